This is an optimization exercise on Yosys and OpenROAD, whose aim is small area and a short achievable clock period, not a production implementation. RTL that was checked went through simulation tests only; none was proved equivalent to the original. Runs are listed by start time; runs that overlapped did not see each other's results, and the first one shown may already differ from the original design. Not every run is shown, and edits may drop behaviour that the tests do not exercise. Function not checked in runs 2, 5, 6, 8 to 12, 21 to 23 and 32: the RTL went through the layout flow alone. Power is estimated from default activity; no workload was simulated. The clock port is modelled as an ideal driver; clocking choices that lean on that would not hold on a real chip.

$ cat design/flow/run.sh
#!/bin/bash
# synth_recipe.tcl (not shown) runs the flow's synth.tcl, then flattens the netlist and writes it again
# the make line also repeats each setting of config.mk as NAME=value (left out here)
make -C /OpenROAD-flow-scripts/flow DESIGN_CONFIG=/design/flow/config.mk WORK_HOME=/design/flow/orfs CLKGATE_MAP_FILE= SYNTH_SCRIPT=/design/flow/synth_recipe.tcl finish
$ cat design/flow/config.mk
export PLATFORM = sky130hd
export DESIGN_NAME = ml_demodulator
export DESIGN_NICKNAME = ml_demodulator
export VERILOG_FILES = /design/flow/design.v
export SDC_FILE = /design/flow/constraint.sdc
export NUM_CORES = 8
export LEC_CHECK = 0
export CAP_MARGIN = 20
export CORE_MARGIN = 2
export CORE_UTILIZATION = 40
export SLEW_MARGIN = 20
$ cat design/flow/constraint.sdc
create_clock -name core_clock -period 11.0 [get_ports {i_clk}]
set_input_delay 2.2000 -clock core_clock [delete_from_list [all_inputs] [get_ports {i_clk}]]
set_output_delay 2.2000 -clock core_clock [all_outputs]
set_load 0.01 [all_outputs]
$ cat design/flow/design.v
module ml_demodulator(
    i_clk,
    i_reset,
    i_trig,
    i_y_hat,
    i_r,
    i_rd_rdy,
    o_rd_vld,
    o_llr,
    o_hard_bit
);
    input i_clk;
    input i_reset;
    input i_trig;
    input [159:0] i_y_hat;
    input [319:0] i_r;
    input i_rd_rdy;
    output o_rd_vld;
    output [7:0] o_llr;
    output o_hard_bit;
integer i;
parameter   INT = 4;
parameter   FRAC = 7;
parameter   INT_TRUNC = 2;
parameter   FRAC_TRUNC = 9;
parameter   LENGTH = INT + FRAC;
parameter   TRUNCATION = INT_TRUNC + FRAC_TRUNC;
parameter   LENGTH_MUL = 2*LENGTH;
parameter   IDLE    		= 4'd0;
parameter   COMPUTE_s4     	= 4'd1;
parameter   COMPUTE_s3_1st  = 4'd2;
parameter   COMPUTE_s3_2nd  = 4'd3;
parameter   COMPUTE_s2_1st  = 4'd4;
parameter   COMPUTE_s2_2nd  = 4'd5;
parameter   COMPUTE_s2_3rd  = 4'd6;
parameter   COMPUTE_s1_1st  = 4'd7;
parameter   COMPUTE_s1_2nd  = 4'd8;
parameter   COMPUTE_s1_3rd  = 4'd9;
parameter   COMPARE_4to1    = 4'd10;
parameter   LLR    		    = 4'd11;
parameter   COMPARE_4to2    = 4'd12;
parameter   COMPARE         = 4'd13;
parameter   COMPARE_3to1    = 4'd14;
reg  [3:0] state, state_nxt;
reg signed [LENGTH - 1 : 0 ] i_y_hat_im_4;
reg signed [LENGTH - 1 : 0 ] i_y_hat_re_4;
reg signed [LENGTH - 1 : 0 ] i_y_hat_im_3;
reg signed [LENGTH - 1 : 0 ] i_y_hat_re_3;
reg signed [LENGTH - 1 : 0 ] i_y_hat_im_2;
reg signed [LENGTH - 1 : 0 ] i_y_hat_re_2;
reg signed [LENGTH - 1 : 0 ] i_y_hat_im_1;
reg signed [LENGTH - 1 : 0 ] i_y_hat_re_1;
reg signed [LENGTH - 1 : 0 ] i_r_re_44;
reg signed [LENGTH - 1 : 0 ] i_r_im_34;
reg signed [LENGTH - 1 : 0 ] i_r_re_34;
reg signed [LENGTH - 1 : 0 ] i_r_im_24;
reg signed [LENGTH - 1 : 0 ] i_r_re_24;
reg signed [LENGTH - 1 : 0 ] i_r_im_14;
reg signed [LENGTH - 1 : 0 ] i_r_re_14;
reg signed [LENGTH - 1 : 0 ] i_r_re_33;
reg signed [LENGTH - 1 : 0 ] i_r_im_23;
reg signed [LENGTH - 1 : 0 ] i_r_re_23;
reg signed [LENGTH - 1 : 0 ] i_r_im_13;
reg signed [LENGTH - 1 : 0 ] i_r_re_13;
reg signed [LENGTH - 1 : 0 ] i_r_re_22;
reg signed [LENGTH - 1 : 0 ] i_r_im_12;
reg signed [LENGTH - 1 : 0 ] i_r_re_12;
reg signed [LENGTH - 1 : 0 ] i_r_re_11;
wire signed [LENGTH - 1 : 0 ] i_r_re_44_pos;
wire signed [LENGTH - 1 : 0 ] i_r_im_34_pos;
wire signed [LENGTH - 1 : 0 ] i_r_re_34_pos;
wire signed [LENGTH - 1 : 0 ] i_r_im_24_pos;
wire signed [LENGTH - 1 : 0 ] i_r_re_24_pos;
wire signed [LENGTH - 1 : 0 ] i_r_im_14_pos;
wire signed [LENGTH - 1 : 0 ] i_r_re_14_pos;
wire signed [LENGTH - 1 : 0 ] i_r_re_33_pos;
wire signed [LENGTH - 1 : 0 ] i_r_im_23_pos;
wire signed [LENGTH - 1 : 0 ] i_r_re_23_pos;
wire signed [LENGTH - 1 : 0 ] i_r_im_13_pos;
wire signed [LENGTH - 1 : 0 ] i_r_re_13_pos;
wire signed [LENGTH - 1 : 0 ] i_r_re_22_pos;
wire signed [LENGTH - 1 : 0 ] i_r_im_12_pos;
wire signed [LENGTH - 1 : 0 ] i_r_re_12_pos;
wire signed [LENGTH - 1 : 0 ] i_r_re_11_pos;
wire signed [LENGTH - 1 : 0 ] i_r_re_44_neg;
wire signed [LENGTH - 1 : 0 ] i_r_im_34_neg;
wire signed [LENGTH - 1 : 0 ] i_r_re_34_neg;
wire signed [LENGTH - 1 : 0 ] i_r_im_24_neg;
wire signed [LENGTH - 1 : 0 ] i_r_re_24_neg;
wire signed [LENGTH - 1 : 0 ] i_r_im_14_neg;
wire signed [LENGTH - 1 : 0 ] i_r_re_14_neg;
wire signed [LENGTH - 1 : 0 ] i_r_re_33_neg;
wire signed [LENGTH - 1 : 0 ] i_r_im_23_neg;
wire signed [LENGTH - 1 : 0 ] i_r_re_23_neg;
wire signed [LENGTH - 1 : 0 ] i_r_im_13_neg;
wire signed [LENGTH - 1 : 0 ] i_r_re_13_neg;
wire signed [LENGTH - 1 : 0 ] i_r_re_22_neg;
wire signed [LENGTH - 1 : 0 ] i_r_im_12_neg;
wire signed [LENGTH - 1 : 0 ] i_r_re_12_neg;
wire signed [LENGTH - 1 : 0 ] i_r_re_11_neg;
assign i_r_re_44_pos = (i_r_re_44 >>> 1) + (i_r_re_44 >>> 3) + (i_r_re_44 >>> 4);
assign i_r_im_34_pos = (i_r_im_34 >>> 1) + (i_r_im_34 >>> 3) + (i_r_im_34 >>> 4);
assign i_r_re_34_pos = (i_r_re_34 >>> 1) + (i_r_re_34 >>> 3) + (i_r_re_34 >>> 4);
assign i_r_im_24_pos = (i_r_im_24 >>> 1) + (i_r_im_24 >>> 3) + (i_r_im_24 >>> 4);
assign i_r_re_24_pos = (i_r_re_24 >>> 1) + (i_r_re_24 >>> 3) + (i_r_re_24 >>> 4);
assign i_r_im_14_pos = (i_r_im_14 >>> 1) + (i_r_im_14 >>> 3) + (i_r_im_14 >>> 4);
assign i_r_re_14_pos = (i_r_re_14 >>> 1) + (i_r_re_14 >>> 3) + (i_r_re_14 >>> 4);
assign i_r_re_33_pos = (i_r_re_33 >>> 1) + (i_r_re_33 >>> 3) + (i_r_re_33 >>> 4);
assign i_r_im_23_pos = (i_r_im_23 >>> 1) + (i_r_im_23 >>> 3) + (i_r_im_23 >>> 4);
assign i_r_re_23_pos = (i_r_re_23 >>> 1) + (i_r_re_23 >>> 3) + (i_r_re_23 >>> 4);
assign i_r_im_13_pos = (i_r_im_13 >>> 1) + (i_r_im_13 >>> 3) + (i_r_im_13 >>> 4);
assign i_r_re_13_pos = (i_r_re_13 >>> 1) + (i_r_re_13 >>> 3) + (i_r_re_13 >>> 4);
assign i_r_re_22_pos = (i_r_re_22 >>> 1) + (i_r_re_22 >>> 3) + (i_r_re_22 >>> 4);
assign i_r_im_12_pos = (i_r_im_12 >>> 1) + (i_r_im_12 >>> 3) + (i_r_im_12 >>> 4);
assign i_r_re_12_pos = (i_r_re_12 >>> 1) + (i_r_re_12 >>> 3) + (i_r_re_12 >>> 4);
assign i_r_re_11_pos = (i_r_re_11 >>> 1) + (i_r_re_11 >>> 3) + (i_r_re_11 >>> 4);
assign i_r_re_44_neg = (-i_r_re_44 >>> 1) + (-i_r_re_44 >>> 3) + (-i_r_re_44 >>> 4);
assign i_r_im_34_neg = (-i_r_im_34 >>> 1) + (-i_r_im_34 >>> 3) + (-i_r_im_34 >>> 4);
assign i_r_re_34_neg = (-i_r_re_34 >>> 1) + (-i_r_re_34 >>> 3) + (-i_r_re_34 >>> 4);
assign i_r_im_24_neg = (-i_r_im_24 >>> 1) + (-i_r_im_24 >>> 3) + (-i_r_im_24 >>> 4);
assign i_r_re_24_neg = (-i_r_re_24 >>> 1) + (-i_r_re_24 >>> 3) + (-i_r_re_24 >>> 4);
assign i_r_im_14_neg = (-i_r_im_14 >>> 1) + (-i_r_im_14 >>> 3) + (-i_r_im_14 >>> 4);
assign i_r_re_14_neg = (-i_r_re_14 >>> 1) + (-i_r_re_14 >>> 3) + (-i_r_re_14 >>> 4);
assign i_r_re_33_neg = (-i_r_re_33 >>> 1) + (-i_r_re_33 >>> 3) + (-i_r_re_33 >>> 4);
assign i_r_im_23_neg = (-i_r_im_23 >>> 1) + (-i_r_im_23 >>> 3) + (-i_r_im_23 >>> 4);
assign i_r_re_23_neg = (-i_r_re_23 >>> 1) + (-i_r_re_23 >>> 3) + (-i_r_re_23 >>> 4);
assign i_r_im_13_neg = (-i_r_im_13 >>> 1) + (-i_r_im_13 >>> 3) + (-i_r_im_13 >>> 4);
assign i_r_re_13_neg = (-i_r_re_13 >>> 1) + (-i_r_re_13 >>> 3) + (-i_r_re_13 >>> 4);
assign i_r_re_22_neg = (-i_r_re_22 >>> 1) + (-i_r_re_22 >>> 3) + (-i_r_re_22 >>> 4);
assign i_r_im_12_neg = (-i_r_im_12 >>> 1) + (-i_r_im_12 >>> 3) + (-i_r_im_12 >>> 4);
assign i_r_re_12_neg = (-i_r_re_12 >>> 1) + (-i_r_re_12 >>> 3) + (-i_r_re_12 >>> 4);
assign i_r_re_11_neg = (-i_r_re_11 >>> 1) + (-i_r_re_11 >>> 3) + (-i_r_re_11 >>> 4);
reg [1:0] s_choose;
reg [7:0] s_fianl_1st;
reg [7:0] s_fianl_2nd;
reg [7:0] s_fianl_3rd;
reg [7:0] s_final_temp;
reg [7:0] s_final_temp2;
reg [7:0] s_fianl_1st_p;
reg [7:0] s_fianl_2nd_p;
reg [7:0] s_fianl_3rd_p;
reg [7:0] s_final_temp_p;
reg [7:0] s_final_temp2_p;
reg [3:0] s_cnt_r, s_cnt_w;
reg       comp_cnt;
reg  [LENGTH_MUL - 1 - TRUNCATION : 0 ] s_temp [3:0];
reg  [LENGTH_MUL - 1 - TRUNCATION : 0 ] min_PED_1st;
reg  [LENGTH_MUL - 1 - TRUNCATION : 0 ] min_PED_2nd;
reg  [LENGTH_MUL - 1 - TRUNCATION : 0 ] min_PED_3rd;
reg  [LENGTH_MUL - 1 - TRUNCATION : 0 ] min_PED_temp;
reg  [LENGTH_MUL - 1 - TRUNCATION : 0 ] min_PED_temp2;
reg  [LENGTH_MUL - 1 - TRUNCATION : 0 ] s_temp_p [3:0];
reg  [LENGTH_MUL - 1 - TRUNCATION : 0 ] min_PED_1st_p;
reg  [LENGTH_MUL - 1 - TRUNCATION : 0 ] min_PED_2nd_p;
reg  [LENGTH_MUL - 1 - TRUNCATION : 0 ] min_PED_3rd_p;
reg  [LENGTH_MUL - 1 - TRUNCATION : 0 ] min_PED_temp_p;
reg  [LENGTH_MUL - 1 - TRUNCATION : 0 ] min_PED_temp2_p;
reg  [LENGTH_MUL - 1 - TRUNCATION : 0 ] mul_temp_01;
reg  [LENGTH_MUL - 1 - TRUNCATION : 0 ] mul_temp_02;
reg  [LENGTH_MUL - 1 - TRUNCATION : 0 ] mul_temp_03;
reg  [LENGTH_MUL - 1 - TRUNCATION : 0 ] mul_temp_04;
reg  [LENGTH_MUL - 1 - TRUNCATION : 0 ] mul_temp_05;
reg  [LENGTH_MUL - 1 - TRUNCATION : 0 ] mul_temp_06;
reg  [LENGTH_MUL - 1 - TRUNCATION : 0 ] mul_temp_07;
reg  [LENGTH_MUL - 1 - TRUNCATION : 0 ] mul_temp_08;
reg signed [LENGTH - 1 : 0 ] i_r_01;
reg signed [LENGTH - 1 : 0 ] i_r_02;
reg signed [LENGTH - 1 : 0 ] i_r_03;
reg signed [LENGTH - 1 : 0 ] i_r_04;
reg signed [LENGTH - 1 : 0 ] i_r_05;
reg signed [LENGTH - 1 : 0 ] i_r_06;
reg signed [LENGTH - 1 : 0 ] i_r_07;
reg signed [LENGTH - 1 : 0 ] i_r_08;
reg signed [LENGTH - 1 : 0 ] i_r_09;
reg signed [LENGTH - 1 : 0 ] i_r_10;
reg signed [LENGTH - 1 : 0 ] i_r_11;
reg signed [LENGTH - 1 : 0 ] i_r_12;
reg signed [LENGTH - 1 : 0 ] i_r_13;
reg signed [LENGTH - 1 : 0 ] i_r_14;
reg signed [LENGTH - 1 : 0 ] i_r_15;
reg signed [LENGTH - 1 : 0 ] i_r_16;
reg signed [LENGTH - 1 : 0 ] i_r_17;
reg signed [LENGTH - 1 : 0 ] i_r_18;
reg signed [LENGTH - 1 : 0 ] i_r_19;
reg signed [LENGTH - 1 : 0 ] i_r_20;
reg signed [LENGTH - 1 : 0 ] i_r_21;
reg signed [LENGTH - 1 : 0 ] i_r_22;
reg signed [LENGTH - 1 : 0 ] i_r_23;
reg signed [LENGTH - 1 : 0 ] i_r_24;
reg signed [LENGTH - 1 : 0 ] i_r_25;
reg signed [LENGTH - 1 : 0 ] i_r_26;
reg  [LENGTH_MUL - 1 - TRUNCATION : 0 ] s_temp_w [3:0];
reg  [LENGTH_MUL - 1 - TRUNCATION : 0 ] min_PED_1st_w;
reg  [LENGTH_MUL - 1 - TRUNCATION : 0 ] min_PED_2nd_w;
reg  [LENGTH_MUL - 1 - TRUNCATION : 0 ] s_temp_p_w [3:0];
reg  [LENGTH_MUL - 1 - TRUNCATION : 0 ] min_PED_1st_p_w;
reg  [LENGTH_MUL - 1 - TRUNCATION : 0 ] min_PED_2nd_p_w;
reg  [LENGTH_MUL - 1 - TRUNCATION : 0 ] mul_temp_01_w;
reg  [LENGTH_MUL - 1 - TRUNCATION : 0 ] mul_temp_02_w;
reg  [LENGTH_MUL - 1 - TRUNCATION : 0 ] mul_temp_03_w;
reg  [LENGTH_MUL - 1 - TRUNCATION : 0 ] mul_temp_04_w;
reg  [LENGTH_MUL - 1 - TRUNCATION : 0 ] mul_temp_05_w;
reg  [LENGTH_MUL - 1 - TRUNCATION : 0 ] mul_temp_06_w;
reg  [LENGTH_MUL - 1 - TRUNCATION : 0 ] mul_temp_07_w;
reg  [LENGTH_MUL - 1 - TRUNCATION : 0 ] mul_temp_08_w;
reg signed [LENGTH - 1 : 0 ] i_r_01_w;
reg signed [LENGTH - 1 : 0 ] i_r_02_w;
reg signed [LENGTH - 1 : 0 ] i_r_03_w;
reg signed [LENGTH - 1 : 0 ] i_r_04_w;
reg signed [LENGTH - 1 : 0 ] i_r_05_w;
reg signed [LENGTH - 1 : 0 ] i_r_06_w;
reg signed [LENGTH - 1 : 0 ] i_r_07_w;
reg signed [LENGTH - 1 : 0 ] i_r_08_w;
reg signed [LENGTH - 1 : 0 ] i_r_09_w;
reg signed [LENGTH - 1 : 0 ] i_r_10_w;
reg signed [LENGTH - 1 : 0 ] i_r_11_w;
reg signed [LENGTH - 1 : 0 ] i_r_12_w;
reg signed [LENGTH - 1 : 0 ] i_r_13_w;
reg signed [LENGTH - 1 : 0 ] i_r_14_w;
reg signed [LENGTH - 1 : 0 ] i_r_15_w;
reg signed [LENGTH - 1 : 0 ] i_r_16_w;
reg signed [LENGTH - 1 : 0 ] i_r_17_w;
reg signed [LENGTH - 1 : 0 ] i_r_18_w;
reg signed [LENGTH - 1 : 0 ] i_r_19_w;
reg signed [LENGTH - 1 : 0 ] i_r_20_w;
reg signed [LENGTH - 1 : 0 ] i_r_21_w;
reg signed [LENGTH - 1 : 0 ] i_r_22_w;
reg signed [LENGTH - 1 : 0 ] i_r_23_w;
reg signed [LENGTH - 1 : 0 ] i_r_24_w;
reg signed [LENGTH - 1 : 0 ] i_r_25_w;
reg signed [LENGTH - 1 : 0 ] i_r_26_w;
wire  [7:0] min111;
wire  [7:0] min110;
wire  [7:0] min121;
wire  [7:0] min120;
wire  [7:0] min211;
wire  [7:0] min210;
wire  [7:0] min221;
wire  [7:0] min220;
wire  [7:0] min311;
wire  [7:0] min310;
wire  [7:0] min321;
wire  [7:0] min320;
wire  [7:0] min411;
wire  [7:0] min410;
wire  [7:0] min421;
wire  [7:0] min420;
reg [ 7:0] i_cnt;
reg	[ 7:0] o_LLR [135:0];
reg [ 7:0] o_cnt;
reg [ 7:0] o_cnt_r;
reg        rd_vld;   
always @(*) begin
    state_nxt = state;
    s_cnt_w = s_cnt_r;
    case (state)
        IDLE:
        begin
            s_cnt_w = 0;
            if(i_trig)
                state_nxt = COMPUTE_s4;
        end
        COMPUTE_s4:
        begin
            if(s_choose == 2'b11)
                state_nxt = COMPUTE_s3_1st;
        end
        COMPUTE_s3_1st:
        begin
            if(s_choose == 2'b11)
            begin
                state_nxt = COMPARE_4to2;
                s_cnt_w = s_cnt_r + 1;
            end
        end
        COMPUTE_s3_2nd:
        begin
            if(s_choose == 2'b11)
            begin
                state_nxt = COMPARE_4to2;
                s_cnt_w = s_cnt_r + 1;
            end
        end
        COMPUTE_s2_1st:
        begin
            if(s_choose == 2'b11)
            begin
                state_nxt = COMPARE_4to2;
                s_cnt_w = s_cnt_r + 1;
            end
        end
        COMPUTE_s2_2nd:
        begin
            if(s_choose == 2'b11)
            begin
                state_nxt = COMPARE_4to2;
                s_cnt_w = s_cnt_r + 1;
            end
        end
        COMPUTE_s2_3rd:
        begin
            if(s_choose == 2'b11)
            begin
                state_nxt = COMPARE_4to2;
                s_cnt_w = s_cnt_r + 1;
            end
        end
        COMPUTE_s1_1st:
        begin
            if(s_choose == 2'b11)
            begin
                state_nxt = COMPARE_4to1;
                s_cnt_w = s_cnt_r + 1;
            end
        end
        COMPUTE_s1_2nd:
        begin
            if(s_choose == 2'b11)
            begin
                state_nxt = COMPARE_4to1;
                s_cnt_w = s_cnt_r + 1;
            end
        end
        COMPUTE_s1_3rd:
        begin
            if(s_choose == 2'b11)
            begin
                state_nxt = COMPARE_4to1;
                s_cnt_w = s_cnt_r + 1;
            end
        end
        COMPARE_4to1:
        begin
            case(s_cnt_r)
                4'b0110:
                    state_nxt = COMPUTE_s1_2nd;
                4'b0111:
                    state_nxt = COMPUTE_s1_3rd;
                4'b1000:
                    state_nxt = COMPARE_3to1;
                default:
                    state_nxt = state;
            endcase
        end
        COMPARE_4to2:
        begin
            case(s_cnt_r)
                4'b0001:
                    state_nxt = COMPUTE_s3_2nd;
                4'b0010:
                    state_nxt = COMPARE;
                4'b0011:
                    state_nxt = COMPUTE_s2_2nd;
                4'b0100:
                    state_nxt = COMPUTE_s2_3rd;
                4'b0101:
                    state_nxt = COMPARE;
                default:
                    state_nxt = state;
            endcase
        end
        COMPARE:
        begin
            if(comp_cnt)
                case(s_cnt_r)
                    4'b0010:
                        state_nxt = COMPUTE_s2_1st;
                    4'b0101:
                        state_nxt = COMPUTE_s1_1st;
                endcase
        end
        COMPARE_3to1:
        begin
            state_nxt = LLR;
        end
        LLR:
        begin
            state_nxt = IDLE;
        end
    endcase    
end
always @(*) begin
    o_cnt = o_cnt_r;
    if ((o_cnt_r != i_cnt) && rd_vld && i_rd_rdy)
    begin
        if (o_cnt_r == 135) o_cnt = 0;
		else        o_cnt = o_cnt_r +1;
	end
end
always @(posedge i_clk or posedge i_reset) begin
	if(i_reset) 
    begin
		i_y_hat_im_4 <= 0;
        i_y_hat_re_4 <= 0;
        i_y_hat_im_3 <= 0;
        i_y_hat_re_3 <= 0;
        i_y_hat_im_2 <= 0;
        i_y_hat_re_2 <= 0;
        i_y_hat_im_1 <= 0;
        i_y_hat_re_1 <= 0;
        i_r_re_44 <= 0;
        i_r_im_34 <= 0;
        i_r_re_34 <= 0;
        i_r_im_24 <= 0;
        i_r_re_24 <= 0;
        i_r_im_14 <= 0;
        i_r_re_14 <= 0;
        i_r_re_33 <= 0;
        i_r_im_23 <= 0;
        i_r_re_23 <= 0;
        i_r_im_13 <= 0;
        i_r_re_13 <= 0;
        i_r_re_22 <= 0;
        i_r_im_12 <= 0;
        i_r_re_12 <= 0;
        i_r_re_11 <= 0;
	end
    else if (i_trig) 
    begin
        i_y_hat_im_4 <= $signed(i_y_hat[159:160 - LENGTH]);
        i_y_hat_re_4 <= $signed(i_y_hat[139:140 - LENGTH]);
        i_y_hat_im_3 <= $signed(i_y_hat[119:120 - LENGTH]);
        i_y_hat_re_3 <= $signed(i_y_hat[ 99:100 - LENGTH]);
        i_y_hat_im_2 <= $signed(i_y_hat[ 79: 80 - LENGTH]);
        i_y_hat_re_2 <= $signed(i_y_hat[ 59: 60 - LENGTH]);
        i_y_hat_im_1 <= $signed(i_y_hat[ 39: 40 - LENGTH]);
        i_y_hat_re_1 <= $signed(i_y_hat[ 19: 20 - LENGTH]);
        i_r_re_44 <= $signed(i_r[319:320 - LENGTH]);
        i_r_im_34 <= $signed(i_r[299:300 - LENGTH]);
        i_r_re_34 <= $signed(i_r[279:280 - LENGTH]);
        i_r_im_24 <= $signed(i_r[259:260 - LENGTH]);
        i_r_re_24 <= $signed(i_r[239:240 - LENGTH]);
        i_r_im_14 <= $signed(i_r[219:220 - LENGTH]);
        i_r_re_14 <= $signed(i_r[199:200 - LENGTH]);
        i_r_re_33 <= $signed(i_r[179:180 - LENGTH]);
        i_r_im_23 <= $signed(i_r[159:160 - LENGTH]);
        i_r_re_23 <= $signed(i_r[139:140 - LENGTH]);
        i_r_im_13 <= $signed(i_r[119:120 - LENGTH]);
        i_r_re_13 <= $signed(i_r[ 99:100 - LENGTH]);
        i_r_re_22 <= $signed(i_r[ 79: 80 - LENGTH]);
        i_r_im_12 <= $signed(i_r[ 59: 60 - LENGTH]);
        i_r_re_12 <= $signed(i_r[ 39: 40 - LENGTH]);
        i_r_re_11 <= $signed(i_r[ 19: 20 - LENGTH]);
    end
end
always@ (*) begin
    s_temp_w[0] = s_temp[0];
    s_temp_w[1] = s_temp[1];
    s_temp_w[2] = s_temp[2];
    s_temp_w[3] = s_temp[3];
    min_PED_1st_w = min_PED_1st;
    min_PED_2nd_w = min_PED_2nd;
    s_temp_p_w[0] = s_temp_p[0];
    s_temp_p_w[1] = s_temp_p[1];
    s_temp_p_w[2] = s_temp_p[2];
    s_temp_p_w[3] = s_temp_p[3];
    min_PED_1st_p_w = min_PED_1st_p;
    min_PED_2nd_p_w = min_PED_2nd_p;
    mul_temp_01_w = mul_temp_01;
    mul_temp_02_w = mul_temp_02;
    mul_temp_03_w = mul_temp_03;
    mul_temp_04_w = mul_temp_04;
    mul_temp_05_w = mul_temp_05;
    mul_temp_06_w = mul_temp_06;
    mul_temp_07_w = mul_temp_07;
    mul_temp_08_w = mul_temp_08;
    i_r_01_w = i_r_01;
    i_r_02_w = i_r_02;
    i_r_03_w = i_r_03;
    i_r_04_w = i_r_04;
    i_r_05_w = i_r_05;
    i_r_06_w = i_r_06;
    i_r_07_w = i_r_07;
    i_r_08_w = i_r_08;
    i_r_09_w = i_r_09;
    i_r_10_w = i_r_10;
    i_r_11_w = i_r_11;
    i_r_12_w = i_r_12;
    i_r_13_w = i_r_13;
    i_r_14_w = i_r_14;
    i_r_15_w = i_r_15;
    i_r_16_w = i_r_16;
    i_r_17_w = i_r_17;
    i_r_18_w = i_r_18;
    i_r_19_w = i_r_19;
    i_r_20_w = i_r_20;
    i_r_21_w = i_r_21;
    i_r_22_w = i_r_22;
    i_r_23_w = i_r_23;
    i_r_24_w = i_r_24;
    i_r_25_w = i_r_25;
    i_r_26_w = i_r_26;
    case (state)
        COMPUTE_s4:
        begin
            case(s_choose)
                2'b00:
                begin
                    i_r_01_w = i_r_re_44_pos;
                    i_r_02_w = i_r_re_44_neg;
                end
                2'b01:
                begin
                    i_r_01_w = i_y_hat_re_4 - i_r_01;
                    i_r_02_w = i_y_hat_im_4 - i_r_01;
                    i_r_03_w = i_y_hat_re_4 - i_r_02;
                    i_r_04_w = i_y_hat_im_4 - i_r_02;
                end
                2'b10:
                begin
                    mul_temp_01_w = trunc(i_r_01 * i_r_01);
                    mul_temp_02_w = trunc(i_r_02 * i_r_02);
                    mul_temp_03_w = trunc(i_r_03 * i_r_03);
                    mul_temp_04_w = trunc(i_r_04 * i_r_04);
                end
                2'b11:
                begin
                    min_PED_1st_w = mul_temp_01 + mul_temp_02;
                    min_PED_2nd_w = mul_temp_01 + mul_temp_04;
                    min_PED_1st_p_w = mul_temp_03 + mul_temp_02;
                    min_PED_2nd_p_w = mul_temp_03 + mul_temp_04;
                end
            endcase
        end
        COMPUTE_s3_1st:
        begin
            case(s_choose)
                2'b00:
                begin
                    i_r_01_w = i_r_re_33_pos;
                    i_r_02_w = i_r_re_33_neg;
                    i_r_03_w = (s_fianl_1st[1])? i_r_re_34_neg : i_r_re_34_pos;
                    i_r_04_w = (s_fianl_1st[0])? i_r_re_34_neg : i_r_re_34_pos;
                    i_r_05_w = (s_fianl_1st_p[1])? i_r_re_34_neg: i_r_re_34_pos;
                    i_r_06_w = (s_fianl_1st_p[0])? i_r_re_34_neg : i_r_re_34_pos;
                    i_r_07_w = (s_fianl_1st[1])? i_r_im_34_neg : i_r_im_34_pos;
                    i_r_08_w = (s_fianl_1st[0])? i_r_im_34_neg : i_r_im_34_pos;
                    i_r_09_w = (s_fianl_1st_p[1])? i_r_im_34_neg: i_r_im_34_pos;
                    i_r_10_w = (s_fianl_1st_p[0])? i_r_im_34_neg : i_r_im_34_pos;
                end
                2'b01:
                begin
                    i_r_01_w = i_y_hat_re_3 - i_r_01 - (i_r_03 - i_r_08);
                    i_r_02_w = i_y_hat_im_3 - i_r_01 - (i_r_04 + i_r_07);
                    i_r_03_w = i_y_hat_re_3 - i_r_02 - (i_r_03 - i_r_08);
                    i_r_04_w = i_y_hat_im_3 - i_r_02 - (i_r_04 + i_r_07);
                    i_r_05_w = i_y_hat_re_3 - i_r_01 - (i_r_05 - i_r_10);
                    i_r_06_w = i_y_hat_im_3 - i_r_01 - (i_r_06 + i_r_09);
                    i_r_07_w = i_y_hat_re_3 - i_r_02 - (i_r_05 - i_r_10);
                    i_r_08_w = i_y_hat_im_3 - i_r_02 - (i_r_06 + i_r_09);
                end
                2'b10:
                begin
                    mul_temp_01_w = trunc(i_r_01 * i_r_01);
                    mul_temp_02_w = trunc(i_r_02 * i_r_02);
                    mul_temp_03_w = trunc(i_r_03 * i_r_03);
                    mul_temp_04_w = trunc(i_r_04 * i_r_04);
                    mul_temp_05_w = trunc(i_r_05 * i_r_05);
                    mul_temp_06_w = trunc(i_r_06 * i_r_06);
                    mul_temp_07_w = trunc(i_r_07 * i_r_07);
                    mul_temp_08_w = trunc(i_r_08 * i_r_08);
                end
                2'b11:
                begin
                    s_temp_w[0] = min_PED_1st + mul_temp_01 + mul_temp_02;
                    s_temp_w[1] = min_PED_1st + mul_temp_01 + mul_temp_04;
                    s_temp_w[2] = min_PED_1st + mul_temp_03 + mul_temp_02;
                    s_temp_w[3] = min_PED_1st + mul_temp_03 + mul_temp_04;
                    s_temp_p_w[0] = min_PED_1st_p + mul_temp_05 + mul_temp_06;
                    s_temp_p_w[1] = min_PED_1st_p + mul_temp_05 + mul_temp_08;
                    s_temp_p_w[2] = min_PED_1st_p + mul_temp_07 + mul_temp_06;
                    s_temp_p_w[3] = min_PED_1st_p + mul_temp_07 + mul_temp_08;
                end
            endcase
        end
        COMPUTE_s3_2nd:
        begin
            case(s_choose)
                2'b00:
                begin
                    i_r_01_w = i_r_re_33_pos;
                    i_r_02_w = i_r_re_33_neg;
                    i_r_03_w = (s_fianl_2nd[1])? i_r_re_34_neg : i_r_re_34_pos;
                    i_r_04_w = (s_fianl_2nd[0])? i_r_re_34_neg : i_r_re_34_pos;
                    i_r_05_w = (s_fianl_2nd_p[1])? i_r_re_34_neg: i_r_re_34_pos;
                    i_r_06_w = (s_fianl_2nd_p[0])? i_r_re_34_neg : i_r_re_34_pos;
                    i_r_07_w = (s_fianl_2nd[1])? i_r_im_34_neg : i_r_im_34_pos;
                    i_r_08_w = (s_fianl_2nd[0])? i_r_im_34_neg : i_r_im_34_pos;
                    i_r_09_w = (s_fianl_2nd_p[1])? i_r_im_34_neg: i_r_im_34_pos;
                    i_r_10_w = (s_fianl_2nd_p[0])? i_r_im_34_neg : i_r_im_34_pos;
                end
                2'b01:
                begin
                    i_r_01_w = i_y_hat_re_3 - i_r_01 - (i_r_03 - i_r_08);
                    i_r_02_w = i_y_hat_im_3 - i_r_01 - (i_r_04 + i_r_07);
                    i_r_03_w = i_y_hat_re_3 - i_r_02 - (i_r_03 - i_r_08);
                    i_r_04_w = i_y_hat_im_3 - i_r_02 - (i_r_04 + i_r_07);
                    i_r_05_w = i_y_hat_re_3 - i_r_01 - (i_r_05 - i_r_10);
                    i_r_06_w = i_y_hat_im_3 - i_r_01 - (i_r_06 + i_r_09);
                    i_r_07_w = i_y_hat_re_3 - i_r_02 - (i_r_05 - i_r_10);
                    i_r_08_w = i_y_hat_im_3 - i_r_02 - (i_r_06 + i_r_09);
                end
                2'b10:
                begin
                    mul_temp_01_w = trunc(i_r_01 * i_r_01);
                    mul_temp_02_w = trunc(i_r_02 * i_r_02);
                    mul_temp_03_w = trunc(i_r_03 * i_r_03);
                    mul_temp_04_w = trunc(i_r_04 * i_r_04);
                    mul_temp_05_w = trunc(i_r_05 * i_r_05);
                    mul_temp_06_w = trunc(i_r_06 * i_r_06);
                    mul_temp_07_w = trunc(i_r_07 * i_r_07);
                    mul_temp_08_w = trunc(i_r_08 * i_r_08);
                end
                2'b11:
                begin
                    s_temp_w[0] = min_PED_2nd + mul_temp_01 + mul_temp_02;
                    s_temp_w[1] = min_PED_2nd + mul_temp_01 + mul_temp_04;
                    s_temp_w[2] = min_PED_2nd + mul_temp_03 + mul_temp_02;
                    s_temp_w[3] = min_PED_2nd + mul_temp_03 + mul_temp_04;
                    s_temp_p_w[0] = min_PED_2nd_p + mul_temp_05 + mul_temp_06;
                    s_temp_p_w[1] = min_PED_2nd_p + mul_temp_05 + mul_temp_08;
                    s_temp_p_w[2] = min_PED_2nd_p + mul_temp_07 + mul_temp_06;
                    s_temp_p_w[3] = min_PED_2nd_p + mul_temp_07 + mul_temp_08;
                end
            endcase
        end
        COMPUTE_s2_1st:
        begin
            case(s_choose)
                2'b00:
                begin
                    i_r_01_w = i_r_re_22_pos;
                    i_r_02_w = i_r_re_22_neg;
                    i_r_03_w = (s_fianl_1st[1])? i_r_re_24_neg : i_r_re_24_pos;
                    i_r_04_w = (s_fianl_1st[0])? i_r_re_24_neg : i_r_re_24_pos;
                    i_r_05_w = (s_fianl_1st_p[1])? i_r_re_24_neg: i_r_re_24_pos;
                    i_r_06_w = (s_fianl_1st_p[0])? i_r_re_24_neg : i_r_re_24_pos;
                    i_r_07_w = (s_fianl_1st[1])? i_r_im_24_neg : i_r_im_24_pos;
                    i_r_08_w = (s_fianl_1st[0])? i_r_im_24_neg : i_r_im_24_pos;
                    i_r_09_w = (s_fianl_1st_p[1])? i_r_im_24_neg: i_r_im_24_pos;
                    i_r_10_w = (s_fianl_1st_p[0])? i_r_im_24_neg : i_r_im_24_pos;
                    i_r_11_w = (s_fianl_1st[3])? i_r_re_23_neg : i_r_re_23_pos;
                    i_r_12_w = (s_fianl_1st[2])? i_r_re_23_neg : i_r_re_23_pos;
                    i_r_13_w = (s_fianl_1st_p[3])? i_r_re_23_neg: i_r_re_23_pos;
                    i_r_14_w = (s_fianl_1st_p[2])? i_r_re_23_neg : i_r_re_23_pos;
                    i_r_15_w = (s_fianl_1st[3])? i_r_im_23_neg : i_r_im_23_pos;
                    i_r_16_w = (s_fianl_1st[2])? i_r_im_23_neg : i_r_im_23_pos;
                    i_r_17_w = (s_fianl_1st_p[3])? i_r_im_23_neg: i_r_im_23_pos;
                    i_r_18_w = (s_fianl_1st_p[2])? i_r_im_23_neg : i_r_im_23_pos;
                end
                2'b01:
                begin
                    i_r_01_w = i_y_hat_re_2 - i_r_01 - (i_r_03 - i_r_08) - (i_r_11 - i_r_16);
                    i_r_02_w = i_y_hat_im_2 - i_r_01 - (i_r_04 + i_r_07) - (i_r_12 + i_r_15);
                    i_r_03_w = i_y_hat_re_2 - i_r_02 - (i_r_03 - i_r_08) - (i_r_11 - i_r_16);
                    i_r_04_w = i_y_hat_im_2 - i_r_02 - (i_r_04 + i_r_07) - (i_r_12 + i_r_15);
                    i_r_05_w = i_y_hat_re_2 - i_r_01 - (i_r_05 - i_r_10) - (i_r_13 - i_r_18);
                    i_r_06_w = i_y_hat_im_2 - i_r_01 - (i_r_06 + i_r_09) - (i_r_14 + i_r_17);
                    i_r_07_w = i_y_hat_re_2 - i_r_02 - (i_r_05 - i_r_10) - (i_r_13 - i_r_18);
                    i_r_08_w = i_y_hat_im_2 - i_r_02 - (i_r_06 + i_r_09) - (i_r_14 + i_r_17);
                end
                2'b10:
                begin
                    mul_temp_01_w = trunc(i_r_01 * i_r_01);
                    mul_temp_02_w = trunc(i_r_02 * i_r_02);
                    mul_temp_03_w = trunc(i_r_03 * i_r_03);
                    mul_temp_04_w = trunc(i_r_04 * i_r_04);
                    mul_temp_05_w = trunc(i_r_05 * i_r_05);
                    mul_temp_06_w = trunc(i_r_06 * i_r_06);
                    mul_temp_07_w = trunc(i_r_07 * i_r_07);
                    mul_temp_08_w = trunc(i_r_08 * i_r_08);
                end
                2'b11:
                begin
                    s_temp_w[0] = min_PED_1st + mul_temp_01 + mul_temp_02;
                    s_temp_w[1] = min_PED_1st + mul_temp_01 + mul_temp_04;
                    s_temp_w[2] = min_PED_1st + mul_temp_03 + mul_temp_02;
                    s_temp_w[3] = min_PED_1st + mul_temp_03 + mul_temp_04;
                    s_temp_p_w[0] = min_PED_1st_p + mul_temp_05 + mul_temp_06;
                    s_temp_p_w[1] = min_PED_1st_p + mul_temp_05 + mul_temp_08;
                    s_temp_p_w[2] = min_PED_1st_p + mul_temp_07 + mul_temp_06;
                    s_temp_p_w[3] = min_PED_1st_p + mul_temp_07 + mul_temp_08;
                end
            endcase
        end
        COMPUTE_s2_2nd:
        begin
            case(s_choose)
                2'b00:
                begin
                    i_r_01_w= i_r_re_22_pos;
                    i_r_02_w= i_r_re_22_neg;
                    i_r_03_w= (s_fianl_2nd[1])? i_r_re_24_neg : i_r_re_24_pos;
                    i_r_04_w= (s_fianl_2nd[0])? i_r_re_24_neg : i_r_re_24_pos;
                    i_r_05_w= (s_fianl_2nd_p[1])? i_r_re_24_neg: i_r_re_24_pos;
                    i_r_06_w= (s_fianl_2nd_p[0])? i_r_re_24_neg : i_r_re_24_pos;
                    i_r_07_w= (s_fianl_2nd[1])? i_r_im_24_neg : i_r_im_24_pos;
                    i_r_08_w= (s_fianl_2nd[0])? i_r_im_24_neg : i_r_im_24_pos;
                    i_r_09_w= (s_fianl_2nd_p[1])? i_r_im_24_neg: i_r_im_24_pos;
                    i_r_10_w= (s_fianl_2nd_p[0])? i_r_im_24_neg : i_r_im_24_pos;
                    i_r_11_w= (s_fianl_2nd[3])? i_r_re_23_neg : i_r_re_23_pos;
                    i_r_12_w= (s_fianl_2nd[2])? i_r_re_23_neg : i_r_re_23_pos;
                    i_r_13_w= (s_fianl_2nd_p[3])? i_r_re_23_neg: i_r_re_23_pos;
                    i_r_14_w= (s_fianl_2nd_p[2])? i_r_re_23_neg : i_r_re_23_pos;
                    i_r_15_w= (s_fianl_2nd[3])? i_r_im_23_neg : i_r_im_23_pos;
                    i_r_16_w= (s_fianl_2nd[2])? i_r_im_23_neg : i_r_im_23_pos;
                    i_r_17_w= (s_fianl_2nd_p[3])? i_r_im_23_neg: i_r_im_23_pos;
                    i_r_18_w= (s_fianl_2nd_p[2])? i_r_im_23_neg : i_r_im_23_pos;
                end
                2'b01:
                begin
                    i_r_01_w = i_y_hat_re_2 - i_r_01 - (i_r_03 - i_r_08) - (i_r_11 - i_r_16);
                    i_r_02_w = i_y_hat_im_2 - i_r_01 - (i_r_04 + i_r_07) - (i_r_12 + i_r_15);
                    i_r_03_w = i_y_hat_re_2 - i_r_02 - (i_r_03 - i_r_08) - (i_r_11 - i_r_16);
                    i_r_04_w = i_y_hat_im_2 - i_r_02 - (i_r_04 + i_r_07) - (i_r_12 + i_r_15);
                    i_r_05_w = i_y_hat_re_2 - i_r_01 - (i_r_05 - i_r_10) - (i_r_13 - i_r_18);
                    i_r_06_w = i_y_hat_im_2 - i_r_01 - (i_r_06 + i_r_09) - (i_r_14 + i_r_17);
                    i_r_07_w = i_y_hat_re_2 - i_r_02 - (i_r_05 - i_r_10) - (i_r_13 - i_r_18);
                    i_r_08_w = i_y_hat_im_2 - i_r_02 - (i_r_06 + i_r_09) - (i_r_14 + i_r_17);
                end
                2'b10:
                begin
                    mul_temp_01_w = trunc(i_r_01 * i_r_01);
                    mul_temp_02_w = trunc(i_r_02 * i_r_02);
                    mul_temp_03_w = trunc(i_r_03 * i_r_03);
                    mul_temp_04_w = trunc(i_r_04 * i_r_04);
                    mul_temp_05_w = trunc(i_r_05 * i_r_05);
                    mul_temp_06_w = trunc(i_r_06 * i_r_06);
                    mul_temp_07_w = trunc(i_r_07 * i_r_07);
                    mul_temp_08_w = trunc(i_r_08 * i_r_08);
                end
                2'b11:
                begin
                    s_temp_w[0] = min_PED_2nd + mul_temp_01 + mul_temp_02;
                    s_temp_w[1] = min_PED_2nd + mul_temp_01 + mul_temp_04;
                    s_temp_w[2] = min_PED_2nd + mul_temp_03 + mul_temp_02;
                    s_temp_w[3] = min_PED_2nd + mul_temp_03 + mul_temp_04;
                    s_temp_p_w[0] = min_PED_2nd_p + mul_temp_05 + mul_temp_06;
                    s_temp_p_w[1] = min_PED_2nd_p + mul_temp_05 + mul_temp_08;
                    s_temp_p_w[2] = min_PED_2nd_p + mul_temp_07 + mul_temp_06;
                    s_temp_p_w[3] = min_PED_2nd_p + mul_temp_07 + mul_temp_08;
                end
            endcase
        end
        COMPUTE_s2_3rd:
        begin
            case(s_choose)
                2'b00:
                begin
                    i_r_01_w= i_r_re_22_pos;
                    i_r_02_w= i_r_re_22_neg;
                    i_r_03_w= (s_fianl_3rd[1])? i_r_re_24_neg : i_r_re_24_pos;
                    i_r_04_w= (s_fianl_3rd[0])? i_r_re_24_neg : i_r_re_24_pos;
                    i_r_05_w= (s_fianl_3rd_p[1])? i_r_re_24_neg: i_r_re_24_pos;
                    i_r_06_w= (s_fianl_3rd_p[0])? i_r_re_24_neg : i_r_re_24_pos;
                    i_r_07_w= (s_fianl_3rd[1])? i_r_im_24_neg : i_r_im_24_pos;
                    i_r_08_w= (s_fianl_3rd[0])? i_r_im_24_neg : i_r_im_24_pos;
                    i_r_09_w= (s_fianl_3rd_p[1])? i_r_im_24_neg: i_r_im_24_pos;
                    i_r_10_w= (s_fianl_3rd_p[0])? i_r_im_24_neg : i_r_im_24_pos;
                    i_r_11_w= (s_fianl_3rd[3])? i_r_re_23_neg : i_r_re_23_pos;
                    i_r_12_w= (s_fianl_3rd[2])? i_r_re_23_neg : i_r_re_23_pos;
                    i_r_13_w= (s_fianl_3rd_p[3])? i_r_re_23_neg: i_r_re_23_pos;
                    i_r_14_w= (s_fianl_3rd_p[2])? i_r_re_23_neg : i_r_re_23_pos;
                    i_r_15_w= (s_fianl_3rd[3])? i_r_im_23_neg : i_r_im_23_pos;
                    i_r_16_w= (s_fianl_3rd[2])? i_r_im_23_neg : i_r_im_23_pos;
                    i_r_17_w= (s_fianl_3rd_p[3])? i_r_im_23_neg: i_r_im_23_pos;
                    i_r_18_w= (s_fianl_3rd_p[2])? i_r_im_23_neg : i_r_im_23_pos;
                end
                2'b01:
                begin
                    i_r_01_w = i_y_hat_re_2 - i_r_01 - (i_r_03 - i_r_08) - (i_r_11 - i_r_16);
                    i_r_02_w = i_y_hat_im_2 - i_r_01 - (i_r_04 + i_r_07) - (i_r_12 + i_r_15);
                    i_r_03_w = i_y_hat_re_2 - i_r_02 - (i_r_03 - i_r_08) - (i_r_11 - i_r_16);
                    i_r_04_w = i_y_hat_im_2 - i_r_02 - (i_r_04 + i_r_07) - (i_r_12 + i_r_15);
                    i_r_05_w = i_y_hat_re_2 - i_r_01 - (i_r_05 - i_r_10) - (i_r_13 - i_r_18);
                    i_r_06_w = i_y_hat_im_2 - i_r_01 - (i_r_06 + i_r_09) - (i_r_14 + i_r_17);
                    i_r_07_w = i_y_hat_re_2 - i_r_02 - (i_r_05 - i_r_10) - (i_r_13 - i_r_18);
                    i_r_08_w = i_y_hat_im_2 - i_r_02 - (i_r_06 + i_r_09) - (i_r_14 + i_r_17);
                end
                2'b10:
                begin
                    mul_temp_01_w = trunc(i_r_01 * i_r_01);
                    mul_temp_02_w = trunc(i_r_02 * i_r_02);
                    mul_temp_03_w = trunc(i_r_03 * i_r_03);
                    mul_temp_04_w = trunc(i_r_04 * i_r_04);
                    mul_temp_05_w = trunc(i_r_05 * i_r_05);
                    mul_temp_06_w = trunc(i_r_06 * i_r_06);
                    mul_temp_07_w = trunc(i_r_07 * i_r_07);
                    mul_temp_08_w = trunc(i_r_08 * i_r_08);
                end
                2'b11:
                begin
                    s_temp_w[0] = min_PED_3rd + mul_temp_01 + mul_temp_02;
                    s_temp_w[1] = min_PED_3rd + mul_temp_01 + mul_temp_04;
                    s_temp_w[2] = min_PED_3rd + mul_temp_03 + mul_temp_02;
                    s_temp_w[3] = min_PED_3rd + mul_temp_03 + mul_temp_04;
                    s_temp_p_w[0] = min_PED_3rd_p + mul_temp_05 + mul_temp_06;
                    s_temp_p_w[1] = min_PED_3rd_p + mul_temp_05 + mul_temp_08;
                    s_temp_p_w[2] = min_PED_3rd_p + mul_temp_07 + mul_temp_06;
                    s_temp_p_w[3] = min_PED_3rd_p + mul_temp_07 + mul_temp_08;
                end
            endcase
        end
        COMPUTE_s1_1st:
        begin
            case(s_choose)
                2'b00:
                begin
                    i_r_01_w = i_r_re_11_pos;
                    i_r_02_w = i_r_re_11_neg;
                    i_r_03_w = (s_fianl_1st[1])? i_r_re_14_neg : i_r_re_14_pos;
                    i_r_04_w = (s_fianl_1st[0])? i_r_re_14_neg : i_r_re_14_pos;
                    i_r_05_w = (s_fianl_1st_p[1])? i_r_re_14_neg : i_r_re_14_pos;
                    i_r_06_w = (s_fianl_1st_p[0])? i_r_re_14_neg : i_r_re_14_pos;
                    i_r_07_w = (s_fianl_1st[1])? i_r_im_14_neg : i_r_im_14_pos;
                    i_r_08_w = (s_fianl_1st[0])? i_r_im_14_neg : i_r_im_14_pos;
                    i_r_09_w = (s_fianl_1st_p[1])? i_r_im_14_neg : i_r_im_14_pos;
                    i_r_10_w = (s_fianl_1st_p[0])? i_r_im_14_neg : i_r_im_14_pos;
                    i_r_11_w = (s_fianl_1st[3])? i_r_re_13_neg : i_r_re_13_pos;
                    i_r_12_w = (s_fianl_1st[2])? i_r_re_13_neg : i_r_re_13_pos;
                    i_r_13_w = (s_fianl_1st_p[3])? i_r_re_13_neg : i_r_re_13_pos;
                    i_r_14_w = (s_fianl_1st_p[2])? i_r_re_13_neg : i_r_re_13_pos;
                    i_r_15_w = (s_fianl_1st[3])? i_r_im_13_neg : i_r_im_13_pos;
                    i_r_16_w = (s_fianl_1st[2])? i_r_im_13_neg : i_r_im_13_pos;
                    i_r_17_w = (s_fianl_1st_p[3])? i_r_im_13_neg : i_r_im_13_pos;
                    i_r_18_w = (s_fianl_1st_p[2])? i_r_im_13_neg : i_r_im_13_pos;
                    i_r_19_w = (s_fianl_1st[5])? i_r_re_12_neg : i_r_re_12_pos;
                    i_r_20_w = (s_fianl_1st[4])? i_r_re_12_neg : i_r_re_12_pos;
                    i_r_21_w = (s_fianl_1st_p[5])? i_r_re_12_neg : i_r_re_12_pos;
                    i_r_22_w = (s_fianl_1st_p[4])? i_r_re_12_neg : i_r_re_12_pos;
                    i_r_23_w = (s_fianl_1st[5])? i_r_im_12_neg : i_r_im_12_pos;
                    i_r_24_w = (s_fianl_1st[4])? i_r_im_12_neg : i_r_im_12_pos;
                    i_r_25_w = (s_fianl_1st_p[5])? i_r_im_12_neg : i_r_im_12_pos;
                    i_r_26_w = (s_fianl_1st_p[4])? i_r_im_12_neg : i_r_im_12_pos;
                end
                2'b01:
                begin
                    i_r_01_w = i_y_hat_re_1 - i_r_01 - (i_r_03 - i_r_08) - (i_r_11 - i_r_16) - (i_r_19 - i_r_24);
                    i_r_02_w = i_y_hat_im_1 - i_r_01 - (i_r_04 + i_r_07) - (i_r_12 + i_r_15) - (i_r_20 + i_r_23);
                    i_r_03_w = i_y_hat_re_1 - i_r_02 - (i_r_03 - i_r_08) - (i_r_11 - i_r_16) - (i_r_19 - i_r_24);
                    i_r_04_w = i_y_hat_im_1 - i_r_02 - (i_r_04 + i_r_07) - (i_r_12 + i_r_15) - (i_r_20 + i_r_23);
                    i_r_05_w = i_y_hat_re_1 - i_r_01 - (i_r_05 - i_r_10) - (i_r_13 - i_r_18) - (i_r_21 - i_r_26);
                    i_r_06_w = i_y_hat_im_1 - i_r_01 - (i_r_06 + i_r_09) - (i_r_14 + i_r_17) - (i_r_22 + i_r_25);
                    i_r_07_w = i_y_hat_re_1 - i_r_02 - (i_r_05 - i_r_10) - (i_r_13 - i_r_18) - (i_r_21 - i_r_26);
                    i_r_08_w = i_y_hat_im_1 - i_r_02 - (i_r_06 + i_r_09) - (i_r_14 + i_r_17) - (i_r_22 + i_r_25);
                end
                2'b10:
                begin
                    mul_temp_01_w = trunc(i_r_01 * i_r_01);
                    mul_temp_02_w = trunc(i_r_02 * i_r_02);
                    mul_temp_03_w = trunc(i_r_03 * i_r_03);
                    mul_temp_04_w = trunc(i_r_04 * i_r_04);
                    mul_temp_05_w = trunc(i_r_05 * i_r_05);
                    mul_temp_06_w = trunc(i_r_06 * i_r_06);
                    mul_temp_07_w = trunc(i_r_07 * i_r_07);
                    mul_temp_08_w = trunc(i_r_08 * i_r_08);
                end
                2'b11:
                begin
                    s_temp_w[0] = min_PED_1st + mul_temp_01 + mul_temp_02;
                    s_temp_w[1] = min_PED_1st + mul_temp_01 + mul_temp_04;
                    s_temp_w[2] = min_PED_1st + mul_temp_03 + mul_temp_02;
                    s_temp_w[3] = min_PED_1st + mul_temp_03 + mul_temp_04;
                    s_temp_p_w[0] = min_PED_1st_p + mul_temp_05 + mul_temp_06;
                    s_temp_p_w[1] = min_PED_1st_p + mul_temp_05 + mul_temp_08;
                    s_temp_p_w[2] = min_PED_1st_p + mul_temp_07 + mul_temp_06;
                    s_temp_p_w[3] = min_PED_1st_p + mul_temp_07 + mul_temp_08;
                end
            endcase
        end
        COMPUTE_s1_2nd:
        begin
            case(s_choose)
                2'b00:
                begin
                    i_r_01_w = i_r_re_11_pos;
                    i_r_02_w = i_r_re_11_neg;
                    i_r_03_w = (s_fianl_2nd[1])? i_r_re_14_neg : i_r_re_14_pos;
                    i_r_04_w = (s_fianl_2nd[0])? i_r_re_14_neg : i_r_re_14_pos;
                    i_r_05_w = (s_fianl_2nd_p[1])? i_r_re_14_neg : i_r_re_14_pos;
                    i_r_06_w = (s_fianl_2nd_p[0])? i_r_re_14_neg : i_r_re_14_pos;
                    i_r_07_w = (s_fianl_2nd[1])? i_r_im_14_neg : i_r_im_14_pos;
                    i_r_08_w = (s_fianl_2nd[0])? i_r_im_14_neg : i_r_im_14_pos;
                    i_r_09_w = (s_fianl_2nd_p[1])? i_r_im_14_neg : i_r_im_14_pos;
                    i_r_10_w = (s_fianl_2nd_p[0])? i_r_im_14_neg : i_r_im_14_pos;
                    i_r_11_w = (s_fianl_2nd[3])? i_r_re_13_neg : i_r_re_13_pos;
                    i_r_12_w = (s_fianl_2nd[2])? i_r_re_13_neg : i_r_re_13_pos;
                    i_r_13_w = (s_fianl_2nd_p[3])? i_r_re_13_neg : i_r_re_13_pos;
                    i_r_14_w = (s_fianl_2nd_p[2])? i_r_re_13_neg : i_r_re_13_pos;
                    i_r_15_w = (s_fianl_2nd[3])? i_r_im_13_neg : i_r_im_13_pos;
                    i_r_16_w = (s_fianl_2nd[2])? i_r_im_13_neg : i_r_im_13_pos;
                    i_r_17_w = (s_fianl_2nd_p[3])? i_r_im_13_neg : i_r_im_13_pos;
                    i_r_18_w = (s_fianl_2nd_p[2])? i_r_im_13_neg : i_r_im_13_pos;
                    i_r_19_w = (s_fianl_2nd[5])? i_r_re_12_neg : i_r_re_12_pos;
                    i_r_20_w = (s_fianl_2nd[4])? i_r_re_12_neg : i_r_re_12_pos;
                    i_r_21_w = (s_fianl_2nd_p[5])? i_r_re_12_neg : i_r_re_12_pos;
                    i_r_22_w = (s_fianl_2nd_p[4])? i_r_re_12_neg : i_r_re_12_pos;
                    i_r_23_w = (s_fianl_2nd[5])? i_r_im_12_neg : i_r_im_12_pos;
                    i_r_24_w = (s_fianl_2nd[4])? i_r_im_12_neg : i_r_im_12_pos;
                    i_r_25_w = (s_fianl_2nd_p[5])? i_r_im_12_neg : i_r_im_12_pos;
                    i_r_26_w = (s_fianl_2nd_p[4])? i_r_im_12_neg : i_r_im_12_pos;
                end
                2'b01:
                begin
                    i_r_01_w = i_y_hat_re_1 - i_r_01 - (i_r_03 - i_r_08) - (i_r_11 - i_r_16) - (i_r_19 - i_r_24);
                    i_r_02_w = i_y_hat_im_1 - i_r_01 - (i_r_04 + i_r_07) - (i_r_12 + i_r_15) - (i_r_20 + i_r_23);
                    i_r_03_w = i_y_hat_re_1 - i_r_02 - (i_r_03 - i_r_08) - (i_r_11 - i_r_16) - (i_r_19 - i_r_24);
                    i_r_04_w = i_y_hat_im_1 - i_r_02 - (i_r_04 + i_r_07) - (i_r_12 + i_r_15) - (i_r_20 + i_r_23);
                    i_r_05_w = i_y_hat_re_1 - i_r_01 - (i_r_05 - i_r_10) - (i_r_13 - i_r_18) - (i_r_21 - i_r_26);
                    i_r_06_w = i_y_hat_im_1 - i_r_01 - (i_r_06 + i_r_09) - (i_r_14 + i_r_17) - (i_r_22 + i_r_25);
                    i_r_07_w = i_y_hat_re_1 - i_r_02 - (i_r_05 - i_r_10) - (i_r_13 - i_r_18) - (i_r_21 - i_r_26);
                    i_r_08_w = i_y_hat_im_1 - i_r_02 - (i_r_06 + i_r_09) - (i_r_14 + i_r_17) - (i_r_22 + i_r_25);
                end
                2'b10:
                begin
                    mul_temp_01_w = trunc(i_r_01 * i_r_01);
                    mul_temp_02_w = trunc(i_r_02 * i_r_02);
                    mul_temp_03_w = trunc(i_r_03 * i_r_03);
                    mul_temp_04_w = trunc(i_r_04 * i_r_04);
                    mul_temp_05_w = trunc(i_r_05 * i_r_05);
                    mul_temp_06_w = trunc(i_r_06 * i_r_06);
                    mul_temp_07_w = trunc(i_r_07 * i_r_07);
                    mul_temp_08_w = trunc(i_r_08 * i_r_08);
                end
                2'b11:
                begin
                    s_temp_w[0] = min_PED_2nd + mul_temp_01 + mul_temp_02;
                    s_temp_w[1] = min_PED_2nd + mul_temp_01 + mul_temp_04;
                    s_temp_w[2] = min_PED_2nd + mul_temp_03 + mul_temp_02;
                    s_temp_w[3] = min_PED_2nd + mul_temp_03 + mul_temp_04;
                    s_temp_p_w[0] = min_PED_2nd_p + mul_temp_05 + mul_temp_06;
                    s_temp_p_w[1] = min_PED_2nd_p + mul_temp_05 + mul_temp_08;
                    s_temp_p_w[2] = min_PED_2nd_p + mul_temp_07 + mul_temp_06;
                    s_temp_p_w[3] = min_PED_2nd_p + mul_temp_07 + mul_temp_08;
                end
            endcase
        end
        COMPUTE_s1_3rd:
        begin
            case(s_choose)
                2'b00:
                begin
                    i_r_01_w = i_r_re_11_pos;
                    i_r_02_w = i_r_re_11_neg;
                    i_r_03_w = (s_fianl_3rd[1])? i_r_re_14_neg : i_r_re_14_pos;
                    i_r_04_w = (s_fianl_3rd[0])? i_r_re_14_neg : i_r_re_14_pos;
                    i_r_05_w = (s_fianl_3rd_p[1])? i_r_re_14_neg : i_r_re_14_pos;
                    i_r_06_w = (s_fianl_3rd_p[0])? i_r_re_14_neg : i_r_re_14_pos;
                    i_r_07_w = (s_fianl_3rd[1])? i_r_im_14_neg : i_r_im_14_pos;
                    i_r_08_w = (s_fianl_3rd[0])? i_r_im_14_neg : i_r_im_14_pos;
                    i_r_09_w = (s_fianl_3rd_p[1])? i_r_im_14_neg : i_r_im_14_pos;
                    i_r_10_w = (s_fianl_3rd_p[0])? i_r_im_14_neg : i_r_im_14_pos;
                    i_r_11_w = (s_fianl_3rd[3])? i_r_re_13_neg : i_r_re_13_pos;
                    i_r_12_w = (s_fianl_3rd[2])? i_r_re_13_neg : i_r_re_13_pos;
                    i_r_13_w = (s_fianl_3rd_p[3])? i_r_re_13_neg : i_r_re_13_pos;
                    i_r_14_w = (s_fianl_3rd_p[2])? i_r_re_13_neg : i_r_re_13_pos;
                    i_r_15_w = (s_fianl_3rd[3])? i_r_im_13_neg : i_r_im_13_pos;
                    i_r_16_w = (s_fianl_3rd[2])? i_r_im_13_neg : i_r_im_13_pos;
                    i_r_17_w = (s_fianl_3rd_p[3])? i_r_im_13_neg : i_r_im_13_pos;
                    i_r_18_w = (s_fianl_3rd_p[2])? i_r_im_13_neg : i_r_im_13_pos;
                    i_r_19_w = (s_fianl_3rd[5])? i_r_re_12_neg : i_r_re_12_pos;
                    i_r_20_w = (s_fianl_3rd[4])? i_r_re_12_neg : i_r_re_12_pos;
                    i_r_21_w = (s_fianl_3rd_p[5])? i_r_re_12_neg : i_r_re_12_pos;
                    i_r_22_w = (s_fianl_3rd_p[4])? i_r_re_12_neg : i_r_re_12_pos;
                    i_r_23_w = (s_fianl_3rd[5])? i_r_im_12_neg : i_r_im_12_pos;
                    i_r_24_w = (s_fianl_3rd[4])? i_r_im_12_neg : i_r_im_12_pos;
                    i_r_25_w = (s_fianl_3rd_p[5])? i_r_im_12_neg : i_r_im_12_pos;
                    i_r_26_w = (s_fianl_3rd_p[4])? i_r_im_12_neg : i_r_im_12_pos;
                end
                2'b01:
                begin
                    i_r_01_w = i_y_hat_re_1 - i_r_01 - (i_r_03 - i_r_08) - (i_r_11 - i_r_16) - (i_r_19 - i_r_24);
                    i_r_02_w = i_y_hat_im_1 - i_r_01 - (i_r_04 + i_r_07) - (i_r_12 + i_r_15) - (i_r_20 + i_r_23);
                    i_r_03_w = i_y_hat_re_1 - i_r_02 - (i_r_03 - i_r_08) - (i_r_11 - i_r_16) - (i_r_19 - i_r_24);
                    i_r_04_w = i_y_hat_im_1 - i_r_02 - (i_r_04 + i_r_07) - (i_r_12 + i_r_15) - (i_r_20 + i_r_23);
                    i_r_05_w = i_y_hat_re_1 - i_r_01 - (i_r_05 - i_r_10) - (i_r_13 - i_r_18) - (i_r_21 - i_r_26);
                    i_r_06_w = i_y_hat_im_1 - i_r_01 - (i_r_06 + i_r_09) - (i_r_14 + i_r_17) - (i_r_22 + i_r_25);
                    i_r_07_w = i_y_hat_re_1 - i_r_02 - (i_r_05 - i_r_10) - (i_r_13 - i_r_18) - (i_r_21 - i_r_26);
                    i_r_08_w = i_y_hat_im_1 - i_r_02 - (i_r_06 + i_r_09) - (i_r_14 + i_r_17) - (i_r_22 + i_r_25);
                end
                2'b10:
                begin
                    mul_temp_01_w = trunc(i_r_01 * i_r_01);
                    mul_temp_02_w = trunc(i_r_02 * i_r_02);
                    mul_temp_03_w = trunc(i_r_03 * i_r_03);
                    mul_temp_04_w = trunc(i_r_04 * i_r_04);
                    mul_temp_05_w = trunc(i_r_05 * i_r_05);
                    mul_temp_06_w = trunc(i_r_06 * i_r_06);
                    mul_temp_07_w = trunc(i_r_07 * i_r_07);
                    mul_temp_08_w = trunc(i_r_08 * i_r_08);
                end
                2'b11:
                begin
                    s_temp_w[0] = min_PED_3rd + mul_temp_01 + mul_temp_02;
                    s_temp_w[1] = min_PED_3rd + mul_temp_01 + mul_temp_04;
                    s_temp_w[2] = min_PED_3rd + mul_temp_03 + mul_temp_02;
                    s_temp_w[3] = min_PED_3rd + mul_temp_03 + mul_temp_04;
                    s_temp_p_w[0] = min_PED_3rd_p + mul_temp_05 + mul_temp_06;
                    s_temp_p_w[1] = min_PED_3rd_p + mul_temp_05 + mul_temp_08;
                    s_temp_p_w[2] = min_PED_3rd_p + mul_temp_07 + mul_temp_06;
                    s_temp_p_w[3] = min_PED_3rd_p + mul_temp_07 + mul_temp_08;
                end
            endcase
        end  
    endcase    
end
always @(posedge i_clk or posedge i_reset) begin
	if(i_reset) 
    begin
        for(i=0;i<4;i=i+1)
        begin
            s_temp[i] <= 0;
        end
        s_choose    <= 0;
        s_fianl_1st <= 0;
        s_fianl_2nd <= 0;
        s_fianl_3rd <= 0;
        s_final_temp<= 0;
        s_final_temp2<= 0;
        min_PED_1st <= 0;
        min_PED_2nd <= 0;
        min_PED_3rd <= 0;
        min_PED_temp<= 0;
        min_PED_temp2<= 0;
        s_fianl_1st_p <= 0;
        s_fianl_2nd_p <= 0;
        s_fianl_3rd_p <= 0;
        s_final_temp_p<= 0;
        s_final_temp2_p<= 0;
        min_PED_1st_p <= 0;
        min_PED_2nd_p <= 0;
        min_PED_3rd_p <= 0;
        min_PED_temp_p<= 0;
        min_PED_temp2_p<= 0;
        comp_cnt <=0;
        s_temp[0] <= 0;
        s_temp[1] <= 0;
        s_temp[2] <= 0;
        s_temp[3] <= 0;
        min_PED_1st <= 0;
        min_PED_2nd <= 0;
        s_temp_p[0] <= 0;
        s_temp_p[1] <= 0;
        s_temp_p[2] <= 0;
        s_temp_p[3] <= 0;
        min_PED_1st_p <= 0;
        min_PED_2nd_p <= 0;
        mul_temp_01 <= 0;
        mul_temp_02 <= 0;
        mul_temp_03 <= 0;
        mul_temp_04 <= 0;
        mul_temp_05 <= 0;
        mul_temp_06 <= 0;
        mul_temp_07 <= 0;
        mul_temp_08 <= 0;
        i_r_01 <= 0;
        i_r_02 <= 0;
        i_r_03 <= 0;
        i_r_04 <= 0;
        i_r_05 <= 0;
        i_r_06 <= 0;
        i_r_07 <= 0;
        i_r_08 <= 0;
        i_r_09 <= 0;
        i_r_10 <= 0;
        i_r_11 <= 0;
        i_r_12 <= 0;
        i_r_13 <= 0;
        i_r_14 <= 0;
        i_r_15 <= 0;
        i_r_16 <= 0;
        i_r_17 <= 0;
        i_r_18 <= 0;
        i_r_19 <= 0;
        i_r_20 <= 0;
        i_r_21 <= 0;
        i_r_22 <= 0;
        i_r_23 <= 0;
        i_r_24 <= 0;
        i_r_25 <= 0;
        i_r_26 <= 0;
    end
    else if (state == IDLE)
    begin
        for(i=0;i<4;i=i+1)
        begin
            s_temp[i] <= 0;
        end
        s_choose    <= 0;
        s_fianl_1st <= 0;
        s_fianl_2nd <= 0;
        s_fianl_3rd <= 0;
        s_final_temp<= 0;
        s_final_temp2<= 0;
        min_PED_1st <= 0;
        min_PED_2nd <= 0;
        min_PED_3rd <= 0;
        min_PED_temp<= 0;
        min_PED_temp2<= 0;
        s_fianl_1st_p <= 0;
        s_fianl_2nd_p <= 0;
        s_fianl_3rd_p <= 0;
        s_final_temp_p<= 0;
        s_final_temp2_p<= 0;
        min_PED_1st_p <= 0;
        min_PED_2nd_p <= 0;
        min_PED_3rd_p <= 0;
        min_PED_temp_p<= 0;
        min_PED_temp2_p<= 0;
        comp_cnt <=0;
        s_temp[0] <= 0;
        s_temp[1] <= 0;
        s_temp[2] <= 0;
        s_temp[3] <= 0;
        min_PED_1st <= 0;
        min_PED_2nd <= 0;
        s_temp_p[0] <= 0;
        s_temp_p[1] <= 0;
        s_temp_p[2] <= 0;
        s_temp_p[3] <= 0;
        min_PED_1st_p <= 0;
        min_PED_2nd_p <= 0;
        mul_temp_01 <= 0;
        mul_temp_02 <= 0;
        mul_temp_03 <= 0;
        mul_temp_04 <= 0;
        mul_temp_05 <= 0;
        mul_temp_06 <= 0;
        mul_temp_07 <= 0;
        mul_temp_08 <= 0;
        i_r_01 <= 0;
        i_r_02 <= 0;
        i_r_03 <= 0;
        i_r_04 <= 0;
        i_r_05 <= 0;
        i_r_06 <= 0;
        i_r_07 <= 0;
        i_r_08 <= 0;
        i_r_09 <= 0;
        i_r_10 <= 0;
        i_r_11 <= 0;
        i_r_12 <= 0;
        i_r_13 <= 0;
        i_r_14 <= 0;
        i_r_15 <= 0;
        i_r_16 <= 0;
        i_r_17 <= 0;
        i_r_18 <= 0;
        i_r_19 <= 0;
        i_r_20 <= 0;
        i_r_21 <= 0;
        i_r_22 <= 0;
        i_r_23 <= 0;
        i_r_24 <= 0;
        i_r_25 <= 0;
        i_r_26 <= 0;
    end
    else if (state == COMPUTE_s4)
    begin
        case(s_choose)
            2'b00:
            begin
                i_r_01 <= i_r_01_w;
                i_r_02 <= i_r_02_w;
                s_fianl_1st <= 8'h00;
            end
            2'b01:
            begin
                i_r_01 <=i_r_01_w ;
                i_r_02 <=i_r_02_w ;
                i_r_03 <=i_r_03_w ;
                i_r_04 <=i_r_04_w ;
                s_fianl_2nd <= 8'h01;
            end
            2'b10:
            begin
                mul_temp_01 <= mul_temp_01_w;
                mul_temp_02 <= mul_temp_02_w;
                mul_temp_03 <= mul_temp_03_w;
                mul_temp_04 <= mul_temp_04_w;
                s_fianl_1st_p <= 8'h02;
            end
            2'b11:
            begin
                min_PED_1st <= min_PED_1st_w;
                min_PED_2nd <= min_PED_2nd_w;
                min_PED_1st_p <= min_PED_1st_p_w;
                min_PED_2nd_p <= min_PED_2nd_p_w;
                s_fianl_2nd_p <= 8'h03;
            end
        endcase
		s_choose <= s_choose + 1;
    end
    else if (state == COMPUTE_s3_1st)
    begin
        case(s_choose)
            2'b00:
            begin
                i_r_01 <= i_r_01_w;
                i_r_02 <= i_r_02_w;
                i_r_03 <= i_r_03_w;
                i_r_04 <= i_r_04_w;
                i_r_05 <= i_r_05_w;
                i_r_06 <= i_r_06_w;
                i_r_07 <= i_r_07_w;
                i_r_08 <= i_r_08_w;
                i_r_09 <= i_r_09_w;
                i_r_10 <= i_r_10_w;
            end
            2'b01:
            begin
                i_r_01 <= i_r_01_w;
                i_r_02 <= i_r_02_w;
                i_r_03 <= i_r_03_w;
                i_r_04 <= i_r_04_w;
                i_r_05 <= i_r_05_w;
                i_r_06 <= i_r_06_w;
                i_r_07 <= i_r_07_w;
                i_r_08 <= i_r_08_w;
            end
            2'b10:
            begin
                mul_temp_01 <= mul_temp_01_w;
                mul_temp_02 <= mul_temp_02_w;
                mul_temp_03 <= mul_temp_03_w;
                mul_temp_04 <= mul_temp_04_w;
                mul_temp_05 <= mul_temp_05_w;
                mul_temp_06 <= mul_temp_06_w;
                mul_temp_07 <= mul_temp_07_w;
                mul_temp_08 <= mul_temp_08_w;
            end
            2'b11:
            begin
                s_temp[0] <= s_temp_w[0];
                s_temp[1] <= s_temp_w[1];
                s_temp[2] <= s_temp_w[2];
                s_temp[3] <= s_temp_w[3];
                s_temp_p[0] <= s_temp_p_w[0];
                s_temp_p[1] <= s_temp_p_w[1];
                s_temp_p[2] <= s_temp_p_w[2];
                s_temp_p[3] <= s_temp_p_w[3];
            end
        endcase
        s_choose <= s_choose + 1;
    end
    else if (state == COMPUTE_s3_2nd)
    begin
	    case(s_choose)
            2'b00:
            begin
                i_r_01 <= i_r_01_w;
                i_r_02 <= i_r_02_w;
                i_r_03 <= i_r_03_w;
                i_r_04 <= i_r_04_w;
                i_r_05 <= i_r_05_w;
                i_r_06 <= i_r_06_w;
                i_r_07 <= i_r_07_w;
                i_r_08 <= i_r_08_w;
                i_r_09 <= i_r_09_w;
                i_r_10 <= i_r_10_w;
            end
            2'b01:
            begin
                i_r_01 <= i_r_01_w;
                i_r_02 <= i_r_02_w;
                i_r_03 <= i_r_03_w;
                i_r_04 <= i_r_04_w;
                i_r_05 <= i_r_05_w;
                i_r_06 <= i_r_06_w;
                i_r_07 <= i_r_07_w;
                i_r_08 <= i_r_08_w;
            end
            2'b10:
            begin
                mul_temp_01 <= mul_temp_01_w;
                mul_temp_02 <= mul_temp_02_w;
                mul_temp_03 <= mul_temp_03_w;
                mul_temp_04 <= mul_temp_04_w;
                mul_temp_05 <= mul_temp_05_w;
                mul_temp_06 <= mul_temp_06_w;
                mul_temp_07 <= mul_temp_07_w;
                mul_temp_08 <= mul_temp_08_w;
            end
            2'b11:
            begin
                s_temp[0] <= s_temp_w[0];
                s_temp[1] <= s_temp_w[1];
                s_temp[2] <= s_temp_w[2];
                s_temp[3] <= s_temp_w[3];
                s_temp_p[0] <= s_temp_p_w[0];
                s_temp_p[1] <= s_temp_p_w[1];
                s_temp_p[2] <= s_temp_p_w[2];
                s_temp_p[3] <= s_temp_p_w[3];
            end
        endcase
        s_choose <= s_choose + 1;
    end
    else if (state == COMPARE_4to1)
    begin
        case(s_cnt_r)
            4'b0110:
            begin
                if(s_temp[0]<s_temp[1] && s_temp[0]<s_temp[2] && s_temp[0]<s_temp[3])
                begin
                    min_PED_1st <= s_temp[0];
                    s_fianl_1st <= {{2'b00},s_fianl_1st[5:0]};
                end
                else if(s_temp[1]<s_temp[0] && s_temp[1]<s_temp[2] && s_temp[1]<s_temp[3])
                begin
                    min_PED_1st <= s_temp[1];
                    s_fianl_1st <= {{2'b01},s_fianl_1st[5:0]};
                end
                else if(s_temp[2]<s_temp[0] && s_temp[2]<s_temp[1] && s_temp[2]<s_temp[3])
                begin
                    min_PED_1st <= s_temp[2];
                    s_fianl_1st <= {{2'b10},s_fianl_1st[5:0]};
                end
                else
                begin
                    min_PED_1st <= s_temp[3];
                    s_fianl_1st <= {{2'b11},s_fianl_1st[5:0]};
                end
                if(s_temp_p[0]<s_temp_p[1] && s_temp_p[0]<s_temp_p[2] && s_temp_p[0]<s_temp_p[3])
                begin
                    min_PED_1st_p <= s_temp_p[0];
                    s_fianl_1st_p <= {{2'b00},s_fianl_1st_p[5:0]};
                end
                else if(s_temp_p[1]<s_temp_p[0] && s_temp_p[1]<s_temp_p[2] && s_temp_p[1]<s_temp_p[3])
                begin
                    min_PED_1st_p <= s_temp_p[1];
                    s_fianl_1st_p <= {{2'b01},s_fianl_1st_p[5:0]};
                end
                else if(s_temp_p[2]<s_temp_p[0] && s_temp_p[2]<s_temp_p[1] && s_temp_p[2]<s_temp_p[3])
                begin
                    min_PED_1st_p <= s_temp_p[2];
                    s_fianl_1st_p <= {{2'b10},s_fianl_1st_p[5:0]};
                end
                else
                begin
                    min_PED_1st_p <= s_temp_p[3];
                    s_fianl_1st_p <= {{2'b11},s_fianl_1st_p[5:0]};
                end
            end
            4'b0111:
            begin
                if(s_temp[0]<s_temp[1] && s_temp[0]<s_temp[2] && s_temp[0]<s_temp[3])
                begin
                    min_PED_2nd <= s_temp[0];
                    s_fianl_2nd <= {{2'b00},s_fianl_2nd[5:0]};
                end
                else if(s_temp[1]<s_temp[0] && s_temp[1]<s_temp[2] && s_temp[1]<s_temp[3])
                begin
                    min_PED_2nd <= s_temp[1];
                    s_fianl_2nd <= {{2'b01},s_fianl_2nd[5:0]};
                end
                else if(s_temp[2]<s_temp[0] && s_temp[2]<s_temp[1] && s_temp[2]<s_temp[3])
                begin
                    min_PED_2nd <= s_temp[2];
                    s_fianl_2nd <= {{2'b10},s_fianl_2nd[5:0]};
                end
                else
                begin
                    min_PED_2nd <= s_temp[3];
                    s_fianl_2nd <= {{2'b11},s_fianl_2nd[5:0]};
                end
                if(s_temp_p[0]<s_temp_p[1] && s_temp_p[0]<s_temp_p[2] && s_temp_p[0]<s_temp_p[3])
                begin
                    min_PED_2nd_p <= s_temp_p[0];
                    s_fianl_2nd_p <= {{2'b00},s_fianl_2nd_p[5:0]};
                end
                else if(s_temp_p[1]<s_temp_p[0] && s_temp_p[1]<s_temp_p[2] && s_temp_p[1]<s_temp_p[3])
                begin
                    min_PED_2nd_p <= s_temp_p[1];
                    s_fianl_2nd_p <= {{2'b01},s_fianl_2nd_p[5:0]};
                end
                else if(s_temp_p[2]<s_temp_p[0] && s_temp_p[2]<s_temp_p[1] && s_temp_p[2]<s_temp_p[3])
                begin
                    min_PED_2nd_p <= s_temp_p[2];
                    s_fianl_2nd_p <= {{2'b10},s_fianl_2nd_p[5:0]};
                end
                else
                begin
                    min_PED_2nd_p <= s_temp_p[3];
                    s_fianl_2nd_p <= {{2'b11},s_fianl_2nd_p[5:0]};
                end
            end
            4'b1000:
            begin
                if(s_temp[0]<s_temp[1] && s_temp[0]<s_temp[2] && s_temp[0]<s_temp[3])
                begin
                    min_PED_3rd <= s_temp[0];
                    s_fianl_3rd <= {{2'b00},s_fianl_3rd[5:0]};
                end
                else if(s_temp[1]<s_temp[0] && s_temp[1]<s_temp[2] && s_temp[1]<s_temp[3])
                begin
                    min_PED_3rd <= s_temp[1];
                    s_fianl_3rd <= {{2'b01},s_fianl_3rd[5:0]};
                end
                else if(s_temp[2]<s_temp[0] && s_temp[2]<s_temp[1] && s_temp[2]<s_temp[3])
                begin
                    min_PED_3rd <= s_temp[2];
                    s_fianl_3rd <= {{2'b10},s_fianl_3rd[5:0]};
                end
                else
                begin
                    min_PED_3rd <= s_temp[3];
                    s_fianl_3rd <= {{2'b11},s_fianl_3rd[5:0]};
                end
                if(s_temp_p[0]<s_temp_p[1] && s_temp_p[0]<s_temp_p[2] && s_temp_p[0]<s_temp_p[3])
                begin
                    min_PED_3rd_p <= s_temp_p[0];
                    s_fianl_3rd_p <= {{2'b00},s_fianl_3rd_p[5:0]};
                end
                else if(s_temp_p[1]<s_temp_p[0] && s_temp_p[1]<s_temp_p[2] && s_temp_p[1]<s_temp_p[3])
                begin
                    min_PED_3rd_p <= s_temp_p[1];
                    s_fianl_3rd_p <= {{2'b01},s_fianl_3rd_p[5:0]};
                end
                else if(s_temp_p[2]<s_temp_p[0] && s_temp_p[2]<s_temp_p[1] && s_temp_p[2]<s_temp_p[3])
                begin
                    min_PED_3rd_p <= s_temp_p[2];
                    s_fianl_3rd_p <= {{2'b10},s_fianl_3rd_p[5:0]};
                end
                else
                begin
                    min_PED_3rd_p <= s_temp_p[3];
                    s_fianl_3rd_p <= {{2'b11},s_fianl_3rd_p[5:0]};
                end
            end
        endcase
    end
    else if (state == COMPARE_4to2)
    begin
		case(s_cnt_r)
            4'b0001:
            begin
                if(s_temp[0]<s_temp[1] && s_temp[0]<s_temp[2] && s_temp[0]<s_temp[3])
                begin
                    min_PED_1st <= s_temp[0];
                    s_fianl_1st <= {s_fianl_1st[7:4],{2'b00},s_fianl_1st[1:0]};
                    if(s_temp[3]>s_temp[1] && s_temp[3]>s_temp[2])
                    begin
                        min_PED_3rd <= s_temp[1];
                        s_fianl_3rd <= {s_fianl_1st[7:4],{2'b01},s_fianl_1st[1:0]};
                        min_PED_temp <= s_temp[2];
                        s_final_temp <= {s_fianl_1st[7:4],{2'b10},s_fianl_1st[1:0]};
                    end
                    else if(s_temp[2]>s_temp[1] && s_temp[2]>s_temp[3])
                    begin
                        min_PED_3rd <= s_temp[1];
                        s_fianl_3rd <= {s_fianl_1st[7:4],{2'b01},s_fianl_1st[1:0]};
                        min_PED_temp <= s_temp[3];
                        s_final_temp <= {s_fianl_1st[7:4],{2'b11},s_fianl_1st[1:0]};
                    end
                    else
                    begin
                        min_PED_3rd <= s_temp[2];
                        s_fianl_3rd <= {s_fianl_1st[7:4],{2'b10},s_fianl_1st[1:0]};
                        min_PED_temp <= s_temp[3];
                        s_final_temp <= {s_fianl_1st[7:4],{2'b11},s_fianl_1st[1:0]};
                    end
                end
                else if(s_temp[1]<s_temp[0] && s_temp[1]<s_temp[2] && s_temp[1]<s_temp[3])
                begin
                    min_PED_1st <= s_temp[1];
                    s_fianl_1st <= {s_fianl_1st[7:4],{2'b01},s_fianl_1st[1:0]};
                    if(s_temp[3]>s_temp[0] && s_temp[3]>s_temp[2])
                    begin
                        min_PED_3rd <= s_temp[0];
                        s_fianl_3rd <= {s_fianl_1st[7:4],{2'b00},s_fianl_1st[1:0]};
                        min_PED_temp <= s_temp[2];
                        s_final_temp <= {s_fianl_1st[7:4],{2'b10},s_fianl_1st[1:0]};
                    end
                    else if(s_temp[2]>s_temp[0] && s_temp[2]>s_temp[3])
                    begin
                        min_PED_3rd <= s_temp[0];
                        s_fianl_3rd <= {s_fianl_1st[7:4],{2'b00},s_fianl_1st[1:0]};
                        min_PED_temp <= s_temp[3];
                        s_final_temp <= {s_fianl_1st[7:4],{2'b11},s_fianl_1st[1:0]};
                    end
                    else
                    begin
                        min_PED_3rd <= s_temp[2];
                        s_fianl_3rd <= {s_fianl_1st[7:4],{2'b10},s_fianl_1st[1:0]};
                        min_PED_temp <= s_temp[3];
                        s_final_temp <= {s_fianl_1st[7:4],{2'b11},s_fianl_1st[1:0]};
                    end
                end
                else if(s_temp[2]<s_temp[0] && s_temp[2]<s_temp[1] && s_temp[2]<s_temp[3])
                begin
                    min_PED_1st <= s_temp[2];
                    s_fianl_1st <= {s_fianl_1st[7:4],{2'b10},s_fianl_1st[1:0]};
                    if(s_temp[3]>s_temp[0] && s_temp[3]>s_temp[1])
                    begin
                        min_PED_3rd <= s_temp[0];
                        s_fianl_3rd <= {s_fianl_1st[7:4],{2'b00},s_fianl_1st[1:0]};
                        min_PED_temp <= s_temp[1];
                        s_final_temp <= {s_fianl_1st[7:4],{2'b01},s_fianl_1st[1:0]};
                    end
                    else if(s_temp[0]>s_temp[1] && s_temp[0]<s_temp[3])
                    begin
                        min_PED_3rd <= s_temp[1];
                        s_fianl_3rd <= {s_fianl_1st[7:4],{2'b01},s_fianl_1st[1:0]};
                        min_PED_temp <= s_temp[3];
                        s_final_temp <= {s_fianl_1st[7:4],{2'b11},s_fianl_1st[1:0]};
                    end
                    else
                    begin
                        min_PED_3rd <= s_temp[0];
                        s_fianl_3rd <= {s_fianl_1st[7:4],{2'b00},s_fianl_1st[1:0]};
                        min_PED_temp <= s_temp[3];
                        s_final_temp <= {s_fianl_1st[7:4],{2'b11},s_fianl_1st[1:0]};
                    end
                end
                else
                begin
                    min_PED_1st <= s_temp[3];
                    s_fianl_1st <= {s_fianl_1st[7:4],{2'b11},s_fianl_1st[1:0]};
                    if(s_temp[2]>s_temp[0] && s_temp[2]>s_temp[1])
                    begin
                        min_PED_3rd <= s_temp[0];
                        s_fianl_3rd <= {s_fianl_1st[7:4],{2'b00},s_fianl_1st[1:0]};
                        min_PED_temp <= s_temp[1];
                        s_final_temp <= {s_fianl_1st[7:4],{2'b01},s_fianl_1st[1:0]};
                    end
                    else if(s_temp[1]>s_temp[0] && s_temp[1]>s_temp[2])
                    begin
                        min_PED_3rd <= s_temp[0];
                        s_fianl_3rd <= {s_fianl_1st[7:4],{2'b00},s_fianl_1st[1:0]};
                        min_PED_temp <= s_temp[2];
                        s_final_temp <= {s_fianl_1st[7:4],{2'b10},s_fianl_1st[1:0]};
                    end
                    else
                    begin
                        min_PED_3rd <= s_temp[2];
                        s_fianl_3rd <= {s_fianl_1st[7:4],{2'b10},s_fianl_1st[1:0]};
                        min_PED_temp <= s_temp[1];
                        s_final_temp <= {s_fianl_1st[7:4],{2'b01},s_fianl_1st[1:0]};
                    end
                end
                if(s_temp_p[0]<s_temp_p[1] && s_temp_p[0]<s_temp_p[2] && s_temp_p[0]<s_temp_p[3])
                begin
                    min_PED_1st_p <= s_temp_p[0];
                    s_fianl_1st_p <= {s_fianl_1st_p[7:4],{2'b00},s_fianl_1st_p[1:0]};
                    if(s_temp_p[3]>s_temp_p[1] && s_temp_p[3]>s_temp_p[2])
                    begin
                        min_PED_3rd_p <= s_temp_p[1];
                        s_fianl_3rd_p <= {s_fianl_1st_p[7:4],{2'b01},s_fianl_1st_p[1:0]};
                        min_PED_temp_p <= s_temp_p[2];
                        s_final_temp_p <= {s_fianl_1st_p[7:4],{2'b10},s_fianl_1st_p[1:0]};
                    end
                    else if(s_temp_p[2]>s_temp_p[1] && s_temp_p[2]>s_temp_p[3])
                    begin
                        min_PED_3rd_p <= s_temp_p[1];
                        s_fianl_3rd_p <= {s_fianl_1st_p[7:4],{2'b01},s_fianl_1st_p[1:0]};
                        min_PED_temp_p <= s_temp_p[3];
                        s_final_temp_p <= {s_fianl_1st_p[7:4],{2'b11},s_fianl_1st_p[1:0]};
                    end
                    else
                    begin
                        min_PED_3rd_p <= s_temp_p[2];
                        s_fianl_3rd_p <= {s_fianl_1st_p[7:4],{2'b10},s_fianl_1st_p[1:0]};
                        min_PED_temp_p <= s_temp_p[3];
                        s_final_temp_p <= {s_fianl_1st_p[7:4],{2'b11},s_fianl_1st_p[1:0]};
                    end
                end
                else if(s_temp_p[1]<s_temp_p[0] && s_temp_p[1]<s_temp_p[2] && s_temp_p[1]<s_temp_p[3])
                begin
                    min_PED_1st_p <= s_temp_p[1];
                    s_fianl_1st_p <= {s_fianl_1st_p[7:4],{2'b01},s_fianl_1st_p[1:0]};
                    if(s_temp_p[3]>s_temp_p[0] && s_temp_p[3]>s_temp_p[2])
                    begin
                        min_PED_3rd_p <= s_temp_p[0];
                        s_fianl_3rd_p <= {s_fianl_1st_p[7:4],{2'b00},s_fianl_1st_p[1:0]};
                        min_PED_temp_p <= s_temp_p[2];
                        s_final_temp_p <= {s_fianl_1st_p[7:4],{2'b10},s_fianl_1st_p[1:0]};
                    end
                    else if(s_temp_p[2]>s_temp_p[0] && s_temp_p[2]>s_temp_p[3])
                    begin
                        min_PED_3rd_p <= s_temp_p[0];
                        s_fianl_3rd_p <= {s_fianl_1st_p[7:4],{2'b00},s_fianl_1st_p[1:0]};
                        min_PED_temp_p <= s_temp_p[3];
                        s_final_temp_p <= {s_fianl_1st_p[7:4],{2'b11},s_fianl_1st_p[1:0]};
                    end
                    else
                    begin
                        min_PED_3rd_p <= s_temp_p[2];
                        s_fianl_3rd_p <= {s_fianl_1st_p[7:4],{2'b10},s_fianl_1st_p[1:0]};
                        min_PED_temp_p <= s_temp_p[3];
                        s_final_temp_p <= {s_fianl_1st_p[7:4],{2'b11},s_fianl_1st_p[1:0]};
                    end
                end
                else if(s_temp_p[2]<s_temp_p[0] && s_temp_p[2]<s_temp_p[1] && s_temp_p[2]<s_temp_p[3])
                begin
                    min_PED_1st_p <= s_temp_p[2];
                    s_fianl_1st_p <= {s_fianl_1st_p[7:4],{2'b10},s_fianl_1st_p[1:0]};
                    if(s_temp_p[3]>s_temp_p[0] && s_temp_p[3]>s_temp_p[1])
                    begin
                        min_PED_3rd_p <= s_temp_p[0];
                        s_fianl_3rd_p <= {s_fianl_1st_p[7:4],{2'b00},s_fianl_1st_p[1:0]};
                        min_PED_temp_p <= s_temp_p[1];
                        s_final_temp_p <= {s_fianl_1st_p[7:4],{2'b01},s_fianl_1st_p[1:0]};
                    end
                    else if(s_temp_p[0]>s_temp_p[1] && s_temp_p[0]<s_temp_p[3])
                    begin
                        min_PED_3rd_p <= s_temp_p[1];
                        s_fianl_3rd_p <= {s_fianl_1st_p[7:4],{2'b01},s_fianl_1st_p[1:0]};
                        min_PED_temp_p <= s_temp_p[3];
                        s_final_temp_p <= {s_fianl_1st_p[7:4],{2'b11},s_fianl_1st_p[1:0]};
                    end
                    else
                    begin
                        min_PED_3rd_p <= s_temp_p[0];
                        s_fianl_3rd_p <= {s_fianl_1st_p[7:4],{2'b00},s_fianl_1st_p[1:0]};
                        min_PED_temp_p <= s_temp_p[3];
                        s_final_temp_p <= {s_fianl_1st_p[7:4],{2'b11},s_fianl_1st_p[1:0]};
                    end
                end
                else
                begin
                    min_PED_1st_p <= s_temp_p[3];
                    s_fianl_1st_p <= {s_fianl_1st_p[7:4],{2'b11},s_fianl_1st_p[1:0]};
                    if(s_temp_p[2]>s_temp_p[0] && s_temp_p[2]>s_temp_p[1])
                    begin
                        min_PED_3rd_p <= s_temp_p[0];
                        s_fianl_3rd_p <= {s_fianl_1st_p[7:4],{2'b00},s_fianl_1st_p[1:0]};
                        min_PED_temp_p <= s_temp_p[1];
                        s_final_temp_p <= {s_fianl_1st_p[7:4],{2'b01},s_fianl_1st_p[1:0]};
                    end
                    else if(s_temp_p[1]>s_temp_p[0] && s_temp_p[1]>s_temp_p[2])
                    begin
                        min_PED_3rd_p <= s_temp_p[0];
                        s_fianl_3rd_p <= {s_fianl_1st_p[7:4],{2'b00},s_fianl_1st_p[1:0]};
                        min_PED_temp_p <= s_temp_p[2];
                        s_final_temp_p <= {s_fianl_1st_p[7:4],{2'b10},s_fianl_1st_p[1:0]};
                    end
                    else
                    begin
                        min_PED_3rd_p <= s_temp_p[2];
                        s_fianl_3rd_p <= {s_fianl_1st_p[7:4],{2'b10},s_fianl_1st_p[1:0]};
                        min_PED_temp_p <= s_temp_p[1];
                        s_final_temp_p <= {s_fianl_1st_p[7:4],{2'b01},s_fianl_1st_p[1:0]};
                    end
                end
            end
            4'b0010:
            begin
                if(s_temp[0]<s_temp[1] && s_temp[0]<s_temp[2] && s_temp[0]<s_temp[3])
                begin
                    min_PED_2nd <= s_temp[0];
                    s_fianl_2nd <= {s_fianl_2nd[7:4],{2'b00},s_fianl_2nd[1:0]};
                    if(s_temp[1]<s_temp[2] && s_temp[1]<s_temp[3])
                    begin
                        min_PED_temp2 <= s_temp[1];
                        s_final_temp2 <= {s_fianl_2nd[7:4],{2'b01},s_fianl_2nd[1:0]};
                    end
                    else if(s_temp[2]<s_temp[1] && s_temp[2]<s_temp[3])
                    begin
                        min_PED_temp2 <= s_temp[2];
                        s_final_temp2 <= {s_fianl_2nd[7:4],{2'b10},s_fianl_2nd[1:0]};
                    end
                    else
                    begin
                        min_PED_temp2 <= s_temp[3];
                        s_final_temp2 <= {s_fianl_2nd[7:4],{2'b11},s_fianl_2nd[1:0]};
                    end
                end
                else if(s_temp[1]<s_temp[0] && s_temp[1]<s_temp[2] && s_temp[1]<s_temp[3])
                begin
                    min_PED_2nd <= s_temp[1];
                    s_fianl_2nd <= {s_fianl_2nd[7:4],{2'b01},s_fianl_2nd[1:0]};
                    if(s_temp[0]<s_temp[2] && s_temp[0]<s_temp[3])
                    begin
                        min_PED_temp2 <= s_temp[0];
                        s_final_temp2 <= {s_fianl_2nd[7:4],{2'b00},s_fianl_2nd[1:0]};
                    end
                    else if(s_temp[2]<s_temp[0] && s_temp[2]<s_temp[3])
                    begin
                        min_PED_temp2 <= s_temp[2];
                        s_final_temp2 <= {s_fianl_2nd[7:4],{2'b10},s_fianl_2nd[1:0]};
                    end
                    else
                    begin
                        min_PED_temp2 <= s_temp[3];
                        s_final_temp2 <= {s_fianl_2nd[7:4],{2'b11},s_fianl_2nd[1:0]};
                    end
                end
                else if(s_temp[2]<s_temp[0] && s_temp[2]<s_temp[1] && s_temp[2]<s_temp[3])
                begin
                    min_PED_2nd <= s_temp[2];
                    s_fianl_2nd <= {s_fianl_2nd[7:4],{2'b10},s_fianl_2nd[1:0]};
                    if(s_temp[0]<s_temp[1] && s_temp[0]<s_temp[3])
                    begin
                        min_PED_temp2 <= s_temp[0];
                        s_final_temp2 <= {s_fianl_2nd[7:4],{2'b00},s_fianl_2nd[1:0]};
                    end
                    else if(s_temp[1]<s_temp[0] && s_temp[1]<s_temp[3])
                    begin
                        min_PED_temp2 <= s_temp[1];
                        s_final_temp2 <= {s_fianl_2nd[7:4],{2'b01},s_fianl_2nd[1:0]};
                    end
                    else
                    begin
                        min_PED_temp2 <= s_temp[3];
                        s_final_temp2 <= {s_fianl_2nd[7:4],{2'b11},s_fianl_2nd[1:0]};
                    end
                end
                else
                begin
                    min_PED_2nd <= s_temp[3];
                    s_fianl_2nd <= {s_fianl_2nd[7:4],{2'b11},s_fianl_2nd[1:0]};
                    if(s_temp[0]<s_temp[1] && s_temp[0]<s_temp[2])
                    begin
                        min_PED_temp2 <= s_temp[0];
                        s_final_temp2 <= {s_fianl_2nd[7:4],{2'b00},s_fianl_2nd[1:0]};
                    end
                    else if(s_temp[1]<s_temp[0] && s_temp[1]<s_temp[2])
                    begin
                        min_PED_temp2 <= s_temp[1];
                        s_final_temp2 <= {s_fianl_2nd[7:4],{2'b01},s_fianl_2nd[1:0]};
                    end
                    else
                    begin
                        min_PED_temp2 <= s_temp[2];
                        s_final_temp2 <= {s_fianl_2nd[7:4],{2'b10},s_fianl_2nd[1:0]};
                    end
                end
                if(s_temp_p[0]<s_temp_p[1] && s_temp_p[0]<s_temp_p[2] && s_temp_p[0]<s_temp_p[3])
                begin
                    min_PED_2nd_p <= s_temp_p[0];
                    s_fianl_2nd_p <= {s_fianl_2nd_p[7:4],{2'b00},s_fianl_2nd_p[1:0]};
                    if(s_temp_p[1]<s_temp_p[2] && s_temp_p[1]<s_temp_p[3])
                    begin
                        min_PED_temp2_p <= s_temp_p[1];
                        s_final_temp2_p <= {s_fianl_2nd_p[7:4],{2'b01},s_fianl_2nd_p[1:0]};
                    end
                    else if(s_temp_p[2]<s_temp_p[1] && s_temp_p[2]<s_temp_p[3])
                    begin
                        min_PED_temp2_p <= s_temp_p[2];
                        s_final_temp2_p <= {s_fianl_2nd_p[7:4],{2'b10},s_fianl_2nd_p[1:0]};
                    end
                    else
                    begin
                        min_PED_temp2_p <= s_temp_p[3];
                        s_final_temp2_p <= {s_fianl_2nd_p[7:4],{2'b11},s_fianl_2nd_p[1:0]};
                    end
                end
                else if(s_temp_p[1]<s_temp_p[0] && s_temp_p[1]<s_temp_p[2] && s_temp_p[1]<s_temp_p[3])
                begin
                    min_PED_2nd_p <= s_temp_p[1];
                    s_fianl_2nd_p <= {s_fianl_2nd_p[7:4],{2'b01},s_fianl_2nd_p[1:0]};
                    if(s_temp_p[0]<s_temp_p[2] && s_temp_p[0]<s_temp_p[3])
                    begin
                        min_PED_temp2_p <= s_temp_p[0];
                        s_final_temp2_p <= {s_fianl_2nd_p[7:4],{2'b00},s_fianl_2nd_p[1:0]};
                    end
                    else if(s_temp_p[2]<s_temp_p[0] && s_temp_p[2]<s_temp_p[3])
                    begin
                        min_PED_temp2_p <= s_temp_p[2];
                        s_final_temp2_p <= {s_fianl_2nd_p[7:4],{2'b10},s_fianl_2nd_p[1:0]};
                    end
                    else
                    begin
                        min_PED_temp2_p <= s_temp_p[3];
                        s_final_temp2_p <= {s_fianl_2nd_p[7:4],{2'b11},s_fianl_2nd_p[1:0]};
                    end
                end
                else if(s_temp_p[2]<s_temp_p[0] && s_temp_p[2]<s_temp_p[1] && s_temp_p[2]<s_temp_p[3])
                begin
                    min_PED_2nd_p <= s_temp_p[2];
                    s_fianl_2nd_p <= {s_fianl_2nd_p[7:4],{2'b10},s_fianl_2nd_p[1:0]};
                    if(s_temp_p[0]<s_temp_p[1] && s_temp_p[0]<s_temp_p[3])
                    begin
                        min_PED_temp2_p <= s_temp_p[0];
                        s_final_temp2_p <= {s_fianl_2nd_p[7:4],{2'b00},s_fianl_2nd_p[1:0]};
                    end
                    else if(s_temp_p[1]<s_temp_p[0] && s_temp_p[1]<s_temp_p[3])
                    begin
                        min_PED_temp2_p <= s_temp_p[1];
                        s_final_temp2_p <= {s_fianl_2nd_p[7:4],{2'b01},s_fianl_2nd_p[1:0]};
                    end
                    else
                    begin
                        min_PED_temp2_p <= s_temp_p[3];
                        s_final_temp2_p <= {s_fianl_2nd_p[7:4],{2'b11},s_fianl_2nd_p[1:0]};
                    end
                end
                else
                begin
                    min_PED_2nd_p <= s_temp_p[3];
                    s_fianl_2nd_p <= {s_fianl_2nd_p[7:4],{2'b11},s_fianl_2nd_p[1:0]};
                    if(s_temp_p[0]<s_temp_p[1] && s_temp_p[0]<s_temp_p[2])
                    begin
                        min_PED_temp2_p <= s_temp_p[0];
                        s_final_temp2_p <= {s_fianl_2nd_p[7:4],{2'b00},s_fianl_2nd_p[1:0]};
                    end
                    else if(s_temp_p[1]<s_temp_p[0] && s_temp_p[1]<s_temp_p[2])
                    begin
                        min_PED_temp2_p <= s_temp_p[1];
                        s_final_temp2_p <= {s_fianl_2nd_p[7:4],{2'b01},s_fianl_2nd_p[1:0]};
                    end
                    else
                    begin
                        min_PED_temp2_p <= s_temp_p[2];
                        s_final_temp2_p <= {s_fianl_2nd_p[7:4],{2'b10},s_fianl_2nd_p[1:0]};
                    end
                end
            end
            4'b0011:
            begin
                if(s_temp[0]<s_temp[1] && s_temp[0]<s_temp[2] && s_temp[0]<s_temp[3])
                begin
                    min_PED_1st <= s_temp[0];
                    s_fianl_1st <= {s_fianl_1st[7:6],{2'b00},s_fianl_1st[3:0]};
                    if(s_temp[1]<s_temp[2] && s_temp[1]<s_temp[3])
                    begin
                        min_PED_temp <= s_temp[1];
                        s_final_temp <= {s_fianl_1st[7:6],{2'b01},s_fianl_1st[3:0]};
                    end
                    else if(s_temp[2]<s_temp[1] && s_temp[2]<s_temp[3])
                    begin
                        min_PED_temp <= s_temp[2];
                        s_final_temp <= {s_fianl_1st[7:6],{2'b10},s_fianl_1st[3:0]};
                    end
                    else
                    begin
                        min_PED_temp <= s_temp[3];
                        s_final_temp <= {s_fianl_1st[7:6],{2'b11},s_fianl_1st[3:0]};
                    end
                end
                else if(s_temp[1]<s_temp[0] && s_temp[1]<s_temp[2] && s_temp[1]<s_temp[3])
                begin
                    min_PED_1st <= s_temp[1];
                    s_fianl_1st <= {s_fianl_1st[7:6],{2'b01},s_fianl_1st[3:0]};
                    if(s_temp[0]<s_temp[2] && s_temp[0]<s_temp[3])
                    begin
                        min_PED_temp <= s_temp[0];
                        s_final_temp <= {s_fianl_1st[7:6],{2'b00},s_fianl_1st[3:0]};
                    end
                    else if(s_temp[2]<s_temp[0] && s_temp[2]<s_temp[3])
                    begin
                        min_PED_temp <= s_temp[2];
                        s_final_temp <= {s_fianl_1st[7:6],{2'b10},s_fianl_1st[3:0]};
                    end
                    else
                    begin
                        min_PED_temp <= s_temp[3];
                        s_final_temp <= {s_fianl_1st[7:6],{2'b11},s_fianl_1st[3:0]};
                    end
                end
                else if(s_temp[2]<s_temp[0] && s_temp[2]<s_temp[1] && s_temp[2]<s_temp[3])
                begin
                    min_PED_1st <= s_temp[2];
                    s_fianl_1st <= {s_fianl_1st[7:6],{2'b10},s_fianl_1st[3:0]};
                    if(s_temp[0]<s_temp[1] && s_temp[0]<s_temp[3])
                    begin
                        min_PED_temp <= s_temp[0];
                        s_final_temp <= {s_fianl_1st[7:6],{2'b00},s_fianl_1st[3:0]};
                    end
                    else if(s_temp[1]<s_temp[0] && s_temp[1]<s_temp[3])
                    begin
                        min_PED_temp <= s_temp[1];
                        s_final_temp <= {s_fianl_1st[7:6],{2'b01},s_fianl_1st[3:0]};
                    end
                    else
                    begin
                        min_PED_temp <= s_temp[3];
                        s_final_temp <= {s_fianl_1st[7:6],{2'b11},s_fianl_1st[3:0]};
                    end
                end
                else
                begin
                    min_PED_1st <= s_temp[3];
                    s_fianl_1st <= {s_fianl_1st[7:4],{2'b11},s_fianl_1st[3:0]};
                    if(s_temp[0]<s_temp[1] && s_temp[0]<s_temp[2])
                    begin
                        min_PED_temp <= s_temp[0];
                        s_final_temp <= {s_fianl_1st[7:6],{2'b00},s_fianl_1st[3:0]};
                    end
                    else if(s_temp[1]<s_temp[0] && s_temp[1]<s_temp[2])
                    begin
                        min_PED_temp <= s_temp[1];
                        s_final_temp <= {s_fianl_1st[7:6],{2'b01},s_fianl_1st[3:0]};
                    end
                    else
                    begin
                        min_PED_temp <= s_temp[2];
                        s_final_temp <= {s_fianl_1st[7:6],{2'b10},s_fianl_1st[3:0]};
                    end
                end
                if(s_temp_p[0]<s_temp_p[1] && s_temp_p[0]<s_temp_p[2] && s_temp_p[0]<s_temp_p[3])
                begin
                    min_PED_1st_p <= s_temp_p[0];
                    s_fianl_1st_p <= {s_fianl_1st_p[7:6],{2'b00},s_fianl_1st_p[3:0]};
                    if(s_temp_p[1]<s_temp_p[2] && s_temp_p[1]<s_temp_p[3])
                    begin
                        min_PED_temp_p <= s_temp_p[1];
                        s_final_temp_p <= {s_fianl_1st_p[7:6],{2'b01},s_fianl_1st_p[3:0]};
                    end
                    else if(s_temp_p[2]<s_temp_p[1] && s_temp_p[2]<s_temp_p[3])
                    begin
                        min_PED_temp_p <= s_temp_p[2];
                        s_final_temp_p <= {s_fianl_1st_p[7:6],{2'b10},s_fianl_1st_p[3:0]};
                    end
                    else
                    begin
                        min_PED_temp_p <= s_temp_p[3];
                        s_final_temp_p <= {s_fianl_1st_p[7:6],{2'b11},s_fianl_1st_p[3:0]};
                    end
                end
                else if(s_temp_p[1]<s_temp_p[0] && s_temp_p[1]<s_temp_p[2] && s_temp_p[1]<s_temp_p[3])
                begin
                    min_PED_1st_p <= s_temp_p[1];
                    s_fianl_1st_p <= {s_fianl_1st_p[7:6],{2'b01},s_fianl_1st_p[3:0]};
                    if(s_temp_p[0]<s_temp_p[2] && s_temp_p[0]<s_temp_p[3])
                    begin
                        min_PED_temp_p <= s_temp_p[0];
                        s_final_temp_p <= {s_fianl_1st_p[7:6],{2'b00},s_fianl_1st_p[3:0]};
                    end
                    else if(s_temp_p[2]<s_temp_p[0] && s_temp_p[2]<s_temp_p[3])
                    begin
                        min_PED_temp_p <= s_temp_p[2];
                        s_final_temp_p <= {s_fianl_1st_p[7:6],{2'b10},s_fianl_1st_p[3:0]};
                    end
                    else
                    begin
                        min_PED_temp_p <= s_temp_p[3];
                        s_final_temp_p <= {s_fianl_1st_p[7:6],{2'b11},s_fianl_1st_p[3:0]};
                    end
                end
                else if(s_temp_p[2]<s_temp_p[0] && s_temp_p[2]<s_temp_p[1] && s_temp_p[2]<s_temp_p[3])
                begin
                    min_PED_1st_p <= s_temp_p[2];
                    s_fianl_1st_p <= {s_fianl_1st_p[7:6],{2'b10},s_fianl_1st_p[3:0]};
                    if(s_temp_p[0]<s_temp_p[1] && s_temp_p[0]<s_temp_p[3])
                    begin
                        min_PED_temp_p <= s_temp_p[0];
                        s_final_temp_p <= {s_fianl_1st_p[7:6],{2'b00},s_fianl_1st_p[3:0]};
                    end
                    else if(s_temp_p[1]<s_temp_p[0] && s_temp_p[1]<s_temp_p[3])
                    begin
                        min_PED_temp_p <= s_temp_p[1];
                        s_final_temp_p <= {s_fianl_1st_p[7:6],{2'b01},s_fianl_1st_p[3:0]};
                    end
                    else
                    begin
                        min_PED_temp_p <= s_temp_p[3];
                        s_final_temp_p <= {s_fianl_1st_p[7:6],{2'b11},s_fianl_1st_p[3:0]};
                    end
                end
                else
                begin
                    min_PED_1st_p <= s_temp_p[3];
                    s_fianl_1st_p <= {s_fianl_1st_p[7:4],{2'b11},s_fianl_1st_p[3:0]};
                    if(s_temp_p[0]<s_temp_p[1] && s_temp_p[0]<s_temp_p[2])
                    begin
                        min_PED_temp_p <= s_temp_p[0];
                        s_final_temp_p <= {s_fianl_1st_p[7:6],{2'b00},s_fianl_1st_p[3:0]};
                    end
                    else if(s_temp_p[1]<s_temp_p[0] && s_temp_p[1]<s_temp_p[2])
                    begin
                        min_PED_temp_p <= s_temp_p[1];
                        s_final_temp_p <= {s_fianl_1st_p[7:6],{2'b01},s_fianl_1st_p[3:0]};
                    end
                    else
                    begin
                        min_PED_temp_p <= s_temp_p[2];
                        s_final_temp_p <= {s_fianl_1st_p[7:6],{2'b10},s_fianl_1st_p[3:0]};
                    end
                end
            end
            4'b0100:
            begin
                if(s_temp[0]<s_temp[1] && s_temp[0]<s_temp[2] && s_temp[0]<s_temp[3])
                begin
                    min_PED_2nd <= s_temp[0];
                    s_fianl_2nd <= {s_fianl_2nd[7:6],{2'b00},s_fianl_2nd[3:0]};
                    if(s_temp[1]<s_temp[2] && s_temp[1]<s_temp[3])
                    begin
                        min_PED_temp2 <= s_temp[1];
                        s_final_temp2 <= {s_fianl_2nd[7:6],{2'b01},s_fianl_2nd[3:0]};
                    end
                    else if(s_temp[2]<s_temp[1] && s_temp[2]<s_temp[3])
                    begin
                        min_PED_temp2 <= s_temp[2];
                        s_final_temp2 <= {s_fianl_2nd[7:6],{2'b10},s_fianl_2nd[3:0]};
                    end
                    else
                    begin
                        min_PED_temp2 <= s_temp[3];
                        s_final_temp2 <= {s_fianl_2nd[7:6],{2'b11},s_fianl_2nd[3:0]};
                    end
                end
                else if(s_temp[1]<s_temp[0] && s_temp[1]<s_temp[2] && s_temp[1]<s_temp[3])
                begin
                    min_PED_2nd <= s_temp[1];
                    s_fianl_2nd <= {s_fianl_2nd[7:6],{2'b01},s_fianl_2nd[3:0]};
                    if(s_temp[0]<s_temp[2] && s_temp[0]<s_temp[3])
                    begin
                        min_PED_temp2 <= s_temp[0];
                        s_final_temp2 <= {s_fianl_2nd[7:6],{2'b00},s_fianl_2nd[3:0]};
                    end
                    else if(s_temp[2]<s_temp[0] && s_temp[2]<s_temp[3])
                    begin
                        min_PED_temp2 <= s_temp[2];
                        s_final_temp2 <= {s_fianl_2nd[7:6],{2'b10},s_fianl_2nd[3:0]};
                    end
                    else
                    begin
                        min_PED_temp2 <= s_temp[3];
                        s_final_temp2 <= {s_fianl_2nd[7:6],{2'b11},s_fianl_2nd[3:0]};
                    end
                end
                else if(s_temp[2]<s_temp[0] && s_temp[2]<s_temp[1] && s_temp[2]<s_temp[3])
                begin
                    min_PED_2nd <= s_temp[2];
                    s_fianl_2nd <= {s_fianl_2nd[7:6],{2'b10},s_fianl_2nd[3:0]};
                    if(s_temp[0]<s_temp[1] && s_temp[0]<s_temp[3])
                    begin
                        min_PED_temp2 <= s_temp[0];
                        s_final_temp2 <= {s_fianl_2nd[7:6],{2'b00},s_fianl_2nd[3:0]};
                    end
                    else if(s_temp[1]<s_temp[0] && s_temp[1]<s_temp[3])
                    begin
                        min_PED_temp2 <= s_temp[1];
                        s_final_temp2 <= {s_fianl_2nd[7:6],{2'b01},s_fianl_2nd[3:0]};
                    end
                    else
                    begin
                        min_PED_temp2 <= s_temp[3];
                        s_final_temp2 <= {s_fianl_2nd[7:6],{2'b11},s_fianl_2nd[3:0]};
                    end
                end
                else
                begin
                    min_PED_2nd <= s_temp[3];
                    s_fianl_2nd <= {s_fianl_2nd[7:6],{2'b11},s_fianl_2nd[3:0]};
                    if(s_temp[0]<s_temp[1] && s_temp[0]<s_temp[2])
                    begin
                        min_PED_temp2 <= s_temp[0];
                        s_final_temp2 <= {s_fianl_2nd[7:6],{2'b00},s_fianl_2nd[3:0]};
                    end
                    else if(s_temp[1]<s_temp[0] && s_temp[1]<s_temp[2])
                    begin
                        min_PED_temp2 <= s_temp[1];
                        s_final_temp2 <= {s_fianl_2nd[7:6],{2'b01},s_fianl_2nd[3:0]};
                    end
                    else
                    begin
                        min_PED_temp2 <= s_temp[2];
                        s_final_temp2 <= {s_fianl_2nd[7:6],{2'b10},s_fianl_2nd[3:0]};
                    end
                end
                if(s_temp_p[0]<s_temp_p[1] && s_temp_p[0]<s_temp_p[2] && s_temp_p[0]<s_temp_p[3])
                begin
                    min_PED_2nd_p <= s_temp_p[0];
                    s_fianl_2nd_p <= {s_fianl_2nd_p[7:6],{2'b00},s_fianl_2nd_p[3:0]};
                    if(s_temp_p[1]<s_temp_p[2] && s_temp_p[1]<s_temp_p[3])
                    begin
                        min_PED_temp2_p <= s_temp_p[1];
                        s_final_temp2_p <= {s_fianl_2nd_p[7:6],{2'b01},s_fianl_2nd_p[3:0]};
                    end
                    else if(s_temp_p[2]<s_temp_p[1] && s_temp_p[2]<s_temp_p[3])
                    begin
                        min_PED_temp2_p <= s_temp_p[2];
                        s_final_temp2_p <= {s_fianl_2nd_p[7:6],{2'b10},s_fianl_2nd_p[3:0]};
                    end
                    else
                    begin
                        min_PED_temp2_p <= s_temp_p[3];
                        s_final_temp2_p <= {s_fianl_2nd_p[7:6],{2'b11},s_fianl_2nd_p[3:0]};
                    end
                end
                else if(s_temp_p[1]<s_temp_p[0] && s_temp_p[1]<s_temp_p[2] && s_temp_p[1]<s_temp_p[3])
                begin
                    min_PED_2nd_p <= s_temp_p[1];
                    s_fianl_2nd_p <= {s_fianl_2nd_p[7:6],{2'b01},s_fianl_2nd_p[3:0]};
                    if(s_temp_p[0]<s_temp_p[2] && s_temp_p[0]<s_temp_p[3])
                    begin
                        min_PED_temp2_p <= s_temp_p[0];
                        s_final_temp2_p <= {s_fianl_2nd_p[7:6],{2'b00},s_fianl_2nd_p[3:0]};
                    end
                    else if(s_temp_p[2]<s_temp_p[0] && s_temp_p[2]<s_temp_p[3])
                    begin
                        min_PED_temp2_p <= s_temp_p[2];
                        s_final_temp2_p <= {s_fianl_2nd_p[7:6],{2'b10},s_fianl_2nd_p[3:0]};
                    end
                    else
                    begin
                        min_PED_temp2_p <= s_temp_p[3];
                        s_final_temp2_p <= {s_fianl_2nd_p[7:6],{2'b11},s_fianl_2nd_p[3:0]};
                    end
                end
                else if(s_temp_p[2]<s_temp_p[0] && s_temp_p[2]<s_temp_p[1] && s_temp_p[2]<s_temp_p[3])
                begin
                    min_PED_2nd_p <= s_temp_p[2];
                    s_fianl_2nd_p <= {s_fianl_2nd_p[7:6],{2'b10},s_fianl_2nd_p[3:0]};
                    if(s_temp_p[0]<s_temp_p[1] && s_temp_p[0]<s_temp_p[3])
                    begin
                        min_PED_temp2_p <= s_temp_p[0];
                        s_final_temp2_p <= {s_fianl_2nd_p[7:6],{2'b00},s_fianl_2nd_p[3:0]};
                    end
                    else if(s_temp_p[1]<s_temp_p[0] && s_temp_p[1]<s_temp_p[3])
                    begin
                        min_PED_temp2_p <= s_temp_p[1];
                        s_final_temp2_p <= {s_fianl_2nd_p[7:6],{2'b01},s_fianl_2nd_p[3:0]};
                    end
                    else
                    begin
                        min_PED_temp2_p <= s_temp_p[3];
                        s_final_temp2_p <= {s_fianl_2nd_p[7:6],{2'b11},s_fianl_2nd_p[3:0]};
                    end
                end
                else
                begin
                    min_PED_2nd_p <= s_temp_p[3];
                    s_fianl_2nd_p <= {s_fianl_2nd_p[7:6],{2'b11},s_fianl_2nd_p[3:0]};
                    if(s_temp_p[0]<s_temp_p[1] && s_temp_p[0]<s_temp_p[2])
                    begin
                        min_PED_temp2_p <= s_temp_p[0];
                        s_final_temp2_p <= {s_fianl_2nd_p[7:6],{2'b00},s_fianl_2nd_p[3:0]};
                    end
                    else if(s_temp_p[1]<s_temp_p[0] && s_temp_p[1]<s_temp_p[2])
                    begin
                        min_PED_temp2_p <= s_temp_p[1];
                        s_final_temp2_p <= {s_fianl_2nd_p[7:6],{2'b01},s_fianl_2nd_p[3:0]};
                    end
                    else
                    begin
                        min_PED_temp2_p <= s_temp_p[2];
                        s_final_temp2_p <= {s_fianl_2nd_p[7:6],{2'b10},s_fianl_2nd_p[3:0]};
                    end
                end
            end
            4'b0101:
            begin
                if(s_temp[0]<s_temp[1] && s_temp[0]<s_temp[2] && s_temp[0]<s_temp[3])
                begin
                    min_PED_3rd <= s_temp[0];
                    s_fianl_3rd <= {s_fianl_3rd[7:6],{2'b00},s_fianl_3rd[3:0]};
                    if(s_temp[1]<s_temp[2] && s_temp[1]<s_temp[3])
                    begin
                        min_PED_temp2 <= s_temp[1];
                        s_final_temp2 <= {s_fianl_3rd[7:6],{2'b01},s_fianl_3rd[3:0]};
                    end
                    else if(s_temp[2]<s_temp[1] && s_temp[2]<s_temp[3])
                    begin
                        min_PED_temp2 <= s_temp[2];
                        s_final_temp2 <= {s_fianl_3rd[7:6],{2'b10},s_fianl_3rd[3:0]};
                    end
                    else
                    begin
                        min_PED_temp2 <= s_temp[3];
                        s_final_temp2 <= {s_fianl_3rd[7:6],{2'b11},s_fianl_3rd[3:0]};
                    end
                end
                else if(s_temp[1]<s_temp[0] && s_temp[1]<s_temp[2] && s_temp[1]<s_temp[3])
                begin
                    min_PED_3rd <= s_temp[1];
                    s_fianl_3rd <= {s_fianl_3rd[7:6],{2'b01},s_fianl_3rd[3:0]};
                    if(s_temp[0]<s_temp[2] && s_temp[0]<s_temp[3])
                    begin
                        min_PED_temp2 <= s_temp[0];
                        s_final_temp2 <= {s_fianl_3rd[7:6],{2'b00},s_fianl_3rd[3:0]};
                    end
                    else if(s_temp[2]<s_temp[0] && s_temp[2]<s_temp[3])
                    begin
                        min_PED_temp2 <= s_temp[2];
                        s_final_temp2 <= {s_fianl_3rd[7:6],{2'b10},s_fianl_3rd[3:0]};
                    end
                    else
                    begin
                        min_PED_temp2 <= s_temp[3];
                        s_final_temp2 <= {s_fianl_3rd[7:6],{2'b11},s_fianl_3rd[3:0]};
                    end
                end
                else if(s_temp[2]<s_temp[0] && s_temp[2]<s_temp[1] && s_temp[2]<s_temp[3])
                begin
                    min_PED_3rd <= s_temp[2];
                    s_fianl_3rd <= {s_fianl_3rd[7:6],{2'b10},s_fianl_3rd[3:0]};
                    if(s_temp[0]<s_temp[1] && s_temp[0]<s_temp[3])
                    begin
                        min_PED_temp2 <= s_temp[0];
                        s_final_temp2 <= {s_fianl_3rd[7:6],{2'b00},s_fianl_3rd[3:0]};
                    end
                    else if(s_temp[1]<s_temp[0] && s_temp[1]<s_temp[3])
                    begin
                        min_PED_temp2 <= s_temp[1];
                        s_final_temp2 <= {s_fianl_3rd[7:6],{2'b01},s_fianl_3rd[3:0]};
                    end
                    else
                    begin
                        min_PED_temp2 <= s_temp[3];
                        s_final_temp2 <= {s_fianl_3rd[7:6],{2'b11},s_fianl_3rd[3:0]};
                    end
                end
                else
                begin
                    min_PED_3rd <= s_temp[3];
                    s_fianl_3rd <= {s_fianl_3rd[7:6],{2'b11},s_fianl_3rd[3:0]};
                    if(s_temp[0]<s_temp[1] && s_temp[0]<s_temp[2])
                    begin
                        min_PED_temp2 <= s_temp[0];
                        s_final_temp2 <= {s_fianl_3rd[7:6],{2'b00},s_fianl_3rd[3:0]};
                    end
                    else if(s_temp[1]<s_temp[0] && s_temp[1]<s_temp[2])
                    begin
                        min_PED_temp2 <= s_temp[1];
                        s_final_temp2 <= {s_fianl_3rd[7:6],{2'b01},s_fianl_3rd[3:0]};
                    end
                    else
                    begin
                        min_PED_temp2 <= s_temp[2];
                        s_final_temp2 <= {s_fianl_3rd[7:6],{2'b10},s_fianl_3rd[3:0]};
                    end
                end
                if(s_temp_p[0]<s_temp_p[1] && s_temp_p[0]<s_temp_p[2] && s_temp_p[0]<s_temp_p[3])
                begin
                    min_PED_3rd_p <= s_temp_p[0];
                    s_fianl_3rd_p <= {s_fianl_3rd_p[7:6],{2'b00},s_fianl_3rd_p[3:0]};
                    if(s_temp_p[1]<s_temp_p[2] && s_temp_p[1]<s_temp_p[3])
                    begin
                        min_PED_temp2_p <= s_temp_p[1];
                        s_final_temp2_p <= {s_fianl_3rd_p[7:6],{2'b01},s_fianl_3rd_p[3:0]};
                    end
                    else if(s_temp_p[2]<s_temp_p[1] && s_temp_p[2]<s_temp_p[3])
                    begin
                        min_PED_temp2_p <= s_temp_p[2];
                        s_final_temp2_p <= {s_fianl_3rd_p[7:6],{2'b10},s_fianl_3rd_p[3:0]};
                    end
                    else
                    begin
                        min_PED_temp2_p <= s_temp_p[3];
                        s_final_temp2_p <= {s_fianl_3rd_p[7:6],{2'b11},s_fianl_3rd_p[3:0]};
                    end
                end
                else if(s_temp_p[1]<s_temp_p[0] && s_temp_p[1]<s_temp_p[2] && s_temp_p[1]<s_temp_p[3])
                begin
                    min_PED_3rd_p <= s_temp_p[1];
                    s_fianl_3rd_p <= {s_fianl_3rd_p[7:6],{2'b01},s_fianl_3rd_p[3:0]};
                    if(s_temp_p[0]<s_temp_p[2] && s_temp_p[0]<s_temp_p[3])
                    begin
                        min_PED_temp2_p <= s_temp_p[0];
                        s_final_temp2_p <= {s_fianl_3rd_p[7:6],{2'b00},s_fianl_3rd_p[3:0]};
                    end
                    else if(s_temp_p[2]<s_temp_p[0] && s_temp_p[2]<s_temp_p[3])
                    begin
                        min_PED_temp2_p <= s_temp_p[2];
                        s_final_temp2_p <= {s_fianl_3rd_p[7:6],{2'b10},s_fianl_3rd_p[3:0]};
                    end
                    else
                    begin
                        min_PED_temp2_p <= s_temp_p[3];
                        s_final_temp2_p <= {s_fianl_3rd_p[7:6],{2'b11},s_fianl_3rd_p[3:0]};
                    end
                end
                else if(s_temp_p[2]<s_temp_p[0] && s_temp_p[2]<s_temp_p[1] && s_temp_p[2]<s_temp_p[3])
                begin
                    min_PED_3rd_p <= s_temp_p[2];
                    s_fianl_3rd_p <= {s_fianl_3rd_p[7:6],{2'b10},s_fianl_3rd_p[3:0]};
                    if(s_temp_p[0]<s_temp_p[1] && s_temp_p[0]<s_temp_p[3])
                    begin
                        min_PED_temp2_p <= s_temp_p[0];
                        s_final_temp2_p <= {s_fianl_3rd_p[7:6],{2'b00},s_fianl_3rd_p[3:0]};
                    end
                    else if(s_temp_p[1]<s_temp_p[0] && s_temp_p[1]<s_temp_p[3])
                    begin
                        min_PED_temp2_p <= s_temp_p[1];
                        s_final_temp2_p <= {s_fianl_3rd_p[7:6],{2'b01},s_fianl_3rd_p[3:0]};
                    end
                    else
                    begin
                        min_PED_temp2_p <= s_temp_p[3];
                        s_final_temp2_p <= {s_fianl_3rd_p[7:6],{2'b11},s_fianl_3rd_p[3:0]};
                    end
                end
                else
                begin
                    min_PED_3rd_p <= s_temp_p[3];
                    s_fianl_3rd_p <= {s_fianl_3rd_p[7:6],{2'b11},s_fianl_3rd_p[3:0]};
                    if(s_temp_p[0]<s_temp_p[1] && s_temp_p[0]<s_temp_p[2])
                    begin
                        min_PED_temp2_p <= s_temp_p[0];
                        s_final_temp2_p <= {s_fianl_3rd_p[7:6],{2'b00},s_fianl_3rd_p[3:0]};
                    end
                    else if(s_temp_p[1]<s_temp_p[0] && s_temp_p[1]<s_temp_p[2])
                    begin
                        min_PED_temp2_p <= s_temp_p[1];
                        s_final_temp2_p <= {s_fianl_3rd_p[7:6],{2'b01},s_fianl_3rd_p[3:0]};
                    end
                    else
                    begin
                        min_PED_temp2_p <= s_temp_p[2];
                        s_final_temp2_p <= {s_fianl_3rd_p[7:6],{2'b10},s_fianl_3rd_p[3:0]};
                    end
                end
            end
        endcase
    end
    else if (state == COMPARE)
    begin
        comp_cnt <= comp_cnt+1;
        if(comp_cnt)
        begin
            if(min_PED_1st > min_PED_2nd && min_PED_1st > min_PED_3rd)
            begin
                if(min_PED_temp < min_PED_1st)
                begin
                    min_PED_1st <= min_PED_temp;
                    s_fianl_1st <= s_final_temp;
                end
            end
            else if(min_PED_2nd > min_PED_1st && min_PED_2nd > min_PED_3rd)
            begin
                if(min_PED_temp < min_PED_2nd)
                begin
                    min_PED_2nd <= min_PED_temp;
                    s_fianl_2nd <= s_final_temp;
                end
            end
            else if(min_PED_3rd > min_PED_1st && min_PED_3rd > min_PED_2nd)
            begin
                if(min_PED_temp < min_PED_3rd)
                begin
                    min_PED_3rd <= min_PED_temp;
                    s_fianl_3rd <= s_final_temp;
                end
            end
            if(min_PED_1st_p > min_PED_2nd_p && min_PED_1st_p > min_PED_3rd_p)
            begin
                if(min_PED_temp_p < min_PED_1st_p)
                begin
                    min_PED_1st_p <= min_PED_temp_p;
                    s_fianl_1st_p <= s_final_temp_p;
                end
            end
            else if(min_PED_2nd_p > min_PED_1st_p && min_PED_2nd_p > min_PED_3rd_p)
            begin
                if(min_PED_temp_p < min_PED_2nd_p)
                begin
                    min_PED_2nd_p <= min_PED_temp_p;
                    s_fianl_2nd_p <= s_final_temp_p;
                end
            end
            else if(min_PED_3rd_p > min_PED_1st_p && min_PED_3rd_p > min_PED_2nd_p)
            begin
                if(min_PED_temp_p < min_PED_3rd_p)
                begin
                    min_PED_3rd_p <= min_PED_temp_p;
                    s_fianl_3rd_p <= s_final_temp_p;
                end
            end
        end
        else
        begin
            if(min_PED_1st > min_PED_2nd && min_PED_1st > min_PED_3rd)
            begin
                if(min_PED_temp2 < min_PED_1st)
                begin
                    min_PED_1st <= min_PED_temp2;
                    s_fianl_1st <= s_final_temp2;
                end
            end
            else if(min_PED_2nd > min_PED_1st && min_PED_2nd > min_PED_3rd)
            begin
                if(min_PED_temp2 < min_PED_2nd)
                begin
                    min_PED_2nd <= min_PED_temp2;
                    s_fianl_2nd <= s_final_temp2;
                end
            end
            else if(min_PED_3rd > min_PED_1st && min_PED_3rd > min_PED_2nd)
            begin
                if(min_PED_temp2 < min_PED_3rd)
                begin
                    min_PED_3rd <= min_PED_temp2;
                    s_fianl_3rd <= s_final_temp2;
                end
            end
            if(min_PED_1st_p > min_PED_2nd_p && min_PED_1st_p > min_PED_3rd_p)
            begin
                if(min_PED_temp2_p < min_PED_1st_p)
                begin
                    min_PED_1st_p <= min_PED_temp2_p;
                    s_fianl_1st_p <= s_final_temp2_p;
                end
            end
            else if(min_PED_2nd_p > min_PED_1st_p && min_PED_2nd_p > min_PED_3rd_p)
            begin
                if(min_PED_temp2_p < min_PED_2nd_p)
                begin
                    min_PED_2nd_p <= min_PED_temp2_p;
                    s_fianl_2nd_p <= s_final_temp2_p;
                end
            end
            else if(min_PED_3rd_p > min_PED_1st_p && min_PED_3rd_p > min_PED_2nd_p)
            begin
                if(min_PED_temp2_p < min_PED_3rd_p)
                begin
                    min_PED_3rd_p <= min_PED_temp2_p;
                    s_fianl_3rd_p <= s_final_temp2_p;
                end
            end
        end
    end
    else if (state == COMPUTE_s2_1st)
    begin
        case(s_choose)
            2'b00:
            begin
                i_r_01 <= i_r_01_w;
                i_r_02 <= i_r_02_w;
                i_r_03 <= i_r_03_w;
                i_r_04 <= i_r_04_w;
                i_r_05 <= i_r_05_w;
                i_r_06 <= i_r_06_w;
                i_r_07 <= i_r_07_w;
                i_r_08 <= i_r_08_w;
                i_r_09 <= i_r_09_w;
                i_r_10 <= i_r_10_w;
                i_r_11 <= i_r_11_w;
                i_r_12 <= i_r_12_w;
                i_r_13 <= i_r_13_w;
                i_r_14 <= i_r_14_w;
                i_r_15 <= i_r_15_w;
                i_r_16 <= i_r_16_w;
                i_r_17 <= i_r_17_w;
                i_r_18 <= i_r_18_w;
            end
            2'b01:
            begin
                i_r_01 <= i_r_01_w;
                i_r_02 <= i_r_02_w;
                i_r_03 <= i_r_03_w;
                i_r_04 <= i_r_04_w;
                i_r_05 <= i_r_05_w;
                i_r_06 <= i_r_06_w;
                i_r_07 <= i_r_07_w;
                i_r_08 <= i_r_08_w;
            end
            2'b10:
            begin
                mul_temp_01 <= mul_temp_01_w;
                mul_temp_02 <= mul_temp_02_w;
                mul_temp_03 <= mul_temp_03_w;
                mul_temp_04 <= mul_temp_04_w;
                mul_temp_05 <= mul_temp_05_w;
                mul_temp_06 <= mul_temp_06_w;
                mul_temp_07 <= mul_temp_07_w;
                mul_temp_08 <= mul_temp_08_w;
            end
            2'b11:
            begin
                s_temp[0] <= s_temp_w[0];
                s_temp[1] <= s_temp_w[1];
                s_temp[2] <= s_temp_w[2];
                s_temp[3] <= s_temp_w[3];
                s_temp_p[0] <= s_temp_p_w[0];
                s_temp_p[1] <= s_temp_p_w[1];
                s_temp_p[2] <= s_temp_p_w[2];
                s_temp_p[3] <= s_temp_p_w[3];
            end
        endcase
        s_choose <= s_choose + 1;
    end
    else if (state == COMPUTE_s2_2nd)
    begin
		case(s_choose)
            2'b00:
            begin
                i_r_01 <= i_r_01_w;
                i_r_02 <= i_r_02_w;
                i_r_03 <= i_r_03_w;
                i_r_04 <= i_r_04_w;
                i_r_05 <= i_r_05_w;
                i_r_06 <= i_r_06_w;
                i_r_07 <= i_r_07_w;
                i_r_08 <= i_r_08_w;
                i_r_09 <= i_r_09_w;
                i_r_10 <= i_r_10_w;
                i_r_11 <= i_r_11_w;
                i_r_12 <= i_r_12_w;
                i_r_13 <= i_r_13_w;
                i_r_14 <= i_r_14_w;
                i_r_15 <= i_r_15_w;
                i_r_16 <= i_r_16_w;
                i_r_17 <= i_r_17_w;
                i_r_18 <= i_r_18_w;
            end
            2'b01:
            begin
                i_r_01 <= i_r_01_w;
                i_r_02 <= i_r_02_w;
                i_r_03 <= i_r_03_w;
                i_r_04 <= i_r_04_w;
                i_r_05 <= i_r_05_w;
                i_r_06 <= i_r_06_w;
                i_r_07 <= i_r_07_w;
                i_r_08 <= i_r_08_w;
            end
            2'b10:
            begin
                mul_temp_01 <= mul_temp_01_w;
                mul_temp_02 <= mul_temp_02_w;
                mul_temp_03 <= mul_temp_03_w;
                mul_temp_04 <= mul_temp_04_w;
                mul_temp_05 <= mul_temp_05_w;
                mul_temp_06 <= mul_temp_06_w;
                mul_temp_07 <= mul_temp_07_w;
                mul_temp_08 <= mul_temp_08_w;
            end
            2'b11:
            begin
                s_temp[0] <= s_temp_w[0];
                s_temp[1] <= s_temp_w[1];
                s_temp[2] <= s_temp_w[2];
                s_temp[3] <= s_temp_w[3];
                s_temp_p[0] <= s_temp_p_w[0];
                s_temp_p[1] <= s_temp_p_w[1];
                s_temp_p[2] <= s_temp_p_w[2];
                s_temp_p[3] <= s_temp_p_w[3];
            end
        endcase
        s_choose <= s_choose + 1;
    end
    else if (state == COMPUTE_s2_3rd)
    begin
		case(s_choose)
            2'b00:
            begin
                i_r_01 <= i_r_01_w;
                i_r_02 <= i_r_02_w;
                i_r_03 <= i_r_03_w;
                i_r_04 <= i_r_04_w;
                i_r_05 <= i_r_05_w;
                i_r_06 <= i_r_06_w;
                i_r_07 <= i_r_07_w;
                i_r_08 <= i_r_08_w;
                i_r_09 <= i_r_09_w;
                i_r_10 <= i_r_10_w;
                i_r_11 <= i_r_11_w;
                i_r_12 <= i_r_12_w;
                i_r_13 <= i_r_13_w;
                i_r_14 <= i_r_14_w;
                i_r_15 <= i_r_15_w;
                i_r_16 <= i_r_16_w;
                i_r_17 <= i_r_17_w;
                i_r_18 <= i_r_18_w;
            end
            2'b01:
            begin
                i_r_01 <= i_r_01_w;
                i_r_02 <= i_r_02_w;
                i_r_03 <= i_r_03_w;
                i_r_04 <= i_r_04_w;
                i_r_05 <= i_r_05_w;
                i_r_06 <= i_r_06_w;
                i_r_07 <= i_r_07_w;
                i_r_08 <= i_r_08_w;
            end
            2'b10:
            begin
                mul_temp_01 <= mul_temp_01_w;
                mul_temp_02 <= mul_temp_02_w;
                mul_temp_03 <= mul_temp_03_w;
                mul_temp_04 <= mul_temp_04_w;
                mul_temp_05 <= mul_temp_05_w;
                mul_temp_06 <= mul_temp_06_w;
                mul_temp_07 <= mul_temp_07_w;
                mul_temp_08 <= mul_temp_08_w;
            end
            2'b11:
            begin
                s_temp[0] <= s_temp_w[0];
                s_temp[1] <= s_temp_w[1];
                s_temp[2] <= s_temp_w[2];
                s_temp[3] <= s_temp_w[3];
                s_temp_p[0] <= s_temp_p_w[0];
                s_temp_p[1] <= s_temp_p_w[1];
                s_temp_p[2] <= s_temp_p_w[2];
                s_temp_p[3] <= s_temp_p_w[3];
            end
        endcase
        s_choose <= s_choose + 1;
        if(min_PED_1st > min_PED_2nd && min_PED_1st > min_PED_temp && min_PED_1st > min_PED_temp2)
        begin
            min_PED_1st <= min_PED_temp2;
            s_fianl_1st <= s_final_temp2;
        end
        else if(min_PED_2nd > min_PED_1st && min_PED_2nd > min_PED_temp && min_PED_2nd > min_PED_temp2)
        begin
            min_PED_2nd <= min_PED_temp2;
            s_fianl_2nd <= s_final_temp2;
        end
        else if(min_PED_temp > min_PED_1st && min_PED_temp > min_PED_2nd && min_PED_temp > min_PED_temp2)
        begin
            min_PED_temp <= min_PED_temp2;
            s_final_temp <= s_final_temp2;
        end
        if(min_PED_1st_p > min_PED_2nd_p && min_PED_1st_p > min_PED_temp_p && min_PED_1st_p > min_PED_temp2_p)
        begin
            min_PED_1st_p <= min_PED_temp2_p;
            s_fianl_1st_p <= s_final_temp2_p;
        end
        else if(min_PED_2nd_p > min_PED_1st_p && min_PED_2nd_p > min_PED_temp_p && min_PED_2nd_p > min_PED_temp2_p)
        begin
            min_PED_2nd_p <= min_PED_temp2_p;
            s_fianl_2nd_p <= s_final_temp2_p;
        end
        else if(min_PED_temp_p > min_PED_1st_p && min_PED_temp_p > min_PED_2nd_p && min_PED_temp_p > min_PED_temp2_p)
        begin
            min_PED_temp_p <= min_PED_temp2_p;
            s_final_temp_p <= s_final_temp2_p;
        end
    end
    else if (state == COMPUTE_s1_1st)
    begin
        case(s_choose)
            2'b00:
            begin
                i_r_01 <= i_r_01_w;
                i_r_02 <= i_r_02_w;
                i_r_03 <= i_r_03_w;
                i_r_04 <= i_r_04_w;
                i_r_05 <= i_r_05_w;
                i_r_06 <= i_r_06_w;
                i_r_07 <= i_r_07_w;
                i_r_08 <= i_r_08_w;
                i_r_09 <= i_r_09_w;
                i_r_10 <= i_r_10_w;
                i_r_11 <= i_r_11_w;
                i_r_12 <= i_r_12_w;
                i_r_13 <= i_r_13_w;
                i_r_14 <= i_r_14_w;
                i_r_15 <= i_r_15_w;
                i_r_16 <= i_r_16_w;
                i_r_17 <= i_r_17_w;
                i_r_18 <= i_r_18_w;
                i_r_19 <= i_r_19_w;
                i_r_20 <= i_r_20_w;
                i_r_21 <= i_r_21_w;
                i_r_22 <= i_r_22_w;
                i_r_23 <= i_r_23_w;
                i_r_24 <= i_r_24_w;
                i_r_25 <= i_r_25_w;
                i_r_26 <= i_r_26_w;
            end
            2'b01:
            begin
                i_r_01 <= i_r_01_w;
                i_r_02 <= i_r_02_w;
                i_r_03 <= i_r_03_w;
                i_r_04 <= i_r_04_w;
                i_r_05 <= i_r_05_w;
                i_r_06 <= i_r_06_w;
                i_r_07 <= i_r_07_w;
                i_r_08 <= i_r_08_w;
            end
            2'b10:
            begin
                mul_temp_01 <= mul_temp_01_w;
                mul_temp_02 <= mul_temp_02_w;
                mul_temp_03 <= mul_temp_03_w;
                mul_temp_04 <= mul_temp_04_w;
                mul_temp_05 <= mul_temp_05_w;
                mul_temp_06 <= mul_temp_06_w;
                mul_temp_07 <= mul_temp_07_w;
                mul_temp_08 <= mul_temp_08_w;
            end
            2'b11:
            begin
                s_temp[0] <= s_temp_w[0];
                s_temp[1] <= s_temp_w[1];
                s_temp[2] <= s_temp_w[2];
                s_temp[3] <= s_temp_w[3];
                s_temp_p[0] <= s_temp_p_w[0];
                s_temp_p[1] <= s_temp_p_w[1];
                s_temp_p[2] <= s_temp_p_w[2];
                s_temp_p[3] <= s_temp_p_w[3];
            end
        endcase
        s_choose <= s_choose + 1;
    end
    else if (state == COMPUTE_s1_2nd)
    begin
		case(s_choose)
            2'b00:
            begin
                i_r_01 <= i_r_01_w;
                i_r_02 <= i_r_02_w;
                i_r_03 <= i_r_03_w;
                i_r_04 <= i_r_04_w;
                i_r_05 <= i_r_05_w;
                i_r_06 <= i_r_06_w;
                i_r_07 <= i_r_07_w;
                i_r_08 <= i_r_08_w;
                i_r_09 <= i_r_09_w;
                i_r_10 <= i_r_10_w;
                i_r_11 <= i_r_11_w;
                i_r_12 <= i_r_12_w;
                i_r_13 <= i_r_13_w;
                i_r_14 <= i_r_14_w;
                i_r_15 <= i_r_15_w;
                i_r_16 <= i_r_16_w;
                i_r_17 <= i_r_17_w;
                i_r_18 <= i_r_18_w;
                i_r_19 <= i_r_19_w;
                i_r_20 <= i_r_20_w;
                i_r_21 <= i_r_21_w;
                i_r_22 <= i_r_22_w;
                i_r_23 <= i_r_23_w;
                i_r_24 <= i_r_24_w;
                i_r_25 <= i_r_25_w;
                i_r_26 <= i_r_26_w;
            end
            2'b01:
            begin
                i_r_01 <= i_r_01_w;
                i_r_02 <= i_r_02_w;
                i_r_03 <= i_r_03_w;
                i_r_04 <= i_r_04_w;
                i_r_05 <= i_r_05_w;
                i_r_06 <= i_r_06_w;
                i_r_07 <= i_r_07_w;
                i_r_08 <= i_r_08_w;
            end
            2'b10:
            begin
                mul_temp_01 <= mul_temp_01_w;
                mul_temp_02 <= mul_temp_02_w;
                mul_temp_03 <= mul_temp_03_w;
                mul_temp_04 <= mul_temp_04_w;
                mul_temp_05 <= mul_temp_05_w;
                mul_temp_06 <= mul_temp_06_w;
                mul_temp_07 <= mul_temp_07_w;
                mul_temp_08 <= mul_temp_08_w;
            end
            2'b11:
            begin
                s_temp[0] <= s_temp_w[0];
                s_temp[1] <= s_temp_w[1];
                s_temp[2] <= s_temp_w[2];
                s_temp[3] <= s_temp_w[3];
                s_temp_p[0] <= s_temp_p_w[0];
                s_temp_p[1] <= s_temp_p_w[1];
                s_temp_p[2] <= s_temp_p_w[2];
                s_temp_p[3] <= s_temp_p_w[3];
            end
        endcase
        s_choose <= s_choose + 1;
    end
    else if (state == COMPUTE_s1_3rd)
    begin
		case(s_choose)
            2'b00:
            begin
                i_r_01 <= i_r_01_w;
                i_r_02 <= i_r_02_w;
                i_r_03 <= i_r_03_w;
                i_r_04 <= i_r_04_w;
                i_r_05 <= i_r_05_w;
                i_r_06 <= i_r_06_w;
                i_r_07 <= i_r_07_w;
                i_r_08 <= i_r_08_w;
                i_r_09 <= i_r_09_w;
                i_r_10 <= i_r_10_w;
                i_r_11 <= i_r_11_w;
                i_r_12 <= i_r_12_w;
                i_r_13 <= i_r_13_w;
                i_r_14 <= i_r_14_w;
                i_r_15 <= i_r_15_w;
                i_r_16 <= i_r_16_w;
                i_r_17 <= i_r_17_w;
                i_r_18 <= i_r_18_w;
                i_r_19 <= i_r_19_w;
                i_r_20 <= i_r_20_w;
                i_r_21 <= i_r_21_w;
                i_r_22 <= i_r_22_w;
                i_r_23 <= i_r_23_w;
                i_r_24 <= i_r_24_w;
                i_r_25 <= i_r_25_w;
                i_r_26 <= i_r_26_w;
            end
            2'b01:
            begin
                i_r_01 <= i_r_01_w;
                i_r_02 <= i_r_02_w;
                i_r_03 <= i_r_03_w;
                i_r_04 <= i_r_04_w;
                i_r_05 <= i_r_05_w;
                i_r_06 <= i_r_06_w;
                i_r_07 <= i_r_07_w;
                i_r_08 <= i_r_08_w;
            end
            2'b10:
            begin
                mul_temp_01 <= mul_temp_01_w;
                mul_temp_02 <= mul_temp_02_w;
                mul_temp_03 <= mul_temp_03_w;
                mul_temp_04 <= mul_temp_04_w;
                mul_temp_05 <= mul_temp_05_w;
                mul_temp_06 <= mul_temp_06_w;
                mul_temp_07 <= mul_temp_07_w;
                mul_temp_08 <= mul_temp_08_w;
            end
            2'b11:
            begin
                s_temp[0] <= s_temp_w[0];
                s_temp[1] <= s_temp_w[1];
                s_temp[2] <= s_temp_w[2];
                s_temp[3] <= s_temp_w[3];
                s_temp_p[0] <= s_temp_p_w[0];
                s_temp_p[1] <= s_temp_p_w[1];
                s_temp_p[2] <= s_temp_p_w[2];
                s_temp_p[3] <= s_temp_p_w[3];
            end
        endcase
        s_choose <= s_choose + 1;
    end
    else if (state == COMPARE_3to1)
    begin
        if(min_PED_2nd < min_PED_1st && min_PED_2nd < min_PED_3rd)
        begin
            min_PED_1st <= min_PED_2nd;
            s_fianl_1st <= s_fianl_2nd;
        end
        else if(min_PED_3rd < min_PED_1st && min_PED_3rd < min_PED_2nd)
        begin
            min_PED_1st <= min_PED_3rd;
            s_fianl_1st <= s_fianl_3rd;
        end
        if(min_PED_2nd_p < min_PED_1st_p && min_PED_2nd_p < min_PED_3rd_p)
        begin
            min_PED_1st_p <= min_PED_2nd_p;
            s_fianl_1st_p <= s_fianl_2nd_p;
        end
        else if(min_PED_3rd_p < min_PED_1st_p && min_PED_3rd_p < min_PED_2nd_p)
        begin
            min_PED_1st_p <= min_PED_3rd_p;
            s_fianl_1st_p <= s_fianl_3rd_p;
        end
    end
end
always @(posedge i_clk or posedge i_reset) begin
	if(i_reset) 
    begin
		state <= IDLE;
        o_cnt_r <= 0;
        s_cnt_r <= 0;
	end 
    else 
    begin
		state <= state_nxt;
        o_cnt_r <= o_cnt;
        s_cnt_r <= s_cnt_w;
	end
end
always @(posedge i_clk or posedge i_reset) begin
	if(i_reset) 
    begin
        rd_vld <= 0;
	end 
    else if (state == LLR)
    begin
		rd_vld <= 1;
	end
    else if(i_cnt == o_cnt)
        rd_vld <= 0;
end
assign min111 = (state == LLR) ? 
                (min_PED_1st < min_PED_1st_p) ? 
                (s_fianl_1st[7])   ? min_PED_1st[LENGTH_MUL -1 -TRUNCATION - INT + INT_TRUNC : LENGTH_MUL - TRUNCATION -INT*3 + INT_TRUNC]  : 8'h7f :
                (s_fianl_1st_p[7]) ? min_PED_1st_p[LENGTH_MUL -1 -TRUNCATION - INT + INT_TRUNC : LENGTH_MUL - TRUNCATION -INT*3 + INT_TRUNC]: 8'h7f : 8'h7f;
assign min110 = (state == LLR) ? 
                (min_PED_1st < min_PED_1st_p) ? 
                (s_fianl_1st[7])   ? 8'h7f  : min_PED_1st[LENGTH_MUL -1 -TRUNCATION - INT + INT_TRUNC : LENGTH_MUL - TRUNCATION -INT*3 + INT_TRUNC] :
                (s_fianl_1st_p[7]) ? 8'h7f  : min_PED_1st_p[LENGTH_MUL -1 -TRUNCATION - INT + INT_TRUNC : LENGTH_MUL - TRUNCATION -INT*3 + INT_TRUNC] : 8'h7f;
assign min121 = (state == LLR) ? 
                (min_PED_1st < min_PED_1st_p) ? 
                (s_fianl_1st[6])   ? min_PED_1st[LENGTH_MUL -1 -TRUNCATION - INT + INT_TRUNC : LENGTH_MUL - TRUNCATION -INT*3 + INT_TRUNC]  : 8'h7f :
                (s_fianl_1st_p[6]) ? min_PED_1st_p[LENGTH_MUL -1 -TRUNCATION - INT + INT_TRUNC : LENGTH_MUL - TRUNCATION -INT*3 + INT_TRUNC]: 8'h7f : 8'h7f;
assign min120 = (state == LLR) ? 
                (min_PED_1st < min_PED_1st_p) ? 
                (s_fianl_1st[6])   ? 8'h7f  : min_PED_1st[LENGTH_MUL -1 -TRUNCATION - INT + INT_TRUNC : LENGTH_MUL - TRUNCATION -INT*3 + INT_TRUNC] :
                (s_fianl_1st_p[6]) ? 8'h7f  : min_PED_1st_p[LENGTH_MUL -1 -TRUNCATION - INT + INT_TRUNC : LENGTH_MUL - TRUNCATION -INT*3 + INT_TRUNC] : 8'h7f;
assign min211 = (state == LLR) ? 
                (min_PED_1st < min_PED_1st_p) ? 
                (s_fianl_1st[5])   ? min_PED_1st[LENGTH_MUL -1 -TRUNCATION - INT + INT_TRUNC : LENGTH_MUL - TRUNCATION -INT*3 + INT_TRUNC]  : 8'h7f :
                (s_fianl_1st_p[5]) ? min_PED_1st_p[LENGTH_MUL -1 -TRUNCATION - INT + INT_TRUNC : LENGTH_MUL - TRUNCATION -INT*3 + INT_TRUNC]: 8'h7f : 8'h7f;
assign min210 = (state == LLR) ? 
                (min_PED_1st < min_PED_1st_p) ? 
                (s_fianl_1st[5])   ? 8'h7f  : min_PED_1st[LENGTH_MUL -1 -TRUNCATION - INT + INT_TRUNC : LENGTH_MUL - TRUNCATION -INT*3 + INT_TRUNC] :
                (s_fianl_1st_p[5]) ? 8'h7f  : min_PED_1st_p[LENGTH_MUL -1 -TRUNCATION - INT + INT_TRUNC : LENGTH_MUL - TRUNCATION -INT*3 + INT_TRUNC] : 8'h7f;
assign min221 = (state == LLR) ? 
                (min_PED_1st < min_PED_1st_p) ? 
                (s_fianl_1st[4])   ? min_PED_1st[LENGTH_MUL -1 -TRUNCATION - INT + INT_TRUNC : LENGTH_MUL - TRUNCATION -INT*3 + INT_TRUNC]  : 8'h7f :
                (s_fianl_1st_p[4]) ? min_PED_1st_p[LENGTH_MUL -1 -TRUNCATION - INT + INT_TRUNC : LENGTH_MUL - TRUNCATION -INT*3 + INT_TRUNC]: 8'h7f : 8'h7f;
assign min220 = (state == LLR) ? 
                (min_PED_1st < min_PED_1st_p) ? 
                (s_fianl_1st[4])   ? 8'h7f  : min_PED_1st[LENGTH_MUL -1 -TRUNCATION - INT + INT_TRUNC : LENGTH_MUL - TRUNCATION -INT*3 + INT_TRUNC] :
                (s_fianl_1st_p[4]) ? 8'h7f  : min_PED_1st_p[LENGTH_MUL -1 -TRUNCATION - INT + INT_TRUNC : LENGTH_MUL - TRUNCATION -INT*3 + INT_TRUNC] : 8'h7f;
assign min311 = (state == LLR) ? 
                (min_PED_1st < min_PED_1st_p) ? 
                (s_fianl_1st[3])   ? min_PED_1st[LENGTH_MUL -1 -TRUNCATION - INT + INT_TRUNC : LENGTH_MUL - TRUNCATION -INT*3 + INT_TRUNC]  : 8'h7f :
                (s_fianl_1st_p[3]) ? min_PED_1st_p[LENGTH_MUL -1 -TRUNCATION - INT + INT_TRUNC : LENGTH_MUL - TRUNCATION -INT*3 + INT_TRUNC]: 8'h7f : 8'h7f;
assign min310 = (state == LLR) ? 
                (min_PED_1st < min_PED_1st_p) ? 
                (s_fianl_1st[3])   ? 8'h7f  : min_PED_1st[LENGTH_MUL -1 -TRUNCATION - INT + INT_TRUNC : LENGTH_MUL - TRUNCATION -INT*3 + INT_TRUNC] :
                (s_fianl_1st_p[3]) ? 8'h7f  : min_PED_1st_p[LENGTH_MUL -1 -TRUNCATION - INT + INT_TRUNC : LENGTH_MUL - TRUNCATION -INT*3 + INT_TRUNC] : 8'h7f;
assign min321 = (state == LLR) ? 
                (min_PED_1st < min_PED_1st_p) ? 
                (s_fianl_1st[2])   ? min_PED_1st[LENGTH_MUL -1 -TRUNCATION - INT + INT_TRUNC : LENGTH_MUL - TRUNCATION -INT*3 + INT_TRUNC]  : 8'h7f :
                (s_fianl_1st_p[2]) ? min_PED_1st_p[LENGTH_MUL -1 -TRUNCATION - INT + INT_TRUNC : LENGTH_MUL - TRUNCATION -INT*3 + INT_TRUNC]: 8'h7f : 8'h7f;
assign min320 = (state == LLR) ? 
                (min_PED_1st < min_PED_1st_p) ? 
                (s_fianl_1st[2])   ? 8'h7f  : min_PED_1st[LENGTH_MUL -1 -TRUNCATION - INT + INT_TRUNC : LENGTH_MUL - TRUNCATION -INT*3 + INT_TRUNC] :
                (s_fianl_1st_p[2]) ? 8'h7f  : min_PED_1st_p[LENGTH_MUL -1 -TRUNCATION - INT + INT_TRUNC : LENGTH_MUL - TRUNCATION -INT*3 + INT_TRUNC] : 8'h7f;
assign min411 = (state == LLR) ? 
                (min_PED_1st < min_PED_1st_p) ? 
                (s_fianl_1st[1])   ? min_PED_1st[LENGTH_MUL -1 -TRUNCATION - INT + INT_TRUNC : LENGTH_MUL - TRUNCATION -INT*3 + INT_TRUNC]  : 8'h7f :
                (s_fianl_1st_p[1]) ? min_PED_1st_p[LENGTH_MUL -1 -TRUNCATION - INT + INT_TRUNC : LENGTH_MUL - TRUNCATION -INT*3 + INT_TRUNC]: 8'h7f : 8'h7f;
assign min410 = (state == LLR) ? 
                (min_PED_1st < min_PED_1st_p) ? 
                (s_fianl_1st[1])   ? 8'h7f  : min_PED_1st[LENGTH_MUL -1 -TRUNCATION - INT + INT_TRUNC : LENGTH_MUL - TRUNCATION -INT*3 + INT_TRUNC] :
                (s_fianl_1st_p[1]) ? 8'h7f  : min_PED_1st_p[LENGTH_MUL -1 -TRUNCATION - INT + INT_TRUNC : LENGTH_MUL - TRUNCATION -INT*3 + INT_TRUNC] : 8'h7f;
assign min421 = (state == LLR) ? 
                (min_PED_1st < min_PED_1st_p) ? 
                (s_fianl_1st[0])   ? min_PED_1st[LENGTH_MUL -1 -TRUNCATION - INT + INT_TRUNC : LENGTH_MUL - TRUNCATION -INT*3 + INT_TRUNC]  : 8'h7f :
                (s_fianl_1st_p[0]) ? min_PED_1st_p[LENGTH_MUL -1 -TRUNCATION - INT + INT_TRUNC : LENGTH_MUL - TRUNCATION -INT*3 + INT_TRUNC]: 8'h7f : 8'h7f;
assign min420 = (state == LLR) ? 
                (min_PED_1st < min_PED_1st_p) ? 
                (s_fianl_1st[0])   ? 8'h7f  : min_PED_1st[LENGTH_MUL -1 -TRUNCATION - INT + INT_TRUNC : LENGTH_MUL - TRUNCATION -INT*3 + INT_TRUNC] :
                (s_fianl_1st_p[0]) ? 8'h7f  : min_PED_1st_p[LENGTH_MUL -1 -TRUNCATION - INT + INT_TRUNC : LENGTH_MUL - TRUNCATION -INT*3 + INT_TRUNC] : 8'h7f;
always @(posedge i_clk or posedge i_reset) begin
	if(i_reset) 
    begin
		for(i=0; i<136; i=i+1) 
        begin
            o_LLR[i] <= 0;
        end
        i_cnt <= 0;
	end
    else if (state == LLR)
    begin
        o_LLR[i_cnt   ] <= (min111 - min110);
        o_LLR[i_cnt +1] <= (min121 - min120);
        o_LLR[i_cnt +2] <= (min211 - min210);
        o_LLR[i_cnt +3] <= (min221 - min220);
        o_LLR[i_cnt +4] <= (min311 - min310);
        o_LLR[i_cnt +5] <= (min321 - min320);
        o_LLR[i_cnt +6] <= (min411 - min410);
        o_LLR[i_cnt +7] <= (min421 - min420);
        if(i_cnt == 128) i_cnt <=0;
        else             i_cnt <= i_cnt +8;
    end 
end
assign o_rd_vld = rd_vld;
assign o_llr = (rd_vld)? o_LLR[o_cnt_r] : 0;
assign o_hard_bit = (rd_vld)? o_LLR[o_cnt_r][7] : 0;
function     [LENGTH_MUL -1 -INT_TRUNC : FRAC_TRUNC] trunc;
input [LENGTH_MUL - 1 : 0] a;  
begin
    trunc = a[LENGTH_MUL -1 -INT_TRUNC : FRAC_TRUNC];
end
endfunction
endmodule
==> flow_summary.toml, run 1 <==
[status]
status = "no timing/DRC/antenna violations"

[clock_network]
clock_sinks = 2029
cts-resized-gates = 0
worstSkewPairLatency_ns = 1.10
cts_buffers = 239
holdBufCountCts = 0
h-tree-depth = 4
post-cts-setup-buffers = 0
clk_pin_slew_ns = 0.07
clk_path_buf_depth = 4
cts_tree = "built"
clockRootBuffer = "clkbuf_16"

[cells_and_area]
area_growth_pct = 10.7
final_cell_mix = "nand2_1, o21ai_0, inv_1"
top_register = "o_LLR"
nFillCells = 48198
final_common_cell = "nand2_1"
drive_gt1_share_pct = 7.58
largest_reg_flops = 1088
nets = 26219
top_regs = "o_LLR: 1088 flops, s_temp: 44 flops, s_temp_p: 44 flops"

[floorplanning]
dieHeight_um = 707
placementRows = 258
io_pins = 494
die_area_um2 = 499000
initial_core_util_pct = 40.1
fp.coreArea_um2 = 493000
fp.dieW_um = 707

[detailed_routing]
drt-total-wl_mm = 918
drc = 0
drt_first_pass_iters = 14
first_iter_violations = 24194
wire_per_inst_um = 31.1
drt-vias-per-instance = 6.25
via_count = 184459
antenna_left = 0

[job]
cap_violations = 0

[synthesis]
netlist_area_um2 = 197000
ys_seq_area_share_pct = 25.7
synth_cell_type_count = 111
synth-edff-count = 0
syn_area_per_cell_um2 = 8.63
synth_nets = 26338
yosys_warnings = 6
ys_ff_latch = 2029
async_flop_share_pct = 100
synthFlopType = "dfrtp_1"
netlist_instances = 22895

[worst_setup_path]
crit_type = "reg -> out"
r2r_start = "i_r_04[1]"
required_ns = 8.80
crit_path_start_kind = "flip-flop"
endpoint = "o_llr[4]"
reg2reg_to = "i_r_04[8]"
setup.worst_path.start = "o_cnt_r[2]"
crit_fanout = 15
end_kind = "output port"
worst_r2r_path_depth = 18
critPathArrivalTime_ns = 6.87
r2r_setup_slack_ns = 3.39

[timing]
period_needed_ns = 9.07
setup_violations = 0
max_freq_mhz = 110
max_slew_margin_pct = 8.52
rsz0062_at_grt = "false"
slew_viol_final = 0
period_share_pct = 82.4
finClkSkew_ns = 0.155
tns_ns = 0
worst_slew_pin_slew_ns = 1.36
hold_viol_final = 0

[grt]
grt_pass1_wl_mm = 1300
grt_overflow = 0
grt_max_degree = 174
grtUsageTotal_pct = 35.8
antenna_found_initial = 61
grt_pass1_vias = 175311

[hold_path]
worst_hold_path_type = "reg -> reg"

[place]
place_hpwl_mm = 693
io_buffers = 277
gp_congestion = 1.08
[synthesized netlist by cell type (84+ instances only)]
| library cell | count | area, um^2 |
|---|---|---|
| nand2_1 | 2411 | 9050 |
| o21ai_0 | 2272 | 11400 |
| inv_1 | 2103 | 7890 |
| dfrtp_1 | 2029 | 50800 |
| ha_1 | 1703 | 21300 |
| nor2_1 | 1459 | 5480 |
| a21oi_1 | 1360 | 6810 |
| fa_1 | 1256 | 25100 |
| clkbuf_1 | 1096 | 4110 |
| xnor2_1 | 807 | 7070 |
| xor2_1 | 418 | 3660 |
| nor3_1 | 403 | 2020 |
| a21o_1 | 402 | 3020 |
| a22oi_1 | 388 | 2910 |
| o22ai_1 | 350 | 2190 |
| mux2_2 | 333 | 3750 |
| and2_1 | 286 | 1790 |
| nand3_1 | 276 | 1380 |
| mux2i_1 | 259 | 2590 |
| a221oi_1 | 258 | 2260 |
| a22o_1 | 241 | 2110 |
| nor2b_1 | 239 | 1500 |
| a211oi_1 | 212 | 1590 |
| o21bai_1 | 162 | 1220 |
| o211ai_1 | 157 | 1180 |
| nand2b_1 | 154 | 963 |
| nand4_1 | 140 | 876 |
| and3_1 | 130 | 813 |
| buf_1 | 118 | 443 |
| or3_1 | 102 | 638 |
| o31ai_1 | 96 | 721 |
| o21a_1 | 95 | 713 |
| nor4_1 | 93 | 582 |
| o221ai_1 | 84 | 736 |
[per-stage QoR]
stage	hold slack, ns	cell area (um^2)	instances	setup WS [ns]	util (%)
floorplan	0.443	197000	22895	-19.37	-
global placement	0.458	210000	29019	3.29	42.5
detailed placement	0.468	210000	29022	3.18	42.6
CTS	0.482	218000	29461	2.05	44.3
global route	0.492	218000	29477	2.01	44.3
finish	0.480	219000	29529	1.93	44.4
[critical path, stage by stage (launching register included)]
cell and delay, ns:
dfrtp_1 0.69, inv_1 0.27, nor2_1 0.54, nand2_1 0.78, nor2_2 1.24, nor4_1 0.12
nand4_1 0.19, nor4_1 0.09, nand3_1 0.13, a2111oi_4 0.05, buf_4 0.27, a21oi_1 0.69
nor2_1 0.15, clkdlybuf4s50_1 0.53
[per-layer routing]
layer,vias up,global-route usage [%],wire length [um]
li1,80243,-,-
met3,2806,11.2,109000
met1,90316,46.1,357000
met4,44,24.1,77200
met2,11050,51.5,374000
met5,-,0.298,629
[kinds of logic after synthesis]
logic type      Yosys count  synth area share [%]
compound gates         6855                  22.2
xor+xnor               1249                  5.68
fa+ha+maj              2960                  23.5
buf+inv                3373                  6.44
flops                  2029                  25.7
mux                     593                  3.22
simple gates           5836                  13.3
[worst min-delay path by stage]
stage	startpoint	to	slack (ns)	depth (start not counted)
2_1_floorplan	i_r_10[4]	i_r_10[4]	0.44	2
3_3_place_gp	s_final_temp_p[1]	s_final_temp_p[1]	0.46	1
3_5_place_dp	s_final_temp_p[1]	s_final_temp_p[1]	0.47	1
4_1_cts	s_final_temp_p[1]	s_final_temp_p[1]	0.48	1
5_1_grt	o_LLR[128][0]	o_LLR[128][0]	0.49	2
6_report	o_LLR[66][5]	o_LLR[66][5]	0.48	2
[cell type report]
type                            count  area [um^2]  area share, %
Clock buffer                      330         6790           3.11
Timing Repair Buffer              888         7560           3.46
Sequential cell                  2029        50800           23.2
Clock inverter                    109         1630          0.745
Multi-Input combinational cell  17493       135000           62.0
Inverter                         2125         7980           3.65
Antenna cell                       55          138         0.0630
Tap cell                         6500         8130           3.72
Power of run 1 is left out: the tool's default activity adds up to more than one toggle a clock period on the data nets, which glitch-free logic cannot reach.
## Run 2: large edit since run 1, in outline
design/flow/design.v: 2966 -> 892 lines; modules unchanged: 0
  ml_demodulator_lane: new, 613 lines, shown in part
  ml_demodulator: edited, 2966 -> 279 lines, not shown
==> module ml_demodulator_lane as of run 2, first 42 of 613 lines <==
module ml_demodulator_lane #(parameter LANE = 0) (
    input             clk,
    input             bwe,         
    input             rb,          
    input             sen,         
    input      [1:0]  sk,          
    input      [1:0]  sp,          
    input      [3:0]  ev,          
    input      [10:0] t_s, t_c,    
    input      [10:0] dpos, dneg,  
    input      [1:0]  sel_j,       
    output reg [5:0]  s_out,
    output     [10:0] p1,
    output     [7:0]  s1
);
    localparam EV_L4 = 4'd1, EV_C1 = 4'd2, EV_C2 = 4'd3, EV_CA = 4'd4, EV_CB = 4'd5,
               EV_C3 = 4'd6, EV_C4 = 4'd7, EV_IT = 4'd8, EV_C5 = 4'd9, EV_D1 = 4'd10,
               EV_D2 = 4'd11, EV_D3 = 4'd12, EV_C31 = 4'd13;
    reg  [10:0] s_temp [0:3];
    reg  [10:0] min_PED_1st, min_PED_2nd, min_PED_3rd, min_PED_temp, min_PED_temp2;
    reg  [1:0]  d1_76, d2_76, d3_76;
    reg  [3:0]  d1_h, d2_h, d3_h, dt_h, dt2_h;      
    reg         d1_0, d2_0, d3_0, dt_0, dt2_0;      
    wire [7:0]  s_fianl_1st   = {d1_76, d1_h, LANE[0], d1_0};
    wire [7:0]  s_fianl_2nd   = {d2_76, d2_h, LANE[0], d2_0};
    wire [7:0]  s_fianl_3rd   = {d3_76, d3_h, LANE[0], d3_0};
    wire [7:0]  s_final_temp  = {2'b00, dt_h, LANE[0], dt_0};
    wire [7:0]  s_final_temp2 = {2'b00, dt2_h, LANE[0], dt2_0};
    assign p1 = min_PED_1st;
    assign s1 = s_fianl_1st;
    always @(*) begin
        case (sel_j)
            2'd0: s_out = s_fianl_1st[5:0];
            2'd1: s_out = s_fianl_2nd[5:0];
            default: s_out = s_fianl_3rd[5:0];
        endcase
    end
    reg [10:0] b_s, b_c;
    always @(posedge clk) if (bwe) begin b_s <= t_s; b_c <= t_c; end
    wire [10:0] rx = rb ? dneg : dpos;
    wire [10:0] e  = b_s + b_c + ~rx + 11'd1;
    wire [9:0]  ae = e[10] ? (~e[9:0] + 10'd1) : e[9:0];    
--- a/design/flow/config.mk
+++ b/design/flow/config.mk
@@ -7,2 +7,3 @@
 export LEC_CHECK = 0
+export ABC_CLOCK_PERIOD_IN_PS = 3000
 export CAP_MARGIN = 20
@@ -10,2 +11,3 @@
 export CORE_UTILIZATION = 40
+export SETUP_SLACK_MARGIN = 5
 export SLEW_MARGIN = 20
==> flow_summary.toml, run 2 <==
[status]
status = "no timing/DRC/antenna violations"

[power]
leakagePower_nw = 28.8
vdd_drop_max_mv = 0.197
power_density_nw_per_um2 = 282

[grt]
grt_overflow = 0
antenna_found_initial = 3
grtUsageTotal_pct = 20.7
grt_max_degree = 129
grt_pass1_vias = 43177
grt_pass1_wl_mm = 261

[detailed_routing]
wire_per_inst_um = 21.8
drt_first_pass_iters = 5
drt-total-wl_mm = 170
via_count = 43550
drc = 0
first_iter_violations = 3678
antenna_left = 0
drt-vias-per-instance = 5.57

[timing]
max_slew_margin_pct = 26.2
slew_viol_final = 0
rsz0062_at_grt = "false"
tns_ns = 0
max_freq_mhz = 174
setup_violations = 0
worst_slew_pin_slew_ns = 1.11
setup_ws_ns = 5.27
holdWs_ns = 0.352
finClkSkew_ns = 0.0679
period_share_pct = 52.1
period_needed_ns = 5.73
hold_viol_final = 0

[clock_network]
h-tree-depth = 3
clk_pin_slew_ns = 0.06
cts_tree = "built"
clock_sinks = 1108
clockRootBuffer = "clkbuf_16"
worstSkewPairLatency_ns = 0.77
clk_path_buf_depth = 3
cts_buffers = 119

[place]
io_buffers = 277
place_ws_ns = 4.13
place_hpwl_mm = 127
gp_congestion = 0.915

[synthesis]
netlist_instances = 5384
ys_ff_latch = 1108
async_flop_share_pct = 2.17
synth-edff-count = 982
post-synth-top-area-fraction_pct = 46.0
synthTopCellsByArea = "edfxtp_1, ha_1, fa_1"
synth_cell_type_count = 89
synthFlopType = "edfxtp_1"
synth_common_cells = "edfxtp_1, ha_1, inv_1"
synthMostInstantiatedCell = "edfxtp_1"
yosysTopAreaCell = "edfxtp_1"
yosys_warnings = 5
synth_nets = 6530
syn_area_per_cell_um2 = 11.9
ys_seq_area_share_pct = 50.1
netlist_area_um2 = 64100

[job]
cap_violations = 0

[worst_setup_path]
path_depth = 20
critPathArrivalTime_ns = 6.29
end_kind = "flip-flop"
crit_fanout = 11
crit_path_start_kind = "flip-flop"
cpPeakStageDelay_ns = 0.64
path_delay_family = "XOR/XNOR gates"
worst-path-buf-inv = 2
required_ns = 11.55
crit_type = "reg -> reg"
critPathSlowestCell = "dfxtp_1"
worst_r2r_path_depth = 20
cp_common_cell = "xnor2_1"
cp_cell_sequence = "mux2_2, mux4_2, mux2i_1, nor2_1, a21oi_1, buf_4, mux2i_1, nor2_1, xnor2_1, fa_1, inv_1, fa_1, fa_1, xor2_1, xnor2_1, xnor2_1, xnor2_1, xnor2_1, xnor2_1, xnor2_1"

[hold_path]
min_path_cells = 0
worst_hold_path_type = "reg -> reg"

[cells_and_area]
final_common_cell = "edfxtp_1"
final_cell_mix = "edfxtp_1, ha_1, inv_1"
top_regs = "q_m: 128 flops, q_sb: 128 flops"
nets = 6794
area_growth_pct = 15.1
fin_util_pct = 46.5
drive_gt1_share_pct = 9.82
antenna_cells = 0

[floorplanning]
die_area_um2 = 164000
placementRows = 146
dieHeight_um = 404
io_pins = 494
fp.dieW_um = 404
initial_core_util_pct = 40.4
fp.coreArea_um2 = 159000
run 2: cell count changes after synthesis, moves of 371 or more:
cell      change
nand2_1    -2061
o21ai_0    -1966
dfrtp_1    -2005
xor2_1      -371
clkbuf_1    -940
nor2_1     -1116
a21oi_1    -1092
edfxtp_1    +982
inv_1      -1611
fa_1       -1089
ha_1       -1208
xnor2_1     -696
run 2: power breakdown:
part	total, W	leakage, nW	internal, W	switching (W)
sequential	0.00657	10.2	0.00608	0.000485
clock	0.00433	2.09	0.00259	0.00174
combinational	0.00988	16.4	0.00410	0.00578
run 2: worst reg2reg max path, cell delays in order (launching register included):
cell and delay, ns:
dfxtp_1 0.64, mux2_2 0.40, mux4_2 0.50, mux2i_1 0.25
nor2_1 0.07, a21oi_1 0.14, buf_4 0.29, mux2i_1 0.23
nor2_1 0.06, xnor2_1 0.16, fa_1 0.52, inv_1 0.05
fa_1 0.48, fa_1 0.45, xor2_1 0.19, xnor2_1 0.19
xnor2_1 0.16, xnor2_1 0.18, xnor2_1 0.17, xnor2_1 0.12
xnor2_1 0.30
run 2: cell families (layout without fill, tap and decap cells):
logic type                 count (synthesis)  count (layout)  synth area share [%]
and+or+nand+nor                         1113            1113                  8.13
adders and majority gates                662             662                  14.9
AOI/OAI and AO/OA                       1159            1159                  11.9
xor gates and xnor gates                 158             158                  2.16
muxes                                    471             471                  8.52
buffers and inverters                    713            1080                  4.27
DFF                                     1108            1108                  50.1
run 2: path summary, 6_finish.rpt:
check | to | start | slack, ns
worst min register to register | cwp[10] | cw[11] | 0.35
max in group asynchronous | rp[0] | i_reset | 8.79
worst max register to register | lane_p.b_s[10] | cw[21] | 5.27
worst min-delay path | cwp[10] | cw[11] | 0.35
min in group asynchronous | cyc[1] | i_reset | 1.85
worst max-delay path | lane_p.b_s[10] | cw[21] | 5.27
run 2: layout make-up:
| class | instances | area (um^2) |
|---|---|---|
| Clock buffer | 147 | 3210 |
| Clock inverter | 77 | 1050 |
| Fill cell | 14240 | 84900 |
| Inverter | 494 | 1870 |
| Multi-Input combinational cell | 3563 | 29500 |
| Sequential cell | 1108 | 32100 |
| Tap cell | 2072 | 2590 |
| Timing Repair Buffer | 362 | 3460 |
run 2: layer usage:
layer | track usage (%) | vias to the layer above | wire, um | share of wire [%]
met5 | 0 | - | 47 | 0.028
met4 | 5.58 | 6 | 4750 | 2.8
met3 | 2.73 | 250 | 8760 | 5.1
met2 | 34.5 | 1364 | 81600 | 48
met1 | 28.3 | 21582 | 75400 | 44
li1 | - | 20348 | - | -
run 2: timing repair:
item                                    in CTS  in global routing
gates resized for setup                     14                 18
endpoints found under the hold margin        0                  0
endpoints found under the setup margin      84                 42
pin swaps                                    1                  0
buffers inserted                             1                  6
hold buffers                                 0                  0
run 2: per-stage QoR:
stage	total power, W	cell area, um^2	instances
detailed placement	0.0166	69300	7591
global route	0.0224	73800	7823
global placement	0.0163	69300	7591
CTS	0.0210	73600	7816
floorplan	0.0136	64100	5384
finish	0.0208	73800	7823
==> run 3, diff against run 2 <==
--- a/design/flow/design.v
+++ b/design/flow/design.v
@@ -634,3 +634,2 @@
     reg [10:0] y4i, y4r, y3i, y3r, y2i, y2r, y1i, y1r;
-    reg [10:0] r44, im34, re34, im24, re24, im14, re14, r33, im23, re23, im13, re13, r22, im12, re12, r11;
     always @(posedge i_clk) if (i_trig) begin
@@ -640,18 +639,27 @@
         y1i <= i_y_hat[ 39: 29]; y1r <= i_y_hat[ 19:  9];
-        r44 <= i_r[319:309];
-        im34 <= i_r[299:289];
-        re34 <= i_r[279:269];
-        im24 <= i_r[259:249];
-        re24 <= i_r[239:229];
-        im14 <= i_r[219:209];
-        re14 <= i_r[199:189];
-        r33 <= i_r[179:169];
-        im23 <= i_r[159:149];
-        re23 <= i_r[139:129];
-        im13 <= i_r[119:109];
-        re13 <= i_r[99:89];
-        r22 <= i_r[79:69];
-        im12 <= i_r[59:49];
-        re12 <= i_r[39:29];
-        r11 <= i_r[19:9];
+    end
+    reg [10:0] ch [0:15];
+    wire       ch_sh = (k_slot != 3'd0);
+    integer ci;
+    always @(posedge i_clk) begin
+        if (i_trig) begin
+        ch[0] <= i_r[319:309];    
+        ch[1] <= i_r[279:269];    
+        ch[2] <= i_r[299:289];    
+        ch[3] <= i_r[179:169];    
+        ch[4] <= i_r[239:229];    
+        ch[5] <= i_r[259:249];    
+        ch[6] <= i_r[139:129];    
+        ch[7] <= i_r[159:149];    
+        ch[8] <= i_r[79:69];    
+        ch[9] <= i_r[39:29];    
+        ch[10] <= i_r[59:49];    
+        ch[11] <= i_r[199:189];    
+        ch[12] <= i_r[219:209];    
+        ch[13] <= i_r[99:89];    
+        ch[14] <= i_r[119:109];    
+        ch[15] <= i_r[19:9];    
+        end else if (ch_sh) begin
+            for (ci = 0; ci < 15; ci = ci + 1) ch[ci] <= ch[ci + 1];
+        end
     end
@@ -668,67 +676,69 @@
             cyc  <= cyc + 6'd1;
-            if (cyc == 6'd55) busy <= 1'b0;
+            if (cyc == 6'd57) busy <= 1'b0;
         end
     end
-    reg [25-1:0] cw_next, cw;
+    reg [21-1:0] cw_next, cw;
     always @(*) begin
-        cw_next = 25'h1800;
+        cw_next = 21'h1800;
         if (busy) begin
             case (cyc)
-            6'd0: cw_next = 25'h112000;
-            6'd1: cw_next = 25'h8bc00;
-            6'd2: cw_next = 25'h180200;
-            6'd3: cw_next = 25'h680;
-            6'd4: cw_next = 25'h839b00;
-            6'd5: cw_next = 25'h900380;
-            6'd6: cw_next = 25'h880c02;
-            6'd7: cw_next = 25'h980220;
-            6'd8: cw_next = 25'ha00ea0;
-            6'd9: cw_next = 25'hb00320;
-            6'd10: cw_next = 25'ha80fa0;
-            6'd11: cw_next = 25'hb80244;
-            6'd12: cw_next = 25'h226c0;
-            6'd13: cw_next = 25'h1b340;
-            6'd14: cw_next = 25'h4c3c0;
-            6'd15: cw_next = 25'h45006;
-            6'd16: cw_next = 25'h61008;
-            6'd17: cw_next = 25'ha;
-            6'd18: cw_next = 25'h1000800;
-            6'd19: cw_next = 25'h1176000;
-            6'd20: cw_next = 25'h10efc00;
-            6'd21: cw_next = 25'h1180220;
-            6'd22: cw_next = 25'h1200ea0;
-            6'd23: cw_next = 25'h1300320;
-            6'd24: cw_next = 25'h1280fa0;
-            6'd25: cw_next = 25'h138024c;
-            6'd26: cw_next = 25'h1400ec0;
-            6'd27: cw_next = 25'h1500340;
-            6'd28: cw_next = 25'h1480fc0;
-            6'd29: cw_next = 25'h158026e;
-            6'd30: cw_next = 25'h326f0;
-            6'd31: cw_next = 25'h2b370;
-            6'd32: cw_next = 25'h5c3f0;
-            6'd33: cw_next = 25'h55012;
-            6'd34: cw_next = 25'h79008;
-            6'd35: cw_next = 25'ha;
-            6'd36: cw_next = 25'h1800800;
-            6'd37: cw_next = 25'h1900000;
-            6'd38: cw_next = 25'h1880c00;
-            6'd39: cw_next = 25'h1980220;
-            6'd40: cw_next = 25'h1a00ea0;
-            6'd41: cw_next = 25'h1b00320;
-            6'd42: cw_next = 25'h1a80fa0;
-            6'd43: cw_next = 25'h1b80254;
-            6'd44: cw_next = 25'h1c00ec0;
-            6'd45: cw_next = 25'h1d00340;
-            6'd46: cw_next = 25'h1c80fc0;
-            6'd47: cw_next = 25'h1d80276;
-            6'd48: cw_next = 25'h6e0;
-            6'd49: cw_next = 25'h360;
-            6'd50: cw_next = 25'h3e0;
-            6'd51: cw_next = 25'h18;
-            6'd52: cw_next = 25'h1a;
-            6'd53: cw_next = 25'h0;
-            6'd54: cw_next = 25'h1;
-            6'd55: cw_next = 25'h1800;
-                default: cw_next = 25'h1800;
+            6'd0: cw_next = 21'h12000;
+            6'd1: cw_next = 21'hbc00;
+            6'd2: cw_next = 21'h18200;
+            6'd3: cw_next = 21'h680;
+            6'd4: cw_next = 21'h81b00;
+            6'd5: cw_next = 21'h90380;
+            6'd6: cw_next = 21'h88c02;
+            6'd7: cw_next = 21'h98220;
+            6'd8: cw_next = 21'ha0ea0;
+            6'd9: cw_next = 21'hb0320;
+            6'd10: cw_next = 21'ha8fa0;
+            6'd11: cw_next = 21'hb8244;
+            6'd12: cw_next = 21'h26c0;
+            6'd13: cw_next = 21'h3340;
+            6'd14: cw_next = 21'h43c0;
+            6'd15: cw_next = 21'h5006;
+            6'd16: cw_next = 21'h1008;
+            6'd17: cw_next = 21'ha;
+            6'd18: cw_next = 21'h0;
+            6'd19: cw_next = 21'h100800;
+            6'd20: cw_next = 21'h116000;
+            6'd21: cw_next = 21'h10fc00;
+            6'd22: cw_next = 21'h118220;
+            6'd23: cw_next = 21'h120ea0;
+            6'd24: cw_next = 21'h130320;
+            6'd25: cw_next = 21'h128fa0;
+            6'd26: cw_next = 21'h13824c;
+            6'd27: cw_next = 21'h140ec0;
+            6'd28: cw_next = 21'h150340;
+            6'd29: cw_next = 21'h148fc0;
+            6'd30: cw_next = 21'h15826e;
+            6'd31: cw_next = 21'h26f0;
+            6'd32: cw_next = 21'h3370;
+            6'd33: cw_next = 21'h43f0;
+            6'd34: cw_next = 21'h5012;
+            6'd35: cw_next = 21'h1008;
+            6'd36: cw_next = 21'ha;
+            6'd37: cw_next = 21'h0;
+            6'd38: cw_next = 21'h180800;
+            6'd39: cw_next = 21'h190000;
+            6'd40: cw_next = 21'h188c00;
+            6'd41: cw_next = 21'h198220;
+            6'd42: cw_next = 21'h1a0ea0;
+            6'd43: cw_next = 21'h1b0320;
+            6'd44: cw_next = 21'h1a8fa0;
+            6'd45: cw_next = 21'h1b8254;
+            6'd46: cw_next = 21'h1c0ec0;
+            6'd47: cw_next = 21'h1d0340;
+            6'd48: cw_next = 21'h1c8fc0;
+            6'd49: cw_next = 21'h1d8276;
+            6'd50: cw_next = 21'h6e0;
+            6'd51: cw_next = 21'h360;
+            6'd52: cw_next = 21'h3e0;
+            6'd53: cw_next = 21'h18;
+            6'd54: cw_next = 21'h1a;
+            6'd55: cw_next = 21'h0;
+            6'd56: cw_next = 21'h1;
+            6'd57: cw_next = 21'h1800;
+                default: cw_next = 21'h1800;
             endcase
@@ -737,7 +747,6 @@
     always @(posedge i_clk) cw <= cw_next;
-    wire [1:0] k_lay = cw[24:23];
-    wire [1:0] k_j = cw[22:21];
-    wire [0:0] k_lane = cw[20:20];
-    wire [0:0] k_part = cw[19:19];
-    wire [3:0] k_fld = cw[18:15];
+    wire [1:0] k_lay = cw[20:19];
+    wire [1:0] k_j = cw[18:17];
+    wire [0:0] k_lane = cw[16:16];
+    wire [0:0] k_part = cw[15:15];
     wire [2:0] k_slot = cw[14:12];
@@ -752,24 +761,3 @@
     always @(posedge i_clk) cwp <= {k_bwe, k_rb, k_sen, k_sk, k_sp, k_ev};
-    reg [10:0] cx;
-    always @(*) begin
-        case (k_fld)
-            4'd0: cx = r44;
-            4'd1: cx = im34;
-            4'd2: cx = re34;
-            4'd3: cx = im24;
-            4'd4: cx = re24;
-            4'd5: cx = im14;
-            4'd6: cx = re14;
-            4'd7: cx = r33;
-            4'd8: cx = im23;
-            4'd9: cx = re23;
-            4'd10: cx = im13;
-            4'd11: cx = re13;
-            4'd12: cx = r22;
-            4'd13: cx = im12;
-            4'd14: cx = re12;
-            4'd15: cx = r11;
-            default: cx = 11'd0;
-        endcase
-    end
+    wire [10:0] cx = ch[0];
     wire [10:0] cx1 = {cx[10], cx[10:1]};
@@ -794,10 +782,17 @@
     end
+    wire [1:0] n_lay = cw_next[20:19];
+    wire [1:0] n_j = cw_next[18:17];
+    wire [0:0] n_lane = cw_next[16:16];
+    wire [0:0] n_part = cw_next[15:15];
     wire [5:0] s_n, s_p;
-    wire [5:0] ts = (k_lay == 2'd1) ? {4'd0, k_lane, k_j[0]} : (k_lane ? s_p : s_n);
-    wire a1s = k_part ? ts[0] : ts[1];
-    wire b1s = k_part ? ts[1] : ts[0];
-    wire a2s = k_part ? ts[2] : ts[3];
-    wire b2s = k_part ? ts[3] : ts[2];
-    wire a3s = k_part ? ts[4] : ts[5];
-    wire b3s = k_part ? ts[5] : ts[4];
+    wire [5:0] ns = (n_lay == 2'd1) ? {4'd0, n_lane, n_j[0]} : (n_lane ? s_p : s_n);
+    reg  a1s, b1s, a2s, b2s, a3s, b3s;
+    always @(posedge i_clk) begin
+        a1s <= n_part ? ns[0] : ns[1];
+        b1s <= n_part ? ns[1] : ns[0];
+        a2s <= n_part ? ns[2] : ns[3];
+        b2s <= n_part ? ns[3] : ns[2];
+        a3s <= n_part ? ns[4] : ns[5];
+        b3s <= n_part ? ns[5] : ns[4];
+    end
     wire g1 = (k_lay != 2'd0);
@@ -848,3 +843,3 @@
         .t_s(trt_s14), .t_c(trt_c14), .dpos(dP), .dneg(dN),
-        .sel_j(k_j), .s_out(s_n), .p1(p1_n), .s1(s1_n));
+        .sel_j(n_j), .s_out(s_n), .p1(p1_n), .s1(s1_n));
     ml_demodulator_lane #(.LANE(1)) lane_p (
@@ -852,3 +847,3 @@
         .t_s(trt_s14), .t_c(trt_c14), .dpos(dP), .dneg(dN),
-        .sel_j(k_j), .s_out(s_p), .p1(p1_p), .s1(s1_p));
+        .sel_j(n_j), .s_out(s_p), .p1(p1_p), .s1(s1_p));
     wire        fin  = busy & k_fin;
==> flow_summary.toml, run 3 <==
[cells_and_area]
drive_gt1_share_pct = 11.3
nFillCells = 14608
fin_util_pct = 46.2
final_cell_mix = "edfxtp_1, inv_1, ha_1"
nets = 6818
area_growth_pct = 14.5
top_regs = "ch: 176 flops, q_m: 128 flops, q_sb: 128 flops"
largest_reg_flops = 176
final_common_cell = "edfxtp_1"
top_register = "ch"

[job]
cap_violations = 0

[worst_setup_path]
crit_fanout = 19
crit_path_start_kind = "flip-flop"
end_kind = "flip-flop"
required_ns = 11.36
crit_type = "reg -> reg"
critPathArrivalTime_ns = 5.68
r2r_setup_slack_ns = 5.68

[clock_network]
holdBufCountCts = 0
clockRootBuffer = "clkbuf_16"
cts_buffers = 119
post-cts-setup-buffers = 0
clk_pin_slew_ns = 0.06
h-tree-depth = 3
cts-resized-gates = 0
worstSkewPairLatency_ns = 0.77
clk_path_buf_depth = 3
cts_tree = "built"
clock_sinks = 1108

[status]
status = "no timing/DRC/antenna violations"

[detailed_routing]
antenna_left = 0
drt-total-wl_mm = 168
drt_first_pass_iters = 6
drc = 0
via_count = 43001
first_iter_violations = 3716
wire_per_inst_um = 21.2
drt-vias-per-instance = 5.41

[grt]
grtUsageTotal_pct = 20.2
antenna_found_initial = 14
grt_pass1_vias = 43337
grt_overflow = 0
grt_pass1_wl_mm = 258
grt_max_degree = 81

[synthesis]
ys_seq_area_share_pct = 49.5
async_flop_share_pct = 2.17
ys_ff_latch = 1108
synth_common_cells = "edfxtp_1, inv_1, ha_1"
synth-edff-count = 982
netlist_instances = 5420
yosys_warnings = 6
netlist_area_um2 = 64900
post-synth-top-area-fraction_pct = 45.4
synthMostInstantiatedCell = "edfxtp_1"
synthFlopType = "edfxtp_1"
synth_cell_type_count = 89
yosysTopAreaCell = "edfxtp_1"
synthTopCellsByArea = "edfxtp_1, ha_1, fa_1"
synth_nets = 6562
syn_area_per_cell_um2 = 12.0

[timing]
finClkSkew_ns = 0.0636
setup_violations = 0
worst_slew_pin_slew_ns = 1.17
rsz0062_at_grt = "false"
period_needed_ns = 5.32
max_slew_margin_pct = 21.4
slew_viol_final = 0
tns_ns = 0
hold_viol_final = 0
max_freq_mhz = 188
period_share_pct = 48.4

[place]
gp_congestion = 0.914
place_hpwl_mm = 124
io_buffers = 277

[floorplanning]
dieHeight_um = 407
die_area_um2 = 166000
io_pins = 494
placementRows = 147
fp.dieW_um = 407
initial_core_util_pct = 40.3
fp.coreArea_um2 = 161000

[power]
vdd_drop_max_mv = 0.215
leakagePower_nw = 28.9
power_density_nw_per_um2 = 270

[hold_path]
worst_hold_path_type = "reg -> reg"
## run 3: changes by cell type after synthesis, sizes merged, moves of 13 or more
cell	before	now
o22ai	36	21
a21oi	269	338
nand3	62	48
o21a	52	35
mux2	156	290
a31oi	42	23
nand2	350	302
o211ai	24	39
o21bai	28	15
a221oi	27	42
and2	119	97
clkbuf	156	171
## run 3: through the flow
step | cell area, um^2 | setup slack (ns) | cells | power, W | hold slack [ns]
floorplan | 64900 | 6.07 | 5420 | 0.0133 | 0.324
global placement | 70300 | 5.19 | 7712 | 0.0159 | 0.333
detailed placement | 70300 | 5.18 | 7713 | 0.0160 | 0.329
CTS | 74300 | 5.16 | 7934 | 0.0202 | 0.353
global route | 74300 | 5.27 | 7939 | 0.0216 | 0.362
finish | 74400 | 5.68 | 7943 | 0.0200 | 0.352
## run 3: layout make-up
| type | count | area, um^2 | area share, % |
|---|---|---|---|
| Sequential cell | 1108 | 32100 | 43.2 |
| Multi-Input combinational cell | 3579 | 30200 | 40.5 |
| Timing Repair Buffer | 367 | 3450 | 4.64 |
| Clock buffer | 150 | 3160 | 4.25 |
| Tap cell | 2160 | 2700 | 3.63 |
| Inverter | 501 | 1880 | 2.53 |
| Clock inverter | 71 | 862 | 1.16 |
| Antenna cell | 7 | 17.5 | 0.0236 |
## run 3: cell families after synthesis
family	after synthesis	share of synthesized area [%]
muxes	607	10.6
adders and majority gates	658	14.6
buffers and inverters	733	4.36
AOI/OAI and AO/OA	1130	11.3
xor gates and xnor gates	156	2.10
DFF	1108	49.5
and+or+nand+nor	1028	7.48
## run 3: metal layers
layer / wire, um / GRT usage, %
met1: 72200 / 26.2
met2: 83000 / 34.9
met3: 8310 / 3.33
met4: 4400 / 5.65
met5: 102 / 0
## run 3: final timing paths
check | startpoint | to | cells after the start
max in group asynchronous | i_reset | cyc[3] | 3
min | cw[11] | cwp[10] | 0
min in group asynchronous | i_reset | vld | 3
max | cwp[2] | lane_p.dt_h[3] | 13
max reg2reg | cwp[2] | lane_p.dt_h[3] | 13
min reg2reg | cw[11] | cwp[10] | 0
## run 3: power breakdown
group          total, W  switching (W)  internal, W
logic           0.00952        0.00555      0.00398
registers       0.00641       0.000504      0.00590
clock network   0.00411        0.00174      0.00237
## run 3: worst max-delay path: stages (launching register included)
cell and delay (ns):
dfxtp_1 0.75, nor4bb_4 0.73, buf_4 0.36, mux2i_1 0.30
inv_1 0.15, ha_1 0.34, a21oi_1 0.14, nor2b_1 0.06
o21ai_0 0.36, o311a_1 0.23, o21ai_0 0.07, nor4_1 0.66
nand2_1 0.12, nand2_1 0.67
==> run 4, diff against run 3 <==
--- a/design/flow/config.mk
+++ b/design/flow/config.mk
@@ -7,3 +7,3 @@
 export LEC_CHECK = 0
-export ABC_CLOCK_PERIOD_IN_PS = 3000
+export ABC_CLOCK_PERIOD_IN_PS = 1500
 export CAP_MARGIN = 20
==> flow_summary.toml, run 4 <==
[timing]
max_freq_mhz = 188
slew_viol_final = 0
rsz0062_at_grt = "false"
period_share_pct = 48.4
period_needed_ns = 5.32
hold_viol_final = 0
worst_slew_pin_slew_ns = 1.17
setup_violations = 0
tns_ns = 0
max_slew_margin_pct = 21.4
finClkSkew_ns = 0.0636

[grt]
grt_pass1_wl_mm = 258
grtUsageTotal_pct = 20.2
grt_pass1_vias = 43337
antenna_found_initial = 14
grt_overflow = 0
grt_max_degree = 81

[worst_setup_path]
critPathArrivalTime_ns = 5.68
cpPeakStageDelay_ns = 0.75
required_ns = 11.36
r2r_setup_slack_ns = 5.68
crit_path_start_kind = "flip-flop"
crit_fanout = 19
critPathSlowestCell = "dfxtp_1"
end_kind = "flip-flop"
cp_cell_sequence = "nor4bb_4, buf_4, mux2i_1, inv_1, ha_1, a21oi_1, nor2b_1, o21ai_0, o311a_1, o21ai_0, nor4_1, nand2_1, nand2_1"
crit_type = "reg -> reg"

[synthesis]
ys_seq_area_share_pct = 49.5
yosysTopAreaCell = "edfxtp_1"
syn_area_per_cell_um2 = 12.0
synthMostInstantiatedCell = "edfxtp_1"
synth_nets = 6562
yosys_warnings = 6
post-synth-top-area-fraction_pct = 45.4
async_flop_share_pct = 2.17
synth-edff-count = 982
synthTopCellsByArea = "edfxtp_1, ha_1, fa_1"
netlist_area_um2 = 64900
ys_ff_latch = 1108
synth_cell_type_count = 89
netlist_instances = 5420
synth_common_cells = "edfxtp_1, inv_1, ha_1"
synthFlopType = "edfxtp_1"

[power]
power_density_nw_per_um2 = 270
vdd_drop_max_mv = 0.215
leakagePower_nw = 28.9

[clock_network]
clk_path_buf_depth = 3
holdBufCountCts = 0
cts-resized-gates = 0
post-cts-setup-buffers = 0
clockRootBuffer = "clkbuf_16"
worstSkewPairLatency_ns = 0.77
clock_sinks = 1108
cts_buffers = 119
h-tree-depth = 3
cts_tree = "built"
clk_pin_slew_ns = 0.06

[status]
status = "no timing/DRC/antenna violations"

[hold_path]
worst_hold_path_type = "reg -> reg"

[detailed_routing]
drt-total-wl_mm = 168
wire_per_inst_um = 21.2
antenna_left = 0
drt-vias-per-instance = 5.41
drc = 0
first_iter_violations = 3716
via_count = 43001
drt_first_pass_iters = 6

[place]
gp_congestion = 0.914
io_buffers = 277
place_inst = 7713
place_hpwl_mm = 124

[cells_and_area]
top_register = "ch"
nFillCells = 14608
stdcell_count = 7943
final_common_cell = "edfxtp_1"
final_cell_mix = "edfxtp_1, inv_1, ha_1"
top_regs = "ch: 176 flops, q_m: 128 flops, q_sb: 128 flops"
area_growth_pct = 14.5
drive_gt1_share_pct = 11.3
nets = 6818
largest_reg_flops = 176

[floorplanning]
placementRows = 147
fp.coreArea_um2 = 161000
dieHeight_um = 407
fp.dieW_um = 407
initial_core_util_pct = 40.3
io_pins = 494
die_area_um2 = 166000

[job]
cap_violations = 0
run 4: logic make-up (layout without fill, tap and decap cells):
group	Yosys count	in the layout	synth area share (%)
fa+ha+maj	658	658	14.6
buf+inv	733	1089	4.36
flops	1108	1108	49.5
xor+xnor	156	156	2.10
simple gates	1028	1028	7.48
mux	607	607	10.6
compound gates	1130	1130	11.3
other cells	0	7	0
run 4: final timing paths:
| check | startpoint | cells after the start | to |
|---|---|---|---|
| setup / recovery | cwp[2] | 13 | lane_p.dt_h[3] |
| hold reg to reg | cw[11] | 0 | cwp[10] |
| max in group asynchronous | i_reset | 3 | cyc[3] |
| min in group asynchronous | i_reset | 3 | vld |
| setup reg to reg | cwp[2] | 13 | lane_p.dt_h[3] |
| hold / removal | cw[11] | 0 | cwp[10] |
run 4: worst max-delay path, delay by kind of cell, from the launching register on:
kind,cells,cell delay [ns]
mux,1,0.30
flops,1,0.75
compound gates,4,0.80
fa+ha+maj,1,0.34
simple gates,5,2.24
buf+inv,2,0.51
run 4: metal layers:
layer / global-route usage (%) / routed length [um] / vias to the layer above
li1: - / - / 20467
met1: 26.2 / 72200 / 21168
met2: 34.9 / 83000 / 1108
met3: 3.33 / 8310 / 244
met4: 5.65 / 4400 / 14
met5: 0 / 102 / -
run 4: metrics by stage:
step / total power, W / setup slack [ns] / instance area, um^2 / hold WS [ns] / utilization, %
after floorplan: 0.0133 / 6.07 / 64900 / 0.324 / -
after global placement: 0.0159 / 5.19 / 70300 / 0.333 / 43.7
after detailed placement: 0.0160 / 5.18 / 70300 / 0.329 / 43.7
after CTS: 0.0202 / 5.16 / 74300 / 0.353 / 46.2
final: 0.0200 / 5.68 / 74400 / 0.352 / 46.2
after global routing: 0.0216 / 5.27 / 74300 / 0.362 / 46.2
run 4: power by group:
group	switching, W	total (W)	internal (W)
logic	0.00555	0.00952	0.00398
clock network	0.00174	0.00411	0.00237
registers	0.000504	0.00641	0.00590
total	0.00779	0.0200	0.0123
run 4: final cells by class:
| type | instances | area (um^2) | share of cell area, % |
|---|---|---|---|
| clock buffer | 150 | 3160 | 4.25 |
| timing repair buffer | 367 | 3450 | 4.64 |
| sequential | 1108 | 32100 | 43.2 |
| multi-input combinational | 3579 | 30200 | 40.5 |
| inverter | 501 | 1880 | 2.53 |
| antenna | 7 | 17.5 | 0.0236 |
| clock inverter | 71 | 862 | 1.16 |
| tap | 2160 | 2700 | 3.63 |
## Run 5: large edit since run 4, in outline
design/flow/design.v: 887 -> 896 lines; modules unchanged: 0
  ml_demodulator_lane: edited, 613 -> 607 lines, not shown
  ml_demodulator: edited, 274 -> 289 lines, shown in part
==> module ml_demodulator as of run 5, first 62 of 289 lines <==
module ml_demodulator(
    i_clk,
    i_reset,
    i_trig,
    i_y_hat,
    i_r,
    i_rd_rdy,
    o_rd_vld,
    o_llr,
    o_hard_bit
);
    input i_clk;
    input i_reset;
    input i_trig;
    input [159:0] i_y_hat;
    input [319:0] i_r;
    input i_rd_rdy;
    output o_rd_vld;
    output [7:0] o_llr;
    output o_hard_bit;
    reg [10:0] y4i, y4r, y3i, y3r, y2i, y2r, y1i, y1r;
    always @(posedge i_clk) if (i_trig) begin
        y4i <= i_y_hat[159:149]; y4r <= i_y_hat[139:129];
        y3i <= i_y_hat[119:109]; y3r <= i_y_hat[ 99: 89];
        y2i <= i_y_hat[ 79: 69]; y2r <= i_y_hat[ 59: 49];
        y1i <= i_y_hat[ 39: 29]; y1r <= i_y_hat[ 19:  9];
    end
    reg [10:0] ch [0:15];
    wire       ch_sh = (k_slot != 3'd0);
    integer ci;
    always @(posedge i_clk) begin
        if (i_trig) begin
        ch[0] <= i_r[319:309];    
        ch[1] <= i_r[279:269];    
        ch[2] <= i_r[299:289];    
        ch[3] <= i_r[179:169];    
        ch[4] <= i_r[239:229];    
        ch[5] <= i_r[259:249];    
        ch[6] <= i_r[139:129];    
        ch[7] <= i_r[159:149];    
        ch[8] <= i_r[79:69];    
        ch[9] <= i_r[39:29];    
        ch[10] <= i_r[59:49];    
        ch[11] <= i_r[199:189];    
        ch[12] <= i_r[219:209];    
        ch[13] <= i_r[99:89];    
        ch[14] <= i_r[119:109];    
        ch[15] <= i_r[19:9];    
        end else if (ch_sh) begin
            for (ci = 0; ci < 15; ci = ci + 1) ch[ci] <= ch[ci + 1];
        end
    end
    reg       busy;
    reg [5:0] cyc;
    always @(posedge i_clk or posedge i_reset) begin
        if (i_reset) begin
            busy <= 1'b0;
            cyc  <= 6'd0;
        end else if (i_trig) begin
            busy <= 1'b1;
            cyc  <= 6'd0;
        end else if (busy) begin
removed: design/flow/run.sh
==> design/flow/flow/run.sh (new file) <==
#!/bin/bash
set -euo pipefail
cd "$(dirname "$0")/.."
bash standard.sh synth > flow_synth.log 2>&1
bash standard.sh SETUP_SLACK_MARGIN=7.5 finish > flow_layout.log 2>&1
==> design/flow/standard.sh (new file) <==
#!/bin/bash
# synth_recipe.tcl (not shown) runs the flow's synth.tcl, then flattens the netlist and writes it again
# the make line also repeats each setting of config.mk as NAME=value (left out here)
make -C /OpenROAD-flow-scripts/flow DESIGN_CONFIG=/design/flow/config.mk WORK_HOME=/design/flow/orfs CLKGATE_MAP_FILE= SYNTH_SCRIPT=/design/flow/synth_recipe.tcl "${@:-finish}"
--- a/design/flow/config.mk
+++ b/design/flow/config.mk
@@ -7,3 +7,3 @@
 export LEC_CHECK = 0
-export ABC_CLOCK_PERIOD_IN_PS = 1500
+export ABC_CLOCK_PERIOD_IN_PS = 3000
 export CAP_MARGIN = 20
==> flow_summary.toml, run 5 <==
[clock_network]
clock_sinks = 1088
cts_buffers = 120
worstSkewPairLatency_ns = 0.79
h-tree-depth = 3
clk_pin_slew_ns = 0.07
clockRootBuffer = "clkbuf_16"
holdBufCountCts = 0
clk_path_buf_depth = 3
cts_tree = "built"

[power]
sw_frac_of_total_pct = 37.3
clkPwrFrac_pct = 20.0
power_density_nw_per_um2 = 252
combPwrFrac_pct = 52.0
leakagePower_nw = 31.9
p_int_w = 0.0130
switching_power_w = 0.00772
vdd_drop_max_mv = 0.173
seq_power_share_pct = 28.0

[worst_setup_path]
setup.worst_path.start = "cyc[1]"
crit_type = "reg -> reg"
crit_path_start_kind = "flip-flop"
r2r_setup_slack_ns = 5.25
required_ns = 11.72
endpoint = "tk[4]"
end_kind = "flip-flop"
r2r_start = "cyc[1]"
crit_fanout = 6
reg2reg_to = "tk[4]"
worst_r2r_path_depth = 21
critPathArrivalTime_ns = 6.46

[timing]
max_slew_margin_pct = 15.1
slew_viol_final = 0
max_freq_mhz = 174
rsz0062_at_grt = "true"
period_share_pct = 52.3
tns_ns = 0
hold_viol_final = 0
finClkSkew_ns = 0.113
worst_slew_pin_slew_ns = 1.27
holdWs_ns = 0.380
setup_violations = 0
period_needed_ns = 5.75

[cells_and_area]
area_growth_pct = 31.5
nFillCells = 12813
top_register = "ch"
largest_reg_flops = 176
final_cell_mix = "edfxtp_1, inv_1, buf_4"
drive_gt1_share_pct = 31.8
fin_util_pct = 53.1
final_common_cell = "edfxtp_1"
top_regs = "ch: 176 flops, q_m: 128 flops, q_sb: 128 flops"
nets = 6824

[synthesis]
synthMostInstantiatedCell = "edfxtp_1"
ys_ff_latch = 1088
synth-edff-count = 934
synthTopCellsByArea = "edfxtp_1, ha_1, fa_1"
synth_nets = 6081
synth_cell_type_count = 98
yosys_warnings = 6
synth_common_cells = "edfxtp_1, inv_1, ha_1"
netlist_area_um2 = 62300
syn_area_per_cell_um2 = 12.4
yosysTopAreaCell = "edfxtp_1"
ys_seq_area_share_pct = 50.2
synthFlopType = "edfxtp_1"
post-synth-top-area-fraction_pct = 45.0
netlist_instances = 5029
async_flop_share_pct = 2.21

[grt]
grt_overflow = 0
grt_pass1_wl_mm = 279
grtUsageTotal_pct = 23.0
grt_pass1_vias = 45230
antenna_found_initial = 18
grt_max_degree = 77

[detailed_routing]
wl_met1_mm = 74.1
wire_per_inst_um = 23.6
drt-total-wl_mm = 187
met3WireLength_mm = 15.6
drc = 0
antenna_left = 0
via_count = 44614
wl_met2_mm = 87.3
drt-vias-per-instance = 5.63
drt_first_pass_iters = 8
first_iter_violations = 4419
top_layer_used = "met5"

[floorplanning]
fp.dieW_um = 399
initial_core_util_pct = 40.3
placementRows = 144
die_area_um2 = 159000
fp.coreArea_um2 = 154000
dieHeight_um = 399
io_pins = 494

[job]
cap_violations = 0

[place]
place_hpwl_mm = 117
io_buffers = 277
gp_congestion = 0.906

[hold_path]
hp-start = "cw[20]"
worst_hold_path_type = "reg -> reg"

[status]
status = "no timing/DRC/antenna violations"
-- run 5: cell types whose count changed in the layout (fill, tap and decap cells not counted), moves of 57 or more --
cell      before  now
ha_1         490  304
o21ai_2        1   61
o21ai_0      282  137
buf_6          0  111
ha_4           0   57
buf_4         89  319
a21oi_1      337  118
nor2_1       329  184
mux2_4         0   66
o221ai_2       0   69
mux2i_1      274  148
buf_12         0   73
-- run 5: through the flow --
step,power [W],instance area (um^2),std cells,worst slack (ns)
2_1_floorplan,0.0117,63700,5029,5.47
3_3_place_gp,0.0137,68500,7211,4.22
3_5_place_dp,0.0138,68500,7211,4.29
4_1_cts,0.0198,79200,7774,5.30
5_1_grt,0.0220,81900,7923,5.03
6_report,0.0207,81900,7930,5.25
-- run 5: worst min-delay path by stage --
| stage | endpoint | slack (ns) | depth (start not counted) |
|---|---|---|---|
| CTS | cwp[19] | 0.37 | 0 |
| global placement | cwp[19] | 0.34 | 0 |
| detailed placement | cwp[19] | 0.35 | 0 |
| floorplan | cwp[19] | 0.32 | 0 |
| finish | cwp[19] | 0.38 | 0 |
| global route | cwp[19] | 0.39 | 0 |
-- run 5: layout make-up --
type	instances	area (um^2)	share of cell area (%)
Multi-Input combinational cell	3228	33100	40.4
Sequential cell	1088	31300	38.2
Timing Repair Buffer	826	8930	10.9
Clock buffer	145	3150	3.84
Tap cell	2044	2560	3.12
Inverter	508	1950	2.39
Clock inverter	83	923	1.13
Antenna cell	8	20.0	0.0244
-- run 5: per-layer routing --
layer	vias to the layer above	track usage, %
met3	595	5.61
met1	22012	29.1
met2	2025	37.4
li1	19964	-
met4	18	10.5
met5	-	0
-- run 5: repair_timing --
action	CTS	global route
endpoints found under the setup margin	635	510
resized for setup	743	337
setup buffers	289	144
gates cloned	46	1
pin swaps	194	194
-- run 5: cells by family after synthesis --
family / count (synthesis) / share of synthesized area (%)
AOI/OAI and AO/OA: 911 / 9.90
xor gates and xnor gates: 175 / 2.46
adders and majority gates: 568 / 13.9
buffers and inverters: 728 / 4.48
DFF: 1088 / 50.2
muxes: 610 / 11.7
and+or+nand+nor: 949 / 7.47
-- run 5: power groups by stage --
stage	Sequential (W)	Clock (W)	Combinational, W
2_1_floorplan	0.00568	0	0.00600
3_3_place_gp	0.00589	0	0.00779
3_5_place_dp	0.00590	0	0.00794
4_1_cts	0.00580	0.00421	0.00983
5_1_grt	0.00585	0.00437	0.0118
6_report	0.00578	0.00414	0.0107
-- run 5: worst max-delay path, cell delays in order, from the launching register on --
cell	delay (ns)
dfrtp_2	0.50
ha_4	0.19
or3b_4	0.41
a311oi_4	0.38
o21ai_4	0.15
mux2_4	0.33
mux4_2	0.51
inv_2	0.06
mux2_4	0.19
nand2_1	0.06
o211ai_1	0.14
o21a_1	0.17
fa_1	0.43
inv_2	0.07
fa_2	0.45
fa_1	0.58
inv_2	0.05
ha_4	0.16
fa_2	0.38
a21o_1	0.18
a21oi_2	0.13
xor2_1	0.15
==> run 6, diff against run 5 <==
--- a/design/flow/design.v
+++ b/design/flow/design.v
@@ -7,3 +7,3 @@
     input      [1:0]  sp,          
-    input      [12:0] eo,          
+    input      [3:0]  ev,          
     input      [10:0] t_s, t_c,    
@@ -15,4 +15,5 @@
 );
-    wire e_l4 = eo[12], e_c1 = eo[11], e_c2 = eo[10], e_c3 = eo[9], e_c4 = eo[8], e_c5 = eo[7];
-    wire e_d1 = eo[6], e_d2 = eo[5], e_d3 = eo[4], e_mrg = eo[3], e_cb = eo[2], e_it = eo[1], e_c31 = eo[0];
+    localparam EV_L4 = 4'd1, EV_C1 = 4'd2, EV_C2 = 4'd3, EV_CA = 4'd4, EV_CB = 4'd5,
+               EV_C3 = 4'd6, EV_C4 = 4'd7, EV_IT = 4'd8, EV_C5 = 4'd9, EV_D1 = 4'd10,
+               EV_D2 = 4'd11, EV_D3 = 4'd12, EV_C31 = 4'd13;
     reg  [10:0] s_temp [0:3];
@@ -121,5 +122,5 @@
     end
-    wire        mIT = e_it;
-    wire        mCB = e_cb;
-    wire        mrg = e_mrg;
+    wire        mIT = (ev == EV_IT);
+    wire        mCB = (ev == EV_CB);
+    wire        mrg = (ev == EV_CA) | (ev == EV_CB) | (ev == EV_IT) | (ev == EV_C31);
     wire [10:0] mC = mIT ? min_PED_temp : min_PED_3rd;
@@ -548,9 +549,20 @@
     end
-    wire [1:0] iM  = e_l4 ? (LANE ? 2'd2 : 2'd0) : C1_1st;
-    wire [1:0] iX2 = e_l4 ? (LANE ? 2'd3 : 2'd1) : (e_c1 ? C1_3rd : C2_temp2);
-    wire [1:0] iX3 = C1_temp;
-    wire       ps1 = e_c1 | e_c3 | e_d1;
-    wire       ps2 = e_c2 | e_c4 | e_d2;
-    wire [4:0] par = ps1 ? {d1_h, d1_0} : (ps2 ? {d2_h, d2_0} : {d3_h, d3_0});
-    wire       f32 = e_c1 | e_c2;        
+    reg  [1:0] iM, iX2, iX3;
+    reg  [4:0] par;         
+    reg        f32;         
+    always @(*) begin
+        iM = D1_1st; iX2 = C2_temp2; iX3 = C1_temp;
+        par = {d1_h, d1_0}; f32 = 1'b0;
+        case (ev)
+            EV_L4: begin iM = LANE ? 2'd2 : 2'd0; iX2 = LANE ? 2'd3 : 2'd1; end
+            EV_C1: begin iM = C1_1st; iX2 = C1_3rd; f32 = 1'b1; end
+            EV_C2: begin iM = C2_2nd; iX2 = C2_temp2; par = {d2_h, d2_0}; f32 = 1'b1; end
+            EV_C3: begin iM = C3_1st; iX2 = C3_temp; end
+            EV_C4: begin iM = C4_2nd; iX2 = C4_temp2; par = {d2_h, d2_0}; end
+            EV_C5: begin iM = C5_3rd; iX2 = C5_temp2; par = {d3_h, d3_0}; end
+            EV_D2: begin iM = D2_2nd; par = {d2_h, d2_0}; end
+            EV_D3: begin iM = D3_3rd; par = {d3_h, d3_0}; end
+            default: ;
+        endcase
+    end
     wire [10:0] vM  = s_temp[iM];
@@ -569,38 +581,40 @@
     wire c31b = ~c31a & gAC & gBC;    
-    wire mg   = e_mrg & ~e_c31;
-    wire rA   = mg & repA, rB = mg & repB, rC3 = mg & repC & ~mIT, rCT = mg & repC & mIT;
-    wire c3a  = e_c31 & c31a, c3b = e_c31 & c31b;
-    wire p1m  = e_l4 | e_c1 | e_c3 | e_d1;
-    wire p2m  = e_c2 | e_c4 | e_d2;
-    wire p3m  = e_c5 | e_d3;
-    wire s1n  = e_c1 | e_c3;
-    wire s2n  = e_c2 | e_c4;
-    wire t2x  = e_c2 | e_c4 | e_c5;
-    wire en1  = p1m | rA | c3a | c3b;
-    wire en2  = p2m | e_l4 | rB;
-    wire en3  = p3m | e_c1 | rC3;
-    wire enT  = e_c1 | e_c3 | rCT;
-    wire [10:0] nP1 = ({11{p1m}} & vM) | ({11{rA}} & mT) | ({11{c3a}} & min_PED_2nd) | ({11{c3b}} & min_PED_3rd);
-    wire [10:0] nP2 = ({11{p2m}} & vM) | ({11{e_l4}} & vX2) | ({11{rB}} & mT);
-    wire [10:0] nP3 = ({11{p3m}} & vM) | ({11{e_c1}} & vX2) | ({11{rC3}} & mT);
-    wire [10:0] nPT = ({11{e_c1}} & vX3) | ({11{e_c3}} & vX2) | ({11{rCT}} & mT);
-    wire [4:0]  nS1 = ({5{s1n}} & nM) | ({5{rA}} & mS) | ({5{c3a}} & {d2_h, d2_0}) | ({5{c3b}} & {d3_h, d3_0});
-    wire [4:0]  nS2 = ({5{s2n}} & nM) | ({5{e_l4}} & 5'b00001) | ({5{rB}} & mS);
-    wire [4:0]  nS3 = ({5{e_c5}} & nM) | ({5{e_c1}} & nX2) | ({5{rC3}} & mS);
-    wire [4:0]  nST = ({5{e_c1}} & nX3) | ({5{e_c3}} & nX2) | ({5{rCT}} & mS);
-    wire [1:0]  n76 = ({2{e_d1}} & iM) | ({2{c3a}} & d2_76) | ({2{c3b}} & d3_76);
     always @(posedge clk) begin
-        if (en1) min_PED_1st <= nP1;
-        if (en2) min_PED_2nd <= nP2;
-        if (en3) min_PED_3rd <= nP3;
-        if (enT) min_PED_temp <= nPT;
-        if (t2x) min_PED_temp2 <= vX2;
-        if (e_l4 | s1n | rA | c3a | c3b) {d1_h, d1_0} <= nS1;
-        if (e_l4 | s2n | rB) {d2_h, d2_0} <= nS2;
-        if (e_c5 | e_c1 | rC3) {d3_h, d3_0} <= nS3;
-        if (enT) {dt_h, dt_0} <= nST;
-        if (t2x) {dt2_h, dt2_0} <= nX2;
-        if (e_d1 | c3a | c3b) d1_76 <= n76;
-        if (e_d2) d2_76 <= iM;
-        if (e_d3) d3_76 <= iM;
+        case (ev)
+            EV_L4: begin
+                min_PED_1st <= vM; min_PED_2nd <= vX2;
+                {d1_h, d1_0} <= 5'b00000; {d2_h, d2_0} <= 5'b00001;
+            end
+            EV_C1: begin
+                min_PED_1st <= vM;  {d1_h, d1_0} <= nM;
+                min_PED_3rd <= vX2; {d3_h, d3_0} <= nX2;
+                min_PED_temp <= vX3; {dt_h, dt_0} <= nX3;
+            end
+            EV_C2, EV_C4: begin
+                min_PED_2nd <= vM;    {d2_h, d2_0} <= nM;
+                min_PED_temp2 <= vX2; {dt2_h, dt2_0} <= nX2;
+            end
+            EV_C3: begin
+                min_PED_1st <= vM;   {d1_h, d1_0} <= nM;
+                min_PED_temp <= vX2; {dt_h, dt_0} <= nX2;
+            end
+            EV_C5: begin
+                min_PED_3rd <= vM;    {d3_h, d3_0} <= nM;
+                min_PED_temp2 <= vX2; {dt2_h, dt2_0} <= nX2;
+            end
+            EV_D1: begin min_PED_1st <= vM; d1_76 <= iM; end
+            EV_D2: begin min_PED_2nd <= vM; d2_76 <= iM; end
+            EV_D3: begin min_PED_3rd <= vM; d3_76 <= iM; end
+            EV_CA, EV_CB, EV_IT: begin
+                if (repA) begin min_PED_1st <= mT; {d1_h, d1_0} <= mS; end
+                if (repB) begin min_PED_2nd <= mT; {d2_h, d2_0} <= mS; end
+                if (repC & mIT) begin min_PED_temp <= mT; {dt_h, dt_0} <= mS; end
+                if (repC & ~mIT) begin min_PED_3rd <= mT; {d3_h, d3_0} <= mS; end
+            end
+            EV_C31: begin
+                if (c31a) begin min_PED_1st <= min_PED_2nd; {d1_76, d1_h, d1_0} <= {d2_76, d2_h, d2_0}; end
+                if (c31b) begin min_PED_1st <= min_PED_3rd; {d1_76, d1_h, d1_0} <= {d3_76, d3_h, d3_0}; end
+            end
+            default: ;
+        endcase
     end
@@ -673,66 +687,66 @@
     end
-    reg [30-1:0] cw_next, cw;
+    reg [21-1:0] cw_next, cw;
     always @(*) begin
-        cw_next = 30'h300000;
+        cw_next = 21'h1800;
         if (busy) begin
             case (cyc)
-            6'd0: cw_next = 30'h2400000;
-            6'd1: cw_next = 30'h1780000;
-            6'd2: cw_next = 30'h3040000;
-            6'd3: cw_next = 30'hd0000;
-            6'd4: cw_next = 30'h10360000;
-            6'd5: cw_next = 30'h12070000;
-            6'd6: cw_next = 30'h11182000;
-            6'd7: cw_next = 30'h13044000;
-            6'd8: cw_next = 30'h141d4000;
-            6'd9: cw_next = 30'h16064000;
-            6'd10: cw_next = 30'h151f4000;
-            6'd11: cw_next = 30'h17049000;
-            6'd12: cw_next = 30'h4d8000;
-            6'd13: cw_next = 30'h668000;
-            6'd14: cw_next = 30'h878000;
-            6'd15: cw_next = 30'ha00800;
-            6'd16: cw_next = 30'h200010;
-            6'd17: cw_next = 30'h18;
-            6'd18: cw_next = 30'h0;
-            6'd19: cw_next = 30'h20100000;
-            6'd20: cw_next = 30'h22c00000;
-            6'd21: cw_next = 30'h21f80000;
-            6'd22: cw_next = 30'h23044000;
-            6'd23: cw_next = 30'h241d4000;
-            6'd24: cw_next = 30'h26064000;
-            6'd25: cw_next = 30'h251f4000;
-            6'd26: cw_next = 30'h27048400;
-            6'd27: cw_next = 30'h281d8000;
-            6'd28: cw_next = 30'h2a068000;
-            6'd29: cw_next = 30'h291f8000;
-            6'd30: cw_next = 30'h2b04c200;
-            6'd31: cw_next = 30'h4dc014;
-            6'd32: cw_next = 30'h66c014;
-            6'd33: cw_next = 30'h87c014;
-            6'd34: cw_next = 30'ha00100;
-            6'd35: cw_next = 30'h200010;
-            6'd36: cw_next = 30'h18;
-            6'd37: cw_next = 30'h0;
-            6'd38: cw_next = 30'h30100000;
-            6'd39: cw_next = 30'h32000000;
-            6'd40: cw_next = 30'h31180000;
-            6'd41: cw_next = 30'h33044000;
-            6'd42: cw_next = 30'h341d4000;
-            6'd43: cw_next = 30'h36064000;
-            6'd44: cw_next = 30'h351f4000;
-            6'd45: cw_next = 30'h37048080;
-            6'd46: cw_next = 30'h381d8000;
-            6'd47: cw_next = 30'h3a068000;
-            6'd48: cw_next = 30'h391f8000;
-            6'd49: cw_next = 30'h3b04c040;
-            6'd50: cw_next = 30'hdc000;
-            6'd51: cw_next = 30'h6c000;
-            6'd52: cw_next = 30'h7c000;
-            6'd53: cw_next = 30'h20;
-            6'd54: cw_next = 30'h12;
-            6'd55: cw_next = 30'h0;
-            6'd56: cw_next = 30'h1;
-            6'd57: cw_next = 30'h300000;
-                default: cw_next = 30'h300000;
+            6'd0: cw_next = 21'h12000;
+            6'd1: cw_next = 21'hbc00;
+            6'd2: cw_next = 21'h18200;
+            6'd3: cw_next = 21'h680;
+            6'd4: cw_next = 21'h81b00;
+            6'd5: cw_next = 21'h90380;
+            6'd6: cw_next = 21'h88c02;
+            6'd7: cw_next = 21'h98220;
+            6'd8: cw_next = 21'ha0ea0;
+            6'd9: cw_next = 21'hb0320;
+            6'd10: cw_next = 21'ha8fa0;
+            6'd11: cw_next = 21'hb8244;
+            6'd12: cw_next = 21'h26c0;
+            6'd13: cw_next = 21'h3340;
+            6'd14: cw_next = 21'h43c0;
+            6'd15: cw_next = 21'h5006;
+            6'd16: cw_next = 21'h1008;
+            6'd17: cw_next = 21'ha;
+            6'd18: cw_next = 21'h0;
+            6'd19: cw_next = 21'h100800;
+            6'd20: cw_next = 21'h116000;
+            6'd21: cw_next = 21'h10fc00;
+            6'd22: cw_next = 21'h118220;
+            6'd23: cw_next = 21'h120ea0;
+            6'd24: cw_next = 21'h130320;
+            6'd25: cw_next = 21'h128fa0;
+            6'd26: cw_next = 21'h13824c;
+            6'd27: cw_next = 21'h140ec0;
+            6'd28: cw_next = 21'h150340;
+            6'd29: cw_next = 21'h148fc0;
+            6'd30: cw_next = 21'h15826e;
+            6'd31: cw_next = 21'h26f0;
+            6'd32: cw_next = 21'h3370;
+            6'd33: cw_next = 21'h43f0;
+            6'd34: cw_next = 21'h5012;
+            6'd35: cw_next = 21'h1008;
+            6'd36: cw_next = 21'ha;
+            6'd37: cw_next = 21'h0;
+            6'd38: cw_next = 21'h180800;
+            6'd39: cw_next = 21'h190000;
+            6'd40: cw_next = 21'h188c00;
+            6'd41: cw_next = 21'h198220;
+            6'd42: cw_next = 21'h1a0ea0;
+            6'd43: cw_next = 21'h1b0320;
+            6'd44: cw_next = 21'h1a8fa0;
+            6'd45: cw_next = 21'h1b8254;
+            6'd46: cw_next = 21'h1c0ec0;
+            6'd47: cw_next = 21'h1d0340;
+            6'd48: cw_next = 21'h1c8fc0;
+            6'd49: cw_next = 21'h1d8276;
+            6'd50: cw_next = 21'h6e0;
+            6'd51: cw_next = 21'h360;
+            6'd52: cw_next = 21'h3e0;
+            6'd53: cw_next = 21'h18;
+            6'd54: cw_next = 21'h1a;
+            6'd55: cw_next = 21'h0;
+            6'd56: cw_next = 21'h1;
+            6'd57: cw_next = 21'h1800;
+                default: cw_next = 21'h1800;
             endcase
@@ -741,16 +755,16 @@
     always @(posedge i_clk) cw <= cw_next;
-    wire [1:0] k_lay = cw[29:28];
-    wire [1:0] k_j = cw[27:26];
-    wire [0:0] k_lane = cw[25:25];
-    wire [0:0] k_part = cw[24:24];
-    wire [2:0] k_slot = cw[23:21];
-    wire [0:0] k_bwe = cw[20:20];
-    wire [0:0] k_rb = cw[19:19];
-    wire [0:0] k_sen = cw[18:18];
-    wire [1:0] k_sk = cw[17:16];
-    wire [1:0] k_sp = cw[15:14];
-    wire [12:0] k_eo = cw[13:1];
+    wire [1:0] k_lay = cw[20:19];
+    wire [1:0] k_j = cw[18:17];
+    wire [0:0] k_lane = cw[16:16];
+    wire [0:0] k_part = cw[15:15];
+    wire [2:0] k_slot = cw[14:12];
+    wire [0:0] k_bwe = cw[11:11];
+    wire [0:0] k_rb = cw[10:10];
+    wire [0:0] k_sen = cw[9:9];
+    wire [1:0] k_sk = cw[8:7];
+    wire [1:0] k_sp = cw[6:5];
+    wire [3:0] k_ev = cw[4:1];
     wire [0:0] k_fin = cw[0:0];
-    reg [19:0] cwp;     
-    always @(posedge i_clk) cwp <= {k_bwe, k_rb, k_sen, k_sk, k_sp, k_eo};
+    reg [10:0] cwp;     
+    always @(posedge i_clk) cwp <= {k_bwe, k_rb, k_sen, k_sk, k_sp, k_ev};
     wire [10:0] cx = ch[0];
@@ -779,6 +793,6 @@
     end
-    wire [1:0] n_lay = cw_next[29:28];
-    wire [1:0] n_j = cw_next[27:26];
-    wire [0:0] n_lane = cw_next[25:25];
-    wire [0:0] n_part = cw_next[24:24];
+    wire [1:0] n_lay = cw_next[20:19];
+    wire [1:0] n_j = cw_next[18:17];
+    wire [0:0] n_lane = cw_next[16:16];
+    wire [0:0] n_part = cw_next[15:15];
     wire [5:0] s_n, s_p;
@@ -811,4 +825,5 @@
     end
-    reg  g1, g2, g3;
-    always @(posedge i_clk) begin g1 <= ng1; g2 <= ng2; g3 <= ng3; end
+    wire g1 = (k_lay != 2'd0);
+    wire g2 = k_lay[1];
+    wire g3 = (k_lay == 2'd3);
     reg  [10:0] t_y;
@@ -850,3 +865,3 @@
     ml_demodulator_lane #(.LANE(0)) lane_n (
-        .clk(i_clk), .bwe(k_bwe & ~k_lane), .rb(k_rb), .sen(k_sen), .sk(k_sk), .sp(k_sp), .eo(k_eo),
+        .clk(i_clk), .bwe(k_bwe & ~k_lane), .rb(k_rb), .sen(k_sen), .sk(k_sk), .sp(k_sp), .ev(k_ev),
         .t_s(trt_s15), .t_c(trt_c15), .dpos(dP), .dneg(dN),
@@ -854,3 +869,3 @@
     ml_demodulator_lane #(.LANE(1)) lane_p (
-        .clk(i_clk), .bwe(cwp[19] & k_lane), .rb(cwp[18]), .sen(cwp[17]), .sk(cwp[16:15]), .sp(cwp[14:13]), .eo(cwp[12:0]),
+        .clk(i_clk), .bwe(cwp[10] & k_lane), .rb(cwp[9]), .sen(cwp[8]), .sk(cwp[7:6]), .sp(cwp[5:4]), .ev(cwp[3:0]),
         .t_s(trt_s15), .t_c(trt_c15), .dpos(dP), .dneg(dN),
==> flow_summary.toml, run 6 <==
[clock_network]
cts_buffers = 117
holdBufCountCts = 0
h-tree-depth = 3
cts_tree = "built"
clock_sinks = 1068
worstSkewPairLatency_ns = 0.78
clk_path_buf_depth = 3
clockRootBuffer = "clkbuf_16"
clk_pin_slew_ns = 0.06

[timing]
setup_violations = 0
tns_ns = 0
slew_viol_final = 0
setup_ws_ns = 5.39
rsz0062_at_grt = "true"
period_share_pct = 51.0
hold_viol_final = 0
period_needed_ns = 5.61
worst_slew_pin_slew_ns = 1.13
max_slew_margin_pct = 24.6
finClkSkew_ns = 0.0654
max_freq_mhz = 178

[detailed_routing]
wl_met2_mm = 85.6
drt_first_pass_iters = 8
first_iter_violations = 3918
drt-vias-per-instance = 5.64
drc = 0
via_count = 43797
top_layer_used = "met5"
antenna_left = 0
wl_met1_mm = 72.8
wire_per_inst_um = 23.7
drt-total-wl_mm = 184
met3WireLength_mm = 16.1

[cells_and_area]
final_cell_mix = "edfxtp_1, inv_1, nand2_1"
nFillCells = 12741
multi_input_area_um2 = 33600
stdcell_count = 7763
drive_gt1_share_pct = 32.8
final_common_cell = "edfxtp_1"
top_regs = "ch: 176 flops, q_m: 128 flops, q_sb: 128 flops"
top_register = "ch"
largest_reg_flops = 176
nets = 6666
area_growth_pct = 31.7
register_area_um2 = 30900

[synthesis]
syn_area_per_cell_um2 = 12.6
ys_seq_area_share_pct = 50.1
post-synth-top-area-fraction_pct = 45.5
synth-edff-count = 934
synthTopCellsByArea = "edfxtp_1, ha_1, fa_1"
synthMostInstantiatedCell = "edfxtp_1"
synth_common_cells = "edfxtp_1, inv_1, ha_1, nand2_1, mux2_2"
synthFlopType = "edfxtp_1"
async_flop_share_pct = 2.25
yosys_warnings = 6
synth_nets = 5946
netlist_area_um2 = 61600
yosysTopAreaCell = "edfxtp_1"
ys_ff_latch = 1068
synth_cell_type_count = 90
netlist_instances = 4894

[power]
combPwrFrac_pct = 55.9
p_int_w = 0.0140
clkPwrFrac_pct = 17.7
vdd_drop_max_mv = 0.296
switching_power_w = 0.00861
seq_power_share_pct = 26.4
sw_frac_of_total_pct = 38.0
leakagePower_nw = 30.7
power_density_nw_per_um2 = 279

[worst_setup_path]
critPathArrivalTime_ns = 6.28
required_ns = 11.67
crit_fanout = 8
critPathSlowestCell = "fa_1"
setup.worst_path.start = "cyc[1]"
crit_path_start_kind = "flip-flop"
r2r_start = "cyc[1]"
end_kind = "flip-flop"
path_delay_family = "adder cells"
cpPeakStageDelay_ns = 0.51
crit_type = "reg -> reg"
worst-path-buf-inv = 4

[floorplanning]
initial_core_util_pct = 40.1
placementRows = 144
dieHeight_um = 397
fp.dieW_um = 397
die_area_um2 = 157000
fp.coreArea_um2 = 154000
io_pins = 494

[grt]
grt_pass1_vias = 44566
grt_pass1_wl_mm = 272
grt_overflow = 0
grt_max_degree = 94
antenna_found_initial = 20
grtUsageTotal_pct = 22.7

[place]
place_ws_ns = 3.70
place_inst = 7073
io_buffers = 277
place_hpwl_mm = 115
gp_congestion = 0.877

[job]
cap_violations = 0

[hold_path]
worst_hold_path_type = "reg -> reg"
hp-start = "cw[11]"

[status]
status = "no timing/DRC/antenna violations"
## run 6: cell count changes after synthesis, moves of 27 or more
cell      before  now
nand2_1      322  365
a21o_1        66   38
o211ai_1      20   52
inv_1        501  423
o21ai_0      266  206
mux2i_1      204  150
o221ai_1      83   56
mux4_2        55  104
a21oi_1      165  196
## run 6: routing by layer
layer	vias up	global-route usage (%)
li1	19508	-
met1	21701	29.0
met2	1967	36.9
met3	597	5.26
met4	24	9.63
met5	-	0
## run 6: kinds of logic (layout without fill, tap and decap cells)
family	count (synthesis)	after routing	share of synthesized area (%)
AOI/OAI and AO/OA	841	842	9.16
xor gates and xnor gates	175	175	2.49
adders and majority gates	568	568	14.0
buffers and inverters	635	1431	3.91
DFF	1068	1068	50.1
muxes	586	593	12.4
other	0	5	0
and+or+nand+nor	1021	1037	7.96
## run 6: final cells by class
type                            count  area share [%]
Multi-Input combinational cell   3215            41.4
Sequential cell                  1068            38.1
Timing Repair Buffer              783            10.5
Clock buffer                      148            3.76
Tap cell                         2044            3.15
Inverter                          429            2.04
Clock inverter                     71            1.02
Antenna cell                        5          0.0154
## run 6: worst paths after layout
check	endpoint	slack (ns)	cells past startpoint
max in group asynchronous	cyc[1]	8.78	3
min in group asynchronous	oi[0]	1.85	3
hold / removal	cwp[10]	0.35	0
setup / recovery	tk[5]	5.39	25
hold reg to reg	cwp[10]	0.35	0
setup reg to reg	tk[5]	5.39	25
## run 6: power groups by stage
stage / Clock [W] / Sequential [W] / Combinational [W]
2_1_floorplan: 0 / 0.00584 / 0.00712
3_5_place_dp: 0 / 0.00609 / 0.00923
4_1_cts: 0.00407 / 0.00597 / 0.0116
3_3_place_gp: 0 / 0.00607 / 0.00906
6_report: 0.00400 / 0.00598 / 0.0127
5_1_grt: 0.00422 / 0.00604 / 0.0138
## run 6: repair_timing
item | in CTS | in global routing
resized for setup | 723 | 309
hold endpoints to repair | 0 | 0
gates cloned | 41 | 12
setup endpoints to repair | 947 | 853
buffers inserted | 313 | 100
pin swaps | 251 | 190
## run 6: through the flow
step / total power (W) / cell area, um^2 / util (%) / hold WS (ns)
global placement: 0.0151 / 68300 / 44.5 / 0.335
CTS: 0.0217 / 78900 / 51.4 / 0.351
global route: 0.0241 / 81100 / 52.9 / 0.354
detailed placement: 0.0153 / 68400 / 44.5 / 0.344
floorplan: 0.0130 / 63800 / - / 0.324
finish: 0.0226 / 81100 / 52.9 / 0.347
==> run 7, diff against run 6 <==
==> design/flow/design.v: back to that of run 3 <==
==> flow_summary.toml, run 7 <==
[synthesis]
yosys_warnings = 6
synth-edff-count = 982
synth_common_cells = "edfxtp_1, inv_1, ha_1"
ys_ff_latch = 1108
synthMostInstantiatedCell = "edfxtp_1"
syn_area_per_cell_um2 = 12.0
yosysTopAreaCell = "edfxtp_1"
synthTopCellsByArea = "edfxtp_1, ha_1, fa_1"
netlist_area_um2 = 64900
synthFlopType = "edfxtp_1"
synth_nets = 6562
synth_cell_type_count = 89
netlist_instances = 5420
async_flop_share_pct = 2.17
post-synth-top-area-fraction_pct = 45.4
ys_seq_area_share_pct = 49.5

[worst_setup_path]
reg2reg_to = "lane_n.s_temp[2][4]"
r2r_setup_slack_ns = 7.08
endpoint = "lane_n.s_temp[2][4]"
setup.worst_path.start = "cw[5]"
crit_path_start_kind = "flip-flop"
r2r_start = "cw[5]"
required_ns = 11.47
worst_r2r_path_depth = 22
end_kind = "flip-flop"
crit_type = "reg -> reg"
critPathArrivalTime_ns = 4.39
crit_fanout = 7

[detailed_routing]
first_iter_violations = 3831
wire_per_inst_um = 22.5
drt-vias-per-instance = 5.57
drc = 0
drt-total-wl_mm = 191
antenna_left = 0
drt_first_pass_iters = 6
via_count = 47243

[floorplanning]
initial_core_util_pct = 40.3
fp.coreArea_um2 = 161000
die_area_um2 = 166000
placementRows = 147
fp.dieW_um = 407
io_pins = 494
dieHeight_um = 407

[grt]
grt_overflow = 0
grt_pass1_wl_mm = 283
antenna_found_initial = 14
grt_pass1_vias = 47139
grt_max_degree = 81
grtUsageTotal_pct = 22.3

[cells_and_area]
drive_gt1_share_pct = 30.1
final_cell_mix = "edfxtp_1, ha_1, buf_4"
area_growth_pct = 30.2
nets = 7361
fin_util_pct = 52.5
final_common_cell = "edfxtp_1"
top_regs = "ch: 176 flops, q_m: 128 flops, q_sb: 128 flops"
top_register = "ch"
largest_reg_flops = 176

[timing]
period_share_pct = 35.6
period_needed_ns = 3.92
setup_ws_ns = 7.08
setup_violations = 0
rsz0062_at_grt = "true"
slew_viol_final = 0
tns_ns = 0
finClkSkew_ns = 0.0815
hold_viol_final = 0
worst_slew_pin_slew_ns = 1.33
max_slew_margin_pct = 11.3
max_freq_mhz = 255
holdWs_ns = 0.354

[power]
leakagePower_nw = 32.9
power_density_nw_per_um2 = 283
vdd_drop_max_mv = 0.252
p_total_w = 0.0240

[clock_network]
clk_path_buf_depth = 3
clock_sinks = 1108
clk_pin_slew_ns = 0.06
cts_buffers = 119
h-tree-depth = 3
clockRootBuffer = "clkbuf_16"
worstSkewPairLatency_ns = 0.78
cts_tree = "built"

[place]
place_ws_ns = 5.40
io_buffers = 277
place_hpwl_mm = 124
gp_congestion = 0.901

[status]
status = "no timing/DRC/antenna violations"

[job]
cap_violations = 0

[hold_path]
worst_hold_path_type = "reg -> reg"
## run 7: changes by cell type after synthesis, moves of 28 or more
cell | previous run | this run
a21oi_1 | 196 | 338
a221oi_1 | 11 | 42
edfxtp_1 | 934 | 982
fa_1 | 203 | 168
ha_1 | 365 | 490
inv_1 | 423 | 497
mux2_2 | 327 | 289
mux2i_1 | 150 | 279
mux4_2 | 104 | 38
nand2_1 | 365 | 302
nor2_1 | 230 | 333
nor2b_1 | 69 | 41
o21ai_0 | 206 | 284
xor2_1 | 73 | 38
## run 7: final cells by class
cell class / instances / area [um^2]
inverter: 501 / 1940
clock inverter: 87 / 901
fill: 13565 / 76400
clock buffer: 138 / 3080
antenna: 2 / 5.00
tap: 2160 / 2700
multi-input combinational: 3597 / 34900
timing repair inverter: 1 / 8.76
sequential: 1108 / 32200
timing repair buffer: 891 / 8850
## run 7: repair_timing
action,in CTS,in global routing
gates cloned,40,5
setup buffers,379,126
pin swaps,304,246
gates resized for setup,828,428
setup endpoints to repair,779,697
hold buffers,0,0
## run 7: report_power, final
group          switching [W]  internal (W)  leakage, nW
clock                0.00172       0.00232         1.92
sequential          0.000442       0.00590         10.4
combinational        0.00725       0.00633         20.6
total                0.00942        0.0145         32.9
## run 7: cell families (layout without fill, tap and decap cells)
logic type      count (synthesis)  in the layout  share of synthesized area (%)
buf+inv                       733           1618                           4.36
fa+ha+maj                     658            658                           14.6
simple gates                 1028           1041                           7.48
compound gates               1130           1134                           11.3
xor+xnor                      156            157                           2.10
flops                        1108           1108                           49.5
other cells                     0              2                              0
mux                           607            607                           10.6
## run 7: worst min path at each step
stage	from	to	slack, ns	depth (start not counted)
2_1_floorplan	cw[11]	cwp[10]	0.32	0
3_3_place_gp	cw[11]	cwp[10]	0.33	0
3_5_place_dp	cw[7]	cwp[6]	0.34	0
4_1_cts	cw[11]	cwp[10]	0.36	0
5_1_grt	cw[11]	cwp[10]	0.38	0
6_report	cw[11]	cwp[10]	0.35	0
## run 7: critical path, stage by stage (launching register included)
cell,delay (ns)
dfxtp_4,0.35
buf_12,0.14
nor2b_4,0.14
a221o_1,0.43
o21ai_2,0.13
fa_1,0.45
inv_1,0.07
ha_2,0.18
inv_2,0.04
fa_2,0.34
nor2b_2,0.13
o21ai_2,0.08
a21boi_2,0.19
buf_4,0.14
buf_6,0.08
buf_6,0.08
buf_6,0.08
buf_6,0.08
buf_6,0.08
buf_6,0.08
buf_6,0.08
nor2_4,0.04
mux2_4,0.27
## run 7: metal layers
layer / GRT usage [%] / vias to the layer above / part of all wire (%)
met3: 3.54 / 461 / 6.3
met1: 28.3 / 23353 / 40
li1: - / 21646 / -
met5: 0 / - / 0.060
met2: 38.8 / 1765 / 50
met4: 7.19 / 18 / 4.0
## run 7: through the flow
stage | area [um^2] | instances
floorplan | 65500 | 5420
finish | 84600 | 8485
global route | 84600 | 8484
detailed placement | 70600 | 7708
CTS | 81700 | 8352
global placement | 70600 | 7708
==> run 8: too many edits to list; what changed since run 7 <==
design/flow/design.v: 887 -> 974 lines; modules unchanged: 0
  ml_demodulator_lane: edited, 613 -> 607 lines, not shown
  ml_demodulator: edited, 274 -> 367 lines, shown in part
==> module ml_demodulator as of run 8, first 66 of 367 lines <==
module ml_demodulator(
    i_clk,
    i_reset,
    i_trig,
    i_y_hat,
    i_r,
    i_rd_rdy,
    o_rd_vld,
    o_llr,
    o_hard_bit
);
    input i_clk;
    input i_reset;
    input i_trig;
    input [159:0] i_y_hat;
    input [319:0] i_r;
    input i_rd_rdy;
    output o_rd_vld;
    output [7:0] o_llr;
    output o_hard_bit;
    reg [10:0] y4i, y4r, y3i, y3r, y2i, y2r, y1i, y1r;
    reg [10:0] ch [0:15];
    wire       ch_sh = (k_slot != 3'd0);
    integer ci;
    always @(posedge i_clk) begin
        if (i_trig) begin
        ch[0] <= i_r[319:309];    
        ch[1] <= i_r[279:269];    
        ch[2] <= i_r[299:289];    
        ch[3] <= i_r[179:169];    
        ch[4] <= i_r[239:229];    
        ch[5] <= i_r[259:249];    
        ch[6] <= i_r[139:129];    
        ch[7] <= i_r[159:149];    
        ch[8] <= i_r[79:69];    
        ch[9] <= i_r[39:29];    
        ch[10] <= i_r[59:49];    
        ch[11] <= i_r[199:189];    
        ch[12] <= i_r[219:209];    
        ch[13] <= i_r[99:89];    
        ch[14] <= i_r[119:109];    
        ch[15] <= i_r[19:9];    
        end else if (ch_sh) begin
            for (ci = 0; ci < 15; ci = ci + 1) ch[ci] <= ch[ci + 1];
        end
    end
    reg       busy;
    reg [5:0] cyc;
    always @(posedge i_clk or posedge i_reset) begin
        if (i_reset) begin
            busy <= 1'b0;
            cyc  <= 6'd0;
        end else if (i_trig) begin
            busy <= 1'b1;
            cyc  <= 6'd0;
        end else if (busy) begin
            cyc  <= cyc + 6'd1;
            if (cyc == 6'd57) busy <= 1'b0;
        end
    end
    reg [30-1:0] cw_next, cw;
    always @(*) begin
        cw_next = 30'h300000;
        if (busy) begin
            case (cyc)
            6'd0: cw_next = 30'h2400000;
==> flow_summary.toml, run 8 <==
[status]
status = "no timing/DRC/antenna violations"

[timing]
max_slew_margin_pct = 12.2
slew_viol_final = 0
hold_viol_final = 0
period_needed_ns = 4.60
tns_ns = 0
rsz0062_at_grt = "true"
worst_slew_pin_slew_ns = 1.31
period_share_pct = 41.8
finClkSkew_ns = 0.0436
max_freq_mhz = 217
setup_violations = 0

[hold_path]
worst_hold_path_type = "reg -> reg"

[floorplanning]
die_area_um2 = 155000
fp.dieW_um = 393
io_pins = 494
placementRows = 142
initial_core_util_pct = 40.4
dieHeight_um = 393
fp.coreArea_um2 = 150000

[cells_and_area]
largest_reg_flops = 176
fin_util_pct = 53.3
nets = 6664
drive_gt1_share_pct = 33.1
final_cell_mix = "edfxtp_1, inv_1, buf_4"
top_register = "ch"
final_common_cell = "edfxtp_1"
top_regs = "ch: 176 flops, q_m: 120 flops, q_sb: 120 flops"
area_growth_pct = 32.1

[grt]
antenna_found_initial = 15
grtUsageTotal_pct = 22.8
grt_max_degree = 172
grt_pass1_vias = 44460
grt_pass1_wl_mm = 272
grt_overflow = 0

[clock_network]
cts_tree = "built"
clk_path_buf_depth = 3
clockRootBuffer = "clkbuf_16"
clk_pin_slew_ns = 0.06
clock_sinks = 1035
h-tree-depth = 3
cts_buffers = 115
worstSkewPairLatency_ns = 0.74
holdBufCountCts = 0

[synthesis]
synthMuxAreaShare_pct = 12.4
synthTopCellsByArea = "edfxtp_1, ha_1, fa_1"
synth_nets = 5958
synthSimpleGateAreaFrac_pct = 7.21
yosysTopAreaCell = "edfxtp_1"
netlist_instances = 4913
synth-edff-count = 874
synth_cell_type_count = 98
synth_xor_area_share_pct = 2.57
async_flop_share_pct = 2.32
syn_area_per_cell_um2 = 12.4
post-synth-top-area-fraction_pct = 43.3
synth_top_family_by_area = "adder cells"
synthAdderAreaFrac_pct = 14.1
synthFlopType = "edfxtp_1"
synth_common_cells = "edfxtp_1, inv_1, ha_1"
yosys_warnings = 6
netlist_area_um2 = 60700
synthMostInstantiatedCell = "edfxtp_1"
synth-compound-area-share_pct = 10.7
ys_seq_area_share_pct = 48.8
ys_ff_latch = 1035

[power]
leakagePower_nw = 30.7
seq_power_share_pct = 27.4
clkPwrFrac_pct = 19.1
power_density_nw_per_um2 = 260
p_int_w = 0.0130
combPwrFrac_pct = 53.5
switching_power_w = 0.00788
sw_frac_of_total_pct = 37.7
vdd_drop_max_mv = 0.173

[worst_setup_path]
crit_path_start_kind = "flip-flop"
r2r_setup_slack_ns = 6.40
critPathSlowestCell = "fa_1"
cpPeakStageDelay_ns = 0.53
cp_cell_sequence = "mux2_4, mux4_2, nand2_2, nor2_2, a31oi_4, nor2_2, and3_4, fa_1, fa_1, inv_2, fa_1, inv_1, ha_1, a21o_1, a21oi_2, inv_1, a21oi_2, nor2_1, nor2_2, xnor2_2"
required_ns = 11.65
crit_type = "reg -> reg"
critPathArrivalTime_ns = 5.25
end_kind = "flip-flop"
crit_fanout = 8

[detailed_routing]
drt-vias-per-instance = 5.65
drt_first_pass_iters = 8
drt-total-wl_mm = 184
antenna_left = 0
wire_per_inst_um = 23.8
drc = 0
first_iter_violations = 4234
via_count = 43737

[place]
gp_congestion = 0.905
io_buffers = 277
place_hpwl_mm = 115

[job]
cap_violations = 0
## run 8: cell count changes after synthesis, moves of 58 or more
cell	delta
a21oi_1	-157
inv_1	-58
edfxtp_1	-108
ha_1	-132
mux2i_1	-58
nor2_1	-103
## run 8: routing by layer
layer | vias up | GRT usage [%] | part of all wire, %
met1 | 21480 | 28.4 | 39
met4 | 18 | 11.9 | 6.3
met2 | 2088 | 37.1 | 46
met5 | - | 0 | 0.062
li1 | 19520 | - | -
met3 | 631 | 5.21 | 8.7
## run 8: layout make-up
| class | instances | area, um^2 |
|---|---|---|
| diodes | 7 | 17.5 |
| clock buffers | 160 | 3360 |
| clock inverters | 58 | 588 |
| fillers | 12471 | 70100 |
| inverters | 442 | 1700 |
| multi-input cells | 3227 | 33600 |
| flip-flops and latches | 1035 | 29700 |
| well taps | 2016 | 2520 |
| repair buffers | 798 | 8690 |
## run 8: final timing paths
kind	startpoint	endpoint	depth (start not counted)
max	tf2[2]	tk[5]	20
min in group asynchronous	i_reset	oi[1]	3
max reg2reg	tf2[2]	tk[5]	20
min	cw[20]	cwp[19]	0
min reg2reg	cw[20]	cwp[19]	0
max in group asynchronous	i_reset	cyc[1]	3
## run 8: timing repair
item | CTS | global route
setup buffers | 308 | 100
pin swaps | 251 | 213
resized for setup | 864 | 359
endpoints found under the hold margin | 0 | 0
cloned | 46 | 10
endpoints found under the setup margin | 656 | 742
## run 8: worst max-delay path: cells and delay by family, from the launching register on
kind / cells / cell delay, ns
buffers and inverters: 3 / 0.16
xor gates and xnor gates: 1 / 0.14
AOI/OAI and AO/OA: 4 / 0.64
and+or+nand+nor: 6 / 0.57
muxes: 2 / 0.83
adders and majority gates: 4 / 1.73
DFF: 1 / 0.43
## run 8: per-stage QoR
stage               worst slack, ns  hold WS [ns]  instance area [um^2]  cells  power [W]
floorplan                      6.67         0.324                 61600   4913     0.0116
finish                         6.40         0.357                 80200   7743     0.0209
global route                   6.16         0.366                 80200   7738     0.0222
CTS                            6.38         0.355                 77600   7626     0.0200
detailed placement             4.91         0.345                 66300   7054     0.0138
global placement               5.04         0.333                 66300   7054     0.0136
## run 8: logic make-up after synthesis
group,after synthesis
flops,1035
compound gates,941
simple gates,913
buf+inv,665
mux,620
fa+ha+maj,561
xor+xnor,178
## run 8: power by group through the flow
stage	logic, W	clock network [W]	registers (W)
2_1_floorplan	0.00606	0	0.00553
3_3_place_gp	0.00782	0	0.00577
3_5_place_dp	0.00798	0	0.00578
4_1_cts	0.0102	0.00406	0.00572
5_1_grt	0.0122	0.00420	0.00579
6_report	0.0112	0.00398	0.00572
==> run 9, diff against run 8 <==
--- a/design/flow/config.mk
+++ b/design/flow/config.mk
@@ -7,3 +7,2 @@
 export LEC_CHECK = 0
-export ABC_CLOCK_PERIOD_IN_PS = 3000
 export CAP_MARGIN = 20
@@ -13 +12,2 @@
 export SLEW_MARGIN = 20
+export TNS_END_PERCENT = 0
==> flow_summary.toml, run 9 <==
[worst_setup_path]
r2r_setup_slack_ns = 6.32
crit_fanout = 68
crit_path_start_kind = "flip-flop"
end_kind = "flip-flop"
critPathArrivalTime_ns = 5.17
r2r_start = "cw[4]"
setup.worst_path.start = "cw[4]"
endpoint = "lane_n.min_PED_temp[0]"
worst_r2r_path_depth = 16
reg2reg_to = "lane_n.min_PED_temp[0]"
crit_type = "reg -> reg"
required_ns = 11.48

[floorplanning]
initial_core_util_pct = 40.4
placementRows = 142
fp.coreArea_um2 = 150000
fp.dieW_um = 393
io_pins = 494
dieHeight_um = 393
die_area_um2 = 155000

[power]
clkPwrFrac_pct = 22.0
switching_power_w = 0.00665
seq_power_share_pct = 32.3
combPwrFrac_pct = 45.6
leakagePower_nw = 27.2
p_int_w = 0.0110
vdd_drop_max_mv = 0.265
power_density_nw_per_um2 = 250
sw_frac_of_total_pct = 37.7

[clock_network]
cts_buffers = 113
holdBufCountCts = 0
worstSkewPairLatency_ns = 0.78
clock_sinks = 1035
cts_tree = "built"
h-tree-depth = 3
clk_pin_slew_ns = 0.06
clockRootBuffer = "clkbuf_16"
clk_path_buf_depth = 3

[synthesis]
synth-edff-count = 874
synth_cell_type_count = 98
synthMostInstantiatedCell = "edfxtp_1"
syn_area_per_cell_um2 = 12.4
yosysTopAreaCell = "edfxtp_1"
synthTopCellsByArea = "edfxtp_1, ha_1, fa_1"
post-synth-top-area-fraction_pct = 43.3
async_flop_share_pct = 2.32
netlist_area_um2 = 60700
ys_ff_latch = 1035
netlist_instances = 4913
synth_nets = 5958
yosys_warnings = 6
synth_common_cells = "edfxtp_1, inv_1, ha_1"
synthFlopType = "edfxtp_1"
ys_seq_area_share_pct = 48.8

[cells_and_area]
drive_gt1_share_pct = 16.1
largest_reg_flops = 176
register_area_um2 = 29600
top_regs = "ch: 176 flops, q_m: 120 flops, q_sb: 120 flops"
nFillCells = 13543
top_register = "ch"
area_growth_pct = 16.4
final_common_cell = "edfxtp_1"
final_cell_mix = "edfxtp_1, inv_1, ha_1"
nets = 6242
final_area_um2 = 70600
multi_input_area_um2 = 29200

[timing]
hold_viol_final = 0
setup_ws_ns = 6.32
setup_violations = 0
period_share_pct = 42.6
worst_slew_pin_slew_ns = 1.17
rsz0062_at_grt = "true"
period_needed_ns = 4.68
slew_viol_final = 0
max_slew_margin_pct = 22.1
finClkSkew_ns = 0.0747
tns_ns = 0
max_freq_mhz = 214

[job]
cap_violations = 0

[grt]
grt_max_degree = 76
antenna_found_initial = 14
grt_pass1_vias = 41140
grtUsageTotal_pct = 20.8
grt_overflow = 0
grt_pass1_wl_mm = 250

[place]
place_ws_ns = 4.94
gp_congestion = 0.899
io_buffers = 277
dpl_cell_area_um2 = 65800
place_hpwl_mm = 116

[detailed_routing]
drt-total-wl_mm = 164
wire_per_inst_um = 22.4
drt-vias-per-instance = 5.52
first_iter_violations = 3550
drc = 0
antenna_left = 0
drt_first_pass_iters = 8
via_count = 40403

[status]
status = "no timing/DRC/antenna violations"

[hold_path]
worst_hold_path_type = "reg -> reg"
-- run 9: cell count changes in the layout (fill, tap and decap cells not counted), moves of 46 or more --
cell	previous run	this run
ha_4	77	0
buf_12	57	7
mux2i_1	143	194
inv_1	392	438
o21ai_0	122	231
a21oi_2	54	8
ha_1	277	358
mux2i_4	64	14
buf_4	310	94
o21ai_2	71	16
a21oi_1	119	177
buf_6	100	9
-- run 9: cells by family (layout without fill, tap and decap cells) --
logic type / count (synthesis) / in the layout / share of synthesized area [%]
multiplexers: 620 / 620 / 12.4
adder cells (fa/ha/maj): 561 / 561 / 14.1
other: 0 / 6 / 0
XOR/XNOR: 178 / 178 / 2.57
flip-flops: 1035 / 1035 / 48.8
buffers and inverters: 665 / 1044 / 4.24
AO/OA/AOI/OAI: 941 / 942 / 10.7
AND/OR/NAND/NOR: 913 / 915 / 7.21
-- run 9: how the worst min path moves through the flow --
stage / startpoint / cells past startpoint / end / slack, ns
floorplan: cw[20] / 0 / cwp[19] / 0.32
global placement: cw[20] / 0 / cwp[19] / 0.33
detailed placement: cw[20] / 0 / cwp[19] / 0.34
CTS: cw[20] / 0 / cwp[19] / 0.35
global route: cw[2] / 0 / cwp[1] / 0.36
finish: cw[20] / 0 / cwp[19] / 0.35
-- run 9: cell type report --
cell class	count	area share (%)
clock inverter	49	0.851
tap	2016	3.57
sequential	1035	41.9
inverter	442	2.35
timing repair buffer	389	5.32
multi-input combinational	3216	41.4
antenna	6	0.0213
clock buffer	164	4.58
-- run 9: metal layers --
metal / vias up / global-route usage (%) / wire length (um)
li1: 18632 / - / -
met4: 14 / 6.85 / 5940
met2: 1633 / 34.1 / 76400
met5: - / 0 / 90
met3: 362 / 4.25 / 12600
met1: 19762 / 27.6 / 68600
-- run 9: what timing repair did --
| item | in CTS | in global routing |
|---|---|---|
| setup endpoints to repair | 722 | 889 |
| cloned | 2 | 1 |
| resized for setup | 131 | 40 |
| pin swaps | 18 | 7 |
| buffers inserted | 31 | 3 |
-- run 9: power groups by stage --
stage	Combinational, W	Clock (W)	Sequential, W
global placement	0.00756	0	0.00577
CTS	0.00803	0.00397	0.00571
detailed placement	0.00771	0	0.00579
floorplan	0.00581	0	0.00552
global route	0.00909	0.00412	0.00579
finish	0.00806	0.00389	0.00571
-- run 9: metrics by stage --
stage	hold WS (ns)	power, W	cells	utilization (%)
floorplan	0.324	0.0113	4913	-
global route	0.363	0.0190	7313	47.0
CTS	0.350	0.0177	7307	46.8
detailed placement	0.342	0.0135	7061	43.8
global placement	0.330	0.0133	7060	43.8
finish	0.349	0.0177	7317	47.0
-- run 9: worst max-delay path, stage by stage (launching register included) --
cell and delay [ns]:
dfxtp_2 0.34, buf_12 0.28, mux2i_1 0.47, inv_1 0.13, ha_1 0.33, nand4_1 0.15, a211oi_2 0.37, a2111o_1 0.33
nor4_4 0.08, buf_6 0.19, or4_1 0.51, o31ai_2 0.09, buf_6 0.27, nor2_1 0.08, buf_4 0.21, a211oi_1 0.31
o221ai_1 0.19
==> run 10, diff against run 9 <==
--- a/design/flow/config.mk
+++ b/design/flow/config.mk
@@ -12,2 +12,2 @@
 export SLEW_MARGIN = 20
-export TNS_END_PERCENT = 0
+export TNS_END_PERCENT = 20
==> flow_summary.toml, run 10 <==
[status]
status = "no timing/DRC/antenna violations"

[grt]
grtUsageMet3_pct = 4.71
antenna_found_initial = 17
use_met1_pct = 28.2
grt_use_met2_pct = 35.6
grt_max_degree = 152
grt_pass1_wl_mm = 262
grt_most_used_layer = "met2"
grt_pass1_vias = 42832
grtUsageTotal_pct = 21.9
grt_overflow = 0

[clock_network]
clock_sinks = 1035
clk_path_buf_depth = 3
cts_tree = "built"
h-tree-depth = 3
clk_pin_slew_ns = 0.06
clockRootBuffer = "clkbuf_16"
cts_buffers = 113
worstSkewPairLatency_ns = 0.76

[timing]
holdWs_ns = 0.354
tns_ns = 0
rsz0062_at_grt = "true"
period_share_pct = 43.4
slew_viol_final = 0
max_freq_mhz = 209
setup_ws_ns = 6.22
setup_violations = 0
max_slew_margin_pct = 20.9
period_needed_ns = 4.78
worst_slew_pin_slew_ns = 1.19
finClkSkew_ns = 0.0682
hold_viol_final = 0

[synthesis]
synthMostInstantiatedCell = "edfxtp_1"
synth_common_cells = "edfxtp_1, inv_1, ha_1"
synth-edff-count = 874
yosys_warnings = 6
ys_ff_latch = 1035
synth_cell_type_count = 98
synthFlopType = "edfxtp_1"
async_flop_share_pct = 2.32
syn_area_per_cell_um2 = 12.4
synthTopCellsByArea = "edfxtp_1, ha_1, fa_1"
netlist_instances = 4913
ys_seq_area_share_pct = 48.8
post-synth-top-area-fraction_pct = 43.3
yosysTopAreaCell = "edfxtp_1"
synth_nets = 5958
netlist_area_um2 = 60700

[detailed_routing]
drt-total-wl_mm = 180
antenna_left = 0
via_count = 43057
drt-vias-per-instance = 5.62
drc = 0
drt_first_pass_iters = 8
first_iter_violations = 4037
wire_per_inst_um = 23.5

[worst_setup_path]
worst-path-buf-inv = 3
cp_cell_sequence = "mux2_4, mux4_2, nand2_2, nor2_1, a31oi_4, nor2_2, and3_4, fa_1, fa_1, inv_1, fa_1, inv_1, ha_1, a21o_1, a21oi_2, inv_1, a21oi_1, nor2_1, nor2_1, xnor2_1"
cpPeakStageDelay_ns = 0.53
critPathArrivalTime_ns = 5.41
crit_fanout = 3
crit_path_start_kind = "flip-flop"
path_delay_family = "adder cells"
crit_type = "reg -> reg"
required_ns = 11.64
end_kind = "flip-flop"
critPathSlowestCell = "fa_1"

[hold_path]
worst_hold_path_type = "reg -> reg"

[place]
place_ws_ns = 5.00
place_inst = 7057
place_hpwl_mm = 116
io_buffers = 277
gp_congestion = 0.895

[floorplanning]
io_pins = 494
placementRows = 142
fp.dieW_um = 393
fp.coreArea_um2 = 150000
die_area_um2 = 155000
dieHeight_um = 393
initial_core_util_pct = 40.4

[cells_and_area]
top_regs = "ch: 176 flops, q_m: 120 flops, q_sb: 120 flops"
register_area_um2 = 29600
largest_reg_flops = 176
drive_gt1_share_pct = 28.0
multi_input_area_um2 = 32300
area_growth_pct = 27.6
top_register = "ch"
final_cell_mix = "edfxtp_1, inv_1, ha_1"
nets = 6577
final_common_cell = "edfxtp_1"
nFillCells = 12754
stdcell_count = 7655

[power]
leakagePower_nw = 29.7
vdd_drop_max_mv = 0.158
power_density_nw_per_um2 = 256

[job]
cap_violations = 0
run 10: cell types whose count changed in the layout (fill, tap and decap cells not counted), sizes merged, moves of 2 or more:
cell | previous run | this run
buf | 113 | 431
inv | 444 | 442
diode | 6 | 8
clkinvlp | 2 | 7
clkbuf | 164 | 158
clkinv | 37 | 54
or2 | 17 | 21
bufinv | 8 | 4
run 10: final timing paths:
kind                           startpoint  endpoint  slack (ns)  cells after the start
min in group asynchronous         i_reset       vld        1.84                      3
hold reg to reg                    cw[20]   cwp[19]        0.35                      0
setup reg to reg           lane_p.d1_h[1]     tk[5]        6.22                     20
max in group asynchronous         i_reset     rp[0]        8.79                      3
hold / removal                     cw[20]   cwp[19]        0.35                      0
setup / recovery           lane_p.d1_h[1]     tk[5]        6.22                     20
run 10: cell families (layout without fill, tap and decap cells):
family | Yosys count | in the layout | synth area share, %
XOR/XNOR | 178 | 178 | 2.57
other | 0 | 8 | 0
buffers and inverters | 665 | 1372 | 4.24
AO/OA/AOI/OAI | 941 | 942 | 10.7
flip-flops | 1035 | 1035 | 48.8
multiplexers | 620 | 620 | 12.4
adder cells (fa/ha/maj) | 561 | 561 | 14.1
AND/OR/NAND/NOR | 913 | 923 | 7.21
run 10: layout make-up:
cell class / count / area share (%)
Multi-Input combinational cell: 3224 / 41.7
Sequential cell: 1035 / 38.3
Timing Repair Buffer: 716 / 9.84
Clock buffer: 149 / 4.00
Tap cell: 2016 / 3.26
Inverter: 442 / 2.16
Clock inverter: 65 / 0.745
Antenna cell: 8 / 0.0259
run 10: metrics by stage:
step           area, um^2  util (%)  power [W]
6_report            77400      51.5     0.0198
5_1_grt             77400      51.5     0.0211
4_1_cts             74200      49.3     0.0190
3_5_place_dp        65800      43.8     0.0135
3_3_place_gp        65800      43.8     0.0134
2_1_floorplan       60700         -     0.0113
run 10: repair_timing:
item,in CTS,in global routing
setup buffers,178,157
cloned,27,14
endpoints found under the setup margin,573,821
pin swaps,170,216
hold buffers,0,0
resized for setup,560,415
run 10: worst register-to-register path, cell delays in order, from the launching register on:
cell,delay [ns]
edfxtp_1,0.44
mux2_4,0.31
mux4_2,0.51
nand2_2,0.11
nor2_1,0.07
a31oi_4,0.24
nor2_2,0.07
and3_4,0.17
fa_1,0.46
fa_1,0.51
inv_1,0.06
fa_1,0.53
inv_1,0.05
ha_1,0.27
a21o_1,0.19
a21oi_2,0.15
inv_1,0.05
a21oi_1,0.13
nor2_1,0.05
nor2_1,0.12
xnor2_1,0.18
run 10: where the power goes:
group	internal, W	total [W]	switching (W)
registers	0.00519	0.00573	0.000533
logic	0.00500	0.0104	0.00539
clock network	0.00209	0.00373	0.00164
run 10: layer usage:
layer | wire length, um | vias up
met5 | 93 | -
met4 | 8740 | 14
li1 | - | 19345
met1 | 71600 | 21104
met3 | 15400 | 557
met2 | 83800 | 2037
==> run 11, diff against run 10 <==
--- a/design/flow/design.v
+++ b/design/flow/design.v
@@ -757,16 +757,10 @@
     wire [10:0] cneg = cmin ? cpos : (~cx1 + ~cx3 + ~cx4 + {9'd0, ccor});
-    wire [1:0]  cc = {1'b0, cx[0]} + {1'b0, |cx[2:0]} + {1'b0, |cx[3:0]};
-    reg [10:0] dP, dN, f1rP, f1iP;
-    wire [10:0] f2rP = y4r, f2iP = y4i, f3rP = y3r, f3iP = y3i;
-    reg [1:0]  f1rC, f1iC, f2rC, f2iC, f3rC, f3iC;
-    reg        f1rM, f1iM, f2rM, f2iM, f3rM, f3iM;
+    reg [10:0] dP, dN, f1rP, f1rN, f1iP, f1iN, f3rP, f3rN, f3iP, f3iN;
     always @(posedge i_clk) begin
         case (k_slot)
-            3'd1: begin dP <= cpos; dN <= cneg; end
-            3'd2: begin f1rP <= cpos; f1rC <= cc; f1rM <= cmin; end
-            3'd3: begin f1iP <= cpos; f1iC <= cc; f1iM <= cmin; end
-            3'd4: begin f2rC <= cc; f2rM <= cmin; end
-            3'd5: begin f2iC <= cc; f2iM <= cmin; end
-            3'd6: begin f3rC <= cc; f3rM <= cmin; end
-            3'd7: begin f3iC <= cc; f3iM <= cmin; end
+            3'd1: begin dP   <= cpos; dN   <= cneg; end
+            3'd2: begin f1rP <= cpos; f1rN <= cneg; end
+            3'd3: begin f1iP <= cpos; f1iN <= cneg; end
+            3'd6: begin f3rP <= cpos; f3rN <= cneg; end
+            3'd7: begin f3iP <= cpos; f3iN <= cneg; end
             default: ;
@@ -781,8 +775,7 @@
         end else begin
-            if (k_slot == 3'd4) y4r <= cpos;
-            if (k_slot == 3'd5) y4i <= cpos;
-            if (k_slot == 3'd6) y3r <= cpos;
-            if (k_slot == 3'd7) y3i <= cpos;
+            if (k_slot == 3'd4) begin y4r <= cpos; y3r <= cneg; end
+            if (k_slot == 3'd5) begin y4i <= cpos; y3i <= cneg; end
         end
     end
+    wire [10:0] f2rP = y4r, f2iP = y4i, f2rN = y3r, f2iN = y3i;
     reg [5:0] tf2_next, tf2;
@@ -861,30 +854,19 @@
     wire [5:0] ns = (n_lay == 2'd1) ? {4'd0, n_lane, n_j[0]} : (n_lane ? s_p : s_n);
-    function automatic [4:0] term;    
-        input g, sub, s, m;
-        input [1:0] c;
-        reg se;
-        begin
-            se = s & ~m;
-            if (!g)       term = 5'b0_0000;
-            else if (sub) term = se ? {1'b0, 2'b00, c} : {1'b1, 4'd1};
-            else          term = se ? {1'b1, 4'd1 - {2'b00, c}} : {1'b0, 4'd0};
-        end
-    endfunction
     wire ng1 = (n_lay != 2'd0), ng2 = n_lay[1], ng3 = (n_lay == 2'd3);
-    wire [4:0] ta1 = term(ng1, 1'b1,   n_part ? ns[0] : ns[1], f1rM, f1rC);
-    wire [4:0] tb1 = term(ng1, n_part, n_part ? ns[1] : ns[0], f1iM, f1iC);
-    wire [4:0] ta2 = term(ng2, 1'b1,   n_part ? ns[2] : ns[3], f2rM, f2rC);
-    wire [4:0] tb2 = term(ng2, n_part, n_part ? ns[3] : ns[2], f2iM, f2iC);
-    wire [4:0] ta3 = term(ng3, 1'b1,   n_part ? ns[4] : ns[5], f3rM, f3rC);
-    wire [4:0] tb3 = term(ng3, n_part, n_part ? ns[5] : ns[4], f3iM, f3iC);
-    wire [5:0] nk = {{2{ta1[3]}}, ta1[3:0]} + {{2{tb1[3]}}, tb1[3:0]} + {{2{ta2[3]}}, ta2[3:0]}
-                  + {{2{tb2[3]}}, tb2[3:0]} + {{2{ta3[3]}}, ta3[3:0]} + {{2{tb3[3]}}, tb3[3:0]};
-    reg  fa1, fb1, fa2, fb2, fa3, fb3;
-    reg  [5:0] tk;
+    reg  a1s, b1s, a2s, b2s, a3s, b3s, g1, g2, g3;
     always @(posedge i_clk) begin
-        fa1 <= ta1[4]; fb1 <= tb1[4]; fa2 <= ta2[4]; fb2 <= tb2[4]; fa3 <= ta3[4]; fb3 <= tb3[4];
-        tk <= nk;
+        a1s <= n_part ? ns[0] : ns[1];
+        b1s <= n_part ? ns[1] : ns[0];
+        a2s <= n_part ? ns[2] : ns[3];
+        b2s <= n_part ? ns[3] : ns[2];
+        a3s <= n_part ? ns[4] : ns[5];
+        b3s <= n_part ? ns[5] : ns[4];
+        g1 <= ng1; g2 <= ng2; g3 <= ng3;
     end
-    reg  g1, g2, g3;
-    always @(posedge i_clk) begin g1 <= ng1; g2 <= ng2; g3 <= ng3; end
+    wire [10:0] va1 = {11{g1}} & (a1s ? f1rN : f1rP);
+    wire [10:0] vb1 = {11{g1}} & (b1s ? f1iN : f1iP);
+    wire [10:0] va2 = {11{g2}} & (a2s ? f2rN : f2rP);
+    wire [10:0] vb2 = {11{g2}} & (b2s ? f2iN : f2iP);
+    wire [10:0] va3 = {11{g3}} & (a3s ? f3rN : f3rP);
+    wire [10:0] vb3 = {11{g3}} & (b3s ? f3iN : f3iP);
     reg  [10:0] t_y;
@@ -898,9 +880,7 @@
     end
-    wire [10:0] t_a1 = ({11{g1}} & f1rP) ^ {11{fa1}};
-    wire [10:0] t_b1 = ({11{g1}} & f1iP) ^ {11{fb1}};
-    wire [10:0] t_a2 = ({11{g2}} & f2rP) ^ {11{fa2}};
-    wire [10:0] t_b2 = ({11{g2}} & f2iP) ^ {11{fb2}};
-    wire [10:0] t_a3 = ({11{g3}} & f3rP) ^ {11{fa3}};
-    wire [10:0] t_b3 = ({11{g3}} & f3iP) ^ {11{fb3}};
-    wire [10:0] t_k  = {{5{tk[5]}}, tk};
+    wire [10:0] t_a1 = ~va1, t_a2 = ~va2, t_a3 = ~va3;
+    wire [10:0] t_b1 = k_part ? ~vb1 : vb1;
+    wire [10:0] t_b2 = k_part ? ~vb2 : vb2;
+    wire [10:0] t_b3 = k_part ? ~vb3 : vb3;
+    wire [10:0] t_k  = k_part ? 11'd6 : 11'd3;
     wire [10:0] trt_s10 = t_y ^ t_a1 ^ t_a2;
--- a/design/flow/config.mk
+++ b/design/flow/config.mk
@@ -7,2 +7,3 @@
 export LEC_CHECK = 0
+export ABC_CLOCK_PERIOD_IN_PS = 3000
 export CAP_MARGIN = 20
@@ -12,2 +13 @@
 export SLEW_MARGIN = 20
-export TNS_END_PERCENT = 20
==> flow_summary.toml, run 11 <==
[detailed_routing]
drt_first_pass_iters = 6
drt-vias-per-instance = 5.77
drt-total-wl_mm = 196
antenna_left = 0
via_count = 45291
drc = 0
first_iter_violations = 4364
wire_per_inst_um = 25.0

[cells_and_area]
top_register = "ch"
area_growth_pct = 31.0
top_regs = "ch: 176 flops, q_m: 120 flops, q_sb: 120 flops"
register_area_um2 = 31000
nFillCells = 12761
final_cell_mix = "edfxtp_1, inv_1, mux2_2"
largest_reg_flops = 176
multi_input_area_um2 = 33800
final_common_cell = "edfxtp_1"
drive_gt1_share_pct = 32.4
nets = 6721

[synthesis]
synthMostInstantiatedCell = "edfxtp_1"
post-synth-top-area-fraction_pct = 44.5
synth_nets = 6036
synthTopCellsByArea = "edfxtp_1, ha_1, mux2_2"
syn_area_per_cell_um2 = 12.4
async_flop_share_pct = 2.23
synthFlopType = "edfxtp_1"
netlist_area_um2 = 62300
yosys_warnings = 6
yosysTopAreaCell = "edfxtp_1"
synth_cell_type_count = 94
synth-edff-count = 922
synth_common_cells = "edfxtp_1, inv_1, mux2_2"
netlist_instances = 5011
ys_ff_latch = 1077
ys_seq_area_share_pct = 49.6

[hold_path]
worst_hold_path_type = "reg -> reg"
min_path_cells = 0
min_to = "g2"
hp-start = "tf2[5]"

[timing]
setup_ws_ns = 6.44
max_slew_margin_pct = 5.36
worst_slew_pin_slew_ns = 1.41
period_needed_ns = 4.56
max_freq_mhz = 219
finClkSkew_ns = 0.0776
period_share_pct = 41.5
setup_violations = 0
rsz0062_at_grt = "true"
hold_viol_final = 0
tns_ns = 0
slew_viol_final = 0

[clock_network]
clk_pin_slew_ns = 0.07
clk_path_buf_depth = 3
worstSkewPairLatency_ns = 0.78
h-tree-depth = 3
cts_buffers = 117
clock_sinks = 1077
clockRootBuffer = "clkbuf_16"
cts_tree = "built"

[floorplanning]
dieHeight_um = 399
initial_core_util_pct = 40.3
io_pins = 494
fp.coreArea_um2 = 154000
placementRows = 144
die_area_um2 = 159000
fp.dieW_um = 399

[worst_setup_path]
worst_r2r_path_depth = 18
required_ns = 11.46
crit_fanout = 6
crit_type = "reg -> reg"
r2r_setup_slack_ns = 6.44
crit_path_start_kind = "flip-flop"
critPathArrivalTime_ns = 5.03
end_kind = "flip-flop"
r2r_start = "cwp[3]"
reg2reg_to = "lane_p.min_PED_temp[7]"

[grt]
grt_overflow = 0
grt_max_degree = 87
grt_pass1_wl_mm = 282
grt_pass1_vias = 45332
grtUsageTotal_pct = 23.6
antenna_found_initial = 20

[place]
place_ws_ns = 4.63
io_buffers = 277
gp_congestion = 0.933
place_hpwl_mm = 123

[job]
cap_violations = 0

[power]
vdd_drop_max_mv = 0.205
leakagePower_nw = 30.7
power_density_nw_per_um2 = 287

[status]
status = "no timing/DRC/antenna violations"
run 11: cell count changes after synthesis, sizes merged, moves of 19 or more:
cell    delta
a22oi     +21
fa        -19
o21ai     -38
edfxtp    +48
nand3     +28
nor2b     +23
o211ai    +20
xor2      -50
inv       -20
mux2      +44
clkbuf    +25
a21o      -20
run 11: through the flow:
step                      cell area [um^2]  hold WS (ns)  instances  power [W]  util [%]
after global placement               67800         0.334       7174     0.0153      43.9
final                                81600         0.394       7852     0.0234      52.8
after global routing                 81500         0.381       7843     0.0248      52.8
after CTS                            78500         0.378       7707     0.0222      50.8
after floorplan                      63000         0.324       5011     0.0129         -
after detailed placement             67800         0.342       7174     0.0155      43.9
run 11: worst max path at each step:
stage / cells after the start / slack (ns) / endpoint / startpoint
2_1_floorplan: 17 / 6.88 / lane_n.min_PED_temp[0] / cw[3]
3_3_place_gp: 14 / 4.69 / lane_n.min_PED_temp[10] / cw[3]
3_5_place_dp: 14 / 4.63 / lane_n.min_PED_temp[1] / cw[3]
4_1_cts: 15 / 6.69 / lane_n.min_PED_temp[1] / cw[3]
5_1_grt: 18 / 6.39 / lane_p.min_PED_temp[7] / cwp[3]
6_report: 18 / 6.44 / lane_p.min_PED_temp[7] / cwp[3]
run 11: metal layers:
metal	share of wire (%)	GRT usage (%)	vias up	routed length, um
met5	0.091	0	-	178
met4	6.1	11.0	24	11900
met3	9.6	5.84	738	18900
met2	47	39.2	2387	91900
met1	37	28.8	22156	73100
li1	-	-	19986	-
run 11: power by group:
group          total, W  internal, W  switching [W]  leakage [nW]
clock network   0.00423      0.00247        0.00176          2.00
logic            0.0130      0.00614        0.00682          18.8
registers       0.00622      0.00565       0.000571          9.90
run 11: layout make-up:
class	count	share of cell area, %
clock inverters	78	1.29
multi-input cells	3289	41.5
inverters	423	1.97
clock buffers	144	3.80
flip-flops and latches	1077	38.0
well taps	2044	3.14
repair buffers	788	10.3
diodes	9	0.0276
run 11: timing repair:
action / in CTS / in global routing
gates resized for setup: 813 / 386
endpoints found under the setup margin: 690 / 536
setup buffers: 268 / 124
cloned: 43 / 10
pin swaps: 201 / 206
hold buffers: 0 / 0
run 11: logic make-up after synthesis:
group	synth area share (%)
buf+inv	4.15
mux	13.1
compound gates	10.5
xor+xnor	1.94
fa+ha+maj	13.1
flops	49.6
simple gates	7.60
run 11: critical path, stage by stage, from the launching register on:
cell	delay [ns]
dfxtp_4	0.39
buf_12	0.16
buf_12	0.12
buf_16	0.12
mux2_4	0.35
ha_4	0.29
nand4_1	0.22
a211oi_4	0.35
a2111o_1	0.24
buf_6	0.13
nand4_1	0.11
or3_1	0.39
a21oi_2	0.24
a31oi_4	0.12
buf_12	0.17
buf_16	0.16
mux2i_1	0.22
mux2i_2	0.14
a221o_1	0.35
==> run 12, diff against run 11 <==
--- a/design/flow/design.v
+++ b/design/flow/design.v
@@ -632,3 +632,3 @@
     always @(posedge i_clk) begin
-        if (i_trig) begin
+        if (~busy) begin
         ch[0] <= i_r[319:309];    
@@ -769,3 +769,3 @@
     always @(posedge i_clk) begin
-        if (i_trig) begin
+        if (~busy) begin
             y4i <= i_y_hat[159:149]; y4r <= i_y_hat[139:129];
==> flow_summary.toml, run 12 <==
[status]
status = "no timing/DRC/antenna violations"

[synthesis]
synthTopCellsByArea = "edfxtp_1, ha_1, mux2_2"
synth_common_cells = "edfxtp_1, inv_1, mux2_2"
yosys_warnings = 6
yosysTopAreaCell = "edfxtp_1"
ys_seq_area_share_pct = 49.7
synth-edff-count = 922
synthFlopType = "edfxtp_1"
synth_cell_type_count = 91
netlist_area_um2 = 62200
synthMostInstantiatedCell = "edfxtp_1"
syn_area_per_cell_um2 = 12.3
synth_nets = 6066
netlist_instances = 5041
async_flop_share_pct = 2.23
post-synth-top-area-fraction_pct = 44.5
ys_ff_latch = 1077

[detailed_routing]
drt-total-wl_mm = 197
drt-vias-per-instance = 5.79
first_iter_violations = 4544
drt_first_pass_iters = 9
antenna_left = 0
via_count = 46015
wire_per_inst_um = 24.8
drc = 0

[power]
sw_frac_of_total_pct = 39.7
seq_power_share_pct = 26.3
switching_power_w = 0.0100
power_density_nw_per_um2 = 306
combPwrFrac_pct = 57.6
leakagePower_nw = 31.6
vdd_drop_max_mv = 0.259
clkPwrFrac_pct = 16.0
p_int_w = 0.0152

[cells_and_area]
final_area_um2 = 82500
nets = 6820
fin_util_pct = 53.5
nFillCells = 12637
drive_gt1_share_pct = 33.8
final_cell_mix = "edfxtp_1, inv_1, buf_4"
register_area_um2 = 31000
top_regs = "ch: 176 flops, q_m: 120 flops, q_sb: 120 flops"
multi_input_area_um2 = 33900
top_register = "ch"
largest_reg_flops = 176
final_common_cell = "edfxtp_1"
area_growth_pct = 32.7

[grt]
antenna_found_initial = 19
grt_max_degree = 166
grt_overflow = 0
grt_pass1_vias = 46616
use_met1_pct = 29.2
grt_most_used_layer = "met2"
grt_use_met2_pct = 39.5
grtUsageMet3_pct = 5.01
grtUsageTotal_pct = 23.7
grt_pass1_wl_mm = 285

[timing]
period_needed_ns = 4.56
slew_viol_final = 0
holdWs_ns = 0.349
setup_violations = 0
worst_slew_pin_slew_ns = 1.37
finClkSkew_ns = 0.0832
setup_ws_ns = 6.44
rsz0062_at_grt = "true"
period_share_pct = 41.4
hold_viol_final = 0
tns_ns = 0
max_freq_mhz = 220
max_slew_margin_pct = 8.40

[clock_network]
clock_sinks = 1077
h-tree-depth = 3
worstSkewPairLatency_ns = 0.77
clockRootBuffer = "clkbuf_16"
clk_pin_slew_ns = 0.07
holdBufCountCts = 0
clk_path_buf_depth = 3
cts_buffers = 116
cts_tree = "built"

[worst_setup_path]
crit_path_start_kind = "flip-flop"
crit_type = "reg -> reg"
critPathArrivalTime_ns = 5.06
critPathSlowestCell = "dfxtp_4"
worst-path-buf-inv = 4
path_delay_family = "compound AO/OA/AOI/OAI gates"
cpPeakStageDelay_ns = 0.49
required_ns = 11.51
crit_fanout = 11
cp_cell_sequence = "buf_12, buf_16, nor2_4, a21o_1, ha_1, nand4_1, a211oi_4, a2111oi_4, buf_4, or3_4, a32oi_2, nand2_1, a221o_2, buf_12, mux4_2, a221o_1"
end_kind = "flip-flop"
cp_common_cell = "buf_12"

[place]
dpl_cell_area_um2 = 68000
io_buffers = 277
gp_congestion = 0.918
place_hpwl_mm = 121
place_ws_ns = 4.68

[floorplanning]
fp.coreArea_um2 = 154000
dieHeight_um = 398
die_area_um2 = 159000
placementRows = 144
fp.dieW_um = 398
io_pins = 494
initial_core_util_pct = 40.3

[job]
cap_violations = 0

[hold_path]
worst_hold_path_type = "reg -> reg"
## run 12: cell types whose count changed in the layout (fill, tap and decap cells not counted), moves of 21 or more
cell	previous run	this run
a21oi_1	121	89
a21oi_2	65	42
a22oi_1	27	5
buf_4	293	323
buf_6	119	141
nand2_1	303	275
o21a_1	10	31
## run 12: cell families after synthesis
group,Yosys count,share of synthesized area (%)
AOI/OAI and AO/OA,940,10.3
xor gates and xnor gates,127,1.79
adders and majority gates,541,13.1
buffers and inverters,700,4.29
DFF,1077,49.7
muxes,671,13.1
and+or+nand+nor,985,7.71
## run 12: cell type report
cell class,instances,area share (%)
multi-input combinational,3277,41.0
sequential,1077,37.5
timing repair buffer,860,11.3
clock buffer,141,3.74
tap,2044,3.10
inverter,463,2.19
clock inverter,79,1.05
antenna,8,0.0243
## run 12: power groups by stage
| stage | clock network, W | logic [W] | registers [W] |
|---|---|---|---|
| finish | 0.00405 | 0.0146 | 0.00665 |
| global placement | 0 | 0.0101 | 0.00672 |
| floorplan | 0 | 0.00754 | 0.00643 |
| CTS | 0.00412 | 0.0128 | 0.00663 |
| global route | 0.00427 | 0.0158 | 0.00672 |
| detailed placement | 0 | 0.0103 | 0.00673 |
## run 12: final timing paths
path | startpoint | endpoint | slack (ns) | cells after the start
worst max-delay path | cwp[3] | lane_p.min_PED_temp[7] | 6.44 | 16
worst min-delay path | cw[17] | cwp[16] | 0.35 | 0
worst max register to register | cwp[3] | lane_p.min_PED_temp[7] | 6.44 | 16
worst min register to register | cw[17] | cwp[16] | 0.35 | 0
max in group asynchronous | i_reset | wp[2] | 8.78 | 3
min in group asynchronous | i_reset | vld | 1.84 | 3
## run 12: per-stage QoR
step | std cells | power (W)
finish | 7949 | 0.0252
global route | 7943 | 0.0268
CTS | 7792 | 0.0235
detailed placement | 7207 | 0.0170
global placement | 7205 | 0.0168
floorplan | 5041 | 0.0140
## run 12: timing repair
action | 4_1_cts | 5_1_grt
endpoints found under the setup margin | 754 | 678
pin swaps | 230 | 202
buffers inserted | 327 | 138
gates resized for setup | 912 | 419
gates cloned | 38 | 11
## run 12: per-layer routing
metal | vias up | wire (um) | part of all wire [%]
met4 | 26 | 12000 | 6.1
met2 | 2475 | 93000 | 47
met3 | 796 | 17600 | 8.9
met1 | 22576 | 74200 | 38
li1 | 20142 | - | -
met5 | - | 178 | 0.090
==> run 13, diff against run 12 <==
--- a/design/flow/design.v
+++ b/design/flow/design.v
@@ -121,15 +121,6 @@
     end
-    wire        mIT = e_it;
-    wire        mCB = e_cb;
-    wire        mrg = e_mrg;
-    wire [10:0] mC = mIT ? min_PED_temp : min_PED_3rd;
-    wire [10:0] mT = mCB ? min_PED_temp : min_PED_temp2;
-    wire [10:0] k0 = mrg ? min_PED_1st : s_temp[0];
-    wire [10:0] k1 = mrg ? min_PED_2nd : s_temp[1];
-    wire [10:0] k2 = mrg ? mC : s_temp[2];
-    wire [10:0] k3 = mrg ? mT : s_temp[3];
-    wire lt01 = k0 < k1, lt02 = k0 < k2, lt03 = k0 < k3;
-    wire lt12 = k1 < k2, lt13 = k1 < k3, lt23 = k2 < k3;
-    wire eq01 = k0 == k1, eq02 = k0 == k2, eq03 = k0 == k3;
-    wire eq12 = k1 == k2, eq13 = k1 == k3, eq23 = k2 == k3;
+    wire lt01 = s_temp[0] < s_temp[1], lt02 = s_temp[0] < s_temp[2], lt03 = s_temp[0] < s_temp[3];
+    wire lt12 = s_temp[1] < s_temp[2], lt13 = s_temp[1] < s_temp[3], lt23 = s_temp[2] < s_temp[3];
+    wire eq01 = s_temp[0] == s_temp[1], eq02 = s_temp[0] == s_temp[2], eq03 = s_temp[0] == s_temp[3];
+    wire eq12 = s_temp[1] == s_temp[2], eq13 = s_temp[1] == s_temp[3], eq23 = s_temp[2] == s_temp[3];
     wire lt10 = ~lt01 & ~eq01, lt20 = ~lt02 & ~eq02, lt30 = ~lt03 & ~eq03;
@@ -561,8 +552,15 @@
     wire [4:0]  nX3 = {par[4:3], iX3, par[0]};
+    wire        mIT = e_it;
+    wire        mCB = e_cb;
+    wire [10:0] mA = min_PED_1st, mB = min_PED_2nd;
+    wire [10:0] mC = mIT ? min_PED_temp : min_PED_3rd;
+    wire [10:0] mT = mCB ? min_PED_temp : min_PED_temp2;
     wire [4:0]  mS = mCB ? {dt_h, dt_0} : {dt2_h, dt2_0};
-    wire gAB = lt10, gAC = lt20, gBA = lt01, gBC = lt21, gCA = lt02, gCB = lt12;
+    wire gAB = mB < mA, gAC = mC < mA, gBC = mC < mB;
+    wire eAB = mA == mB, eAC = mA == mC, eBC = mB == mC;
+    wire gBA = ~gAB & ~eAB, gCA = ~gAC & ~eAC, gCB = ~gBC & ~eBC;
     wire amax = gAB & gAC, bmax = gBA & gBC, cmax = gCA & gCB;
-    wire repA = amax & lt30;
-    wire repB = ~amax & bmax & lt31;
-    wire repC = ~amax & ~bmax & cmax & lt32;
+    wire repA = amax & (mT < mA);
+    wire repB = ~amax & bmax & (mT < mB);
+    wire repC = ~amax & ~bmax & cmax & (mT < mC);
     wire c31a = gAB & gCB;            
==> flow_summary.toml, run 13 <==
[cells_and_area]
nets = 7192
largest_reg_flops = 176
fin_util_pct = 52.0
stdcell_count = 8225
top_regs = "ch: 176 flops, q_m: 120 flops, q_sb: 120 flops"
area_growth_pct = 29.0
top_register = "ch"
nFillCells = 13362
final_cell_mix = "edfxtp_1, inv_1, ha_1"
final_common_cell = "edfxtp_1"
drive_gt1_share_pct = 29.9

[timing]
period_needed_ns = 4.07
worst_slew_pin_slew_ns = 1.21
tns_ns = 0
rsz0062_at_grt = "true"
setup_violations = 0
max_slew_margin_pct = 19.3
max_freq_mhz = 246
setup_ws_ns = 6.93
hold_viol_final = 0
finClkSkew_ns = 0.0796
slew_viol_final = 0
period_share_pct = 37.0

[power]
sw_frac_of_total_pct = 39.6
leakagePower_nw = 32.3
vdd_drop_max_mv = 0.230
switching_power_w = 0.0102
clkPwrFrac_pct = 15.9
combPwrFrac_pct = 58.3
seq_power_share_pct = 25.8
p_int_w = 0.0156
p_total_w = 0.0258
power_density_nw_per_um2 = 314

[floorplanning]
fp.coreArea_um2 = 158000
fp.dieW_um = 403
dieHeight_um = 403
initial_core_util_pct = 40.3
placementRows = 146
die_area_um2 = 163000
io_pins = 494

[synthesis]
synth_cell_type_count = 94
synth_common_cells = "edfxtp_1, inv_1, ha_1"
yosys_warnings = 6
netlist_area_um2 = 63800
async_flop_share_pct = 2.23
syn_area_per_cell_um2 = 12.1
synthMostInstantiatedCell = "edfxtp_1"
netlist_instances = 5272
ys_seq_area_share_pct = 48.4
synth_nets = 6419
ys_ff_latch = 1077
synth-edff-count = 922
post-synth-top-area-fraction_pct = 43.4
yosysTopAreaCell = "edfxtp_1"
synthFlopType = "edfxtp_1"
synthTopCellsByArea = "edfxtp_1, ha_1, fa_1"

[worst_setup_path]
crit_type = "reg -> reg"
required_ns = 11.42
end_kind = "flip-flop"
r2r_setup_slack_ns = 6.93
crit_fanout = 6
reg2reg_to = "lane_p.min_PED_temp[1]"
crit_path_start_kind = "flip-flop"
r2r_start = "lane_p.s_temp[2][10]"
critPathArrivalTime_ns = 4.48
endpoint = "lane_p.min_PED_temp[1]"
setup.worst_path.start = "lane_p.s_temp[2][10]"
worst_r2r_path_depth = 13

[detailed_routing]
wire_per_inst_um = 22.4
drt-vias-per-instance = 5.54
via_count = 45583
antenna_left = 0
first_iter_violations = 3926
drt-total-wl_mm = 184
drc = 0
drt_first_pass_iters = 7

[clock_network]
holdBufCountCts = 0
clk_path_buf_depth = 3
clockRootBuffer = "clkbuf_16"
cts_tree = "built"
worstSkewPairLatency_ns = 0.76
clk_pin_slew_ns = 0.06
h-tree-depth = 3
clock_sinks = 1077
cts_buffers = 121

[status]
status = "no timing/DRC/antenna violations"

[grt]
grt_pass1_vias = 45757
antenna_found_initial = 13
grtUsageTotal_pct = 21.7
grt_max_degree = 89
grt_pass1_wl_mm = 274
grt_overflow = 0

[place]
place_hpwl_mm = 123
gp_congestion = 0.896
io_buffers = 277
place_inst = 7484
place_ws_ns = 5.50

[hold_path]
worst_hold_path_type = "reg -> reg"

[job]
cap_violations = 0
-- run 13: changes by cell type in the layout (fill, tap and decap cells not counted), moves of 28 or more --
cell,delta
ha_1,+134
buf_4,+82
a21oi_1,+66
inv_1,+63
o21ai_0,+59
nand2_1,+55
buf_6,-48
mux2_2,-46
mux2_4,-34
nor2_1,+30
o21a_1,+28
-- run 13: metrics by stage --
step	instance area, um^2	hold slack [ns]
floorplan	64300	0.324
global placement	69300	0.333
detailed placement	69400	0.343
CTS	78900	0.359
global route	82300	0.373
finish	82300	0.361
-- run 13: worst min path at each step --
stage,from,endpoint,slack (ns),depth (start not counted)
floorplan,cw[20],cwp[19],0.32,0
global placement,cw[20],cwp[19],0.33,0
detailed placement,cw[20],cwp[19],0.34,0
CTS,cw[20],cwp[19],0.36,0
global route,cw[20],cwp[19],0.37,0
finish,cw[20],cwp[19],0.36,0
-- run 13: final cells by class --
cell class                 count  area (um^2)  share of cell area (%)
antenna                        3         7.51                 0.00912
clock buffer                 155         3280                    3.99
clock inverter                73          807                   0.980
inverter                     541         2090                    2.53
multi-input combinational   3449        34100                    41.5
sequential                  1077        31000                    37.6
tap                         2072         2590                    3.15
timing repair buffer         855         8450                    10.3
-- run 13: timing repair --
item,4_1_cts,5_1_grt
buffers inserted,309,167
pin swaps,180,230
cloned,20,13
setup endpoints to repair,703,438
resized for setup,638,408
-- run 13: power groups by stage --
stage | registers, W | logic [W] | clock network, W
detailed placement | 0.00683 | 0.0109 | 0
floorplan | 0.00649 | 0.00773 | 0
CTS | 0.00667 | 0.0134 | 0.00420
finish | 0.00665 | 0.0151 | 0.00411
global route | 0.00673 | 0.0165 | 0.00435
global placement | 0.00682 | 0.0106 | 0
-- run 13: critical path: stages (launching register included) --
cell	delay, ns
edfxtp_1	0.49
inv_2	0.13
ha_4	0.29
nand4_1	0.25
a211oi_4	0.41
a2111o_1	0.23
and4_4	0.30
nand3_2	0.08
and3_4	0.18
o21a_1	0.19
a221o_4	0.49
mux4_2	0.49
nand2_2	0.09
o221ai_2	0.10
-- run 13: cells by family (layout without fill, tap and decap cells) --
logic type / after synthesis / count (layout) / synth area share (%)
flops: 1077 / 1077 / 48.4
compound gates: 1033 / 1035 / 10.8
simple gates: 1024 / 1033 / 7.62
buf+inv: 757 / 1624 / 4.57
fa+ha+maj: 663 / 663 / 15.2
mux: 582 / 582 / 11.5
xor+xnor: 136 / 136 / 1.87
other cells: 0 / 3 / 0
-- run 13: layer usage --
metal,vias up,global-route usage (%),wire (um)
met5,-,0,80
met4,12,6.12,6470
met3,412,4.34,13600
met2,1767,36.1,88100
met1,22466,28.7,76000
li1,20926,-,-
==> run 14, diff against run 13 <==
==> design/flow/flow/run.sh (replaced) <==
#!/bin/bash
set -euo pipefail
cd "$(dirname "$0")/.."
bash standard.sh synth > flow_synth.log 2>&1
bash standard.sh SETUP_SLACK_MARGIN=7.0 finish > flow_layout.log 2>&1
==> flow_summary.toml, run 14 <==
[detailed_routing]
via_count = 44237
drt-vias-per-instance = 5.51
first_iter_violations = 3356
drt_first_pass_iters = 9
antenna_left = 0
drt-total-wl_mm = 175
wire_per_inst_um = 21.9
drc = 0

[cells_and_area]
register_area_um2 = 30900
drive_gt1_share_pct = 22.9
top_register = "ch"
nets = 7000
area_growth_pct = 22.5
final_cell_mix = "edfxtp_1, inv_1, ha_1"
largest_reg_flops = 176
multi_input_area_um2 = 32300
final_common_cell = "edfxtp_1"
top_regs = "ch: 176 flops, q_m: 120 flops, q_sb: 120 flops"
nFillCells = 13768
fin_util_pct = 49.4
stdcell_count = 8026

[worst_setup_path]
cpPeakStageDelay_ns = 0.52
required_ns = 11.44
critPathSlowestCell = "a2111o_2"
end_kind = "flip-flop"
crit_path_start_kind = "flip-flop"
critPathArrivalTime_ns = 4.54
crit_type = "reg -> reg"
setup.worst_path.start = "lane_p.s_temp[2][7]"
crit_fanout = 6
r2r_start = "lane_p.s_temp[2][7]"
cp_cell_sequence = "inv_2, ha_4, nand4_1, a211oi_2, buf_4, a2111oi_4, buf_4, buf_6, or3_4, o21ai_2, a211oi_2, a2111o_2, buf_12, bufbuf_16, mux4_2, nand2_1, o221ai_2"
reg2reg_to = "lane_p.min_PED_temp[7]"
r2r_setup_slack_ns = 6.90
worst-path-buf-inv = 6
path_delay_family = "compound AO/OA/AOI/OAI gates"
worst_r2r_path_depth = 17

[timing]
rsz0062_at_grt = "true"
hold_viol_final = 0
slew_viol_final = 0
worst_slew_pin_slew_ns = 1.21
max_slew_margin_pct = 19.0
finClkSkew_ns = 0.0611
tns_ns = 0
setup_violations = 0
max_freq_mhz = 244
period_share_pct = 37.3
period_needed_ns = 4.10

[hold_path]
hp-start = "cw[20]"
min_path_cells = 0
worst_hold_path_type = "reg -> reg"
min_to = "cwp[19]"

[synthesis]
post-synth-top-area-fraction_pct = 43.4
ys_ff_latch = 1077
async_flop_share_pct = 2.23
netlist_instances = 5272
synth_nets = 6419
synthMostInstantiatedCell = "edfxtp_1"
yosysTopAreaCell = "edfxtp_1"
yosys_warnings = 6
synth_cell_type_count = 94
syn_area_per_cell_um2 = 12.1
synthFlopType = "edfxtp_1"
netlist_area_um2 = 63800
synth-edff-count = 922
ys_seq_area_share_pct = 48.4
synth_common_cells = "edfxtp_1, inv_1, ha_1"
synthTopCellsByArea = "edfxtp_1, ha_1, fa_1"

[clock_network]
clockRootBuffer = "clkbuf_16"
clk_pin_slew_ns = 0.06
h-tree-depth = 3
cts_tree = "built"
clk_path_buf_depth = 3
cts_buffers = 116
worstSkewPairLatency_ns = 0.75
holdBufCountCts = 0
clock_sinks = 1077

[grt]
grt_max_degree = 80
antenna_found_initial = 13
grt_pass1_wl_mm = 265
grt_pass1_vias = 44132
grt_overflow = 0
grtUsageTotal_pct = 20.9

[place]
gp_congestion = 0.918
place_hpwl_mm = 124
place_inst = 7489
io_buffers = 277

[job]
cap_violations = 0

[floorplanning]
fp.dieW_um = 403
placementRows = 146
die_area_um2 = 163000
io_pins = 494
dieHeight_um = 403
initial_core_util_pct = 40.3
fp.coreArea_um2 = 158000

[power]
vdd_drop_max_mv = 0.216
power_density_nw_per_um2 = 304
leakagePower_nw = 30.7

[status]
status = "no timing/DRC/antenna violations"
## run 14: worst max-delay path by stage
stage	endpoint	cells after the start	slack (ns)
after global routing	lane_p.min_PED_1st[4]	14	6.79
after global placement	lane_p.s_temp[3][10]	20	5.87
final	lane_p.min_PED_temp[7]	17	6.90
after floorplan	lane_n.b_s[10]	14	7.03
after CTS	y3i[10]	18	6.93
after detailed placement	lane_p.s_temp[3][10]	20	5.72
## run 14: per-stage QoR
stage                     total power (W)  hold slack, ns  setup slack [ns]  cell area (um^2)
after global routing               0.0254           0.366              6.79             78200
after global placement             0.0174           0.342              5.87             69000
final                              0.0238           0.350              6.90             78200
after CTS                          0.0226           0.355              6.93             75300
after floorplan                    0.0141           0.324              7.03             63800
after detailed placement           0.0176           0.342              5.72             69000
## run 14: worst reg2reg max path, cell delays in order, from the launching register on
cell and delay, ns:
edfxtp_1 0.49, inv_2 0.12, ha_4 0.29, nand4_1 0.19, a211oi_2 0.25, buf_4 0.17
a2111oi_4 0.05, buf_4 0.17, buf_6 0.12, or3_4 0.33, o21ai_2 0.08, a211oi_2 0.10
a2111o_2 0.52, buf_12 0.16, bufbuf_16 0.27, mux4_2 0.32, nand2_1 0.10, o221ai_2 0.11
## run 14: routing by layer
| metal | vias to the layer above | GRT usage (%) | part of all wire, % |
|---|---|---|---|
| met3 | 340 | 4.06 | 6.8 |
| met5 | - | 0 | 0.062 |
| li1 | 20538 | - | - |
| met2 | 1517 | 34.7 | 48 |
| met4 | 16 | 5.57 | 2.9 |
| met1 | 21826 | 28.1 | 43 |
## run 14: cells by family (layout without fill, tap and decap cells)
group	after synthesis	after routing	synth area share, %
mux	582	582	11.5
compound gates	1033	1035	10.8
buf+inv	757	1429	4.57
xor+xnor	136	136	1.87
flops	1077	1077	48.4
other cells	0	5	0
fa+ha+maj	663	663	15.2
simple gates	1024	1027	7.62
## run 14: layout make-up
class / count / share of cell area [%]
Antenna cell: 5 / 0.0160
Clock buffer: 147 / 4.08
Clock inverter: 67 / 0.810
Inverter: 541 / 2.62
Multi-Input combinational cell: 3443 / 41.3
Sequential cell: 1077 / 39.6
Tap cell: 2072 / 3.32
Timing Repair Buffer: 674 / 8.22
## run 14: timing repair
action                     4_1_cts  5_1_grt
setup endpoints to repair      458      393
buffers inserted               162      136
pin swaps                       78      134
cloned                          11        9
gates resized for setup        248      357
## run 14: report_power, final
group          leakage [nW]  switching, W  internal (W)  total, W
logic                  18.9       0.00729       0.00589    0.0132
registers              9.93      0.000545       0.00612   0.00666
clock network          1.85       0.00168       0.00223   0.00391
total                  30.7       0.00952        0.0142    0.0238
==> run 15, diff against run 14 <==
==> design/flow/flow/run.sh (replaced) <==
#!/bin/bash
set -euo pipefail
cd "$(dirname "$0")/.."
bash standard.sh synth > flow_synth.log 2>&1
bash standard.sh SETUP_SLACK_MARGIN=6.6 finish > flow_layout.log 2>&1
==> flow_summary.toml, run 15 <==
[status]
status = "no timing/DRC/antenna violations"

[power]
p_int_w = 0.0129
clkPwrFrac_pct = 17.5
seq_power_share_pct = 30.7
p_total_w = 0.0217
sw_frac_of_total_pct = 40.5
vdd_drop_max_mv = 0.250
combPwrFrac_pct = 51.8
power_density_nw_per_um2 = 294
leakagePower_nw = 29.0
switching_power_w = 0.00878

[cells_and_area]
area_growth_pct = 15.7
final_common_cell = "edfxtp_1"
nFillCells = 14234
largest_reg_flops = 176
drive_gt1_share_pct = 14.6
nets = 6749
top_regs = "ch: 176 flops, q_m: 120 flops, q_sb: 120 flops"
final_cell_mix = "edfxtp_1, inv_1, ha_1"
top_register = "ch"

[clock_network]
cts_buffers = 118
h-tree-depth = 3
worstSkewPairLatency_ns = 0.77
clock_sinks = 1077
holdBufCountCts = 0
clk_pin_slew_ns = 0.06
cts_tree = "built"
clk_path_buf_depth = 3
clockRootBuffer = "clkbuf_16"

[synthesis]
syn_area_per_cell_um2 = 12.1
async_flop_share_pct = 2.23
synth-edff-count = 922
synth_common_cells = "edfxtp_1, inv_1, ha_1"
yosys_warnings = 6
synthTopCellsByArea = "edfxtp_1, ha_1, fa_1"
synth_cell_type_count = 94
ys_seq_area_share_pct = 48.4
synth_nets = 6419
netlist_instances = 5272
yosysTopAreaCell = "edfxtp_1"
synthMostInstantiatedCell = "edfxtp_1"
ys_ff_latch = 1077
post-synth-top-area-fraction_pct = 43.4
netlist_area_um2 = 63800
synthFlopType = "edfxtp_1"

[hold_path]
worst_hold_path_type = "reg -> reg"

[timing]
setup_violations = 0
tns_ns = 0
worst_slew_pin_slew_ns = 1.09
hold_viol_final = 0
finClkSkew_ns = 0.0512
max_slew_margin_pct = 26.6
period_needed_ns = 4.37
max_freq_mhz = 229
period_share_pct = 39.7
slew_viol_final = 0
rsz0062_at_grt = "true"
setup_ws_ns = 6.63

[grt]
grt_overflow = 0
grt_pass1_vias = 43722
grtUsageTotal_pct = 20.4
antenna_found_initial = 18
grt_max_degree = 87
grt_pass1_wl_mm = 259

[floorplanning]
placementRows = 146
initial_core_util_pct = 40.3
fp.dieW_um = 403
io_pins = 494
dieHeight_um = 403
fp.coreArea_um2 = 158000
die_area_um2 = 163000

[detailed_routing]
drt_first_pass_iters = 9
via_count = 42591
wire_per_inst_um = 21.7
drt-vias-per-instance = 5.48
drt-total-wl_mm = 168
first_iter_violations = 3148
antenna_left = 0
drc = 0

[place]
gp_congestion = 0.897
place_ws_ns = 5.58
io_buffers = 277
place_hpwl_mm = 124

[worst_setup_path]
critPathArrivalTime_ns = 4.81
crit_type = "reg -> reg"
crit_fanout = 7
end_kind = "flip-flop"
required_ns = 11.44
crit_path_start_kind = "flip-flop"

[job]
cap_violations = 0
-- run 15: stage by stage --
| step | cell area (um^2) | hold WS (ns) | instances | utilization [%] |
|---|---|---|---|---|
| detailed placement | 69000 | 0.356 | 7486 | 43.6 |
| global route | 73800 | 0.379 | 7775 | 46.6 |
| floorplan | 63800 | 0.324 | 5272 | - |
| CTS | 73100 | 0.366 | 7724 | 46.2 |
| finish | 73800 | 0.372 | 7778 | 46.6 |
| global placement | 69000 | 0.335 | 7486 | 43.6 |
-- run 15: power groups by stage --
| stage | combinational, W | sequential [W] | clock (W) |
|---|---|---|---|
| floorplan | 0.00759 | 0.00648 | 0 |
| global placement | 0.0106 | 0.00676 | 0 |
| detailed placement | 0.0109 | 0.00678 | 0 |
| CTS | 0.0111 | 0.00669 | 0.00388 |
| global route | 0.0126 | 0.00676 | 0.00404 |
| finish | 0.0112 | 0.00667 | 0.00379 |
-- run 15: logic make-up (layout without fill, tap and decap cells) --
kind of cell	after synthesis	after routing	share of synthesized area, %
xor+xnor	136	136	1.87
compound gates	1033	1036	10.8
flops	1077	1077	48.4
mux	582	582	11.5
simple gates	1024	1025	7.62
buf+inv	757	1183	4.57
other cells	0	4	0
fa+ha+maj	663	663	15.2
-- run 15: path summary, 6_finish.rpt --
kind                                          start                      to  slack [ns]  cells past startpoint
worst max register to register  lane_p.s_temp[3][1]  lane_p.min_PED_temp[0]        6.63                     12
min in group asynchronous                   i_reset                     vld        1.67                      2
worst min register to register               cw[20]                 cwp[19]        0.37                      0
worst max-delay path            lane_p.s_temp[3][1]  lane_p.min_PED_temp[0]        6.63                     12
worst min-delay path                         cw[20]                 cwp[19]        0.37                      0
max in group asynchronous                   i_reset                    busy        8.62                      3
-- run 15: final cells by class --
cell class | instances | area, um^2 | share of cell area, %
sequential | 1077 | 30900 | 41.9
multi-input combinational | 3442 | 30600 | 41.4
inverter | 541 | 2040 | 2.76
antenna | 4 | 10.0 | 0.0136
tap | 2072 | 2590 | 3.51
clock inverter | 64 | 520 | 0.705
clock buffer | 156 | 3190 | 4.32
timing repair buffer | 422 | 3980 | 5.39
-- run 15: per-layer routing --
metal  share of wire, %  GRT usage [%]  up-vias
li1                   -              -    20031
met3                6.4           4.02      284
met4                3.0           5.41       16
met2                 47           33.9     1300
met1                 44           27.4    20960
met5              0.062              0        -
-- run 15: what timing repair did --
item                       4_1_cts  5_1_grt
gates cloned                     2        4
pin swaps                        7       27
buffers inserted                16       46
resized for setup               60       78
setup endpoints to repair      208      208
-- run 15: worst max-delay path, cell delays in order, from the launching register on --
cell and delay (ns):
edfxtp_1 0.56, inv_1 0.15, ha_1 0.22, a21o_1 0.16, a31oi_1 0.25, or3_1 0.20
a32o_1 0.46, nand3_1 0.39, o21ai_1 0.53, a2111o_2 0.38, mux4_2 0.58, nand2_1 0.09
o221ai_1 0.12
==> run 16, diff against run 15 <==
==> design/flow/flow/run.sh (replaced) <==
#!/bin/bash
set -euo pipefail
cd "$(dirname "$0")/.."
bash standard.sh synth > flow_synth.log 2>&1
bash standard.sh SETUP_SLACK_MARGIN=7.0 \
  'CTS_ARGS=-sink_clustering_enable -repair_clock_nets -dont_use_dummy_load -sink_clustering_size 24 -buf_list sky130_fd_sc_hd__clkbuf_8' \
  finish > flow_layout.log 2>&1
==> flow_summary.toml, run 16 <==
[cells_and_area]
area_growth_pct = 19.3
drive_gt1_share_pct = 22.1
nets = 7038
top_register = "ch"
stdcell_count = 7964
final_cell_mix = "edfxtp_1, inv_1, ha_1"
largest_reg_flops = 176
final_common_cell = "edfxtp_1"
top_regs = "ch: 176 flops, q_m: 120 flops, q_sb: 120 flops"

[grt]
grt_overflow = 0
antenna_found_initial = 14
grt_pass1_vias = 44461
grtUsageTotal_pct = 20.9
grt_max_degree = 80
grt_pass1_wl_mm = 264

[synthesis]
yosysTopAreaCell = "edfxtp_1"
synthMostInstantiatedCell = "edfxtp_1"
yosys_warnings = 6
async_flop_share_pct = 2.23
netlist_area_um2 = 63800
netlist_instances = 5272
synth_common_cells = "edfxtp_1, inv_1, ha_1"
synth_nets = 6419
ys_ff_latch = 1077
synthTopCellsByArea = "edfxtp_1, ha_1, fa_1"
post-synth-top-area-fraction_pct = 43.4
synthFlopType = "edfxtp_1"
syn_area_per_cell_um2 = 12.1
synth-edff-count = 922
synth_cell_type_count = 94
ys_seq_area_share_pct = 48.4

[job]
cap_violations = 0

[power]
p_int_w = 0.0131
leakagePower_nw = 29.9
switching_power_w = 0.00909
vdd_drop_max_mv = 0.217
clkPwrFrac_pct = 13.0
sw_frac_of_total_pct = 40.9
power_density_nw_per_um2 = 292
combPwrFrac_pct = 57.0
seq_power_share_pct = 30.0

[worst_setup_path]
required_ns = 11.52
crit_fanout = 6
crit_type = "reg -> reg"
cpPeakStageDelay_ns = 0.51
crit_path_start_kind = "flip-flop"
end_kind = "flip-flop"
worst-path-buf-inv = 6
critPathSlowestCell = "edfxtp_1"
cp_cell_sequence = "buf_6, ha_4, nand4_1, a211oi_2, buf_4, buf_4, a2111oi_4, buf_4, buf_6, nor2_4, o21ai_2, a311oi_2, a21oi_2, buf_6, a221o_4, mux4_2, nand2_2, o221ai_2"
critPathArrivalTime_ns = 4.66
path_delay_family = "compound AO/OA/AOI/OAI gates"

[floorplanning]
placementRows = 146
fp.dieW_um = 403
die_area_um2 = 163000
dieHeight_um = 403
initial_core_util_pct = 40.3
io_pins = 494
fp.coreArea_um2 = 158000

[clock_network]
clk_pin_slew_ns = 0.05
clock_sinks = 1077
clk_path_buf_depth = 3
cts_buffers = 180
cts_tree = "built"
h-tree-depth = 4
clockRootBuffer = "clkbuf_8"
holdBufCountCts = 0
worstSkewPairLatency_ns = 0.90

[timing]
worst_slew_pin_slew_ns = 1.15
max_freq_mhz = 241
max_slew_margin_pct = 23.1
setup_violations = 0
finClkSkew_ns = 0.112
rsz0062_at_grt = "true"
period_needed_ns = 4.14
hold_viol_final = 0
slew_viol_final = 0
period_share_pct = 37.7
setup_ws_ns = 6.86
tns_ns = 0

[place]
gp_congestion = 0.918
place_inst = 7489
place_hpwl_mm = 124
place_ws_ns = 5.72
io_buffers = 277

[status]
status = "no timing/DRC/antenna violations"

[hold_path]
worst_hold_path_type = "reg -> reg"

[detailed_routing]
via_count = 44127
first_iter_violations = 3470
wire_per_inst_um = 21.9
antenna_left = 0
drt_first_pass_iters = 8
drt-vias-per-instance = 5.54
drt-total-wl_mm = 174
drc = 0
## run 16: cell count changes in the layout (fill, tap and decap cells not counted), moves of 24 or more
cell	change
buf_4	+188
clkbuf_1	-30
clkbuf_16	-118
clkbuf_8	+174
clkinv_1	-26
ha_1	-25
ha_4	+24
inv_1	-35
inv_2	+32
o21ai_0	-41
## run 16: worst paths after layout
path / startpoint / end / slack (ns) / cells after the start
max: lane_p.s_temp[1][7] / lane_p.min_PED_temp[10] / 6.86 / 18
min: cw[20] / cwp[19] / 0.35 / 0
max reg2reg: lane_p.s_temp[1][7] / lane_p.min_PED_temp[10] / 6.86 / 18
min reg2reg: cw[20] / cwp[19] / 0.35 / 0
max in group asynchronous: i_reset / cnt[1] / 8.91 / 3
min in group asynchronous: i_reset / rp[3] / 1.69 / 3
## run 16: layer usage
| layer | share of wire, % | global-route usage [%] |
|---|---|---|
| met1 | 43 | 27.8 |
| met2 | 48 | 34.4 |
| met3 | 7.1 | 4.42 |
| met4 | 2.7 | 6.07 |
| met5 | 0.082 | 0 |
## run 16: cell families after synthesis
family / count (synthesis) / synth area share (%)
flops: 1077 / 48.4
buf+inv: 757 / 4.57
xor+xnor: 136 / 1.87
fa+ha+maj: 663 / 15.2
simple gates: 1024 / 7.62
mux: 582 / 11.5
compound gates: 1033 / 10.8
## run 16: timing repair
| action | CTS | global route |
|---|---|---|
| setup endpoints to repair | 463 | 361 |
| gates cloned | 9 | 5 |
| gates resized for setup | 278 | 260 |
| pin swaps | 83 | 97 |
| setup buffers | 164 | 114 |
| hold endpoints to repair | 0 | 0 |
## run 16: metrics by stage
stage | total power [W] | instance area, um^2 | util (%) | hold WS [ns]
after detailed placement | 0.0176 | 69000 | 43.6 | 0.342
after global routing | 0.0239 | 76100 | 48.1 | 0.361
after global placement | 0.0174 | 69000 | 43.6 | 0.342
after CTS | 0.0215 | 74000 | 46.7 | 0.349
after floorplan | 0.0141 | 63800 | - | 0.324
final | 0.0222 | 76100 | 48.1 | 0.349
## run 16: final cells by class
| type | instances | area, um^2 |
|---|---|---|
| clock buffers | 180 | 2480 |
| flip-flops and latches | 1077 | 30900 |
| diodes | 3 | 7.51 |
| multi-input cells | 3443 | 32000 |
| repair buffers | 648 | 6040 |
| fillers | 14003 | 82300 |
| inverters | 541 | 2050 |
| well taps | 2072 | 2590 |
## run 16: power by group through the flow
stage	clock network [W]	logic, W	registers [W]
finish	0.00289	0.0127	0.00667
global route	0.00313	0.0140	0.00675
CTS	0.00298	0.0119	0.00669
detailed placement	0	0.0108	0.00682
global placement	0	0.0106	0.00680
floorplan	0	0.00759	0.00648
==> run 17, diff against run 16 <==
==> design/flow/flow/run.sh (replaced) <==
#!/bin/bash
set -euo pipefail
cd "$(dirname "$0")/.."
bash standard.sh synth > flow_synth.log 2>&1
bash standard.sh SETUP_SLACK_MARGIN=7.0 \
  'CTS_ARGS=-sink_clustering_enable -repair_clock_nets -dont_use_dummy_load' \
  finish > flow_layout.log 2>&1
==> flow_summary.toml, run 17 <==
[synthesis]
netlist_area_um2 = 63800
synth_nets = 6419
async_flop_share_pct = 2.23
yosysTopAreaCell = "edfxtp_1"
synth_common_cells = "edfxtp_1, inv_1, ha_1"
netlist_instances = 5272
synthAdderAreaFrac_pct = 15.2
yosys_warnings = 6
synth-edff-count = 922
ys_ff_latch = 1077
synthMuxAreaShare_pct = 11.5
synthMostInstantiatedCell = "edfxtp_1"
post-synth-top-area-fraction_pct = 43.4
synthTopCellsByArea = "edfxtp_1, ha_1, fa_1"
ys_seq_area_share_pct = 48.4
synth_top_family_by_area = "adder cells"
synthSimpleGateAreaFrac_pct = 7.62
synthFlopType = "edfxtp_1"
synth_xor_area_share_pct = 1.87
syn_area_per_cell_um2 = 12.1
synth-compound-area-share_pct = 10.8
synth_cell_type_count = 94

[timing]
slew_viol_final = 0
tns_ns = 0
setup_ws_ns = 6.91
hold_viol_final = 0
finClkSkew_ns = 0.105
max_freq_mhz = 244
worst_slew_pin_slew_ns = 1.14
max_slew_margin_pct = 24.0
holdWs_ns = 0.349
setup_violations = 0
period_share_pct = 37.2
period_needed_ns = 4.09
rsz0062_at_grt = "true"

[place]
io_buffers = 277
dpl_cell_area_um2 = 69000
place_hpwl_mm = 124
place_ws_ns = 5.72
gp_congestion = 0.918
place_inst = 7489

[floorplanning]
initial_core_util_pct = 40.3
dieHeight_um = 403
fp.coreArea_um2 = 158000
placementRows = 146
die_area_um2 = 163000
fp.dieW_um = 403
io_pins = 494

[hold_path]
min_path_cells = 0
worst_hold_path_type = "reg -> reg"

[power]
switching_power_w = 0.00916
seq_power_share_pct = 29.3
vdd_drop_max_mv = 0.212
p_int_w = 0.0136
power_density_nw_per_um2 = 297
leakagePower_nw = 30.0
sw_frac_of_total_pct = 40.3
combPwrFrac_pct = 56.1
clkPwrFrac_pct = 14.6

[cells_and_area]
largest_reg_flops = 176
multi_input_area_um2 = 32000
final_area_um2 = 76500
final_cell_mix = "edfxtp_1, inv_1, ha_1"
top_regs = "ch: 176 flops, q_m: 120 flops, q_sb: 120 flops"
stdcell_count = 7893
nets = 6967
top_register = "ch"
area_growth_pct = 19.9
register_area_um2 = 30900
drive_gt1_share_pct = 21.3
nFillCells = 13897
final_common_cell = "edfxtp_1"

[worst_setup_path]
required_ns = 11.39
worst_r2r_path_depth = 17
cp_cell_sequence = "inv_2, ha_1, nand4_1, a211oi_2, buf_4, a2111o_1, and4_4, buf_6, a21oi_2, o22ai_2, nand2_2, a221o_2, buf_6, buf_6, mux4_2, nand2_1, o221ai_1"
critPathSlowestCell = "a221o_2"
crit_type = "reg -> reg"
path_depth = 17
worst-path-buf-inv = 5
cpPeakStageDelay_ns = 0.51
crit_path_start_kind = "flip-flop"
crit_fanout = 5
cp_common_cell = "buf_6"
critPathArrivalTime_ns = 4.48
path_delay_family = "compound AO/OA/AOI/OAI gates"
end_kind = "flip-flop"

[grt]
grt_max_degree = 80
grt_overflow = 0
grt_pass1_vias = 43782
grtUsageTotal_pct = 20.7
grt_pass1_wl_mm = 263
antenna_found_initial = 13

[detailed_routing]
first_iter_violations = 3605
drt_first_pass_iters = 6
antenna_left = 0
drt-vias-per-instance = 5.56
drc = 0
via_count = 43876
wire_per_inst_um = 22.1
drt-total-wl_mm = 174

[clock_network]
holdBufCountCts = 0
cts_buffers = 116
worstSkewPairLatency_ns = 0.75
clk_pin_slew_ns = 0.06
clockRootBuffer = "clkbuf_16"
clock_sinks = 1077
clk_path_buf_depth = 3
cts_tree = "built"
h-tree-depth = 3

[status]
status = "no timing/DRC/antenna violations"

[job]
cap_violations = 0
==> run 17: cell counts after synthesis <==
Identical to the previous run, type by type.
==> run 17: worst register-to-register path, stage by stage (launching register included) <==
cell      delay (ns)
edfxtp_1        0.47
inv_2           0.13
ha_1            0.39
nand4_1         0.19
a211oi_2        0.18
buf_4           0.16
a2111o_1        0.25
and4_4          0.32
buf_6           0.12
a21oi_2         0.05
o22ai_2         0.17
nand2_2         0.11
a221o_2         0.51
buf_6           0.16
buf_6           0.12
mux4_2          0.30
nand2_1         0.08
o221ai_1        0.12
==> run 17: area by class of cell <==
class	count	area share [%]
Multi-Input combinational cell	3443	41.9
Sequential cell	1077	40.4
Timing Repair Buffer	641	7.83
Clock buffer	116	3.79
Tap cell	2072	3.39
Inverter	541	2.68
Antenna cell	3	0.00981
==> run 17: repair_timing <==
item                                    4_1_cts  5_1_grt
gates resized for setup                     229      313
pin swaps                                    68      122
endpoints found under the setup margin      459      350
endpoints found under the hold margin         0        0
gates cloned                                  8        6
setup buffers                               153      118
==> run 17: power by group through the flow <==
stage | Combinational (W) | Sequential (W) | Clock (W)
after global routing | 0.0141 | 0.00675 | 0.00353
final | 0.0128 | 0.00666 | 0.00331
after CTS | 0.0117 | 0.00667 | 0.00340
after floorplan | 0.00759 | 0.00648 | 0
after detailed placement | 0.0108 | 0.00682 | 0
after global placement | 0.0106 | 0.00680 | 0
==> run 17: final timing paths <==
kind	startpoint	end	slack [ns]
max	lane_p.s_temp[2][5]	lane_p.min_PED_temp[9]	6.91
min	cw[20]	cwp[19]	0.35
max reg2reg	lane_p.s_temp[2][5]	lane_p.min_PED_temp[9]	6.91
min reg2reg	cw[20]	cwp[19]	0.35
max in group asynchronous	i_reset	busy	8.76
min in group asynchronous	i_reset	oi[2]	1.84
==> run 17: routing by layer <==
layer  track usage [%]  vias up  part of all wire, %
met2              34.5     1483                   48
met5                 0        -                0.063
li1                  -    20349                    -
met4              5.32       16                  2.6
met1              27.9    21712                   43
met3              3.82      316                  6.8
==> run 17: kinds of logic after synthesis <==
group | count (synthesis)
compound gates | 1033
xor+xnor | 136
fa+ha+maj | 663
buf+inv | 757
flops | 1077
mux | 582
simple gates | 1024
==> run 17: stage by stage <==
step / total power (W) / utilization (%)
after floorplan: 0.0141 / -
after global placement: 0.0174 / 43.6
after detailed placement: 0.0176 / 43.6
after CTS: 0.0218 / 46.8
after global routing: 0.0244 / 48.3
final: 0.0227 / 48.3
==> run 18, diff against run 17 <==
--- a/design/flow/config.mk
+++ b/design/flow/config.mk
@@ -7,6 +7,6 @@
 export LEC_CHECK = 0
-export ABC_CLOCK_PERIOD_IN_PS = 3000
 export CAP_MARGIN = 20
 export CORE_MARGIN = 2
-export CORE_UTILIZATION = 40
+export CORE_UTILIZATION = 70
+export PLACE_DENSITY = 0.8
 export SETUP_SLACK_MARGIN = 5
==> flow_summary.toml, run 18 <==
[status]
status = "no timing/DRC/antenna violations"

[synthesis]
synthMuxAreaShare_pct = 11.5
synthTopCellsByArea = "edfxtp_1, ha_1, fa_1"
netlist_area_um2 = 63800
yosys_warnings = 6
yosysTopAreaCell = "edfxtp_1"
ys_ff_latch = 1077
synth-edff-count = 922
synth_common_cells = "edfxtp_1, inv_1, ha_1"
synthAdderAreaFrac_pct = 15.2
async_flop_share_pct = 2.23
synth_nets = 6419
synthSimpleGateAreaFrac_pct = 7.62
synth-compound-area-share_pct = 10.8
post-synth-top-area-fraction_pct = 43.4
synthFlopType = "edfxtp_1"
ys_seq_area_share_pct = 48.4
synth_cell_type_count = 94
netlist_instances = 5272
synthMostInstantiatedCell = "edfxtp_1"
synth_xor_area_share_pct = 1.87
syn_area_per_cell_um2 = 12.1
synth_top_family_by_area = "adder cells"

[worst_setup_path]
critPathArrivalTime_ns = 4.54
required_ns = 11.41
cp_cell_sequence = "inv_2, ha_4, nand4_1, buf_6, a211oi_4, a2111o_1, and4_4, nand3_2, and3_4, o21a_1, a221o_4, mux4_2, nand2_2, o221ai_2"
r2r_setup_slack_ns = 6.88
worst-path-buf-inv = 2
crit_fanout = 7
critPathSlowestCell = "a221o_4"
crit_path_start_kind = "flip-flop"
path_delay_family = "compound AO/OA/AOI/OAI gates"
end_kind = "flip-flop"
cpPeakStageDelay_ns = 0.55
crit_type = "reg -> reg"

[detailed_routing]
via_count = 45272
drc = 0
drt_first_pass_iters = 8
drt-vias-per-instance = 6.52
drt-total-wl_mm = 168
first_iter_violations = 5122
antenna_left = 0
wire_per_inst_um = 24.3

[floorplanning]
dieHeight_um = 306
fp.coreArea_um2 = 90100
die_area_um2 = 93600
initial_core_util_pct = 70.8
io_pins = 494
placementRows = 110
fp.dieW_um = 306

[power]
clkPwrFrac_pct = 14.0
seq_power_share_pct = 29.9
power_density_nw_per_um2 = 299
combPwrFrac_pct = 56.1
p_int_w = 0.0132
leakagePower_nw = 29.6
switching_power_w = 0.00902
vdd_drop_max_mv = 0.466
sw_frac_of_total_pct = 40.6

[cells_and_area]
nFillCells = 5017
final_cell_mix = "edfxtp_1, inv_1, ha_1"
nets = 6913
area_growth_pct = 16.2
top_regs = "ch: 176 flops, q_m: 120 flops, q_sb: 120 flops"
largest_reg_flops = 176
drive_gt1_share_pct = 19.4
fin_util_pct = 82.3
top_register = "ch"
final_common_cell = "edfxtp_1"

[timing]
tns_ns = 0
max_freq_mhz = 242
max_slew_margin_pct = 27.9
slew_viol_final = 0
holdWs_ns = 0.335
finClkSkew_ns = 0.0837
setup_violations = 0
rsz0062_at_grt = "true"
hold_viol_final = 0
worst_slew_pin_slew_ns = 1.08
period_share_pct = 37.5
period_needed_ns = 4.12

[grt]
grt_pass1_wl_mm = 257
grt_max_degree = 98
antenna_found_initial = 5
grtUsageTotal_pct = 35.4
grt_overflow = 0
grt_pass1_vias = 46077

[clock_network]
worstSkewPairLatency_ns = 0.70
clk_path_buf_depth = 3
clk_pin_slew_ns = 0.06
clock_sinks = 1077
cts_tree = "built"
h-tree-depth = 3
holdBufCountCts = 0
clockRootBuffer = "clkbuf_16"
cts_buffers = 108

[place]
io_buffers = 277
place_hpwl_mm = 117
gp_congestion = 0.960

[hold_path]
worst_hold_path_type = "reg -> reg"

[job]
cap_violations = 0
[run 18: cell counts after synthesis]
No cell type changed its count.
[run 18: worst register-to-register path, cell delays in order, from the launching register on]
cell and delay [ns]:
edfxtp_1 0.53, inv_2 0.17, ha_4 0.31, nand4_1 0.10
buf_6 0.15, a211oi_4 0.34, a2111o_1 0.25, and4_4 0.32
nand3_2 0.09, and3_4 0.17, o21a_1 0.21, a221o_4 0.55
mux4_2 0.49, nand2_2 0.10, o221ai_2 0.11
[run 18: path summary, 6_finish.rpt]
check / endpoint / depth (start not counted) / from
min in group asynchronous: cnt[2] / 3 / i_reset
max reg2reg: lane_p.min_PED_temp[3] / 14 / lane_p.s_temp[2][8]
min: g2 / 0 / tf2[5]
max in group asynchronous: busy / 3 / i_reset
min reg2reg: g2 / 0 / tf2[5]
max: lane_p.min_PED_temp[3] / 14 / lane_p.s_temp[2][8]
[run 18: area by class of cell]
type | count | area [um^2] | area share (%)
multi-input cells | 3442 | 31500 | 42.5
inverters | 541 | 2040 | 2.75
flip-flops and latches | 1077 | 31000 | 41.7
clock buffers | 108 | 2700 | 3.64
repair buffers | 596 | 5500 | 7.42
well taps | 1176 | 1470 | 1.98
diodes | 3 | 7.51 | 0.0101
[run 18: kinds of logic after synthesis]
family / Yosys count
DFF: 1077
AOI/OAI and AO/OA: 1033
and+or+nand+nor: 1024
buffers and inverters: 757
adders and majority gates: 663
muxes: 582
xor gates and xnor gates: 136
[run 18: repair_timing]
item | 4_1_cts | 5_1_grt
pin swaps | 68 | 114
gates cloned | 7 | 2
endpoints found under the setup margin | 383 | 263
gates resized for setup | 210 | 202
setup buffers | 129 | 112
[run 18: power groups by stage]
stage / Combinational [W] / Sequential, W / Clock (W)
global placement: 0.0102 / 0.00675 / 0
floorplan: 0.00759 / 0.00648 / 0
CTS: 0.0114 / 0.00665 / 0.00314
detailed placement: 0.0106 / 0.00677 / 0
finish: 0.0124 / 0.00664 / 0.00311
global route: 0.0136 / 0.00671 / 0.00328
[run 18: through the flow]
step	cell area (um^2)	instances	power (W)	setup slack (ns)
after CTS	72400	6826	0.0212	6.91
after detailed placement	67800	6582	0.0174	5.64
after floorplan	63800	5272	0.0141	7.03
after global routing	74200	6940	0.0235	6.78
final	74200	6943	0.0222	6.88
after global placement	67800	6582	0.0169	5.65
[run 18: routing by layer]
layer  GRT usage, %  wire length (um)  vias up
li1               -                 -    20213
met1           45.7             64600    22107
met2           59.0             81400     2442
met3           7.47             15600      504
met4           13.5              6790        6
met5              0                39        -
==> run 19, diff against run 18 <==
--- a/design/flow/config.mk
+++ b/design/flow/config.mk
@@ -9,4 +9,4 @@
 export CORE_MARGIN = 2
-export CORE_UTILIZATION = 70
-export PLACE_DENSITY = 0.8
+export CORE_UTILIZATION = 60
+export PLACE_DENSITY = 0.7
 export SETUP_SLACK_MARGIN = 5
==> flow_summary.toml, run 19 <==
[synthesis]
ys_seq_area_share_pct = 48.4
post-synth-top-area-fraction_pct = 43.4
async_flop_share_pct = 2.23
synthMostInstantiatedCell = "edfxtp_1"
synth_top_family_by_area = "adder cells"
synthFlopType = "edfxtp_1"
synthTopCellsByArea = "edfxtp_1, ha_1, fa_1"
synth-compound-area-share_pct = 10.8
synth_nets = 6419
synth-edff-count = 922
synth_common_cells = "edfxtp_1, inv_1, ha_1"
ys_ff_latch = 1077
yosys_warnings = 6
synth_xor_area_share_pct = 1.87
syn_area_per_cell_um2 = 12.1
synthMuxAreaShare_pct = 11.5
synthSimpleGateAreaFrac_pct = 7.62
netlist_instances = 5272
synthAdderAreaFrac_pct = 15.2
synth_cell_type_count = 94
yosysTopAreaCell = "edfxtp_1"
netlist_area_um2 = 63800

[detailed_routing]
drt-vias-per-instance = 6.18
drc = 0
first_iter_violations = 3976
antenna_left = 0
drt_first_pass_iters = 17
drt-total-wl_mm = 170
via_count = 44357
wire_per_inst_um = 23.7

[timing]
period_needed_ns = 4.06
slew_viol_final = 0
setup_violations = 0
holdWs_ns = 0.361
hold_viol_final = 0
rsz0062_at_grt = "true"
period_share_pct = 37.0
max_freq_mhz = 246
max_slew_margin_pct = 26.2
worst_slew_pin_slew_ns = 1.11
tns_ns = 0
finClkSkew_ns = 0.0895

[floorplanning]
io_pins = 494
placementRows = 119
dieHeight_um = 330
die_area_um2 = 109000
fp.coreArea_um2 = 105000
fp.dieW_um = 330
initial_core_util_pct = 60.5

[worst_setup_path]
required_ns = 11.43
worst_r2r_path_depth = 14
crit_path_start_kind = "flip-flop"
critPathArrivalTime_ns = 4.49
end_kind = "flip-flop"
crit_fanout = 8
crit_type = "reg -> reg"

[power]
clkPwrFrac_pct = 14.3
seq_power_share_pct = 29.6
switching_power_w = 0.00903
leakagePower_nw = 29.9
sw_frac_of_total_pct = 40.2
vdd_drop_max_mv = 0.396
power_density_nw_per_um2 = 299
combPwrFrac_pct = 56.1
p_int_w = 0.0134

[clock_network]
h-tree-depth = 3
clock_sinks = 1077
cts_tree = "built"
clk_pin_slew_ns = 0.06
cts_buffers = 112
clk_path_buf_depth = 3
clockRootBuffer = "clkbuf_16"
worstSkewPairLatency_ns = 0.71

[cells_and_area]
fin_util_pct = 71.2
top_regs = "ch: 176 flops, q_m: 120 flops, q_sb: 120 flops"
final_common_cell = "edfxtp_1"
largest_reg_flops = 176
stdcell_count = 7177
nets = 6934
area_growth_pct = 17.6
drive_gt1_share_pct = 20.3
nFillCells = 7473
final_cell_mix = "edfxtp_1, inv_1, ha_1"
top_register = "ch"
register_area_um2 = 30900
multi_input_area_um2 = 31700

[status]
status = "no timing/DRC/antenna violations"

[job]
cap_violations = 0

[grt]
grtUsageTotal_pct = 30.6
grt_pass1_wl_mm = 256
antenna_found_initial = 9
grt_pass1_vias = 44613
grt_overflow = 0
grt_max_degree = 90

[place]
place_hpwl_mm = 118
place_inst = 6795
io_buffers = 277
gp_congestion = 0.925

[hold_path]
min_path_cells = 0
worst_hold_path_type = "reg -> reg"
==> run 19: changes by cell type in the layout (fill, tap and decap cells not counted), sizes merged, moves of 2 or more <==
cell	before	now
diode	3	1
inv	533	535
buf	316	328
clkbuf	108	114
bufbuf	3	6
==> run 19: power groups by stage <==
stage	Sequential, W	Combinational [W]	Clock, W
after floorplan	0.00648	0.00759	0
after detailed placement	0.00677	0.0107	0
after CTS	0.00666	0.0116	0.00326
after global placement	0.00676	0.0105	0
final	0.00664	0.0126	0.00320
after global routing	0.00672	0.0138	0.00340
==> run 19: cell type report <==
type,instances,area share (%)
inverter,541,2.73
sequential,1077,41.2
tap,1391,2.32
clock buffer,112,3.73
timing repair buffer,613,7.74
multi-input combinational,3442,42.3
antenna,1,0.00333
==> run 19: routing by layer <==
| layer | up-vias | part of all wire, % | global-route usage, % |
|---|---|---|---|
| met2 | 1775 | 48 | 51.7 |
| met5 | - | 0.071 | 0 |
| met3 | 395 | 7.8 | 5.73 |
| li1 | 20293 | - | - |
| met4 | 18 | 3.2 | 8.89 |
| met1 | 21876 | 41 | 40.5 |
==> run 19: final timing paths <==
path / start / to / slack, ns
min reg2reg: cw[20] / cwp[19] / 0.36
max reg2reg: lane_n.s_temp[1][6] / lane_n.min_PED_temp[2] / 6.94
max in group asynchronous: i_reset / busy / 8.58
min: cw[20] / cwp[19] / 0.36
max: lane_n.s_temp[1][6] / lane_n.min_PED_temp[2] / 6.94
min in group asynchronous: i_reset / rp[3] / 1.90
==> run 19: stage by stage <==
stage	area, um^2	power (W)	setup WS (ns)
2_1_floorplan	63800	0.0141	7.03
3_3_place_gp	68100	0.0172	5.76
3_5_place_dp	68100	0.0175	5.62
4_1_cts	73000	0.0216	6.97
5_1_grt	75100	0.0239	6.82
6_report	75100	0.0225	6.94
==> run 19: logic make-up (layout without fill, tap and decap cells) <==
| kind of cell | count (synthesis) | count (layout) |
|---|---|---|
| adders and majority gates | 663 | 663 |
| and+or+nand+nor | 1024 | 1027 |
| AOI/OAI and AO/OA | 1033 | 1034 |
| xor gates and xnor gates | 136 | 136 |
| muxes | 582 | 582 |
| other | 0 | 1 |
| buffers and inverters | 757 | 1266 |
| DFF | 1077 | 1077 |
==> run 19: critical path: stages, from the launching register on <==
cell       delay [ns]
edfxtp_1         0.46
buf_4            0.18
ha_1             0.34
and3_4           0.24
o2111ai_2        0.17
o211a_4          0.22
or3_4            0.38
or4_4            0.43
a31o_4           0.26
o221ai_4         0.18
buf_12           0.19
buf_12           0.11
mux2i_4          0.25
o22ai_2          0.08
or3b_1           0.35
==> run 19: what timing repair did <==
action / 4_1_cts / 5_1_grt
gates cloned: 8 / 5
endpoints found under the setup margin: 369 / 329
hold buffers: 0 / 0
gates resized for setup: 220 / 248
pin swaps: 61 / 109
setup buffers: 146 / 109
==> run 20, diff against run 19 <==
--- a/design/flow/config.mk
+++ b/design/flow/config.mk
@@ -7,3 +7,3 @@
 export LEC_CHECK = 0
-export CAP_MARGIN = 20
+export CAP_MARGIN = 5
 export CORE_MARGIN = 2
@@ -12,2 +12,2 @@
 export SETUP_SLACK_MARGIN = 5
-export SLEW_MARGIN = 20
+export SLEW_MARGIN = 5
==> flow_summary.toml, run 20 <==
[power]
power_density_nw_per_um2 = 299
vdd_drop_max_mv = 0.374
leakagePower_nw = 29.9

[timing]
setup_ws_ns = 6.89
worst_slew_pin_slew_ns = 1.27
period_needed_ns = 4.11
tns_ns = 0
period_share_pct = 37.3
hold_viol_final = 0
max_freq_mhz = 243
rsz0062_at_grt = "true"
slew_viol_final = 0
finClkSkew_ns = 0.0647
max_slew_margin_pct = 14.7
setup_violations = 0

[cells_and_area]
area_growth_pct = 18.0
final_cell_mix = "edfxtp_1, inv_1, ha_1"
final_common_cell = "edfxtp_1"
largest_reg_flops = 176
stdcell_count = 7198
top_register = "ch"
top_regs = "ch: 176 flops, q_m: 120 flops, q_sb: 120 flops"
nets = 6953
drive_gt1_share_pct = 20.8

[synthesis]
netlist_area_um2 = 63800
post-synth-top-area-fraction_pct = 43.4
synth_top_family_by_area = "adder cells"
syn_area_per_cell_um2 = 12.1
synth-compound-area-share_pct = 10.8
yosys_warnings = 6
synthFlopType = "edfxtp_1"
ys_seq_area_share_pct = 48.4
synthMuxAreaShare_pct = 11.5
synthTopCellsByArea = "edfxtp_1, ha_1, fa_1"
synthSimpleGateAreaFrac_pct = 7.62
yosysTopAreaCell = "edfxtp_1"
ys_ff_latch = 1077
synth_xor_area_share_pct = 1.87
synth_common_cells = "edfxtp_1, inv_1, ha_1"
netlist_instances = 5272
synthMostInstantiatedCell = "edfxtp_1"
synth-edff-count = 922
synth_cell_type_count = 94
synthAdderAreaFrac_pct = 15.2
async_flop_share_pct = 2.23
synth_nets = 6419

[clock_network]
clk_pin_slew_ns = 0.07
cts_buffers = 112
clock_sinks = 1077
clk_path_buf_depth = 3
h-tree-depth = 3
worstSkewPairLatency_ns = 0.70
clockRootBuffer = "clkbuf_16"
cts_tree = "built"
holdBufCountCts = 0

[detailed_routing]
via_count = 44291
antenna_left = 0
first_iter_violations = 3847
drt-total-wl_mm = 169
drt_first_pass_iters = 17
drc = 0
drt-vias-per-instance = 6.15
wire_per_inst_um = 23.4

[place]
io_buffers = 277
place_inst = 6795
place_hpwl_mm = 118
place_ws_ns = 5.60
gp_congestion = 0.925

[floorplanning]
placementRows = 119
dieHeight_um = 330
fp.dieW_um = 330
io_pins = 494
initial_core_util_pct = 60.5
die_area_um2 = 109000
fp.coreArea_um2 = 105000

[worst_setup_path]
end_kind = "flip-flop"
crit_type = "reg -> reg"
crit_path_start_kind = "flip-flop"
worst_r2r_path_depth = 14
reg2reg_to = "lane_p.min_PED_temp[8]"
required_ns = 11.42
crit_fanout = 6
critPathArrivalTime_ns = 4.52
r2r_setup_slack_ns = 6.89
r2r_start = "lane_p.s_temp[1][9]"

[hold_path]
min_path_cells = 0
worst_hold_path_type = "reg -> reg"
hp-start = "cw[20]"
min_to = "cwp[19]"

[status]
status = "no timing/DRC/antenna violations"

[grt]
grt_max_degree = 90
grt_pass1_vias = 44396
antenna_found_initial = 14
grt_overflow = 0
grtUsageTotal_pct = 30.4
grt_pass1_wl_mm = 255

[job]
cap_violations = 0
-- run 20: changes by cell type in the layout (fill, tap and decap cells not counted), moves of 6 or more --
cell      delta
mux2i_4      +9
mux2i_1     -10
o221ai_1     -6
buf_4       +23
ha_4         +8
ha_1         -7
o221ai_2     +6
-- run 20: timing repair --
item	in CTS	in global routing
pin swaps	71	101
endpoints found under the setup margin	374	402
gates resized for setup	221	271
setup buffers	159	115
cloned	10	4
-- run 20: power breakdown --
part           switching (W)  total (W)  internal [W]
Sequential          0.000526    0.00665       0.00612
Combinational        0.00712     0.0127       0.00556
Clock                0.00144    0.00321       0.00177
Total                0.00908     0.0225        0.0134
-- run 20: cell type report --
type / instances / area [um^2]
Multi-Input combinational cell: 3442 / 31800
Sequential cell: 1077 / 30900
Fill cell: 7457 / 30100
Timing Repair Buffer: 632 / 5900
Clock buffer: 112 / 2800
Inverter: 541 / 2060
Tap cell: 1391 / 1740
Antenna cell: 3 / 7.51
-- run 20: worst max path at each step --
stage / start / cells past startpoint / endpoint
floorplan: cw[24] / 14 / lane_n.b_s[10]
global placement: cw[14] / 19 / lane_n.s_temp[3][10]
detailed placement: cw[14] / 19 / lane_n.s_temp[3][10]
CTS: ch[0][4] / 16 / f3iN[9]
global route: lane_p.s_temp[1][9] / 14 / lane_p.min_PED_temp[3]
finish: lane_p.s_temp[1][9] / 14 / lane_p.min_PED_temp[8]
-- run 20: cells by family (layout without fill, tap and decap cells) --
kind of cell / after synthesis / in the layout
compound gates: 1033 / 1035
xor+xnor: 136 / 136
fa+ha+maj: 663 / 663
buf+inv: 757 / 1285
flops: 1077 / 1077
mux: 582 / 582
other cells: 0 / 3
simple gates: 1024 / 1026
-- run 20: per-stage QoR --
step	instance area (um^2)	utilization [%]	power [W]	hold WS [ns]
after detailed placement	68100	64.6	0.0175	0.339
after global routing	75300	71.4	0.0240	0.372
after CTS	73100	69.4	0.0216	0.363
final	75300	71.4	0.0225	0.361
after global placement	68100	64.6	0.0172	0.334
after floorplan	63800	-	0.0141	0.324
-- run 20: worst max-delay path: stages (launching register included) --
cell and delay, ns:
edfxtp_1 0.55, inv_2 0.12, ha_4 0.30, nand4_1 0.24
a211oi_4 0.36, a2111o_1 0.26, and2_4 0.24, nand3_4 0.09
a311oi_2 0.26, a21oi_2 0.06, buf_4 0.15, a221o_4 0.49
mux4_2 0.50, nand2_2 0.10, o221ai_2 0.10
-- run 20: per-layer routing --
layer,vias to the layer above,part of all wire (%),global-route usage [%]
met3,354,7.7,5.87
met1,21760,41,40.3
li1,20314,-,-
met2,1837,48,51.2
met4,26,2.8,8.54
met5,-,0.10,0
==> run 21, diff against run 20 <==
--- a/design/flow/design.v
+++ b/design/flow/design.v
@@ -627,26 +627,2 @@
     reg [10:0] ch [0:15];
-    wire       ch_sh = (k_slot != 3'd0);
-    integer ci;
-    always @(posedge i_clk) begin
-        if (~busy) begin
-        ch[0] <= i_r[319:309];    
-        ch[1] <= i_r[279:269];    
-        ch[2] <= i_r[299:289];    
-        ch[3] <= i_r[179:169];    
-        ch[4] <= i_r[239:229];    
-        ch[5] <= i_r[259:249];    
-        ch[6] <= i_r[139:129];    
-        ch[7] <= i_r[159:149];    
-        ch[8] <= i_r[79:69];    
-        ch[9] <= i_r[39:29];    
-        ch[10] <= i_r[59:49];    
-        ch[11] <= i_r[199:189];    
-        ch[12] <= i_r[219:209];    
-        ch[13] <= i_r[99:89];    
-        ch[14] <= i_r[119:109];    
-        ch[15] <= i_r[19:9];    
-        end else if (ch_sh) begin
-            for (ci = 0; ci < 15; ci = ci + 1) ch[ci] <= ch[ci + 1];
-        end
-    end
     reg       busy;
@@ -755,3 +731,4 @@
     wire [10:0] cneg = cmin ? cpos : (~cx1 + ~cx3 + ~cx4 + {9'd0, ccor});
-    reg [10:0] dP, dN, f1rP, f1rN, f1iP, f1iN, f3rP, f3rN, f3iP, f3iN;
+    reg [10:0] dP, dN, f1rP, f1rN, f1iP, f1iN;
+    wire [10:0] f3rP = ch[12], f3rN = ch[13], f3iP = ch[14], f3iN = ch[15];
     always @(posedge i_clk) begin
@@ -761,4 +738,2 @@
             3'd3: begin f1iP <= cpos; f1iN <= cneg; end
-            3'd6: begin f3rP <= cpos; f3rN <= cneg; end
-            3'd7: begin f3iP <= cpos; f3iN <= cneg; end
             default: ;
@@ -766,2 +741,30 @@
     end
+    wire       ch_sh = (k_slot != 3'd0);
+    wire       ch_tail = ch_sh & (cyc < 6'd6);
+    integer ci;
+    always @(posedge i_clk) begin
+        if (~busy) begin
+        ch[0] <= i_r[319:309];    
+        ch[1] <= i_r[279:269];    
+        ch[2] <= i_r[299:289];    
+        ch[3] <= i_r[179:169];    
+        ch[4] <= i_r[239:229];    
+        ch[5] <= i_r[259:249];    
+        ch[6] <= i_r[139:129];    
+        ch[7] <= i_r[159:149];    
+        ch[8] <= i_r[79:69];    
+        ch[9] <= i_r[39:29];    
+        ch[10] <= i_r[59:49];    
+        ch[11] <= i_r[199:189];    
+        ch[12] <= i_r[219:209];    
+        ch[13] <= i_r[99:89];    
+        ch[14] <= i_r[119:109];    
+        ch[15] <= i_r[19:9];    
+        end else begin
+            if (ch_sh) for (ci = 0; ci < 12; ci = ci + 1) ch[ci] <= ch[ci + 1];
+            if (k_slot == 3'd6) begin ch[12] <= cpos; ch[13] <= cneg; end
+            else if (k_slot == 3'd7) begin ch[14] <= cpos; ch[15] <= cneg; end
+            else if (ch_tail) for (ci = 12; ci < 15; ci = ci + 1) ch[ci] <= ch[ci + 1];
+        end
+    end
     always @(posedge i_clk) begin
--- a/design/flow/config.mk
+++ b/design/flow/config.mk
@@ -7,3 +7,3 @@
 export LEC_CHECK = 0
-export CAP_MARGIN = 5
+export CAP_MARGIN = 20
 export CORE_MARGIN = 2
@@ -12,2 +12,2 @@
 export SETUP_SLACK_MARGIN = 5
-export SLEW_MARGIN = 5
+export SLEW_MARGIN = 20
==> flow_summary.toml, run 21 <==
[floorplanning]
fp.dieW_um = 328
io_pins = 494
fp.coreArea_um2 = 104000
initial_core_util_pct = 60.6
placementRows = 118
dieHeight_um = 328
die_area_um2 = 107000

[status]
status = "no timing/DRC/antenna violations"

[clock_network]
clk_path_buf_depth = 3
cts_buffers = 109
cts_tree = "built"
clock_sinks = 1033
worstSkewPairLatency_ns = 0.70
clockRootBuffer = "clkbuf_16"
clk_pin_slew_ns = 0.06
holdBufCountCts = 0
h-tree-depth = 3

[synthesis]
syn_area_per_cell_um2 = 11.8
netlist_area_um2 = 62900
synthFlopType = "edfxtp_1"
netlist_instances = 5345
async_flop_share_pct = 2.32
synth_common_cells = "edfxtp_1, inv_1, ha_1"
synthTopCellsByArea = "edfxtp_1, ha_1, fa_1"
post-synth-top-area-fraction_pct = 41.9
synthMostInstantiatedCell = "edfxtp_1"
yosysTopAreaCell = "edfxtp_1"
ys_seq_area_share_pct = 47.1
ys_ff_latch = 1033
synth_cell_type_count = 92
yosys_warnings = 6
synth_nets = 6494
synth-edff-count = 878

[worst_setup_path]
crit_fanout = 15
critPathArrivalTime_ns = 4.45
end_kind = "flip-flop"
r2r_start = "cw[28]"
required_ns = 11.42
crit_path_start_kind = "flip-flop"
r2r_setup_slack_ns = 6.97
reg2reg_to = "lane_n.b_s[10]"
crit_type = "reg -> reg"
worst_r2r_path_depth = 15

[cells_and_area]
largest_reg_flops = 176
final_common_cell = "edfxtp_1"
area_growth_pct = 16.4
final_area_um2 = 73200
top_register = "ch"
top_regs = "ch: 176 flops, q_m: 120 flops, q_sb: 120 flops"
final_cell_mix = "edfxtp_1, inv_1, ha_1"
drive_gt1_share_pct = 18.1
nets = 6968
stdcell_count = 7204
nFillCells = 7507

[power]
power_density_nw_per_um2 = 300
combPwrFrac_pct = 57.0
p_total_w = 0.0220
seq_power_share_pct = 28.8
leakagePower_nw = 29.2
switching_power_w = 0.00914
p_int_w = 0.0128
vdd_drop_max_mv = 0.413
sw_frac_of_total_pct = 41.6
clkPwrFrac_pct = 14.2

[detailed_routing]
wire_per_inst_um = 24.0
via_count = 44611
first_iter_violations = 4307
drt_first_pass_iters = 8
drt-total-wl_mm = 173
drc = 0
drt-vias-per-instance = 6.19
antenna_left = 0

[timing]
slew_viol_final = 0
max_freq_mhz = 248
period_needed_ns = 4.03
worst_slew_pin_slew_ns = 1.08
setup_ws_ns = 6.97
tns_ns = 0
max_slew_margin_pct = 28.2
rsz0062_at_grt = "true"
period_share_pct = 36.6
finClkSkew_ns = 0.0578
setup_violations = 0
hold_viol_final = 0

[grt]
grtUsageTotal_pct = 31.3
grt_pass1_wl_mm = 259
grt_overflow = 0
grt_max_degree = 133
grt_pass1_vias = 44291
antenna_found_initial = 7

[place]
place_inst = 6852
dpl_cell_area_um2 = 67200
gp_congestion = 0.927
io_buffers = 277
place_ws_ns = 5.18
place_hpwl_mm = 123

[hold_path]
min_path_cells = 0
worst_hold_path_type = "reg -> reg"
hp-start = "cw[20]"
min_to = "cwp[19]"

[job]
cap_violations = 0
[run 21: through the flow]
stage | hold slack [ns] | util [%]
final | 0.381 | 70.5
after global routing | 0.402 | 70.5
after CTS | 0.384 | 68.8
after detailed placement | 0.348 | 64.7
after global placement | 0.327 | 64.7
after floorplan | 0.324 | -
[run 21: timing repair]
item / 4_1_cts / 5_1_grt
setup buffers: 102 / 121
gates resized for setup: 197 / 182
gates cloned: 3 / 9
setup endpoints to repair: 422 / 303
pin swaps: 75 / 96
hold endpoints to repair: 0 / 0
[run 21: kinds of logic after synthesis]
family	count (synthesis)	synth area share (%)
AOI/OAI and AO/OA	1165	12.1
DFF	1033	47.1
muxes	551	11.1
xor gates and xnor gates	124	1.73
and+or+nand+nor	1027	7.85
buffers and inverters	780	4.74
adders and majority gates	665	15.4
[run 21: worst max-delay path: stages, from the launching register on]
cell	delay [ns]
dfxtp_4	0.40
buf_12	0.17
mux2i_1	0.19
nor2_1	0.05
a311oi_1	0.33
a21oi_1	0.11
o22ai_2	0.16
fa_1	0.46
fa_1	0.49
fa_2	0.37
xor2_2	0.18
xnor2_2	0.22
xnor2_1	0.16
xnor2_1	0.09
xnor2_1	0.25
xnor2_2	0.13
[run 21: how the worst max path moves through the flow]
| stage | start | endpoint | slack (ns) |
|---|---|---|---|
| floorplan | cw[24] | lane_n.b_s[5] | 7.02 |
| global placement | lane_n.s_temp[3][8] | lane_n.min_PED_temp[2] | 5.23 |
| detailed placement | lane_n.s_temp[3][8] | lane_n.min_PED_temp[2] | 5.18 |
| CTS | cw[29] | lane_p.b_s[10] | 6.88 |
| global route | cw[28] | lane_p.b_s[10] | 6.85 |
| finish | cw[28] | lane_n.b_s[10] | 6.97 |
[run 21: area by class of cell]
| cell class | instances | area (um^2) | area share [%] |
|---|---|---|---|
| multi-input cells | 3535 | 31600 | 43.1 |
| repair buffers | 585 | 5470 | 7.47 |
| well taps | 1380 | 1730 | 2.36 |
| inverters | 555 | 2100 | 2.87 |
| diodes | 7 | 17.5 | 0.0239 |
| flip-flops and latches | 1033 | 29600 | 40.5 |
| clock buffers | 109 | 2730 | 3.73 |
[run 21: power by group through the flow]
stage / Clock (W) / Combinational (W) / Sequential, W
2_1_floorplan: 0 / 0.00755 / 0.00616
3_3_place_gp: 0 / 0.0108 / 0.00642
3_5_place_dp: 0 / 0.0110 / 0.00644
4_1_cts: 0.00315 / 0.0117 / 0.00635
5_1_grt: 0.00328 / 0.0137 / 0.00640
6_report: 0.00311 / 0.0125 / 0.00633
[run 21: per-layer routing]
layer	GRT usage (%)	vias to the layer above	share of wire (%)
met2	52.0	1914	48
met5	0	-	0.0075
met3	4.29	350	7.1
met4	10.4	2	3.5
met1	42.7	21852	41
li1	-	20493	-
==> run 22, diff against run 21 <==
--- a/design/flow/config.mk
+++ b/design/flow/config.mk
@@ -9,4 +9,4 @@
 export CORE_MARGIN = 2
-export CORE_UTILIZATION = 60
-export PLACE_DENSITY = 0.7
+export CORE_UTILIZATION = 70
+export PLACE_DENSITY = 0.8
 export SETUP_SLACK_MARGIN = 5
==> flow_summary.toml, run 22 <==
[synthesis]
post-synth-top-area-fraction_pct = 41.9
yosys_warnings = 6
async_flop_share_pct = 2.32
yosysTopAreaCell = "edfxtp_1"
syn_area_per_cell_um2 = 11.8
ys_ff_latch = 1033
ys_seq_area_share_pct = 47.1
synthTopCellsByArea = "edfxtp_1, ha_1, fa_1"
synthFlopType = "edfxtp_1"
synth_nets = 6494
synth_cell_type_count = 92
synth_common_cells = "edfxtp_1, inv_1, ha_1"
netlist_area_um2 = 62900
synthMostInstantiatedCell = "edfxtp_1"
netlist_instances = 5345
synth-edff-count = 878

[detailed_routing]
first_iter_violations = 6082
drt-total-wl_mm = 180
via_count = 46410
antenna_left = 0
wire_per_inst_um = 26.0
drc = 0
drt_first_pass_iters = 10
drt-vias-per-instance = 6.68

[place]
io_buffers = 277
place_hpwl_mm = 124
place_inst = 6635
gp_congestion = 0.958

[clock_network]
worstSkewPairLatency_ns = 0.71
clk_path_buf_depth = 3
cts_buffers = 105
clk_pin_slew_ns = 0.06
clockRootBuffer = "clkbuf_16"
h-tree-depth = 3
cts_tree = "built"
clock_sinks = 1033

[cells_and_area]
final_common_cell = "edfxtp_1"
top_regs = "ch: 176 flops, q_m: 120 flops, q_sb: 120 flops"
top_register = "ch"
area_growth_pct = 15.5
fin_util_pct = 81.9
drive_gt1_share_pct = 17.4
stdcell_count = 6946
final_cell_mix = "edfxtp_1, inv_1, ha_1"
nets = 6923
largest_reg_flops = 176

[floorplanning]
placementRows = 109
io_pins = 494
fp.coreArea_um2 = 88600
initial_core_util_pct = 70.9
fp.dieW_um = 304
dieHeight_um = 304
die_area_um2 = 92200

[worst_setup_path]
worst_r2r_path_depth = 13
path_delay_family = "compound AO/OA/AOI/OAI gates"
critPathSlowestCell = "edfxtp_1"
r2r_start = "lane_n.s_temp[2][10]"
worst-path-buf-inv = 2
crit_fanout = 6
end_kind = "flip-flop"
reg2reg_to = "lane_n.min_PED_temp[5]"
critPathArrivalTime_ns = 4.54
crit_type = "reg -> reg"
crit_path_start_kind = "flip-flop"
cp_cell_sequence = "ha_4, nand4_1, a211oi_4, a2111o_1, o31ai_2, a311oi_1, a41oi_1, a32oi_2, a21boi_4, buf_12, buf_8, mux4_2, a221o_1"
required_ns = 11.40
cpPeakStageDelay_ns = 0.53
r2r_setup_slack_ns = 6.86

[hold_path]
min_path_cells = 0
worst_hold_path_type = "reg -> reg"
hp-start = "tf2[5]"
min_to = "g2"

[power]
p_total_w = 0.0223
power_density_nw_per_um2 = 307
leakagePower_nw = 28.9
vdd_drop_max_mv = 0.396

[timing]
slew_viol_final = 0
setup_violations = 0
max_freq_mhz = 242
worst_slew_pin_slew_ns = 1.10
finClkSkew_ns = 0.0761
max_slew_margin_pct = 26.6
hold_viol_final = 0
period_needed_ns = 4.14
period_share_pct = 37.6
rsz0062_at_grt = "true"
tns_ns = 0

[grt]
grt_pass1_vias = 45831
antenna_found_initial = 15
grtUsageTotal_pct = 37.5
grt_max_degree = 180
grt_overflow = 0
grt_pass1_wl_mm = 267

[job]
cap_violations = 0

[status]
status = "no timing/DRC/antenna violations"
## run 22: layout make-up
cell class / instances / area [um^2]
Antenna cell: 9 / 22.5
Inverter: 555 / 2090
Fill cell: 5064 / 16000
Timing Repair Buffer: 542 / 5100
Multi-Input combinational cell: 3537 / 31700
Clock buffer: 105 / 2630
Tap cell: 1165 / 1460
Sequential cell: 1033 / 29600
## run 22: cells by family (layout without fill, tap and decap cells)
kind of cell | Yosys count | after routing | synth area share (%)
xor+xnor | 124 | 124 | 1.73
buf+inv | 780 | 1202 | 4.74
simple gates | 1027 | 1032 | 7.85
compound gates | 1165 | 1165 | 12.1
flops | 1033 | 1033 | 47.1
mux | 551 | 551 | 11.1
fa+ha+maj | 665 | 665 | 15.4
other cells | 0 | 9 | 0
## run 22: worst max-delay path by stage
stage	slack, ns	cells after the start	startpoint	to
after floorplan	7.02	11	cw[24]	lane_n.b_s[5]
after global placement	5.29	11	lane_n.s_temp[3][5]	lane_n.min_PED_temp[2]
after detailed placement	5.27	11	lane_n.s_temp[3][6]	lane_n.min_PED_temp[2]
after CTS	6.84	11	lane_p.min_PED_1st[1]	q_m[11][1]
after global routing	6.79	13	lane_n.s_temp[0][4]	lane_n.min_PED_temp[0]
final	6.86	13	lane_n.s_temp[2][10]	lane_n.min_PED_temp[5]
## run 22: power breakdown
part	switching (W)	internal, W	leakage, nW
registers	0.000547	0.00580	9.47
clock network	0.00140	0.00166	1.29
logic	0.00744	0.00542	18.2
total	0.00939	0.0129	28.9
## run 22: per-layer routing
metal  global-route usage (%)  up-vias  wire [um]
met3                     5.39      630      16800
met2                     62.5     2887      87100
met5                        0        -         23
met4                     17.3        4       9760
met1                     48.9    22466      66600
li1                         -    20423          -
## run 22: what timing repair did
item                                    CTS  global route
gates cloned                              2             9
endpoints found under the setup margin  503           354
hold endpoints to repair                  0             0
buffers inserted                        105            80
pin swaps                                73            94
resized for setup                       196           188
hold buffers                              0             0
## run 22: stage by stage
stage	setup WS [ns]	area (um^2)	hold WS, ns
final	6.86	72600	0.346
after global routing	6.79	72600	0.358
after CTS	6.84	71000	0.345
after global placement	5.29	66900	0.338
after detailed placement	5.27	66900	0.334
after floorplan	7.02	62900	0.324
==> run 23, diff against run 22 <==
==> design/flow/flow/run.sh (replaced) <==
#!/bin/bash
set -euo pipefail
cd "$(dirname "$0")/.."
bash standard.sh synth > flow_synth.log 2>&1
bash standard.sh SETUP_SLACK_MARGIN=7.2 \
  'CTS_ARGS=-sink_clustering_enable -repair_clock_nets -dont_use_dummy_load' \
  finish > flow_layout.log 2>&1
--- a/design/flow/config.mk
+++ b/design/flow/config.mk
@@ -9,4 +9,4 @@
 export CORE_MARGIN = 2
-export CORE_UTILIZATION = 70
-export PLACE_DENSITY = 0.8
+export CORE_UTILIZATION = 60
+export PLACE_DENSITY = 0.7
 export SETUP_SLACK_MARGIN = 5
==> flow_summary.toml, run 23 <==
[status]
status = "no timing/DRC/antenna violations"

[worst_setup_path]
required_ns = 11.45
critPathArrivalTime_ns = 4.53
r2r_setup_slack_ns = 6.93
worst-path-buf-inv = 1
crit_fanout = 3
critPathSlowestCell = "fa_2"
worst_r2r_path_depth = 15
crit_type = "reg -> reg"
cp_cell_sequence = "buf_12, mux2_4, a221oi_2, a31oi_1, a221oi_1, a21o_1, fa_2, fa_2, fa_2, xor2_4, xnor2_2, xnor2_1, xnor2_1, xnor2_1, xnor2_2"
end_kind = "flip-flop"
path_delay_family = "adder cells"
cpPeakStageDelay_ns = 0.46
path_depth = 15
crit_path_start_kind = "flip-flop"

[detailed_routing]
antenna_left = 0
wl_met2_mm = 84.6
first_iter_violations = 4909
drt-total-wl_mm = 175
wire_per_inst_um = 24.0
met3WireLength_mm = 12.6
drc = 0
drt-vias-per-instance = 6.21
wl_met1_mm = 71.7
via_count = 45189
top_layer_used = "met4"
drt_first_pass_iters = 8

[floorplanning]
io_pins = 494
initial_core_util_pct = 60.6
dieHeight_um = 328
fp.coreArea_um2 = 104000
placementRows = 118
die_area_um2 = 107000
fp.dieW_um = 328

[hold_path]
worst_hold_path_type = "reg -> reg"
min_path_cells = 0

[clock_network]
h-tree-depth = 3
clockRootBuffer = "clkbuf_16"
worstSkewPairLatency_ns = 0.73
holdBufCountCts = 0
cts_buffers = 110
cts_tree = "built"
clk_pin_slew_ns = 0.05
clock_sinks = 1033
clk_path_buf_depth = 3

[cells_and_area]
largest_reg_flops = 176
top_regs = "ch: 176 flops, q_m: 120 flops, q_sb: 120 flops"
final_cell_mix = "edfxtp_1, inv_1, ha_1"
final_area_um2 = 74900
area_growth_pct = 19.0
stdcell_count = 7276
nFillCells = 7162
nets = 7041
drive_gt1_share_pct = 21.3
top_register = "ch"
final_common_cell = "edfxtp_1"

[synthesis]
synthMostInstantiatedCell = "edfxtp_1"
synth_cell_type_count = 92
netlist_area_um2 = 62900
synth-edff-count = 878
ys_ff_latch = 1033
async_flop_share_pct = 2.32
yosys_warnings = 6
synth_common_cells = "edfxtp_1, inv_1, ha_1"
synthFlopType = "edfxtp_1"
netlist_instances = 5345
yosysTopAreaCell = "edfxtp_1"
synthTopCellsByArea = "edfxtp_1, ha_1, fa_1"
syn_area_per_cell_um2 = 11.8
synth_nets = 6494
ys_seq_area_share_pct = 47.1
post-synth-top-area-fraction_pct = 41.9

[power]
seq_power_share_pct = 27.6
vdd_drop_max_mv = 0.456
sw_frac_of_total_pct = 41.6
combPwrFrac_pct = 58.7
leakagePower_nw = 29.7
switching_power_w = 0.00950
clkPwrFrac_pct = 13.7
p_int_w = 0.0134
power_density_nw_per_um2 = 305

[timing]
period_needed_ns = 4.07
max_freq_mhz = 245
max_slew_margin_pct = 17.8
setup_violations = 0
tns_ns = 0
slew_viol_final = 0
setup_ws_ns = 6.93
rsz0062_at_grt = "true"
period_share_pct = 37.0
hold_viol_final = 0
finClkSkew_ns = 0.0877
worst_slew_pin_slew_ns = 1.22

[grt]
grt_pass1_vias = 45091
grt_pass1_wl_mm = 262
antenna_found_initial = 6
grt_max_degree = 206
grtUsageTotal_pct = 31.7
grt_overflow = 0

[place]
place_hpwl_mm = 123
io_buffers = 277
place_ws_ns = 5.15
dpl_cell_area_um2 = 67300
gp_congestion = 0.933
place_inst = 6853

[job]
cap_violations = 0
==> run 23: cell type report <==
cell class | instances | area [um^2] | share of cell area, %
Antenna cell | 6 | 15.0 | 0.0201
Multi-Input combinational cell | 3536 | 32300 | 43.2
Timing Repair Buffer | 656 | 6270 | 8.37
Inverter | 555 | 2110 | 2.81
Tap cell | 1380 | 1730 | 2.31
Sequential cell | 1033 | 29600 | 39.6
Clock buffer | 110 | 2750 | 3.68
==> run 23: power by group through the flow <==
stage	Combinational [W]	Sequential (W)	Clock, W
2_1_floorplan	0.00758	0.00616	0
3_3_place_gp	0.0108	0.00642	0
3_5_place_dp	0.0110	0.00645	0
4_1_cts	0.0123	0.00632	0.00316
5_1_grt	0.0146	0.00639	0.00330
6_report	0.0134	0.00632	0.00312
==> run 23: repair_timing <==
item / 4_1_cts / 5_1_grt
gates resized for setup: 331 / 243
setup buffers: 196 / 93
pin swaps: 108 / 110
cloned: 8 / 9
endpoints found under the setup margin: 544 / 392
==> run 23: cells by family (layout without fill, tap and decap cells) <==
kind of cell             Yosys count  in the layout  synth area share [%]
flip-flops                      1033           1033                  47.1
AO/OA/AOI/OAI                   1165           1165                  12.1
multiplexers                     551            551                  11.1
buffers and inverters            780           1321                  4.74
adder cells (fa/ha/maj)          665            665                  15.4
other                              0              6                     0
AND/OR/NAND/NOR                 1027           1031                  7.85
XOR/XNOR                         124            124                  1.73
==> run 23: through the flow <==
step / util [%] / total power (W) / hold slack (ns)
6_report: 72.1 / 0.0229 / 0.354
5_1_grt: 72.1 / 0.0243 / 0.360
4_1_cts: 70.3 / 0.0218 / 0.348
3_5_place_dp: 64.9 / 0.0175 / 0.336
3_3_place_gp: 64.9 / 0.0172 / 0.335
2_1_floorplan: - / 0.0137 / 0.324
==> run 23: worst paths after layout <==
kind                              start        endpoint
worst max-delay path             cw[29]  lane_p.b_s[10]
worst min-delay path             cw[20]         cwp[19]
worst max register to register   cw[29]  lane_p.b_s[10]
worst min register to register   cw[20]         cwp[19]
max in group asynchronous       i_reset           rp[0]
min in group asynchronous       i_reset          cyc[0]
==> run 23: layer usage <==
layer  up-vias  track usage [%]
li1      20673                -
met1     22191             43.3
met2      1961             52.8
met3       364             4.23
met4         0             10.2
met5         -                0
==> run 24, diff against run 23 <==
--- a/design/flow/design.v
+++ b/design/flow/design.v
@@ -7,3 +7,3 @@
     input      [1:0]  sp,          
-    input      [12:0] eo,          
+    input      [3:0]  eo,          
     input      [10:0] t_s, t_c,    
@@ -15,4 +15,6 @@
 );
-    wire e_l4 = eo[12], e_c1 = eo[11], e_c2 = eo[10], e_c3 = eo[9], e_c4 = eo[8], e_c5 = eo[7];
-    wire e_d1 = eo[6], e_d2 = eo[5], e_d3 = eo[4], e_mrg = eo[3], e_cb = eo[2], e_it = eo[1], e_c31 = eo[0];
+    wire e_l4 = (eo == 4'd1), e_c1 = (eo == 4'd2), e_c2 = (eo == 4'd3), e_c3 = (eo == 4'd4);
+    wire e_c4 = (eo == 4'd5), e_c5 = (eo == 4'd6), e_d1 = (eo == 4'd7), e_d2 = (eo == 4'd8);
+    wire e_d3 = (eo == 4'd9), e_cb = (eo == 4'd11), e_it = (eo == 4'd12), e_c31 = (eo == 4'd13);
+    wire e_mrg = (eo == 4'd10) | e_cb | e_it | e_c31;
     reg  [10:0] s_temp [0:3];
@@ -641,66 +643,66 @@
     end
-    reg [30-1:0] cw_next, cw;
+    reg [21-1:0] cw_next, cw;
     always @(*) begin
-        cw_next = 30'h300000;
+        cw_next = 21'h1800;
         if (busy) begin
             case (cyc)
-            6'd0: cw_next = 30'h2400000;
-            6'd1: cw_next = 30'h1780000;
-            6'd2: cw_next = 30'h3040000;
-            6'd3: cw_next = 30'hd0000;
-            6'd4: cw_next = 30'h10360000;
-            6'd5: cw_next = 30'h12070000;
-            6'd6: cw_next = 30'h11182000;
-            6'd7: cw_next = 30'h13044000;
-            6'd8: cw_next = 30'h141d4000;
-            6'd9: cw_next = 30'h16064000;
-            6'd10: cw_next = 30'h151f4000;
-            6'd11: cw_next = 30'h17049000;
-            6'd12: cw_next = 30'h4d8000;
-            6'd13: cw_next = 30'h668000;
-            6'd14: cw_next = 30'h878000;
-            6'd15: cw_next = 30'ha00800;
-            6'd16: cw_next = 30'h200010;
-            6'd17: cw_next = 30'h18;
-            6'd18: cw_next = 30'h0;
-            6'd19: cw_next = 30'h20100000;
-            6'd20: cw_next = 30'h22c00000;
-            6'd21: cw_next = 30'h21f80000;
-            6'd22: cw_next = 30'h23044000;
-            6'd23: cw_next = 30'h241d4000;
-            6'd24: cw_next = 30'h26064000;
-            6'd25: cw_next = 30'h251f4000;
-            6'd26: cw_next = 30'h27048400;
-            6'd27: cw_next = 30'h281d8000;
-            6'd28: cw_next = 30'h2a068000;
-            6'd29: cw_next = 30'h291f8000;
-            6'd30: cw_next = 30'h2b04c200;
-            6'd31: cw_next = 30'h4dc014;
-            6'd32: cw_next = 30'h66c014;
-            6'd33: cw_next = 30'h87c014;
-            6'd34: cw_next = 30'ha00100;
-            6'd35: cw_next = 30'h200010;
-            6'd36: cw_next = 30'h18;
-            6'd37: cw_next = 30'h0;
-            6'd38: cw_next = 30'h30100000;
-            6'd39: cw_next = 30'h32000000;
-            6'd40: cw_next = 30'h31180000;
-            6'd41: cw_next = 30'h33044000;
-            6'd42: cw_next = 30'h341d4000;
-            6'd43: cw_next = 30'h36064000;
-            6'd44: cw_next = 30'h351f4000;
-            6'd45: cw_next = 30'h37048080;
-            6'd46: cw_next = 30'h381d8000;
-            6'd47: cw_next = 30'h3a068000;
-            6'd48: cw_next = 30'h391f8000;
-            6'd49: cw_next = 30'h3b04c040;
-            6'd50: cw_next = 30'hdc000;
-            6'd51: cw_next = 30'h6c000;
-            6'd52: cw_next = 30'h7c000;
-            6'd53: cw_next = 30'h20;
-            6'd54: cw_next = 30'h12;
-            6'd55: cw_next = 30'h0;
-            6'd56: cw_next = 30'h1;
-            6'd57: cw_next = 30'h300000;
-                default: cw_next = 30'h300000;
+            6'd0: cw_next = 21'h12000;
+            6'd1: cw_next = 21'hbc00;
+            6'd2: cw_next = 21'h18200;
+            6'd3: cw_next = 21'h680;
+            6'd4: cw_next = 21'h81b00;
+            6'd5: cw_next = 21'h90380;
+            6'd6: cw_next = 21'h88c02;
+            6'd7: cw_next = 21'h98220;
+            6'd8: cw_next = 21'ha0ea0;
+            6'd9: cw_next = 21'hb0320;
+            6'd10: cw_next = 21'ha8fa0;
+            6'd11: cw_next = 21'hb8244;
+            6'd12: cw_next = 21'h26c0;
+            6'd13: cw_next = 21'h3340;
+            6'd14: cw_next = 21'h43c0;
+            6'd15: cw_next = 21'h5006;
+            6'd16: cw_next = 21'h1014;
+            6'd17: cw_next = 21'h16;
+            6'd18: cw_next = 21'h0;
+            6'd19: cw_next = 21'h100800;
+            6'd20: cw_next = 21'h116000;
+            6'd21: cw_next = 21'h10fc00;
+            6'd22: cw_next = 21'h118220;
+            6'd23: cw_next = 21'h120ea0;
+            6'd24: cw_next = 21'h130320;
+            6'd25: cw_next = 21'h128fa0;
+            6'd26: cw_next = 21'h138248;
+            6'd27: cw_next = 21'h140ec0;
+            6'd28: cw_next = 21'h150340;
+            6'd29: cw_next = 21'h148fc0;
+            6'd30: cw_next = 21'h15826a;
+            6'd31: cw_next = 21'h26f8;
+            6'd32: cw_next = 21'h3378;
+            6'd33: cw_next = 21'h43f8;
+            6'd34: cw_next = 21'h500c;
+            6'd35: cw_next = 21'h1014;
+            6'd36: cw_next = 21'h16;
+            6'd37: cw_next = 21'h0;
+            6'd38: cw_next = 21'h180800;
+            6'd39: cw_next = 21'h190000;
+            6'd40: cw_next = 21'h188c00;
+            6'd41: cw_next = 21'h198220;
+            6'd42: cw_next = 21'h1a0ea0;
+            6'd43: cw_next = 21'h1b0320;
+            6'd44: cw_next = 21'h1a8fa0;
+            6'd45: cw_next = 21'h1b824e;
+            6'd46: cw_next = 21'h1c0ec0;
+            6'd47: cw_next = 21'h1d0340;
+            6'd48: cw_next = 21'h1c8fc0;
+            6'd49: cw_next = 21'h1d8270;
+            6'd50: cw_next = 21'h6e0;
+            6'd51: cw_next = 21'h360;
+            6'd52: cw_next = 21'h3e0;
+            6'd53: cw_next = 21'h12;
+            6'd54: cw_next = 21'h1a;
+            6'd55: cw_next = 21'h0;
+            6'd56: cw_next = 21'h1;
+            6'd57: cw_next = 21'h1800;
+                default: cw_next = 21'h1800;
             endcase
@@ -709,15 +711,15 @@
     always @(posedge i_clk) cw <= cw_next;
-    wire [1:0] k_lay = cw[29:28];
-    wire [1:0] k_j = cw[27:26];
-    wire [0:0] k_lane = cw[25:25];
-    wire [0:0] k_part = cw[24:24];
-    wire [2:0] k_slot = cw[23:21];
-    wire [0:0] k_bwe = cw[20:20];
-    wire [0:0] k_rb = cw[19:19];
-    wire [0:0] k_sen = cw[18:18];
-    wire [1:0] k_sk = cw[17:16];
-    wire [1:0] k_sp = cw[15:14];
-    wire [12:0] k_eo = cw[13:1];
+    wire [1:0] k_lay = cw[20:19];
+    wire [1:0] k_j = cw[18:17];
+    wire [0:0] k_lane = cw[16:16];
+    wire [0:0] k_part = cw[15:15];
+    wire [2:0] k_slot = cw[14:12];
+    wire [0:0] k_bwe = cw[11:11];
+    wire [0:0] k_rb = cw[10:10];
+    wire [0:0] k_sen = cw[9:9];
+    wire [1:0] k_sk = cw[8:7];
+    wire [1:0] k_sp = cw[6:5];
+    wire [3:0] k_eo = cw[4:1];
     wire [0:0] k_fin = cw[0:0];
-    reg [19:0] cwp;     
+    reg [10:0] cwp;     
     always @(posedge i_clk) cwp <= {k_bwe, k_rb, k_sen, k_sk, k_sp, k_eo};
@@ -911,3 +913,3 @@
     ml_demodulator_lane #(.LANE(1)) lane_p (
-        .clk(i_clk), .bwe(cwp[19] & k_lane), .rb(cwp[18]), .sen(cwp[17]), .sk(cwp[16:15]), .sp(cwp[14:13]), .eo(cwp[12:0]),
+        .clk(i_clk), .bwe(cwp[10] & k_lane), .rb(cwp[9]), .sen(cwp[8]), .sk(cwp[7:6]), .sp(cwp[5:4]), .eo(cwp[3:0]),
         .t_s(trt_s15), .t_c(trt_c15), .dpos(dP), .dneg(dN),
==> design/flow/flow/run.sh (replaced) <==
#!/bin/bash
set -euo pipefail
cd "$(dirname "$0")/.."
bash standard.sh synth > flow_synth.log 2>&1
bash standard.sh SETUP_SLACK_MARGIN=6.8 \
  'CTS_ARGS=-sink_clustering_enable -repair_clock_nets -dont_use_dummy_load' \
  finish > flow_layout.log 2>&1
==> flow_summary.toml, run 24 <==
[synthesis]
synth-edff-count = 878
netlist_area_um2 = 63100
synth_cell_type_count = 95
synthFlopType = "edfxtp_1"
synth_common_cells = "edfxtp_1, inv_1, ha_1"
synthMostInstantiatedCell = "edfxtp_1"
synth_nets = 6613
post-synth-top-area-fraction_pct = 41.8
ys_ff_latch = 1015
netlist_instances = 5463
syn_area_per_cell_um2 = 11.6
yosys_warnings = 6
ys_seq_area_share_pct = 46.3
synthTopCellsByArea = "edfxtp_1, ha_1, fa_1"
yosysTopAreaCell = "edfxtp_1"
async_flop_share_pct = 2.36

[clock_network]
holdBufCountCts = 0
clock_sinks = 1015
clk_pin_slew_ns = 0.06
h-tree-depth = 3
clk_path_buf_depth = 3
worstSkewPairLatency_ns = 0.73
clockRootBuffer = "clkbuf_16"
cts_buffers = 111
cts_tree = "built"

[detailed_routing]
drc = 0
drt_first_pass_iters = 7
wire_per_inst_um = 23.8
via_count = 44479
first_iter_violations = 4456
drt-vias-per-instance = 6.21
antenna_left = 0
drt-total-wl_mm = 170

[worst_setup_path]
required_ns = 11.36
path_delay_family = "compound AO/OA/AOI/OAI gates"
worst-path-buf-inv = 2
cp_cell_sequence = "inv_1, ha_1, a21oi_1, o21ai_0, a21oi_2, nand2_1, a211o_4, or2_4, mux2_4, a41oi_4, buf_12, mux2i_2, o221ai_1"
r2r_setup_slack_ns = 6.92
crit_fanout = 18
reg2reg_to = "lane_n.min_PED_2nd[10]"
r2r_start = "lane_n.s_temp[3][6]"
critPathSlowestCell = "edfxtp_1"
end_kind = "flip-flop"
worst_r2r_path_depth = 13
crit_path_start_kind = "flip-flop"
critPathArrivalTime_ns = 4.45
cpPeakStageDelay_ns = 0.52
crit_type = "reg -> reg"

[hold_path]
min_to = "cwp[10]"
worst_hold_path_type = "reg -> reg"
min_path_cells = 0
hp-start = "cw[11]"

[cells_and_area]
final_cell_mix = "edfxtp_1, inv_1, ha_1"
area_growth_pct = 13.9
largest_reg_flops = 176
nFillCells = 7677
stdcell_count = 7160
final_common_cell = "edfxtp_1"
top_regs = "ch: 176 flops, q_m: 120 flops, q_sb: 120 flops"
nets = 6925
top_register = "ch"
final_area_um2 = 71900
drive_gt1_share_pct = 14.8

[place]
gp_congestion = 0.941
place_inst = 6939
place_hpwl_mm = 125
io_buffers = 277
dpl_cell_area_um2 = 67300

[timing]
finClkSkew_ns = 0.0958
holdWs_ns = 0.346
setup_violations = 0
hold_viol_final = 0
period_needed_ns = 4.08
max_slew_margin_pct = 28.7
max_freq_mhz = 245
period_share_pct = 37.1
tns_ns = 0
rsz0062_at_grt = "true"
worst_slew_pin_slew_ns = 1.07
slew_viol_final = 0

[power]
leakagePower_nw = 28.6
vdd_drop_max_mv = 0.349
p_total_w = 0.0214
power_density_nw_per_um2 = 297

[floorplanning]
fp.coreArea_um2 = 104000
initial_core_util_pct = 60.7
fp.dieW_um = 328
die_area_um2 = 108000
dieHeight_um = 328
placementRows = 118
io_pins = 494

[status]
status = "no timing/DRC/antenna violations"

[grt]
grt_pass1_vias = 43794
grtUsageTotal_pct = 31.1
grt_pass1_wl_mm = 258
grt_max_degree = 192
grt_overflow = 0
antenna_found_initial = 6

[job]
cap_violations = 0
==> run 24: cell count changes after synthesis, moves of 19 or more <==
cell	before	now
a21oi_1	262	243
nor2_1	242	275
o221a_2	0	23
o221ai_1	33	64
a22oi_1	62	30
o21ai_0	342	317
nand2_1	353	416
nand3_1	49	77
==> run 24: per-stage QoR <==
step	setup slack (ns)	utilization, %
after floorplan	6.83	-
after global placement	5.40	64.7
after detailed placement	5.39	64.7
after CTS	6.80	68.2
after global routing	6.76	69.2
final	6.92	69.2
==> run 24: how the worst max path moves through the flow <==
stage                   startpoint  cells after the start                      to  slack [ns]
5_1_grt                   ch[0][0]                     17                 y3r[10]        6.76
4_1_cts                     cw[15]                     16          lane_n.b_s[10]        6.80
2_1_floorplan               cw[15]                     15          lane_n.b_s[10]        6.83
6_report       lane_n.s_temp[3][6]                     13  lane_n.min_PED_2nd[10]        6.92
3_3_place_gp                 cw[3]                     13  lane_n.min_PED_1st[10]        5.40
3_5_place_dp                 cw[3]                     13   lane_n.min_PED_1st[9]        5.39
==> run 24: cell type report <==
cell class | instances | area, um^2 | share of cell area [%]
flip-flops and latches | 1015 | 29300 | 40.7
well taps | 1380 | 1730 | 2.40
diodes | 7 | 17.5 | 0.0244
multi-input cells | 3666 | 31800 | 44.2
inverters | 536 | 2020 | 2.81
repair buffers | 445 | 4260 | 5.93
clock buffers | 111 | 2780 | 3.86
==> run 24: power by group <==
part | total, W | internal (W) | switching [W] | leakage [nW]
Clock | 0.00313 | 0.00175 | 0.00138 | 1.37
Combinational | 0.0119 | 0.00493 | 0.00700 | 17.9
Sequential | 0.00631 | 0.00575 | 0.000564 | 9.40
==> run 24: repair_timing <==
item                       CTS  global route
setup buffers               33            62
resized for setup          132           114
setup endpoints to repair  411           278
cloned                       3             2
pin swaps                   15            36
==> run 24: kinds of logic (layout without fill, tap and decap cells) <==
family	Yosys count	in the layout	share of synthesized area [%]
buffers and inverters	784	1092	4.80
AND/OR/NAND/NOR	1169	1170	8.81
multiplexers	556	556	10.8
AO/OA/AOI/OAI	1147	1148	12.2
flip-flops	1015	1015	46.3
XOR/XNOR	126	126	1.75
other	0	7	0
adder cells (fa/ha/maj)	666	666	15.4
==> run 24: worst reg2reg max path: cells and delay by family, from the launching register on <==
kind,cells,cell delay (ns)
muxes,2,0.72
adders and majority gates,1,0.33
AOI/OAI and AO/OA,6,1.35
DFF,1,0.52
buffers and inverters,2,0.37
and+or+nand+nor,2,0.50
==> run 24: routing by layer <==
layer  track usage (%)  vias to the layer above  part of all wire (%)  wire (um)
met5                 0                        -                     0          0
met4              9.52                        0                   3.5       5930
met3              4.02                      306                   6.9      11800
met2              51.3                     1830                    48      81100
met1              43.2                    21744                    42      71300
li1                  -                    20599                     -          -
==> run 25, diff against run 24 <==
==> design/flow/flow/run.sh (replaced) <==
#!/bin/bash
set -euo pipefail
cd "$(dirname "$0")/.."
bash standard.sh synth > flow_synth.log 2>&1
bash standard.sh SETUP_SLACK_MARGIN=7.0 \
  'CTS_ARGS=-sink_clustering_enable -repair_clock_nets -dont_use_dummy_load' \
  finish > flow_layout.log 2>&1
--- a/design/flow/config.mk
+++ b/design/flow/config.mk
@@ -13 +13,2 @@
 export SLEW_MARGIN = 20
+export TNS_END_PERCENT = 50
==> flow_summary.toml, run 25 <==
[floorplanning]
dieHeight_um = 328
initial_core_util_pct = 60.7
fp.dieW_um = 328
placementRows = 118
io_pins = 494
fp.coreArea_um2 = 104000
die_area_um2 = 108000

[cells_and_area]
drive_gt1_share_pct = 17.3
largest_reg_flops = 176
top_regs = "ch: 176 flops, q_m: 120 flops, q_sb: 120 flops"
register_area_um2 = 29300
top_register = "ch"
area_growth_pct = 15.9
nFillCells = 7472
final_common_cell = "edfxtp_1"
nets = 7014
multi_input_area_um2 = 32300
stdcell_count = 7248
final_cell_mix = "edfxtp_1, inv_1, ha_1"

[detailed_routing]
via_count = 45397
drc = 0
drt-vias-per-instance = 6.26
antenna_left = 0
drt-total-wl_mm = 175
first_iter_violations = 4255
drt_first_pass_iters = 8
wire_per_inst_um = 24.1

[grt]
grt_pass1_wl_mm = 262
antenna_found_initial = 5
grt_max_degree = 133
grtUsageTotal_pct = 31.6
grt_overflow = 0
grt_pass1_vias = 44322

[worst_setup_path]
crit_path_start_kind = "flip-flop"
crit_type = "reg -> reg"
required_ns = 11.43
critPathArrivalTime_ns = 4.41
crit_fanout = 13
end_kind = "flip-flop"

[timing]
setup_violations = 0
period_share_pct = 36.2
slew_viol_final = 0
hold_viol_final = 0
rsz0062_at_grt = "true"
tns_ns = 0
holdWs_ns = 0.355
worst_slew_pin_slew_ns = 1.10
period_needed_ns = 3.99
finClkSkew_ns = 0.0863
max_slew_margin_pct = 26.9
max_freq_mhz = 251

[synthesis]
synth_common_cells = "edfxtp_1, inv_1, ha_1"
netlist_area_um2 = 63100
yosysTopAreaCell = "edfxtp_1"
synth_cell_type_count = 95
synth-edff-count = 878
ys_ff_latch = 1015
post-synth-top-area-fraction_pct = 41.8
synthFlopType = "edfxtp_1"
synthTopCellsByArea = "edfxtp_1, ha_1, fa_1"
synth_nets = 6613
async_flop_share_pct = 2.36
synth_top_family_by_area = "adder cells"
yosys_warnings = 6
synth_xor_area_share_pct = 1.75
syn_area_per_cell_um2 = 11.6
ys_seq_area_share_pct = 46.3
synthMostInstantiatedCell = "edfxtp_1"
synthSimpleGateAreaFrac_pct = 8.81
synthAdderAreaFrac_pct = 15.4
synthMuxAreaShare_pct = 10.8
synth-compound-area-share_pct = 12.2
netlist_instances = 5463

[place]
place_inst = 6942
place_hpwl_mm = 126
gp_congestion = 0.939
io_buffers = 277

[clock_network]
cts_tree = "built"
cts_buffers = 107
holdBufCountCts = 0
h-tree-depth = 3
clock_sinks = 1015
worstSkewPairLatency_ns = 0.72
clk_path_buf_depth = 3
clk_pin_slew_ns = 0.06
clockRootBuffer = "clkbuf_16"

[power]
leakagePower_nw = 29.1
vdd_drop_max_mv = 0.334
power_density_nw_per_um2 = 300
p_total_w = 0.0220

[status]
status = "no timing/DRC/antenna violations"

[hold_path]
worst_hold_path_type = "reg -> reg"

[job]
cap_violations = 0
[run 25: cell counts after synthesis]
No cell type changed its count.
[run 25: report_power, final]
| group | internal [W] | switching (W) |
|---|---|---|
| logic | 0.00527 | 0.00730 |
| registers | 0.00575 | 0.000576 |
| clock network | 0.00169 | 0.00138 |
[run 25: critical path, stage by stage, from the launching register on]
cell,delay [ns]
dfxtp_4,0.37
buf_12,0.11
bufbuf_16,0.30
mux4_2,0.50
o221ai_1,0.36
fa_1,0.53
fa_1,0.51
inv_1,0.05
fa_1,0.49
fa_1,0.48
[run 25: path summary, 6_finish.rpt]
path,endpoint,cells past startpoint,start,slack (ns)
max,lane_p.b_s[6],9,cw[15],7.01
min,cwp[10],0,cw[11],0.36
max reg2reg,lane_p.b_s[6],9,cw[15],7.01
min reg2reg,cwp[10],0,cw[11],0.36
max in group asynchronous,busy,3,i_reset,8.73
min in group asynchronous,oi[2],3,i_reset,1.89
[run 25: cells by family (layout without fill, tap and decap cells)]
| family | after synthesis | after routing |
|---|---|---|
| compound gates | 1147 | 1150 |
| buf+inv | 784 | 1179 |
| simple gates | 1169 | 1170 |
| mux | 556 | 556 |
| xor+xnor | 126 | 126 |
| other cells | 0 | 6 |
| flops | 1015 | 1015 |
| fa+ha+maj | 666 | 666 |
[run 25: area by class of cell]
type | count | share of cell area (%)
Antenna cell | 6 | 0.0205
Timing Repair Buffer | 536 | 7.03
Clock buffer | 107 | 3.66
Sequential cell | 1015 | 40.0
Tap cell | 1380 | 2.36
Inverter | 536 | 2.76
Multi-Input combinational cell | 3668 | 44.1
[run 25: what timing repair did]
item / 4_1_cts / 5_1_grt
resized for setup: 202 / 189
cloned: 7 / 5
setup endpoints to repair: 442 / 349
buffers inserted: 85 / 95
pin swaps: 54 / 67
[run 25: per-layer routing]
layer | routed length (um) | global-route usage [%] | part of all wire, % | up-vias
met2 | 82500 | 51.7 | 47 | 2015
met4 | 6570 | 10.8 | 3.8 | 2
met5 | 8 | 0 | 0.0046 | -
met1 | 72300 | 43.7 | 41 | 22218
met3 | 13100 | 4.38 | 7.5 | 349
li1 | - | - | - | 20813
[run 25: through the flow]
stage | worst slack, ns | util, % | cell area (um^2)
2_1_floorplan | 6.61 | - | 63200
3_3_place_gp | 5.59 | 64.7 | 67300
3_5_place_dp | 5.54 | 64.7 | 67300
4_1_cts | 6.85 | 68.9 | 71600
5_1_grt | 6.83 | 70.4 | 73100
6_report | 7.01 | 70.4 | 73100
==> run 26, diff against run 25 <==
==> design/flow/flow/run.sh (replaced) <==
#!/bin/bash
set -euo pipefail
cd "$(dirname "$0")/.."
bash standard.sh synth > flow_synth.log 2>&1
bash standard.sh SETUP_SLACK_MARGIN=7.0 \
  'CTS_ARGS=-sink_clustering_enable -repair_clock_nets -dont_use_dummy_load -sink_clustering_size 30 -sink_clustering_max_diameter 150' \
  finish > flow_layout.log 2>&1
--- a/design/flow/config.mk
+++ b/design/flow/config.mk
@@ -13,2 +13 @@
 export SLEW_MARGIN = 20
-export TNS_END_PERCENT = 50
==> flow_summary.toml, run 26 <==
[detailed_routing]
antenna_left = 0
first_iter_violations = 4593
drt_first_pass_iters = 7
drt-vias-per-instance = 6.21
drt-total-wl_mm = 171
drc = 0
wire_per_inst_um = 23.8
via_count = 44510

[place]
gp_congestion = 0.933
place_ws_ns = 5.47
place_hpwl_mm = 124
place_inst = 6941
io_buffers = 277

[grt]
use_met1_pct = 43.6
grt_most_used_layer = "met2"
grtUsageMet3_pct = 3.77
grt_overflow = 0
grt_pass1_vias = 43531
antenna_found_initial = 5
grt_use_met2_pct = 50.8
grt_pass1_wl_mm = 257
grtUsageTotal_pct = 30.9
grt_max_degree = 193

[timing]
max_freq_mhz = 247
worst_slew_pin_slew_ns = 1.19
hold_viol_final = 0
setup_ws_ns = 6.95
rsz0062_at_grt = "true"
slew_viol_final = 0
max_slew_margin_pct = 20.9
holdWs_ns = 0.376
period_share_pct = 36.8
finClkSkew_ns = 0.0667
tns_ns = 0
period_needed_ns = 4.05
setup_violations = 0

[floorplanning]
initial_core_util_pct = 60.7
die_area_um2 = 108000
placementRows = 118
fp.dieW_um = 328
io_pins = 494
dieHeight_um = 328
fp.coreArea_um2 = 104000

[cells_and_area]
final_common_cell = "edfxtp_1"
nFillCells = 7844
final_cell_mix = "edfxtp_1, inv_1, ha_1"
drive_gt1_share_pct = 16.2
stdcell_count = 7173
area_growth_pct = 12.9
nets = 6940
top_regs = "ch: 176 flops, q_m: 120 flops, q_sb: 120 flops"
top_register = "ch"
largest_reg_flops = 176

[synthesis]
synthTopCellsByArea = "edfxtp_1, ha_1, fa_1"
yosysTopAreaCell = "edfxtp_1"
async_flop_share_pct = 2.36
synth_common_cells = "edfxtp_1, inv_1, ha_1"
netlist_instances = 5463
synth-edff-count = 878
synth_nets = 6613
synthFlopType = "edfxtp_1"
ys_seq_area_share_pct = 46.3
post-synth-top-area-fraction_pct = 41.8
synth_cell_type_count = 95
syn_area_per_cell_um2 = 11.6
netlist_area_um2 = 63100
synthMostInstantiatedCell = "edfxtp_1"
ys_ff_latch = 1015
yosys_warnings = 6

[worst_setup_path]
crit_fanout = 3
path_delay_family = "compound AO/OA/AOI/OAI gates"
crit_path_start_kind = "flip-flop"
worst-path-buf-inv = 3
r2r_setup_slack_ns = 6.95
required_ns = 11.37
cpPeakStageDelay_ns = 0.45
cp_cell_sequence = "nand2_1, o21ai_1, a221o_2, o21ai_4, fa_1, inv_1, ha_2, inv_2, fa_2, nor2b_1, o21ai_1, a21boi_1, o21ai_1, a21boi_1, o21ai_1, a21boi_1, o21a_1, buf_4, nor2_1, xor2_1"
r2r_start = "lane_n.min_PED_3rd[0]"
reg2reg_to = "lane_n.s_temp[1][10]"
cp_common_cell = "o21ai_1"
setup.worst_path.start = "lane_n.min_PED_3rd[0]"
path_depth = 20
worst_r2r_path_depth = 20
crit_type = "reg -> reg"
end_kind = "flip-flop"
critPathSlowestCell = "edfxtp_1"
critPathArrivalTime_ns = 4.42

[clock_network]
clk_path_buf_depth = 3
worstSkewPairLatency_ns = 0.68
h-tree-depth = 2
clockRootBuffer = "clkbuf_16"
cts_tree = "built"
cts_buffers = 39
clk_pin_slew_ns = 0.12
holdBufCountCts = 0
clock_sinks = 1015

[power]
leakagePower_nw = 28.3
power_density_nw_per_um2 = 289
vdd_drop_max_mv = 0.389
p_total_w = 0.0206

[status]
status = "no timing/DRC/antenna violations"

[hold_path]
min_to = "cwp[10]"
worst_hold_path_type = "reg -> reg"
hp-start = "cw[11]"
min_path_cells = 0

[job]
cap_violations = 0
run 26: metrics by stage:
stage / utilization [%] / cell area, um^2
floorplan: - / 63200
global placement: 64.8 / 67300
detailed placement: 64.8 / 67300
CTS: 66.9 / 69600
global route: 68.6 / 71300
finish: 68.6 / 71300
run 26: logic make-up (layout without fill, tap and decap cells):
| kind of cell | Yosys count | count (layout) | share of synthesized area (%) |
|---|---|---|---|
| simple gates | 1169 | 1171 | 8.81 |
| compound gates | 1147 | 1150 | 12.2 |
| mux | 556 | 556 | 10.8 |
| buf+inv | 784 | 1104 | 4.80 |
| other cells | 0 | 5 | 0 |
| xor+xnor | 126 | 126 | 1.75 |
| fa+ha+maj | 666 | 666 | 15.4 |
| flops | 1015 | 1015 | 46.3 |
run 26: what timing repair did:
item | CTS | global route
gates cloned | 4 | 7
resized for setup | 175 | 198
setup buffers | 69 | 106
endpoints found under the setup margin | 457 | 338
endpoints found under the hold margin | 0 | 0
pin swaps | 36 | 80
run 26: worst max path at each step:
stage                                 to  slack, ns
CTS                 lane_n.s_temp[3][10]       6.86
global placement    lane_n.s_temp[3][10]       5.53
detailed placement  lane_n.s_temp[3][10]       5.47
global route        lane_n.s_temp[3][10]       6.70
finish              lane_n.s_temp[1][10]       6.95
floorplan                    lane_n.d1_0       7.01
run 26: layer usage:
| metal | routed length [um] | vias up | share of wire (%) |
|---|---|---|---|
| li1 | - | 20626 | - |
| met5 | 0 | - | 0 |
| met4 | 5370 | 0 | 3.1 |
| met1 | 72500 | 21814 | 42 |
| met3 | 11700 | 263 | 6.9 |
| met2 | 81100 | 1807 | 48 |
run 26: cell type report:
class                      count  area [um^2]  area share, %
sequential                  1015        29300           41.1
multi-input combinational   3669        32200           45.2
antenna                        5         12.5         0.0176
clock buffer                  39          976           1.37
inverter                     536         2030           2.84
timing repair buffer         529         5010           7.02
tap                         1380         1730           2.42
run 26: worst register-to-register path, cell delays in order, from the launching register on:
cell and delay [ns]:
edfxtp_1 0.45, nand2_1 0.08, o21ai_1 0.05, a221o_2 0.44, o21ai_4 0.11, fa_1 0.43
inv_1 0.07, ha_2 0.18, inv_2 0.04, fa_2 0.34, nor2b_1 0.11, o21ai_1 0.09
a21boi_1 0.19, o21ai_1 0.11, a21boi_1 0.21, o21ai_1 0.12, a21boi_1 0.20, o21a_1 0.18
buf_4 0.13, nor2_1 0.04, xor2_1 0.18
run 26: power breakdown:
group	internal (W)	leakage, nW	total (W)	switching, W
sequential	0.00573	9.40	0.00628	0.000544
clock	0.000645	0.481	0.00181	0.00117
combinational	0.00524	18.4	0.0125	0.00727
total	0.0116	28.3	0.0206	0.00898
==> run 27, diff against run 26 <==
==> design/flow/flow/run.sh (replaced) <==
#!/bin/bash
set -euo pipefail
cd "$(dirname "$0")/.."
bash standard.sh synth > flow_synth.log 2>&1
bash standard.sh SETUP_SLACK_MARGIN=7.0 \
  'CTS_ARGS=-sink_clustering_enable -repair_clock_nets -dont_use_dummy_load' \
  finish > flow_layout.log 2>&1
==> flow_summary.toml, run 27 <==
[status]
status = "no timing/DRC/antenna violations"

[worst_setup_path]
path_delay_family = "compound AO/OA/AOI/OAI gates"
required_ns = 11.35
crit_path_start_kind = "flip-flop"
critPathSlowestCell = "edfxtp_1"
worst-path-buf-inv = 2
crit_type = "reg -> reg"
critPathArrivalTime_ns = 4.35
cp_cell_sequence = "ha_1, nand4_1, a211oi_2, a2111oi_4, buf_6, nor2_4, a21boi_0, a21boi_1, a221o_1, a221oi_4, buf_12, mux2i_2, o221ai_1"
end_kind = "flip-flop"
crit_fanout = 18
r2r_setup_slack_ns = 7.00
r2r_start = "lane_p.s_temp[0][8]"
cpPeakStageDelay_ns = 0.50
worst_r2r_path_depth = 13
reg2reg_to = "lane_p.min_PED_temp[3]"

[timing]
hold_viol_final = 0
max_slew_margin_pct = 24.4
period_share_pct = 36.3
rsz0062_at_grt = "true"
holdWs_ns = 0.269
period_needed_ns = 4.00
setup_ws_ns = 7.00
tns_ns = 0
max_freq_mhz = 250
slew_viol_final = 0
setup_violations = 0
finClkSkew_ns = 0.102
worst_slew_pin_slew_ns = 1.13

[clock_network]
holdBufCountCts = 0
cts_buffers = 107
clk_path_buf_depth = 3
clk_pin_slew_ns = 0.06
cts_tree = "built"
clock_sinks = 1015
worstSkewPairLatency_ns = 0.73
clockRootBuffer = "clkbuf_16"
h-tree-depth = 3

[synthesis]
synthTopCellsByArea = "edfxtp_1, ha_1, fa_1"
yosysTopAreaCell = "edfxtp_1"
synth-edff-count = 878
syn_area_per_cell_um2 = 11.6
netlist_area_um2 = 63100
synthMostInstantiatedCell = "edfxtp_1"
synth_common_cells = "edfxtp_1, inv_1, ha_1"
synth_nets = 6613
ys_seq_area_share_pct = 46.3
netlist_instances = 5463
yosys_warnings = 6
async_flop_share_pct = 2.36
ys_ff_latch = 1015
synth_cell_type_count = 95
post-synth-top-area-fraction_pct = 41.8
synthFlopType = "edfxtp_1"

[grt]
grt_pass1_vias = 44356
grt_max_degree = 193
grtUsageTotal_pct = 31.4
antenna_found_initial = 7
grt_pass1_wl_mm = 260
grt_overflow = 0

[detailed_routing]
first_iter_violations = 3993
drc = 0
drt_first_pass_iters = 7
antenna_left = 0
drt-total-wl_mm = 174
drt-vias-per-instance = 6.22
via_count = 45035
wire_per_inst_um = 24.0

[cells_and_area]
area_growth_pct = 15.5
final_area_um2 = 72900
register_area_um2 = 29300
top_register = "ch"
top_regs = "ch: 176 flops, q_m: 120 flops, q_sb: 120 flops"
final_common_cell = "edfxtp_1"
largest_reg_flops = 176
stdcell_count = 7242
final_cell_mix = "edfxtp_1, inv_1, ha_1"
nFillCells = 7662
drive_gt1_share_pct = 17.1
nets = 7010
multi_input_area_um2 = 32200

[place]
gp_congestion = 0.933
place_inst = 6941
io_buffers = 277
place_ws_ns = 5.47
dpl_cell_area_um2 = 67300
place_hpwl_mm = 124

[power]
vdd_drop_max_mv = 0.386
power_density_nw_per_um2 = 299
leakagePower_nw = 29.1

[hold_path]
min_path_cells = 0
hp-start = "cw[11]"
min_to = "cwp[10]"
worst_hold_path_type = "reg -> reg"

[floorplanning]
die_area_um2 = 108000
fp.dieW_um = 328
io_pins = 494
placementRows = 118
fp.coreArea_um2 = 104000
initial_core_util_pct = 60.7
dieHeight_um = 328

[job]
cap_violations = 0
[run 27: cell type report]
| type | instances | area share [%] |
|---|---|---|
| inverter | 536 | 2.78 |
| clock buffer | 107 | 3.67 |
| tap | 1380 | 2.37 |
| multi-input combinational | 3667 | 44.1 |
| sequential | 1015 | 40.2 |
| timing repair buffer | 533 | 6.86 |
| antenna | 4 | 0.0137 |
[run 27: power breakdown]
part           internal [W]  total (W)  leakage [nW]  switching [W]
combinational       0.00521     0.0125          18.4        0.00725
sequential          0.00575    0.00630          9.40       0.000550
clock               0.00169    0.00307          1.32        0.00138
total                0.0126     0.0218          29.1        0.00918
[run 27: stage by stage]
stage                     util [%]  total power, W
after detailed placement      64.8          0.0175
after floorplan                  -          0.0137
after global routing          70.1          0.0233
final                         70.1          0.0218
after CTS                     68.7          0.0212
after global placement        64.8          0.0172
[run 27: how the worst max path moves through the flow]
stage	start	endpoint	slack, ns	cells past startpoint
after floorplan	cw[3]	lane_n.d1_0	7.01	18
final	lane_p.s_temp[0][8]	lane_p.min_PED_temp[3]	7.00	13
after global placement	cw[5]	lane_n.s_temp[3][10]	5.53	18
after detailed placement	cw[5]	lane_n.s_temp[3][10]	5.47	18
after global routing	lane_n.s_temp[2][2]	lane_n.s_temp[3][10]	6.90	14
after CTS	lane_n.min_PED_2nd[2]	lane_n.s_temp[3][10]	6.83	17
[run 27: cells by family (layout without fill, tap and decap cells)]
group | after synthesis | count (layout) | share of synthesized area [%]
compound gates | 1147 | 1148 | 12.2
xor+xnor | 126 | 126 | 1.75
fa+ha+maj | 666 | 666 | 15.4
buf+inv | 784 | 1176 | 4.80
flops | 1015 | 1015 | 46.3
mux | 556 | 556 | 10.8
other cells | 0 | 4 | 0
simple gates | 1169 | 1171 | 8.81
[run 27: metal layers]
metal	global-route usage, %	up-vias	wire length (um)
li1	-	20781	-
met1	43.5	22067	73200
met2	51.5	1869	82300
met3	4.58	318	12100
met4	9.25	0	5910
met5	0	-	0
[run 27: what timing repair did]
| action | 4_1_cts | 5_1_grt |
|---|---|---|
| resized for setup | 186 | 176 |
| endpoints found under the setup margin | 450 | 317 |
| endpoints found under the hold margin | 0 | 0 |
| pin swaps | 40 | 81 |
| cloned | 5 | 4 |
| buffers inserted | 77 | 102 |
==> run 28, diff against run 27 <==
--- a/design/flow/config.mk
+++ b/design/flow/config.mk
@@ -10,2 +10,3 @@
 export CORE_UTILIZATION = 60
+export GPL_ROUTABILITY_DRIVEN = 0
 export PLACE_DENSITY = 0.7
==> flow_summary.toml, run 28 <==
[status]
status = "no timing/DRC/antenna violations"

[detailed_routing]
drt-total-wl_mm = 171
drt-vias-per-instance = 6.22
wire_per_inst_um = 23.7
via_count = 44972
drc = 0
antenna_left = 0
drt_first_pass_iters = 8
first_iter_violations = 4559

[synthesis]
synthFlopType = "edfxtp_1"
synth_common_cells = "edfxtp_1, inv_1, ha_1"
ys_ff_latch = 1015
synthMostInstantiatedCell = "edfxtp_1"
syn_area_per_cell_um2 = 11.6
netlist_instances = 5463
netlist_area_um2 = 63100
post-synth-top-area-fraction_pct = 41.8
yosysTopAreaCell = "edfxtp_1"
ys_seq_area_share_pct = 46.3
async_flop_share_pct = 2.36
synthTopCellsByArea = "edfxtp_1, ha_1, fa_1"
synth_nets = 6613
yosys_warnings = 6
synth_cell_type_count = 95
synth-edff-count = 878

[timing]
slew_viol_final = 0
finClkSkew_ns = 0.0801
period_share_pct = 36.5
holdWs_ns = 0.293
rsz0062_at_grt = "true"
max_freq_mhz = 249
worst_slew_pin_slew_ns = 1.04
hold_viol_final = 0
max_slew_margin_pct = 30.4
setup_violations = 0
period_needed_ns = 4.02
tns_ns = 0

[worst_setup_path]
crit_path_start_kind = "flip-flop"
end_kind = "flip-flop"
crit_type = "reg -> reg"
crit_fanout = 7
critPathArrivalTime_ns = 4.56
required_ns = 11.54

[clock_network]
clk_path_buf_depth = 3
cts_buffers = 108
clk_pin_slew_ns = 0.06
holdBufCountCts = 0
worstSkewPairLatency_ns = 0.71
h-tree-depth = 3
clockRootBuffer = "clkbuf_16"
cts_tree = "built"
clock_sinks = 1015

[floorplanning]
fp.coreArea_um2 = 104000
io_pins = 494
fp.dieW_um = 328
initial_core_util_pct = 60.7
dieHeight_um = 328
placementRows = 118
die_area_um2 = 108000

[power]
switching_power_w = 0.00907
seq_power_share_pct = 29.2
clkPwrFrac_pct = 14.3
power_density_nw_per_um2 = 296
leakagePower_nw = 29.0
p_int_w = 0.0126
vdd_drop_max_mv = 0.412
p_total_w = 0.0216
combPwrFrac_pct = 56.5
sw_frac_of_total_pct = 41.9

[cells_and_area]
final_area_um2 = 72900
top_regs = "ch: 176 flops, q_m: 120 flops, q_sb: 120 flops"
nets = 6992
area_growth_pct = 15.5
drive_gt1_share_pct = 16.9
top_register = "ch"
largest_reg_flops = 176
stdcell_count = 7229
final_common_cell = "edfxtp_1"
final_cell_mix = "edfxtp_1, inv_1, ha_1"
nFillCells = 7537

[grt]
grtUsageTotal_pct = 31.0
grt_pass1_wl_mm = 257
antenna_found_initial = 10
grt_pass1_vias = 43993
grt_max_degree = 197
grt_overflow = 0

[place]
place_inst = 6935
io_buffers = 277
place_hpwl_mm = 123
dpl_cell_area_um2 = 67300

[hold_path]
worst_hold_path_type = "reg -> reg"

[job]
cap_violations = 0
-- run 28: changes by cell type in the layout (fill, tap and decap cells not counted), sizes merged --
cell / previous run / this run
buf: 250 / 231
diode: 4 / 9
clkinv: 3 / 4
clkinvlp: 2 / 1
o2111ai: 5 / 6
or2: 27 / 28
or4: 9 / 8
-- run 28: worst paths after layout --
kind / startpoint / endpoint / slack (ns) / depth (start not counted)
max: cwp[4] / lane_p.s_temp[2][10] / 6.98 / 17
min: cw[11] / cwp[10] / 0.29 / 0
max reg2reg: cwp[4] / lane_p.s_temp[2][10] / 6.98 / 17
min reg2reg: cw[11] / cwp[10] / 0.29 / 0
max in group asynchronous: i_reset / busy / 8.73 / 3
min in group asynchronous: i_reset / wp[3] / 1.88 / 3
-- run 28: worst max-delay path: stages (launching register included) --
cell	delay, ns
dfxtp_4	0.40
buf_2	0.21
o21ai_0	0.12
a221o_1	0.34
o21ai_1	0.18
fa_1	0.47
inv_1	0.07
ha_1	0.26
nor2b_2	0.18
o21ai_2	0.17
a21boi_2	0.09
o21ai_2	0.17
a21boi_2	0.09
o21ai_2	0.19
a21boi_2	0.09
o21a_2	0.23
or4_1	0.47
nand4_1	0.11
-- run 28: per-layer routing --
layer | vias to the layer above | global-route usage, % | wire (um)
met2 | 1895 | 51.3 | 82700
met5 | - | 0 | 11
met4 | 2 | 11.2 | 6280
li1 | 20759 | - | -
met1 | 21963 | 42.5 | 70400
met3 | 353 | 3.72 | 12100
-- run 28: kinds of logic after synthesis --
| group | Yosys count | share of synthesized area [%] |
|---|---|---|
| buf+inv | 784 | 4.80 |
| simple gates | 1169 | 8.81 |
| flops | 1015 | 46.3 |
| compound gates | 1147 | 12.2 |
| fa+ha+maj | 666 | 15.4 |
| mux | 556 | 10.8 |
| xor+xnor | 126 | 1.75 |
-- run 28: final cells by class --
class	instances	area [um^2]	share of cell area [%]
Timing Repair Buffer	513	4900	6.72
Antenna cell	9	22.5	0.0309
Clock buffer	108	2700	3.71
Sequential cell	1015	29300	40.2
Inverter	536	2020	2.77
Tap cell	1380	1730	2.37
Multi-Input combinational cell	3668	32300	44.2
-- run 28: timing repair --
action,4_1_cts,5_1_grt
setup buffers,84,82
resized for setup,174,198
cloned,6,2
setup endpoints to repair,444,333
pin swaps,50,81
-- run 28: power by group through the flow --
stage	Clock [W]	Combinational, W	Sequential (W)
after detailed placement	0	0.0110	0.00642
after global placement	0	0.0107	0.00639
after floorplan	0	0.00763	0.00611
final	0.00309	0.0122	0.00632
after global routing	0.00325	0.0134	0.00640
after CTS	0.00313	0.0116	0.00632
-- run 28: per-stage QoR --
step | setup slack [ns] | utilization, %
6_report | 6.98 | 70.2
5_1_grt | 6.82 | 70.2
4_1_cts | 6.86 | 68.7
3_5_place_dp | 5.51 | 64.8
3_3_place_gp | 5.56 | 64.7
2_1_floorplan | 7.01 | -
==> run 29, diff against run 28 <==
==> design/flow/flow/run.sh (replaced) <==
#!/bin/bash
set -euo pipefail
cd "$(dirname "$0")/.."
bash standard.sh synth > flow_synth.log 2>&1
bash standard.sh SETUP_SLACK_MARGIN=7.0 \
  'CTS_ARGS=-sink_clustering_enable -repair_clock_nets -dont_use_dummy_load -sink_clustering_size 20 -sink_clustering_max_diameter 120' \
  finish > flow_layout.log 2>&1
--- a/design/flow/config.mk
+++ b/design/flow/config.mk
@@ -10,3 +10,2 @@
 export CORE_UTILIZATION = 60
-export GPL_ROUTABILITY_DRIVEN = 0
 export PLACE_DENSITY = 0.7
==> flow_summary.toml, run 29 <==
[grt]
grt_pass1_vias = 43687
antenna_found_initial = 6
grt_pass1_wl_mm = 258
grtUsageTotal_pct = 31.0
grt_overflow = 0
grt_max_degree = 193

[detailed_routing]
wire_per_inst_um = 23.8
drc = 0
drt-vias-per-instance = 6.20
via_count = 44559
antenna_left = 0
first_iter_violations = 4228
drt_first_pass_iters = 7
drt-total-wl_mm = 171

[worst_setup_path]
cpPeakStageDelay_ns = 0.52
crit_fanout = 7
crit_path_start_kind = "flip-flop"
r2r_setup_slack_ns = 6.98
required_ns = 11.50
critPathArrivalTime_ns = 4.52
end_kind = "flip-flop"
worst-path-buf-inv = 2
critPathSlowestCell = "or4_4"
crit_type = "reg -> reg"
path_delay_family = "compound AO/OA/AOI/OAI gates"
cp_cell_sequence = "buf_4, o21ai_0, a221o_1, o21ai_2, fa_1, inv_1, ha_1, nor2b_1, o21ai_1, a21boi_1, o21ai_1, a21boi_1, o21ai_1, a21boi_1, o21a_1, or4_4, nand4_1"

[cells_and_area]
fin_util_pct = 68.9
nFillCells = 7826
final_cell_mix = "edfxtp_1, inv_1, ha_1"
drive_gt1_share_pct = 16.2
top_register = "ch"
largest_reg_flops = 176
nets = 6953
top_regs = "ch: 176 flops, q_m: 120 flops, q_sb: 120 flops"
area_growth_pct = 13.4
final_common_cell = "edfxtp_1"

[synthesis]
synth_cell_type_count = 95
ys_seq_area_share_pct = 46.3
synthTopCellsByArea = "edfxtp_1, ha_1, fa_1"
yosys_warnings = 6
netlist_area_um2 = 63100
yosysTopAreaCell = "edfxtp_1"
synthMostInstantiatedCell = "edfxtp_1"
netlist_instances = 5463
post-synth-top-area-fraction_pct = 41.8
synthFlopType = "edfxtp_1"
async_flop_share_pct = 2.36
syn_area_per_cell_um2 = 11.6
synth-edff-count = 878
synth_nets = 6613
synth_common_cells = "edfxtp_1, inv_1, ha_1"
ys_ff_latch = 1015

[power]
leakagePower_nw = 28.4
switching_power_w = 0.00893
clkPwrFrac_pct = 10.2
p_int_w = 0.0118
power_density_nw_per_um2 = 290
combPwrFrac_pct = 59.4
p_total_w = 0.0207
sw_frac_of_total_pct = 43.1
vdd_drop_max_mv = 0.370
seq_power_share_pct = 30.4

[timing]
period_needed_ns = 4.02
setup_violations = 0
rsz0062_at_grt = "true"
period_share_pct = 36.6
slew_viol_final = 0
worst_slew_pin_slew_ns = 1.24
setup_ws_ns = 6.98
finClkSkew_ns = 0.0839
hold_viol_final = 0
max_freq_mhz = 249
max_slew_margin_pct = 17.2
tns_ns = 0

[floorplanning]
io_pins = 494
die_area_um2 = 108000
fp.coreArea_um2 = 104000
dieHeight_um = 328
fp.dieW_um = 328
placementRows = 118
initial_core_util_pct = 60.7

[place]
place_hpwl_mm = 124
gp_congestion = 0.933
place_ws_ns = 5.47
io_buffers = 277

[clock_network]
clk_path_buf_depth = 3
cts_buffers = 56
clk_pin_slew_ns = 0.09
clockRootBuffer = "clkbuf_16"
clock_sinks = 1015
holdBufCountCts = 0
worstSkewPairLatency_ns = 0.71
h-tree-depth = 2
cts_tree = "built"

[job]
cap_violations = 0

[status]
status = "no timing/DRC/antenna violations"

[hold_path]
worst_hold_path_type = "reg -> reg"
==> run 29: timing repair <==
action | in CTS | in global routing
setup buffers | 78 | 95
gates resized for setup | 186 | 177
setup endpoints to repair | 457 | 320
cloned | 5 | 4
pin swaps | 42 | 83
==> run 29: cells by family (layout without fill, tap and decap cells) <==
logic type	Yosys count	in the layout	synth area share, %
other	0	4	0
buffers and inverters	784	1118	4.80
DFF	1015	1015	46.3
and+or+nand+nor	1169	1171	8.81
AOI/OAI and AO/OA	1147	1149	12.2
xor gates and xnor gates	126	126	1.75
adders and majority gates	666	666	15.4
muxes	556	556	10.8
==> run 29: final cells by class <==
cell class | instances | area [um^2] | area share (%)
sequential | 1015 | 29300 | 40.9
timing repair buffer | 526 | 4970 | 6.94
clock buffer | 56 | 1400 | 1.96
antenna | 4 | 10.0 | 0.0140
multi-input combinational | 3668 | 32200 | 45.0
tap | 1380 | 1730 | 2.41
inverter | 536 | 2020 | 2.83
==> run 29: stage by stage <==
| step | cells | instance area [um^2] | hold WS [ns] |
|---|---|---|---|
| floorplan | 5463 | 63200 | 0.324 |
| global placement | 6940 | 67300 | 0.343 |
| detailed placement | 6941 | 67300 | 0.351 |
| CTS | 7080 | 70100 | 0.372 |
| global route | 7184 | 71600 | 0.383 |
| finish | 7185 | 71600 | 0.368 |
==> run 29: path summary, 6_finish.rpt <==
| check | start | to | cells past startpoint |
|---|---|---|---|
| max | cwp[4] | lane_p.s_temp[2][10] | 17 |
| min | cw[11] | cwp[10] | 0 |
| max reg2reg | cwp[4] | lane_p.s_temp[2][10] | 17 |
| min reg2reg | cw[11] | cwp[10] | 0 |
| max in group asynchronous | i_reset | busy | 3 |
| min in group asynchronous | i_reset | vld | 3 |
==> run 29: metal layers <==
layer	vias to the layer above	GRT usage, %	routed length, um
li1	20671	-	-
met1	21780	43.8	71900
met2	1824	51.0	81400
met3	284	3.59	12200
met4	0	8.88	5290
met5	-	0	0
==> run 29: power by group through the flow <==
| stage | Sequential (W) | Clock (W) | Combinational (W) |
|---|---|---|---|
| after floorplan | 0.00611 | 0 | 0.00763 |
| after global placement | 0.00637 | 0 | 0.0108 |
| after detailed placement | 0.00640 | 0 | 0.0111 |
| final | 0.00630 | 0.00212 | 0.0123 |
| after global routing | 0.00638 | 0.00227 | 0.0136 |
| after CTS | 0.00630 | 0.00215 | 0.0117 |
==> run 30, diff against run 29 <==
==> design/flow/flow/run.sh (replaced) <==
#!/bin/bash
set -euo pipefail
cd "$(dirname "$0")/.."
bash standard.sh synth > flow_synth.log 2>&1
bash standard.sh SETUP_SLACK_MARGIN=7.1 \
  'CTS_ARGS=-sink_clustering_enable -repair_clock_nets -dont_use_dummy_load -sink_clustering_size 20 -sink_clustering_max_diameter 120' \
  finish > flow_layout.log 2>&1
==> flow_summary.toml, run 30 <==
[grt]
grt_max_degree = 133
grt_pass1_vias = 43777
grtUsageTotal_pct = 31.7
grt_overflow = 0
grt_pass1_wl_mm = 262
antenna_found_initial = 9

[cells_and_area]
top_regs = "ch: 176 flops, q_m: 120 flops, q_sb: 120 flops"
fin_util_pct = 70.4
nFillCells = 7499
final_common_cell = "edfxtp_1"
nets = 7053
drive_gt1_share_pct = 19.3
register_area_um2 = 29300
final_cell_mix = "edfxtp_1, inv_1, ha_1"
multi_input_area_um2 = 32800
area_growth_pct = 15.9
top_register = "ch"
largest_reg_flops = 176

[place]
gp_congestion = 0.957
io_buffers = 277
place_hpwl_mm = 127
place_ws_ns = 5.24

[detailed_routing]
via_count = 45871
first_iter_violations = 4907
drt-vias-per-instance = 6.29
antenna_left = 0
drt-total-wl_mm = 177
drc = 0
wire_per_inst_um = 24.3
drt_first_pass_iters = 7

[timing]
setup_ws_ns = 6.85
hold_viol_final = 0
finClkSkew_ns = 0.0962
setup_violations = 0
period_share_pct = 37.7
max_slew_margin_pct = 23.0
rsz0062_at_grt = "true"
period_needed_ns = 4.15
worst_slew_pin_slew_ns = 1.15
slew_viol_final = 0
max_freq_mhz = 241
tns_ns = 0

[worst_setup_path]
crit_fanout = 8
critPathArrivalTime_ns = 4.66
end_kind = "flip-flop"
r2r_start = "cw[5]"
required_ns = 11.51
crit_type = "reg -> reg"
setup.worst_path.start = "cw[5]"
crit_path_start_kind = "flip-flop"

[clock_network]
h-tree-depth = 2
cts_buffers = 56
clk_path_buf_depth = 3
cts_tree = "built"
holdBufCountCts = 0
clockRootBuffer = "clkbuf_16"
worstSkewPairLatency_ns = 0.73
clk_pin_slew_ns = 0.08
clock_sinks = 1015

[synthesis]
synth-edff-count = 878
ys_ff_latch = 1015
synth_cell_type_count = 95
synthMostInstantiatedCell = "edfxtp_1"
syn_area_per_cell_um2 = 11.6
synthFlopType = "edfxtp_1"
synth_common_cells = "edfxtp_1, inv_1, ha_1"
netlist_area_um2 = 63100
ys_seq_area_share_pct = 46.3
post-synth-top-area-fraction_pct = 41.8
async_flop_share_pct = 2.36
synthTopCellsByArea = "edfxtp_1, ha_1, fa_1"
yosys_warnings = 6
synth_nets = 6613
netlist_instances = 5463
yosysTopAreaCell = "edfxtp_1"

[power]
sw_frac_of_total_pct = 43.0
leakagePower_nw = 29.1
power_density_nw_per_um2 = 295
seq_power_share_pct = 29.0
combPwrFrac_pct = 61.1
switching_power_w = 0.00928
clkPwrFrac_pct = 9.9
p_int_w = 0.0123
vdd_drop_max_mv = 0.458

[floorplanning]
die_area_um2 = 108000
fp.dieW_um = 328
fp.coreArea_um2 = 104000
dieHeight_um = 328
placementRows = 118
io_pins = 494
initial_core_util_pct = 60.7

[job]
cap_violations = 0

[hold_path]
worst_hold_path_type = "reg -> reg"
hp-start = "cw[11]"

[status]
status = "no timing/DRC/antenna violations"
run 30: layout make-up:
class	count	area share [%]
sequential	1015	40.0
clock buffer	56	1.92
tap	1380	2.36
multi-input combinational	3670	44.9
antenna	9	0.0308
inverter	536	2.76
timing repair buffer	624	8.03
run 30: path summary, 6_finish.rpt:
check | end | slack (ns) | cells past startpoint
min | cwp[10] | 0.30 | 0
min reg2reg | cwp[10] | 0.30 | 0
max reg2reg | lane_n.s_temp[2][10] | 6.85 | 18
max in group asynchronous | busy | 8.68 | 3
max | lane_n.s_temp[2][10] | 6.85 | 18
min in group asynchronous | cyc[1] | 1.89 | 3
run 30: timing repair:
item,CTS,global route
buffers inserted,119,141
pin swaps,84,127
cloned,9,8
gates resized for setup,269,256
endpoints found under the setup margin,521,354
run 30: critical path, stage by stage (launching register included):
cell	delay [ns]
dfxtp_4	0.35
buf_12	0.13
nor2b_1	0.13
buf_4	0.13
buf_4	0.13
buf_4	0.16
a221o_1	0.43
o21ai_2	0.13
fa_1	0.43
inv_1	0.08
ha_1	0.28
a21boi_2	0.19
o21ai_2	0.15
a21boi_2	0.09
o21ai_2	0.20
a21boi_2	0.10
o21a_2	0.24
or4_1	0.52
nand4_1	0.09
run 30: kinds of logic after synthesis:
kind of cell             share of synthesized area [%]
AO/OA/AOI/OAI                                     12.2
multiplexers                                      10.8
buffers and inverters                             4.80
adder cells (fa/ha/maj)                           15.4
AND/OR/NAND/NOR                                   8.81
flip-flops                                        46.3
XOR/XNOR                                          1.75
run 30: routing by layer:
layer | track usage [%] | part of all wire [%] | up-vias
li1 | - | - | 20868
met1 | 44.8 | 41 | 22590
met2 | 52.3 | 48 | 2132
met3 | 3.29 | 7.5 | 281
met4 | 8.89 | 2.9 | 0
met5 | 0 | 0 | -
run 30: metrics by stage:
step | hold WS [ns] | cells | total power (W) | instance area, um^2
detailed placement | 0.335 | 6946 | 0.0175 | 67400
global placement | 0.342 | 6946 | 0.0172 | 67400
global route | 0.309 | 7290 | 0.0229 | 73200
floorplan | 0.324 | 5463 | 0.0137 | 63300
CTS | 0.296 | 7130 | 0.0204 | 70800
finish | 0.300 | 7290 | 0.0216 | 73200
run 30: power groups by stage:
stage	Sequential [W]	Combinational, W	Clock [W]
5_1_grt	0.00633	0.0143	0.00228
3_5_place_dp	0.00641	0.0110	0
4_1_cts	0.00629	0.0119	0.00216
2_1_floorplan	0.00611	0.00763	0
3_3_place_gp	0.00639	0.0108	0
6_report	0.00625	0.0132	0.00213
==> run 31, diff against run 30 <==
==> design/flow/flow/run.sh (replaced) <==
#!/bin/bash
set -euo pipefail
cd "$(dirname "$0")/.."
bash standard.sh synth > flow_synth.log 2>&1
bash standard.sh SETUP_SLACK_MARGIN=6.9 \
  'CTS_ARGS=-sink_clustering_enable -repair_clock_nets -dont_use_dummy_load -sink_clustering_size 20 -sink_clustering_max_diameter 120' \
  finish > flow_layout.log 2>&1
==> flow_summary.toml, run 31 <==
[job]
cap_violations = 0

[synthesis]
post-synth-top-area-fraction_pct = 41.8
syn_area_per_cell_um2 = 11.6
yosysTopAreaCell = "edfxtp_1"
synthFlopType = "edfxtp_1"
netlist_area_um2 = 63100
ys_seq_area_share_pct = 46.3
synth_cell_type_count = 95
ys_ff_latch = 1015
synthTopCellsByArea = "edfxtp_1, ha_1, fa_1"
netlist_instances = 5463
yosys_warnings = 6
synth_common_cells = "edfxtp_1, inv_1, ha_1"
synthMostInstantiatedCell = "edfxtp_1"
async_flop_share_pct = 2.36
synth_nets = 6613
synth-edff-count = 878

[timing]
worst_slew_pin_slew_ns = 1.12
max_freq_mhz = 242
setup_violations = 0
period_needed_ns = 4.12
slew_viol_final = 0
period_share_pct = 37.5
tns_ns = 0
finClkSkew_ns = 0.0812
rsz0062_at_grt = "true"
setup_ws_ns = 6.88
max_slew_margin_pct = 25.3
hold_viol_final = 0

[clock_network]
cts_tree = "built"
holdBufCountCts = 0
worstSkewPairLatency_ns = 0.72
clk_path_buf_depth = 3
clock_sinks = 1015
clockRootBuffer = "clkbuf_16"
cts_buffers = 56
h-tree-depth = 2
clk_pin_slew_ns = 0.09

[status]
status = "no timing/DRC/antenna violations"

[power]
power_density_nw_per_um2 = 291
p_total_w = 0.0208
seq_power_share_pct = 30.3
switching_power_w = 0.00893
vdd_drop_max_mv = 0.365
leakagePower_nw = 28.3
combPwrFrac_pct = 59.6
clkPwrFrac_pct = 10.1
sw_frac_of_total_pct = 43.0
p_int_w = 0.0119

[detailed_routing]
via_count = 44490
drt_first_pass_iters = 9
drt-total-wl_mm = 171
drt-vias-per-instance = 6.21
drc = 0
first_iter_violations = 4530
antenna_left = 0
wire_per_inst_um = 23.8

[place]
io_buffers = 277
gp_congestion = 0.966
place_hpwl_mm = 125
place_ws_ns = 5.31

[grt]
grt_overflow = 0
grt_pass1_vias = 43142
grtUsageTotal_pct = 30.9
grt_pass1_wl_mm = 257
antenna_found_initial = 7
grt_max_degree = 133

[worst_setup_path]
required_ns = 11.37
crit_type = "reg -> reg"
critPathArrivalTime_ns = 4.50
crit_fanout = 9
end_kind = "flip-flop"
crit_path_start_kind = "flip-flop"

[cells_and_area]
final_common_cell = "edfxtp_1"
area_growth_pct = 13.0
final_cell_mix = "edfxtp_1, inv_1, ha_1"
top_regs = "ch: 176 flops, q_m: 120 flops, q_sb: 120 flops"
nets = 6932
largest_reg_flops = 176
top_register = "ch"
drive_gt1_share_pct = 15.9

[floorplanning]
fp.dieW_um = 328
io_pins = 494
placementRows = 118
dieHeight_um = 328
fp.coreArea_um2 = 104000
die_area_um2 = 108000
initial_core_util_pct = 60.7

[hold_path]
worst_hold_path_type = "reg -> reg"
==> run 31: cell families after synthesis <==
kind of cell	Yosys count	synth area share [%]
buf+inv	784	4.80
fa+ha+maj	666	15.4
mux	556	10.8
xor+xnor	126	1.75
compound gates	1147	12.2
simple gates	1169	8.81
flops	1015	46.3
==> run 31: area by class of cell <==
type                            instances  area (um^2)
Timing Repair Buffer                  507         4780
Fill cell                            7796        32600
Inverter                              536         2020
Sequential cell                      1015        29300
Tap cell                             1380         1730
Multi-Input combinational cell       3666        32100
Antenna cell                            6         15.0
Clock buffer                           56         1400
==> run 31: critical path, stage by stage (launching register included) <==
cell       delay [ns]
edfxtp_1         0.50
ha_1             0.37
nand4_1          0.29
a211oi_4         0.41
a2111oi_4        0.09
buf_4            0.18
nor2_4           0.15
a21boi_0         0.14
a21boi_1         0.18
a221o_1          0.39
a221oi_4         0.33
buf_6            0.18
buf_12           0.17
mux2i_2          0.27
o221ai_1         0.16
==> run 31: path summary, 6_finish.rpt <==
check / startpoint / to / slack, ns / depth (start not counted)
max reg2reg: lane_p.s_temp[0][10] / lane_p.min_PED_temp[1] / 6.88 / 14
max: lane_p.s_temp[0][10] / lane_p.min_PED_temp[1] / 6.88 / 14
min: cw[11] / cwp[10] / 0.35 / 0
min reg2reg: cw[11] / cwp[10] / 0.35 / 0
min in group asynchronous: i_reset / vld / 1.86 / 3
max in group asynchronous: i_reset / busy / 8.75 / 3
==> run 31: power by group through the flow <==
| stage | clock network [W] | logic [W] | registers (W) |
|---|---|---|---|
| after floorplan | 0 | 0.00763 | 0.00611 |
| after global placement | 0 | 0.0108 | 0.00638 |
| after detailed placement | 0 | 0.0111 | 0.00640 |
| after CTS | 0.00214 | 0.0116 | 0.00631 |
| after global routing | 0.00226 | 0.0136 | 0.00639 |
| final | 0.00210 | 0.0124 | 0.00630 |
==> run 31: routing by layer <==
layer | track usage [%] | part of all wire (%)
met1 | 43.8 | 42
met2 | 50.7 | 48
met3 | 3.38 | 7.0
met4 | 9.01 | 3.2
met5 | 0 | 0.0047
==> run 31: metrics by stage <==
step                std cells  util, %  hold WS, ns  cell area (um^2)
floorplan                5463        -        0.324             63200
global placement         6941     64.7        0.339             67300
detailed placement       6941     64.7        0.337             67300
CTS                      7047     67.0        0.354             69600
global route             7165     68.6        0.369             71300
finish                   7166     68.6        0.353             71300
==> run 31: repair_timing <==
| item | CTS | global route |
|---|---|---|
| endpoints found under the setup margin | 427 | 334 |
| gates resized for setup | 162 | 190 |
| buffers inserted | 48 | 105 |
| cloned | 2 | 6 |
| pin swaps | 28 | 66 |
==> run 32, diff against run 31 <==
--- a/design/flow/design.v
+++ b/design/flow/design.v
@@ -6,2 +6,3 @@
     input      [1:0]  sk,          
+    input             pld,         
     input      [1:0]  sp,          
@@ -98,3 +99,3 @@
     end
-    reg  [10:0] pa;
+    reg  [10:0] pa, pcur;
     always @(*) begin
@@ -107,3 +108,4 @@
     end
-    wire [10:0] a1 = sk[1] ? (sk[0] ? s_temp[1] : s_temp[0]) : pa;
+    always @(posedge clk) if (pld) pcur <= pa;
+    wire [10:0] a1 = sk[1] ? (sk[0] ? s_temp[1] : s_temp[0]) : pcur;
     wire [10:0] a2 = sk[0] ? s_temp[3] : s_temp[2];
@@ -640,69 +642,70 @@
             cyc  <= cyc + 6'd1;
-            if (cyc == 6'd57) busy <= 1'b0;
+            if (cyc == 6'd58) busy <= 1'b0;
         end
     end
-    reg [21-1:0] cw_next, cw;
+    reg [22-1:0] cw_next, cw;
     always @(*) begin
-        cw_next = 21'h1800;
+        cw_next = 22'h3000;
         if (busy) begin
             case (cyc)
-            6'd0: cw_next = 21'h12000;
-            6'd1: cw_next = 21'hbc00;
-            6'd2: cw_next = 21'h18200;
-            6'd3: cw_next = 21'h680;
-            6'd4: cw_next = 21'h81b00;
-            6'd5: cw_next = 21'h90380;
-            6'd6: cw_next = 21'h88c02;
-            6'd7: cw_next = 21'h98220;
-            6'd8: cw_next = 21'ha0ea0;
-            6'd9: cw_next = 21'hb0320;
-            6'd10: cw_next = 21'ha8fa0;
-            6'd11: cw_next = 21'hb8244;
-            6'd12: cw_next = 21'h26c0;
-            6'd13: cw_next = 21'h3340;
-            6'd14: cw_next = 21'h43c0;
-            6'd15: cw_next = 21'h5006;
-            6'd16: cw_next = 21'h1014;
-            6'd17: cw_next = 21'h16;
-            6'd18: cw_next = 21'h0;
-            6'd19: cw_next = 21'h100800;
-            6'd20: cw_next = 21'h116000;
-            6'd21: cw_next = 21'h10fc00;
-            6'd22: cw_next = 21'h118220;
-            6'd23: cw_next = 21'h120ea0;
-            6'd24: cw_next = 21'h130320;
-            6'd25: cw_next = 21'h128fa0;
-            6'd26: cw_next = 21'h138248;
-            6'd27: cw_next = 21'h140ec0;
-            6'd28: cw_next = 21'h150340;
-            6'd29: cw_next = 21'h148fc0;
-            6'd30: cw_next = 21'h15826a;
-            6'd31: cw_next = 21'h26f8;
-            6'd32: cw_next = 21'h3378;
-            6'd33: cw_next = 21'h43f8;
-            6'd34: cw_next = 21'h500c;
-            6'd35: cw_next = 21'h1014;
-            6'd36: cw_next = 21'h16;
-            6'd37: cw_next = 21'h0;
-            6'd38: cw_next = 21'h180800;
-            6'd39: cw_next = 21'h190000;
-            6'd40: cw_next = 21'h188c00;
-            6'd41: cw_next = 21'h198220;
-            6'd42: cw_next = 21'h1a0ea0;
-            6'd43: cw_next = 21'h1b0320;
-            6'd44: cw_next = 21'h1a8fa0;
-            6'd45: cw_next = 21'h1b824e;
-            6'd46: cw_next = 21'h1c0ec0;
-            6'd47: cw_next = 21'h1d0340;
-            6'd48: cw_next = 21'h1c8fc0;
-            6'd49: cw_next = 21'h1d8270;
-            6'd50: cw_next = 21'h6e0;
-            6'd51: cw_next = 21'h360;
-            6'd52: cw_next = 21'h3e0;
-            6'd53: cw_next = 21'h12;
-            6'd54: cw_next = 21'h1a;
-            6'd55: cw_next = 21'h0;
-            6'd56: cw_next = 21'h1;
-            6'd57: cw_next = 21'h1800;
-                default: cw_next = 21'h1800;
+            6'd0: cw_next = 22'h24000;
+            6'd1: cw_next = 22'h17880;
+            6'd2: cw_next = 22'h30400;
+            6'd3: cw_next = 22'hd00;
+            6'd4: cw_next = 22'h2600;
+            6'd5: cw_next = 22'h101700;
+            6'd6: cw_next = 22'h120002;
+            6'd7: cw_next = 22'h1118a0;
+            6'd8: cw_next = 22'h130400;
+            6'd9: cw_next = 22'h141d00;
+            6'd10: cw_next = 22'h160600;
+            6'd11: cw_next = 22'h151fc0;
+            6'd12: cw_next = 22'h174404;
+            6'd13: cw_next = 22'h6d00;
+            6'd14: cw_next = 22'h8600;
+            6'd15: cw_next = 22'ha700;
+            6'd16: cw_next = 22'h2006;
+            6'd17: cw_next = 22'h14;
+            6'd18: cw_next = 22'h16;
+            6'd19: cw_next = 22'h0;
+            6'd20: cw_next = 22'h20d000;
+            6'd21: cw_next = 22'h22e000;
+            6'd22: cw_next = 22'h2118a0;
+            6'd23: cw_next = 22'h230400;
+            6'd24: cw_next = 22'h241d00;
+            6'd25: cw_next = 22'h260600;
+            6'd26: cw_next = 22'h251fc0;
+            6'd27: cw_next = 22'h270408;
+            6'd28: cw_next = 22'h281d00;
+            6'd29: cw_next = 22'h2a0600;
+            6'd30: cw_next = 22'h291fe0;
+            6'd31: cw_next = 22'h2b440a;
+            6'd32: cw_next = 22'h6d18;
+            6'd33: cw_next = 22'h8618;
+            6'd34: cw_next = 22'ha718;
+            6'd35: cw_next = 22'h200c;
+            6'd36: cw_next = 22'h14;
+            6'd37: cw_next = 22'h16;
+            6'd38: cw_next = 22'h0;
+            6'd39: cw_next = 22'h301000;
+            6'd40: cw_next = 22'h320000;
+            6'd41: cw_next = 22'h3118a0;
+            6'd42: cw_next = 22'h330400;
+            6'd43: cw_next = 22'h341d00;
+            6'd44: cw_next = 22'h360600;
+            6'd45: cw_next = 22'h351fc0;
+            6'd46: cw_next = 22'h37040e;
+            6'd47: cw_next = 22'h381d00;
+            6'd48: cw_next = 22'h3a0600;
+            6'd49: cw_next = 22'h391fe0;
+            6'd50: cw_next = 22'h3b0410;
+            6'd51: cw_next = 22'hd00;
+            6'd52: cw_next = 22'h600;
+            6'd53: cw_next = 22'h700;
+            6'd54: cw_next = 22'h12;
+            6'd55: cw_next = 22'h1a;
+            6'd56: cw_next = 22'h0;
+            6'd57: cw_next = 22'h1;
+            6'd58: cw_next = 22'h3000;
+                default: cw_next = 22'h3000;
             endcase
@@ -711,11 +714,12 @@
     always @(posedge i_clk) cw <= cw_next;
-    wire [1:0] k_lay = cw[20:19];
-    wire [1:0] k_j = cw[18:17];
-    wire [0:0] k_lane = cw[16:16];
-    wire [0:0] k_part = cw[15:15];
-    wire [2:0] k_slot = cw[14:12];
-    wire [0:0] k_bwe = cw[11:11];
-    wire [0:0] k_rb = cw[10:10];
-    wire [0:0] k_sen = cw[9:9];
-    wire [1:0] k_sk = cw[8:7];
+    wire [1:0] k_lay = cw[21:20];
+    wire [1:0] k_j = cw[19:18];
+    wire [0:0] k_lane = cw[17:17];
+    wire [0:0] k_part = cw[16:16];
+    wire [2:0] k_slot = cw[15:13];
+    wire [0:0] k_bwe = cw[12:12];
+    wire [0:0] k_rb = cw[11:11];
+    wire [0:0] k_sen = cw[10:10];
+    wire [1:0] k_sk = cw[9:8];
+    wire [0:0] k_pld = cw[7:7];
     wire [1:0] k_sp = cw[6:5];
@@ -723,4 +727,4 @@
     wire [0:0] k_fin = cw[0:0];
-    reg [10:0] cwp;     
-    always @(posedge i_clk) cwp <= {k_bwe, k_rb, k_sen, k_sk, k_sp, k_eo};
+    reg [11:0] cwp;     
+    always @(posedge i_clk) cwp <= {k_bwe, k_rb, k_sen, k_sk, k_pld, k_sp, k_eo};
     wire [10:0] cx = ch[0];
@@ -791,11 +795,11 @@
                 6'd2: tf2_next = 6'h0;
-                6'd3: tf2_next = 6'h10;
-                6'd4: tf2_next = 6'h12;
-                6'd5: tf2_next = 6'h11;
-                6'd6: tf2_next = 6'h13;
-                6'd7: tf2_next = 6'h14;
-                6'd8: tf2_next = 6'h16;
-                6'd9: tf2_next = 6'h15;
-                6'd10: tf2_next = 6'h17;
-                6'd11: tf2_next = 6'h0;
+                6'd3: tf2_next = 6'h0;
+                6'd4: tf2_next = 6'h10;
+                6'd5: tf2_next = 6'h12;
+                6'd6: tf2_next = 6'h11;
+                6'd7: tf2_next = 6'h13;
+                6'd8: tf2_next = 6'h14;
+                6'd9: tf2_next = 6'h16;
+                6'd10: tf2_next = 6'h15;
+                6'd11: tf2_next = 6'h17;
                 6'd12: tf2_next = 6'h0;
@@ -806,15 +810,15 @@
                 6'd17: tf2_next = 6'h0;
-                6'd18: tf2_next = 6'h20;
-                6'd19: tf2_next = 6'h22;
-                6'd20: tf2_next = 6'h21;
-                6'd21: tf2_next = 6'h23;
-                6'd22: tf2_next = 6'h24;
-                6'd23: tf2_next = 6'h26;
-                6'd24: tf2_next = 6'h25;
-                6'd25: tf2_next = 6'h27;
-                6'd26: tf2_next = 6'h28;
-                6'd27: tf2_next = 6'h2a;
-                6'd28: tf2_next = 6'h29;
-                6'd29: tf2_next = 6'h2b;
-                6'd30: tf2_next = 6'h0;
+                6'd18: tf2_next = 6'h0;
+                6'd19: tf2_next = 6'h20;
+                6'd20: tf2_next = 6'h22;
+                6'd21: tf2_next = 6'h21;
+                6'd22: tf2_next = 6'h23;
+                6'd23: tf2_next = 6'h24;
+                6'd24: tf2_next = 6'h26;
+                6'd25: tf2_next = 6'h25;
+                6'd26: tf2_next = 6'h27;
+                6'd27: tf2_next = 6'h28;
+                6'd28: tf2_next = 6'h2a;
+                6'd29: tf2_next = 6'h29;
+                6'd30: tf2_next = 6'h2b;
                 6'd31: tf2_next = 6'h0;
@@ -825,15 +829,15 @@
                 6'd36: tf2_next = 6'h0;
-                6'd37: tf2_next = 6'h30;
-                6'd38: tf2_next = 6'h32;
-                6'd39: tf2_next = 6'h31;
-                6'd40: tf2_next = 6'h33;
-                6'd41: tf2_next = 6'h34;
-                6'd42: tf2_next = 6'h36;
-                6'd43: tf2_next = 6'h35;
-                6'd44: tf2_next = 6'h37;
-                6'd45: tf2_next = 6'h38;
-                6'd46: tf2_next = 6'h3a;
-                6'd47: tf2_next = 6'h39;
-                6'd48: tf2_next = 6'h3b;
-                6'd49: tf2_next = 6'h0;
+                6'd37: tf2_next = 6'h0;
+                6'd38: tf2_next = 6'h30;
+                6'd39: tf2_next = 6'h32;
+                6'd40: tf2_next = 6'h31;
+                6'd41: tf2_next = 6'h33;
+                6'd42: tf2_next = 6'h34;
+                6'd43: tf2_next = 6'h36;
+                6'd44: tf2_next = 6'h35;
+                6'd45: tf2_next = 6'h37;
+                6'd46: tf2_next = 6'h38;
+                6'd47: tf2_next = 6'h3a;
+                6'd48: tf2_next = 6'h39;
+                6'd49: tf2_next = 6'h3b;
                 6'd50: tf2_next = 6'h0;
@@ -845,3 +849,4 @@
                 6'd56: tf2_next = 6'h0;
-                6'd57: tf2_next = 6'h2;
+                6'd57: tf2_next = 6'h0;
+                6'd58: tf2_next = 6'h2;
                 default: tf2_next = 6'h2;
@@ -909,3 +914,3 @@
     ml_demodulator_lane #(.LANE(0)) lane_n (
-        .clk(i_clk), .bwe(k_bwe & ~k_lane), .rb(k_rb), .sen(k_sen), .sk(k_sk), .sp(k_sp), .eo(k_eo),
+        .clk(i_clk), .bwe(k_bwe & ~k_lane), .rb(k_rb), .sen(k_sen), .sk(k_sk), .pld(k_pld), .sp(k_sp), .eo(k_eo),
         .t_s(trt_s15), .t_c(trt_c15), .dpos(dP), .dneg(dN),
@@ -913,3 +918,3 @@
     ml_demodulator_lane #(.LANE(1)) lane_p (
-        .clk(i_clk), .bwe(cwp[10] & k_lane), .rb(cwp[9]), .sen(cwp[8]), .sk(cwp[7:6]), .sp(cwp[5:4]), .eo(cwp[3:0]),
+        .clk(i_clk), .bwe(cwp[11] & k_lane), .rb(cwp[10]), .sen(cwp[9]), .sk(cwp[8:7]), .pld(cwp[6]), .sp(cwp[5:4]), .eo(cwp[3:0]),
         .t_s(trt_s15), .t_c(trt_c15), .dpos(dP), .dneg(dN),
==> design/flow/flow/run.sh (replaced) <==
#!/bin/bash
set -euo pipefail
cd "$(dirname "$0")/.."
bash standard.sh synth > flow_synth.log 2>&1
bash standard.sh SETUP_SLACK_MARGIN=7.0 \
  'CTS_ARGS=-sink_clustering_enable -repair_clock_nets -dont_use_dummy_load -sink_clustering_size 20 -sink_clustering_max_diameter 120' \
  finish > flow_layout.log 2>&1
==> flow_summary.toml, run 32 <==
[status]
status = "no timing/DRC/antenna violations"

[detailed_routing]
wl_met1_mm = 71.0
antenna_left = 0
top_layer_used = "met5"
via_count = 45268
drt_first_pass_iters = 7
drt-vias-per-instance = 6.25
first_iter_violations = 4848
wl_met2_mm = 86.2
drc = 0
wire_per_inst_um = 24.5
met3WireLength_mm = 13.9
drt-total-wl_mm = 177

[clock_network]
cts_tree = "built"
holdBufCountCts = 0
clk_pin_slew_ns = 0.09
clock_sinks = 1039
clockRootBuffer = "clkbuf_16"
clk_path_buf_depth = 3
h-tree-depth = 2
cts_buffers = 58
worstSkewPairLatency_ns = 0.71

[floorplanning]
initial_core_util_pct = 60.5
fp.dieW_um = 330
io_pins = 494
fp.coreArea_um2 = 105000
die_area_um2 = 109000
dieHeight_um = 330
placementRows = 119

[synthesis]
ys_ff_latch = 1039
netlist_area_um2 = 63700
syn_area_per_cell_um2 = 11.7
synth-edff-count = 900
yosysTopAreaCell = "edfxtp_1"
synthMostInstantiatedCell = "edfxtp_1"
synth_nets = 6594
synthFlopType = "edfxtp_1"
post-synth-top-area-fraction_pct = 42.4
netlist_instances = 5447
async_flop_share_pct = 2.31
synth_cell_type_count = 95
synth_common_cells = "edfxtp_1, ha_1, inv_1"
ys_seq_area_share_pct = 47.0
synthTopCellsByArea = "edfxtp_1, ha_1, fa_1"
yosys_warnings = 6

[cells_and_area]
multi_input_area_um2 = 32400
fin_util_pct = 69.4
nets = 7002
stdcell_count = 7248
largest_reg_flops = 176
top_register = "ch"
final_common_cell = "edfxtp_1"
final_cell_mix = "edfxtp_1, ha_1, inv_1"
area_growth_pct = 14.6
register_area_um2 = 30000
nFillCells = 7786
drive_gt1_share_pct = 17.3
top_regs = "ch: 176 flops, q_m: 120 flops, q_sb: 120 flops"

[grt]
grt_pass1_wl_mm = 263
antenna_found_initial = 6
grt_max_degree = 179
grtUsageTotal_pct = 31.9
grt_overflow = 0
grt_pass1_vias = 44371

[worst_setup_path]
worst_r2r_path_depth = 18
end_kind = "flip-flop"
required_ns = 11.47
crit_path_start_kind = "flip-flop"
crit_fanout = 3
crit_type = "reg -> reg"
critPathArrivalTime_ns = 4.54

[timing]
finClkSkew_ns = 0.0685
setup_violations = 0
period_share_pct = 37.1
slew_viol_final = 0
max_freq_mhz = 245
hold_viol_final = 0
max_slew_margin_pct = 26.4
rsz0062_at_grt = "true"
period_needed_ns = 4.08
worst_slew_pin_slew_ns = 1.10
tns_ns = 0
setup_ws_ns = 6.92

[place]
place_inst = 6942
place_ws_ns = 5.35
gp_congestion = 0.953
io_buffers = 277
place_hpwl_mm = 126

[hold_path]
worst_hold_path_type = "reg -> reg"
min_path_cells = 0

[job]
cap_violations = 0
==> run 32: cell types whose count changed in the layout (fill, tap and decap cells not counted), sizes merged, moves of 18 or more <==
cell / delta
a22oi: +31
or2: -18
nand2: +18
o221ai: -34
edfxtp: +22
a22o: +34
o22ai: +19
buf: +78
a21oi: +23
inv: -54
o221a: -21
==> run 32: per-stage QoR <==
stage	area, um^2	hold WS (ns)
final	73000	0.360
after global routing	73000	0.375
after CTS	71300	0.360
after detailed placement	67900	0.340
after global placement	67900	0.333
after floorplan	63700	0.324
==> run 32: layer usage <==
metal	up-vias	track usage, %
met4	6	10.0
met2	2033	53.5
met3	371	4.71
li1	20761	-
met1	22097	42.9
met5	-	0
==> run 32: cell type report <==
class | count | area share, %
repair buffers | 585 | 7.68
flip-flops and latches | 1039 | 41.1
inverters | 481 | 2.49
clock buffers | 58 | 1.99
diodes | 4 | 0.0137
well taps | 1391 | 2.38
multi-input cells | 3690 | 44.4
==> run 32: logic make-up after synthesis <==
family,Yosys count,synth area share [%]
xor gates and xnor gates,131,1.80
and+or+nand+nor,1161,8.61
adders and majority gates,663,15.2
AOI/OAI and AO/OA,1158,11.9
DFF,1039,47.0
buffers and inverters,728,4.48
muxes,567,11.0
==> run 32: final timing paths <==
path                       slack [ns]          to  startpoint
setup / recovery                 6.92  ch[13][10]    ch[0][0]
hold / removal                   0.36     cwp[11]      cw[12]
setup reg to reg                 6.92  ch[13][10]    ch[0][0]
hold reg to reg                  0.36     cwp[11]      cw[12]
max in group asynchronous        8.63        busy     i_reset
min in group asynchronous        1.87       rp[0]     i_reset
==> run 32: critical path, cell delays in order, from the launching register on <==
cell      delay, ns
edfxtp_1       0.43
or3_4          0.41
nand2b_4       0.16
fa_2           0.48
inv_2          0.09
ha_4           0.13
inv_2          0.04
fa_2           0.37
nor2b_4        0.15
o21ai_4        0.07
a21boi_2       0.17
o21ai_2        0.09
a21boi_2       0.18
o21ai_2        0.08
a21oi_2        0.21
o21ai_2        0.11
a211oi_4       0.32
o21ai_2        0.08
mux2_2         0.26
==> run 32: timing repair <==
item                       CTS  global route
pin swaps                   42            60
cloned                      15             4
setup endpoints to repair  437           327
gates resized for setup    197           197
setup buffers              118           106
Power of run 32 is not shown: the default activity estimate is doubtful for this run.
==> run 33, diff against run 32 <==
==> design/flow/design.v: back to that of run 24 <==
==> design/flow/flow/run.sh (replaced) <==
#!/bin/bash
set -euo pipefail
cd "$(dirname "$0")/.."
bash standard.sh synth > flow_synth.log 2>&1
bash standard.sh SETUP_SLACK_MARGIN=7.0 \
  'CTS_ARGS=-sink_clustering_enable -repair_clock_nets -dont_use_dummy_load -sink_clustering_size 16 -sink_clustering_max_diameter 100' \
  finish > flow_layout.log 2>&1
==> flow_summary.toml, run 33 <==
[status]
status = "no timing/DRC/antenna violations"

[synthesis]
synthFlopType = "edfxtp_1"
post-synth-top-area-fraction_pct = 41.8
async_flop_share_pct = 2.36
synth-edff-count = 878
synth_common_cells = "edfxtp_1, inv_1, ha_1"
synthMostInstantiatedCell = "edfxtp_1"
ys_seq_area_share_pct = 46.3
yosys_warnings = 6
syn_area_per_cell_um2 = 11.6
ys_ff_latch = 1015
synth_nets = 6613
synthTopCellsByArea = "edfxtp_1, ha_1, fa_1"
yosysTopAreaCell = "edfxtp_1"
netlist_instances = 5463
synth_cell_type_count = 95
netlist_area_um2 = 63100

[timing]
hold_viol_final = 0
setup_violations = 0
worst_slew_pin_slew_ns = 1.13
tns_ns = 0
setup_ws_ns = 6.97
period_share_pct = 36.6
finClkSkew_ns = 0.0601
max_freq_mhz = 248
holdWs_ns = 0.365
period_needed_ns = 4.03
max_slew_margin_pct = 24.6
rsz0062_at_grt = "true"
slew_viol_final = 0

[floorplanning]
fp.dieW_um = 328
placementRows = 118
initial_core_util_pct = 60.7
dieHeight_um = 328
fp.coreArea_um2 = 104000
io_pins = 494
die_area_um2 = 108000

[worst_setup_path]
crit_type = "reg -> reg"
r2r_start = "lane_p.min_PED_3rd[0]"
end_kind = "flip-flop"
cp_cell_sequence = "nand2_1, o21ai_1, a221o_1, o21ai_2, fa_1, inv_1, ha_2, inv_2, fa_2, nor2b_1, o21ai_1, a21boi_1, o21ai_1, a21boi_1, o21ai_1, a21boi_1, o21a_1, or4_1, nand4_1"
critPathSlowestCell = "edfxtp_1"
cp_common_cell = "o21ai_1"
crit_path_start_kind = "flip-flop"
reg2reg_to = "lane_p.s_temp[2][10]"
required_ns = 11.37
setup.worst_path.start = "lane_p.min_PED_3rd[0]"
worst_r2r_path_depth = 19
crit_fanout = 5
cpPeakStageDelay_ns = 0.44
critPathArrivalTime_ns = 4.40
r2r_setup_slack_ns = 6.97

[cells_and_area]
final_cell_mix = "edfxtp_1, inv_1, ha_1"
largest_reg_flops = 176
top_register = "ch"
top_regs = "ch: 176 flops, q_m: 120 flops, q_sb: 120 flops"
area_growth_pct = 14.1
stdcell_count = 7196
final_common_cell = "edfxtp_1"
drive_gt1_share_pct = 16.4
nets = 6965

[hold_path]
worst_hold_path_type = "reg -> reg"
min_path_cells = 0
hp-start = "cw[11]"
min_to = "cwp[10]"

[detailed_routing]
antenna_left = 0
via_count = 44826
drt_first_pass_iters = 8
wire_per_inst_um = 23.9
drt-total-wl_mm = 172
first_iter_violations = 4529
drc = 0
drt-vias-per-instance = 6.23

[clock_network]
cts_buffers = 74
holdBufCountCts = 0
clk_pin_slew_ns = 0.08
worstSkewPairLatency_ns = 0.67
clk_path_buf_depth = 3
cts_tree = "built"
clockRootBuffer = "clkbuf_16"
h-tree-depth = 3
clock_sinks = 1015

[grt]
grt_most_used_layer = "met2"
use_met1_pct = 43.7
grt_use_met2_pct = 51.5
grtUsageTotal_pct = 31.3
grt_pass1_vias = 43926
antenna_found_initial = 7
grt_pass1_wl_mm = 259
grt_overflow = 0
grt_max_degree = 193
grtUsageMet3_pct = 4.32

[power]
power_density_nw_per_um2 = 293
leakagePower_nw = 28.6
vdd_drop_max_mv = 0.389

[place]
place_hpwl_mm = 124
place_ws_ns = 5.47
place_inst = 6941
io_buffers = 277
gp_congestion = 0.933

[job]
cap_violations = 0
## run 33: area by class of cell
class / instances / area, um^2
well taps: 1380 / 1730
clock buffers: 74 / 1850
multi-input cells: 3667 / 32200
fillers: 7770 / 31900
diodes: 3 / 7.51
flip-flops and latches: 1015 / 29300
repair buffers: 521 / 4950
inverters: 536 / 2020
## run 33: report_power, final
part | leakage, nW | total (W) | internal, W | switching, W
Clock | 0.912 | 0.00248 | 0.00119 | 0.00129
Sequential | 9.40 | 0.00629 | 0.00574 | 0.000550
Combinational | 18.3 | 0.0123 | 0.00514 | 0.00721
## run 33: critical path: cells and delay by family, from the launching register on
family                     cells  cell delay (ns)
AOI/OAI and AO/OA             10             1.84
adders and majority gates      3             0.95
and+or+nand+nor                4             0.45
DFF                            1             0.44
buffers and inverters          2             0.11
## run 33: cells by family after synthesis
| family | count (synthesis) | synth area share (%) |
|---|---|---|
| buf+inv | 784 | 4.80 |
| simple gates | 1169 | 8.81 |
| xor+xnor | 126 | 1.75 |
| compound gates | 1147 | 12.2 |
| flops | 1015 | 46.3 |
| mux | 556 | 10.8 |
| fa+ha+maj | 666 | 15.4 |
## run 33: what timing repair did
| action | in CTS | in global routing |
|---|---|---|
| pin swaps | 37 | 74 |
| resized for setup | 181 | 180 |
| cloned | 6 | 3 |
| buffers inserted | 79 | 88 |
| setup endpoints to repair | 459 | 329 |
## run 33: worst max-delay path by stage
| stage | endpoint | slack [ns] |
|---|---|---|
| after global placement | lane_n.s_temp[3][10] | 5.53 |
| after floorplan | lane_n.d1_0 | 7.01 |
| after CTS | ch[12][9] | 6.95 |
| after detailed placement | lane_n.s_temp[3][10] | 5.47 |
| after global routing | lane_p.s_temp[2][10] | 6.83 |
| final | lane_p.s_temp[2][10] | 6.97 |
## run 33: per-stage QoR
stage	total power [W]	utilization (%)	instance area, um^2
after detailed placement	0.0175	64.8	67300
after global placement	0.0172	64.8	67300
final	0.0211	69.3	72000
after floorplan	0.0137	-	63200
after CTS	0.0205	67.9	70600
after global routing	0.0226	69.3	72000
## run 33: layer usage
layer,vias up,share of wire [%]
met3,305,7.1
li1,20685,-
met4,2,3.0
met5,-,0.0075
met2,1854,48
met1,21980,42

[static timing again, ports no longer ideal]
The flow's constraints put no driver on any port. The routed layouts listed below were extracted and timed again, unchanged, in two steps.
Step 1: set_driving_cell puts a clkbuf_16 on i_clk and a buf_2 on each other input, an assumption about the parent block.
Step 2 moves the port delays by t, midway between the first and last clock arrival at a register: inputs arrive t later, outputs are due t later. That takes back most of the time a late clock gives input paths.
Three values: no drivers, after step 1, after step 2; two values: the first two.
| run | t (ns) | setup slack, ns | slew at the worst register clock pin (ns) |
|---|---|---|---|
| run 1 | 1.125 | 1.931 / 1.822 / 2.947 | 0.10 / 0.10 |
| run 2 | 0.822 | 5.267 / 5.267 / 5.267 | 0.07 / 0.07 |
| run 3 | 0.826 | 5.675 / 5.675 / 5.675 | 0.07 / 0.07 |
| run 4 | 0.826 | 5.675 / 5.675 / 5.675 | 0.07 / 0.07 |
| run 5 | 0.818 | 5.251 / 5.251 / 5.251 | 0.07 / 0.07 |
| run 6 | 0.827 | 5.393 / 5.393 / 5.393 | 0.07 / 0.07 |
| run 7 | 0.812 | 7.083 / 7.083 / 6.785 | 0.07 / 0.07 |
| run 8 | 0.800 | 6.398 / 6.398 / 6.398 | 0.07 / 0.07 |
| run 9 | 0.826 | 6.318 / 6.318 / 5.776 | 0.08 / 0.08 |
| run 10 | 0.801 | 6.225 / 6.225 / 6.225 | 0.07 / 0.07 |
| run 11 | 0.827 | 6.438 / 6.438 / 6.438 | 0.07 / 0.07 |
| run 12 | 0.827 | 6.444 / 6.444 / 6.444 | 0.07 / 0.07 |
| run 13 | 0.816 | 6.934 / 6.934 / 6.859 | 0.06 / 0.06 |
| run 14 | 0.800 | 6.900 / 6.900 / 6.564 | 0.07 / 0.07 |
| run 15 | 0.829 | 6.629 / 6.629 / 6.108 | 0.06 / 0.06 |
| run 16 | 0.929 | 6.858 / 6.858 / 6.253 | 0.06 / 0.06 |
| run 17 | 0.775 | 6.906 / 6.906 / 6.605 | 0.06 / 0.06 |
| run 18 | 0.736 | 6.876 / 6.876 / 6.650 | 0.06 / 0.06 |
| run 19 | 0.738 | 6.935 / 6.935 / 6.655 | 0.06 / 0.06 |
| run 20 | 0.737 | 6.892 / 6.892 / 6.602 | 0.07 / 0.07 |
| run 21 | 0.754 | 6.969 / 6.969 / 6.632 | 0.07 / 0.07 |
| run 22 | 0.749 | 6.862 / 6.862 / 6.491 | 0.07 / 0.07 |
| run 23 | 0.760 | 6.925 / 6.925 / 6.731 | 0.06 / 0.06 |
| run 24 | 0.757 | 6.917 / 6.917 / 6.352 | 0.07 / 0.07 |
| run 25 | 0.752 | 7.014 / 7.014 / 6.424 | 0.07 / 0.07 |
| run 26 | 0.722 | 6.950 / 6.950 / 6.559 | 0.12 / 0.12 |
| run 27 | 0.752 | 7.005 / 7.005 / 6.580 | 0.06 / 0.06 |
| run 28 | 0.752 | 6.982 / 6.982 / 6.500 | 0.06 / 0.06 |
| run 29 | 0.745 | 6.977 / 6.977 / 6.535 | 0.09 / 0.09 |
| run 30 | 0.760 | 6.848 / 6.848 / 6.536 | 0.11 / 0.11 |
| run 31 | 0.752 | 6.875 / 6.875 / 6.521 | 0.10 / 0.10 |
| run 32 | 0.751 | 6.923 / 6.923 / 6.622 | 0.10 / 0.10 |
| run 33 | 0.713 | 6.970 / 6.970 / 6.596 | 0.08 / 0.08 |
After both steps every run listed still meets setup and hold. For run 16, which loses most, drivers alone change the setup slack by 0.000 ns; drivers and shift together by -0.605 ns.
